This design comes from an exercise in tuning for small area, a short achievable clock period and few clock cycles on the open sky130 flow, not from production work.
At most, simulation tests tie the RTL to the original design; equivalence was not proved.
Runs are listed by start time; runs that overlapped did not see each other's results, and the first one shown may already differ from the original design.
Not every run is shown, and edits may drop behaviour that the tests do not exercise.
Function not checked in run 14: the RTL went through the layout flow alone.

[run.sh]
#!/bin/bash
# synth_recipe.tcl (not shown) runs the flow's synth.tcl, then flattens the netlist and writes it again
# the make line also repeats each setting of config.mk as NAME=value (left out here)
make -C /OpenROAD-flow-scripts/flow DESIGN_CONFIG=/design/flow/config.mk WORK_HOME=/design/flow/orfs CLKGATE_MAP_FILE= SYNTH_SCRIPT=/design/flow/synth_recipe.tcl finish
[config.mk]
export PLATFORM = sky130hd
export DESIGN_NAME = lampFPU_top
export DESIGN_NICKNAME = lampFPU_top
export VERILOG_FILES = /design/flow/design.v
export SDC_FILE = /design/flow/constraint.sdc
export NUM_CORES = 4
export LEC_CHECK = 0
export CAP_MARGIN = 20
export CORE_MARGIN = 2
export CORE_UTILIZATION = 40
export SLEW_MARGIN = 20
[constraint.sdc]
create_clock -name core_clock -period 15.0 [get_ports {clk}]
set_input_delay 3.0000 -clock core_clock [delete_from_list [all_inputs] [get_ports {clk}]]
set_output_delay 3.0000 -clock core_clock [all_outputs]
set_load 0.01 [all_outputs]
[design.v]
package lampFPU_pkg;
	parameter LAMP_FLOAT_DW		=	16;
	parameter LAMP_FLOAT_S_DW 	=	1;
	parameter LAMP_FLOAT_E_DW 	=	8;
	parameter LAMP_FLOAT_F_DW 	=	7;
	parameter LAMP_INTEGER_DW	=	32;
	parameter LAMP_INTEGER_S_DW	=	1;
	parameter LAMP_INTEGER_F_DW	=	31;
	parameter LAMP_FLOAT_E_BIAS	=	(2 ** (LAMP_FLOAT_E_DW - 1)) - 1;
	parameter LAMP_FLOAT_E_MAX	=	(2 ** LAMP_FLOAT_E_DW) - 1;
	parameter INF				=	15'h7f80;
	parameter ZERO				=	15'h0000;
	parameter SNAN				=	15'h7fbf;
	parameter QNAN				=	15'h7fc0;
	parameter PLUS_INF			=	16'h7f80;
	parameter MINUS_INF			=	16'hff80;
	parameter PLUS_ZERO			=	16'h0000;
	parameter MINUS_ZERO		=	16'h8000;
	parameter INF_E_F			=	15'b111111110000000;  
	parameter SNAN_E_F			=	15'b111111110111111;  
	parameter QNAN_E_F			=	15'b111111111000000;  
	parameter ZERO_E_F			=	15'b000000000000000;  
	parameter LAMP_APPROX_DW	=	4;
	parameter LAMP_PREC_DW		=	8;
	parameter LAMP_APPROX_MULS	=	$clog2 ((LAMP_FLOAT_DW+1)/LAMP_APPROX_DW);
	typedef enum logic
	{
		FPU_RNDMODE_NEAREST		=	'd0,
		FPU_RNDMODE_TRUNCATE	=	'd1
	} rndModeFPU_t;
	typedef enum logic[3:0]
	{
		FPU_IDLE	= 4'd0,
		FPU_I2F		= 4'd1,
		FPU_F2I		= 4'd2,
		FPU_ADD		= 4'd3,
		FPU_SUB		= 4'd4,
		FPU_MUL		= 4'd5,
		FPU_DIV		= 4'd6,
		FPU_EQ		= 4'd7,
		FPU_LT		= 4'd8,
		FPU_LE		= 4'd9,
		FPU_SQRT    = 4'd10,
		FPU_INVSQRT = 4'd11
	} opcodeFPU_t;
endpackage
	function automatic logic [LAMP_FLOAT_S_DW+LAMP_FLOAT_E_DW+LAMP_FLOAT_F_DW-1:0] FUNC_splitOperand(input [LAMP_FLOAT_DW-1:0] op);
		FUNC_splitOperand = op;
	endfunction
	function automatic logic [LAMP_FLOAT_E_DW+1-1:0] FUNC_extendExp(input [LAMP_FLOAT_E_DW-1:0] e_op, input isDN);
		FUNC_extendExp = { 1'b0, e_op[7:1], (e_op[0] | isDN) };
	endfunction
	function automatic logic [LAMP_FLOAT_F_DW+1-1:0] FUNC_extendFrac(input [LAMP_FLOAT_F_DW-1:0] f_op, input isDN, input isZ);
		FUNC_extendFrac = { (~isDN & ~isZ), f_op};
	endfunction
	function automatic logic FUNC_op1_GT_op2(
			input [LAMP_FLOAT_F_DW+1-1:0] f_op1, input [LAMP_FLOAT_E_DW+1-1:0] e_op1,
			input [LAMP_FLOAT_F_DW+1-1:0] f_op2, input [LAMP_FLOAT_E_DW+1-1:0] e_op2
	);
		logic 		e_op1_GT_op2, e_op1_EQ_op2;
		logic 		f_op1_GT_op2;
		logic 		op1_GT_op2, op1_EQ_op2;
		e_op1_GT_op2 	= (e_op1 > e_op2);
		e_op1_EQ_op2 	= (e_op1 == e_op2);
		f_op1_GT_op2 	= (f_op1 > f_op2);
		op1_GT_op2		= e_op1_GT_op2 | (e_op1_EQ_op2 & f_op1_GT_op2);
		FUNC_op1_GT_op2 = op1_GT_op2;
	endfunction
	function automatic logic [4-1:0] FUNC_AddSubPostNorm_numLeadingZeros( input [1+1+LAMP_FLOAT_F_DW+3-1:0] f_initial_res);
		casez(f_initial_res)
			12'b1???????????: FUNC_AddSubPostNorm_numLeadingZeros = 'd0;
			12'b01??????????: FUNC_AddSubPostNorm_numLeadingZeros = 'd0;
			12'b001?????????: FUNC_AddSubPostNorm_numLeadingZeros = 'd1;
			12'b0001????????: FUNC_AddSubPostNorm_numLeadingZeros = 'd2;
			12'b00001???????: FUNC_AddSubPostNorm_numLeadingZeros = 'd3;
			12'b000001??????: FUNC_AddSubPostNorm_numLeadingZeros = 'd4;
			12'b0000001?????: FUNC_AddSubPostNorm_numLeadingZeros = 'd5;
			12'b00000001????: FUNC_AddSubPostNorm_numLeadingZeros = 'd6;
			12'b000000001???: FUNC_AddSubPostNorm_numLeadingZeros = 'd7;
			12'b0000000001??: FUNC_AddSubPostNorm_numLeadingZeros = 'd8;
			12'b00000000001?: FUNC_AddSubPostNorm_numLeadingZeros = 'd9;
			12'b000000000001: FUNC_AddSubPostNorm_numLeadingZeros = 'd10;
			12'b000000000000: FUNC_AddSubPostNorm_numLeadingZeros = 'd0;  
		endcase
	endfunction
	function automatic logic [3-1:0] FUNC_numLeadingZeros(
					input logic [(LAMP_FLOAT_F_DW+1)-1:0] f_i
				);
				    casez(f_i)
				      8'b1???????: FUNC_numLeadingZeros = 'd0;
				      8'b01??????: FUNC_numLeadingZeros = 'd1;
				      8'b001?????: FUNC_numLeadingZeros = 'd2;
				      8'b0001????: FUNC_numLeadingZeros = 'd3;
				      8'b00001???: FUNC_numLeadingZeros = 'd4;
				      8'b000001??: FUNC_numLeadingZeros = 'd5;
				      8'b0000001?: FUNC_numLeadingZeros = 'd6;
				      8'b00000001: FUNC_numLeadingZeros = 'd7;
				      8'b00000000: FUNC_numLeadingZeros = 'd0;  
    				endcase
	endfunction
	function automatic logic [5-1:0] FUNC_checkOperand(input [LAMP_FLOAT_DW-1:0] op);
		logic [LAMP_FLOAT_S_DW-1:0] s_op;
		logic [LAMP_FLOAT_E_DW-1:0] e_op;
		logic [LAMP_FLOAT_F_DW-1:0] f_op;
		logic isInf_op, isDN_op, isZ_op, isSNAN_op, isQNAN_op;
		s_op = op[15];
		e_op = op[14-:8];
		f_op = op[8:0];
		isInf_op 	= (&e_op) &  ~(|f_op); 					 
		isDN_op 	= ~(|e_op) & (|f_op);					 
		isZ_op 		= ~(|op[14:0]);							 
		isSNAN_op 	= (&e_op) & ~f_op[6] & (|f_op[5:0]);
		isQNAN_op 	= (&e_op) & f_op[6];
		FUNC_checkOperand = {isInf_op, isDN_op, isZ_op, isSNAN_op, isQNAN_op};
	endfunction
	function automatic logic [5-1:0] FUNC_i2f_integerExponent(
					input logic [LAMP_INTEGER_DW-1:0] int32_i
				);
					casez(int32_i)
						32'b1???????????????????????????????: FUNC_i2f_integerExponent = 'd31;
						32'b01??????????????????????????????: FUNC_i2f_integerExponent = 'd30;
						32'b001?????????????????????????????: FUNC_i2f_integerExponent = 'd29;
						32'b0001????????????????????????????: FUNC_i2f_integerExponent = 'd28;
						32'b00001???????????????????????????: FUNC_i2f_integerExponent = 'd27;
						32'b000001??????????????????????????: FUNC_i2f_integerExponent = 'd26;
						32'b0000001?????????????????????????: FUNC_i2f_integerExponent = 'd25;
						32'b00000001????????????????????????: FUNC_i2f_integerExponent = 'd24;
						32'b000000001???????????????????????: FUNC_i2f_integerExponent = 'd23;
						32'b0000000001??????????????????????: FUNC_i2f_integerExponent = 'd22;
						32'b00000000001?????????????????????: FUNC_i2f_integerExponent = 'd21;
						32'b000000000001????????????????????: FUNC_i2f_integerExponent = 'd20;
						32'b0000000000001???????????????????: FUNC_i2f_integerExponent = 'd19;
						32'b00000000000001??????????????????: FUNC_i2f_integerExponent = 'd18;
						32'b000000000000001?????????????????: FUNC_i2f_integerExponent = 'd17;
						32'b0000000000000001????????????????: FUNC_i2f_integerExponent = 'd16;
						32'b00000000000000001???????????????: FUNC_i2f_integerExponent = 'd15;
						32'b000000000000000001??????????????: FUNC_i2f_integerExponent = 'd14;
						32'b0000000000000000001?????????????: FUNC_i2f_integerExponent = 'd13;
						32'b00000000000000000001????????????: FUNC_i2f_integerExponent = 'd12;
						32'b000000000000000000001???????????: FUNC_i2f_integerExponent = 'd11;
						32'b0000000000000000000001??????????: FUNC_i2f_integerExponent = 'd10;
						32'b00000000000000000000001?????????: FUNC_i2f_integerExponent = 'd9;
						32'b000000000000000000000001????????: FUNC_i2f_integerExponent = 'd8;
						32'b0000000000000000000000001???????: FUNC_i2f_integerExponent = 'd7;
						32'b00000000000000000000000001??????: FUNC_i2f_integerExponent = 'd6;
						32'b000000000000000000000000001?????: FUNC_i2f_integerExponent = 'd5;
						32'b0000000000000000000000000001????: FUNC_i2f_integerExponent = 'd4;
						32'b00000000000000000000000000001???: FUNC_i2f_integerExponent = 'd3;
						32'b000000000000000000000000000001??: FUNC_i2f_integerExponent = 'd2;
						32'b0000000000000000000000000000001?: FUNC_i2f_integerExponent = 'd1;
						32'b0000000000000000000000000000000?: FUNC_i2f_integerExponent = 'd0;
					endcase
	endfunction
	function automatic logic FUNC_i2f_stickyBit(
					input logic [(LAMP_INTEGER_F_DW+3)-1:0] f_i,
					input logic [5-1:0] s_i
				);
					case (s_i)
						0	:	FUNC_i2f_stickyBit = 1'b0;
						1	:	FUNC_i2f_stickyBit = 1'b0;
						2	:	FUNC_i2f_stickyBit = f_i[3];
						3	:	FUNC_i2f_stickyBit = |f_i[4:3];
						4	:	FUNC_i2f_stickyBit = |f_i[5:3];
						5	:	FUNC_i2f_stickyBit = |f_i[6:3];
						6	:	FUNC_i2f_stickyBit = |f_i[7:3];
						7	:	FUNC_i2f_stickyBit = |f_i[8:3];
						8	:	FUNC_i2f_stickyBit = |f_i[9:3];
						9	:	FUNC_i2f_stickyBit = |f_i[10:3];
						10	:	FUNC_i2f_stickyBit = |f_i[11:3];
						11	:	FUNC_i2f_stickyBit = |f_i[12:3];
						12	:	FUNC_i2f_stickyBit = |f_i[13:3];
						13	:	FUNC_i2f_stickyBit = |f_i[14:3];
						14	:	FUNC_i2f_stickyBit = |f_i[15:3];
						15	:	FUNC_i2f_stickyBit = |f_i[16:3];
						16	:	FUNC_i2f_stickyBit = |f_i[17:3];
						17	:	FUNC_i2f_stickyBit = |f_i[18:3];
						18	:	FUNC_i2f_stickyBit = |f_i[19:3];
						19	:	FUNC_i2f_stickyBit = |f_i[20:3];
						20	:	FUNC_i2f_stickyBit = |f_i[21:3];
						21	:	FUNC_i2f_stickyBit = |f_i[22:3];
						22	:	FUNC_i2f_stickyBit = |f_i[23:3];
						23	:	FUNC_i2f_stickyBit = |f_i[24:3];
					endcase
	endfunction
	function automatic logic FUNC_f2i_stickyBit(
					input logic [(LAMP_INTEGER_DW+3)-1:0] f_i,
					input logic [5-1:0] s_i
				);
					case (s_i)
						0	:	FUNC_f2i_stickyBit = 1'b0;
						1	:	FUNC_f2i_stickyBit = 1'b0;
						2	:	FUNC_f2i_stickyBit = f_i[3];
						3	:	FUNC_f2i_stickyBit = |f_i[4:3];
						4	:	FUNC_f2i_stickyBit = |f_i[5:3];
						5	:	FUNC_f2i_stickyBit = |f_i[6:3];
						6	:	FUNC_f2i_stickyBit = |f_i[7:3];
						7	:	FUNC_f2i_stickyBit = |f_i[8:3];
						8	:	FUNC_f2i_stickyBit = |f_i[9:3];
					endcase
	endfunction
	function automatic logic FUNC_addsub_calcStickyBit(
					input logic [(1+LAMP_FLOAT_F_DW+3)-1:0] f_i,
					input logic [(LAMP_FLOAT_E_DW+1)-1:0] num_shr_i
				);
			    case(num_shr_i)
			    	5'd0 :		FUNC_addsub_calcStickyBit = 1'b0;		 
					5'd1 :		FUNC_addsub_calcStickyBit = 1'b0;		 
					5'd2 :		FUNC_addsub_calcStickyBit = 1'b0;		 
					5'd3 :		FUNC_addsub_calcStickyBit = f_i[3];
					5'd4 :		FUNC_addsub_calcStickyBit = |f_i[3+:1];
			    	5'd5 :		FUNC_addsub_calcStickyBit = |f_i[3+:2];
			    	5'd6 :		FUNC_addsub_calcStickyBit = |f_i[3+:3];
			    	5'd7 :		FUNC_addsub_calcStickyBit = |f_i[3+:4];
			    	5'd8 :		FUNC_addsub_calcStickyBit = |f_i[3+:5];
			    	5'd9 :		FUNC_addsub_calcStickyBit = |f_i[3+:6];
					default:	FUNC_addsub_calcStickyBit = |f_i[3+:7];
			    endcase
		endfunction
	function automatic logic[LAMP_FLOAT_F_DW-1:0] FUNC_rndToNearestEven
			(
				input [(1 +1 +LAMP_FLOAT_F_DW+3 )-1:0]		f_res_postNorm
			);
		localparam NUM_BIT_TO_RND	=	4;
		logic 								isAddOne;
		logic [(1+1+LAMP_FLOAT_F_DW+3)-1:0] tempF_1;
		logic [(1+1+LAMP_FLOAT_F_DW+3)-1:0] tempF;
		tempF_1 = f_res_postNorm;
		case(f_res_postNorm[3:1]   )
			3'b0_00:	begin tempF_1[3] = 0;	isAddOne =0; end
			3'b0_01:	begin tempF_1[3] = 0;	isAddOne =0; end
			3'b0_10:	begin tempF_1[3] = 0;	isAddOne =0; end
			3'b0_11:	begin tempF_1[3] = 1;	isAddOne =0; end
			3'b1_00:	begin tempF_1[3] = 1;	isAddOne =0; end
			3'b1_01:	begin tempF_1[3] = 1; 	isAddOne =0; end
			3'b1_10:	begin tempF_1[3] = 1;	isAddOne =1; end
			3'b1_11:	begin tempF_1[3] = 1;	isAddOne =1; end
		endcase
		if(&tempF_1[3+:NUM_BIT_TO_RND])
			tempF =	tempF_1 ;
		else
			tempF =	tempF_1 + (isAddOne<<3);
		FUNC_rndToNearestEven = tempF[3+:LAMP_FLOAT_F_DW];
	endfunction
	function automatic logic[LAMP_INTEGER_DW-1:0] FUNC_f2i_rndToNearestEven
			(
				input [(LAMP_INTEGER_DW+3)-1:0]	f_res_postNorm
			);
		logic							isAddOne;
		logic	[LAMP_INTEGER_DW-1:0]	f_res;
		isAddOne	=	(f_res_postNorm[3] && f_res_postNorm[2]) || (f_res_postNorm[2] && f_res_postNorm[1]);
		f_res		=	f_res_postNorm[3+:LAMP_INTEGER_DW] + isAddOne;
		FUNC_f2i_rndToNearestEven = f_res;
	endfunction
	function automatic logic[3:0] FUNC_calcInfNanResAddSub (
				input isOpSub_i,
				input isInf_op1_i, input sign_op1_i, input isSNan_op1_i, input isQNan_op1_i,
				input isInf_op2_i, input sign_op2_i, input isSNan_op2_i, input isQNan_op2_i
			);
		logic realOp2_sign;
		logic isNan_op1;
		logic isNan_op2;
		logic isValidRes, isInfRes, isNanRes, signRes;
		isNan_op1 = isSNan_op1_i || isQNan_op1_i;
		isNan_op2 = isSNan_op2_i || isQNan_op2_i;
		realOp2_sign 	= sign_op2_i ^ isOpSub_i;
		isValidRes 		= (isInf_op1_i || isInf_op2_i || isNan_op1 || isNan_op2) ? 1 : 0;
		if (isNan_op1)
		begin  
			isInfRes = 0; isNanRes = 1; signRes = sign_op1_i;
		end
		else if (isNan_op2)
		begin
			isInfRes = 0; isNanRes = 1; signRes = sign_op2_i;
		end
		else  
		begin
			case({sign_op1_i, isInf_op1_i, realOp2_sign, isInf_op2_i})
				4'b00_00: begin isNanRes = 0; isInfRes = 0; signRes = 0; end
				4'b00_01: begin isNanRes = 0; isInfRes = 1; signRes = 0; end
				4'b00_10: begin isNanRes = 0; isInfRes = 0; signRes = 0; end
				4'b00_11: begin isNanRes = 0; isInfRes = 1; signRes = 1; end
				4'b01_00: begin isNanRes = 0; isInfRes = 1; signRes = 0; end
				4'b01_01: begin isNanRes = 0; isInfRes = 1; signRes = 0; end
				4'b01_10: begin isNanRes = 0; isInfRes = 1; signRes = 0; end
				4'b01_11: begin isNanRes = 1; isInfRes = 0; signRes = 1; end  
				4'b10_00: begin isNanRes = 0; isInfRes = 0; signRes = 0; end
				4'b10_01: begin isNanRes = 0; isInfRes = 1; signRes = 0; end
				4'b10_10: begin isNanRes = 0; isInfRes = 0; signRes = 0; end
				4'b10_11: begin isNanRes = 0; isInfRes = 1; signRes = 1; end
				4'b11_00: begin isNanRes = 0; isInfRes = 1; signRes = 1; end
				4'b11_01: begin isNanRes = 1; isInfRes = 0; signRes = 1; end  
				4'b11_10: begin isNanRes = 0; isInfRes = 1; signRes = 1; end
				4'b11_11: begin isNanRes = 0; isInfRes = 1; signRes = 1; end
			endcase
		end
		FUNC_calcInfNanResAddSub = {isValidRes, isInfRes, isNanRes, signRes};
	endfunction
	function automatic logic[4:0] FUNC_calcInfNanZeroResMul (
				input isZero_op1_i, isInf_op1_i, input sign_op1_i, input isSNan_op1_i, input isQNan_op1_i,
				input isZero_op2_i, isInf_op2_i, input sign_op2_i, input isSNan_op2_i, input isQNan_op2_i
			);
		logic isNan_op1;
		logic isNan_op2;
		logic isValidRes, isZeroRes, isInfRes, isNanRes, signRes;
		isNan_op1 = isSNan_op1_i || isQNan_op1_i;
		isNan_op2 = isSNan_op2_i || isQNan_op2_i;
		isValidRes	= (isZero_op1_i || isZero_op2_i || isInf_op1_i || isInf_op2_i || isNan_op1 || isNan_op2) ? 1 : 0;
		if (isNan_op1)
		begin  
			isZeroRes = 0; isInfRes = 0; isNanRes = 1; signRes = sign_op1_i;
		end
		else if (isNan_op2)
		begin
			isZeroRes = 0; isInfRes = 0; isNanRes = 1; signRes = sign_op2_i;
		end
		else  
		begin
			case({isZero_op1_i, isZero_op2_i, isInf_op1_i,isInf_op2_i})
				4'b00_00: begin isNanRes = 0; isZeroRes = 0; isInfRes = 0; signRes = 0; 						end
				4'b00_01: begin isNanRes = 0; isZeroRes = 0; isInfRes = 1; signRes = sign_op1_i ^ sign_op2_i; 	end
				4'b00_10: begin isNanRes = 0; isZeroRes = 0; isInfRes = 1; signRes = sign_op1_i ^ sign_op2_i; 	end
				4'b00_11: begin isNanRes = 0; isZeroRes = 0; isInfRes = 1; signRes = sign_op1_i ^ sign_op2_i; 	end
				4'b01_00: begin isNanRes = 0; isZeroRes = 1; isInfRes = 0; signRes = sign_op1_i ^ sign_op2_i; 	end	 
				4'b01_01: begin isNanRes = 0; isZeroRes = 0; isInfRes = 0; signRes = 0; 						end	 
				4'b01_10: begin isNanRes = 1; isZeroRes = 0; isInfRes = 0; signRes = 1; 						end	 
				4'b01_11: begin isNanRes = 0; isZeroRes = 0; isInfRes = 0; signRes = 0; 						end  
				4'b10_00: begin isNanRes = 0; isZeroRes = 1; isInfRes = 0; signRes = sign_op1_i ^ sign_op2_i; 	end
				4'b10_01: begin isNanRes = 1; isZeroRes = 0; isInfRes = 0; signRes = 1;						 	end
				4'b10_10: begin isNanRes = 0; isZeroRes = 0; isInfRes = 0; signRes = 0; 						end  
				4'b10_11: begin isNanRes = 0; isZeroRes = 0; isInfRes = 0; signRes = 0; 						end  
				4'b11_00: begin isNanRes = 0; isZeroRes = 1; isInfRes = 0; signRes = sign_op1_i ^ sign_op2_i; 	end
				4'b11_01: begin isNanRes = 0; isZeroRes = 0; isInfRes = 0; signRes = 0; 						end  
				4'b11_10: begin isNanRes = 0; isZeroRes = 0; isInfRes = 0; signRes = 0; 						end  
				4'b11_11: begin isNanRes = 0; isZeroRes = 0; isInfRes = 0; signRes = 0; 						end  
			endcase
		end
		FUNC_calcInfNanZeroResMul = {isValidRes, isZeroRes, isInfRes, isNanRes, signRes};
	endfunction
	function automatic logic[4:0] FUNC_calcInfNanZeroResDiv (
				input isZero_op1_i, isInf_op1_i, input sign_op1_i, input isSNan_op1_i, input isQNan_op1_i,
				input isZero_op2_i, isInf_op2_i, input sign_op2_i, input isSNan_op2_i, input isQNan_op2_i
			);
		logic isNan_op1;
		logic isNan_op2;
		logic isValidRes, isZeroRes, isInfRes, isNanRes, signRes;
		isNan_op1 = isSNan_op1_i || isQNan_op1_i;
		isNan_op2 = isSNan_op2_i || isQNan_op2_i;
		isValidRes	= (isZero_op1_i || isZero_op2_i || isInf_op1_i || isInf_op2_i || isNan_op1 || isNan_op2) ? 1 : 0;
		if (isNan_op1)
		begin  
			isZeroRes = 0; isInfRes = 0; isNanRes = 1; signRes = sign_op1_i;
		end
		else if (isNan_op2)
		begin
			isZeroRes = 0; isInfRes = 0; isNanRes = 1; signRes = sign_op2_i;
		end
		else  
		begin
			case({isZero_op1_i, isZero_op2_i, isInf_op1_i,isInf_op2_i})
				4'b00_00: begin isNanRes = 0; isZeroRes = 0; isInfRes = 0; signRes = 0; 						end
				4'b00_01: begin isNanRes = 0; isZeroRes = 1; isInfRes = 0; signRes = sign_op1_i ^ sign_op2_i;	end	 
				4'b00_10: begin isNanRes = 0; isZeroRes = 0; isInfRes = 1; signRes = sign_op1_i ^ sign_op2_i; 	end	 
				4'b00_11: begin isNanRes = 1; isZeroRes = 0; isInfRes = 0; signRes = sign_op1_i ^ sign_op2_i; 	end	 
				4'b01_00: begin isNanRes = 0; isZeroRes = 0; isInfRes = 1; signRes = sign_op1_i ^ sign_op2_i; 	end	 
				4'b01_01: begin isNanRes = 0; isZeroRes = 0; isInfRes = 0; signRes = 0; 						end	 
				4'b01_10: begin isNanRes = 0; isZeroRes = 0; isInfRes = 1; signRes = sign_op1_i ^ sign_op2_i; 	end	 
				4'b01_11: begin isNanRes = 0; isZeroRes = 0; isInfRes = 0; signRes = 0; 						end  
				4'b10_00: begin isNanRes = 0; isZeroRes = 1; isInfRes = 0; signRes = sign_op1_i ^ sign_op2_i; 	end	 
				4'b10_01: begin isNanRes = 0; isZeroRes = 1; isInfRes = 0; signRes = sign_op1_i ^ sign_op2_i; 	end	 
				4'b10_10: begin isNanRes = 0; isZeroRes = 0; isInfRes = 0; signRes = 0; 						end  
				4'b10_11: begin isNanRes = 0; isZeroRes = 0; isInfRes = 0; signRes = 0; 						end  
				4'b11_00: begin isNanRes = 1; isZeroRes = 0; isInfRes = 0; signRes = sign_op1_i ^ sign_op2_i; 	end	 
				4'b11_01: begin isNanRes = 0; isZeroRes = 0; isInfRes = 0; signRes = 0; 						end  
				4'b11_10: begin isNanRes = 0; isZeroRes = 0; isInfRes = 0; signRes = 0; 						end  
				4'b11_11: begin isNanRes = 0; isZeroRes = 0; isInfRes = 0; signRes = 0; 						end  
			endcase
		end
		FUNC_calcInfNanZeroResDiv = {isValidRes, isZeroRes, isInfRes, isNanRes, signRes};
	endfunction
	function automatic logic[LAMP_APPROX_DW-1:0] FUNC_approxRecip(
		input [(1+LAMP_FLOAT_F_DW)-1:0] f_i
	);
		case(f_i[(1+LAMP_FLOAT_F_DW)-2-:LAMP_APPROX_DW])
			'b0000	:	FUNC_approxRecip = 'b1111;
			'b0001	:	FUNC_approxRecip = 'b1101;
			'b0010	:	FUNC_approxRecip = 'b1100;
			'b0011	:	FUNC_approxRecip = 'b1010;
			'b0100	:	FUNC_approxRecip = 'b1001;
			'b0101	:	FUNC_approxRecip = 'b1000;
			'b0110	:	FUNC_approxRecip = 'b0111;
			'b0111	:	FUNC_approxRecip = 'b0110;
			'b1000	:	FUNC_approxRecip = 'b0101;
			'b1001	:	FUNC_approxRecip = 'b0100;
			'b1010	:	FUNC_approxRecip = 'b0011;
			'b1011	:	FUNC_approxRecip = 'b0011;
			'b1100	:	FUNC_approxRecip = 'b0010;
			'b1101	:	FUNC_approxRecip = 'b0001;
			'b1110	:	FUNC_approxRecip = 'b0001;
			'b1111	:	FUNC_approxRecip = 'b0000;
		endcase
	endfunction
		function automatic logic[LAMP_APPROX_DW-1+1:0] FUNC_approxInvSqrt(
							input [(1+1+LAMP_FLOAT_F_DW)-1:0] f_i
					);
							case(f_i[(1+1+LAMP_FLOAT_F_DW)-1-:LAMP_APPROX_DW])
									'b0000    :    FUNC_approxInvSqrt = 'b00000;
									'b0100    :    FUNC_approxInvSqrt = 'b10110;
									'b0101    :    FUNC_approxInvSqrt = 'b10100;
									'b0110    :    FUNC_approxInvSqrt = 'b10010;
									'b0111    :    FUNC_approxInvSqrt = 'b10001;
									'b1000    :    FUNC_approxInvSqrt = 'b10000;
									'b1001    :    FUNC_approxInvSqrt = 'b01111;
									'b1010    :    FUNC_approxInvSqrt = 'b01110;
									'b1011    :    FUNC_approxInvSqrt = 'b01101;
									'b1100    :    FUNC_approxInvSqrt = 'b01101;
									'b1101    :    FUNC_approxInvSqrt = 'b01100;
									'b1110    :    FUNC_approxInvSqrt = 'b01100;
									'b1111    :    FUNC_approxInvSqrt = 'b01011;
							endcase
			endfunction
	    function automatic logic[4:0] FUNC_calcInfNanZeroResSqrt(input isZ_in, isInf_in, s_in, isSNAN_in, isQNAN_in, doSqrt, doInvSqrt);
					logic isZeroRes;
					logic isNanRes;
					logic isInfRes;
					logic SignRes;
					logic isNanInfValid;
					isZeroRes     = 1'b0;
					isNanRes      = 1'b0;
					isInfRes      = 1'b0;
					SignRes       = s_in;
					isNanInfValid = 1'b1;
					if (doSqrt) begin
						if (isZ_in) begin
								isZeroRes = 1'b1;
						end else if (s_in) begin
								isNanRes  = 1'b1;
						end else if (isInf_in) begin
								isInfRes  = 1'b1;
						end else if (isSNAN_in|isQNAN_in) begin
								isNanRes  = 1'b1;
								SignRes	  = 1'b1;
						end else begin
								isNanInfValid = 1'b0;
						end
					end else if (doInvSqrt) begin
						if (isZ_in) begin
								isInfRes = 1'b1;
						end else if (s_in) begin
								isNanRes = 1'b1;
						end else if (isInf_in) begin
								isZeroRes = 1'b1;
						end else if (isSNAN_in|isQNAN_in) begin
								isNanRes  = 1'b1;
								SignRes   = 1'b1;
						end else begin
							 isNanInfValid = 1'b0;
						end
					end
	        FUNC_calcInfNanZeroResSqrt = {isNanInfValid, isZeroRes, isInfRes, isNanRes, SignRes};
	    endfunction
`timescale 1ns / 1ps
import lampFPU_pkg::*;
module lampFPU_addsub (
	clk, rst,
	doAddSub_i, isOpSub_i,
	s_op1_i, extF_op1_i, extE_op1_i,
	isInf_op1_i, isSNAN_op1_i, isQNAN_op1_i,
	s_op2_i, extF_op2_i, extE_op2_i,
	isInf_op2_i, isSNAN_op2_i, isQNAN_op2_i,
	op1_GT_op2_i, e_diff_i,
	s_res_o, e_res_o, f_res_o, valid_o,
	isOverflow_o, isUnderflow_o, isToRound_o
);
	function automatic logic [LAMP_FLOAT_S_DW+LAMP_FLOAT_E_DW+LAMP_FLOAT_F_DW-1:0] FUNC_splitOperand(input [LAMP_FLOAT_DW-1:0] op);
		FUNC_splitOperand = op;
	endfunction
	function automatic logic [LAMP_FLOAT_E_DW+1-1:0] FUNC_extendExp(input [LAMP_FLOAT_E_DW-1:0] e_op, input isDN);
		FUNC_extendExp = { 1'b0, e_op[7:1], (e_op[0] | isDN) };
	endfunction
	function automatic logic [LAMP_FLOAT_F_DW+1-1:0] FUNC_extendFrac(input [LAMP_FLOAT_F_DW-1:0] f_op, input isDN, input isZ);
		FUNC_extendFrac = { (~isDN & ~isZ), f_op};
	endfunction
	function automatic logic FUNC_op1_GT_op2(
			input [LAMP_FLOAT_F_DW+1-1:0] f_op1, input [LAMP_FLOAT_E_DW+1-1:0] e_op1,
			input [LAMP_FLOAT_F_DW+1-1:0] f_op2, input [LAMP_FLOAT_E_DW+1-1:0] e_op2
	);
		logic 		e_op1_GT_op2, e_op1_EQ_op2;
		logic 		f_op1_GT_op2;
		logic 		op1_GT_op2, op1_EQ_op2;
		e_op1_GT_op2 	= (e_op1 > e_op2);
		e_op1_EQ_op2 	= (e_op1 == e_op2);
		f_op1_GT_op2 	= (f_op1 > f_op2);
		op1_GT_op2		= e_op1_GT_op2 | (e_op1_EQ_op2 & f_op1_GT_op2);
		FUNC_op1_GT_op2 = op1_GT_op2;
	endfunction
	function automatic logic [4-1:0] FUNC_AddSubPostNorm_numLeadingZeros( input [1+1+LAMP_FLOAT_F_DW+3-1:0] f_initial_res);
		casez(f_initial_res)
			12'b1???????????: FUNC_AddSubPostNorm_numLeadingZeros = 'd0;
			12'b01??????????: FUNC_AddSubPostNorm_numLeadingZeros = 'd0;
			12'b001?????????: FUNC_AddSubPostNorm_numLeadingZeros = 'd1;
			12'b0001????????: FUNC_AddSubPostNorm_numLeadingZeros = 'd2;
			12'b00001???????: FUNC_AddSubPostNorm_numLeadingZeros = 'd3;
			12'b000001??????: FUNC_AddSubPostNorm_numLeadingZeros = 'd4;
			12'b0000001?????: FUNC_AddSubPostNorm_numLeadingZeros = 'd5;
			12'b00000001????: FUNC_AddSubPostNorm_numLeadingZeros = 'd6;
			12'b000000001???: FUNC_AddSubPostNorm_numLeadingZeros = 'd7;
			12'b0000000001??: FUNC_AddSubPostNorm_numLeadingZeros = 'd8;
			12'b00000000001?: FUNC_AddSubPostNorm_numLeadingZeros = 'd9;
			12'b000000000001: FUNC_AddSubPostNorm_numLeadingZeros = 'd10;
			12'b000000000000: FUNC_AddSubPostNorm_numLeadingZeros = 'd0;  
		endcase
	endfunction
	function automatic logic [3-1:0] FUNC_numLeadingZeros(
					input logic [(LAMP_FLOAT_F_DW+1)-1:0] f_i
				);
				    casez(f_i)
				      8'b1???????: FUNC_numLeadingZeros = 'd0;
				      8'b01??????: FUNC_numLeadingZeros = 'd1;
				      8'b001?????: FUNC_numLeadingZeros = 'd2;
				      8'b0001????: FUNC_numLeadingZeros = 'd3;
				      8'b00001???: FUNC_numLeadingZeros = 'd4;
				      8'b000001??: FUNC_numLeadingZeros = 'd5;
				      8'b0000001?: FUNC_numLeadingZeros = 'd6;
				      8'b00000001: FUNC_numLeadingZeros = 'd7;
				      8'b00000000: FUNC_numLeadingZeros = 'd0;  
    				endcase
	endfunction
	function automatic logic [5-1:0] FUNC_checkOperand(input [LAMP_FLOAT_DW-1:0] op);
		logic [LAMP_FLOAT_S_DW-1:0] s_op;
		logic [LAMP_FLOAT_E_DW-1:0] e_op;
		logic [LAMP_FLOAT_F_DW-1:0] f_op;
		logic isInf_op, isDN_op, isZ_op, isSNAN_op, isQNAN_op;
		s_op = op[15];
		e_op = op[14-:8];
		f_op = op[8:0];
		isInf_op 	= (&e_op) &  ~(|f_op); 					 
		isDN_op 	= ~(|e_op) & (|f_op);					 
		isZ_op 		= ~(|op[14:0]);							 
		isSNAN_op 	= (&e_op) & ~f_op[6] & (|f_op[5:0]);
		isQNAN_op 	= (&e_op) & f_op[6];
		FUNC_checkOperand = {isInf_op, isDN_op, isZ_op, isSNAN_op, isQNAN_op};
	endfunction
	function automatic logic [5-1:0] FUNC_i2f_integerExponent(
					input logic [LAMP_INTEGER_DW-1:0] int32_i
				);
					casez(int32_i)
						32'b1???????????????????????????????: FUNC_i2f_integerExponent = 'd31;
						32'b01??????????????????????????????: FUNC_i2f_integerExponent = 'd30;
						32'b001?????????????????????????????: FUNC_i2f_integerExponent = 'd29;
						32'b0001????????????????????????????: FUNC_i2f_integerExponent = 'd28;
						32'b00001???????????????????????????: FUNC_i2f_integerExponent = 'd27;
						32'b000001??????????????????????????: FUNC_i2f_integerExponent = 'd26;
						32'b0000001?????????????????????????: FUNC_i2f_integerExponent = 'd25;
						32'b00000001????????????????????????: FUNC_i2f_integerExponent = 'd24;
						32'b000000001???????????????????????: FUNC_i2f_integerExponent = 'd23;
						32'b0000000001??????????????????????: FUNC_i2f_integerExponent = 'd22;
						32'b00000000001?????????????????????: FUNC_i2f_integerExponent = 'd21;
						32'b000000000001????????????????????: FUNC_i2f_integerExponent = 'd20;
						32'b0000000000001???????????????????: FUNC_i2f_integerExponent = 'd19;
						32'b00000000000001??????????????????: FUNC_i2f_integerExponent = 'd18;
						32'b000000000000001?????????????????: FUNC_i2f_integerExponent = 'd17;
						32'b0000000000000001????????????????: FUNC_i2f_integerExponent = 'd16;
						32'b00000000000000001???????????????: FUNC_i2f_integerExponent = 'd15;
						32'b000000000000000001??????????????: FUNC_i2f_integerExponent = 'd14;
						32'b0000000000000000001?????????????: FUNC_i2f_integerExponent = 'd13;
						32'b00000000000000000001????????????: FUNC_i2f_integerExponent = 'd12;
						32'b000000000000000000001???????????: FUNC_i2f_integerExponent = 'd11;
						32'b0000000000000000000001??????????: FUNC_i2f_integerExponent = 'd10;
						32'b00000000000000000000001?????????: FUNC_i2f_integerExponent = 'd9;
						32'b000000000000000000000001????????: FUNC_i2f_integerExponent = 'd8;
						32'b0000000000000000000000001???????: FUNC_i2f_integerExponent = 'd7;
						32'b00000000000000000000000001??????: FUNC_i2f_integerExponent = 'd6;
						32'b000000000000000000000000001?????: FUNC_i2f_integerExponent = 'd5;
						32'b0000000000000000000000000001????: FUNC_i2f_integerExponent = 'd4;
						32'b00000000000000000000000000001???: FUNC_i2f_integerExponent = 'd3;
						32'b000000000000000000000000000001??: FUNC_i2f_integerExponent = 'd2;
						32'b0000000000000000000000000000001?: FUNC_i2f_integerExponent = 'd1;
						32'b0000000000000000000000000000000?: FUNC_i2f_integerExponent = 'd0;
					endcase
	endfunction
	function automatic logic FUNC_i2f_stickyBit(
					input logic [(LAMP_INTEGER_F_DW+3)-1:0] f_i,
					input logic [5-1:0] s_i
				);
					case (s_i)
						0	:	FUNC_i2f_stickyBit = 1'b0;
						1	:	FUNC_i2f_stickyBit = 1'b0;
						2	:	FUNC_i2f_stickyBit = f_i[3];
						3	:	FUNC_i2f_stickyBit = |f_i[4:3];
						4	:	FUNC_i2f_stickyBit = |f_i[5:3];
						5	:	FUNC_i2f_stickyBit = |f_i[6:3];
						6	:	FUNC_i2f_stickyBit = |f_i[7:3];
						7	:	FUNC_i2f_stickyBit = |f_i[8:3];
						8	:	FUNC_i2f_stickyBit = |f_i[9:3];
						9	:	FUNC_i2f_stickyBit = |f_i[10:3];
						10	:	FUNC_i2f_stickyBit = |f_i[11:3];
						11	:	FUNC_i2f_stickyBit = |f_i[12:3];
						12	:	FUNC_i2f_stickyBit = |f_i[13:3];
						13	:	FUNC_i2f_stickyBit = |f_i[14:3];
						14	:	FUNC_i2f_stickyBit = |f_i[15:3];
						15	:	FUNC_i2f_stickyBit = |f_i[16:3];
						16	:	FUNC_i2f_stickyBit = |f_i[17:3];
						17	:	FUNC_i2f_stickyBit = |f_i[18:3];
						18	:	FUNC_i2f_stickyBit = |f_i[19:3];
						19	:	FUNC_i2f_stickyBit = |f_i[20:3];
						20	:	FUNC_i2f_stickyBit = |f_i[21:3];
						21	:	FUNC_i2f_stickyBit = |f_i[22:3];
						22	:	FUNC_i2f_stickyBit = |f_i[23:3];
						23	:	FUNC_i2f_stickyBit = |f_i[24:3];
					endcase
	endfunction
	function automatic logic FUNC_f2i_stickyBit(
					input logic [(LAMP_INTEGER_DW+3)-1:0] f_i,
					input logic [5-1:0] s_i
				);
					case (s_i)
						0	:	FUNC_f2i_stickyBit = 1'b0;
						1	:	FUNC_f2i_stickyBit = 1'b0;
						2	:	FUNC_f2i_stickyBit = f_i[3];
						3	:	FUNC_f2i_stickyBit = |f_i[4:3];
						4	:	FUNC_f2i_stickyBit = |f_i[5:3];
						5	:	FUNC_f2i_stickyBit = |f_i[6:3];
						6	:	FUNC_f2i_stickyBit = |f_i[7:3];
						7	:	FUNC_f2i_stickyBit = |f_i[8:3];
						8	:	FUNC_f2i_stickyBit = |f_i[9:3];
					endcase
	endfunction
	function automatic logic FUNC_addsub_calcStickyBit(
					input logic [(1+LAMP_FLOAT_F_DW+3)-1:0] f_i,
					input logic [(LAMP_FLOAT_E_DW+1)-1:0] num_shr_i
				);
			    case(num_shr_i)
			    	5'd0 :		FUNC_addsub_calcStickyBit = 1'b0;		 
					5'd1 :		FUNC_addsub_calcStickyBit = 1'b0;		 
					5'd2 :		FUNC_addsub_calcStickyBit = 1'b0;		 
					5'd3 :		FUNC_addsub_calcStickyBit = f_i[3];
					5'd4 :		FUNC_addsub_calcStickyBit = |f_i[3+:1];
			    	5'd5 :		FUNC_addsub_calcStickyBit = |f_i[3+:2];
			    	5'd6 :		FUNC_addsub_calcStickyBit = |f_i[3+:3];
			    	5'd7 :		FUNC_addsub_calcStickyBit = |f_i[3+:4];
			    	5'd8 :		FUNC_addsub_calcStickyBit = |f_i[3+:5];
			    	5'd9 :		FUNC_addsub_calcStickyBit = |f_i[3+:6];
					default:	FUNC_addsub_calcStickyBit = |f_i[3+:7];
			    endcase
		endfunction
	function automatic logic[LAMP_FLOAT_F_DW-1:0] FUNC_rndToNearestEven
			(
				input [(1 +1 +LAMP_FLOAT_F_DW+3 )-1:0]		f_res_postNorm
			);
		localparam NUM_BIT_TO_RND	=	4;
		logic 								isAddOne;
		logic [(1+1+LAMP_FLOAT_F_DW+3)-1:0] tempF_1;
		logic [(1+1+LAMP_FLOAT_F_DW+3)-1:0] tempF;
		tempF_1 = f_res_postNorm;
		case(f_res_postNorm[3:1]   )
			3'b0_00:	begin tempF_1[3] = 0;	isAddOne =0; end
			3'b0_01:	begin tempF_1[3] = 0;	isAddOne =0; end
			3'b0_10:	begin tempF_1[3] = 0;	isAddOne =0; end
			3'b0_11:	begin tempF_1[3] = 1;	isAddOne =0; end
			3'b1_00:	begin tempF_1[3] = 1;	isAddOne =0; end
			3'b1_01:	begin tempF_1[3] = 1; 	isAddOne =0; end
			3'b1_10:	begin tempF_1[3] = 1;	isAddOne =1; end
			3'b1_11:	begin tempF_1[3] = 1;	isAddOne =1; end
		endcase
		if(&tempF_1[3+:NUM_BIT_TO_RND])
			tempF =	tempF_1 ;
		else
			tempF =	tempF_1 + (isAddOne<<3);
		FUNC_rndToNearestEven = tempF[3+:LAMP_FLOAT_F_DW];
	endfunction
	function automatic logic[LAMP_INTEGER_DW-1:0] FUNC_f2i_rndToNearestEven
			(
				input [(LAMP_INTEGER_DW+3)-1:0]	f_res_postNorm
			);
		logic							isAddOne;
		logic	[LAMP_INTEGER_DW-1:0]	f_res;
		isAddOne	=	(f_res_postNorm[3] && f_res_postNorm[2]) || (f_res_postNorm[2] && f_res_postNorm[1]);
		f_res		=	f_res_postNorm[3+:LAMP_INTEGER_DW] + isAddOne;
		FUNC_f2i_rndToNearestEven = f_res;
	endfunction
	function automatic logic[3:0] FUNC_calcInfNanResAddSub (
				input isOpSub_i,
				input isInf_op1_i, input sign_op1_i, input isSNan_op1_i, input isQNan_op1_i,
				input isInf_op2_i, input sign_op2_i, input isSNan_op2_i, input isQNan_op2_i
			);
		logic realOp2_sign;
		logic isNan_op1;
		logic isNan_op2;
		logic isValidRes, isInfRes, isNanRes, signRes;
		isNan_op1 = isSNan_op1_i || isQNan_op1_i;
		isNan_op2 = isSNan_op2_i || isQNan_op2_i;
		realOp2_sign 	= sign_op2_i ^ isOpSub_i;
		isValidRes 		= (isInf_op1_i || isInf_op2_i || isNan_op1 || isNan_op2) ? 1 : 0;
		if (isNan_op1)
		begin  
			isInfRes = 0; isNanRes = 1; signRes = sign_op1_i;
		end
		else if (isNan_op2)
		begin
			isInfRes = 0; isNanRes = 1; signRes = sign_op2_i;
		end
		else  
		begin
			case({sign_op1_i, isInf_op1_i, realOp2_sign, isInf_op2_i})
				4'b00_00: begin isNanRes = 0; isInfRes = 0; signRes = 0; end
				4'b00_01: begin isNanRes = 0; isInfRes = 1; signRes = 0; end
				4'b00_10: begin isNanRes = 0; isInfRes = 0; signRes = 0; end
				4'b00_11: begin isNanRes = 0; isInfRes = 1; signRes = 1; end
				4'b01_00: begin isNanRes = 0; isInfRes = 1; signRes = 0; end
				4'b01_01: begin isNanRes = 0; isInfRes = 1; signRes = 0; end
				4'b01_10: begin isNanRes = 0; isInfRes = 1; signRes = 0; end
				4'b01_11: begin isNanRes = 1; isInfRes = 0; signRes = 1; end  
				4'b10_00: begin isNanRes = 0; isInfRes = 0; signRes = 0; end
				4'b10_01: begin isNanRes = 0; isInfRes = 1; signRes = 0; end
				4'b10_10: begin isNanRes = 0; isInfRes = 0; signRes = 0; end
				4'b10_11: begin isNanRes = 0; isInfRes = 1; signRes = 1; end
				4'b11_00: begin isNanRes = 0; isInfRes = 1; signRes = 1; end
				4'b11_01: begin isNanRes = 1; isInfRes = 0; signRes = 1; end  
				4'b11_10: begin isNanRes = 0; isInfRes = 1; signRes = 1; end
				4'b11_11: begin isNanRes = 0; isInfRes = 1; signRes = 1; end
			endcase
		end
		FUNC_calcInfNanResAddSub = {isValidRes, isInfRes, isNanRes, signRes};
	endfunction
	function automatic logic[4:0] FUNC_calcInfNanZeroResMul (
				input isZero_op1_i, isInf_op1_i, input sign_op1_i, input isSNan_op1_i, input isQNan_op1_i,
				input isZero_op2_i, isInf_op2_i, input sign_op2_i, input isSNan_op2_i, input isQNan_op2_i
			);
		logic isNan_op1;
		logic isNan_op2;
		logic isValidRes, isZeroRes, isInfRes, isNanRes, signRes;
		isNan_op1 = isSNan_op1_i || isQNan_op1_i;
		isNan_op2 = isSNan_op2_i || isQNan_op2_i;
		isValidRes	= (isZero_op1_i || isZero_op2_i || isInf_op1_i || isInf_op2_i || isNan_op1 || isNan_op2) ? 1 : 0;
		if (isNan_op1)
		begin  
			isZeroRes = 0; isInfRes = 0; isNanRes = 1; signRes = sign_op1_i;
		end
		else if (isNan_op2)
		begin
			isZeroRes = 0; isInfRes = 0; isNanRes = 1; signRes = sign_op2_i;
		end
		else  
		begin
			case({isZero_op1_i, isZero_op2_i, isInf_op1_i,isInf_op2_i})
				4'b00_00: begin isNanRes = 0; isZeroRes = 0; isInfRes = 0; signRes = 0; 						end
				4'b00_01: begin isNanRes = 0; isZeroRes = 0; isInfRes = 1; signRes = sign_op1_i ^ sign_op2_i; 	end
				4'b00_10: begin isNanRes = 0; isZeroRes = 0; isInfRes = 1; signRes = sign_op1_i ^ sign_op2_i; 	end
				4'b00_11: begin isNanRes = 0; isZeroRes = 0; isInfRes = 1; signRes = sign_op1_i ^ sign_op2_i; 	end
				4'b01_00: begin isNanRes = 0; isZeroRes = 1; isInfRes = 0; signRes = sign_op1_i ^ sign_op2_i; 	end	 
				4'b01_01: begin isNanRes = 0; isZeroRes = 0; isInfRes = 0; signRes = 0; 						end	 
				4'b01_10: begin isNanRes = 1; isZeroRes = 0; isInfRes = 0; signRes = 1; 						end	 
				4'b01_11: begin isNanRes = 0; isZeroRes = 0; isInfRes = 0; signRes = 0; 						end  
				4'b10_00: begin isNanRes = 0; isZeroRes = 1; isInfRes = 0; signRes = sign_op1_i ^ sign_op2_i; 	end
				4'b10_01: begin isNanRes = 1; isZeroRes = 0; isInfRes = 0; signRes = 1;						 	end
				4'b10_10: begin isNanRes = 0; isZeroRes = 0; isInfRes = 0; signRes = 0; 						end  
				4'b10_11: begin isNanRes = 0; isZeroRes = 0; isInfRes = 0; signRes = 0; 						end  
				4'b11_00: begin isNanRes = 0; isZeroRes = 1; isInfRes = 0; signRes = sign_op1_i ^ sign_op2_i; 	end
				4'b11_01: begin isNanRes = 0; isZeroRes = 0; isInfRes = 0; signRes = 0; 						end  
				4'b11_10: begin isNanRes = 0; isZeroRes = 0; isInfRes = 0; signRes = 0; 						end  
				4'b11_11: begin isNanRes = 0; isZeroRes = 0; isInfRes = 0; signRes = 0; 						end  
			endcase
		end
		FUNC_calcInfNanZeroResMul = {isValidRes, isZeroRes, isInfRes, isNanRes, signRes};
	endfunction
	function automatic logic[4:0] FUNC_calcInfNanZeroResDiv (
				input isZero_op1_i, isInf_op1_i, input sign_op1_i, input isSNan_op1_i, input isQNan_op1_i,
				input isZero_op2_i, isInf_op2_i, input sign_op2_i, input isSNan_op2_i, input isQNan_op2_i
			);
		logic isNan_op1;
		logic isNan_op2;
		logic isValidRes, isZeroRes, isInfRes, isNanRes, signRes;
		isNan_op1 = isSNan_op1_i || isQNan_op1_i;
		isNan_op2 = isSNan_op2_i || isQNan_op2_i;
		isValidRes	= (isZero_op1_i || isZero_op2_i || isInf_op1_i || isInf_op2_i || isNan_op1 || isNan_op2) ? 1 : 0;
		if (isNan_op1)
		begin  
			isZeroRes = 0; isInfRes = 0; isNanRes = 1; signRes = sign_op1_i;
		end
		else if (isNan_op2)
		begin
			isZeroRes = 0; isInfRes = 0; isNanRes = 1; signRes = sign_op2_i;
		end
		else  
		begin
			case({isZero_op1_i, isZero_op2_i, isInf_op1_i,isInf_op2_i})
				4'b00_00: begin isNanRes = 0; isZeroRes = 0; isInfRes = 0; signRes = 0; 						end
				4'b00_01: begin isNanRes = 0; isZeroRes = 1; isInfRes = 0; signRes = sign_op1_i ^ sign_op2_i;	end	 
				4'b00_10: begin isNanRes = 0; isZeroRes = 0; isInfRes = 1; signRes = sign_op1_i ^ sign_op2_i; 	end	 
				4'b00_11: begin isNanRes = 1; isZeroRes = 0; isInfRes = 0; signRes = sign_op1_i ^ sign_op2_i; 	end	 
				4'b01_00: begin isNanRes = 0; isZeroRes = 0; isInfRes = 1; signRes = sign_op1_i ^ sign_op2_i; 	end	 
				4'b01_01: begin isNanRes = 0; isZeroRes = 0; isInfRes = 0; signRes = 0; 						end	 
				4'b01_10: begin isNanRes = 0; isZeroRes = 0; isInfRes = 1; signRes = sign_op1_i ^ sign_op2_i; 	end	 
				4'b01_11: begin isNanRes = 0; isZeroRes = 0; isInfRes = 0; signRes = 0; 						end  
				4'b10_00: begin isNanRes = 0; isZeroRes = 1; isInfRes = 0; signRes = sign_op1_i ^ sign_op2_i; 	end	 
				4'b10_01: begin isNanRes = 0; isZeroRes = 1; isInfRes = 0; signRes = sign_op1_i ^ sign_op2_i; 	end	 
				4'b10_10: begin isNanRes = 0; isZeroRes = 0; isInfRes = 0; signRes = 0; 						end  
				4'b10_11: begin isNanRes = 0; isZeroRes = 0; isInfRes = 0; signRes = 0; 						end  
				4'b11_00: begin isNanRes = 1; isZeroRes = 0; isInfRes = 0; signRes = sign_op1_i ^ sign_op2_i; 	end	 
				4'b11_01: begin isNanRes = 0; isZeroRes = 0; isInfRes = 0; signRes = 0; 						end  
				4'b11_10: begin isNanRes = 0; isZeroRes = 0; isInfRes = 0; signRes = 0; 						end  
				4'b11_11: begin isNanRes = 0; isZeroRes = 0; isInfRes = 0; signRes = 0; 						end  
			endcase
		end
		FUNC_calcInfNanZeroResDiv = {isValidRes, isZeroRes, isInfRes, isNanRes, signRes};
	endfunction
	function automatic logic[LAMP_APPROX_DW-1:0] FUNC_approxRecip(
		input [(1+LAMP_FLOAT_F_DW)-1:0] f_i
	);
		case(f_i[(1+LAMP_FLOAT_F_DW)-2-:LAMP_APPROX_DW])
			'b0000	:	FUNC_approxRecip = 'b1111;
			'b0001	:	FUNC_approxRecip = 'b1101;
			'b0010	:	FUNC_approxRecip = 'b1100;
			'b0011	:	FUNC_approxRecip = 'b1010;
			'b0100	:	FUNC_approxRecip = 'b1001;
			'b0101	:	FUNC_approxRecip = 'b1000;
			'b0110	:	FUNC_approxRecip = 'b0111;
			'b0111	:	FUNC_approxRecip = 'b0110;
			'b1000	:	FUNC_approxRecip = 'b0101;
			'b1001	:	FUNC_approxRecip = 'b0100;
			'b1010	:	FUNC_approxRecip = 'b0011;
			'b1011	:	FUNC_approxRecip = 'b0011;
			'b1100	:	FUNC_approxRecip = 'b0010;
			'b1101	:	FUNC_approxRecip = 'b0001;
			'b1110	:	FUNC_approxRecip = 'b0001;
			'b1111	:	FUNC_approxRecip = 'b0000;
		endcase
	endfunction
		function automatic logic[LAMP_APPROX_DW-1+1:0] FUNC_approxInvSqrt(
							input [(1+1+LAMP_FLOAT_F_DW)-1:0] f_i
					);
							case(f_i[(1+1+LAMP_FLOAT_F_DW)-1-:LAMP_APPROX_DW])
									'b0000    :    FUNC_approxInvSqrt = 'b00000;
									'b0100    :    FUNC_approxInvSqrt = 'b10110;
									'b0101    :    FUNC_approxInvSqrt = 'b10100;
									'b0110    :    FUNC_approxInvSqrt = 'b10010;
									'b0111    :    FUNC_approxInvSqrt = 'b10001;
									'b1000    :    FUNC_approxInvSqrt = 'b10000;
									'b1001    :    FUNC_approxInvSqrt = 'b01111;
									'b1010    :    FUNC_approxInvSqrt = 'b01110;
									'b1011    :    FUNC_approxInvSqrt = 'b01101;
									'b1100    :    FUNC_approxInvSqrt = 'b01101;
									'b1101    :    FUNC_approxInvSqrt = 'b01100;
									'b1110    :    FUNC_approxInvSqrt = 'b01100;
									'b1111    :    FUNC_approxInvSqrt = 'b01011;
							endcase
			endfunction
	    function automatic logic[4:0] FUNC_calcInfNanZeroResSqrt(input isZ_in, isInf_in, s_in, isSNAN_in, isQNAN_in, doSqrt, doInvSqrt);
					logic isZeroRes;
					logic isNanRes;
					logic isInfRes;
					logic SignRes;
					logic isNanInfValid;
					isZeroRes     = 1'b0;
					isNanRes      = 1'b0;
					isInfRes      = 1'b0;
					SignRes       = s_in;
					isNanInfValid = 1'b1;
					if (doSqrt) begin
						if (isZ_in) begin
								isZeroRes = 1'b1;
						end else if (s_in) begin
								isNanRes  = 1'b1;
						end else if (isInf_in) begin
								isInfRes  = 1'b1;
						end else if (isSNAN_in|isQNAN_in) begin
								isNanRes  = 1'b1;
								SignRes	  = 1'b1;
						end else begin
								isNanInfValid = 1'b0;
						end
					end else if (doInvSqrt) begin
						if (isZ_in) begin
								isInfRes = 1'b1;
						end else if (s_in) begin
								isNanRes = 1'b1;
						end else if (isInf_in) begin
								isZeroRes = 1'b1;
						end else if (isSNAN_in|isQNAN_in) begin
								isNanRes  = 1'b1;
								SignRes   = 1'b1;
						end else begin
							 isNanInfValid = 1'b0;
						end
					end
	        FUNC_calcInfNanZeroResSqrt = {isNanInfValid, isZeroRes, isInfRes, isNanRes, SignRes};
	    endfunction
input										clk;
input										rst;
input										doAddSub_i;
input										isOpSub_i;
input			[LAMP_FLOAT_S_DW-1:0]		s_op1_i;
input			[(LAMP_FLOAT_F_DW+1)-1:0]	extF_op1_i;
input			[(LAMP_FLOAT_E_DW+1)-1:0]	extE_op1_i;
input										isInf_op1_i;
input										isSNAN_op1_i;
input										isQNAN_op1_i;
input			[LAMP_FLOAT_S_DW-1:0]		s_op2_i;
input			[(LAMP_FLOAT_F_DW+1)-1:0]	extF_op2_i;
input			[(LAMP_FLOAT_E_DW+1)-1:0]	extE_op2_i;
input										isInf_op2_i;
input										isSNAN_op2_i;
input										isQNAN_op2_i;
input										op1_GT_op2_i;
input			[(LAMP_FLOAT_E_DW+1)-1:0]	e_diff_i;
output	logic								s_res_o;
output	logic	[LAMP_FLOAT_E_DW-1:0]		e_res_o;
output	logic	[LAMP_FLOAT_F_DW+5-1:0]		f_res_o;
output	logic								valid_o;
output	logic								isOverflow_o;
output	logic								isUnderflow_o;
output	logic								isToRound_o;
	logic										doOpSub;	 
	logic	[(LAMP_FLOAT_F_DW+1)+3-1:0]			f_op_rhs;					 
	logic	[(LAMP_FLOAT_F_DW+1)+3-1:0]			f_op_rhs_shifted;			 
	logic	[1+(LAMP_FLOAT_F_DW+1)+3-1:0]		f_op_rhs_shifted_2comp;		 
	logic	[1+(LAMP_FLOAT_F_DW+1)+3-1:0]		f_op_noShift;				 
	logic										s_initial_res_addsub;		 
	logic	[1+1+LAMP_FLOAT_F_DW+3-1:0]			f_initial_res_addsub_temp;	 
	logic	[1+1+LAMP_FLOAT_F_DW+3-1:0]			f_initial_res_addsub;		 
	logic	[LAMP_FLOAT_E_DW+1-1:0]				e_initial_res_addsub;		 
	logic	[$clog2(1+LAMP_FLOAT_F_DW+3)-1:0]	leftShiftAmount;
	logic										s_res_postNorm;
	logic	[1+1+LAMP_FLOAT_F_DW+3-1:0]			f_res_postNorm;			 
	logic	[LAMP_FLOAT_E_DW+1-1:0]				e_res_postNorm;
	logic										isOverflow_postNorm;
	logic										isUnderflow_postNorm;
	logic										s_res;
	logic	[LAMP_FLOAT_E_DW-1:0]				e_res;
	logic	[LAMP_FLOAT_F_DW+5-1:0]				f_res;
	logic										valid;
	logic										isOverflow;
	logic										isUnderflow;
	logic										isToRound;
	logic										stickyBit;
	logic										isCheckNanInfValid;
	logic										isCheckInfRes;
	logic										isCheckNanRes;
	logic										isCheckSignRes;
	logic										doAddSub_r;
	logic	[LAMP_FLOAT_S_DW-1:0]				s_op1_r;
	logic	[LAMP_FLOAT_S_DW-1:0]				s_op2_r;
	logic										isOpSub_r;
	logic										isInf_op1_r;
	logic										isSNAN_op1_r;
	logic										isQNAN_op1_r;
	logic										isInf_op2_r;
	logic										isSNAN_op2_r;
	logic										isQNAN_op2_r;
	logic										s_initial_res_addsub_r;
	logic	[1+1+LAMP_FLOAT_F_DW+3-1:0]			f_initial_res_addsub_r;
	logic	[LAMP_FLOAT_E_DW+1-1:0]				e_initial_res_addsub_r;
	logic	[$clog2(1+LAMP_FLOAT_F_DW+3)-1:0]	leftShiftAmount_r;
	always_ff @(posedge clk)
	begin
		if (rst)
		begin
			doAddSub_r				<=	'0;
			s_op1_r					<=	'0;
			s_op2_r					<=	'0;
			isOpSub_r				<=	'0;
			isInf_op1_r				<=	'0;
			isSNAN_op1_r			<=	'0;
			isQNAN_op1_r			<=	'0;
			isInf_op2_r				<=	'0;
			isSNAN_op2_r			<=	'0;
			isQNAN_op2_r			<=	'0;
			s_initial_res_addsub_r	<=	'0;
			f_initial_res_addsub_r	<=	'0;
			e_initial_res_addsub_r	<=	'0;
			leftShiftAmount_r		<=	'0;
			s_res_o					<=	'0;
			e_res_o					<=	'0;
			f_res_o					<=	'0;
			valid_o					<=	'0;
			isOverflow_o			<=	'0;
			isUnderflow_o			<=	'0;
			isToRound_o				<=	'0;
		end
		else
		begin
			doAddSub_r				<=	doAddSub_i;
			s_op1_r					<=	s_op1_i;
			s_op2_r					<=	s_op2_i;
			isOpSub_r				<=	isOpSub_i;
			isInf_op1_r				<=	isInf_op1_i;
			isSNAN_op1_r			<=	isSNAN_op1_i;
			isQNAN_op1_r			<=	isQNAN_op1_i;
			isInf_op2_r				<=	isInf_op2_i;
			isSNAN_op2_r			<=	isSNAN_op2_i;
			isQNAN_op2_r			<=	isQNAN_op2_i;
			s_initial_res_addsub_r	<=	s_initial_res_addsub;
			f_initial_res_addsub_r	<=	f_initial_res_addsub;
			e_initial_res_addsub_r	<=	e_initial_res_addsub;
			leftShiftAmount_r		<=	leftShiftAmount;
			s_res_o					<=	s_res;
			e_res_o					<=	e_res;
			f_res_o					<=	f_res;
			valid_o					<=	valid;
			isOverflow_o			<=	isOverflow;
			isUnderflow_o			<=	isUnderflow;
			isToRound_o				<=	isToRound;
		end
	end
	always_comb
	begin
		f_op_rhs				= op1_GT_op2_i ? {extF_op2_i,3'b0} : {extF_op1_i,3'b0};  
		f_op_noShift			= op1_GT_op2_i ? {1'b0,extF_op1_i,3'b0} : {1'b0,extF_op2_i,3'b0};	 
		f_op_rhs_shifted		= f_op_rhs	>>	e_diff_i;
		stickyBit				= FUNC_addsub_calcStickyBit(f_op_rhs, e_diff_i);  
		f_op_rhs_shifted		= {f_op_rhs_shifted[1+LAMP_FLOAT_F_DW+3-1: 1], f_op_rhs_shifted[0]|stickyBit};  
		doOpSub					= (isOpSub_i && (s_op1_i == s_op2_i)) || (!isOpSub_i && (s_op1_i != s_op2_i));
		f_op_rhs_shifted_2comp	= doOpSub ? ({1'b0,f_op_rhs_shifted} ^ {(1 +(1+LAMP_FLOAT_F_DW )+3){1'b1}}) + 1'b1 : {1'b0,f_op_rhs_shifted};
		f_initial_res_addsub_temp	= {f_op_noShift} + {f_op_rhs_shifted_2comp};  
		e_initial_res_addsub	= op1_GT_op2_i ? extE_op1_i : extE_op2_i;
		s_initial_res_addsub	= op1_GT_op2_i ? s_op1_i : ( ! isOpSub_i ? s_op2_i   :    ! s_op2_i);
		f_initial_res_addsub	= doOpSub ? {1'b0,f_initial_res_addsub_temp[((1 +LAMP_FLOAT_F_DW)+3 )-1:0]} : f_initial_res_addsub_temp;
		leftShiftAmount			= FUNC_AddSubPostNorm_numLeadingZeros(f_initial_res_addsub);
		isOverflow_postNorm		= '0;
		isUnderflow_postNorm	= '0;
		s_res_postNorm			= s_initial_res_addsub_r;  
		if (f_initial_res_addsub_r[1 +(1 +LAMP_FLOAT_F_DW+3 )-1] == 1)
			if (e_initial_res_addsub_r + 1 == LAMP_FLOAT_E_MAX)
			begin  
				isOverflow_postNorm	= 1;
				e_res_postNorm		= LAMP_FLOAT_E_MAX;
				f_res_postNorm		= '0;
			end
			else
			begin  
				e_res_postNorm	= e_initial_res_addsub_r + 1;
				f_res_postNorm	= {1'b0,f_initial_res_addsub_r [1+1+LAMP_FLOAT_F_DW+3-1:1]};  
			end
		else if (f_initial_res_addsub_r[(1+1+LAMP_FLOAT_F_DW+3 )-2] == 1)  
		begin
			f_res_postNorm	= {f_initial_res_addsub_r [1+1+LAMP_FLOAT_F_DW+3-1:2], f_initial_res_addsub_r[1] | f_initial_res_addsub_r[0], 1'b0   };
			e_res_postNorm	= e_initial_res_addsub_r;
		end
		else  
		begin
			if (f_initial_res_addsub_r == '0)
			begin
				e_res_postNorm	= '0;
				f_res_postNorm	= '0;
			end
			else if (e_initial_res_addsub_r > leftShiftAmount_r)	 
			begin
				e_res_postNorm	= e_initial_res_addsub_r - leftShiftAmount_r;
				f_res_postNorm	= f_initial_res_addsub_r << leftShiftAmount_r; 
			end
			else
			begin
				e_res_postNorm				= '0;
				f_res_postNorm				= f_initial_res_addsub_r << (e_initial_res_addsub_r - 1);	 
				if (leftShiftAmount_r > e_initial_res_addsub)
					isUnderflow_postNorm	= '1;
			end
		end
		{isCheckNanInfValid, isCheckInfRes, isCheckNanRes, isCheckSignRes} = FUNC_calcInfNanResAddSub(
					isOpSub_r,												 
					isInf_op1_r, s_op1_r, isSNAN_op1_r, isQNAN_op1_r,		 
					isInf_op2_r, s_op2_r, isSNAN_op2_r, isQNAN_op2_r		 
			);
		unique if (isCheckInfRes)
			{s_res, e_res, f_res}	=	{isCheckSignRes, INF_E_F, 5'b0};
		else if (isCheckNanRes)
			{s_res, e_res, f_res}	=	{isCheckSignRes, QNAN_E_F, 5'b0};
		else
			{s_res, e_res, f_res}	=	{s_res_postNorm, e_res_postNorm[LAMP_FLOAT_E_DW-1:0], f_res_postNorm};
		valid		= doAddSub_r;
		isToRound	= ~isCheckNanInfValid;
		isOverflow	= isOverflow_postNorm;
		isUnderflow	= isUnderflow_postNorm;
	end
endmodule
`timescale 1ns / 1ps
import lampFPU_pkg::*;
module lampFPU_mul (
	clk, rst,
	doMul_i,
	s_op1_i, extShF_op1_i, extE_op1_i, nlz_op1_i,
	isZ_op1_i, isInf_op1_i, isSNAN_op1_i, isQNAN_op1_i,
	s_op2_i, extShF_op2_i, extE_op2_i, nlz_op2_i,
	isZ_op2_i, isInf_op2_i, isSNAN_op2_i, isQNAN_op2_i,
	s_res_o, e_res_o, f_res_o, valid_o,
	isOverflow_o, isUnderflow_o, isToRound_o
);
	function automatic logic [LAMP_FLOAT_S_DW+LAMP_FLOAT_E_DW+LAMP_FLOAT_F_DW-1:0] FUNC_splitOperand(input [LAMP_FLOAT_DW-1:0] op);
		FUNC_splitOperand = op;
	endfunction
	function automatic logic [LAMP_FLOAT_E_DW+1-1:0] FUNC_extendExp(input [LAMP_FLOAT_E_DW-1:0] e_op, input isDN);
		FUNC_extendExp = { 1'b0, e_op[7:1], (e_op[0] | isDN) };
	endfunction
	function automatic logic [LAMP_FLOAT_F_DW+1-1:0] FUNC_extendFrac(input [LAMP_FLOAT_F_DW-1:0] f_op, input isDN, input isZ);
		FUNC_extendFrac = { (~isDN & ~isZ), f_op};
	endfunction
	function automatic logic FUNC_op1_GT_op2(
			input [LAMP_FLOAT_F_DW+1-1:0] f_op1, input [LAMP_FLOAT_E_DW+1-1:0] e_op1,
			input [LAMP_FLOAT_F_DW+1-1:0] f_op2, input [LAMP_FLOAT_E_DW+1-1:0] e_op2
	);
		logic 		e_op1_GT_op2, e_op1_EQ_op2;
		logic 		f_op1_GT_op2;
		logic 		op1_GT_op2, op1_EQ_op2;
		e_op1_GT_op2 	= (e_op1 > e_op2);
		e_op1_EQ_op2 	= (e_op1 == e_op2);
		f_op1_GT_op2 	= (f_op1 > f_op2);
		op1_GT_op2		= e_op1_GT_op2 | (e_op1_EQ_op2 & f_op1_GT_op2);
		FUNC_op1_GT_op2 = op1_GT_op2;
	endfunction
	function automatic logic [4-1:0] FUNC_AddSubPostNorm_numLeadingZeros( input [1+1+LAMP_FLOAT_F_DW+3-1:0] f_initial_res);
		casez(f_initial_res)
			12'b1???????????: FUNC_AddSubPostNorm_numLeadingZeros = 'd0;
			12'b01??????????: FUNC_AddSubPostNorm_numLeadingZeros = 'd0;
			12'b001?????????: FUNC_AddSubPostNorm_numLeadingZeros = 'd1;
			12'b0001????????: FUNC_AddSubPostNorm_numLeadingZeros = 'd2;
			12'b00001???????: FUNC_AddSubPostNorm_numLeadingZeros = 'd3;
			12'b000001??????: FUNC_AddSubPostNorm_numLeadingZeros = 'd4;
			12'b0000001?????: FUNC_AddSubPostNorm_numLeadingZeros = 'd5;
			12'b00000001????: FUNC_AddSubPostNorm_numLeadingZeros = 'd6;
			12'b000000001???: FUNC_AddSubPostNorm_numLeadingZeros = 'd7;
			12'b0000000001??: FUNC_AddSubPostNorm_numLeadingZeros = 'd8;
			12'b00000000001?: FUNC_AddSubPostNorm_numLeadingZeros = 'd9;
			12'b000000000001: FUNC_AddSubPostNorm_numLeadingZeros = 'd10;
			12'b000000000000: FUNC_AddSubPostNorm_numLeadingZeros = 'd0;  
		endcase
	endfunction
	function automatic logic [3-1:0] FUNC_numLeadingZeros(
					input logic [(LAMP_FLOAT_F_DW+1)-1:0] f_i
				);
				    casez(f_i)
				      8'b1???????: FUNC_numLeadingZeros = 'd0;
				      8'b01??????: FUNC_numLeadingZeros = 'd1;
				      8'b001?????: FUNC_numLeadingZeros = 'd2;
				      8'b0001????: FUNC_numLeadingZeros = 'd3;
				      8'b00001???: FUNC_numLeadingZeros = 'd4;
				      8'b000001??: FUNC_numLeadingZeros = 'd5;
				      8'b0000001?: FUNC_numLeadingZeros = 'd6;
				      8'b00000001: FUNC_numLeadingZeros = 'd7;
				      8'b00000000: FUNC_numLeadingZeros = 'd0;  
    				endcase
	endfunction
	function automatic logic [5-1:0] FUNC_checkOperand(input [LAMP_FLOAT_DW-1:0] op);
		logic [LAMP_FLOAT_S_DW-1:0] s_op;
		logic [LAMP_FLOAT_E_DW-1:0] e_op;
		logic [LAMP_FLOAT_F_DW-1:0] f_op;
		logic isInf_op, isDN_op, isZ_op, isSNAN_op, isQNAN_op;
		s_op = op[15];
		e_op = op[14-:8];
		f_op = op[8:0];
		isInf_op 	= (&e_op) &  ~(|f_op); 					 
		isDN_op 	= ~(|e_op) & (|f_op);					 
		isZ_op 		= ~(|op[14:0]);							 
		isSNAN_op 	= (&e_op) & ~f_op[6] & (|f_op[5:0]);
		isQNAN_op 	= (&e_op) & f_op[6];
		FUNC_checkOperand = {isInf_op, isDN_op, isZ_op, isSNAN_op, isQNAN_op};
	endfunction
	function automatic logic [5-1:0] FUNC_i2f_integerExponent(
					input logic [LAMP_INTEGER_DW-1:0] int32_i
				);
					casez(int32_i)
						32'b1???????????????????????????????: FUNC_i2f_integerExponent = 'd31;
						32'b01??????????????????????????????: FUNC_i2f_integerExponent = 'd30;
						32'b001?????????????????????????????: FUNC_i2f_integerExponent = 'd29;
						32'b0001????????????????????????????: FUNC_i2f_integerExponent = 'd28;
						32'b00001???????????????????????????: FUNC_i2f_integerExponent = 'd27;
						32'b000001??????????????????????????: FUNC_i2f_integerExponent = 'd26;
						32'b0000001?????????????????????????: FUNC_i2f_integerExponent = 'd25;
						32'b00000001????????????????????????: FUNC_i2f_integerExponent = 'd24;
						32'b000000001???????????????????????: FUNC_i2f_integerExponent = 'd23;
						32'b0000000001??????????????????????: FUNC_i2f_integerExponent = 'd22;
						32'b00000000001?????????????????????: FUNC_i2f_integerExponent = 'd21;
						32'b000000000001????????????????????: FUNC_i2f_integerExponent = 'd20;
						32'b0000000000001???????????????????: FUNC_i2f_integerExponent = 'd19;
						32'b00000000000001??????????????????: FUNC_i2f_integerExponent = 'd18;
						32'b000000000000001?????????????????: FUNC_i2f_integerExponent = 'd17;
						32'b0000000000000001????????????????: FUNC_i2f_integerExponent = 'd16;
						32'b00000000000000001???????????????: FUNC_i2f_integerExponent = 'd15;
						32'b000000000000000001??????????????: FUNC_i2f_integerExponent = 'd14;
						32'b0000000000000000001?????????????: FUNC_i2f_integerExponent = 'd13;
						32'b00000000000000000001????????????: FUNC_i2f_integerExponent = 'd12;
						32'b000000000000000000001???????????: FUNC_i2f_integerExponent = 'd11;
						32'b0000000000000000000001??????????: FUNC_i2f_integerExponent = 'd10;
						32'b00000000000000000000001?????????: FUNC_i2f_integerExponent = 'd9;
						32'b000000000000000000000001????????: FUNC_i2f_integerExponent = 'd8;
						32'b0000000000000000000000001???????: FUNC_i2f_integerExponent = 'd7;
						32'b00000000000000000000000001??????: FUNC_i2f_integerExponent = 'd6;
						32'b000000000000000000000000001?????: FUNC_i2f_integerExponent = 'd5;
						32'b0000000000000000000000000001????: FUNC_i2f_integerExponent = 'd4;
						32'b00000000000000000000000000001???: FUNC_i2f_integerExponent = 'd3;
						32'b000000000000000000000000000001??: FUNC_i2f_integerExponent = 'd2;
						32'b0000000000000000000000000000001?: FUNC_i2f_integerExponent = 'd1;
						32'b0000000000000000000000000000000?: FUNC_i2f_integerExponent = 'd0;
					endcase
	endfunction
	function automatic logic FUNC_i2f_stickyBit(
					input logic [(LAMP_INTEGER_F_DW+3)-1:0] f_i,
					input logic [5-1:0] s_i
				);
					case (s_i)
						0	:	FUNC_i2f_stickyBit = 1'b0;
						1	:	FUNC_i2f_stickyBit = 1'b0;
						2	:	FUNC_i2f_stickyBit = f_i[3];
						3	:	FUNC_i2f_stickyBit = |f_i[4:3];
						4	:	FUNC_i2f_stickyBit = |f_i[5:3];
						5	:	FUNC_i2f_stickyBit = |f_i[6:3];
						6	:	FUNC_i2f_stickyBit = |f_i[7:3];
						7	:	FUNC_i2f_stickyBit = |f_i[8:3];
						8	:	FUNC_i2f_stickyBit = |f_i[9:3];
						9	:	FUNC_i2f_stickyBit = |f_i[10:3];
						10	:	FUNC_i2f_stickyBit = |f_i[11:3];
						11	:	FUNC_i2f_stickyBit = |f_i[12:3];
						12	:	FUNC_i2f_stickyBit = |f_i[13:3];
						13	:	FUNC_i2f_stickyBit = |f_i[14:3];
						14	:	FUNC_i2f_stickyBit = |f_i[15:3];
						15	:	FUNC_i2f_stickyBit = |f_i[16:3];
						16	:	FUNC_i2f_stickyBit = |f_i[17:3];
						17	:	FUNC_i2f_stickyBit = |f_i[18:3];
						18	:	FUNC_i2f_stickyBit = |f_i[19:3];
						19	:	FUNC_i2f_stickyBit = |f_i[20:3];
						20	:	FUNC_i2f_stickyBit = |f_i[21:3];
						21	:	FUNC_i2f_stickyBit = |f_i[22:3];
						22	:	FUNC_i2f_stickyBit = |f_i[23:3];
						23	:	FUNC_i2f_stickyBit = |f_i[24:3];
					endcase
	endfunction
	function automatic logic FUNC_f2i_stickyBit(
					input logic [(LAMP_INTEGER_DW+3)-1:0] f_i,
					input logic [5-1:0] s_i
				);
					case (s_i)
						0	:	FUNC_f2i_stickyBit = 1'b0;
						1	:	FUNC_f2i_stickyBit = 1'b0;
						2	:	FUNC_f2i_stickyBit = f_i[3];
						3	:	FUNC_f2i_stickyBit = |f_i[4:3];
						4	:	FUNC_f2i_stickyBit = |f_i[5:3];
						5	:	FUNC_f2i_stickyBit = |f_i[6:3];
						6	:	FUNC_f2i_stickyBit = |f_i[7:3];
						7	:	FUNC_f2i_stickyBit = |f_i[8:3];
						8	:	FUNC_f2i_stickyBit = |f_i[9:3];
					endcase
	endfunction
	function automatic logic FUNC_addsub_calcStickyBit(
					input logic [(1+LAMP_FLOAT_F_DW+3)-1:0] f_i,
					input logic [(LAMP_FLOAT_E_DW+1)-1:0] num_shr_i
				);
			    case(num_shr_i)
			    	5'd0 :		FUNC_addsub_calcStickyBit = 1'b0;		 
					5'd1 :		FUNC_addsub_calcStickyBit = 1'b0;		 
					5'd2 :		FUNC_addsub_calcStickyBit = 1'b0;		 
					5'd3 :		FUNC_addsub_calcStickyBit = f_i[3];
					5'd4 :		FUNC_addsub_calcStickyBit = |f_i[3+:1];
			    	5'd5 :		FUNC_addsub_calcStickyBit = |f_i[3+:2];
			    	5'd6 :		FUNC_addsub_calcStickyBit = |f_i[3+:3];
			    	5'd7 :		FUNC_addsub_calcStickyBit = |f_i[3+:4];
			    	5'd8 :		FUNC_addsub_calcStickyBit = |f_i[3+:5];
			    	5'd9 :		FUNC_addsub_calcStickyBit = |f_i[3+:6];
					default:	FUNC_addsub_calcStickyBit = |f_i[3+:7];
			    endcase
		endfunction
	function automatic logic[LAMP_FLOAT_F_DW-1:0] FUNC_rndToNearestEven
			(
				input [(1 +1 +LAMP_FLOAT_F_DW+3 )-1:0]		f_res_postNorm
			);
		localparam NUM_BIT_TO_RND	=	4;
		logic 								isAddOne;
		logic [(1+1+LAMP_FLOAT_F_DW+3)-1:0] tempF_1;
		logic [(1+1+LAMP_FLOAT_F_DW+3)-1:0] tempF;
		tempF_1 = f_res_postNorm;
		case(f_res_postNorm[3:1]   )
			3'b0_00:	begin tempF_1[3] = 0;	isAddOne =0; end
			3'b0_01:	begin tempF_1[3] = 0;	isAddOne =0; end
			3'b0_10:	begin tempF_1[3] = 0;	isAddOne =0; end
			3'b0_11:	begin tempF_1[3] = 1;	isAddOne =0; end
			3'b1_00:	begin tempF_1[3] = 1;	isAddOne =0; end
			3'b1_01:	begin tempF_1[3] = 1; 	isAddOne =0; end
			3'b1_10:	begin tempF_1[3] = 1;	isAddOne =1; end
			3'b1_11:	begin tempF_1[3] = 1;	isAddOne =1; end
		endcase
		if(&tempF_1[3+:NUM_BIT_TO_RND])
			tempF =	tempF_1 ;
		else
			tempF =	tempF_1 + (isAddOne<<3);
		FUNC_rndToNearestEven = tempF[3+:LAMP_FLOAT_F_DW];
	endfunction
	function automatic logic[LAMP_INTEGER_DW-1:0] FUNC_f2i_rndToNearestEven
			(
				input [(LAMP_INTEGER_DW+3)-1:0]	f_res_postNorm
			);
		logic							isAddOne;
		logic	[LAMP_INTEGER_DW-1:0]	f_res;
		isAddOne	=	(f_res_postNorm[3] && f_res_postNorm[2]) || (f_res_postNorm[2] && f_res_postNorm[1]);
		f_res		=	f_res_postNorm[3+:LAMP_INTEGER_DW] + isAddOne;
		FUNC_f2i_rndToNearestEven = f_res;
	endfunction
	function automatic logic[3:0] FUNC_calcInfNanResAddSub (
				input isOpSub_i,
				input isInf_op1_i, input sign_op1_i, input isSNan_op1_i, input isQNan_op1_i,
				input isInf_op2_i, input sign_op2_i, input isSNan_op2_i, input isQNan_op2_i
			);
		logic realOp2_sign;
		logic isNan_op1;
		logic isNan_op2;
		logic isValidRes, isInfRes, isNanRes, signRes;
		isNan_op1 = isSNan_op1_i || isQNan_op1_i;
		isNan_op2 = isSNan_op2_i || isQNan_op2_i;
		realOp2_sign 	= sign_op2_i ^ isOpSub_i;
		isValidRes 		= (isInf_op1_i || isInf_op2_i || isNan_op1 || isNan_op2) ? 1 : 0;
		if (isNan_op1)
		begin  
			isInfRes = 0; isNanRes = 1; signRes = sign_op1_i;
		end
		else if (isNan_op2)
		begin
			isInfRes = 0; isNanRes = 1; signRes = sign_op2_i;
		end
		else  
		begin
			case({sign_op1_i, isInf_op1_i, realOp2_sign, isInf_op2_i})
				4'b00_00: begin isNanRes = 0; isInfRes = 0; signRes = 0; end
				4'b00_01: begin isNanRes = 0; isInfRes = 1; signRes = 0; end
				4'b00_10: begin isNanRes = 0; isInfRes = 0; signRes = 0; end
				4'b00_11: begin isNanRes = 0; isInfRes = 1; signRes = 1; end
				4'b01_00: begin isNanRes = 0; isInfRes = 1; signRes = 0; end
				4'b01_01: begin isNanRes = 0; isInfRes = 1; signRes = 0; end
				4'b01_10: begin isNanRes = 0; isInfRes = 1; signRes = 0; end
				4'b01_11: begin isNanRes = 1; isInfRes = 0; signRes = 1; end  
				4'b10_00: begin isNanRes = 0; isInfRes = 0; signRes = 0; end
				4'b10_01: begin isNanRes = 0; isInfRes = 1; signRes = 0; end
				4'b10_10: begin isNanRes = 0; isInfRes = 0; signRes = 0; end
				4'b10_11: begin isNanRes = 0; isInfRes = 1; signRes = 1; end
				4'b11_00: begin isNanRes = 0; isInfRes = 1; signRes = 1; end
				4'b11_01: begin isNanRes = 1; isInfRes = 0; signRes = 1; end  
				4'b11_10: begin isNanRes = 0; isInfRes = 1; signRes = 1; end
				4'b11_11: begin isNanRes = 0; isInfRes = 1; signRes = 1; end
			endcase
		end
		FUNC_calcInfNanResAddSub = {isValidRes, isInfRes, isNanRes, signRes};
	endfunction
	function automatic logic[4:0] FUNC_calcInfNanZeroResMul (
				input isZero_op1_i, isInf_op1_i, input sign_op1_i, input isSNan_op1_i, input isQNan_op1_i,
				input isZero_op2_i, isInf_op2_i, input sign_op2_i, input isSNan_op2_i, input isQNan_op2_i
			);
		logic isNan_op1;
		logic isNan_op2;
		logic isValidRes, isZeroRes, isInfRes, isNanRes, signRes;
		isNan_op1 = isSNan_op1_i || isQNan_op1_i;
		isNan_op2 = isSNan_op2_i || isQNan_op2_i;
		isValidRes	= (isZero_op1_i || isZero_op2_i || isInf_op1_i || isInf_op2_i || isNan_op1 || isNan_op2) ? 1 : 0;
		if (isNan_op1)
		begin  
			isZeroRes = 0; isInfRes = 0; isNanRes = 1; signRes = sign_op1_i;
		end
		else if (isNan_op2)
		begin
			isZeroRes = 0; isInfRes = 0; isNanRes = 1; signRes = sign_op2_i;
		end
		else  
		begin
			case({isZero_op1_i, isZero_op2_i, isInf_op1_i,isInf_op2_i})
				4'b00_00: begin isNanRes = 0; isZeroRes = 0; isInfRes = 0; signRes = 0; 						end
				4'b00_01: begin isNanRes = 0; isZeroRes = 0; isInfRes = 1; signRes = sign_op1_i ^ sign_op2_i; 	end
				4'b00_10: begin isNanRes = 0; isZeroRes = 0; isInfRes = 1; signRes = sign_op1_i ^ sign_op2_i; 	end
				4'b00_11: begin isNanRes = 0; isZeroRes = 0; isInfRes = 1; signRes = sign_op1_i ^ sign_op2_i; 	end
				4'b01_00: begin isNanRes = 0; isZeroRes = 1; isInfRes = 0; signRes = sign_op1_i ^ sign_op2_i; 	end	 
				4'b01_01: begin isNanRes = 0; isZeroRes = 0; isInfRes = 0; signRes = 0; 						end	 
				4'b01_10: begin isNanRes = 1; isZeroRes = 0; isInfRes = 0; signRes = 1; 						end	 
				4'b01_11: begin isNanRes = 0; isZeroRes = 0; isInfRes = 0; signRes = 0; 						end  
				4'b10_00: begin isNanRes = 0; isZeroRes = 1; isInfRes = 0; signRes = sign_op1_i ^ sign_op2_i; 	end
				4'b10_01: begin isNanRes = 1; isZeroRes = 0; isInfRes = 0; signRes = 1;						 	end
				4'b10_10: begin isNanRes = 0; isZeroRes = 0; isInfRes = 0; signRes = 0; 						end  
				4'b10_11: begin isNanRes = 0; isZeroRes = 0; isInfRes = 0; signRes = 0; 						end  
				4'b11_00: begin isNanRes = 0; isZeroRes = 1; isInfRes = 0; signRes = sign_op1_i ^ sign_op2_i; 	end
				4'b11_01: begin isNanRes = 0; isZeroRes = 0; isInfRes = 0; signRes = 0; 						end  
				4'b11_10: begin isNanRes = 0; isZeroRes = 0; isInfRes = 0; signRes = 0; 						end  
				4'b11_11: begin isNanRes = 0; isZeroRes = 0; isInfRes = 0; signRes = 0; 						end  
			endcase
		end
		FUNC_calcInfNanZeroResMul = {isValidRes, isZeroRes, isInfRes, isNanRes, signRes};
	endfunction
	function automatic logic[4:0] FUNC_calcInfNanZeroResDiv (
				input isZero_op1_i, isInf_op1_i, input sign_op1_i, input isSNan_op1_i, input isQNan_op1_i,
				input isZero_op2_i, isInf_op2_i, input sign_op2_i, input isSNan_op2_i, input isQNan_op2_i
			);
		logic isNan_op1;
		logic isNan_op2;
		logic isValidRes, isZeroRes, isInfRes, isNanRes, signRes;
		isNan_op1 = isSNan_op1_i || isQNan_op1_i;
		isNan_op2 = isSNan_op2_i || isQNan_op2_i;
		isValidRes	= (isZero_op1_i || isZero_op2_i || isInf_op1_i || isInf_op2_i || isNan_op1 || isNan_op2) ? 1 : 0;
		if (isNan_op1)
		begin  
			isZeroRes = 0; isInfRes = 0; isNanRes = 1; signRes = sign_op1_i;
		end
		else if (isNan_op2)
		begin
			isZeroRes = 0; isInfRes = 0; isNanRes = 1; signRes = sign_op2_i;
		end
		else  
		begin
			case({isZero_op1_i, isZero_op2_i, isInf_op1_i,isInf_op2_i})
				4'b00_00: begin isNanRes = 0; isZeroRes = 0; isInfRes = 0; signRes = 0; 						end
				4'b00_01: begin isNanRes = 0; isZeroRes = 1; isInfRes = 0; signRes = sign_op1_i ^ sign_op2_i;	end	 
				4'b00_10: begin isNanRes = 0; isZeroRes = 0; isInfRes = 1; signRes = sign_op1_i ^ sign_op2_i; 	end	 
				4'b00_11: begin isNanRes = 1; isZeroRes = 0; isInfRes = 0; signRes = sign_op1_i ^ sign_op2_i; 	end	 
				4'b01_00: begin isNanRes = 0; isZeroRes = 0; isInfRes = 1; signRes = sign_op1_i ^ sign_op2_i; 	end	 
				4'b01_01: begin isNanRes = 0; isZeroRes = 0; isInfRes = 0; signRes = 0; 						end	 
				4'b01_10: begin isNanRes = 0; isZeroRes = 0; isInfRes = 1; signRes = sign_op1_i ^ sign_op2_i; 	end	 
				4'b01_11: begin isNanRes = 0; isZeroRes = 0; isInfRes = 0; signRes = 0; 						end  
				4'b10_00: begin isNanRes = 0; isZeroRes = 1; isInfRes = 0; signRes = sign_op1_i ^ sign_op2_i; 	end	 
				4'b10_01: begin isNanRes = 0; isZeroRes = 1; isInfRes = 0; signRes = sign_op1_i ^ sign_op2_i; 	end	 
				4'b10_10: begin isNanRes = 0; isZeroRes = 0; isInfRes = 0; signRes = 0; 						end  
				4'b10_11: begin isNanRes = 0; isZeroRes = 0; isInfRes = 0; signRes = 0; 						end  
				4'b11_00: begin isNanRes = 1; isZeroRes = 0; isInfRes = 0; signRes = sign_op1_i ^ sign_op2_i; 	end	 
				4'b11_01: begin isNanRes = 0; isZeroRes = 0; isInfRes = 0; signRes = 0; 						end  
				4'b11_10: begin isNanRes = 0; isZeroRes = 0; isInfRes = 0; signRes = 0; 						end  
				4'b11_11: begin isNanRes = 0; isZeroRes = 0; isInfRes = 0; signRes = 0; 						end  
			endcase
		end
		FUNC_calcInfNanZeroResDiv = {isValidRes, isZeroRes, isInfRes, isNanRes, signRes};
	endfunction
	function automatic logic[LAMP_APPROX_DW-1:0] FUNC_approxRecip(
		input [(1+LAMP_FLOAT_F_DW)-1:0] f_i
	);
		case(f_i[(1+LAMP_FLOAT_F_DW)-2-:LAMP_APPROX_DW])
			'b0000	:	FUNC_approxRecip = 'b1111;
			'b0001	:	FUNC_approxRecip = 'b1101;
			'b0010	:	FUNC_approxRecip = 'b1100;
			'b0011	:	FUNC_approxRecip = 'b1010;
			'b0100	:	FUNC_approxRecip = 'b1001;
			'b0101	:	FUNC_approxRecip = 'b1000;
			'b0110	:	FUNC_approxRecip = 'b0111;
			'b0111	:	FUNC_approxRecip = 'b0110;
			'b1000	:	FUNC_approxRecip = 'b0101;
			'b1001	:	FUNC_approxRecip = 'b0100;
			'b1010	:	FUNC_approxRecip = 'b0011;
			'b1011	:	FUNC_approxRecip = 'b0011;
			'b1100	:	FUNC_approxRecip = 'b0010;
			'b1101	:	FUNC_approxRecip = 'b0001;
			'b1110	:	FUNC_approxRecip = 'b0001;
			'b1111	:	FUNC_approxRecip = 'b0000;
		endcase
	endfunction
		function automatic logic[LAMP_APPROX_DW-1+1:0] FUNC_approxInvSqrt(
							input [(1+1+LAMP_FLOAT_F_DW)-1:0] f_i
					);
							case(f_i[(1+1+LAMP_FLOAT_F_DW)-1-:LAMP_APPROX_DW])
									'b0000    :    FUNC_approxInvSqrt = 'b00000;
									'b0100    :    FUNC_approxInvSqrt = 'b10110;
									'b0101    :    FUNC_approxInvSqrt = 'b10100;
									'b0110    :    FUNC_approxInvSqrt = 'b10010;
									'b0111    :    FUNC_approxInvSqrt = 'b10001;
									'b1000    :    FUNC_approxInvSqrt = 'b10000;
									'b1001    :    FUNC_approxInvSqrt = 'b01111;
									'b1010    :    FUNC_approxInvSqrt = 'b01110;
									'b1011    :    FUNC_approxInvSqrt = 'b01101;
									'b1100    :    FUNC_approxInvSqrt = 'b01101;
									'b1101    :    FUNC_approxInvSqrt = 'b01100;
									'b1110    :    FUNC_approxInvSqrt = 'b01100;
									'b1111    :    FUNC_approxInvSqrt = 'b01011;
							endcase
			endfunction
	    function automatic logic[4:0] FUNC_calcInfNanZeroResSqrt(input isZ_in, isInf_in, s_in, isSNAN_in, isQNAN_in, doSqrt, doInvSqrt);
					logic isZeroRes;
					logic isNanRes;
					logic isInfRes;
					logic SignRes;
					logic isNanInfValid;
					isZeroRes     = 1'b0;
					isNanRes      = 1'b0;
					isInfRes      = 1'b0;
					SignRes       = s_in;
					isNanInfValid = 1'b1;
					if (doSqrt) begin
						if (isZ_in) begin
								isZeroRes = 1'b1;
						end else if (s_in) begin
								isNanRes  = 1'b1;
						end else if (isInf_in) begin
								isInfRes  = 1'b1;
						end else if (isSNAN_in|isQNAN_in) begin
								isNanRes  = 1'b1;
								SignRes	  = 1'b1;
						end else begin
								isNanInfValid = 1'b0;
						end
					end else if (doInvSqrt) begin
						if (isZ_in) begin
								isInfRes = 1'b1;
						end else if (s_in) begin
								isNanRes = 1'b1;
						end else if (isInf_in) begin
								isZeroRes = 1'b1;
						end else if (isSNAN_in|isQNAN_in) begin
								isNanRes  = 1'b1;
								SignRes   = 1'b1;
						end else begin
							 isNanInfValid = 1'b0;
						end
					end
	        FUNC_calcInfNanZeroResSqrt = {isNanInfValid, isZeroRes, isInfRes, isNanRes, SignRes};
	    endfunction
input											clk;
input											rst;
input											doMul_i;
input			[LAMP_FLOAT_S_DW-1:0]			s_op1_i;
input			[(1+LAMP_FLOAT_F_DW)-1:0]		extShF_op1_i;
input			[(LAMP_FLOAT_E_DW+1)-1:0]		extE_op1_i;
input			[$clog2(1+LAMP_FLOAT_F_DW)-1:0]	nlz_op1_i;
input											isZ_op1_i;
input											isInf_op1_i;
input											isSNAN_op1_i;
input											isQNAN_op1_i;
input			[LAMP_FLOAT_S_DW-1:0]			s_op2_i;
input			[(1+LAMP_FLOAT_F_DW)-1:0]		extShF_op2_i;
input			[(LAMP_FLOAT_E_DW+1)-1:0]		extE_op2_i;
input			[$clog2(1+LAMP_FLOAT_F_DW)-1:0]	nlz_op2_i;
input											isZ_op2_i;
input											isInf_op2_i;
input											isSNAN_op2_i;
input											isQNAN_op2_i;
output	logic									s_res_o;
output	logic	[LAMP_FLOAT_E_DW-1:0]			e_res_o;
output	logic	[LAMP_FLOAT_F_DW+5-1:0]			f_res_o;
output	logic									valid_o;
output	logic									isOverflow_o;
output	logic									isUnderflow_o;
output	logic									isToRound_o;
	logic									s_initial_res_mul;
	logic	[1+1+LAMP_FLOAT_E_DW-1:0]		e_initial_res_mul_temp;		 
	logic	[1+1+LAMP_FLOAT_E_DW-1:0]		e_initial_extra_neg_temp;	 
	logic	[1+1+LAMP_FLOAT_E_DW-1:0]		e_initial_res_mul;			 
	logic	[2*(1+LAMP_FLOAT_F_DW)-1:0]		f_initial_dsp_res_mul;		 
	logic	[(1+1+LAMP_FLOAT_F_DW+3)-1:0]	f_initial_res_mul;			 
	logic									s_res_postNorm;
	logic	[1+1+LAMP_FLOAT_F_DW+3-1:0]		f_res_postNorm;				 
	logic	[LAMP_FLOAT_E_DW+1-1:0]			e_res_postNorm;
	logic									isOverflow_postNorm;
	logic									isUnderflow_postNorm;
	logic									s_res;
	logic	[LAMP_FLOAT_E_DW-1:0]			e_res;
	logic	[LAMP_FLOAT_F_DW+5-1:0]			f_res;
	logic									valid;
	logic									isOverflow;
	logic									isUnderflow;
	logic									isToRound;
	logic									stickyBit;
	logic									isCheckNanInfValid;
	logic									isZeroRes;
	logic									isCheckInfRes;
	logic									isCheckNanRes;
	logic									isCheckSignRes;
	always_ff @(posedge clk)
	begin
		if (rst)
		begin
			s_res_o					<=	'0;
			e_res_o					<=	'0;
			f_res_o					<=	'0;
			valid_o					<=	'0;
			isOverflow_o			<=	'0;
			isUnderflow_o			<=	'0;
			isToRound_o				<=	'0;
		end
		else
		begin
			s_res_o					<=	s_res;
			e_res_o					<=	e_res;
			f_res_o					<=	f_res;
			valid_o					<=	valid;
			isOverflow_o			<=	isOverflow;
			isUnderflow_o			<=	isUnderflow;
			isToRound_o				<=	isToRound;
		end
	end
	always_comb
	begin
		e_initial_res_mul_temp		= extE_op1_i + extE_op2_i - LAMP_FLOAT_E_BIAS - nlz_op1_i - nlz_op2_i;
		e_initial_extra_neg_temp	= LAMP_FLOAT_E_BIAS + nlz_op1_i + nlz_op2_i - extE_op1_i - extE_op2_i;
		f_initial_dsp_res_mul	= extShF_op1_i * extShF_op2_i;
		if (e_initial_res_mul_temp[(1+1+LAMP_FLOAT_E_DW)-1])
		begin
			if(e_initial_extra_neg_temp > 1+LAMP_FLOAT_F_DW+3)
			begin
				f_initial_dsp_res_mul	= '0;
				e_initial_res_mul		= '0;
			end
			else
			begin
				f_initial_dsp_res_mul	= f_initial_dsp_res_mul >> (e_initial_extra_neg_temp+1);
				e_initial_res_mul		= e_initial_res_mul_temp + e_initial_extra_neg_temp;
			end
		end
		else if (e_initial_res_mul_temp >= LAMP_FLOAT_E_MAX)	 
		begin
			f_initial_dsp_res_mul		= '0;
			e_initial_res_mul			= -1;
		end
		else
		begin
			e_initial_res_mul			= e_initial_res_mul_temp;
		end
		s_initial_res_mul		= s_op1_i ^ s_op2_i;
		f_initial_res_mul		= f_initial_dsp_res_mul[(2*(1+LAMP_FLOAT_F_DW)-1) -:(1+1+LAMP_FLOAT_F_DW+3 )];
		isOverflow_postNorm		= '0;
		isUnderflow_postNorm	= '0;
		s_res_postNorm			= s_initial_res_mul;  
		stickyBit				= |f_initial_dsp_res_mul[0+: (2*(1+LAMP_FLOAT_F_DW)-1) -(1+1+LAMP_FLOAT_F_DW+3) ];
		f_initial_res_mul[0]	= f_initial_res_mul[0] | stickyBit;
		if (f_initial_res_mul[1 +(1 +LAMP_FLOAT_F_DW+3 )-1] == 1)
			if (e_initial_res_mul + 1 == LAMP_FLOAT_E_MAX)
			begin  
				isOverflow_postNorm	= '1;
				e_res_postNorm		= LAMP_FLOAT_E_MAX;
				f_res_postNorm		= '0;
			end
			else
			begin  
				e_res_postNorm		= e_initial_res_mul + 1;
				f_res_postNorm		= {1'b0,f_initial_res_mul [1+1+LAMP_FLOAT_F_DW+3-1:1]};  
			end
		else if (e_initial_res_mul != 0)  
		begin
			f_res_postNorm			= {f_initial_res_mul [1+1+LAMP_FLOAT_F_DW+3-1:2], f_initial_res_mul[1] | f_initial_res_mul[0], 1'b0   };
			e_res_postNorm			= e_initial_res_mul;
		end
		else if (f_initial_res_mul[1 +(1 +LAMP_FLOAT_F_DW+3 )-2] == 1)
		begin
			e_res_postNorm			= '1;
			f_res_postNorm			= f_initial_res_mul;
		end
		else
		begin
			isUnderflow_postNorm	= '1;
			e_res_postNorm			= '0;
			f_res_postNorm			= f_initial_res_mul;
		end
		f_res_postNorm [1] = f_res_postNorm[1] | stickyBit;
		f_res_postNorm [0] = stickyBit;
		{isCheckNanInfValid, isZeroRes, isCheckInfRes, isCheckNanRes, isCheckSignRes} = FUNC_calcInfNanZeroResMul(
					isZ_op1_i, isInf_op1_i, s_op1_i, isSNAN_op1_i, isQNAN_op1_i,	 
					isZ_op2_i, isInf_op2_i, s_op2_i, isSNAN_op2_i, isQNAN_op2_i		 
			);
		unique if (isZeroRes)
			{s_res, e_res, f_res}	=	{isCheckSignRes, ZERO_E_F, 5'b0};
		else if (isCheckInfRes)
			{s_res, e_res, f_res}	=	{isCheckSignRes, INF_E_F, 5'b0};
		else if (isCheckNanRes)
			{s_res, e_res, f_res}	=	{isCheckSignRes, QNAN_E_F, 5'b0};
		else
			{s_res, e_res, f_res}	=	{s_res_postNorm, e_res_postNorm[LAMP_FLOAT_E_DW-1:0], f_res_postNorm};
		valid		= doMul_i;
		isToRound	= ~isCheckNanInfValid;
		isOverflow	= isOverflow_postNorm;
		isUnderflow	= isUnderflow_postNorm;
	end
endmodule
`timescale 1ns / 1ps
import lampFPU_pkg::*;
module lampFPU_fractDiv (
	clk, rst,
	doDiv_i, n_i, d_i,
	res_o, valid_o
);
	function automatic logic [LAMP_FLOAT_S_DW+LAMP_FLOAT_E_DW+LAMP_FLOAT_F_DW-1:0] FUNC_splitOperand(input [LAMP_FLOAT_DW-1:0] op);
		FUNC_splitOperand = op;
	endfunction
	function automatic logic [LAMP_FLOAT_E_DW+1-1:0] FUNC_extendExp(input [LAMP_FLOAT_E_DW-1:0] e_op, input isDN);
		FUNC_extendExp = { 1'b0, e_op[7:1], (e_op[0] | isDN) };
	endfunction
	function automatic logic [LAMP_FLOAT_F_DW+1-1:0] FUNC_extendFrac(input [LAMP_FLOAT_F_DW-1:0] f_op, input isDN, input isZ);
		FUNC_extendFrac = { (~isDN & ~isZ), f_op};
	endfunction
	function automatic logic FUNC_op1_GT_op2(
			input [LAMP_FLOAT_F_DW+1-1:0] f_op1, input [LAMP_FLOAT_E_DW+1-1:0] e_op1,
			input [LAMP_FLOAT_F_DW+1-1:0] f_op2, input [LAMP_FLOAT_E_DW+1-1:0] e_op2
	);
		logic 		e_op1_GT_op2, e_op1_EQ_op2;
		logic 		f_op1_GT_op2;
		logic 		op1_GT_op2, op1_EQ_op2;
		e_op1_GT_op2 	= (e_op1 > e_op2);
		e_op1_EQ_op2 	= (e_op1 == e_op2);
		f_op1_GT_op2 	= (f_op1 > f_op2);
		op1_GT_op2		= e_op1_GT_op2 | (e_op1_EQ_op2 & f_op1_GT_op2);
		FUNC_op1_GT_op2 = op1_GT_op2;
	endfunction
	function automatic logic [4-1:0] FUNC_AddSubPostNorm_numLeadingZeros( input [1+1+LAMP_FLOAT_F_DW+3-1:0] f_initial_res);
		casez(f_initial_res)
			12'b1???????????: FUNC_AddSubPostNorm_numLeadingZeros = 'd0;
			12'b01??????????: FUNC_AddSubPostNorm_numLeadingZeros = 'd0;
			12'b001?????????: FUNC_AddSubPostNorm_numLeadingZeros = 'd1;
			12'b0001????????: FUNC_AddSubPostNorm_numLeadingZeros = 'd2;
			12'b00001???????: FUNC_AddSubPostNorm_numLeadingZeros = 'd3;
			12'b000001??????: FUNC_AddSubPostNorm_numLeadingZeros = 'd4;
			12'b0000001?????: FUNC_AddSubPostNorm_numLeadingZeros = 'd5;
			12'b00000001????: FUNC_AddSubPostNorm_numLeadingZeros = 'd6;
			12'b000000001???: FUNC_AddSubPostNorm_numLeadingZeros = 'd7;
			12'b0000000001??: FUNC_AddSubPostNorm_numLeadingZeros = 'd8;
			12'b00000000001?: FUNC_AddSubPostNorm_numLeadingZeros = 'd9;
			12'b000000000001: FUNC_AddSubPostNorm_numLeadingZeros = 'd10;
			12'b000000000000: FUNC_AddSubPostNorm_numLeadingZeros = 'd0;  
		endcase
	endfunction
	function automatic logic [3-1:0] FUNC_numLeadingZeros(
					input logic [(LAMP_FLOAT_F_DW+1)-1:0] f_i
				);
				    casez(f_i)
				      8'b1???????: FUNC_numLeadingZeros = 'd0;
				      8'b01??????: FUNC_numLeadingZeros = 'd1;
				      8'b001?????: FUNC_numLeadingZeros = 'd2;
				      8'b0001????: FUNC_numLeadingZeros = 'd3;
				      8'b00001???: FUNC_numLeadingZeros = 'd4;
				      8'b000001??: FUNC_numLeadingZeros = 'd5;
				      8'b0000001?: FUNC_numLeadingZeros = 'd6;
				      8'b00000001: FUNC_numLeadingZeros = 'd7;
				      8'b00000000: FUNC_numLeadingZeros = 'd0;  
    				endcase
	endfunction
	function automatic logic [5-1:0] FUNC_checkOperand(input [LAMP_FLOAT_DW-1:0] op);
		logic [LAMP_FLOAT_S_DW-1:0] s_op;
		logic [LAMP_FLOAT_E_DW-1:0] e_op;
		logic [LAMP_FLOAT_F_DW-1:0] f_op;
		logic isInf_op, isDN_op, isZ_op, isSNAN_op, isQNAN_op;
		s_op = op[15];
		e_op = op[14-:8];
		f_op = op[8:0];
		isInf_op 	= (&e_op) &  ~(|f_op); 					 
		isDN_op 	= ~(|e_op) & (|f_op);					 
		isZ_op 		= ~(|op[14:0]);							 
		isSNAN_op 	= (&e_op) & ~f_op[6] & (|f_op[5:0]);
		isQNAN_op 	= (&e_op) & f_op[6];
		FUNC_checkOperand = {isInf_op, isDN_op, isZ_op, isSNAN_op, isQNAN_op};
	endfunction
	function automatic logic [5-1:0] FUNC_i2f_integerExponent(
					input logic [LAMP_INTEGER_DW-1:0] int32_i
				);
					casez(int32_i)
						32'b1???????????????????????????????: FUNC_i2f_integerExponent = 'd31;
						32'b01??????????????????????????????: FUNC_i2f_integerExponent = 'd30;
						32'b001?????????????????????????????: FUNC_i2f_integerExponent = 'd29;
						32'b0001????????????????????????????: FUNC_i2f_integerExponent = 'd28;
						32'b00001???????????????????????????: FUNC_i2f_integerExponent = 'd27;
						32'b000001??????????????????????????: FUNC_i2f_integerExponent = 'd26;
						32'b0000001?????????????????????????: FUNC_i2f_integerExponent = 'd25;
						32'b00000001????????????????????????: FUNC_i2f_integerExponent = 'd24;
						32'b000000001???????????????????????: FUNC_i2f_integerExponent = 'd23;
						32'b0000000001??????????????????????: FUNC_i2f_integerExponent = 'd22;
						32'b00000000001?????????????????????: FUNC_i2f_integerExponent = 'd21;
						32'b000000000001????????????????????: FUNC_i2f_integerExponent = 'd20;
						32'b0000000000001???????????????????: FUNC_i2f_integerExponent = 'd19;
						32'b00000000000001??????????????????: FUNC_i2f_integerExponent = 'd18;
						32'b000000000000001?????????????????: FUNC_i2f_integerExponent = 'd17;
						32'b0000000000000001????????????????: FUNC_i2f_integerExponent = 'd16;
						32'b00000000000000001???????????????: FUNC_i2f_integerExponent = 'd15;
						32'b000000000000000001??????????????: FUNC_i2f_integerExponent = 'd14;
						32'b0000000000000000001?????????????: FUNC_i2f_integerExponent = 'd13;
						32'b00000000000000000001????????????: FUNC_i2f_integerExponent = 'd12;
						32'b000000000000000000001???????????: FUNC_i2f_integerExponent = 'd11;
						32'b0000000000000000000001??????????: FUNC_i2f_integerExponent = 'd10;
						32'b00000000000000000000001?????????: FUNC_i2f_integerExponent = 'd9;
						32'b000000000000000000000001????????: FUNC_i2f_integerExponent = 'd8;
						32'b0000000000000000000000001???????: FUNC_i2f_integerExponent = 'd7;
						32'b00000000000000000000000001??????: FUNC_i2f_integerExponent = 'd6;
						32'b000000000000000000000000001?????: FUNC_i2f_integerExponent = 'd5;
						32'b0000000000000000000000000001????: FUNC_i2f_integerExponent = 'd4;
						32'b00000000000000000000000000001???: FUNC_i2f_integerExponent = 'd3;
						32'b000000000000000000000000000001??: FUNC_i2f_integerExponent = 'd2;
						32'b0000000000000000000000000000001?: FUNC_i2f_integerExponent = 'd1;
						32'b0000000000000000000000000000000?: FUNC_i2f_integerExponent = 'd0;
					endcase
	endfunction
	function automatic logic FUNC_i2f_stickyBit(
					input logic [(LAMP_INTEGER_F_DW+3)-1:0] f_i,
					input logic [5-1:0] s_i
				);
					case (s_i)
						0	:	FUNC_i2f_stickyBit = 1'b0;
						1	:	FUNC_i2f_stickyBit = 1'b0;
						2	:	FUNC_i2f_stickyBit = f_i[3];
						3	:	FUNC_i2f_stickyBit = |f_i[4:3];
						4	:	FUNC_i2f_stickyBit = |f_i[5:3];
						5	:	FUNC_i2f_stickyBit = |f_i[6:3];
						6	:	FUNC_i2f_stickyBit = |f_i[7:3];
						7	:	FUNC_i2f_stickyBit = |f_i[8:3];
						8	:	FUNC_i2f_stickyBit = |f_i[9:3];
						9	:	FUNC_i2f_stickyBit = |f_i[10:3];
						10	:	FUNC_i2f_stickyBit = |f_i[11:3];
						11	:	FUNC_i2f_stickyBit = |f_i[12:3];
						12	:	FUNC_i2f_stickyBit = |f_i[13:3];
						13	:	FUNC_i2f_stickyBit = |f_i[14:3];
						14	:	FUNC_i2f_stickyBit = |f_i[15:3];
						15	:	FUNC_i2f_stickyBit = |f_i[16:3];
						16	:	FUNC_i2f_stickyBit = |f_i[17:3];
						17	:	FUNC_i2f_stickyBit = |f_i[18:3];
						18	:	FUNC_i2f_stickyBit = |f_i[19:3];
						19	:	FUNC_i2f_stickyBit = |f_i[20:3];
						20	:	FUNC_i2f_stickyBit = |f_i[21:3];
						21	:	FUNC_i2f_stickyBit = |f_i[22:3];
						22	:	FUNC_i2f_stickyBit = |f_i[23:3];
						23	:	FUNC_i2f_stickyBit = |f_i[24:3];
					endcase
	endfunction
	function automatic logic FUNC_f2i_stickyBit(
					input logic [(LAMP_INTEGER_DW+3)-1:0] f_i,
					input logic [5-1:0] s_i
				);
					case (s_i)
						0	:	FUNC_f2i_stickyBit = 1'b0;
						1	:	FUNC_f2i_stickyBit = 1'b0;
						2	:	FUNC_f2i_stickyBit = f_i[3];
						3	:	FUNC_f2i_stickyBit = |f_i[4:3];
						4	:	FUNC_f2i_stickyBit = |f_i[5:3];
						5	:	FUNC_f2i_stickyBit = |f_i[6:3];
						6	:	FUNC_f2i_stickyBit = |f_i[7:3];
						7	:	FUNC_f2i_stickyBit = |f_i[8:3];
						8	:	FUNC_f2i_stickyBit = |f_i[9:3];
					endcase
	endfunction
	function automatic logic FUNC_addsub_calcStickyBit(
					input logic [(1+LAMP_FLOAT_F_DW+3)-1:0] f_i,
					input logic [(LAMP_FLOAT_E_DW+1)-1:0] num_shr_i
				);
			    case(num_shr_i)
			    	5'd0 :		FUNC_addsub_calcStickyBit = 1'b0;		 
					5'd1 :		FUNC_addsub_calcStickyBit = 1'b0;		 
					5'd2 :		FUNC_addsub_calcStickyBit = 1'b0;		 
					5'd3 :		FUNC_addsub_calcStickyBit = f_i[3];
					5'd4 :		FUNC_addsub_calcStickyBit = |f_i[3+:1];
			    	5'd5 :		FUNC_addsub_calcStickyBit = |f_i[3+:2];
			    	5'd6 :		FUNC_addsub_calcStickyBit = |f_i[3+:3];
			    	5'd7 :		FUNC_addsub_calcStickyBit = |f_i[3+:4];
			    	5'd8 :		FUNC_addsub_calcStickyBit = |f_i[3+:5];
			    	5'd9 :		FUNC_addsub_calcStickyBit = |f_i[3+:6];
					default:	FUNC_addsub_calcStickyBit = |f_i[3+:7];
			    endcase
		endfunction
	function automatic logic[LAMP_FLOAT_F_DW-1:0] FUNC_rndToNearestEven
			(
				input [(1 +1 +LAMP_FLOAT_F_DW+3 )-1:0]		f_res_postNorm
			);
		localparam NUM_BIT_TO_RND	=	4;
		logic 								isAddOne;
		logic [(1+1+LAMP_FLOAT_F_DW+3)-1:0] tempF_1;
		logic [(1+1+LAMP_FLOAT_F_DW+3)-1:0] tempF;
		tempF_1 = f_res_postNorm;
		case(f_res_postNorm[3:1]   )
			3'b0_00:	begin tempF_1[3] = 0;	isAddOne =0; end
			3'b0_01:	begin tempF_1[3] = 0;	isAddOne =0; end
			3'b0_10:	begin tempF_1[3] = 0;	isAddOne =0; end
			3'b0_11:	begin tempF_1[3] = 1;	isAddOne =0; end
			3'b1_00:	begin tempF_1[3] = 1;	isAddOne =0; end
			3'b1_01:	begin tempF_1[3] = 1; 	isAddOne =0; end
			3'b1_10:	begin tempF_1[3] = 1;	isAddOne =1; end
			3'b1_11:	begin tempF_1[3] = 1;	isAddOne =1; end
		endcase
		if(&tempF_1[3+:NUM_BIT_TO_RND])
			tempF =	tempF_1 ;
		else
			tempF =	tempF_1 + (isAddOne<<3);
		FUNC_rndToNearestEven = tempF[3+:LAMP_FLOAT_F_DW];
	endfunction
	function automatic logic[LAMP_INTEGER_DW-1:0] FUNC_f2i_rndToNearestEven
			(
				input [(LAMP_INTEGER_DW+3)-1:0]	f_res_postNorm
			);
		logic							isAddOne;
		logic	[LAMP_INTEGER_DW-1:0]	f_res;
		isAddOne	=	(f_res_postNorm[3] && f_res_postNorm[2]) || (f_res_postNorm[2] && f_res_postNorm[1]);
		f_res		=	f_res_postNorm[3+:LAMP_INTEGER_DW] + isAddOne;
		FUNC_f2i_rndToNearestEven = f_res;
	endfunction
	function automatic logic[3:0] FUNC_calcInfNanResAddSub (
				input isOpSub_i,
				input isInf_op1_i, input sign_op1_i, input isSNan_op1_i, input isQNan_op1_i,
				input isInf_op2_i, input sign_op2_i, input isSNan_op2_i, input isQNan_op2_i
			);
		logic realOp2_sign;
		logic isNan_op1;
		logic isNan_op2;
		logic isValidRes, isInfRes, isNanRes, signRes;
		isNan_op1 = isSNan_op1_i || isQNan_op1_i;
		isNan_op2 = isSNan_op2_i || isQNan_op2_i;
		realOp2_sign 	= sign_op2_i ^ isOpSub_i;
		isValidRes 		= (isInf_op1_i || isInf_op2_i || isNan_op1 || isNan_op2) ? 1 : 0;
		if (isNan_op1)
		begin  
			isInfRes = 0; isNanRes = 1; signRes = sign_op1_i;
		end
		else if (isNan_op2)
		begin
			isInfRes = 0; isNanRes = 1; signRes = sign_op2_i;
		end
		else  
		begin
			case({sign_op1_i, isInf_op1_i, realOp2_sign, isInf_op2_i})
				4'b00_00: begin isNanRes = 0; isInfRes = 0; signRes = 0; end
				4'b00_01: begin isNanRes = 0; isInfRes = 1; signRes = 0; end
				4'b00_10: begin isNanRes = 0; isInfRes = 0; signRes = 0; end
				4'b00_11: begin isNanRes = 0; isInfRes = 1; signRes = 1; end
				4'b01_00: begin isNanRes = 0; isInfRes = 1; signRes = 0; end
				4'b01_01: begin isNanRes = 0; isInfRes = 1; signRes = 0; end
				4'b01_10: begin isNanRes = 0; isInfRes = 1; signRes = 0; end
				4'b01_11: begin isNanRes = 1; isInfRes = 0; signRes = 1; end  
				4'b10_00: begin isNanRes = 0; isInfRes = 0; signRes = 0; end
				4'b10_01: begin isNanRes = 0; isInfRes = 1; signRes = 0; end
				4'b10_10: begin isNanRes = 0; isInfRes = 0; signRes = 0; end
				4'b10_11: begin isNanRes = 0; isInfRes = 1; signRes = 1; end
				4'b11_00: begin isNanRes = 0; isInfRes = 1; signRes = 1; end
				4'b11_01: begin isNanRes = 1; isInfRes = 0; signRes = 1; end  
				4'b11_10: begin isNanRes = 0; isInfRes = 1; signRes = 1; end
				4'b11_11: begin isNanRes = 0; isInfRes = 1; signRes = 1; end
			endcase
		end
		FUNC_calcInfNanResAddSub = {isValidRes, isInfRes, isNanRes, signRes};
	endfunction
	function automatic logic[4:0] FUNC_calcInfNanZeroResMul (
				input isZero_op1_i, isInf_op1_i, input sign_op1_i, input isSNan_op1_i, input isQNan_op1_i,
				input isZero_op2_i, isInf_op2_i, input sign_op2_i, input isSNan_op2_i, input isQNan_op2_i
			);
		logic isNan_op1;
		logic isNan_op2;
		logic isValidRes, isZeroRes, isInfRes, isNanRes, signRes;
		isNan_op1 = isSNan_op1_i || isQNan_op1_i;
		isNan_op2 = isSNan_op2_i || isQNan_op2_i;
		isValidRes	= (isZero_op1_i || isZero_op2_i || isInf_op1_i || isInf_op2_i || isNan_op1 || isNan_op2) ? 1 : 0;
		if (isNan_op1)
		begin  
			isZeroRes = 0; isInfRes = 0; isNanRes = 1; signRes = sign_op1_i;
		end
		else if (isNan_op2)
		begin
			isZeroRes = 0; isInfRes = 0; isNanRes = 1; signRes = sign_op2_i;
		end
		else  
		begin
			case({isZero_op1_i, isZero_op2_i, isInf_op1_i,isInf_op2_i})
				4'b00_00: begin isNanRes = 0; isZeroRes = 0; isInfRes = 0; signRes = 0; 						end
				4'b00_01: begin isNanRes = 0; isZeroRes = 0; isInfRes = 1; signRes = sign_op1_i ^ sign_op2_i; 	end
				4'b00_10: begin isNanRes = 0; isZeroRes = 0; isInfRes = 1; signRes = sign_op1_i ^ sign_op2_i; 	end
				4'b00_11: begin isNanRes = 0; isZeroRes = 0; isInfRes = 1; signRes = sign_op1_i ^ sign_op2_i; 	end
				4'b01_00: begin isNanRes = 0; isZeroRes = 1; isInfRes = 0; signRes = sign_op1_i ^ sign_op2_i; 	end	 
				4'b01_01: begin isNanRes = 0; isZeroRes = 0; isInfRes = 0; signRes = 0; 						end	 
				4'b01_10: begin isNanRes = 1; isZeroRes = 0; isInfRes = 0; signRes = 1; 						end	 
				4'b01_11: begin isNanRes = 0; isZeroRes = 0; isInfRes = 0; signRes = 0; 						end  
				4'b10_00: begin isNanRes = 0; isZeroRes = 1; isInfRes = 0; signRes = sign_op1_i ^ sign_op2_i; 	end
				4'b10_01: begin isNanRes = 1; isZeroRes = 0; isInfRes = 0; signRes = 1;						 	end
				4'b10_10: begin isNanRes = 0; isZeroRes = 0; isInfRes = 0; signRes = 0; 						end  
				4'b10_11: begin isNanRes = 0; isZeroRes = 0; isInfRes = 0; signRes = 0; 						end  
				4'b11_00: begin isNanRes = 0; isZeroRes = 1; isInfRes = 0; signRes = sign_op1_i ^ sign_op2_i; 	end
				4'b11_01: begin isNanRes = 0; isZeroRes = 0; isInfRes = 0; signRes = 0; 						end  
				4'b11_10: begin isNanRes = 0; isZeroRes = 0; isInfRes = 0; signRes = 0; 						end  
				4'b11_11: begin isNanRes = 0; isZeroRes = 0; isInfRes = 0; signRes = 0; 						end  
			endcase
		end
		FUNC_calcInfNanZeroResMul = {isValidRes, isZeroRes, isInfRes, isNanRes, signRes};
	endfunction
	function automatic logic[4:0] FUNC_calcInfNanZeroResDiv (
				input isZero_op1_i, isInf_op1_i, input sign_op1_i, input isSNan_op1_i, input isQNan_op1_i,
				input isZero_op2_i, isInf_op2_i, input sign_op2_i, input isSNan_op2_i, input isQNan_op2_i
			);
		logic isNan_op1;
		logic isNan_op2;
		logic isValidRes, isZeroRes, isInfRes, isNanRes, signRes;
		isNan_op1 = isSNan_op1_i || isQNan_op1_i;
		isNan_op2 = isSNan_op2_i || isQNan_op2_i;
		isValidRes	= (isZero_op1_i || isZero_op2_i || isInf_op1_i || isInf_op2_i || isNan_op1 || isNan_op2) ? 1 : 0;
		if (isNan_op1)
		begin  
			isZeroRes = 0; isInfRes = 0; isNanRes = 1; signRes = sign_op1_i;
		end
		else if (isNan_op2)
		begin
			isZeroRes = 0; isInfRes = 0; isNanRes = 1; signRes = sign_op2_i;
		end
		else  
		begin
			case({isZero_op1_i, isZero_op2_i, isInf_op1_i,isInf_op2_i})
				4'b00_00: begin isNanRes = 0; isZeroRes = 0; isInfRes = 0; signRes = 0; 						end
				4'b00_01: begin isNanRes = 0; isZeroRes = 1; isInfRes = 0; signRes = sign_op1_i ^ sign_op2_i;	end	 
				4'b00_10: begin isNanRes = 0; isZeroRes = 0; isInfRes = 1; signRes = sign_op1_i ^ sign_op2_i; 	end	 
				4'b00_11: begin isNanRes = 1; isZeroRes = 0; isInfRes = 0; signRes = sign_op1_i ^ sign_op2_i; 	end	 
				4'b01_00: begin isNanRes = 0; isZeroRes = 0; isInfRes = 1; signRes = sign_op1_i ^ sign_op2_i; 	end	 
				4'b01_01: begin isNanRes = 0; isZeroRes = 0; isInfRes = 0; signRes = 0; 						end	 
				4'b01_10: begin isNanRes = 0; isZeroRes = 0; isInfRes = 1; signRes = sign_op1_i ^ sign_op2_i; 	end	 
				4'b01_11: begin isNanRes = 0; isZeroRes = 0; isInfRes = 0; signRes = 0; 						end  
				4'b10_00: begin isNanRes = 0; isZeroRes = 1; isInfRes = 0; signRes = sign_op1_i ^ sign_op2_i; 	end	 
				4'b10_01: begin isNanRes = 0; isZeroRes = 1; isInfRes = 0; signRes = sign_op1_i ^ sign_op2_i; 	end	 
				4'b10_10: begin isNanRes = 0; isZeroRes = 0; isInfRes = 0; signRes = 0; 						end  
				4'b10_11: begin isNanRes = 0; isZeroRes = 0; isInfRes = 0; signRes = 0; 						end  
				4'b11_00: begin isNanRes = 1; isZeroRes = 0; isInfRes = 0; signRes = sign_op1_i ^ sign_op2_i; 	end	 
				4'b11_01: begin isNanRes = 0; isZeroRes = 0; isInfRes = 0; signRes = 0; 						end  
				4'b11_10: begin isNanRes = 0; isZeroRes = 0; isInfRes = 0; signRes = 0; 						end  
				4'b11_11: begin isNanRes = 0; isZeroRes = 0; isInfRes = 0; signRes = 0; 						end  
			endcase
		end
		FUNC_calcInfNanZeroResDiv = {isValidRes, isZeroRes, isInfRes, isNanRes, signRes};
	endfunction
	function automatic logic[LAMP_APPROX_DW-1:0] FUNC_approxRecip(
		input [(1+LAMP_FLOAT_F_DW)-1:0] f_i
	);
		case(f_i[(1+LAMP_FLOAT_F_DW)-2-:LAMP_APPROX_DW])
			'b0000	:	FUNC_approxRecip = 'b1111;
			'b0001	:	FUNC_approxRecip = 'b1101;
			'b0010	:	FUNC_approxRecip = 'b1100;
			'b0011	:	FUNC_approxRecip = 'b1010;
			'b0100	:	FUNC_approxRecip = 'b1001;
			'b0101	:	FUNC_approxRecip = 'b1000;
			'b0110	:	FUNC_approxRecip = 'b0111;
			'b0111	:	FUNC_approxRecip = 'b0110;
			'b1000	:	FUNC_approxRecip = 'b0101;
			'b1001	:	FUNC_approxRecip = 'b0100;
			'b1010	:	FUNC_approxRecip = 'b0011;
			'b1011	:	FUNC_approxRecip = 'b0011;
			'b1100	:	FUNC_approxRecip = 'b0010;
			'b1101	:	FUNC_approxRecip = 'b0001;
			'b1110	:	FUNC_approxRecip = 'b0001;
			'b1111	:	FUNC_approxRecip = 'b0000;
		endcase
	endfunction
		function automatic logic[LAMP_APPROX_DW-1+1:0] FUNC_approxInvSqrt(
							input [(1+1+LAMP_FLOAT_F_DW)-1:0] f_i
					);
							case(f_i[(1+1+LAMP_FLOAT_F_DW)-1-:LAMP_APPROX_DW])
									'b0000    :    FUNC_approxInvSqrt = 'b00000;
									'b0100    :    FUNC_approxInvSqrt = 'b10110;
									'b0101    :    FUNC_approxInvSqrt = 'b10100;
									'b0110    :    FUNC_approxInvSqrt = 'b10010;
									'b0111    :    FUNC_approxInvSqrt = 'b10001;
									'b1000    :    FUNC_approxInvSqrt = 'b10000;
									'b1001    :    FUNC_approxInvSqrt = 'b01111;
									'b1010    :    FUNC_approxInvSqrt = 'b01110;
									'b1011    :    FUNC_approxInvSqrt = 'b01101;
									'b1100    :    FUNC_approxInvSqrt = 'b01101;
									'b1101    :    FUNC_approxInvSqrt = 'b01100;
									'b1110    :    FUNC_approxInvSqrt = 'b01100;
									'b1111    :    FUNC_approxInvSqrt = 'b01011;
							endcase
			endfunction
	    function automatic logic[4:0] FUNC_calcInfNanZeroResSqrt(input isZ_in, isInf_in, s_in, isSNAN_in, isQNAN_in, doSqrt, doInvSqrt);
					logic isZeroRes;
					logic isNanRes;
					logic isInfRes;
					logic SignRes;
					logic isNanInfValid;
					isZeroRes     = 1'b0;
					isNanRes      = 1'b0;
					isInfRes      = 1'b0;
					SignRes       = s_in;
					isNanInfValid = 1'b1;
					if (doSqrt) begin
						if (isZ_in) begin
								isZeroRes = 1'b1;
						end else if (s_in) begin
								isNanRes  = 1'b1;
						end else if (isInf_in) begin
								isInfRes  = 1'b1;
						end else if (isSNAN_in|isQNAN_in) begin
								isNanRes  = 1'b1;
								SignRes	  = 1'b1;
						end else begin
								isNanInfValid = 1'b0;
						end
					end else if (doInvSqrt) begin
						if (isZ_in) begin
								isInfRes = 1'b1;
						end else if (s_in) begin
								isNanRes = 1'b1;
						end else if (isInf_in) begin
								isZeroRes = 1'b1;
						end else if (isSNAN_in|isQNAN_in) begin
								isNanRes  = 1'b1;
								SignRes   = 1'b1;
						end else begin
							 isNanInfValid = 1'b0;
						end
					end
	        FUNC_calcInfNanZeroResSqrt = {isNanInfValid, isZeroRes, isInfRes, isNanRes, SignRes};
	    endfunction
input										clk;
input										rst;
input										doDiv_i;
input			[(1+LAMP_FLOAT_F_DW)-1:0]	n_i;
input			[(1+LAMP_FLOAT_F_DW)-1:0]	d_i;
output	logic	[2*(1+LAMP_FLOAT_F_DW)-1:0]	res_o;
output	logic								valid_o;
	logic	[2*(1+LAMP_FLOAT_F_DW+LAMP_PREC_DW)-1:0] 	n_tmp;
	logic	[2*(1+LAMP_FLOAT_F_DW+LAMP_PREC_DW)-1:0] 	d_tmp;
	logic	[(1+LAMP_FLOAT_F_DW+LAMP_PREC_DW)-1:0]		n_r, n_next;
	logic	[(1+LAMP_FLOAT_F_DW+LAMP_PREC_DW)-1:0]		d_r, d_next;
	logic	[(1+LAMP_FLOAT_F_DW+LAMP_PREC_DW)-1:0]		r_r, r_next;
	logic	[$clog2(LAMP_APPROX_MULS)-1:0]				i_r, i_next;
	logic	[2*(1+LAMP_FLOAT_F_DW)-1:0]					res_next;
	logic												valid_next;
	typedef enum logic [1:0]
	{
		IDLE	= 'd0,
		MUL		= 'd1,
		COMPL	= 'd2
	}	ssFractDiv_t;
	ssFractDiv_t	ss, ss_next;
	always_ff @(posedge clk)
	begin
		if (rst)
		begin
			ss		<=	IDLE;
			n_r		<=	'0;
			d_r		<=	'0;
			r_r		<=	'0;
			i_r		<=	'0;
			res_o	<=	'0;
			valid_o	<=	1'b0;
		end
		else
		begin
			ss		<=	ss_next;
			n_r		<=	n_next;
			d_r		<=	d_next;
			r_r		<=	r_next;
			i_r		<=	i_next;
			res_o	<=	res_next;
			valid_o	<=	valid_next;
		end
	end
	always_comb
	begin
		ss_next		=	ss;
		n_tmp		=	n_r * r_r;
		d_tmp		=	d_r * r_r;
		n_next		=	n_r;
		d_next		=	d_r;
		r_next		=	r_r;
		i_next		=	i_r;
		res_next	=	res_o;
		valid_next	=	1'b0;
		case (ss)
			IDLE:
			begin
				if (doDiv_i)
				begin
					ss_next		=	MUL;
					n_next		=	n_i << LAMP_PREC_DW;
					d_next		=	d_i << LAMP_PREC_DW;
					r_next		=	{2'b01, FUNC_approxRecip (d_i)} << ((1+LAMP_FLOAT_F_DW+LAMP_PREC_DW)-(LAMP_APPROX_DW+2));
					i_next		=	'0;
				end
			end
			MUL:
			begin
				if (i_r == LAMP_APPROX_MULS - 1)
				begin
					ss_next		=	IDLE;
					res_next	=	n_tmp[(2*(1+LAMP_FLOAT_F_DW+LAMP_PREC_DW)-1)-:(2*(1+LAMP_FLOAT_F_DW))];
					valid_next	=	1'b1;
				end
				else
					ss_next		=	COMPL;
				n_next			=	n_tmp[(2*(1+LAMP_FLOAT_F_DW+LAMP_PREC_DW)-2)-:(1+LAMP_FLOAT_F_DW+LAMP_PREC_DW)];
				d_next			=	d_tmp[(2*(1+LAMP_FLOAT_F_DW+LAMP_PREC_DW)-2)-:(1+LAMP_FLOAT_F_DW+LAMP_PREC_DW)];
			end
			COMPL:
			begin
				ss_next			=	MUL;
				r_next			=	(1'b1 << (LAMP_FLOAT_F_DW+2+LAMP_PREC_DW)) - d_r;
				i_next			=	i_r + 1;
			end
		endcase
	end
endmodule
`timescale 1ns / 1ps
import lampFPU_pkg::*;
module lampFPU_div (
	clk, rst,
	doDiv_i,
	s_op1_i, extShF_op1_i, extE_op1_i, nlz_op1_i,
	isZ_op1_i, isInf_op1_i, isSNAN_op1_i, isQNAN_op1_i,
	s_op2_i, extShF_op2_i, extE_op2_i, nlz_op2_i,
	isZ_op2_i, isInf_op2_i, isSNAN_op2_i, isQNAN_op2_i,
	s_res_o, e_res_o, f_res_o, valid_o,
	isOverflow_o, isUnderflow_o, isToRound_o
);
	function automatic logic [LAMP_FLOAT_S_DW+LAMP_FLOAT_E_DW+LAMP_FLOAT_F_DW-1:0] FUNC_splitOperand(input [LAMP_FLOAT_DW-1:0] op);
		FUNC_splitOperand = op;
	endfunction
	function automatic logic [LAMP_FLOAT_E_DW+1-1:0] FUNC_extendExp(input [LAMP_FLOAT_E_DW-1:0] e_op, input isDN);
		FUNC_extendExp = { 1'b0, e_op[7:1], (e_op[0] | isDN) };
	endfunction
	function automatic logic [LAMP_FLOAT_F_DW+1-1:0] FUNC_extendFrac(input [LAMP_FLOAT_F_DW-1:0] f_op, input isDN, input isZ);
		FUNC_extendFrac = { (~isDN & ~isZ), f_op};
	endfunction
	function automatic logic FUNC_op1_GT_op2(
			input [LAMP_FLOAT_F_DW+1-1:0] f_op1, input [LAMP_FLOAT_E_DW+1-1:0] e_op1,
			input [LAMP_FLOAT_F_DW+1-1:0] f_op2, input [LAMP_FLOAT_E_DW+1-1:0] e_op2
	);
		logic 		e_op1_GT_op2, e_op1_EQ_op2;
		logic 		f_op1_GT_op2;
		logic 		op1_GT_op2, op1_EQ_op2;
		e_op1_GT_op2 	= (e_op1 > e_op2);
		e_op1_EQ_op2 	= (e_op1 == e_op2);
		f_op1_GT_op2 	= (f_op1 > f_op2);
		op1_GT_op2		= e_op1_GT_op2 | (e_op1_EQ_op2 & f_op1_GT_op2);
		FUNC_op1_GT_op2 = op1_GT_op2;
	endfunction
	function automatic logic [4-1:0] FUNC_AddSubPostNorm_numLeadingZeros( input [1+1+LAMP_FLOAT_F_DW+3-1:0] f_initial_res);
		casez(f_initial_res)
			12'b1???????????: FUNC_AddSubPostNorm_numLeadingZeros = 'd0;
			12'b01??????????: FUNC_AddSubPostNorm_numLeadingZeros = 'd0;
			12'b001?????????: FUNC_AddSubPostNorm_numLeadingZeros = 'd1;
			12'b0001????????: FUNC_AddSubPostNorm_numLeadingZeros = 'd2;
			12'b00001???????: FUNC_AddSubPostNorm_numLeadingZeros = 'd3;
			12'b000001??????: FUNC_AddSubPostNorm_numLeadingZeros = 'd4;
			12'b0000001?????: FUNC_AddSubPostNorm_numLeadingZeros = 'd5;
			12'b00000001????: FUNC_AddSubPostNorm_numLeadingZeros = 'd6;
			12'b000000001???: FUNC_AddSubPostNorm_numLeadingZeros = 'd7;
			12'b0000000001??: FUNC_AddSubPostNorm_numLeadingZeros = 'd8;
			12'b00000000001?: FUNC_AddSubPostNorm_numLeadingZeros = 'd9;
			12'b000000000001: FUNC_AddSubPostNorm_numLeadingZeros = 'd10;
			12'b000000000000: FUNC_AddSubPostNorm_numLeadingZeros = 'd0;  
		endcase
	endfunction
	function automatic logic [3-1:0] FUNC_numLeadingZeros(
					input logic [(LAMP_FLOAT_F_DW+1)-1:0] f_i
				);
				    casez(f_i)
				      8'b1???????: FUNC_numLeadingZeros = 'd0;
				      8'b01??????: FUNC_numLeadingZeros = 'd1;
				      8'b001?????: FUNC_numLeadingZeros = 'd2;
				      8'b0001????: FUNC_numLeadingZeros = 'd3;
				      8'b00001???: FUNC_numLeadingZeros = 'd4;
				      8'b000001??: FUNC_numLeadingZeros = 'd5;
				      8'b0000001?: FUNC_numLeadingZeros = 'd6;
				      8'b00000001: FUNC_numLeadingZeros = 'd7;
				      8'b00000000: FUNC_numLeadingZeros = 'd0;  
    				endcase
	endfunction
	function automatic logic [5-1:0] FUNC_checkOperand(input [LAMP_FLOAT_DW-1:0] op);
		logic [LAMP_FLOAT_S_DW-1:0] s_op;
		logic [LAMP_FLOAT_E_DW-1:0] e_op;
		logic [LAMP_FLOAT_F_DW-1:0] f_op;
		logic isInf_op, isDN_op, isZ_op, isSNAN_op, isQNAN_op;
		s_op = op[15];
		e_op = op[14-:8];
		f_op = op[8:0];
		isInf_op 	= (&e_op) &  ~(|f_op); 					 
		isDN_op 	= ~(|e_op) & (|f_op);					 
		isZ_op 		= ~(|op[14:0]);							 
		isSNAN_op 	= (&e_op) & ~f_op[6] & (|f_op[5:0]);
		isQNAN_op 	= (&e_op) & f_op[6];
		FUNC_checkOperand = {isInf_op, isDN_op, isZ_op, isSNAN_op, isQNAN_op};
	endfunction
	function automatic logic [5-1:0] FUNC_i2f_integerExponent(
					input logic [LAMP_INTEGER_DW-1:0] int32_i
				);
					casez(int32_i)
						32'b1???????????????????????????????: FUNC_i2f_integerExponent = 'd31;
						32'b01??????????????????????????????: FUNC_i2f_integerExponent = 'd30;
						32'b001?????????????????????????????: FUNC_i2f_integerExponent = 'd29;
						32'b0001????????????????????????????: FUNC_i2f_integerExponent = 'd28;
						32'b00001???????????????????????????: FUNC_i2f_integerExponent = 'd27;
						32'b000001??????????????????????????: FUNC_i2f_integerExponent = 'd26;
						32'b0000001?????????????????????????: FUNC_i2f_integerExponent = 'd25;
						32'b00000001????????????????????????: FUNC_i2f_integerExponent = 'd24;
						32'b000000001???????????????????????: FUNC_i2f_integerExponent = 'd23;
						32'b0000000001??????????????????????: FUNC_i2f_integerExponent = 'd22;
						32'b00000000001?????????????????????: FUNC_i2f_integerExponent = 'd21;
						32'b000000000001????????????????????: FUNC_i2f_integerExponent = 'd20;
						32'b0000000000001???????????????????: FUNC_i2f_integerExponent = 'd19;
						32'b00000000000001??????????????????: FUNC_i2f_integerExponent = 'd18;
						32'b000000000000001?????????????????: FUNC_i2f_integerExponent = 'd17;
						32'b0000000000000001????????????????: FUNC_i2f_integerExponent = 'd16;
						32'b00000000000000001???????????????: FUNC_i2f_integerExponent = 'd15;
						32'b000000000000000001??????????????: FUNC_i2f_integerExponent = 'd14;
						32'b0000000000000000001?????????????: FUNC_i2f_integerExponent = 'd13;
						32'b00000000000000000001????????????: FUNC_i2f_integerExponent = 'd12;
						32'b000000000000000000001???????????: FUNC_i2f_integerExponent = 'd11;
						32'b0000000000000000000001??????????: FUNC_i2f_integerExponent = 'd10;
						32'b00000000000000000000001?????????: FUNC_i2f_integerExponent = 'd9;
						32'b000000000000000000000001????????: FUNC_i2f_integerExponent = 'd8;
						32'b0000000000000000000000001???????: FUNC_i2f_integerExponent = 'd7;
						32'b00000000000000000000000001??????: FUNC_i2f_integerExponent = 'd6;
						32'b000000000000000000000000001?????: FUNC_i2f_integerExponent = 'd5;
						32'b0000000000000000000000000001????: FUNC_i2f_integerExponent = 'd4;
						32'b00000000000000000000000000001???: FUNC_i2f_integerExponent = 'd3;
						32'b000000000000000000000000000001??: FUNC_i2f_integerExponent = 'd2;
						32'b0000000000000000000000000000001?: FUNC_i2f_integerExponent = 'd1;
						32'b0000000000000000000000000000000?: FUNC_i2f_integerExponent = 'd0;
					endcase
	endfunction
	function automatic logic FUNC_i2f_stickyBit(
					input logic [(LAMP_INTEGER_F_DW+3)-1:0] f_i,
					input logic [5-1:0] s_i
				);
					case (s_i)
						0	:	FUNC_i2f_stickyBit = 1'b0;
						1	:	FUNC_i2f_stickyBit = 1'b0;
						2	:	FUNC_i2f_stickyBit = f_i[3];
						3	:	FUNC_i2f_stickyBit = |f_i[4:3];
						4	:	FUNC_i2f_stickyBit = |f_i[5:3];
						5	:	FUNC_i2f_stickyBit = |f_i[6:3];
						6	:	FUNC_i2f_stickyBit = |f_i[7:3];
						7	:	FUNC_i2f_stickyBit = |f_i[8:3];
						8	:	FUNC_i2f_stickyBit = |f_i[9:3];
						9	:	FUNC_i2f_stickyBit = |f_i[10:3];
						10	:	FUNC_i2f_stickyBit = |f_i[11:3];
						11	:	FUNC_i2f_stickyBit = |f_i[12:3];
						12	:	FUNC_i2f_stickyBit = |f_i[13:3];
						13	:	FUNC_i2f_stickyBit = |f_i[14:3];
						14	:	FUNC_i2f_stickyBit = |f_i[15:3];
						15	:	FUNC_i2f_stickyBit = |f_i[16:3];
						16	:	FUNC_i2f_stickyBit = |f_i[17:3];
						17	:	FUNC_i2f_stickyBit = |f_i[18:3];
						18	:	FUNC_i2f_stickyBit = |f_i[19:3];
						19	:	FUNC_i2f_stickyBit = |f_i[20:3];
						20	:	FUNC_i2f_stickyBit = |f_i[21:3];
						21	:	FUNC_i2f_stickyBit = |f_i[22:3];
						22	:	FUNC_i2f_stickyBit = |f_i[23:3];
						23	:	FUNC_i2f_stickyBit = |f_i[24:3];
					endcase
	endfunction
	function automatic logic FUNC_f2i_stickyBit(
					input logic [(LAMP_INTEGER_DW+3)-1:0] f_i,
					input logic [5-1:0] s_i
				);
					case (s_i)
						0	:	FUNC_f2i_stickyBit = 1'b0;
						1	:	FUNC_f2i_stickyBit = 1'b0;
						2	:	FUNC_f2i_stickyBit = f_i[3];
						3	:	FUNC_f2i_stickyBit = |f_i[4:3];
						4	:	FUNC_f2i_stickyBit = |f_i[5:3];
						5	:	FUNC_f2i_stickyBit = |f_i[6:3];
						6	:	FUNC_f2i_stickyBit = |f_i[7:3];
						7	:	FUNC_f2i_stickyBit = |f_i[8:3];
						8	:	FUNC_f2i_stickyBit = |f_i[9:3];
					endcase
	endfunction
	function automatic logic FUNC_addsub_calcStickyBit(
					input logic [(1+LAMP_FLOAT_F_DW+3)-1:0] f_i,
					input logic [(LAMP_FLOAT_E_DW+1)-1:0] num_shr_i
				);
			    case(num_shr_i)
			    	5'd0 :		FUNC_addsub_calcStickyBit = 1'b0;		 
					5'd1 :		FUNC_addsub_calcStickyBit = 1'b0;		 
					5'd2 :		FUNC_addsub_calcStickyBit = 1'b0;		 
					5'd3 :		FUNC_addsub_calcStickyBit = f_i[3];
					5'd4 :		FUNC_addsub_calcStickyBit = |f_i[3+:1];
			    	5'd5 :		FUNC_addsub_calcStickyBit = |f_i[3+:2];
			    	5'd6 :		FUNC_addsub_calcStickyBit = |f_i[3+:3];
			    	5'd7 :		FUNC_addsub_calcStickyBit = |f_i[3+:4];
			    	5'd8 :		FUNC_addsub_calcStickyBit = |f_i[3+:5];
			    	5'd9 :		FUNC_addsub_calcStickyBit = |f_i[3+:6];
					default:	FUNC_addsub_calcStickyBit = |f_i[3+:7];
			    endcase
		endfunction
	function automatic logic[LAMP_FLOAT_F_DW-1:0] FUNC_rndToNearestEven
			(
				input [(1 +1 +LAMP_FLOAT_F_DW+3 )-1:0]		f_res_postNorm
			);
		localparam NUM_BIT_TO_RND	=	4;
		logic 								isAddOne;
		logic [(1+1+LAMP_FLOAT_F_DW+3)-1:0] tempF_1;
		logic [(1+1+LAMP_FLOAT_F_DW+3)-1:0] tempF;
		tempF_1 = f_res_postNorm;
		case(f_res_postNorm[3:1]   )
			3'b0_00:	begin tempF_1[3] = 0;	isAddOne =0; end
			3'b0_01:	begin tempF_1[3] = 0;	isAddOne =0; end
			3'b0_10:	begin tempF_1[3] = 0;	isAddOne =0; end
			3'b0_11:	begin tempF_1[3] = 1;	isAddOne =0; end
			3'b1_00:	begin tempF_1[3] = 1;	isAddOne =0; end
			3'b1_01:	begin tempF_1[3] = 1; 	isAddOne =0; end
			3'b1_10:	begin tempF_1[3] = 1;	isAddOne =1; end
			3'b1_11:	begin tempF_1[3] = 1;	isAddOne =1; end
		endcase
		if(&tempF_1[3+:NUM_BIT_TO_RND])
			tempF =	tempF_1 ;
		else
			tempF =	tempF_1 + (isAddOne<<3);
		FUNC_rndToNearestEven = tempF[3+:LAMP_FLOAT_F_DW];
	endfunction
	function automatic logic[LAMP_INTEGER_DW-1:0] FUNC_f2i_rndToNearestEven
			(
				input [(LAMP_INTEGER_DW+3)-1:0]	f_res_postNorm
			);
		logic							isAddOne;
		logic	[LAMP_INTEGER_DW-1:0]	f_res;
		isAddOne	=	(f_res_postNorm[3] && f_res_postNorm[2]) || (f_res_postNorm[2] && f_res_postNorm[1]);
		f_res		=	f_res_postNorm[3+:LAMP_INTEGER_DW] + isAddOne;
		FUNC_f2i_rndToNearestEven = f_res;
	endfunction
	function automatic logic[3:0] FUNC_calcInfNanResAddSub (
				input isOpSub_i,
				input isInf_op1_i, input sign_op1_i, input isSNan_op1_i, input isQNan_op1_i,
				input isInf_op2_i, input sign_op2_i, input isSNan_op2_i, input isQNan_op2_i
			);
		logic realOp2_sign;
		logic isNan_op1;
		logic isNan_op2;
		logic isValidRes, isInfRes, isNanRes, signRes;
		isNan_op1 = isSNan_op1_i || isQNan_op1_i;
		isNan_op2 = isSNan_op2_i || isQNan_op2_i;
		realOp2_sign 	= sign_op2_i ^ isOpSub_i;
		isValidRes 		= (isInf_op1_i || isInf_op2_i || isNan_op1 || isNan_op2) ? 1 : 0;
		if (isNan_op1)
		begin  
			isInfRes = 0; isNanRes = 1; signRes = sign_op1_i;
		end
		else if (isNan_op2)
		begin
			isInfRes = 0; isNanRes = 1; signRes = sign_op2_i;
		end
		else  
		begin
			case({sign_op1_i, isInf_op1_i, realOp2_sign, isInf_op2_i})
				4'b00_00: begin isNanRes = 0; isInfRes = 0; signRes = 0; end
				4'b00_01: begin isNanRes = 0; isInfRes = 1; signRes = 0; end
				4'b00_10: begin isNanRes = 0; isInfRes = 0; signRes = 0; end
				4'b00_11: begin isNanRes = 0; isInfRes = 1; signRes = 1; end
				4'b01_00: begin isNanRes = 0; isInfRes = 1; signRes = 0; end
				4'b01_01: begin isNanRes = 0; isInfRes = 1; signRes = 0; end
				4'b01_10: begin isNanRes = 0; isInfRes = 1; signRes = 0; end
				4'b01_11: begin isNanRes = 1; isInfRes = 0; signRes = 1; end  
				4'b10_00: begin isNanRes = 0; isInfRes = 0; signRes = 0; end
				4'b10_01: begin isNanRes = 0; isInfRes = 1; signRes = 0; end
				4'b10_10: begin isNanRes = 0; isInfRes = 0; signRes = 0; end
				4'b10_11: begin isNanRes = 0; isInfRes = 1; signRes = 1; end
				4'b11_00: begin isNanRes = 0; isInfRes = 1; signRes = 1; end
				4'b11_01: begin isNanRes = 1; isInfRes = 0; signRes = 1; end  
				4'b11_10: begin isNanRes = 0; isInfRes = 1; signRes = 1; end
				4'b11_11: begin isNanRes = 0; isInfRes = 1; signRes = 1; end
			endcase
		end
		FUNC_calcInfNanResAddSub = {isValidRes, isInfRes, isNanRes, signRes};
	endfunction
	function automatic logic[4:0] FUNC_calcInfNanZeroResMul (
				input isZero_op1_i, isInf_op1_i, input sign_op1_i, input isSNan_op1_i, input isQNan_op1_i,
				input isZero_op2_i, isInf_op2_i, input sign_op2_i, input isSNan_op2_i, input isQNan_op2_i
			);
		logic isNan_op1;
		logic isNan_op2;
		logic isValidRes, isZeroRes, isInfRes, isNanRes, signRes;
		isNan_op1 = isSNan_op1_i || isQNan_op1_i;
		isNan_op2 = isSNan_op2_i || isQNan_op2_i;
		isValidRes	= (isZero_op1_i || isZero_op2_i || isInf_op1_i || isInf_op2_i || isNan_op1 || isNan_op2) ? 1 : 0;
		if (isNan_op1)
		begin  
			isZeroRes = 0; isInfRes = 0; isNanRes = 1; signRes = sign_op1_i;
		end
		else if (isNan_op2)
		begin
			isZeroRes = 0; isInfRes = 0; isNanRes = 1; signRes = sign_op2_i;
		end
		else  
		begin
			case({isZero_op1_i, isZero_op2_i, isInf_op1_i,isInf_op2_i})
				4'b00_00: begin isNanRes = 0; isZeroRes = 0; isInfRes = 0; signRes = 0; 						end
				4'b00_01: begin isNanRes = 0; isZeroRes = 0; isInfRes = 1; signRes = sign_op1_i ^ sign_op2_i; 	end
				4'b00_10: begin isNanRes = 0; isZeroRes = 0; isInfRes = 1; signRes = sign_op1_i ^ sign_op2_i; 	end
				4'b00_11: begin isNanRes = 0; isZeroRes = 0; isInfRes = 1; signRes = sign_op1_i ^ sign_op2_i; 	end
				4'b01_00: begin isNanRes = 0; isZeroRes = 1; isInfRes = 0; signRes = sign_op1_i ^ sign_op2_i; 	end	 
				4'b01_01: begin isNanRes = 0; isZeroRes = 0; isInfRes = 0; signRes = 0; 						end	 
				4'b01_10: begin isNanRes = 1; isZeroRes = 0; isInfRes = 0; signRes = 1; 						end	 
				4'b01_11: begin isNanRes = 0; isZeroRes = 0; isInfRes = 0; signRes = 0; 						end  
				4'b10_00: begin isNanRes = 0; isZeroRes = 1; isInfRes = 0; signRes = sign_op1_i ^ sign_op2_i; 	end
				4'b10_01: begin isNanRes = 1; isZeroRes = 0; isInfRes = 0; signRes = 1;						 	end
				4'b10_10: begin isNanRes = 0; isZeroRes = 0; isInfRes = 0; signRes = 0; 						end  
				4'b10_11: begin isNanRes = 0; isZeroRes = 0; isInfRes = 0; signRes = 0; 						end  
				4'b11_00: begin isNanRes = 0; isZeroRes = 1; isInfRes = 0; signRes = sign_op1_i ^ sign_op2_i; 	end
				4'b11_01: begin isNanRes = 0; isZeroRes = 0; isInfRes = 0; signRes = 0; 						end  
				4'b11_10: begin isNanRes = 0; isZeroRes = 0; isInfRes = 0; signRes = 0; 						end  
				4'b11_11: begin isNanRes = 0; isZeroRes = 0; isInfRes = 0; signRes = 0; 						end  
			endcase
		end
		FUNC_calcInfNanZeroResMul = {isValidRes, isZeroRes, isInfRes, isNanRes, signRes};
	endfunction
	function automatic logic[4:0] FUNC_calcInfNanZeroResDiv (
				input isZero_op1_i, isInf_op1_i, input sign_op1_i, input isSNan_op1_i, input isQNan_op1_i,
				input isZero_op2_i, isInf_op2_i, input sign_op2_i, input isSNan_op2_i, input isQNan_op2_i
			);
		logic isNan_op1;
		logic isNan_op2;
		logic isValidRes, isZeroRes, isInfRes, isNanRes, signRes;
		isNan_op1 = isSNan_op1_i || isQNan_op1_i;
		isNan_op2 = isSNan_op2_i || isQNan_op2_i;
		isValidRes	= (isZero_op1_i || isZero_op2_i || isInf_op1_i || isInf_op2_i || isNan_op1 || isNan_op2) ? 1 : 0;
		if (isNan_op1)
		begin  
			isZeroRes = 0; isInfRes = 0; isNanRes = 1; signRes = sign_op1_i;
		end
		else if (isNan_op2)
		begin
			isZeroRes = 0; isInfRes = 0; isNanRes = 1; signRes = sign_op2_i;
		end
		else  
		begin
			case({isZero_op1_i, isZero_op2_i, isInf_op1_i,isInf_op2_i})
				4'b00_00: begin isNanRes = 0; isZeroRes = 0; isInfRes = 0; signRes = 0; 						end
				4'b00_01: begin isNanRes = 0; isZeroRes = 1; isInfRes = 0; signRes = sign_op1_i ^ sign_op2_i;	end	 
				4'b00_10: begin isNanRes = 0; isZeroRes = 0; isInfRes = 1; signRes = sign_op1_i ^ sign_op2_i; 	end	 
				4'b00_11: begin isNanRes = 1; isZeroRes = 0; isInfRes = 0; signRes = sign_op1_i ^ sign_op2_i; 	end	 
				4'b01_00: begin isNanRes = 0; isZeroRes = 0; isInfRes = 1; signRes = sign_op1_i ^ sign_op2_i; 	end	 
				4'b01_01: begin isNanRes = 0; isZeroRes = 0; isInfRes = 0; signRes = 0; 						end	 
				4'b01_10: begin isNanRes = 0; isZeroRes = 0; isInfRes = 1; signRes = sign_op1_i ^ sign_op2_i; 	end	 
				4'b01_11: begin isNanRes = 0; isZeroRes = 0; isInfRes = 0; signRes = 0; 						end  
				4'b10_00: begin isNanRes = 0; isZeroRes = 1; isInfRes = 0; signRes = sign_op1_i ^ sign_op2_i; 	end	 
				4'b10_01: begin isNanRes = 0; isZeroRes = 1; isInfRes = 0; signRes = sign_op1_i ^ sign_op2_i; 	end	 
				4'b10_10: begin isNanRes = 0; isZeroRes = 0; isInfRes = 0; signRes = 0; 						end  
				4'b10_11: begin isNanRes = 0; isZeroRes = 0; isInfRes = 0; signRes = 0; 						end  
				4'b11_00: begin isNanRes = 1; isZeroRes = 0; isInfRes = 0; signRes = sign_op1_i ^ sign_op2_i; 	end	 
				4'b11_01: begin isNanRes = 0; isZeroRes = 0; isInfRes = 0; signRes = 0; 						end  
				4'b11_10: begin isNanRes = 0; isZeroRes = 0; isInfRes = 0; signRes = 0; 						end  
				4'b11_11: begin isNanRes = 0; isZeroRes = 0; isInfRes = 0; signRes = 0; 						end  
			endcase
		end
		FUNC_calcInfNanZeroResDiv = {isValidRes, isZeroRes, isInfRes, isNanRes, signRes};
	endfunction
	function automatic logic[LAMP_APPROX_DW-1:0] FUNC_approxRecip(
		input [(1+LAMP_FLOAT_F_DW)-1:0] f_i
	);
		case(f_i[(1+LAMP_FLOAT_F_DW)-2-:LAMP_APPROX_DW])
			'b0000	:	FUNC_approxRecip = 'b1111;
			'b0001	:	FUNC_approxRecip = 'b1101;
			'b0010	:	FUNC_approxRecip = 'b1100;
			'b0011	:	FUNC_approxRecip = 'b1010;
			'b0100	:	FUNC_approxRecip = 'b1001;
			'b0101	:	FUNC_approxRecip = 'b1000;
			'b0110	:	FUNC_approxRecip = 'b0111;
			'b0111	:	FUNC_approxRecip = 'b0110;
			'b1000	:	FUNC_approxRecip = 'b0101;
			'b1001	:	FUNC_approxRecip = 'b0100;
			'b1010	:	FUNC_approxRecip = 'b0011;
			'b1011	:	FUNC_approxRecip = 'b0011;
			'b1100	:	FUNC_approxRecip = 'b0010;
			'b1101	:	FUNC_approxRecip = 'b0001;
			'b1110	:	FUNC_approxRecip = 'b0001;
			'b1111	:	FUNC_approxRecip = 'b0000;
		endcase
	endfunction
		function automatic logic[LAMP_APPROX_DW-1+1:0] FUNC_approxInvSqrt(
							input [(1+1+LAMP_FLOAT_F_DW)-1:0] f_i
					);
							case(f_i[(1+1+LAMP_FLOAT_F_DW)-1-:LAMP_APPROX_DW])
									'b0000    :    FUNC_approxInvSqrt = 'b00000;
									'b0100    :    FUNC_approxInvSqrt = 'b10110;
									'b0101    :    FUNC_approxInvSqrt = 'b10100;
									'b0110    :    FUNC_approxInvSqrt = 'b10010;
									'b0111    :    FUNC_approxInvSqrt = 'b10001;
									'b1000    :    FUNC_approxInvSqrt = 'b10000;
									'b1001    :    FUNC_approxInvSqrt = 'b01111;
									'b1010    :    FUNC_approxInvSqrt = 'b01110;
									'b1011    :    FUNC_approxInvSqrt = 'b01101;
									'b1100    :    FUNC_approxInvSqrt = 'b01101;
									'b1101    :    FUNC_approxInvSqrt = 'b01100;
									'b1110    :    FUNC_approxInvSqrt = 'b01100;
									'b1111    :    FUNC_approxInvSqrt = 'b01011;
							endcase
			endfunction
	    function automatic logic[4:0] FUNC_calcInfNanZeroResSqrt(input isZ_in, isInf_in, s_in, isSNAN_in, isQNAN_in, doSqrt, doInvSqrt);
					logic isZeroRes;
					logic isNanRes;
					logic isInfRes;
					logic SignRes;
					logic isNanInfValid;
					isZeroRes     = 1'b0;
					isNanRes      = 1'b0;
					isInfRes      = 1'b0;
					SignRes       = s_in;
					isNanInfValid = 1'b1;
					if (doSqrt) begin
						if (isZ_in) begin
								isZeroRes = 1'b1;
						end else if (s_in) begin
								isNanRes  = 1'b1;
						end else if (isInf_in) begin
								isInfRes  = 1'b1;
						end else if (isSNAN_in|isQNAN_in) begin
								isNanRes  = 1'b1;
								SignRes	  = 1'b1;
						end else begin
								isNanInfValid = 1'b0;
						end
					end else if (doInvSqrt) begin
						if (isZ_in) begin
								isInfRes = 1'b1;
						end else if (s_in) begin
								isNanRes = 1'b1;
						end else if (isInf_in) begin
								isZeroRes = 1'b1;
						end else if (isSNAN_in|isQNAN_in) begin
								isNanRes  = 1'b1;
								SignRes   = 1'b1;
						end else begin
							 isNanInfValid = 1'b0;
						end
					end
	        FUNC_calcInfNanZeroResSqrt = {isNanInfValid, isZeroRes, isInfRes, isNanRes, SignRes};
	    endfunction
input											clk;
input											rst;
input											doDiv_i;
input			[LAMP_FLOAT_S_DW-1:0]			s_op1_i;
input			[(1+LAMP_FLOAT_F_DW)-1:0]		extShF_op1_i;
input			[(LAMP_FLOAT_E_DW+1)-1:0]		extE_op1_i;
input			[$clog2(1+LAMP_FLOAT_F_DW)-1:0]	nlz_op1_i;
input											isZ_op1_i;
input											isInf_op1_i;
input											isSNAN_op1_i;
input											isQNAN_op1_i;
input			[LAMP_FLOAT_S_DW-1:0]			s_op2_i;
input			[(1+LAMP_FLOAT_F_DW)-1:0]		extShF_op2_i;
input			[(LAMP_FLOAT_E_DW+1)-1:0]		extE_op2_i;
input			[$clog2(1+LAMP_FLOAT_F_DW)-1:0]	nlz_op2_i;
input											isZ_op2_i;
input											isInf_op2_i;
input											isSNAN_op2_i;
input											isQNAN_op2_i;
output	logic									s_res_o;
output	logic	[LAMP_FLOAT_E_DW-1:0]			e_res_o;
output	logic	[LAMP_FLOAT_F_DW+5-1:0]			f_res_o;
output	logic									valid_o;
output	logic									isOverflow_o;
output	logic									isUnderflow_o;
output	logic									isToRound_o;
	logic									s_initial_res_div;
	logic	[1+1+LAMP_FLOAT_E_DW-1:0]		e_initial_res_div_temp;		 
	logic	[1+1+LAMP_FLOAT_E_DW-1:0]		e_initial_extra_neg_temp;	 
	logic	[1+1+LAMP_FLOAT_E_DW-1:0]		e_initial_res_div;			 
	logic	[2*(1+LAMP_FLOAT_F_DW)-1:0]		f_initial_dsp_res_div;		 
	logic	[(1+1+LAMP_FLOAT_F_DW+3)-1:0]	f_initial_res_div;			 
	logic									leftShift;
	logic									s_res_postNorm;
	logic	[1+1+LAMP_FLOAT_F_DW+3-1:0]		f_res_postNorm;			 
	logic	[LAMP_FLOAT_E_DW+1-1:0]			e_res_postNorm;
	logic									isOverflow_postNorm;
	logic									isUnderflow_postNorm;
	logic									s_res;
	logic	[LAMP_FLOAT_E_DW-1:0]			e_res;
	logic	[LAMP_FLOAT_F_DW+5-1:0]			f_res;
	logic									valid;
	logic									isOverflow;
	logic									isUnderflow;
	logic									isToRound;
	logic									stickyBit;
	logic									isCheckNanInfValid;
	logic									isZeroRes;
	logic									isCheckInfRes;
	logic									isCheckNanRes;
	logic									isCheckSignRes;
	logic									fd_doDiv;
	logic	[(1+LAMP_FLOAT_F_DW)-1:0]		fd_n;
	logic	[(1+LAMP_FLOAT_F_DW)-1:0]		fd_d;
	logic	[2*(1+LAMP_FLOAT_F_DW)-1:0]		fd_res;
	logic									fd_valid;
	logic	[LAMP_FLOAT_S_DW-1:0]			s_op1_r;
	logic	[LAMP_FLOAT_S_DW-1:0]			s_op2_r;
	logic									isZ_op1_r, isInf_op1_r, isSNAN_op1_r, isQNAN_op1_r;
	logic									isZ_op2_r, isInf_op2_r, isSNAN_op2_r, isQNAN_op2_r;
	logic	[1+1+LAMP_FLOAT_E_DW-1:0]		e_initial_res_div_r;
	logic	[1+1+LAMP_FLOAT_E_DW-1:0]		e_initial_extra_neg_r;
	logic	[1+1+LAMP_FLOAT_E_DW-1:0]		e_initial_extra_neg;
	lampFPU_fractDiv lampFPU_fractDiv0 (
		.clk		(clk),
		.rst		(rst),
		.doDiv_i	(fd_doDiv),
		.n_i		(fd_n),
		.d_i		(fd_d),
		.res_o		(fd_res),
		.valid_o	(fd_valid)
	);
	assign	fd_doDiv	=	doDiv_i;
	assign	fd_n		=	extShF_op1_i;
	assign	fd_d		=	extShF_op2_i;
	always_ff @(posedge clk)
	begin
		if (rst)
		begin
			s_op1_r					<=	'0;
			isZ_op1_r				<=	'0;
			isInf_op1_r				<=	'0;
			isSNAN_op1_r			<=	'0;
			isQNAN_op1_r			<=	'0;
			s_op2_r					<=	'0;
			isZ_op2_r				<=	'0;
			isInf_op2_r				<=	'0;
			isSNAN_op2_r			<=	'0;
			isQNAN_op2_r			<=	'0;
			e_initial_res_div_r		<=	'0;
			e_initial_extra_neg_r	<=	'0;
			s_res_o					<=	'0;
			e_res_o					<=	'0;
			f_res_o					<=	'0;
			valid_o					<=	'0;
			isOverflow_o			<=	'0;
			isUnderflow_o			<=	'0;
			isToRound_o				<=	'0;
		end
		else
		begin
			s_op1_r					<=	s_op1_i;
			isZ_op1_r				<=	isZ_op1_i;
			isInf_op1_r				<=	isInf_op1_i;
			isSNAN_op1_r			<=	isSNAN_op1_i;
			isQNAN_op1_r			<=	isQNAN_op1_i;
			s_op2_r					<=	s_op2_i;
			isZ_op2_r				<=	isZ_op2_i;
			isInf_op2_r				<=	isInf_op2_i;
			isSNAN_op2_r			<=	isSNAN_op2_i;
			isQNAN_op2_r			<=	isQNAN_op2_i;
			e_initial_res_div_r		<=	e_initial_res_div_temp;
			e_initial_extra_neg_r	<=	e_initial_extra_neg_temp;
			s_res_o					<=	s_res;
			e_res_o					<=	e_res;
			f_res_o					<=	f_res;
			valid_o					<=	valid;
			isOverflow_o			<=	isOverflow;
			isUnderflow_o			<=	isUnderflow;
			isToRound_o				<=	isToRound;
		end
	end
	always_comb
	begin
		e_initial_res_div_temp		= LAMP_FLOAT_E_BIAS + extE_op1_i + nlz_op2_i - nlz_op1_i - extE_op2_i;
		e_initial_extra_neg_temp	= nlz_op1_i + extE_op2_i - LAMP_FLOAT_E_BIAS - extE_op1_i - nlz_op2_i;
		f_initial_dsp_res_div	= fd_res;
		e_initial_res_div		= e_initial_res_div_r;
		f_initial_res_div		= f_initial_dsp_res_div[(2*(1+LAMP_FLOAT_F_DW)-1) -:(1+1+LAMP_FLOAT_F_DW+3 )];
		s_initial_res_div		= s_op1_r ^ s_op2_r;
		if (f_initial_dsp_res_div[2*(1+LAMP_FLOAT_F_DW)-2] == 1'b1)
			leftShift	= 1'b0;
		else
			leftShift	= 1'b1;
		e_initial_extra_neg		= e_initial_extra_neg_r;
		if (~e_initial_extra_neg_r[(1+1+LAMP_FLOAT_E_DW)-1])
		begin  
			if (e_initial_extra_neg_r > 1+LAMP_FLOAT_F_DW+3)
			begin
				f_initial_dsp_res_div	= '0;
				e_initial_res_div		= '0;
			end
			else
			begin
				f_initial_dsp_res_div	= f_initial_dsp_res_div >>  (e_initial_extra_neg_r+1);
				e_initial_res_div 		= e_initial_res_div + e_initial_extra_neg;
			end
		end
		else if (e_initial_res_div >= LAMP_FLOAT_E_MAX & (e_initial_res_div-LAMP_FLOAT_E_MAX) >= leftShift)
		begin
			f_initial_dsp_res_div	= '0;
			e_initial_res_div		= -1;
		end
		else
		begin
			f_initial_dsp_res_div	= f_initial_dsp_res_div << leftShift;
			e_initial_res_div		= e_initial_res_div - leftShift;
		end
		f_initial_res_div	= f_initial_dsp_res_div[(2*(1+LAMP_FLOAT_F_DW)-1) -:(1+1+LAMP_FLOAT_F_DW+3 )];
		isOverflow_postNorm		= '0;
		isUnderflow_postNorm	= '0;
		s_res_postNorm			= s_initial_res_div;  
		stickyBit = |f_initial_dsp_res_div[0+: (2*(1+LAMP_FLOAT_F_DW)-1) -(1+1+LAMP_FLOAT_F_DW+3) ];
		f_initial_res_div [0]	= f_initial_res_div[0] | stickyBit;
		if (e_initial_res_div != 0)  
		begin
			f_res_postNorm	= {f_initial_res_div [1+1+LAMP_FLOAT_F_DW+3-1:2], f_initial_res_div[1] | f_initial_res_div[0], 1'b0   };
			e_res_postNorm	= e_initial_res_div;
		end
		else if (f_initial_res_div[1 +(1 +LAMP_FLOAT_F_DW+3 )-2] == 1)
		begin
			e_res_postNorm		= '1;
			f_res_postNorm		= f_initial_res_div;
		end
		else
		begin
			isUnderflow_postNorm	= '1;
			e_res_postNorm			= '0;
			f_res_postNorm			= f_initial_res_div;
		end
		f_res_postNorm [1] = f_res_postNorm[1] | stickyBit;
		f_res_postNorm [0] = stickyBit;
		{isCheckNanInfValid, isZeroRes, isCheckInfRes, isCheckNanRes, isCheckSignRes} = FUNC_calcInfNanZeroResDiv(
					isZ_op1_r, isInf_op1_r, s_op1_r, isSNAN_op1_r, isQNAN_op1_r,	 
					isZ_op2_r, isInf_op2_r, s_op2_r, isSNAN_op2_r, isQNAN_op2_r		 
			);
		unique if (isZeroRes)
			{s_res, e_res, f_res}	=	{isCheckSignRes, ZERO_E_F, 5'b0};
		else if (isCheckInfRes)
			{s_res, e_res, f_res}	=	{isCheckSignRes, INF_E_F, 5'b0};
		else if (isCheckNanRes)
			{s_res, e_res, f_res}	=	{isCheckSignRes, QNAN_E_F, 5'b0};
		else
			{s_res, e_res, f_res}	=	{s_res_postNorm, e_res_postNorm[LAMP_FLOAT_E_DW-1:0], f_res_postNorm};
		valid		= fd_valid;
		isToRound	= ~isCheckNanInfValid;
		isOverflow	= isOverflow_postNorm;
		isUnderflow	= isUnderflow_postNorm;
	end
endmodule
`timescale 1ns / 1ps
import lampFPU_pkg::*;
module lampFPU_fractSqrt(
        clk, rst,                              
        doSqrt_i, doInvSqrt_i, f_i,            
        result_o, valid_o                      
);
	function automatic logic [LAMP_FLOAT_S_DW+LAMP_FLOAT_E_DW+LAMP_FLOAT_F_DW-1:0] FUNC_splitOperand(input [LAMP_FLOAT_DW-1:0] op);
		FUNC_splitOperand = op;
	endfunction
	function automatic logic [LAMP_FLOAT_E_DW+1-1:0] FUNC_extendExp(input [LAMP_FLOAT_E_DW-1:0] e_op, input isDN);
		FUNC_extendExp = { 1'b0, e_op[7:1], (e_op[0] | isDN) };
	endfunction
	function automatic logic [LAMP_FLOAT_F_DW+1-1:0] FUNC_extendFrac(input [LAMP_FLOAT_F_DW-1:0] f_op, input isDN, input isZ);
		FUNC_extendFrac = { (~isDN & ~isZ), f_op};
	endfunction
	function automatic logic FUNC_op1_GT_op2(
			input [LAMP_FLOAT_F_DW+1-1:0] f_op1, input [LAMP_FLOAT_E_DW+1-1:0] e_op1,
			input [LAMP_FLOAT_F_DW+1-1:0] f_op2, input [LAMP_FLOAT_E_DW+1-1:0] e_op2
	);
		logic 		e_op1_GT_op2, e_op1_EQ_op2;
		logic 		f_op1_GT_op2;
		logic 		op1_GT_op2, op1_EQ_op2;
		e_op1_GT_op2 	= (e_op1 > e_op2);
		e_op1_EQ_op2 	= (e_op1 == e_op2);
		f_op1_GT_op2 	= (f_op1 > f_op2);
		op1_GT_op2		= e_op1_GT_op2 | (e_op1_EQ_op2 & f_op1_GT_op2);
		FUNC_op1_GT_op2 = op1_GT_op2;
	endfunction
	function automatic logic [4-1:0] FUNC_AddSubPostNorm_numLeadingZeros( input [1+1+LAMP_FLOAT_F_DW+3-1:0] f_initial_res);
		casez(f_initial_res)
			12'b1???????????: FUNC_AddSubPostNorm_numLeadingZeros = 'd0;
			12'b01??????????: FUNC_AddSubPostNorm_numLeadingZeros = 'd0;
			12'b001?????????: FUNC_AddSubPostNorm_numLeadingZeros = 'd1;
			12'b0001????????: FUNC_AddSubPostNorm_numLeadingZeros = 'd2;
			12'b00001???????: FUNC_AddSubPostNorm_numLeadingZeros = 'd3;
			12'b000001??????: FUNC_AddSubPostNorm_numLeadingZeros = 'd4;
			12'b0000001?????: FUNC_AddSubPostNorm_numLeadingZeros = 'd5;
			12'b00000001????: FUNC_AddSubPostNorm_numLeadingZeros = 'd6;
			12'b000000001???: FUNC_AddSubPostNorm_numLeadingZeros = 'd7;
			12'b0000000001??: FUNC_AddSubPostNorm_numLeadingZeros = 'd8;
			12'b00000000001?: FUNC_AddSubPostNorm_numLeadingZeros = 'd9;
			12'b000000000001: FUNC_AddSubPostNorm_numLeadingZeros = 'd10;
			12'b000000000000: FUNC_AddSubPostNorm_numLeadingZeros = 'd0;  
		endcase
	endfunction
	function automatic logic [3-1:0] FUNC_numLeadingZeros(
					input logic [(LAMP_FLOAT_F_DW+1)-1:0] f_i
				);
				    casez(f_i)
				      8'b1???????: FUNC_numLeadingZeros = 'd0;
				      8'b01??????: FUNC_numLeadingZeros = 'd1;
				      8'b001?????: FUNC_numLeadingZeros = 'd2;
				      8'b0001????: FUNC_numLeadingZeros = 'd3;
				      8'b00001???: FUNC_numLeadingZeros = 'd4;
				      8'b000001??: FUNC_numLeadingZeros = 'd5;
				      8'b0000001?: FUNC_numLeadingZeros = 'd6;
				      8'b00000001: FUNC_numLeadingZeros = 'd7;
				      8'b00000000: FUNC_numLeadingZeros = 'd0;  
    				endcase
	endfunction
	function automatic logic [5-1:0] FUNC_checkOperand(input [LAMP_FLOAT_DW-1:0] op);
		logic [LAMP_FLOAT_S_DW-1:0] s_op;
		logic [LAMP_FLOAT_E_DW-1:0] e_op;
		logic [LAMP_FLOAT_F_DW-1:0] f_op;
		logic isInf_op, isDN_op, isZ_op, isSNAN_op, isQNAN_op;
		s_op = op[15];
		e_op = op[14-:8];
		f_op = op[8:0];
		isInf_op 	= (&e_op) &  ~(|f_op); 					 
		isDN_op 	= ~(|e_op) & (|f_op);					 
		isZ_op 		= ~(|op[14:0]);							 
		isSNAN_op 	= (&e_op) & ~f_op[6] & (|f_op[5:0]);
		isQNAN_op 	= (&e_op) & f_op[6];
		FUNC_checkOperand = {isInf_op, isDN_op, isZ_op, isSNAN_op, isQNAN_op};
	endfunction
	function automatic logic [5-1:0] FUNC_i2f_integerExponent(
					input logic [LAMP_INTEGER_DW-1:0] int32_i
				);
					casez(int32_i)
						32'b1???????????????????????????????: FUNC_i2f_integerExponent = 'd31;
						32'b01??????????????????????????????: FUNC_i2f_integerExponent = 'd30;
						32'b001?????????????????????????????: FUNC_i2f_integerExponent = 'd29;
						32'b0001????????????????????????????: FUNC_i2f_integerExponent = 'd28;
						32'b00001???????????????????????????: FUNC_i2f_integerExponent = 'd27;
						32'b000001??????????????????????????: FUNC_i2f_integerExponent = 'd26;
						32'b0000001?????????????????????????: FUNC_i2f_integerExponent = 'd25;
						32'b00000001????????????????????????: FUNC_i2f_integerExponent = 'd24;
						32'b000000001???????????????????????: FUNC_i2f_integerExponent = 'd23;
						32'b0000000001??????????????????????: FUNC_i2f_integerExponent = 'd22;
						32'b00000000001?????????????????????: FUNC_i2f_integerExponent = 'd21;
						32'b000000000001????????????????????: FUNC_i2f_integerExponent = 'd20;
						32'b0000000000001???????????????????: FUNC_i2f_integerExponent = 'd19;
						32'b00000000000001??????????????????: FUNC_i2f_integerExponent = 'd18;
						32'b000000000000001?????????????????: FUNC_i2f_integerExponent = 'd17;
						32'b0000000000000001????????????????: FUNC_i2f_integerExponent = 'd16;
						32'b00000000000000001???????????????: FUNC_i2f_integerExponent = 'd15;
						32'b000000000000000001??????????????: FUNC_i2f_integerExponent = 'd14;
						32'b0000000000000000001?????????????: FUNC_i2f_integerExponent = 'd13;
						32'b00000000000000000001????????????: FUNC_i2f_integerExponent = 'd12;
						32'b000000000000000000001???????????: FUNC_i2f_integerExponent = 'd11;
						32'b0000000000000000000001??????????: FUNC_i2f_integerExponent = 'd10;
						32'b00000000000000000000001?????????: FUNC_i2f_integerExponent = 'd9;
						32'b000000000000000000000001????????: FUNC_i2f_integerExponent = 'd8;
						32'b0000000000000000000000001???????: FUNC_i2f_integerExponent = 'd7;
						32'b00000000000000000000000001??????: FUNC_i2f_integerExponent = 'd6;
						32'b000000000000000000000000001?????: FUNC_i2f_integerExponent = 'd5;
						32'b0000000000000000000000000001????: FUNC_i2f_integerExponent = 'd4;
						32'b00000000000000000000000000001???: FUNC_i2f_integerExponent = 'd3;
						32'b000000000000000000000000000001??: FUNC_i2f_integerExponent = 'd2;
						32'b0000000000000000000000000000001?: FUNC_i2f_integerExponent = 'd1;
						32'b0000000000000000000000000000000?: FUNC_i2f_integerExponent = 'd0;
					endcase
	endfunction
	function automatic logic FUNC_i2f_stickyBit(
					input logic [(LAMP_INTEGER_F_DW+3)-1:0] f_i,
					input logic [5-1:0] s_i
				);
					case (s_i)
						0	:	FUNC_i2f_stickyBit = 1'b0;
						1	:	FUNC_i2f_stickyBit = 1'b0;
						2	:	FUNC_i2f_stickyBit = f_i[3];
						3	:	FUNC_i2f_stickyBit = |f_i[4:3];
						4	:	FUNC_i2f_stickyBit = |f_i[5:3];
						5	:	FUNC_i2f_stickyBit = |f_i[6:3];
						6	:	FUNC_i2f_stickyBit = |f_i[7:3];
						7	:	FUNC_i2f_stickyBit = |f_i[8:3];
						8	:	FUNC_i2f_stickyBit = |f_i[9:3];
						9	:	FUNC_i2f_stickyBit = |f_i[10:3];
						10	:	FUNC_i2f_stickyBit = |f_i[11:3];
						11	:	FUNC_i2f_stickyBit = |f_i[12:3];
						12	:	FUNC_i2f_stickyBit = |f_i[13:3];
						13	:	FUNC_i2f_stickyBit = |f_i[14:3];
						14	:	FUNC_i2f_stickyBit = |f_i[15:3];
						15	:	FUNC_i2f_stickyBit = |f_i[16:3];
						16	:	FUNC_i2f_stickyBit = |f_i[17:3];
						17	:	FUNC_i2f_stickyBit = |f_i[18:3];
						18	:	FUNC_i2f_stickyBit = |f_i[19:3];
						19	:	FUNC_i2f_stickyBit = |f_i[20:3];
						20	:	FUNC_i2f_stickyBit = |f_i[21:3];
						21	:	FUNC_i2f_stickyBit = |f_i[22:3];
						22	:	FUNC_i2f_stickyBit = |f_i[23:3];
						23	:	FUNC_i2f_stickyBit = |f_i[24:3];
					endcase
	endfunction
	function automatic logic FUNC_f2i_stickyBit(
					input logic [(LAMP_INTEGER_DW+3)-1:0] f_i,
					input logic [5-1:0] s_i
				);
					case (s_i)
						0	:	FUNC_f2i_stickyBit = 1'b0;
						1	:	FUNC_f2i_stickyBit = 1'b0;
						2	:	FUNC_f2i_stickyBit = f_i[3];
						3	:	FUNC_f2i_stickyBit = |f_i[4:3];
						4	:	FUNC_f2i_stickyBit = |f_i[5:3];
						5	:	FUNC_f2i_stickyBit = |f_i[6:3];
						6	:	FUNC_f2i_stickyBit = |f_i[7:3];
						7	:	FUNC_f2i_stickyBit = |f_i[8:3];
						8	:	FUNC_f2i_stickyBit = |f_i[9:3];
					endcase
	endfunction
	function automatic logic FUNC_addsub_calcStickyBit(
					input logic [(1+LAMP_FLOAT_F_DW+3)-1:0] f_i,
					input logic [(LAMP_FLOAT_E_DW+1)-1:0] num_shr_i
				);
			    case(num_shr_i)
			    	5'd0 :		FUNC_addsub_calcStickyBit = 1'b0;		 
					5'd1 :		FUNC_addsub_calcStickyBit = 1'b0;		 
					5'd2 :		FUNC_addsub_calcStickyBit = 1'b0;		 
					5'd3 :		FUNC_addsub_calcStickyBit = f_i[3];
					5'd4 :		FUNC_addsub_calcStickyBit = |f_i[3+:1];
			    	5'd5 :		FUNC_addsub_calcStickyBit = |f_i[3+:2];
			    	5'd6 :		FUNC_addsub_calcStickyBit = |f_i[3+:3];
			    	5'd7 :		FUNC_addsub_calcStickyBit = |f_i[3+:4];
			    	5'd8 :		FUNC_addsub_calcStickyBit = |f_i[3+:5];
			    	5'd9 :		FUNC_addsub_calcStickyBit = |f_i[3+:6];
					default:	FUNC_addsub_calcStickyBit = |f_i[3+:7];
			    endcase
		endfunction
	function automatic logic[LAMP_FLOAT_F_DW-1:0] FUNC_rndToNearestEven
			(
				input [(1 +1 +LAMP_FLOAT_F_DW+3 )-1:0]		f_res_postNorm
			);
		localparam NUM_BIT_TO_RND	=	4;
		logic 								isAddOne;
		logic [(1+1+LAMP_FLOAT_F_DW+3)-1:0] tempF_1;
		logic [(1+1+LAMP_FLOAT_F_DW+3)-1:0] tempF;
		tempF_1 = f_res_postNorm;
		case(f_res_postNorm[3:1]   )
			3'b0_00:	begin tempF_1[3] = 0;	isAddOne =0; end
			3'b0_01:	begin tempF_1[3] = 0;	isAddOne =0; end
			3'b0_10:	begin tempF_1[3] = 0;	isAddOne =0; end
			3'b0_11:	begin tempF_1[3] = 1;	isAddOne =0; end
			3'b1_00:	begin tempF_1[3] = 1;	isAddOne =0; end
			3'b1_01:	begin tempF_1[3] = 1; 	isAddOne =0; end
			3'b1_10:	begin tempF_1[3] = 1;	isAddOne =1; end
			3'b1_11:	begin tempF_1[3] = 1;	isAddOne =1; end
		endcase
		if(&tempF_1[3+:NUM_BIT_TO_RND])
			tempF =	tempF_1 ;
		else
			tempF =	tempF_1 + (isAddOne<<3);
		FUNC_rndToNearestEven = tempF[3+:LAMP_FLOAT_F_DW];
	endfunction
	function automatic logic[LAMP_INTEGER_DW-1:0] FUNC_f2i_rndToNearestEven
			(
				input [(LAMP_INTEGER_DW+3)-1:0]	f_res_postNorm
			);
		logic							isAddOne;
		logic	[LAMP_INTEGER_DW-1:0]	f_res;
		isAddOne	=	(f_res_postNorm[3] && f_res_postNorm[2]) || (f_res_postNorm[2] && f_res_postNorm[1]);
		f_res		=	f_res_postNorm[3+:LAMP_INTEGER_DW] + isAddOne;
		FUNC_f2i_rndToNearestEven = f_res;
	endfunction
	function automatic logic[3:0] FUNC_calcInfNanResAddSub (
				input isOpSub_i,
				input isInf_op1_i, input sign_op1_i, input isSNan_op1_i, input isQNan_op1_i,
				input isInf_op2_i, input sign_op2_i, input isSNan_op2_i, input isQNan_op2_i
			);
		logic realOp2_sign;
		logic isNan_op1;
		logic isNan_op2;
		logic isValidRes, isInfRes, isNanRes, signRes;
		isNan_op1 = isSNan_op1_i || isQNan_op1_i;
		isNan_op2 = isSNan_op2_i || isQNan_op2_i;
		realOp2_sign 	= sign_op2_i ^ isOpSub_i;
		isValidRes 		= (isInf_op1_i || isInf_op2_i || isNan_op1 || isNan_op2) ? 1 : 0;
		if (isNan_op1)
		begin  
			isInfRes = 0; isNanRes = 1; signRes = sign_op1_i;
		end
		else if (isNan_op2)
		begin
			isInfRes = 0; isNanRes = 1; signRes = sign_op2_i;
		end
		else  
		begin
			case({sign_op1_i, isInf_op1_i, realOp2_sign, isInf_op2_i})
				4'b00_00: begin isNanRes = 0; isInfRes = 0; signRes = 0; end
				4'b00_01: begin isNanRes = 0; isInfRes = 1; signRes = 0; end
				4'b00_10: begin isNanRes = 0; isInfRes = 0; signRes = 0; end
				4'b00_11: begin isNanRes = 0; isInfRes = 1; signRes = 1; end
				4'b01_00: begin isNanRes = 0; isInfRes = 1; signRes = 0; end
				4'b01_01: begin isNanRes = 0; isInfRes = 1; signRes = 0; end
				4'b01_10: begin isNanRes = 0; isInfRes = 1; signRes = 0; end
				4'b01_11: begin isNanRes = 1; isInfRes = 0; signRes = 1; end  
				4'b10_00: begin isNanRes = 0; isInfRes = 0; signRes = 0; end
				4'b10_01: begin isNanRes = 0; isInfRes = 1; signRes = 0; end
				4'b10_10: begin isNanRes = 0; isInfRes = 0; signRes = 0; end
				4'b10_11: begin isNanRes = 0; isInfRes = 1; signRes = 1; end
				4'b11_00: begin isNanRes = 0; isInfRes = 1; signRes = 1; end
				4'b11_01: begin isNanRes = 1; isInfRes = 0; signRes = 1; end  
				4'b11_10: begin isNanRes = 0; isInfRes = 1; signRes = 1; end
				4'b11_11: begin isNanRes = 0; isInfRes = 1; signRes = 1; end
			endcase
		end
		FUNC_calcInfNanResAddSub = {isValidRes, isInfRes, isNanRes, signRes};
	endfunction
	function automatic logic[4:0] FUNC_calcInfNanZeroResMul (
				input isZero_op1_i, isInf_op1_i, input sign_op1_i, input isSNan_op1_i, input isQNan_op1_i,
				input isZero_op2_i, isInf_op2_i, input sign_op2_i, input isSNan_op2_i, input isQNan_op2_i
			);
		logic isNan_op1;
		logic isNan_op2;
		logic isValidRes, isZeroRes, isInfRes, isNanRes, signRes;
		isNan_op1 = isSNan_op1_i || isQNan_op1_i;
		isNan_op2 = isSNan_op2_i || isQNan_op2_i;
		isValidRes	= (isZero_op1_i || isZero_op2_i || isInf_op1_i || isInf_op2_i || isNan_op1 || isNan_op2) ? 1 : 0;
		if (isNan_op1)
		begin  
			isZeroRes = 0; isInfRes = 0; isNanRes = 1; signRes = sign_op1_i;
		end
		else if (isNan_op2)
		begin
			isZeroRes = 0; isInfRes = 0; isNanRes = 1; signRes = sign_op2_i;
		end
		else  
		begin
			case({isZero_op1_i, isZero_op2_i, isInf_op1_i,isInf_op2_i})
				4'b00_00: begin isNanRes = 0; isZeroRes = 0; isInfRes = 0; signRes = 0; 						end
				4'b00_01: begin isNanRes = 0; isZeroRes = 0; isInfRes = 1; signRes = sign_op1_i ^ sign_op2_i; 	end
				4'b00_10: begin isNanRes = 0; isZeroRes = 0; isInfRes = 1; signRes = sign_op1_i ^ sign_op2_i; 	end
				4'b00_11: begin isNanRes = 0; isZeroRes = 0; isInfRes = 1; signRes = sign_op1_i ^ sign_op2_i; 	end
				4'b01_00: begin isNanRes = 0; isZeroRes = 1; isInfRes = 0; signRes = sign_op1_i ^ sign_op2_i; 	end	 
				4'b01_01: begin isNanRes = 0; isZeroRes = 0; isInfRes = 0; signRes = 0; 						end	 
				4'b01_10: begin isNanRes = 1; isZeroRes = 0; isInfRes = 0; signRes = 1; 						end	 
				4'b01_11: begin isNanRes = 0; isZeroRes = 0; isInfRes = 0; signRes = 0; 						end  
				4'b10_00: begin isNanRes = 0; isZeroRes = 1; isInfRes = 0; signRes = sign_op1_i ^ sign_op2_i; 	end
				4'b10_01: begin isNanRes = 1; isZeroRes = 0; isInfRes = 0; signRes = 1;						 	end
				4'b10_10: begin isNanRes = 0; isZeroRes = 0; isInfRes = 0; signRes = 0; 						end  
				4'b10_11: begin isNanRes = 0; isZeroRes = 0; isInfRes = 0; signRes = 0; 						end  
				4'b11_00: begin isNanRes = 0; isZeroRes = 1; isInfRes = 0; signRes = sign_op1_i ^ sign_op2_i; 	end
				4'b11_01: begin isNanRes = 0; isZeroRes = 0; isInfRes = 0; signRes = 0; 						end  
				4'b11_10: begin isNanRes = 0; isZeroRes = 0; isInfRes = 0; signRes = 0; 						end  
				4'b11_11: begin isNanRes = 0; isZeroRes = 0; isInfRes = 0; signRes = 0; 						end  
			endcase
		end
		FUNC_calcInfNanZeroResMul = {isValidRes, isZeroRes, isInfRes, isNanRes, signRes};
	endfunction
	function automatic logic[4:0] FUNC_calcInfNanZeroResDiv (
				input isZero_op1_i, isInf_op1_i, input sign_op1_i, input isSNan_op1_i, input isQNan_op1_i,
				input isZero_op2_i, isInf_op2_i, input sign_op2_i, input isSNan_op2_i, input isQNan_op2_i
			);
		logic isNan_op1;
		logic isNan_op2;
		logic isValidRes, isZeroRes, isInfRes, isNanRes, signRes;
		isNan_op1 = isSNan_op1_i || isQNan_op1_i;
		isNan_op2 = isSNan_op2_i || isQNan_op2_i;
		isValidRes	= (isZero_op1_i || isZero_op2_i || isInf_op1_i || isInf_op2_i || isNan_op1 || isNan_op2) ? 1 : 0;
		if (isNan_op1)
		begin  
			isZeroRes = 0; isInfRes = 0; isNanRes = 1; signRes = sign_op1_i;
		end
		else if (isNan_op2)
		begin
			isZeroRes = 0; isInfRes = 0; isNanRes = 1; signRes = sign_op2_i;
		end
		else  
		begin
			case({isZero_op1_i, isZero_op2_i, isInf_op1_i,isInf_op2_i})
				4'b00_00: begin isNanRes = 0; isZeroRes = 0; isInfRes = 0; signRes = 0; 						end
				4'b00_01: begin isNanRes = 0; isZeroRes = 1; isInfRes = 0; signRes = sign_op1_i ^ sign_op2_i;	end	 
				4'b00_10: begin isNanRes = 0; isZeroRes = 0; isInfRes = 1; signRes = sign_op1_i ^ sign_op2_i; 	end	 
				4'b00_11: begin isNanRes = 1; isZeroRes = 0; isInfRes = 0; signRes = sign_op1_i ^ sign_op2_i; 	end	 
				4'b01_00: begin isNanRes = 0; isZeroRes = 0; isInfRes = 1; signRes = sign_op1_i ^ sign_op2_i; 	end	 
				4'b01_01: begin isNanRes = 0; isZeroRes = 0; isInfRes = 0; signRes = 0; 						end	 
				4'b01_10: begin isNanRes = 0; isZeroRes = 0; isInfRes = 1; signRes = sign_op1_i ^ sign_op2_i; 	end	 
				4'b01_11: begin isNanRes = 0; isZeroRes = 0; isInfRes = 0; signRes = 0; 						end  
				4'b10_00: begin isNanRes = 0; isZeroRes = 1; isInfRes = 0; signRes = sign_op1_i ^ sign_op2_i; 	end	 
				4'b10_01: begin isNanRes = 0; isZeroRes = 1; isInfRes = 0; signRes = sign_op1_i ^ sign_op2_i; 	end	 
				4'b10_10: begin isNanRes = 0; isZeroRes = 0; isInfRes = 0; signRes = 0; 						end  
				4'b10_11: begin isNanRes = 0; isZeroRes = 0; isInfRes = 0; signRes = 0; 						end  
				4'b11_00: begin isNanRes = 1; isZeroRes = 0; isInfRes = 0; signRes = sign_op1_i ^ sign_op2_i; 	end	 
				4'b11_01: begin isNanRes = 0; isZeroRes = 0; isInfRes = 0; signRes = 0; 						end  
				4'b11_10: begin isNanRes = 0; isZeroRes = 0; isInfRes = 0; signRes = 0; 						end  
				4'b11_11: begin isNanRes = 0; isZeroRes = 0; isInfRes = 0; signRes = 0; 						end  
			endcase
		end
		FUNC_calcInfNanZeroResDiv = {isValidRes, isZeroRes, isInfRes, isNanRes, signRes};
	endfunction
	function automatic logic[LAMP_APPROX_DW-1:0] FUNC_approxRecip(
		input [(1+LAMP_FLOAT_F_DW)-1:0] f_i
	);
		case(f_i[(1+LAMP_FLOAT_F_DW)-2-:LAMP_APPROX_DW])
			'b0000	:	FUNC_approxRecip = 'b1111;
			'b0001	:	FUNC_approxRecip = 'b1101;
			'b0010	:	FUNC_approxRecip = 'b1100;
			'b0011	:	FUNC_approxRecip = 'b1010;
			'b0100	:	FUNC_approxRecip = 'b1001;
			'b0101	:	FUNC_approxRecip = 'b1000;
			'b0110	:	FUNC_approxRecip = 'b0111;
			'b0111	:	FUNC_approxRecip = 'b0110;
			'b1000	:	FUNC_approxRecip = 'b0101;
			'b1001	:	FUNC_approxRecip = 'b0100;
			'b1010	:	FUNC_approxRecip = 'b0011;
			'b1011	:	FUNC_approxRecip = 'b0011;
			'b1100	:	FUNC_approxRecip = 'b0010;
			'b1101	:	FUNC_approxRecip = 'b0001;
			'b1110	:	FUNC_approxRecip = 'b0001;
			'b1111	:	FUNC_approxRecip = 'b0000;
		endcase
	endfunction
		function automatic logic[LAMP_APPROX_DW-1+1:0] FUNC_approxInvSqrt(
							input [(1+1+LAMP_FLOAT_F_DW)-1:0] f_i
					);
							case(f_i[(1+1+LAMP_FLOAT_F_DW)-1-:LAMP_APPROX_DW])
									'b0000    :    FUNC_approxInvSqrt = 'b00000;
									'b0100    :    FUNC_approxInvSqrt = 'b10110;
									'b0101    :    FUNC_approxInvSqrt = 'b10100;
									'b0110    :    FUNC_approxInvSqrt = 'b10010;
									'b0111    :    FUNC_approxInvSqrt = 'b10001;
									'b1000    :    FUNC_approxInvSqrt = 'b10000;
									'b1001    :    FUNC_approxInvSqrt = 'b01111;
									'b1010    :    FUNC_approxInvSqrt = 'b01110;
									'b1011    :    FUNC_approxInvSqrt = 'b01101;
									'b1100    :    FUNC_approxInvSqrt = 'b01101;
									'b1101    :    FUNC_approxInvSqrt = 'b01100;
									'b1110    :    FUNC_approxInvSqrt = 'b01100;
									'b1111    :    FUNC_approxInvSqrt = 'b01011;
							endcase
			endfunction
	    function automatic logic[4:0] FUNC_calcInfNanZeroResSqrt(input isZ_in, isInf_in, s_in, isSNAN_in, isQNAN_in, doSqrt, doInvSqrt);
					logic isZeroRes;
					logic isNanRes;
					logic isInfRes;
					logic SignRes;
					logic isNanInfValid;
					isZeroRes     = 1'b0;
					isNanRes      = 1'b0;
					isInfRes      = 1'b0;
					SignRes       = s_in;
					isNanInfValid = 1'b1;
					if (doSqrt) begin
						if (isZ_in) begin
								isZeroRes = 1'b1;
						end else if (s_in) begin
								isNanRes  = 1'b1;
						end else if (isInf_in) begin
								isInfRes  = 1'b1;
						end else if (isSNAN_in|isQNAN_in) begin
								isNanRes  = 1'b1;
								SignRes	  = 1'b1;
						end else begin
								isNanInfValid = 1'b0;
						end
					end else if (doInvSqrt) begin
						if (isZ_in) begin
								isInfRes = 1'b1;
						end else if (s_in) begin
								isNanRes = 1'b1;
						end else if (isInf_in) begin
								isZeroRes = 1'b1;
						end else if (isSNAN_in|isQNAN_in) begin
								isNanRes  = 1'b1;
								SignRes   = 1'b1;
						end else begin
							 isNanInfValid = 1'b0;
						end
					end
	        FUNC_calcInfNanZeroResSqrt = {isNanInfValid, isZeroRes, isInfRes, isNanRes, SignRes};
	    endfunction
localparam IDLE='d0, STATE1='d1, STATE2='d2;  
input                                           clk;        
input                                           rst;
input                                           doSqrt_i;                   
input                                           doInvSqrt_i;                
input           [LAMP_FLOAT_F_DW+1:0]           f_i;                        
output logic    [(2*(LAMP_FLOAT_F_DW+1)-1):0]   result_o;                   
output logic                                    valid_o;                    
logic                                                        sqrt,sqrt_next,inver,inver_next;
logic           [1:0]                                        ss,ss_nxt;                  
logic           [LAMP_FLOAT_F_DW+1+LAMP_PREC_DW:0]           b,b_nxt;                     
logic           [LAMP_FLOAT_F_DW+1+LAMP_PREC_DW:0]           y,y_nxt;
logic           [2*(LAMP_FLOAT_F_DW+2+LAMP_PREC_DW)-1:0]     y_sqr,y_sqr_nxt;                    
logic           [3*(LAMP_FLOAT_F_DW+2+LAMP_PREC_DW)-1:0]     aux_b;                      
logic           [LAMP_FLOAT_F_DW+1+LAMP_PREC_DW:0]           res,res_nxt;          
logic           [2*(LAMP_FLOAT_F_DW+2+LAMP_PREC_DW)-1:0]     aux_res;                    
logic           [2*(LAMP_FLOAT_F_DW+1)-1:0]                  result_o_nxt;
logic                                                        valid_o_nxt;
logic           [$clog2(LAMP_APPROX_MULS)-1:0]               i,i_nxt;                    
always_ff @(posedge clk)
begin
if(rst)
begin 
    sqrt        <= 0;
    inver       <= 0;
    valid_o     <= 0;
    i           <= 0;
    ss          <= IDLE;
    b           <= 0;
    res         <= 0;
    y           <= 0;
    y_sqr       <= 0;
    result_o    <= 0;
end    
else
begin 
    sqrt        <= sqrt_next;
    inver       <= inver_next;
    b           <= b_nxt;
    res         <= res_nxt;
    y           <= y_nxt;
    y_sqr       <= y_sqr_nxt;
    ss          <= ss_nxt;
    i           <= i_nxt;
    valid_o     <= valid_o_nxt;
    result_o    <= result_o_nxt;
end
end
always @(*) 
begin    
b_nxt         =   b; 
y_nxt         =   y;
y_sqr_nxt     =   y_sqr;
res_nxt       =   res;
sqrt_next     =   sqrt;
inver_next    =   inver;
valid_o_nxt   =   1'b0;
ss_nxt        =   ss;
i_nxt         =   i;
result_o_nxt  =   'b0;
aux_b         =   '0;          
aux_res       =   '0;
case (ss)
IDLE:  
begin   
    if (doSqrt_i || doInvSqrt_i)                
    begin                  
        ss_nxt          =   STATE1; 
        b_nxt           =   f_i << LAMP_PREC_DW;
        y_nxt           =   FUNC_approxInvSqrt(f_i) << (LAMP_FLOAT_F_DW+1+LAMP_PREC_DW+1) - (LAMP_APPROX_DW+1);
        y_sqr_nxt       =   y_nxt*y_nxt;                             
        i_nxt           =   0;
        sqrt_next       =   doSqrt_i;
        inver_next      =   doInvSqrt_i;
    end
end
STATE1:  
begin        
    ss_nxt  =   STATE2;   
    aux_b   =   b*y_sqr;
    b_nxt   =   aux_b[3*(LAMP_FLOAT_F_DW+2+LAMP_PREC_DW)-3-:(LAMP_FLOAT_F_DW+LAMP_PREC_DW+2)];
    if (i == 0) begin
        aux_res=b*y;
        if(sqrt) begin
            res_nxt =  aux_res[2*(LAMP_FLOAT_F_DW+2+LAMP_PREC_DW)-2-:(LAMP_FLOAT_F_DW+LAMP_PREC_DW+2)];
        end else if (inver) begin 
            res_nxt = y; 
        end 
    end
end
STATE2:  
begin
    ss_nxt      =   STATE1;
    y_nxt       =   (2'b11<<(LAMP_FLOAT_F_DW+LAMP_PREC_DW+2-2)) - (b>>1);
    y_sqr_nxt   =   y_nxt*y_nxt;                
    aux_res     =   res*y_nxt;    
    res_nxt     =   aux_res[2*(LAMP_FLOAT_F_DW+2+LAMP_PREC_DW)-2-:(LAMP_FLOAT_F_DW+LAMP_PREC_DW+2)];
    i_nxt       =   i+1;
    if (i == LAMP_APPROX_MULS - 1) begin
        ss_nxt        =   IDLE;
        valid_o_nxt   =   1'b1;    
        result_o_nxt  =   aux_res[2*(LAMP_FLOAT_F_DW+2+LAMP_PREC_DW)-1-:(2*(LAMP_FLOAT_F_DW+1))];   
    end
end
endcase 
end
endmodule
`timescale 1ns / 1ps
import lampFPU_pkg::*;
module lampFPU_sqrt(
    clk, rst,
    doSqrt_i, doInvSqrt_i,
    s_i, extF_i, extE_i, nlz_i,
    isZ_i, isInf_i, isSNAN_i, isQNAN_i,
    s_res_o, e_res_o, f_res_o, valid_o,
    isOverflow_o,isUnderflow_o, isToRound_o
    );
	function automatic logic [LAMP_FLOAT_S_DW+LAMP_FLOAT_E_DW+LAMP_FLOAT_F_DW-1:0] FUNC_splitOperand(input [LAMP_FLOAT_DW-1:0] op);
		FUNC_splitOperand = op;
	endfunction
	function automatic logic [LAMP_FLOAT_E_DW+1-1:0] FUNC_extendExp(input [LAMP_FLOAT_E_DW-1:0] e_op, input isDN);
		FUNC_extendExp = { 1'b0, e_op[7:1], (e_op[0] | isDN) };
	endfunction
	function automatic logic [LAMP_FLOAT_F_DW+1-1:0] FUNC_extendFrac(input [LAMP_FLOAT_F_DW-1:0] f_op, input isDN, input isZ);
		FUNC_extendFrac = { (~isDN & ~isZ), f_op};
	endfunction
	function automatic logic FUNC_op1_GT_op2(
			input [LAMP_FLOAT_F_DW+1-1:0] f_op1, input [LAMP_FLOAT_E_DW+1-1:0] e_op1,
			input [LAMP_FLOAT_F_DW+1-1:0] f_op2, input [LAMP_FLOAT_E_DW+1-1:0] e_op2
	);
		logic 		e_op1_GT_op2, e_op1_EQ_op2;
		logic 		f_op1_GT_op2;
		logic 		op1_GT_op2, op1_EQ_op2;
		e_op1_GT_op2 	= (e_op1 > e_op2);
		e_op1_EQ_op2 	= (e_op1 == e_op2);
		f_op1_GT_op2 	= (f_op1 > f_op2);
		op1_GT_op2		= e_op1_GT_op2 | (e_op1_EQ_op2 & f_op1_GT_op2);
		FUNC_op1_GT_op2 = op1_GT_op2;
	endfunction
	function automatic logic [4-1:0] FUNC_AddSubPostNorm_numLeadingZeros( input [1+1+LAMP_FLOAT_F_DW+3-1:0] f_initial_res);
		casez(f_initial_res)
			12'b1???????????: FUNC_AddSubPostNorm_numLeadingZeros = 'd0;
			12'b01??????????: FUNC_AddSubPostNorm_numLeadingZeros = 'd0;
			12'b001?????????: FUNC_AddSubPostNorm_numLeadingZeros = 'd1;
			12'b0001????????: FUNC_AddSubPostNorm_numLeadingZeros = 'd2;
			12'b00001???????: FUNC_AddSubPostNorm_numLeadingZeros = 'd3;
			12'b000001??????: FUNC_AddSubPostNorm_numLeadingZeros = 'd4;
			12'b0000001?????: FUNC_AddSubPostNorm_numLeadingZeros = 'd5;
			12'b00000001????: FUNC_AddSubPostNorm_numLeadingZeros = 'd6;
			12'b000000001???: FUNC_AddSubPostNorm_numLeadingZeros = 'd7;
			12'b0000000001??: FUNC_AddSubPostNorm_numLeadingZeros = 'd8;
			12'b00000000001?: FUNC_AddSubPostNorm_numLeadingZeros = 'd9;
			12'b000000000001: FUNC_AddSubPostNorm_numLeadingZeros = 'd10;
			12'b000000000000: FUNC_AddSubPostNorm_numLeadingZeros = 'd0;  
		endcase
	endfunction
	function automatic logic [3-1:0] FUNC_numLeadingZeros(
					input logic [(LAMP_FLOAT_F_DW+1)-1:0] f_i
				);
				    casez(f_i)
				      8'b1???????: FUNC_numLeadingZeros = 'd0;
				      8'b01??????: FUNC_numLeadingZeros = 'd1;
				      8'b001?????: FUNC_numLeadingZeros = 'd2;
				      8'b0001????: FUNC_numLeadingZeros = 'd3;
				      8'b00001???: FUNC_numLeadingZeros = 'd4;
				      8'b000001??: FUNC_numLeadingZeros = 'd5;
				      8'b0000001?: FUNC_numLeadingZeros = 'd6;
				      8'b00000001: FUNC_numLeadingZeros = 'd7;
				      8'b00000000: FUNC_numLeadingZeros = 'd0;  
    				endcase
	endfunction
	function automatic logic [5-1:0] FUNC_checkOperand(input [LAMP_FLOAT_DW-1:0] op);
		logic [LAMP_FLOAT_S_DW-1:0] s_op;
		logic [LAMP_FLOAT_E_DW-1:0] e_op;
		logic [LAMP_FLOAT_F_DW-1:0] f_op;
		logic isInf_op, isDN_op, isZ_op, isSNAN_op, isQNAN_op;
		s_op = op[15];
		e_op = op[14-:8];
		f_op = op[8:0];
		isInf_op 	= (&e_op) &  ~(|f_op); 					 
		isDN_op 	= ~(|e_op) & (|f_op);					 
		isZ_op 		= ~(|op[14:0]);							 
		isSNAN_op 	= (&e_op) & ~f_op[6] & (|f_op[5:0]);
		isQNAN_op 	= (&e_op) & f_op[6];
		FUNC_checkOperand = {isInf_op, isDN_op, isZ_op, isSNAN_op, isQNAN_op};
	endfunction
	function automatic logic [5-1:0] FUNC_i2f_integerExponent(
					input logic [LAMP_INTEGER_DW-1:0] int32_i
				);
					casez(int32_i)
						32'b1???????????????????????????????: FUNC_i2f_integerExponent = 'd31;
						32'b01??????????????????????????????: FUNC_i2f_integerExponent = 'd30;
						32'b001?????????????????????????????: FUNC_i2f_integerExponent = 'd29;
						32'b0001????????????????????????????: FUNC_i2f_integerExponent = 'd28;
						32'b00001???????????????????????????: FUNC_i2f_integerExponent = 'd27;
						32'b000001??????????????????????????: FUNC_i2f_integerExponent = 'd26;
						32'b0000001?????????????????????????: FUNC_i2f_integerExponent = 'd25;
						32'b00000001????????????????????????: FUNC_i2f_integerExponent = 'd24;
						32'b000000001???????????????????????: FUNC_i2f_integerExponent = 'd23;
						32'b0000000001??????????????????????: FUNC_i2f_integerExponent = 'd22;
						32'b00000000001?????????????????????: FUNC_i2f_integerExponent = 'd21;
						32'b000000000001????????????????????: FUNC_i2f_integerExponent = 'd20;
						32'b0000000000001???????????????????: FUNC_i2f_integerExponent = 'd19;
						32'b00000000000001??????????????????: FUNC_i2f_integerExponent = 'd18;
						32'b000000000000001?????????????????: FUNC_i2f_integerExponent = 'd17;
						32'b0000000000000001????????????????: FUNC_i2f_integerExponent = 'd16;
						32'b00000000000000001???????????????: FUNC_i2f_integerExponent = 'd15;
						32'b000000000000000001??????????????: FUNC_i2f_integerExponent = 'd14;
						32'b0000000000000000001?????????????: FUNC_i2f_integerExponent = 'd13;
						32'b00000000000000000001????????????: FUNC_i2f_integerExponent = 'd12;
						32'b000000000000000000001???????????: FUNC_i2f_integerExponent = 'd11;
						32'b0000000000000000000001??????????: FUNC_i2f_integerExponent = 'd10;
						32'b00000000000000000000001?????????: FUNC_i2f_integerExponent = 'd9;
						32'b000000000000000000000001????????: FUNC_i2f_integerExponent = 'd8;
						32'b0000000000000000000000001???????: FUNC_i2f_integerExponent = 'd7;
						32'b00000000000000000000000001??????: FUNC_i2f_integerExponent = 'd6;
						32'b000000000000000000000000001?????: FUNC_i2f_integerExponent = 'd5;
						32'b0000000000000000000000000001????: FUNC_i2f_integerExponent = 'd4;
						32'b00000000000000000000000000001???: FUNC_i2f_integerExponent = 'd3;
						32'b000000000000000000000000000001??: FUNC_i2f_integerExponent = 'd2;
						32'b0000000000000000000000000000001?: FUNC_i2f_integerExponent = 'd1;
						32'b0000000000000000000000000000000?: FUNC_i2f_integerExponent = 'd0;
					endcase
	endfunction
	function automatic logic FUNC_i2f_stickyBit(
					input logic [(LAMP_INTEGER_F_DW+3)-1:0] f_i,
					input logic [5-1:0] s_i
				);
					case (s_i)
						0	:	FUNC_i2f_stickyBit = 1'b0;
						1	:	FUNC_i2f_stickyBit = 1'b0;
						2	:	FUNC_i2f_stickyBit = f_i[3];
						3	:	FUNC_i2f_stickyBit = |f_i[4:3];
						4	:	FUNC_i2f_stickyBit = |f_i[5:3];
						5	:	FUNC_i2f_stickyBit = |f_i[6:3];
						6	:	FUNC_i2f_stickyBit = |f_i[7:3];
						7	:	FUNC_i2f_stickyBit = |f_i[8:3];
						8	:	FUNC_i2f_stickyBit = |f_i[9:3];
						9	:	FUNC_i2f_stickyBit = |f_i[10:3];
						10	:	FUNC_i2f_stickyBit = |f_i[11:3];
						11	:	FUNC_i2f_stickyBit = |f_i[12:3];
						12	:	FUNC_i2f_stickyBit = |f_i[13:3];
						13	:	FUNC_i2f_stickyBit = |f_i[14:3];
						14	:	FUNC_i2f_stickyBit = |f_i[15:3];
						15	:	FUNC_i2f_stickyBit = |f_i[16:3];
						16	:	FUNC_i2f_stickyBit = |f_i[17:3];
						17	:	FUNC_i2f_stickyBit = |f_i[18:3];
						18	:	FUNC_i2f_stickyBit = |f_i[19:3];
						19	:	FUNC_i2f_stickyBit = |f_i[20:3];
						20	:	FUNC_i2f_stickyBit = |f_i[21:3];
						21	:	FUNC_i2f_stickyBit = |f_i[22:3];
						22	:	FUNC_i2f_stickyBit = |f_i[23:3];
						23	:	FUNC_i2f_stickyBit = |f_i[24:3];
					endcase
	endfunction
	function automatic logic FUNC_f2i_stickyBit(
					input logic [(LAMP_INTEGER_DW+3)-1:0] f_i,
					input logic [5-1:0] s_i
				);
					case (s_i)
						0	:	FUNC_f2i_stickyBit = 1'b0;
						1	:	FUNC_f2i_stickyBit = 1'b0;
						2	:	FUNC_f2i_stickyBit = f_i[3];
						3	:	FUNC_f2i_stickyBit = |f_i[4:3];
						4	:	FUNC_f2i_stickyBit = |f_i[5:3];
						5	:	FUNC_f2i_stickyBit = |f_i[6:3];
						6	:	FUNC_f2i_stickyBit = |f_i[7:3];
						7	:	FUNC_f2i_stickyBit = |f_i[8:3];
						8	:	FUNC_f2i_stickyBit = |f_i[9:3];
					endcase
	endfunction
	function automatic logic FUNC_addsub_calcStickyBit(
					input logic [(1+LAMP_FLOAT_F_DW+3)-1:0] f_i,
					input logic [(LAMP_FLOAT_E_DW+1)-1:0] num_shr_i
				);
			    case(num_shr_i)
			    	5'd0 :		FUNC_addsub_calcStickyBit = 1'b0;		 
					5'd1 :		FUNC_addsub_calcStickyBit = 1'b0;		 
					5'd2 :		FUNC_addsub_calcStickyBit = 1'b0;		 
					5'd3 :		FUNC_addsub_calcStickyBit = f_i[3];
					5'd4 :		FUNC_addsub_calcStickyBit = |f_i[3+:1];
			    	5'd5 :		FUNC_addsub_calcStickyBit = |f_i[3+:2];
			    	5'd6 :		FUNC_addsub_calcStickyBit = |f_i[3+:3];
			    	5'd7 :		FUNC_addsub_calcStickyBit = |f_i[3+:4];
			    	5'd8 :		FUNC_addsub_calcStickyBit = |f_i[3+:5];
			    	5'd9 :		FUNC_addsub_calcStickyBit = |f_i[3+:6];
					default:	FUNC_addsub_calcStickyBit = |f_i[3+:7];
			    endcase
		endfunction
	function automatic logic[LAMP_FLOAT_F_DW-1:0] FUNC_rndToNearestEven
			(
				input [(1 +1 +LAMP_FLOAT_F_DW+3 )-1:0]		f_res_postNorm
			);
		localparam NUM_BIT_TO_RND	=	4;
		logic 								isAddOne;
		logic [(1+1+LAMP_FLOAT_F_DW+3)-1:0] tempF_1;
		logic [(1+1+LAMP_FLOAT_F_DW+3)-1:0] tempF;
		tempF_1 = f_res_postNorm;
		case(f_res_postNorm[3:1]   )
			3'b0_00:	begin tempF_1[3] = 0;	isAddOne =0; end
			3'b0_01:	begin tempF_1[3] = 0;	isAddOne =0; end
			3'b0_10:	begin tempF_1[3] = 0;	isAddOne =0; end
			3'b0_11:	begin tempF_1[3] = 1;	isAddOne =0; end
			3'b1_00:	begin tempF_1[3] = 1;	isAddOne =0; end
			3'b1_01:	begin tempF_1[3] = 1; 	isAddOne =0; end
			3'b1_10:	begin tempF_1[3] = 1;	isAddOne =1; end
			3'b1_11:	begin tempF_1[3] = 1;	isAddOne =1; end
		endcase
		if(&tempF_1[3+:NUM_BIT_TO_RND])
			tempF =	tempF_1 ;
		else
			tempF =	tempF_1 + (isAddOne<<3);
		FUNC_rndToNearestEven = tempF[3+:LAMP_FLOAT_F_DW];
	endfunction
	function automatic logic[LAMP_INTEGER_DW-1:0] FUNC_f2i_rndToNearestEven
			(
				input [(LAMP_INTEGER_DW+3)-1:0]	f_res_postNorm
			);
		logic							isAddOne;
		logic	[LAMP_INTEGER_DW-1:0]	f_res;
		isAddOne	=	(f_res_postNorm[3] && f_res_postNorm[2]) || (f_res_postNorm[2] && f_res_postNorm[1]);
		f_res		=	f_res_postNorm[3+:LAMP_INTEGER_DW] + isAddOne;
		FUNC_f2i_rndToNearestEven = f_res;
	endfunction
	function automatic logic[3:0] FUNC_calcInfNanResAddSub (
				input isOpSub_i,
				input isInf_op1_i, input sign_op1_i, input isSNan_op1_i, input isQNan_op1_i,
				input isInf_op2_i, input sign_op2_i, input isSNan_op2_i, input isQNan_op2_i
			);
		logic realOp2_sign;
		logic isNan_op1;
		logic isNan_op2;
		logic isValidRes, isInfRes, isNanRes, signRes;
		isNan_op1 = isSNan_op1_i || isQNan_op1_i;
		isNan_op2 = isSNan_op2_i || isQNan_op2_i;
		realOp2_sign 	= sign_op2_i ^ isOpSub_i;
		isValidRes 		= (isInf_op1_i || isInf_op2_i || isNan_op1 || isNan_op2) ? 1 : 0;
		if (isNan_op1)
		begin  
			isInfRes = 0; isNanRes = 1; signRes = sign_op1_i;
		end
		else if (isNan_op2)
		begin
			isInfRes = 0; isNanRes = 1; signRes = sign_op2_i;
		end
		else  
		begin
			case({sign_op1_i, isInf_op1_i, realOp2_sign, isInf_op2_i})
				4'b00_00: begin isNanRes = 0; isInfRes = 0; signRes = 0; end
				4'b00_01: begin isNanRes = 0; isInfRes = 1; signRes = 0; end
				4'b00_10: begin isNanRes = 0; isInfRes = 0; signRes = 0; end
				4'b00_11: begin isNanRes = 0; isInfRes = 1; signRes = 1; end
				4'b01_00: begin isNanRes = 0; isInfRes = 1; signRes = 0; end
				4'b01_01: begin isNanRes = 0; isInfRes = 1; signRes = 0; end
				4'b01_10: begin isNanRes = 0; isInfRes = 1; signRes = 0; end
				4'b01_11: begin isNanRes = 1; isInfRes = 0; signRes = 1; end  
				4'b10_00: begin isNanRes = 0; isInfRes = 0; signRes = 0; end
				4'b10_01: begin isNanRes = 0; isInfRes = 1; signRes = 0; end
				4'b10_10: begin isNanRes = 0; isInfRes = 0; signRes = 0; end
				4'b10_11: begin isNanRes = 0; isInfRes = 1; signRes = 1; end
				4'b11_00: begin isNanRes = 0; isInfRes = 1; signRes = 1; end
				4'b11_01: begin isNanRes = 1; isInfRes = 0; signRes = 1; end  
				4'b11_10: begin isNanRes = 0; isInfRes = 1; signRes = 1; end
				4'b11_11: begin isNanRes = 0; isInfRes = 1; signRes = 1; end
			endcase
		end
		FUNC_calcInfNanResAddSub = {isValidRes, isInfRes, isNanRes, signRes};
	endfunction
	function automatic logic[4:0] FUNC_calcInfNanZeroResMul (
				input isZero_op1_i, isInf_op1_i, input sign_op1_i, input isSNan_op1_i, input isQNan_op1_i,
				input isZero_op2_i, isInf_op2_i, input sign_op2_i, input isSNan_op2_i, input isQNan_op2_i
			);
		logic isNan_op1;
		logic isNan_op2;
		logic isValidRes, isZeroRes, isInfRes, isNanRes, signRes;
		isNan_op1 = isSNan_op1_i || isQNan_op1_i;
		isNan_op2 = isSNan_op2_i || isQNan_op2_i;
		isValidRes	= (isZero_op1_i || isZero_op2_i || isInf_op1_i || isInf_op2_i || isNan_op1 || isNan_op2) ? 1 : 0;
		if (isNan_op1)
		begin  
			isZeroRes = 0; isInfRes = 0; isNanRes = 1; signRes = sign_op1_i;
		end
		else if (isNan_op2)
		begin
			isZeroRes = 0; isInfRes = 0; isNanRes = 1; signRes = sign_op2_i;
		end
		else  
		begin
			case({isZero_op1_i, isZero_op2_i, isInf_op1_i,isInf_op2_i})
				4'b00_00: begin isNanRes = 0; isZeroRes = 0; isInfRes = 0; signRes = 0; 						end
				4'b00_01: begin isNanRes = 0; isZeroRes = 0; isInfRes = 1; signRes = sign_op1_i ^ sign_op2_i; 	end
				4'b00_10: begin isNanRes = 0; isZeroRes = 0; isInfRes = 1; signRes = sign_op1_i ^ sign_op2_i; 	end
				4'b00_11: begin isNanRes = 0; isZeroRes = 0; isInfRes = 1; signRes = sign_op1_i ^ sign_op2_i; 	end
				4'b01_00: begin isNanRes = 0; isZeroRes = 1; isInfRes = 0; signRes = sign_op1_i ^ sign_op2_i; 	end	 
				4'b01_01: begin isNanRes = 0; isZeroRes = 0; isInfRes = 0; signRes = 0; 						end	 
				4'b01_10: begin isNanRes = 1; isZeroRes = 0; isInfRes = 0; signRes = 1; 						end	 
				4'b01_11: begin isNanRes = 0; isZeroRes = 0; isInfRes = 0; signRes = 0; 						end  
				4'b10_00: begin isNanRes = 0; isZeroRes = 1; isInfRes = 0; signRes = sign_op1_i ^ sign_op2_i; 	end
				4'b10_01: begin isNanRes = 1; isZeroRes = 0; isInfRes = 0; signRes = 1;						 	end
				4'b10_10: begin isNanRes = 0; isZeroRes = 0; isInfRes = 0; signRes = 0; 						end  
				4'b10_11: begin isNanRes = 0; isZeroRes = 0; isInfRes = 0; signRes = 0; 						end  
				4'b11_00: begin isNanRes = 0; isZeroRes = 1; isInfRes = 0; signRes = sign_op1_i ^ sign_op2_i; 	end
				4'b11_01: begin isNanRes = 0; isZeroRes = 0; isInfRes = 0; signRes = 0; 						end  
				4'b11_10: begin isNanRes = 0; isZeroRes = 0; isInfRes = 0; signRes = 0; 						end  
				4'b11_11: begin isNanRes = 0; isZeroRes = 0; isInfRes = 0; signRes = 0; 						end  
			endcase
		end
		FUNC_calcInfNanZeroResMul = {isValidRes, isZeroRes, isInfRes, isNanRes, signRes};
	endfunction
	function automatic logic[4:0] FUNC_calcInfNanZeroResDiv (
				input isZero_op1_i, isInf_op1_i, input sign_op1_i, input isSNan_op1_i, input isQNan_op1_i,
				input isZero_op2_i, isInf_op2_i, input sign_op2_i, input isSNan_op2_i, input isQNan_op2_i
			);
		logic isNan_op1;
		logic isNan_op2;
		logic isValidRes, isZeroRes, isInfRes, isNanRes, signRes;
		isNan_op1 = isSNan_op1_i || isQNan_op1_i;
		isNan_op2 = isSNan_op2_i || isQNan_op2_i;
		isValidRes	= (isZero_op1_i || isZero_op2_i || isInf_op1_i || isInf_op2_i || isNan_op1 || isNan_op2) ? 1 : 0;
		if (isNan_op1)
		begin  
			isZeroRes = 0; isInfRes = 0; isNanRes = 1; signRes = sign_op1_i;
		end
		else if (isNan_op2)
		begin
			isZeroRes = 0; isInfRes = 0; isNanRes = 1; signRes = sign_op2_i;
		end
		else  
		begin
			case({isZero_op1_i, isZero_op2_i, isInf_op1_i,isInf_op2_i})
				4'b00_00: begin isNanRes = 0; isZeroRes = 0; isInfRes = 0; signRes = 0; 						end
				4'b00_01: begin isNanRes = 0; isZeroRes = 1; isInfRes = 0; signRes = sign_op1_i ^ sign_op2_i;	end	 
				4'b00_10: begin isNanRes = 0; isZeroRes = 0; isInfRes = 1; signRes = sign_op1_i ^ sign_op2_i; 	end	 
				4'b00_11: begin isNanRes = 1; isZeroRes = 0; isInfRes = 0; signRes = sign_op1_i ^ sign_op2_i; 	end	 
				4'b01_00: begin isNanRes = 0; isZeroRes = 0; isInfRes = 1; signRes = sign_op1_i ^ sign_op2_i; 	end	 
				4'b01_01: begin isNanRes = 0; isZeroRes = 0; isInfRes = 0; signRes = 0; 						end	 
				4'b01_10: begin isNanRes = 0; isZeroRes = 0; isInfRes = 1; signRes = sign_op1_i ^ sign_op2_i; 	end	 
				4'b01_11: begin isNanRes = 0; isZeroRes = 0; isInfRes = 0; signRes = 0; 						end  
				4'b10_00: begin isNanRes = 0; isZeroRes = 1; isInfRes = 0; signRes = sign_op1_i ^ sign_op2_i; 	end	 
				4'b10_01: begin isNanRes = 0; isZeroRes = 1; isInfRes = 0; signRes = sign_op1_i ^ sign_op2_i; 	end	 
				4'b10_10: begin isNanRes = 0; isZeroRes = 0; isInfRes = 0; signRes = 0; 						end  
				4'b10_11: begin isNanRes = 0; isZeroRes = 0; isInfRes = 0; signRes = 0; 						end  
				4'b11_00: begin isNanRes = 1; isZeroRes = 0; isInfRes = 0; signRes = sign_op1_i ^ sign_op2_i; 	end	 
				4'b11_01: begin isNanRes = 0; isZeroRes = 0; isInfRes = 0; signRes = 0; 						end  
				4'b11_10: begin isNanRes = 0; isZeroRes = 0; isInfRes = 0; signRes = 0; 						end  
				4'b11_11: begin isNanRes = 0; isZeroRes = 0; isInfRes = 0; signRes = 0; 						end  
			endcase
		end
		FUNC_calcInfNanZeroResDiv = {isValidRes, isZeroRes, isInfRes, isNanRes, signRes};
	endfunction
	function automatic logic[LAMP_APPROX_DW-1:0] FUNC_approxRecip(
		input [(1+LAMP_FLOAT_F_DW)-1:0] f_i
	);
		case(f_i[(1+LAMP_FLOAT_F_DW)-2-:LAMP_APPROX_DW])
			'b0000	:	FUNC_approxRecip = 'b1111;
			'b0001	:	FUNC_approxRecip = 'b1101;
			'b0010	:	FUNC_approxRecip = 'b1100;
			'b0011	:	FUNC_approxRecip = 'b1010;
			'b0100	:	FUNC_approxRecip = 'b1001;
			'b0101	:	FUNC_approxRecip = 'b1000;
			'b0110	:	FUNC_approxRecip = 'b0111;
			'b0111	:	FUNC_approxRecip = 'b0110;
			'b1000	:	FUNC_approxRecip = 'b0101;
			'b1001	:	FUNC_approxRecip = 'b0100;
			'b1010	:	FUNC_approxRecip = 'b0011;
			'b1011	:	FUNC_approxRecip = 'b0011;
			'b1100	:	FUNC_approxRecip = 'b0010;
			'b1101	:	FUNC_approxRecip = 'b0001;
			'b1110	:	FUNC_approxRecip = 'b0001;
			'b1111	:	FUNC_approxRecip = 'b0000;
		endcase
	endfunction
		function automatic logic[LAMP_APPROX_DW-1+1:0] FUNC_approxInvSqrt(
							input [(1+1+LAMP_FLOAT_F_DW)-1:0] f_i
					);
							case(f_i[(1+1+LAMP_FLOAT_F_DW)-1-:LAMP_APPROX_DW])
									'b0000    :    FUNC_approxInvSqrt = 'b00000;
									'b0100    :    FUNC_approxInvSqrt = 'b10110;
									'b0101    :    FUNC_approxInvSqrt = 'b10100;
									'b0110    :    FUNC_approxInvSqrt = 'b10010;
									'b0111    :    FUNC_approxInvSqrt = 'b10001;
									'b1000    :    FUNC_approxInvSqrt = 'b10000;
									'b1001    :    FUNC_approxInvSqrt = 'b01111;
									'b1010    :    FUNC_approxInvSqrt = 'b01110;
									'b1011    :    FUNC_approxInvSqrt = 'b01101;
									'b1100    :    FUNC_approxInvSqrt = 'b01101;
									'b1101    :    FUNC_approxInvSqrt = 'b01100;
									'b1110    :    FUNC_approxInvSqrt = 'b01100;
									'b1111    :    FUNC_approxInvSqrt = 'b01011;
							endcase
			endfunction
	    function automatic logic[4:0] FUNC_calcInfNanZeroResSqrt(input isZ_in, isInf_in, s_in, isSNAN_in, isQNAN_in, doSqrt, doInvSqrt);
					logic isZeroRes;
					logic isNanRes;
					logic isInfRes;
					logic SignRes;
					logic isNanInfValid;
					isZeroRes     = 1'b0;
					isNanRes      = 1'b0;
					isInfRes      = 1'b0;
					SignRes       = s_in;
					isNanInfValid = 1'b1;
					if (doSqrt) begin
						if (isZ_in) begin
								isZeroRes = 1'b1;
						end else if (s_in) begin
								isNanRes  = 1'b1;
						end else if (isInf_in) begin
								isInfRes  = 1'b1;
						end else if (isSNAN_in|isQNAN_in) begin
								isNanRes  = 1'b1;
								SignRes	  = 1'b1;
						end else begin
								isNanInfValid = 1'b0;
						end
					end else if (doInvSqrt) begin
						if (isZ_in) begin
								isInfRes = 1'b1;
						end else if (s_in) begin
								isNanRes = 1'b1;
						end else if (isInf_in) begin
								isZeroRes = 1'b1;
						end else if (isSNAN_in|isQNAN_in) begin
								isNanRes  = 1'b1;
								SignRes   = 1'b1;
						end else begin
							 isNanInfValid = 1'b0;
						end
					end
	        FUNC_calcInfNanZeroResSqrt = {isNanInfValid, isZeroRes, isInfRes, isNanRes, SignRes};
	    endfunction
input                                  clk;
input                                  rst;
input                                  doSqrt_i;
input                                  doInvSqrt_i;
input [LAMP_FLOAT_S_DW-1:0]			   s_i;
input [(1+LAMP_FLOAT_F_DW)-1:0]		   extF_i;
input [(LAMP_FLOAT_E_DW+1)-1:0]		   extE_i;
input [$clog2(LAMP_FLOAT_F_DW+1)-1:0]  nlz_i;
input								   isZ_i;
input								   isInf_i;
input								   isSNAN_i;
input								   isQNAN_i;
output	logic						   s_res_o;
output	logic [LAMP_FLOAT_E_DW-1:0]	   e_res_o;
output	logic [LAMP_FLOAT_F_DW+5-1:0]  f_res_o;
output	logic						   valid_o;
output	logic						   isOverflow_o;
output	logic						   isUnderflow_o;
output	logic						   isToRound_o;
logic [LAMP_FLOAT_S_DW-1:0]			   s_r;
logic [(1+LAMP_FLOAT_F_DW)-1:0]		   extF_r;
logic [(LAMP_FLOAT_E_DW+1)-1:0]		   extE_r;
logic								   isZ_r;
logic								   isInf_r;
logic								   isSNAN_r;
logic								   isQNAN_r;
logic								   doSqrt_r;
logic								   doInvSqrt_r;
logic						           s_res;
logic [LAMP_FLOAT_E_DW-1:0]	           e_res;
logic [LAMP_FLOAT_F_DW+5-1:0]	       f_res;
logic						   	       valid;
logic							       isOverflow;
logic							       isUnderflow;
logic						           isToRound;
logic [LAMP_FLOAT_E_DW-1:0]	           e_res_postNorm, e_res_preNorm_r, e_res_preNorm;
logic [LAMP_FLOAT_F_DW+5-1:0]	       f_res_postNorm;
logic [2*(1+LAMP_FLOAT_F_DW)-1:0]      f_res_preNorm;
logic                                  stickyBit;
logic			   					   isCheckNanInfValid;
logic								   isZeroRes;
logic								   isCheckInfRes;
logic								   isCheckNanRes;
logic								   isCheckSignRes;
logic                                  fs_doSqrt;
logic                                  fs_doInvSqrt;
logic [(1+LAMP_FLOAT_F_DW+1)-1:0]      fs_f;
logic [2*(1+LAMP_FLOAT_F_DW)-1:0]      fs_result;
logic                                  fs_valid;
lampFPU_fractSqrt lampFPU_fractSqrt0 (
        .clk         (clk),
        .rst         (rst),
        .doSqrt_i    (fs_doSqrt),
        .doInvSqrt_i (fs_doInvSqrt),
        .f_i         (fs_f),
        .result_o    (fs_result),
        .valid_o     (fs_valid)
    );
always_ff @(posedge clk)
begin
    if(rst)
    begin
        s_r             <= '0;
        isZ_r           <= '0;
        isInf_r         <= '0;
        isSNAN_r        <= '0;
        isQNAN_r        <= '0;
        doSqrt_r        <= '0;
        doInvSqrt_r     <= '0;
        e_res_preNorm_r <= '0;
        s_res_o         <= '0;
        e_res_o         <= '0;
        f_res_o         <= '0;
        valid_o         <= '0;
        isOverflow_o    <= '0;
        isUnderflow_o   <= '0;
        isToRound_o     <= '0;
    end
    else
    begin
        s_r             <= s_i;
        isZ_r           <= isZ_i;
        isInf_r         <= isInf_i;
        isSNAN_r        <= isSNAN_i;
        isQNAN_r        <= isQNAN_i;
        if(doSqrt_i|doInvSqrt_i) begin
            doSqrt_r        <= doSqrt_i;          
            doInvSqrt_r     <= doInvSqrt_i;       
        end
        e_res_preNorm_r <= e_res_preNorm;
        s_res_o         <= s_res;
        e_res_o         <= e_res;
        f_res_o         <= f_res;
        valid_o         <= valid;
        isOverflow_o    <= isOverflow;
        isUnderflow_o   <= isUnderflow;
        isToRound_o     <= isToRound;
    end
end
assign fs_doSqrt    = doSqrt_i;
assign fs_doInvSqrt = doInvSqrt_i;
assign f_res_preNorm = fs_result;
always_comb
begin
    if( (~extE_i[0]) | nlz_i[0] )  
        fs_f = {1'b0 , extF_i}; 
    else
        fs_f = {extF_i , 1'b0};
end
always_comb
begin
    e_res_preNorm = e_res_preNorm_r;
    if(doSqrt_i)
        e_res_preNorm =   (LAMP_FLOAT_E_BIAS-1)/2 + ((extE_i-nlz_i)>>1) + 1; 
    else if(doInvSqrt_i)
        e_res_preNorm = (3*LAMP_FLOAT_E_BIAS-3)/2 - ((extE_i-nlz_i)>>1) + 1;
end
always_comb
begin
    if(~f_res_preNorm[2*(1+LAMP_FLOAT_F_DW)-2])
    begin  
        stickyBit         =|f_res_preNorm[0 +:2*(1+LAMP_FLOAT_F_DW)-(LAMP_FLOAT_F_DW+5-1)-1];
        f_res_postNorm    = f_res_preNorm[2*(1+LAMP_FLOAT_F_DW)-1-1 -: LAMP_FLOAT_F_DW+5];
        e_res_postNorm    = e_res_preNorm_r - 1;
    end
    else
    begin  
        stickyBit         =|f_res_preNorm[0 +:2*(1+LAMP_FLOAT_F_DW)-(LAMP_FLOAT_F_DW+5-1)];
        f_res_postNorm    = f_res_preNorm[2*(1+LAMP_FLOAT_F_DW)-1 -: LAMP_FLOAT_F_DW+5];
        e_res_postNorm    = e_res_preNorm_r;
    end
    f_res_postNorm[1]  = f_res_postNorm[1] | stickyBit;
    f_res_postNorm[0]  = stickyBit;
end
always_comb
begin
    {isCheckNanInfValid, isZeroRes, isCheckInfRes, isCheckNanRes, isCheckSignRes} = FUNC_calcInfNanZeroResSqrt(isZ_r, isInf_r, s_r, isSNAN_r, isQNAN_r, doSqrt_r, doInvSqrt_r);
    unique if (isZeroRes)
        {s_res, e_res, f_res} = {isCheckSignRes, ZERO_E_F, 5'b0};
    else if (isCheckInfRes)
        {s_res, e_res, f_res} = {isCheckSignRes, INF_E_F,  5'b0};
    else if (isCheckNanRes) 
        {s_res, e_res, f_res} = {isCheckSignRes, QNAN_E_F, 5'b0};
    else
        {s_res, e_res, f_res} = {isCheckSignRes, e_res_postNorm[LAMP_FLOAT_E_DW-1:0], f_res_postNorm};
    valid       = fs_valid;
    isToRound   = ~isCheckNanInfValid;
    isOverflow  = 1'b0;
    isUnderflow = 1'b0;
end
endmodule
`timescale 1ns / 1ps
import lampFPU_pkg::*;
module lampFPU_f2i (
	clk, rst,
	doF2i_i,
	s_op1_i, extF_op1_i, extE_op1_i,
	isSNAN_op1_i, isQNAN_op1_i,
	s_res_o, f_res_o, valid_o,
	isOverflow_o, isUnderflow_o, isSNaN_o
);
	function automatic logic [LAMP_FLOAT_S_DW+LAMP_FLOAT_E_DW+LAMP_FLOAT_F_DW-1:0] FUNC_splitOperand(input [LAMP_FLOAT_DW-1:0] op);
		FUNC_splitOperand = op;
	endfunction
	function automatic logic [LAMP_FLOAT_E_DW+1-1:0] FUNC_extendExp(input [LAMP_FLOAT_E_DW-1:0] e_op, input isDN);
		FUNC_extendExp = { 1'b0, e_op[7:1], (e_op[0] | isDN) };
	endfunction
	function automatic logic [LAMP_FLOAT_F_DW+1-1:0] FUNC_extendFrac(input [LAMP_FLOAT_F_DW-1:0] f_op, input isDN, input isZ);
		FUNC_extendFrac = { (~isDN & ~isZ), f_op};
	endfunction
	function automatic logic FUNC_op1_GT_op2(
			input [LAMP_FLOAT_F_DW+1-1:0] f_op1, input [LAMP_FLOAT_E_DW+1-1:0] e_op1,
			input [LAMP_FLOAT_F_DW+1-1:0] f_op2, input [LAMP_FLOAT_E_DW+1-1:0] e_op2
	);
		logic 		e_op1_GT_op2, e_op1_EQ_op2;
		logic 		f_op1_GT_op2;
		logic 		op1_GT_op2, op1_EQ_op2;
		e_op1_GT_op2 	= (e_op1 > e_op2);
		e_op1_EQ_op2 	= (e_op1 == e_op2);
		f_op1_GT_op2 	= (f_op1 > f_op2);
		op1_GT_op2		= e_op1_GT_op2 | (e_op1_EQ_op2 & f_op1_GT_op2);
		FUNC_op1_GT_op2 = op1_GT_op2;
	endfunction
	function automatic logic [4-1:0] FUNC_AddSubPostNorm_numLeadingZeros( input [1+1+LAMP_FLOAT_F_DW+3-1:0] f_initial_res);
		casez(f_initial_res)
			12'b1???????????: FUNC_AddSubPostNorm_numLeadingZeros = 'd0;
			12'b01??????????: FUNC_AddSubPostNorm_numLeadingZeros = 'd0;
			12'b001?????????: FUNC_AddSubPostNorm_numLeadingZeros = 'd1;
			12'b0001????????: FUNC_AddSubPostNorm_numLeadingZeros = 'd2;
			12'b00001???????: FUNC_AddSubPostNorm_numLeadingZeros = 'd3;
			12'b000001??????: FUNC_AddSubPostNorm_numLeadingZeros = 'd4;
			12'b0000001?????: FUNC_AddSubPostNorm_numLeadingZeros = 'd5;
			12'b00000001????: FUNC_AddSubPostNorm_numLeadingZeros = 'd6;
			12'b000000001???: FUNC_AddSubPostNorm_numLeadingZeros = 'd7;
			12'b0000000001??: FUNC_AddSubPostNorm_numLeadingZeros = 'd8;
			12'b00000000001?: FUNC_AddSubPostNorm_numLeadingZeros = 'd9;
			12'b000000000001: FUNC_AddSubPostNorm_numLeadingZeros = 'd10;
			12'b000000000000: FUNC_AddSubPostNorm_numLeadingZeros = 'd0;  
		endcase
	endfunction
	function automatic logic [3-1:0] FUNC_numLeadingZeros(
					input logic [(LAMP_FLOAT_F_DW+1)-1:0] f_i
				);
				    casez(f_i)
				      8'b1???????: FUNC_numLeadingZeros = 'd0;
				      8'b01??????: FUNC_numLeadingZeros = 'd1;
				      8'b001?????: FUNC_numLeadingZeros = 'd2;
				      8'b0001????: FUNC_numLeadingZeros = 'd3;
				      8'b00001???: FUNC_numLeadingZeros = 'd4;
				      8'b000001??: FUNC_numLeadingZeros = 'd5;
				      8'b0000001?: FUNC_numLeadingZeros = 'd6;
				      8'b00000001: FUNC_numLeadingZeros = 'd7;
				      8'b00000000: FUNC_numLeadingZeros = 'd0;  
    				endcase
	endfunction
	function automatic logic [5-1:0] FUNC_checkOperand(input [LAMP_FLOAT_DW-1:0] op);
		logic [LAMP_FLOAT_S_DW-1:0] s_op;
		logic [LAMP_FLOAT_E_DW-1:0] e_op;
		logic [LAMP_FLOAT_F_DW-1:0] f_op;
		logic isInf_op, isDN_op, isZ_op, isSNAN_op, isQNAN_op;
		s_op = op[15];
		e_op = op[14-:8];
		f_op = op[8:0];
		isInf_op 	= (&e_op) &  ~(|f_op); 					 
		isDN_op 	= ~(|e_op) & (|f_op);					 
		isZ_op 		= ~(|op[14:0]);							 
		isSNAN_op 	= (&e_op) & ~f_op[6] & (|f_op[5:0]);
		isQNAN_op 	= (&e_op) & f_op[6];
		FUNC_checkOperand = {isInf_op, isDN_op, isZ_op, isSNAN_op, isQNAN_op};
	endfunction
	function automatic logic [5-1:0] FUNC_i2f_integerExponent(
					input logic [LAMP_INTEGER_DW-1:0] int32_i
				);
					casez(int32_i)
						32'b1???????????????????????????????: FUNC_i2f_integerExponent = 'd31;
						32'b01??????????????????????????????: FUNC_i2f_integerExponent = 'd30;
						32'b001?????????????????????????????: FUNC_i2f_integerExponent = 'd29;
						32'b0001????????????????????????????: FUNC_i2f_integerExponent = 'd28;
						32'b00001???????????????????????????: FUNC_i2f_integerExponent = 'd27;
						32'b000001??????????????????????????: FUNC_i2f_integerExponent = 'd26;
						32'b0000001?????????????????????????: FUNC_i2f_integerExponent = 'd25;
						32'b00000001????????????????????????: FUNC_i2f_integerExponent = 'd24;
						32'b000000001???????????????????????: FUNC_i2f_integerExponent = 'd23;
						32'b0000000001??????????????????????: FUNC_i2f_integerExponent = 'd22;
						32'b00000000001?????????????????????: FUNC_i2f_integerExponent = 'd21;
						32'b000000000001????????????????????: FUNC_i2f_integerExponent = 'd20;
						32'b0000000000001???????????????????: FUNC_i2f_integerExponent = 'd19;
						32'b00000000000001??????????????????: FUNC_i2f_integerExponent = 'd18;
						32'b000000000000001?????????????????: FUNC_i2f_integerExponent = 'd17;
						32'b0000000000000001????????????????: FUNC_i2f_integerExponent = 'd16;
						32'b00000000000000001???????????????: FUNC_i2f_integerExponent = 'd15;
						32'b000000000000000001??????????????: FUNC_i2f_integerExponent = 'd14;
						32'b0000000000000000001?????????????: FUNC_i2f_integerExponent = 'd13;
						32'b00000000000000000001????????????: FUNC_i2f_integerExponent = 'd12;
						32'b000000000000000000001???????????: FUNC_i2f_integerExponent = 'd11;
						32'b0000000000000000000001??????????: FUNC_i2f_integerExponent = 'd10;
						32'b00000000000000000000001?????????: FUNC_i2f_integerExponent = 'd9;
						32'b000000000000000000000001????????: FUNC_i2f_integerExponent = 'd8;
						32'b0000000000000000000000001???????: FUNC_i2f_integerExponent = 'd7;
						32'b00000000000000000000000001??????: FUNC_i2f_integerExponent = 'd6;
						32'b000000000000000000000000001?????: FUNC_i2f_integerExponent = 'd5;
						32'b0000000000000000000000000001????: FUNC_i2f_integerExponent = 'd4;
						32'b00000000000000000000000000001???: FUNC_i2f_integerExponent = 'd3;
						32'b000000000000000000000000000001??: FUNC_i2f_integerExponent = 'd2;
						32'b0000000000000000000000000000001?: FUNC_i2f_integerExponent = 'd1;
						32'b0000000000000000000000000000000?: FUNC_i2f_integerExponent = 'd0;
					endcase
	endfunction
	function automatic logic FUNC_i2f_stickyBit(
					input logic [(LAMP_INTEGER_F_DW+3)-1:0] f_i,
					input logic [5-1:0] s_i
				);
					case (s_i)
						0	:	FUNC_i2f_stickyBit = 1'b0;
						1	:	FUNC_i2f_stickyBit = 1'b0;
						2	:	FUNC_i2f_stickyBit = f_i[3];
						3	:	FUNC_i2f_stickyBit = |f_i[4:3];
						4	:	FUNC_i2f_stickyBit = |f_i[5:3];
						5	:	FUNC_i2f_stickyBit = |f_i[6:3];
						6	:	FUNC_i2f_stickyBit = |f_i[7:3];
						7	:	FUNC_i2f_stickyBit = |f_i[8:3];
						8	:	FUNC_i2f_stickyBit = |f_i[9:3];
						9	:	FUNC_i2f_stickyBit = |f_i[10:3];
						10	:	FUNC_i2f_stickyBit = |f_i[11:3];
						11	:	FUNC_i2f_stickyBit = |f_i[12:3];
						12	:	FUNC_i2f_stickyBit = |f_i[13:3];
						13	:	FUNC_i2f_stickyBit = |f_i[14:3];
						14	:	FUNC_i2f_stickyBit = |f_i[15:3];
						15	:	FUNC_i2f_stickyBit = |f_i[16:3];
						16	:	FUNC_i2f_stickyBit = |f_i[17:3];
						17	:	FUNC_i2f_stickyBit = |f_i[18:3];
						18	:	FUNC_i2f_stickyBit = |f_i[19:3];
						19	:	FUNC_i2f_stickyBit = |f_i[20:3];
						20	:	FUNC_i2f_stickyBit = |f_i[21:3];
						21	:	FUNC_i2f_stickyBit = |f_i[22:3];
						22	:	FUNC_i2f_stickyBit = |f_i[23:3];
						23	:	FUNC_i2f_stickyBit = |f_i[24:3];
					endcase
	endfunction
	function automatic logic FUNC_f2i_stickyBit(
					input logic [(LAMP_INTEGER_DW+3)-1:0] f_i,
					input logic [5-1:0] s_i
				);
					case (s_i)
						0	:	FUNC_f2i_stickyBit = 1'b0;
						1	:	FUNC_f2i_stickyBit = 1'b0;
						2	:	FUNC_f2i_stickyBit = f_i[3];
						3	:	FUNC_f2i_stickyBit = |f_i[4:3];
						4	:	FUNC_f2i_stickyBit = |f_i[5:3];
						5	:	FUNC_f2i_stickyBit = |f_i[6:3];
						6	:	FUNC_f2i_stickyBit = |f_i[7:3];
						7	:	FUNC_f2i_stickyBit = |f_i[8:3];
						8	:	FUNC_f2i_stickyBit = |f_i[9:3];
					endcase
	endfunction
	function automatic logic FUNC_addsub_calcStickyBit(
					input logic [(1+LAMP_FLOAT_F_DW+3)-1:0] f_i,
					input logic [(LAMP_FLOAT_E_DW+1)-1:0] num_shr_i
				);
			    case(num_shr_i)
			    	5'd0 :		FUNC_addsub_calcStickyBit = 1'b0;		 
					5'd1 :		FUNC_addsub_calcStickyBit = 1'b0;		 
					5'd2 :		FUNC_addsub_calcStickyBit = 1'b0;		 
					5'd3 :		FUNC_addsub_calcStickyBit = f_i[3];
					5'd4 :		FUNC_addsub_calcStickyBit = |f_i[3+:1];
			    	5'd5 :		FUNC_addsub_calcStickyBit = |f_i[3+:2];
			    	5'd6 :		FUNC_addsub_calcStickyBit = |f_i[3+:3];
			    	5'd7 :		FUNC_addsub_calcStickyBit = |f_i[3+:4];
			    	5'd8 :		FUNC_addsub_calcStickyBit = |f_i[3+:5];
			    	5'd9 :		FUNC_addsub_calcStickyBit = |f_i[3+:6];
					default:	FUNC_addsub_calcStickyBit = |f_i[3+:7];
			    endcase
		endfunction
	function automatic logic[LAMP_FLOAT_F_DW-1:0] FUNC_rndToNearestEven
			(
				input [(1 +1 +LAMP_FLOAT_F_DW+3 )-1:0]		f_res_postNorm
			);
		localparam NUM_BIT_TO_RND	=	4;
		logic 								isAddOne;
		logic [(1+1+LAMP_FLOAT_F_DW+3)-1:0] tempF_1;
		logic [(1+1+LAMP_FLOAT_F_DW+3)-1:0] tempF;
		tempF_1 = f_res_postNorm;
		case(f_res_postNorm[3:1]   )
			3'b0_00:	begin tempF_1[3] = 0;	isAddOne =0; end
			3'b0_01:	begin tempF_1[3] = 0;	isAddOne =0; end
			3'b0_10:	begin tempF_1[3] = 0;	isAddOne =0; end
			3'b0_11:	begin tempF_1[3] = 1;	isAddOne =0; end
			3'b1_00:	begin tempF_1[3] = 1;	isAddOne =0; end
			3'b1_01:	begin tempF_1[3] = 1; 	isAddOne =0; end
			3'b1_10:	begin tempF_1[3] = 1;	isAddOne =1; end
			3'b1_11:	begin tempF_1[3] = 1;	isAddOne =1; end
		endcase
		if(&tempF_1[3+:NUM_BIT_TO_RND])
			tempF =	tempF_1 ;
		else
			tempF =	tempF_1 + (isAddOne<<3);
		FUNC_rndToNearestEven = tempF[3+:LAMP_FLOAT_F_DW];
	endfunction
	function automatic logic[LAMP_INTEGER_DW-1:0] FUNC_f2i_rndToNearestEven
			(
				input [(LAMP_INTEGER_DW+3)-1:0]	f_res_postNorm
			);
		logic							isAddOne;
		logic	[LAMP_INTEGER_DW-1:0]	f_res;
		isAddOne	=	(f_res_postNorm[3] && f_res_postNorm[2]) || (f_res_postNorm[2] && f_res_postNorm[1]);
		f_res		=	f_res_postNorm[3+:LAMP_INTEGER_DW] + isAddOne;
		FUNC_f2i_rndToNearestEven = f_res;
	endfunction
	function automatic logic[3:0] FUNC_calcInfNanResAddSub (
				input isOpSub_i,
				input isInf_op1_i, input sign_op1_i, input isSNan_op1_i, input isQNan_op1_i,
				input isInf_op2_i, input sign_op2_i, input isSNan_op2_i, input isQNan_op2_i
			);
		logic realOp2_sign;
		logic isNan_op1;
		logic isNan_op2;
		logic isValidRes, isInfRes, isNanRes, signRes;
		isNan_op1 = isSNan_op1_i || isQNan_op1_i;
		isNan_op2 = isSNan_op2_i || isQNan_op2_i;
		realOp2_sign 	= sign_op2_i ^ isOpSub_i;
		isValidRes 		= (isInf_op1_i || isInf_op2_i || isNan_op1 || isNan_op2) ? 1 : 0;
		if (isNan_op1)
		begin  
			isInfRes = 0; isNanRes = 1; signRes = sign_op1_i;
		end
		else if (isNan_op2)
		begin
			isInfRes = 0; isNanRes = 1; signRes = sign_op2_i;
		end
		else  
		begin
			case({sign_op1_i, isInf_op1_i, realOp2_sign, isInf_op2_i})
				4'b00_00: begin isNanRes = 0; isInfRes = 0; signRes = 0; end
				4'b00_01: begin isNanRes = 0; isInfRes = 1; signRes = 0; end
				4'b00_10: begin isNanRes = 0; isInfRes = 0; signRes = 0; end
				4'b00_11: begin isNanRes = 0; isInfRes = 1; signRes = 1; end
				4'b01_00: begin isNanRes = 0; isInfRes = 1; signRes = 0; end
				4'b01_01: begin isNanRes = 0; isInfRes = 1; signRes = 0; end
				4'b01_10: begin isNanRes = 0; isInfRes = 1; signRes = 0; end
				4'b01_11: begin isNanRes = 1; isInfRes = 0; signRes = 1; end  
				4'b10_00: begin isNanRes = 0; isInfRes = 0; signRes = 0; end
				4'b10_01: begin isNanRes = 0; isInfRes = 1; signRes = 0; end
				4'b10_10: begin isNanRes = 0; isInfRes = 0; signRes = 0; end
				4'b10_11: begin isNanRes = 0; isInfRes = 1; signRes = 1; end
				4'b11_00: begin isNanRes = 0; isInfRes = 1; signRes = 1; end
				4'b11_01: begin isNanRes = 1; isInfRes = 0; signRes = 1; end  
				4'b11_10: begin isNanRes = 0; isInfRes = 1; signRes = 1; end
				4'b11_11: begin isNanRes = 0; isInfRes = 1; signRes = 1; end
			endcase
		end
		FUNC_calcInfNanResAddSub = {isValidRes, isInfRes, isNanRes, signRes};
	endfunction
	function automatic logic[4:0] FUNC_calcInfNanZeroResMul (
				input isZero_op1_i, isInf_op1_i, input sign_op1_i, input isSNan_op1_i, input isQNan_op1_i,
				input isZero_op2_i, isInf_op2_i, input sign_op2_i, input isSNan_op2_i, input isQNan_op2_i
			);
		logic isNan_op1;
		logic isNan_op2;
		logic isValidRes, isZeroRes, isInfRes, isNanRes, signRes;
		isNan_op1 = isSNan_op1_i || isQNan_op1_i;
		isNan_op2 = isSNan_op2_i || isQNan_op2_i;
		isValidRes	= (isZero_op1_i || isZero_op2_i || isInf_op1_i || isInf_op2_i || isNan_op1 || isNan_op2) ? 1 : 0;
		if (isNan_op1)
		begin  
			isZeroRes = 0; isInfRes = 0; isNanRes = 1; signRes = sign_op1_i;
		end
		else if (isNan_op2)
		begin
			isZeroRes = 0; isInfRes = 0; isNanRes = 1; signRes = sign_op2_i;
		end
		else  
		begin
			case({isZero_op1_i, isZero_op2_i, isInf_op1_i,isInf_op2_i})
				4'b00_00: begin isNanRes = 0; isZeroRes = 0; isInfRes = 0; signRes = 0; 						end
				4'b00_01: begin isNanRes = 0; isZeroRes = 0; isInfRes = 1; signRes = sign_op1_i ^ sign_op2_i; 	end
				4'b00_10: begin isNanRes = 0; isZeroRes = 0; isInfRes = 1; signRes = sign_op1_i ^ sign_op2_i; 	end
				4'b00_11: begin isNanRes = 0; isZeroRes = 0; isInfRes = 1; signRes = sign_op1_i ^ sign_op2_i; 	end
				4'b01_00: begin isNanRes = 0; isZeroRes = 1; isInfRes = 0; signRes = sign_op1_i ^ sign_op2_i; 	end	 
				4'b01_01: begin isNanRes = 0; isZeroRes = 0; isInfRes = 0; signRes = 0; 						end	 
				4'b01_10: begin isNanRes = 1; isZeroRes = 0; isInfRes = 0; signRes = 1; 						end	 
				4'b01_11: begin isNanRes = 0; isZeroRes = 0; isInfRes = 0; signRes = 0; 						end  
				4'b10_00: begin isNanRes = 0; isZeroRes = 1; isInfRes = 0; signRes = sign_op1_i ^ sign_op2_i; 	end
				4'b10_01: begin isNanRes = 1; isZeroRes = 0; isInfRes = 0; signRes = 1;						 	end
				4'b10_10: begin isNanRes = 0; isZeroRes = 0; isInfRes = 0; signRes = 0; 						end  
				4'b10_11: begin isNanRes = 0; isZeroRes = 0; isInfRes = 0; signRes = 0; 						end  
				4'b11_00: begin isNanRes = 0; isZeroRes = 1; isInfRes = 0; signRes = sign_op1_i ^ sign_op2_i; 	end
				4'b11_01: begin isNanRes = 0; isZeroRes = 0; isInfRes = 0; signRes = 0; 						end  
				4'b11_10: begin isNanRes = 0; isZeroRes = 0; isInfRes = 0; signRes = 0; 						end  
				4'b11_11: begin isNanRes = 0; isZeroRes = 0; isInfRes = 0; signRes = 0; 						end  
			endcase
		end
		FUNC_calcInfNanZeroResMul = {isValidRes, isZeroRes, isInfRes, isNanRes, signRes};
	endfunction
	function automatic logic[4:0] FUNC_calcInfNanZeroResDiv (
				input isZero_op1_i, isInf_op1_i, input sign_op1_i, input isSNan_op1_i, input isQNan_op1_i,
				input isZero_op2_i, isInf_op2_i, input sign_op2_i, input isSNan_op2_i, input isQNan_op2_i
			);
		logic isNan_op1;
		logic isNan_op2;
		logic isValidRes, isZeroRes, isInfRes, isNanRes, signRes;
		isNan_op1 = isSNan_op1_i || isQNan_op1_i;
		isNan_op2 = isSNan_op2_i || isQNan_op2_i;
		isValidRes	= (isZero_op1_i || isZero_op2_i || isInf_op1_i || isInf_op2_i || isNan_op1 || isNan_op2) ? 1 : 0;
		if (isNan_op1)
		begin  
			isZeroRes = 0; isInfRes = 0; isNanRes = 1; signRes = sign_op1_i;
		end
		else if (isNan_op2)
		begin
			isZeroRes = 0; isInfRes = 0; isNanRes = 1; signRes = sign_op2_i;
		end
		else  
		begin
			case({isZero_op1_i, isZero_op2_i, isInf_op1_i,isInf_op2_i})
				4'b00_00: begin isNanRes = 0; isZeroRes = 0; isInfRes = 0; signRes = 0; 						end
				4'b00_01: begin isNanRes = 0; isZeroRes = 1; isInfRes = 0; signRes = sign_op1_i ^ sign_op2_i;	end	 
				4'b00_10: begin isNanRes = 0; isZeroRes = 0; isInfRes = 1; signRes = sign_op1_i ^ sign_op2_i; 	end	 
				4'b00_11: begin isNanRes = 1; isZeroRes = 0; isInfRes = 0; signRes = sign_op1_i ^ sign_op2_i; 	end	 
				4'b01_00: begin isNanRes = 0; isZeroRes = 0; isInfRes = 1; signRes = sign_op1_i ^ sign_op2_i; 	end	 
				4'b01_01: begin isNanRes = 0; isZeroRes = 0; isInfRes = 0; signRes = 0; 						end	 
				4'b01_10: begin isNanRes = 0; isZeroRes = 0; isInfRes = 1; signRes = sign_op1_i ^ sign_op2_i; 	end	 
				4'b01_11: begin isNanRes = 0; isZeroRes = 0; isInfRes = 0; signRes = 0; 						end  
				4'b10_00: begin isNanRes = 0; isZeroRes = 1; isInfRes = 0; signRes = sign_op1_i ^ sign_op2_i; 	end	 
				4'b10_01: begin isNanRes = 0; isZeroRes = 1; isInfRes = 0; signRes = sign_op1_i ^ sign_op2_i; 	end	 
				4'b10_10: begin isNanRes = 0; isZeroRes = 0; isInfRes = 0; signRes = 0; 						end  
				4'b10_11: begin isNanRes = 0; isZeroRes = 0; isInfRes = 0; signRes = 0; 						end  
				4'b11_00: begin isNanRes = 1; isZeroRes = 0; isInfRes = 0; signRes = sign_op1_i ^ sign_op2_i; 	end	 
				4'b11_01: begin isNanRes = 0; isZeroRes = 0; isInfRes = 0; signRes = 0; 						end  
				4'b11_10: begin isNanRes = 0; isZeroRes = 0; isInfRes = 0; signRes = 0; 						end  
				4'b11_11: begin isNanRes = 0; isZeroRes = 0; isInfRes = 0; signRes = 0; 						end  
			endcase
		end
		FUNC_calcInfNanZeroResDiv = {isValidRes, isZeroRes, isInfRes, isNanRes, signRes};
	endfunction
	function automatic logic[LAMP_APPROX_DW-1:0] FUNC_approxRecip(
		input [(1+LAMP_FLOAT_F_DW)-1:0] f_i
	);
		case(f_i[(1+LAMP_FLOAT_F_DW)-2-:LAMP_APPROX_DW])
			'b0000	:	FUNC_approxRecip = 'b1111;
			'b0001	:	FUNC_approxRecip = 'b1101;
			'b0010	:	FUNC_approxRecip = 'b1100;
			'b0011	:	FUNC_approxRecip = 'b1010;
			'b0100	:	FUNC_approxRecip = 'b1001;
			'b0101	:	FUNC_approxRecip = 'b1000;
			'b0110	:	FUNC_approxRecip = 'b0111;
			'b0111	:	FUNC_approxRecip = 'b0110;
			'b1000	:	FUNC_approxRecip = 'b0101;
			'b1001	:	FUNC_approxRecip = 'b0100;
			'b1010	:	FUNC_approxRecip = 'b0011;
			'b1011	:	FUNC_approxRecip = 'b0011;
			'b1100	:	FUNC_approxRecip = 'b0010;
			'b1101	:	FUNC_approxRecip = 'b0001;
			'b1110	:	FUNC_approxRecip = 'b0001;
			'b1111	:	FUNC_approxRecip = 'b0000;
		endcase
	endfunction
		function automatic logic[LAMP_APPROX_DW-1+1:0] FUNC_approxInvSqrt(
							input [(1+1+LAMP_FLOAT_F_DW)-1:0] f_i
					);
							case(f_i[(1+1+LAMP_FLOAT_F_DW)-1-:LAMP_APPROX_DW])
									'b0000    :    FUNC_approxInvSqrt = 'b00000;
									'b0100    :    FUNC_approxInvSqrt = 'b10110;
									'b0101    :    FUNC_approxInvSqrt = 'b10100;
									'b0110    :    FUNC_approxInvSqrt = 'b10010;
									'b0111    :    FUNC_approxInvSqrt = 'b10001;
									'b1000    :    FUNC_approxInvSqrt = 'b10000;
									'b1001    :    FUNC_approxInvSqrt = 'b01111;
									'b1010    :    FUNC_approxInvSqrt = 'b01110;
									'b1011    :    FUNC_approxInvSqrt = 'b01101;
									'b1100    :    FUNC_approxInvSqrt = 'b01101;
									'b1101    :    FUNC_approxInvSqrt = 'b01100;
									'b1110    :    FUNC_approxInvSqrt = 'b01100;
									'b1111    :    FUNC_approxInvSqrt = 'b01011;
							endcase
			endfunction
	    function automatic logic[4:0] FUNC_calcInfNanZeroResSqrt(input isZ_in, isInf_in, s_in, isSNAN_in, isQNAN_in, doSqrt, doInvSqrt);
					logic isZeroRes;
					logic isNanRes;
					logic isInfRes;
					logic SignRes;
					logic isNanInfValid;
					isZeroRes     = 1'b0;
					isNanRes      = 1'b0;
					isInfRes      = 1'b0;
					SignRes       = s_in;
					isNanInfValid = 1'b1;
					if (doSqrt) begin
						if (isZ_in) begin
								isZeroRes = 1'b1;
						end else if (s_in) begin
								isNanRes  = 1'b1;
						end else if (isInf_in) begin
								isInfRes  = 1'b1;
						end else if (isSNAN_in|isQNAN_in) begin
								isNanRes  = 1'b1;
								SignRes	  = 1'b1;
						end else begin
								isNanInfValid = 1'b0;
						end
					end else if (doInvSqrt) begin
						if (isZ_in) begin
								isInfRes = 1'b1;
						end else if (s_in) begin
								isNanRes = 1'b1;
						end else if (isInf_in) begin
								isZeroRes = 1'b1;
						end else if (isSNAN_in|isQNAN_in) begin
								isNanRes  = 1'b1;
								SignRes   = 1'b1;
						end else begin
							 isNanInfValid = 1'b0;
						end
					end
	        FUNC_calcInfNanZeroResSqrt = {isNanInfValid, isZeroRes, isInfRes, isNanRes, SignRes};
	    endfunction
input										clk;
input										rst;
input										doF2i_i;
input			[LAMP_FLOAT_S_DW-1:0]		s_op1_i;
input			[(LAMP_FLOAT_F_DW+1)-1:0]	extF_op1_i;
input			[(LAMP_FLOAT_E_DW+1)-1:0]	extE_op1_i;
input										isSNAN_op1_i;
input										isQNAN_op1_i;
output	logic								s_res_o;
output	logic	[(LAMP_INTEGER_DW+3)-1:0]	f_res_o;
output	logic								valid_o;
output	logic								isOverflow_o;
output	logic								isUnderflow_o;
output	logic								isSNaN_o;
	logic	[$clog2(LAMP_INTEGER_F_DW)-1:0]	shiftLeft;
	logic	[$clog2(LAMP_INTEGER_F_DW)-1:0]	shiftRight;
	logic									isShiftRight;
	logic									isOverflow_temp;
	logic	[LAMP_INTEGER_S_DW-1:0]			intResSign;
	logic	[(LAMP_INTEGER_DW+3)-1:0]		floatFractExt;
	logic	[(LAMP_INTEGER_DW+3)-1:0]		floatFractExtSh;
	logic	[LAMP_FLOAT_S_DW-1:0]			s_res_postNorm;
	logic	[(LAMP_INTEGER_DW+3)-1:0]		f_res_postNorm;
	logic									isOverflow_postNorm;
	logic									isUnderflow_postNorm;
	logic									s_res;
	logic	[(LAMP_INTEGER_DW+3)-1:0]		f_res;
	logic									valid;
	logic									isOverflow;
	logic									isUnderflow;
	logic									isSNaN;
	always_ff @(posedge clk)
	begin
		if (rst)
		begin
			s_res_o			<=	'0;
			f_res_o			<=	'0;
			valid_o			<=	'0;
			isOverflow_o	<=	'0;
			isUnderflow_o	<=	'0;
			isSNaN_o		<=	'0;	
		end
		else
		begin
			s_res_o			<=	s_res;
			f_res_o			<=	f_res;
			valid_o			<=	valid;
			isOverflow_o	<=	isOverflow;
			isUnderflow_o	<=	isUnderflow;
			isSNaN_o		<=	isSNaN;	
		end
	end
	always_comb
	begin
		shiftLeft				=	'0;
		shiftRight				=	'0;
		isShiftRight			=	1'b0;
		isOverflow_temp			=	1'b0;
		if (extE_op1_i < (LAMP_FLOAT_E_BIAS + LAMP_FLOAT_F_DW - LAMP_INTEGER_F_DW))
		begin
			shiftRight			=	LAMP_INTEGER_F_DW;
			isShiftRight		=	1'b1;
		end
		else if (extE_op1_i < (LAMP_FLOAT_E_BIAS + LAMP_FLOAT_F_DW))
		begin
			shiftRight			=	LAMP_FLOAT_E_BIAS + LAMP_FLOAT_F_DW - extE_op1_i;
			isShiftRight		=	1'b1;
		end
		else if (extE_op1_i < (LAMP_FLOAT_E_BIAS + LAMP_INTEGER_F_DW) ||
					(s_op1_i == '1 && extE_op1_i == (LAMP_FLOAT_E_BIAS + LAMP_INTEGER_F_DW) &&
						extF_op1_i[(LAMP_FLOAT_F_DW+1)-1] == '1 && extF_op1_i[(LAMP_FLOAT_F_DW+1)-2:0] == '0))
		begin
			shiftLeft			=	extE_op1_i - LAMP_FLOAT_E_BIAS - LAMP_FLOAT_F_DW;
		end
		else
		begin
			isOverflow_temp		=	1'b1;
		end
		intResSign				=	s_op1_i && (~(isQNAN_op1_i | isSNAN_op1_i));
		floatFractExt			=	extF_op1_i << 3;
		if (isShiftRight)
			floatFractExtSh		=	floatFractExt >> shiftRight;
		else
			floatFractExtSh		=	floatFractExt << shiftLeft;
		floatFractExtSh[1]		=	FUNC_f2i_stickyBit (floatFractExtSh, shiftRight);
		s_res_postNorm			=	intResSign;
		f_res_postNorm			=	floatFractExtSh;
		isOverflow_postNorm		=	isOverflow;
		isUnderflow_postNorm	=	1'b0;
		s_res					=	s_res_postNorm;
		f_res					=	f_res_postNorm;
		valid					=	doF2i_i;
		isOverflow				=	isOverflow_postNorm;
		isUnderflow				=	isUnderflow_postNorm;
		isSNaN					=	isSNAN_op1_i;
	end
endmodule
`timescale 1ns / 1ps
import lampFPU_pkg::*;
module lampFPU_i2f (
	clk, rst,
	doI2f_i, op1_i,
	s_res_o, e_res_o, f_res_o, valid_o,
	isOverflow_o, isUnderflow_o, isToRound_o
);
	function automatic logic [LAMP_FLOAT_S_DW+LAMP_FLOAT_E_DW+LAMP_FLOAT_F_DW-1:0] FUNC_splitOperand(input [LAMP_FLOAT_DW-1:0] op);
		FUNC_splitOperand = op;
	endfunction
	function automatic logic [LAMP_FLOAT_E_DW+1-1:0] FUNC_extendExp(input [LAMP_FLOAT_E_DW-1:0] e_op, input isDN);
		FUNC_extendExp = { 1'b0, e_op[7:1], (e_op[0] | isDN) };
	endfunction
	function automatic logic [LAMP_FLOAT_F_DW+1-1:0] FUNC_extendFrac(input [LAMP_FLOAT_F_DW-1:0] f_op, input isDN, input isZ);
		FUNC_extendFrac = { (~isDN & ~isZ), f_op};
	endfunction
	function automatic logic FUNC_op1_GT_op2(
			input [LAMP_FLOAT_F_DW+1-1:0] f_op1, input [LAMP_FLOAT_E_DW+1-1:0] e_op1,
			input [LAMP_FLOAT_F_DW+1-1:0] f_op2, input [LAMP_FLOAT_E_DW+1-1:0] e_op2
	);
		logic 		e_op1_GT_op2, e_op1_EQ_op2;
		logic 		f_op1_GT_op2;
		logic 		op1_GT_op2, op1_EQ_op2;
		e_op1_GT_op2 	= (e_op1 > e_op2);
		e_op1_EQ_op2 	= (e_op1 == e_op2);
		f_op1_GT_op2 	= (f_op1 > f_op2);
		op1_GT_op2		= e_op1_GT_op2 | (e_op1_EQ_op2 & f_op1_GT_op2);
		FUNC_op1_GT_op2 = op1_GT_op2;
	endfunction
	function automatic logic [4-1:0] FUNC_AddSubPostNorm_numLeadingZeros( input [1+1+LAMP_FLOAT_F_DW+3-1:0] f_initial_res);
		casez(f_initial_res)
			12'b1???????????: FUNC_AddSubPostNorm_numLeadingZeros = 'd0;
			12'b01??????????: FUNC_AddSubPostNorm_numLeadingZeros = 'd0;
			12'b001?????????: FUNC_AddSubPostNorm_numLeadingZeros = 'd1;
			12'b0001????????: FUNC_AddSubPostNorm_numLeadingZeros = 'd2;
			12'b00001???????: FUNC_AddSubPostNorm_numLeadingZeros = 'd3;
			12'b000001??????: FUNC_AddSubPostNorm_numLeadingZeros = 'd4;
			12'b0000001?????: FUNC_AddSubPostNorm_numLeadingZeros = 'd5;
			12'b00000001????: FUNC_AddSubPostNorm_numLeadingZeros = 'd6;
			12'b000000001???: FUNC_AddSubPostNorm_numLeadingZeros = 'd7;
			12'b0000000001??: FUNC_AddSubPostNorm_numLeadingZeros = 'd8;
			12'b00000000001?: FUNC_AddSubPostNorm_numLeadingZeros = 'd9;
			12'b000000000001: FUNC_AddSubPostNorm_numLeadingZeros = 'd10;
			12'b000000000000: FUNC_AddSubPostNorm_numLeadingZeros = 'd0;  
		endcase
	endfunction
	function automatic logic [3-1:0] FUNC_numLeadingZeros(
					input logic [(LAMP_FLOAT_F_DW+1)-1:0] f_i
				);
				    casez(f_i)
				      8'b1???????: FUNC_numLeadingZeros = 'd0;
				      8'b01??????: FUNC_numLeadingZeros = 'd1;
				      8'b001?????: FUNC_numLeadingZeros = 'd2;
				      8'b0001????: FUNC_numLeadingZeros = 'd3;
				      8'b00001???: FUNC_numLeadingZeros = 'd4;
				      8'b000001??: FUNC_numLeadingZeros = 'd5;
				      8'b0000001?: FUNC_numLeadingZeros = 'd6;
				      8'b00000001: FUNC_numLeadingZeros = 'd7;
				      8'b00000000: FUNC_numLeadingZeros = 'd0;  
    				endcase
	endfunction
	function automatic logic [5-1:0] FUNC_checkOperand(input [LAMP_FLOAT_DW-1:0] op);
		logic [LAMP_FLOAT_S_DW-1:0] s_op;
		logic [LAMP_FLOAT_E_DW-1:0] e_op;
		logic [LAMP_FLOAT_F_DW-1:0] f_op;
		logic isInf_op, isDN_op, isZ_op, isSNAN_op, isQNAN_op;
		s_op = op[15];
		e_op = op[14-:8];
		f_op = op[8:0];
		isInf_op 	= (&e_op) &  ~(|f_op); 					 
		isDN_op 	= ~(|e_op) & (|f_op);					 
		isZ_op 		= ~(|op[14:0]);							 
		isSNAN_op 	= (&e_op) & ~f_op[6] & (|f_op[5:0]);
		isQNAN_op 	= (&e_op) & f_op[6];
		FUNC_checkOperand = {isInf_op, isDN_op, isZ_op, isSNAN_op, isQNAN_op};
	endfunction
	function automatic logic [5-1:0] FUNC_i2f_integerExponent(
					input logic [LAMP_INTEGER_DW-1:0] int32_i
				);
					casez(int32_i)
						32'b1???????????????????????????????: FUNC_i2f_integerExponent = 'd31;
						32'b01??????????????????????????????: FUNC_i2f_integerExponent = 'd30;
						32'b001?????????????????????????????: FUNC_i2f_integerExponent = 'd29;
						32'b0001????????????????????????????: FUNC_i2f_integerExponent = 'd28;
						32'b00001???????????????????????????: FUNC_i2f_integerExponent = 'd27;
						32'b000001??????????????????????????: FUNC_i2f_integerExponent = 'd26;
						32'b0000001?????????????????????????: FUNC_i2f_integerExponent = 'd25;
						32'b00000001????????????????????????: FUNC_i2f_integerExponent = 'd24;
						32'b000000001???????????????????????: FUNC_i2f_integerExponent = 'd23;
						32'b0000000001??????????????????????: FUNC_i2f_integerExponent = 'd22;
						32'b00000000001?????????????????????: FUNC_i2f_integerExponent = 'd21;
						32'b000000000001????????????????????: FUNC_i2f_integerExponent = 'd20;
						32'b0000000000001???????????????????: FUNC_i2f_integerExponent = 'd19;
						32'b00000000000001??????????????????: FUNC_i2f_integerExponent = 'd18;
						32'b000000000000001?????????????????: FUNC_i2f_integerExponent = 'd17;
						32'b0000000000000001????????????????: FUNC_i2f_integerExponent = 'd16;
						32'b00000000000000001???????????????: FUNC_i2f_integerExponent = 'd15;
						32'b000000000000000001??????????????: FUNC_i2f_integerExponent = 'd14;
						32'b0000000000000000001?????????????: FUNC_i2f_integerExponent = 'd13;
						32'b00000000000000000001????????????: FUNC_i2f_integerExponent = 'd12;
						32'b000000000000000000001???????????: FUNC_i2f_integerExponent = 'd11;
						32'b0000000000000000000001??????????: FUNC_i2f_integerExponent = 'd10;
						32'b00000000000000000000001?????????: FUNC_i2f_integerExponent = 'd9;
						32'b000000000000000000000001????????: FUNC_i2f_integerExponent = 'd8;
						32'b0000000000000000000000001???????: FUNC_i2f_integerExponent = 'd7;
						32'b00000000000000000000000001??????: FUNC_i2f_integerExponent = 'd6;
						32'b000000000000000000000000001?????: FUNC_i2f_integerExponent = 'd5;
						32'b0000000000000000000000000001????: FUNC_i2f_integerExponent = 'd4;
						32'b00000000000000000000000000001???: FUNC_i2f_integerExponent = 'd3;
						32'b000000000000000000000000000001??: FUNC_i2f_integerExponent = 'd2;
						32'b0000000000000000000000000000001?: FUNC_i2f_integerExponent = 'd1;
						32'b0000000000000000000000000000000?: FUNC_i2f_integerExponent = 'd0;
					endcase
	endfunction
	function automatic logic FUNC_i2f_stickyBit(
					input logic [(LAMP_INTEGER_F_DW+3)-1:0] f_i,
					input logic [5-1:0] s_i
				);
					case (s_i)
						0	:	FUNC_i2f_stickyBit = 1'b0;
						1	:	FUNC_i2f_stickyBit = 1'b0;
						2	:	FUNC_i2f_stickyBit = f_i[3];
						3	:	FUNC_i2f_stickyBit = |f_i[4:3];
						4	:	FUNC_i2f_stickyBit = |f_i[5:3];
						5	:	FUNC_i2f_stickyBit = |f_i[6:3];
						6	:	FUNC_i2f_stickyBit = |f_i[7:3];
						7	:	FUNC_i2f_stickyBit = |f_i[8:3];
						8	:	FUNC_i2f_stickyBit = |f_i[9:3];
						9	:	FUNC_i2f_stickyBit = |f_i[10:3];
						10	:	FUNC_i2f_stickyBit = |f_i[11:3];
						11	:	FUNC_i2f_stickyBit = |f_i[12:3];
						12	:	FUNC_i2f_stickyBit = |f_i[13:3];
						13	:	FUNC_i2f_stickyBit = |f_i[14:3];
						14	:	FUNC_i2f_stickyBit = |f_i[15:3];
						15	:	FUNC_i2f_stickyBit = |f_i[16:3];
						16	:	FUNC_i2f_stickyBit = |f_i[17:3];
						17	:	FUNC_i2f_stickyBit = |f_i[18:3];
						18	:	FUNC_i2f_stickyBit = |f_i[19:3];
						19	:	FUNC_i2f_stickyBit = |f_i[20:3];
						20	:	FUNC_i2f_stickyBit = |f_i[21:3];
						21	:	FUNC_i2f_stickyBit = |f_i[22:3];
						22	:	FUNC_i2f_stickyBit = |f_i[23:3];
						23	:	FUNC_i2f_stickyBit = |f_i[24:3];
					endcase
	endfunction
	function automatic logic FUNC_f2i_stickyBit(
					input logic [(LAMP_INTEGER_DW+3)-1:0] f_i,
					input logic [5-1:0] s_i
				);
					case (s_i)
						0	:	FUNC_f2i_stickyBit = 1'b0;
						1	:	FUNC_f2i_stickyBit = 1'b0;
						2	:	FUNC_f2i_stickyBit = f_i[3];
						3	:	FUNC_f2i_stickyBit = |f_i[4:3];
						4	:	FUNC_f2i_stickyBit = |f_i[5:3];
						5	:	FUNC_f2i_stickyBit = |f_i[6:3];
						6	:	FUNC_f2i_stickyBit = |f_i[7:3];
						7	:	FUNC_f2i_stickyBit = |f_i[8:3];
						8	:	FUNC_f2i_stickyBit = |f_i[9:3];
					endcase
	endfunction
	function automatic logic FUNC_addsub_calcStickyBit(
					input logic [(1+LAMP_FLOAT_F_DW+3)-1:0] f_i,
					input logic [(LAMP_FLOAT_E_DW+1)-1:0] num_shr_i
				);
			    case(num_shr_i)
			    	5'd0 :		FUNC_addsub_calcStickyBit = 1'b0;		 
					5'd1 :		FUNC_addsub_calcStickyBit = 1'b0;		 
					5'd2 :		FUNC_addsub_calcStickyBit = 1'b0;		 
					5'd3 :		FUNC_addsub_calcStickyBit = f_i[3];
					5'd4 :		FUNC_addsub_calcStickyBit = |f_i[3+:1];
			    	5'd5 :		FUNC_addsub_calcStickyBit = |f_i[3+:2];
			    	5'd6 :		FUNC_addsub_calcStickyBit = |f_i[3+:3];
			    	5'd7 :		FUNC_addsub_calcStickyBit = |f_i[3+:4];
			    	5'd8 :		FUNC_addsub_calcStickyBit = |f_i[3+:5];
			    	5'd9 :		FUNC_addsub_calcStickyBit = |f_i[3+:6];
					default:	FUNC_addsub_calcStickyBit = |f_i[3+:7];
			    endcase
		endfunction
	function automatic logic[LAMP_FLOAT_F_DW-1:0] FUNC_rndToNearestEven
			(
				input [(1 +1 +LAMP_FLOAT_F_DW+3 )-1:0]		f_res_postNorm
			);
		localparam NUM_BIT_TO_RND	=	4;
		logic 								isAddOne;
		logic [(1+1+LAMP_FLOAT_F_DW+3)-1:0] tempF_1;
		logic [(1+1+LAMP_FLOAT_F_DW+3)-1:0] tempF;
		tempF_1 = f_res_postNorm;
		case(f_res_postNorm[3:1]   )
			3'b0_00:	begin tempF_1[3] = 0;	isAddOne =0; end
			3'b0_01:	begin tempF_1[3] = 0;	isAddOne =0; end
			3'b0_10:	begin tempF_1[3] = 0;	isAddOne =0; end
			3'b0_11:	begin tempF_1[3] = 1;	isAddOne =0; end
			3'b1_00:	begin tempF_1[3] = 1;	isAddOne =0; end
			3'b1_01:	begin tempF_1[3] = 1; 	isAddOne =0; end
			3'b1_10:	begin tempF_1[3] = 1;	isAddOne =1; end
			3'b1_11:	begin tempF_1[3] = 1;	isAddOne =1; end
		endcase
		if(&tempF_1[3+:NUM_BIT_TO_RND])
			tempF =	tempF_1 ;
		else
			tempF =	tempF_1 + (isAddOne<<3);
		FUNC_rndToNearestEven = tempF[3+:LAMP_FLOAT_F_DW];
	endfunction
	function automatic logic[LAMP_INTEGER_DW-1:0] FUNC_f2i_rndToNearestEven
			(
				input [(LAMP_INTEGER_DW+3)-1:0]	f_res_postNorm
			);
		logic							isAddOne;
		logic	[LAMP_INTEGER_DW-1:0]	f_res;
		isAddOne	=	(f_res_postNorm[3] && f_res_postNorm[2]) || (f_res_postNorm[2] && f_res_postNorm[1]);
		f_res		=	f_res_postNorm[3+:LAMP_INTEGER_DW] + isAddOne;
		FUNC_f2i_rndToNearestEven = f_res;
	endfunction
	function automatic logic[3:0] FUNC_calcInfNanResAddSub (
				input isOpSub_i,
				input isInf_op1_i, input sign_op1_i, input isSNan_op1_i, input isQNan_op1_i,
				input isInf_op2_i, input sign_op2_i, input isSNan_op2_i, input isQNan_op2_i
			);
		logic realOp2_sign;
		logic isNan_op1;
		logic isNan_op2;
		logic isValidRes, isInfRes, isNanRes, signRes;
		isNan_op1 = isSNan_op1_i || isQNan_op1_i;
		isNan_op2 = isSNan_op2_i || isQNan_op2_i;
		realOp2_sign 	= sign_op2_i ^ isOpSub_i;
		isValidRes 		= (isInf_op1_i || isInf_op2_i || isNan_op1 || isNan_op2) ? 1 : 0;
		if (isNan_op1)
		begin  
			isInfRes = 0; isNanRes = 1; signRes = sign_op1_i;
		end
		else if (isNan_op2)
		begin
			isInfRes = 0; isNanRes = 1; signRes = sign_op2_i;
		end
		else  
		begin
			case({sign_op1_i, isInf_op1_i, realOp2_sign, isInf_op2_i})
				4'b00_00: begin isNanRes = 0; isInfRes = 0; signRes = 0; end
				4'b00_01: begin isNanRes = 0; isInfRes = 1; signRes = 0; end
				4'b00_10: begin isNanRes = 0; isInfRes = 0; signRes = 0; end
				4'b00_11: begin isNanRes = 0; isInfRes = 1; signRes = 1; end
				4'b01_00: begin isNanRes = 0; isInfRes = 1; signRes = 0; end
				4'b01_01: begin isNanRes = 0; isInfRes = 1; signRes = 0; end
				4'b01_10: begin isNanRes = 0; isInfRes = 1; signRes = 0; end
				4'b01_11: begin isNanRes = 1; isInfRes = 0; signRes = 1; end  
				4'b10_00: begin isNanRes = 0; isInfRes = 0; signRes = 0; end
				4'b10_01: begin isNanRes = 0; isInfRes = 1; signRes = 0; end
				4'b10_10: begin isNanRes = 0; isInfRes = 0; signRes = 0; end
				4'b10_11: begin isNanRes = 0; isInfRes = 1; signRes = 1; end
				4'b11_00: begin isNanRes = 0; isInfRes = 1; signRes = 1; end
				4'b11_01: begin isNanRes = 1; isInfRes = 0; signRes = 1; end  
				4'b11_10: begin isNanRes = 0; isInfRes = 1; signRes = 1; end
				4'b11_11: begin isNanRes = 0; isInfRes = 1; signRes = 1; end
			endcase
		end
		FUNC_calcInfNanResAddSub = {isValidRes, isInfRes, isNanRes, signRes};
	endfunction
	function automatic logic[4:0] FUNC_calcInfNanZeroResMul (
				input isZero_op1_i, isInf_op1_i, input sign_op1_i, input isSNan_op1_i, input isQNan_op1_i,
				input isZero_op2_i, isInf_op2_i, input sign_op2_i, input isSNan_op2_i, input isQNan_op2_i
			);
		logic isNan_op1;
		logic isNan_op2;
		logic isValidRes, isZeroRes, isInfRes, isNanRes, signRes;
		isNan_op1 = isSNan_op1_i || isQNan_op1_i;
		isNan_op2 = isSNan_op2_i || isQNan_op2_i;
		isValidRes	= (isZero_op1_i || isZero_op2_i || isInf_op1_i || isInf_op2_i || isNan_op1 || isNan_op2) ? 1 : 0;
		if (isNan_op1)
		begin  
			isZeroRes = 0; isInfRes = 0; isNanRes = 1; signRes = sign_op1_i;
		end
		else if (isNan_op2)
		begin
			isZeroRes = 0; isInfRes = 0; isNanRes = 1; signRes = sign_op2_i;
		end
		else  
		begin
			case({isZero_op1_i, isZero_op2_i, isInf_op1_i,isInf_op2_i})
				4'b00_00: begin isNanRes = 0; isZeroRes = 0; isInfRes = 0; signRes = 0; 						end
				4'b00_01: begin isNanRes = 0; isZeroRes = 0; isInfRes = 1; signRes = sign_op1_i ^ sign_op2_i; 	end
				4'b00_10: begin isNanRes = 0; isZeroRes = 0; isInfRes = 1; signRes = sign_op1_i ^ sign_op2_i; 	end
				4'b00_11: begin isNanRes = 0; isZeroRes = 0; isInfRes = 1; signRes = sign_op1_i ^ sign_op2_i; 	end
				4'b01_00: begin isNanRes = 0; isZeroRes = 1; isInfRes = 0; signRes = sign_op1_i ^ sign_op2_i; 	end	 
				4'b01_01: begin isNanRes = 0; isZeroRes = 0; isInfRes = 0; signRes = 0; 						end	 
				4'b01_10: begin isNanRes = 1; isZeroRes = 0; isInfRes = 0; signRes = 1; 						end	 
				4'b01_11: begin isNanRes = 0; isZeroRes = 0; isInfRes = 0; signRes = 0; 						end  
				4'b10_00: begin isNanRes = 0; isZeroRes = 1; isInfRes = 0; signRes = sign_op1_i ^ sign_op2_i; 	end
				4'b10_01: begin isNanRes = 1; isZeroRes = 0; isInfRes = 0; signRes = 1;						 	end
				4'b10_10: begin isNanRes = 0; isZeroRes = 0; isInfRes = 0; signRes = 0; 						end  
				4'b10_11: begin isNanRes = 0; isZeroRes = 0; isInfRes = 0; signRes = 0; 						end  
				4'b11_00: begin isNanRes = 0; isZeroRes = 1; isInfRes = 0; signRes = sign_op1_i ^ sign_op2_i; 	end
				4'b11_01: begin isNanRes = 0; isZeroRes = 0; isInfRes = 0; signRes = 0; 						end  
				4'b11_10: begin isNanRes = 0; isZeroRes = 0; isInfRes = 0; signRes = 0; 						end  
				4'b11_11: begin isNanRes = 0; isZeroRes = 0; isInfRes = 0; signRes = 0; 						end  
			endcase
		end
		FUNC_calcInfNanZeroResMul = {isValidRes, isZeroRes, isInfRes, isNanRes, signRes};
	endfunction
	function automatic logic[4:0] FUNC_calcInfNanZeroResDiv (
				input isZero_op1_i, isInf_op1_i, input sign_op1_i, input isSNan_op1_i, input isQNan_op1_i,
				input isZero_op2_i, isInf_op2_i, input sign_op2_i, input isSNan_op2_i, input isQNan_op2_i
			);
		logic isNan_op1;
		logic isNan_op2;
		logic isValidRes, isZeroRes, isInfRes, isNanRes, signRes;
		isNan_op1 = isSNan_op1_i || isQNan_op1_i;
		isNan_op2 = isSNan_op2_i || isQNan_op2_i;
		isValidRes	= (isZero_op1_i || isZero_op2_i || isInf_op1_i || isInf_op2_i || isNan_op1 || isNan_op2) ? 1 : 0;
		if (isNan_op1)
		begin  
			isZeroRes = 0; isInfRes = 0; isNanRes = 1; signRes = sign_op1_i;
		end
		else if (isNan_op2)
		begin
			isZeroRes = 0; isInfRes = 0; isNanRes = 1; signRes = sign_op2_i;
		end
		else  
		begin
			case({isZero_op1_i, isZero_op2_i, isInf_op1_i,isInf_op2_i})
				4'b00_00: begin isNanRes = 0; isZeroRes = 0; isInfRes = 0; signRes = 0; 						end
				4'b00_01: begin isNanRes = 0; isZeroRes = 1; isInfRes = 0; signRes = sign_op1_i ^ sign_op2_i;	end	 
				4'b00_10: begin isNanRes = 0; isZeroRes = 0; isInfRes = 1; signRes = sign_op1_i ^ sign_op2_i; 	end	 
				4'b00_11: begin isNanRes = 1; isZeroRes = 0; isInfRes = 0; signRes = sign_op1_i ^ sign_op2_i; 	end	 
				4'b01_00: begin isNanRes = 0; isZeroRes = 0; isInfRes = 1; signRes = sign_op1_i ^ sign_op2_i; 	end	 
				4'b01_01: begin isNanRes = 0; isZeroRes = 0; isInfRes = 0; signRes = 0; 						end	 
				4'b01_10: begin isNanRes = 0; isZeroRes = 0; isInfRes = 1; signRes = sign_op1_i ^ sign_op2_i; 	end	 
				4'b01_11: begin isNanRes = 0; isZeroRes = 0; isInfRes = 0; signRes = 0; 						end  
				4'b10_00: begin isNanRes = 0; isZeroRes = 1; isInfRes = 0; signRes = sign_op1_i ^ sign_op2_i; 	end	 
				4'b10_01: begin isNanRes = 0; isZeroRes = 1; isInfRes = 0; signRes = sign_op1_i ^ sign_op2_i; 	end	 
				4'b10_10: begin isNanRes = 0; isZeroRes = 0; isInfRes = 0; signRes = 0; 						end  
				4'b10_11: begin isNanRes = 0; isZeroRes = 0; isInfRes = 0; signRes = 0; 						end  
				4'b11_00: begin isNanRes = 1; isZeroRes = 0; isInfRes = 0; signRes = sign_op1_i ^ sign_op2_i; 	end	 
				4'b11_01: begin isNanRes = 0; isZeroRes = 0; isInfRes = 0; signRes = 0; 						end  
				4'b11_10: begin isNanRes = 0; isZeroRes = 0; isInfRes = 0; signRes = 0; 						end  
				4'b11_11: begin isNanRes = 0; isZeroRes = 0; isInfRes = 0; signRes = 0; 						end  
			endcase
		end
		FUNC_calcInfNanZeroResDiv = {isValidRes, isZeroRes, isInfRes, isNanRes, signRes};
	endfunction
	function automatic logic[LAMP_APPROX_DW-1:0] FUNC_approxRecip(
		input [(1+LAMP_FLOAT_F_DW)-1:0] f_i
	);
		case(f_i[(1+LAMP_FLOAT_F_DW)-2-:LAMP_APPROX_DW])
			'b0000	:	FUNC_approxRecip = 'b1111;
			'b0001	:	FUNC_approxRecip = 'b1101;
			'b0010	:	FUNC_approxRecip = 'b1100;
			'b0011	:	FUNC_approxRecip = 'b1010;
			'b0100	:	FUNC_approxRecip = 'b1001;
			'b0101	:	FUNC_approxRecip = 'b1000;
			'b0110	:	FUNC_approxRecip = 'b0111;
			'b0111	:	FUNC_approxRecip = 'b0110;
			'b1000	:	FUNC_approxRecip = 'b0101;
			'b1001	:	FUNC_approxRecip = 'b0100;
			'b1010	:	FUNC_approxRecip = 'b0011;
			'b1011	:	FUNC_approxRecip = 'b0011;
			'b1100	:	FUNC_approxRecip = 'b0010;
			'b1101	:	FUNC_approxRecip = 'b0001;
			'b1110	:	FUNC_approxRecip = 'b0001;
			'b1111	:	FUNC_approxRecip = 'b0000;
		endcase
	endfunction
		function automatic logic[LAMP_APPROX_DW-1+1:0] FUNC_approxInvSqrt(
							input [(1+1+LAMP_FLOAT_F_DW)-1:0] f_i
					);
							case(f_i[(1+1+LAMP_FLOAT_F_DW)-1-:LAMP_APPROX_DW])
									'b0000    :    FUNC_approxInvSqrt = 'b00000;
									'b0100    :    FUNC_approxInvSqrt = 'b10110;
									'b0101    :    FUNC_approxInvSqrt = 'b10100;
									'b0110    :    FUNC_approxInvSqrt = 'b10010;
									'b0111    :    FUNC_approxInvSqrt = 'b10001;
									'b1000    :    FUNC_approxInvSqrt = 'b10000;
									'b1001    :    FUNC_approxInvSqrt = 'b01111;
									'b1010    :    FUNC_approxInvSqrt = 'b01110;
									'b1011    :    FUNC_approxInvSqrt = 'b01101;
									'b1100    :    FUNC_approxInvSqrt = 'b01101;
									'b1101    :    FUNC_approxInvSqrt = 'b01100;
									'b1110    :    FUNC_approxInvSqrt = 'b01100;
									'b1111    :    FUNC_approxInvSqrt = 'b01011;
							endcase
			endfunction
	    function automatic logic[4:0] FUNC_calcInfNanZeroResSqrt(input isZ_in, isInf_in, s_in, isSNAN_in, isQNAN_in, doSqrt, doInvSqrt);
					logic isZeroRes;
					logic isNanRes;
					logic isInfRes;
					logic SignRes;
					logic isNanInfValid;
					isZeroRes     = 1'b0;
					isNanRes      = 1'b0;
					isInfRes      = 1'b0;
					SignRes       = s_in;
					isNanInfValid = 1'b1;
					if (doSqrt) begin
						if (isZ_in) begin
								isZeroRes = 1'b1;
						end else if (s_in) begin
								isNanRes  = 1'b1;
						end else if (isInf_in) begin
								isInfRes  = 1'b1;
						end else if (isSNAN_in|isQNAN_in) begin
								isNanRes  = 1'b1;
								SignRes	  = 1'b1;
						end else begin
								isNanInfValid = 1'b0;
						end
					end else if (doInvSqrt) begin
						if (isZ_in) begin
								isInfRes = 1'b1;
						end else if (s_in) begin
								isNanRes = 1'b1;
						end else if (isInf_in) begin
								isZeroRes = 1'b1;
						end else if (isSNAN_in|isQNAN_in) begin
								isNanRes  = 1'b1;
								SignRes   = 1'b1;
						end else begin
							 isNanInfValid = 1'b0;
						end
					end
	        FUNC_calcInfNanZeroResSqrt = {isNanInfValid, isZeroRes, isInfRes, isNanRes, SignRes};
	    endfunction
input									clk;
input									rst;
input									doI2f_i;
input			[LAMP_INTEGER_DW-1:0]	op1_i;
output	logic							s_res_o;
output	logic	[LAMP_FLOAT_E_DW-1:0]	e_res_o;
output	logic	[LAMP_FLOAT_F_DW+5-1:0]	f_res_o;
output	logic							valid_o;
output	logic							isOverflow_o;
output	logic							isUnderflow_o;
output	logic							isToRound_o;
	logic									intOpSign;
	logic	[LAMP_INTEGER_DW-1:0] 			intOpMagnitude;
	logic	[LAMP_FLOAT_E_DW-1:0]			intOpExp;
	logic									isIntOpZero;
	logic	[$clog2(LAMP_INTEGER_DW)-1:0]	shiftLeft;
	logic	[$clog2(LAMP_INTEGER_DW)-1:0]	shiftRight;
	logic	[(LAMP_INTEGER_DW+3)-1:0]		floatFractExt;
	logic	[(1+1+LAMP_FLOAT_F_DW+3)-1:0]	floatFractExtSh;
	logic	[LAMP_FLOAT_S_DW-1:0]			s_res_postNorm;
	logic	[LAMP_FLOAT_E_DW-1:0]			e_res_postNorm;
	logic	[(1+1+LAMP_FLOAT_F_DW+3)-1:0]	f_res_postNorm;
	logic									isOverflow_postNorm;
	logic									isUnderflow_postNorm;
	logic									s_res;
	logic	[LAMP_FLOAT_E_DW-1:0]			e_res;
	logic	[(1+1+LAMP_FLOAT_F_DW+3)-1:0]	f_res;
	logic									valid;
	logic									isOverflow;
	logic									isUnderflow;
	logic									isToRound;
	always_ff @(posedge clk)
	begin
		if (rst)
		begin
			s_res_o			<=	'0;
			e_res_o			<=	'0;
			f_res_o			<=	'0;
			valid_o			<=	'0;
			isOverflow_o	<=	'0;
			isUnderflow_o	<=	'0;
			isToRound_o		<=	'0;
		end
		else
		begin
			s_res_o			<=	s_res;
			e_res_o			<=	e_res;
			f_res_o			<=	f_res;
			valid_o			<=	valid;
			isOverflow_o	<=	isOverflow;
			isUnderflow_o	<=	isUnderflow;
			isToRound_o		<=	isToRound;
		end
	end
	always_comb
	begin
		intOpSign					=	op1_i[LAMP_INTEGER_DW-1];
		intOpMagnitude				=	(op1_i ^ {LAMP_INTEGER_DW{intOpSign}}) + intOpSign;
		intOpExp					=	FUNC_i2f_integerExponent (intOpMagnitude);
		isIntOpZero					=	~(|op1_i);
		shiftRight					=	'0;
		shiftLeft					=	'0;
		if (intOpExp > LAMP_FLOAT_F_DW)
			shiftRight				=	intOpExp - LAMP_FLOAT_F_DW;
		else
			shiftLeft				=	LAMP_FLOAT_F_DW - intOpExp;
		floatFractExt				=	intOpMagnitude << 3;
		if (intOpExp > LAMP_FLOAT_F_DW)
			floatFractExtSh			=	floatFractExt >> shiftRight;
		else
			floatFractExtSh			=	floatFractExt << shiftLeft;
		floatFractExtSh[1]			=	FUNC_i2f_stickyBit (floatFractExt, shiftRight);
		s_res_postNorm				=	intOpSign;
		e_res_postNorm				=	intOpExp + LAMP_FLOAT_E_BIAS;
		f_res_postNorm				=	floatFractExtSh;
		isOverflow_postNorm			=	1'b0;
		isUnderflow_postNorm		=	1'b0;
		if (isIntOpZero)
			{s_res, e_res, f_res}	=	{1'b0, ZERO_E_F, 5'b0};
		else
			{s_res, e_res, f_res}	=	{s_res_postNorm, e_res_postNorm, f_res_postNorm};
		valid						=	doI2f_i;
		isToRound					=	~isIntOpZero;
		isOverflow					=	isOverflow_postNorm;
		isUnderflow					=	isUnderflow_postNorm;
	end
endmodule
`timescale 1ns / 1ps
import lampFPU_pkg::*;
module lampFPU_cmp (
	clk,rst,
	doEq_i, doLt_i, doLe_i,
	opASign_i, opAExp_i, opAFract_i,
	opBSign_i, opBExp_i, opBFract_i,
	isAZer_i, isASNaN_i, isAQNaN_i,
	isBZer_i, isBSNaN_i, isBQNaN_i,
	cmp_o, isCmpValid_o, isCmpInvalid_o
);
input							clk;
input							rst;
input							doEq_i;
input							doLt_i;
input							doLe_i;
input	[LAMP_FLOAT_S_DW-1:0]	opASign_i;
input	[LAMP_FLOAT_E_DW-1:0]	opAExp_i;
input	[LAMP_FLOAT_F_DW-1:0]	opAFract_i;
input	[LAMP_FLOAT_S_DW-1:0]	opBSign_i;
input	[LAMP_FLOAT_E_DW-1:0]	opBExp_i;
input	[LAMP_FLOAT_F_DW-1:0]	opBFract_i;
input							isAZer_i;
input							isASNaN_i;
input							isAQNaN_i;
input							isBZer_i;
input							isBSNaN_i;
input							isBQNaN_i;
output	logic					cmp_o;
output	logic					isCmpValid_o;
output	logic					isCmpInvalid_o;		 
	logic							isABZer;
	logic							isABSNaN, isABQNaN, isABNaN;
	logic							signAEqB, signAEqpB, signAEqmB, signALtB;
	logic							expAGtB, expAEqB, expALtB;
	logic							fractAGtB, fractAEqB, fractALtB;
	logic							cmpAEqB, cmpALtB, cmpALeB;
	logic							cmp;
	logic							isCmpValid;
	logic							isCmpInvalid;
	always_ff @(posedge clk)
	begin
		if (rst)
		begin
			cmp_o					<=	'0;
			isCmpValid_o			<=	'0;
			isCmpInvalid_o			<=	'0;
		end
		else
		begin
			cmp_o					<=	cmp;
			isCmpValid_o			<=	isCmpValid;
			isCmpInvalid_o			<=	isCmpInvalid;
		end
	end
	always_comb
	begin
		isABZer			=	isAZer_i && isBZer_i;
		isABSNaN		=	isASNaN_i || isBSNaN_i;
		isABQNaN		=	isAQNaN_i || isBQNaN_i;
		isABNaN			=	isABSNaN || isABQNaN;
		signAEqB		=	opASign_i == opBSign_i;
		signAEqpB		=	~opASign_i && ~opBSign_i;
		signAEqmB		=	opASign_i && opBSign_i;
		signALtB		=	opASign_i > opBSign_i;
		expAGtB			=	opAExp_i > opBExp_i;
		expAEqB			=	opAExp_i == opBExp_i;
		expALtB			=	opAExp_i < opBExp_i;
		fractAGtB		=	opAFract_i > opBFract_i;
		fractAEqB		=	opAFract_i == opBFract_i;
		fractALtB		=	opAFract_i < opBFract_i;
		cmpAEqB			=	~isABNaN && (isABZer ||
											(signAEqB && expAEqB && fractAEqB));
		cmpALtB			=	~isABNaN && ~isABZer && (signALtB ||
														(signAEqpB && expALtB) ||
														(signAEqmB && expAGtB) ||
														(signAEqpB && expAEqB && fractALtB) ||
														(signAEqmB && expAEqB && fractAGtB));
		cmpALeB			=	cmpAEqB || cmpALtB;
		if (doEq_i)
			cmp			=	cmpAEqB;
		else if (doLt_i)
			cmp			=	cmpALtB;
		else  
			cmp			=	cmpALeB;
		isCmpValid		=	doEq_i || doLt_i || doLe_i;
		isCmpInvalid	=	((doLe_i || doLt_i) && isABNaN) || (doEq_i && isABSNaN);
	end
endmodule
import lampFPU_pkg::*;
module lampFPU_top (
	clk, rst,
	flush_i, padv_i,
	opcode_i, rndMode_i, op1_i, op2_i,
	result_o, isResultValid_o, isReady_o
);
	function automatic logic [LAMP_FLOAT_S_DW+LAMP_FLOAT_E_DW+LAMP_FLOAT_F_DW-1:0] FUNC_splitOperand(input [LAMP_FLOAT_DW-1:0] op);
		FUNC_splitOperand = op;
	endfunction
	function automatic logic [LAMP_FLOAT_E_DW+1-1:0] FUNC_extendExp(input [LAMP_FLOAT_E_DW-1:0] e_op, input isDN);
		FUNC_extendExp = { 1'b0, e_op[7:1], (e_op[0] | isDN) };
	endfunction
	function automatic logic [LAMP_FLOAT_F_DW+1-1:0] FUNC_extendFrac(input [LAMP_FLOAT_F_DW-1:0] f_op, input isDN, input isZ);
		FUNC_extendFrac = { (~isDN & ~isZ), f_op};
	endfunction
	function automatic logic FUNC_op1_GT_op2(
			input [LAMP_FLOAT_F_DW+1-1:0] f_op1, input [LAMP_FLOAT_E_DW+1-1:0] e_op1,
			input [LAMP_FLOAT_F_DW+1-1:0] f_op2, input [LAMP_FLOAT_E_DW+1-1:0] e_op2
	);
		logic 		e_op1_GT_op2, e_op1_EQ_op2;
		logic 		f_op1_GT_op2;
		logic 		op1_GT_op2, op1_EQ_op2;
		e_op1_GT_op2 	= (e_op1 > e_op2);
		e_op1_EQ_op2 	= (e_op1 == e_op2);
		f_op1_GT_op2 	= (f_op1 > f_op2);
		op1_GT_op2		= e_op1_GT_op2 | (e_op1_EQ_op2 & f_op1_GT_op2);
		FUNC_op1_GT_op2 = op1_GT_op2;
	endfunction
	function automatic logic [4-1:0] FUNC_AddSubPostNorm_numLeadingZeros( input [1+1+LAMP_FLOAT_F_DW+3-1:0] f_initial_res);
		casez(f_initial_res)
			12'b1???????????: FUNC_AddSubPostNorm_numLeadingZeros = 'd0;
			12'b01??????????: FUNC_AddSubPostNorm_numLeadingZeros = 'd0;
			12'b001?????????: FUNC_AddSubPostNorm_numLeadingZeros = 'd1;
			12'b0001????????: FUNC_AddSubPostNorm_numLeadingZeros = 'd2;
			12'b00001???????: FUNC_AddSubPostNorm_numLeadingZeros = 'd3;
			12'b000001??????: FUNC_AddSubPostNorm_numLeadingZeros = 'd4;
			12'b0000001?????: FUNC_AddSubPostNorm_numLeadingZeros = 'd5;
			12'b00000001????: FUNC_AddSubPostNorm_numLeadingZeros = 'd6;
			12'b000000001???: FUNC_AddSubPostNorm_numLeadingZeros = 'd7;
			12'b0000000001??: FUNC_AddSubPostNorm_numLeadingZeros = 'd8;
			12'b00000000001?: FUNC_AddSubPostNorm_numLeadingZeros = 'd9;
			12'b000000000001: FUNC_AddSubPostNorm_numLeadingZeros = 'd10;
			12'b000000000000: FUNC_AddSubPostNorm_numLeadingZeros = 'd0;  
		endcase
	endfunction
	function automatic logic [3-1:0] FUNC_numLeadingZeros(
					input logic [(LAMP_FLOAT_F_DW+1)-1:0] f_i
				);
				    casez(f_i)
				      8'b1???????: FUNC_numLeadingZeros = 'd0;
				      8'b01??????: FUNC_numLeadingZeros = 'd1;
				      8'b001?????: FUNC_numLeadingZeros = 'd2;
				      8'b0001????: FUNC_numLeadingZeros = 'd3;
				      8'b00001???: FUNC_numLeadingZeros = 'd4;
				      8'b000001??: FUNC_numLeadingZeros = 'd5;
				      8'b0000001?: FUNC_numLeadingZeros = 'd6;
				      8'b00000001: FUNC_numLeadingZeros = 'd7;
				      8'b00000000: FUNC_numLeadingZeros = 'd0;  
    				endcase
	endfunction
	function automatic logic [5-1:0] FUNC_checkOperand(input [LAMP_FLOAT_DW-1:0] op);
		logic [LAMP_FLOAT_S_DW-1:0] s_op;
		logic [LAMP_FLOAT_E_DW-1:0] e_op;
		logic [LAMP_FLOAT_F_DW-1:0] f_op;
		logic isInf_op, isDN_op, isZ_op, isSNAN_op, isQNAN_op;
		s_op = op[15];
		e_op = op[14-:8];
		f_op = op[8:0];
		isInf_op 	= (&e_op) &  ~(|f_op); 					 
		isDN_op 	= ~(|e_op) & (|f_op);					 
		isZ_op 		= ~(|op[14:0]);							 
		isSNAN_op 	= (&e_op) & ~f_op[6] & (|f_op[5:0]);
		isQNAN_op 	= (&e_op) & f_op[6];
		FUNC_checkOperand = {isInf_op, isDN_op, isZ_op, isSNAN_op, isQNAN_op};
	endfunction
	function automatic logic [5-1:0] FUNC_i2f_integerExponent(
					input logic [LAMP_INTEGER_DW-1:0] int32_i
				);
					casez(int32_i)
						32'b1???????????????????????????????: FUNC_i2f_integerExponent = 'd31;
						32'b01??????????????????????????????: FUNC_i2f_integerExponent = 'd30;
						32'b001?????????????????????????????: FUNC_i2f_integerExponent = 'd29;
						32'b0001????????????????????????????: FUNC_i2f_integerExponent = 'd28;
						32'b00001???????????????????????????: FUNC_i2f_integerExponent = 'd27;
						32'b000001??????????????????????????: FUNC_i2f_integerExponent = 'd26;
						32'b0000001?????????????????????????: FUNC_i2f_integerExponent = 'd25;
						32'b00000001????????????????????????: FUNC_i2f_integerExponent = 'd24;
						32'b000000001???????????????????????: FUNC_i2f_integerExponent = 'd23;
						32'b0000000001??????????????????????: FUNC_i2f_integerExponent = 'd22;
						32'b00000000001?????????????????????: FUNC_i2f_integerExponent = 'd21;
						32'b000000000001????????????????????: FUNC_i2f_integerExponent = 'd20;
						32'b0000000000001???????????????????: FUNC_i2f_integerExponent = 'd19;
						32'b00000000000001??????????????????: FUNC_i2f_integerExponent = 'd18;
						32'b000000000000001?????????????????: FUNC_i2f_integerExponent = 'd17;
						32'b0000000000000001????????????????: FUNC_i2f_integerExponent = 'd16;
						32'b00000000000000001???????????????: FUNC_i2f_integerExponent = 'd15;
						32'b000000000000000001??????????????: FUNC_i2f_integerExponent = 'd14;
						32'b0000000000000000001?????????????: FUNC_i2f_integerExponent = 'd13;
						32'b00000000000000000001????????????: FUNC_i2f_integerExponent = 'd12;
						32'b000000000000000000001???????????: FUNC_i2f_integerExponent = 'd11;
						32'b0000000000000000000001??????????: FUNC_i2f_integerExponent = 'd10;
						32'b00000000000000000000001?????????: FUNC_i2f_integerExponent = 'd9;
						32'b000000000000000000000001????????: FUNC_i2f_integerExponent = 'd8;
						32'b0000000000000000000000001???????: FUNC_i2f_integerExponent = 'd7;
						32'b00000000000000000000000001??????: FUNC_i2f_integerExponent = 'd6;
						32'b000000000000000000000000001?????: FUNC_i2f_integerExponent = 'd5;
						32'b0000000000000000000000000001????: FUNC_i2f_integerExponent = 'd4;
						32'b00000000000000000000000000001???: FUNC_i2f_integerExponent = 'd3;
						32'b000000000000000000000000000001??: FUNC_i2f_integerExponent = 'd2;
						32'b0000000000000000000000000000001?: FUNC_i2f_integerExponent = 'd1;
						32'b0000000000000000000000000000000?: FUNC_i2f_integerExponent = 'd0;
					endcase
	endfunction
	function automatic logic FUNC_i2f_stickyBit(
					input logic [(LAMP_INTEGER_F_DW+3)-1:0] f_i,
					input logic [5-1:0] s_i
				);
					case (s_i)
						0	:	FUNC_i2f_stickyBit = 1'b0;
						1	:	FUNC_i2f_stickyBit = 1'b0;
						2	:	FUNC_i2f_stickyBit = f_i[3];
						3	:	FUNC_i2f_stickyBit = |f_i[4:3];
						4	:	FUNC_i2f_stickyBit = |f_i[5:3];
						5	:	FUNC_i2f_stickyBit = |f_i[6:3];
						6	:	FUNC_i2f_stickyBit = |f_i[7:3];
						7	:	FUNC_i2f_stickyBit = |f_i[8:3];
						8	:	FUNC_i2f_stickyBit = |f_i[9:3];
						9	:	FUNC_i2f_stickyBit = |f_i[10:3];
						10	:	FUNC_i2f_stickyBit = |f_i[11:3];
						11	:	FUNC_i2f_stickyBit = |f_i[12:3];
						12	:	FUNC_i2f_stickyBit = |f_i[13:3];
						13	:	FUNC_i2f_stickyBit = |f_i[14:3];
						14	:	FUNC_i2f_stickyBit = |f_i[15:3];
						15	:	FUNC_i2f_stickyBit = |f_i[16:3];
						16	:	FUNC_i2f_stickyBit = |f_i[17:3];
						17	:	FUNC_i2f_stickyBit = |f_i[18:3];
						18	:	FUNC_i2f_stickyBit = |f_i[19:3];
						19	:	FUNC_i2f_stickyBit = |f_i[20:3];
						20	:	FUNC_i2f_stickyBit = |f_i[21:3];
						21	:	FUNC_i2f_stickyBit = |f_i[22:3];
						22	:	FUNC_i2f_stickyBit = |f_i[23:3];
						23	:	FUNC_i2f_stickyBit = |f_i[24:3];
					endcase
	endfunction
	function automatic logic FUNC_f2i_stickyBit(
					input logic [(LAMP_INTEGER_DW+3)-1:0] f_i,
					input logic [5-1:0] s_i
				);
					case (s_i)
						0	:	FUNC_f2i_stickyBit = 1'b0;
						1	:	FUNC_f2i_stickyBit = 1'b0;
						2	:	FUNC_f2i_stickyBit = f_i[3];
						3	:	FUNC_f2i_stickyBit = |f_i[4:3];
						4	:	FUNC_f2i_stickyBit = |f_i[5:3];
						5	:	FUNC_f2i_stickyBit = |f_i[6:3];
						6	:	FUNC_f2i_stickyBit = |f_i[7:3];
						7	:	FUNC_f2i_stickyBit = |f_i[8:3];
						8	:	FUNC_f2i_stickyBit = |f_i[9:3];
					endcase
	endfunction
	function automatic logic FUNC_addsub_calcStickyBit(
					input logic [(1+LAMP_FLOAT_F_DW+3)-1:0] f_i,
					input logic [(LAMP_FLOAT_E_DW+1)-1:0] num_shr_i
				);
			    case(num_shr_i)
			    	5'd0 :		FUNC_addsub_calcStickyBit = 1'b0;		 
					5'd1 :		FUNC_addsub_calcStickyBit = 1'b0;		 
					5'd2 :		FUNC_addsub_calcStickyBit = 1'b0;		 
					5'd3 :		FUNC_addsub_calcStickyBit = f_i[3];
					5'd4 :		FUNC_addsub_calcStickyBit = |f_i[3+:1];
			    	5'd5 :		FUNC_addsub_calcStickyBit = |f_i[3+:2];
			    	5'd6 :		FUNC_addsub_calcStickyBit = |f_i[3+:3];
			    	5'd7 :		FUNC_addsub_calcStickyBit = |f_i[3+:4];
			    	5'd8 :		FUNC_addsub_calcStickyBit = |f_i[3+:5];
			    	5'd9 :		FUNC_addsub_calcStickyBit = |f_i[3+:6];
					default:	FUNC_addsub_calcStickyBit = |f_i[3+:7];
			    endcase
		endfunction
	function automatic logic[LAMP_FLOAT_F_DW-1:0] FUNC_rndToNearestEven
			(
				input [(1 +1 +LAMP_FLOAT_F_DW+3 )-1:0]		f_res_postNorm
			);
		localparam NUM_BIT_TO_RND	=	4;
		logic 								isAddOne;
		logic [(1+1+LAMP_FLOAT_F_DW+3)-1:0] tempF_1;
		logic [(1+1+LAMP_FLOAT_F_DW+3)-1:0] tempF;
		tempF_1 = f_res_postNorm;
		case(f_res_postNorm[3:1]   )
			3'b0_00:	begin tempF_1[3] = 0;	isAddOne =0; end
			3'b0_01:	begin tempF_1[3] = 0;	isAddOne =0; end
			3'b0_10:	begin tempF_1[3] = 0;	isAddOne =0; end
			3'b0_11:	begin tempF_1[3] = 1;	isAddOne =0; end
			3'b1_00:	begin tempF_1[3] = 1;	isAddOne =0; end
			3'b1_01:	begin tempF_1[3] = 1; 	isAddOne =0; end
			3'b1_10:	begin tempF_1[3] = 1;	isAddOne =1; end
			3'b1_11:	begin tempF_1[3] = 1;	isAddOne =1; end
		endcase
		if(&tempF_1[3+:NUM_BIT_TO_RND])
			tempF =	tempF_1 ;
		else
			tempF =	tempF_1 + (isAddOne<<3);
		FUNC_rndToNearestEven = tempF[3+:LAMP_FLOAT_F_DW];
	endfunction
	function automatic logic[LAMP_INTEGER_DW-1:0] FUNC_f2i_rndToNearestEven
			(
				input [(LAMP_INTEGER_DW+3)-1:0]	f_res_postNorm
			);
		logic							isAddOne;
		logic	[LAMP_INTEGER_DW-1:0]	f_res;
		isAddOne	=	(f_res_postNorm[3] && f_res_postNorm[2]) || (f_res_postNorm[2] && f_res_postNorm[1]);
		f_res		=	f_res_postNorm[3+:LAMP_INTEGER_DW] + isAddOne;
		FUNC_f2i_rndToNearestEven = f_res;
	endfunction
	function automatic logic[3:0] FUNC_calcInfNanResAddSub (
				input isOpSub_i,
				input isInf_op1_i, input sign_op1_i, input isSNan_op1_i, input isQNan_op1_i,
				input isInf_op2_i, input sign_op2_i, input isSNan_op2_i, input isQNan_op2_i
			);
		logic realOp2_sign;
		logic isNan_op1;
		logic isNan_op2;
		logic isValidRes, isInfRes, isNanRes, signRes;
		isNan_op1 = isSNan_op1_i || isQNan_op1_i;
		isNan_op2 = isSNan_op2_i || isQNan_op2_i;
		realOp2_sign 	= sign_op2_i ^ isOpSub_i;
		isValidRes 		= (isInf_op1_i || isInf_op2_i || isNan_op1 || isNan_op2) ? 1 : 0;
		if (isNan_op1)
		begin  
			isInfRes = 0; isNanRes = 1; signRes = sign_op1_i;
		end
		else if (isNan_op2)
		begin
			isInfRes = 0; isNanRes = 1; signRes = sign_op2_i;
		end
		else  
		begin
			case({sign_op1_i, isInf_op1_i, realOp2_sign, isInf_op2_i})
				4'b00_00: begin isNanRes = 0; isInfRes = 0; signRes = 0; end
				4'b00_01: begin isNanRes = 0; isInfRes = 1; signRes = 0; end
				4'b00_10: begin isNanRes = 0; isInfRes = 0; signRes = 0; end
				4'b00_11: begin isNanRes = 0; isInfRes = 1; signRes = 1; end
				4'b01_00: begin isNanRes = 0; isInfRes = 1; signRes = 0; end
				4'b01_01: begin isNanRes = 0; isInfRes = 1; signRes = 0; end
				4'b01_10: begin isNanRes = 0; isInfRes = 1; signRes = 0; end
				4'b01_11: begin isNanRes = 1; isInfRes = 0; signRes = 1; end  
				4'b10_00: begin isNanRes = 0; isInfRes = 0; signRes = 0; end
				4'b10_01: begin isNanRes = 0; isInfRes = 1; signRes = 0; end
				4'b10_10: begin isNanRes = 0; isInfRes = 0; signRes = 0; end
				4'b10_11: begin isNanRes = 0; isInfRes = 1; signRes = 1; end
				4'b11_00: begin isNanRes = 0; isInfRes = 1; signRes = 1; end
				4'b11_01: begin isNanRes = 1; isInfRes = 0; signRes = 1; end  
				4'b11_10: begin isNanRes = 0; isInfRes = 1; signRes = 1; end
				4'b11_11: begin isNanRes = 0; isInfRes = 1; signRes = 1; end
			endcase
		end
		FUNC_calcInfNanResAddSub = {isValidRes, isInfRes, isNanRes, signRes};
	endfunction
	function automatic logic[4:0] FUNC_calcInfNanZeroResMul (
				input isZero_op1_i, isInf_op1_i, input sign_op1_i, input isSNan_op1_i, input isQNan_op1_i,
				input isZero_op2_i, isInf_op2_i, input sign_op2_i, input isSNan_op2_i, input isQNan_op2_i
			);
		logic isNan_op1;
		logic isNan_op2;
		logic isValidRes, isZeroRes, isInfRes, isNanRes, signRes;
		isNan_op1 = isSNan_op1_i || isQNan_op1_i;
		isNan_op2 = isSNan_op2_i || isQNan_op2_i;
		isValidRes	= (isZero_op1_i || isZero_op2_i || isInf_op1_i || isInf_op2_i || isNan_op1 || isNan_op2) ? 1 : 0;
		if (isNan_op1)
		begin  
			isZeroRes = 0; isInfRes = 0; isNanRes = 1; signRes = sign_op1_i;
		end
		else if (isNan_op2)
		begin
			isZeroRes = 0; isInfRes = 0; isNanRes = 1; signRes = sign_op2_i;
		end
		else  
		begin
			case({isZero_op1_i, isZero_op2_i, isInf_op1_i,isInf_op2_i})
				4'b00_00: begin isNanRes = 0; isZeroRes = 0; isInfRes = 0; signRes = 0; 						end
				4'b00_01: begin isNanRes = 0; isZeroRes = 0; isInfRes = 1; signRes = sign_op1_i ^ sign_op2_i; 	end
				4'b00_10: begin isNanRes = 0; isZeroRes = 0; isInfRes = 1; signRes = sign_op1_i ^ sign_op2_i; 	end
				4'b00_11: begin isNanRes = 0; isZeroRes = 0; isInfRes = 1; signRes = sign_op1_i ^ sign_op2_i; 	end
				4'b01_00: begin isNanRes = 0; isZeroRes = 1; isInfRes = 0; signRes = sign_op1_i ^ sign_op2_i; 	end	 
				4'b01_01: begin isNanRes = 0; isZeroRes = 0; isInfRes = 0; signRes = 0; 						end	 
				4'b01_10: begin isNanRes = 1; isZeroRes = 0; isInfRes = 0; signRes = 1; 						end	 
				4'b01_11: begin isNanRes = 0; isZeroRes = 0; isInfRes = 0; signRes = 0; 						end  
				4'b10_00: begin isNanRes = 0; isZeroRes = 1; isInfRes = 0; signRes = sign_op1_i ^ sign_op2_i; 	end
				4'b10_01: begin isNanRes = 1; isZeroRes = 0; isInfRes = 0; signRes = 1;						 	end
				4'b10_10: begin isNanRes = 0; isZeroRes = 0; isInfRes = 0; signRes = 0; 						end  
				4'b10_11: begin isNanRes = 0; isZeroRes = 0; isInfRes = 0; signRes = 0; 						end  
				4'b11_00: begin isNanRes = 0; isZeroRes = 1; isInfRes = 0; signRes = sign_op1_i ^ sign_op2_i; 	end
				4'b11_01: begin isNanRes = 0; isZeroRes = 0; isInfRes = 0; signRes = 0; 						end  
				4'b11_10: begin isNanRes = 0; isZeroRes = 0; isInfRes = 0; signRes = 0; 						end  
				4'b11_11: begin isNanRes = 0; isZeroRes = 0; isInfRes = 0; signRes = 0; 						end  
			endcase
		end
		FUNC_calcInfNanZeroResMul = {isValidRes, isZeroRes, isInfRes, isNanRes, signRes};
	endfunction
	function automatic logic[4:0] FUNC_calcInfNanZeroResDiv (
				input isZero_op1_i, isInf_op1_i, input sign_op1_i, input isSNan_op1_i, input isQNan_op1_i,
				input isZero_op2_i, isInf_op2_i, input sign_op2_i, input isSNan_op2_i, input isQNan_op2_i
			);
		logic isNan_op1;
		logic isNan_op2;
		logic isValidRes, isZeroRes, isInfRes, isNanRes, signRes;
		isNan_op1 = isSNan_op1_i || isQNan_op1_i;
		isNan_op2 = isSNan_op2_i || isQNan_op2_i;
		isValidRes	= (isZero_op1_i || isZero_op2_i || isInf_op1_i || isInf_op2_i || isNan_op1 || isNan_op2) ? 1 : 0;
		if (isNan_op1)
		begin  
			isZeroRes = 0; isInfRes = 0; isNanRes = 1; signRes = sign_op1_i;
		end
		else if (isNan_op2)
		begin
			isZeroRes = 0; isInfRes = 0; isNanRes = 1; signRes = sign_op2_i;
		end
		else  
		begin
			case({isZero_op1_i, isZero_op2_i, isInf_op1_i,isInf_op2_i})
				4'b00_00: begin isNanRes = 0; isZeroRes = 0; isInfRes = 0; signRes = 0; 						end
				4'b00_01: begin isNanRes = 0; isZeroRes = 1; isInfRes = 0; signRes = sign_op1_i ^ sign_op2_i;	end	 
				4'b00_10: begin isNanRes = 0; isZeroRes = 0; isInfRes = 1; signRes = sign_op1_i ^ sign_op2_i; 	end	 
				4'b00_11: begin isNanRes = 1; isZeroRes = 0; isInfRes = 0; signRes = sign_op1_i ^ sign_op2_i; 	end	 
				4'b01_00: begin isNanRes = 0; isZeroRes = 0; isInfRes = 1; signRes = sign_op1_i ^ sign_op2_i; 	end	 
				4'b01_01: begin isNanRes = 0; isZeroRes = 0; isInfRes = 0; signRes = 0; 						end	 
				4'b01_10: begin isNanRes = 0; isZeroRes = 0; isInfRes = 1; signRes = sign_op1_i ^ sign_op2_i; 	end	 
				4'b01_11: begin isNanRes = 0; isZeroRes = 0; isInfRes = 0; signRes = 0; 						end  
				4'b10_00: begin isNanRes = 0; isZeroRes = 1; isInfRes = 0; signRes = sign_op1_i ^ sign_op2_i; 	end	 
				4'b10_01: begin isNanRes = 0; isZeroRes = 1; isInfRes = 0; signRes = sign_op1_i ^ sign_op2_i; 	end	 
				4'b10_10: begin isNanRes = 0; isZeroRes = 0; isInfRes = 0; signRes = 0; 						end  
				4'b10_11: begin isNanRes = 0; isZeroRes = 0; isInfRes = 0; signRes = 0; 						end  
				4'b11_00: begin isNanRes = 1; isZeroRes = 0; isInfRes = 0; signRes = sign_op1_i ^ sign_op2_i; 	end	 
				4'b11_01: begin isNanRes = 0; isZeroRes = 0; isInfRes = 0; signRes = 0; 						end  
				4'b11_10: begin isNanRes = 0; isZeroRes = 0; isInfRes = 0; signRes = 0; 						end  
				4'b11_11: begin isNanRes = 0; isZeroRes = 0; isInfRes = 0; signRes = 0; 						end  
			endcase
		end
		FUNC_calcInfNanZeroResDiv = {isValidRes, isZeroRes, isInfRes, isNanRes, signRes};
	endfunction
	function automatic logic[LAMP_APPROX_DW-1:0] FUNC_approxRecip(
		input [(1+LAMP_FLOAT_F_DW)-1:0] f_i
	);
		case(f_i[(1+LAMP_FLOAT_F_DW)-2-:LAMP_APPROX_DW])
			'b0000	:	FUNC_approxRecip = 'b1111;
			'b0001	:	FUNC_approxRecip = 'b1101;
			'b0010	:	FUNC_approxRecip = 'b1100;
			'b0011	:	FUNC_approxRecip = 'b1010;
			'b0100	:	FUNC_approxRecip = 'b1001;
			'b0101	:	FUNC_approxRecip = 'b1000;
			'b0110	:	FUNC_approxRecip = 'b0111;
			'b0111	:	FUNC_approxRecip = 'b0110;
			'b1000	:	FUNC_approxRecip = 'b0101;
			'b1001	:	FUNC_approxRecip = 'b0100;
			'b1010	:	FUNC_approxRecip = 'b0011;
			'b1011	:	FUNC_approxRecip = 'b0011;
			'b1100	:	FUNC_approxRecip = 'b0010;
			'b1101	:	FUNC_approxRecip = 'b0001;
			'b1110	:	FUNC_approxRecip = 'b0001;
			'b1111	:	FUNC_approxRecip = 'b0000;
		endcase
	endfunction
		function automatic logic[LAMP_APPROX_DW-1+1:0] FUNC_approxInvSqrt(
							input [(1+1+LAMP_FLOAT_F_DW)-1:0] f_i
					);
							case(f_i[(1+1+LAMP_FLOAT_F_DW)-1-:LAMP_APPROX_DW])
									'b0000    :    FUNC_approxInvSqrt = 'b00000;
									'b0100    :    FUNC_approxInvSqrt = 'b10110;
									'b0101    :    FUNC_approxInvSqrt = 'b10100;
									'b0110    :    FUNC_approxInvSqrt = 'b10010;
									'b0111    :    FUNC_approxInvSqrt = 'b10001;
									'b1000    :    FUNC_approxInvSqrt = 'b10000;
									'b1001    :    FUNC_approxInvSqrt = 'b01111;
									'b1010    :    FUNC_approxInvSqrt = 'b01110;
									'b1011    :    FUNC_approxInvSqrt = 'b01101;
									'b1100    :    FUNC_approxInvSqrt = 'b01101;
									'b1101    :    FUNC_approxInvSqrt = 'b01100;
									'b1110    :    FUNC_approxInvSqrt = 'b01100;
									'b1111    :    FUNC_approxInvSqrt = 'b01011;
							endcase
			endfunction
	    function automatic logic[4:0] FUNC_calcInfNanZeroResSqrt(input isZ_in, isInf_in, s_in, isSNAN_in, isQNAN_in, doSqrt, doInvSqrt);
					logic isZeroRes;
					logic isNanRes;
					logic isInfRes;
					logic SignRes;
					logic isNanInfValid;
					isZeroRes     = 1'b0;
					isNanRes      = 1'b0;
					isInfRes      = 1'b0;
					SignRes       = s_in;
					isNanInfValid = 1'b1;
					if (doSqrt) begin
						if (isZ_in) begin
								isZeroRes = 1'b1;
						end else if (s_in) begin
								isNanRes  = 1'b1;
						end else if (isInf_in) begin
								isInfRes  = 1'b1;
						end else if (isSNAN_in|isQNAN_in) begin
								isNanRes  = 1'b1;
								SignRes	  = 1'b1;
						end else begin
								isNanInfValid = 1'b0;
						end
					end else if (doInvSqrt) begin
						if (isZ_in) begin
								isInfRes = 1'b1;
						end else if (s_in) begin
								isNanRes = 1'b1;
						end else if (isInf_in) begin
								isZeroRes = 1'b1;
						end else if (isSNAN_in|isQNAN_in) begin
								isNanRes  = 1'b1;
								SignRes   = 1'b1;
						end else begin
							 isNanInfValid = 1'b0;
						end
					end
	        FUNC_calcInfNanZeroResSqrt = {isNanInfValid, isZeroRes, isInfRes, isNanRes, SignRes};
	    endfunction
input									clk;
input									rst;
input									flush_i;	 
input									padv_i;		 
input			[3:0]					opcode_i;	 
input									rndMode_i;	 
input			[LAMP_INTEGER_DW-1:0]	op1_i;
input			[LAMP_FLOAT_DW-1:0]		op2_i;
output	logic	[LAMP_INTEGER_DW-1:0]	result_o;
output	logic							isResultValid_o;
output	logic							isReady_o;
	logic 									flush_r, flush_r_next;
	logic	[3:0]							opcode_r, opcode_r_next;
	logic									rndMode_r, rndMode_r_next;
	logic	[LAMP_INTEGER_DW-1:0]			op1_r, op1_r_next;
	logic	[LAMP_INTEGER_DW-1:0]			result_o_next;
	logic									isResultValid_o_next;
	logic									fpcsr_o_next;
	logic									addsub_s_res;
	logic	[LAMP_FLOAT_E_DW-1:0]			addsub_e_res;
	logic	[LAMP_FLOAT_F_DW+5-1:0]			addsub_f_res;
	logic									addsub_valid;
	logic									addsub_isOverflow;
	logic									addsub_isUnderflow;
	logic									addsub_isToRound;
	logic									mul_s_res;
	logic	[LAMP_FLOAT_E_DW-1:0]			mul_e_res;
	logic	[LAMP_FLOAT_F_DW+5-1:0]			mul_f_res;
	logic									mul_valid;
	logic									mul_isOverflow;
	logic									mul_isUnderflow;
	logic									mul_isToRound;
	logic									div_s_res;
	logic	[LAMP_FLOAT_E_DW-1:0]			div_e_res;
	logic	[LAMP_FLOAT_F_DW+5-1:0]			div_f_res;
	logic									div_valid;
	logic									div_isOverflow;
	logic									div_isUnderflow;
	logic									div_isToRound;
    logic                                   sqrt_s_res;
    logic    [LAMP_FLOAT_E_DW-1:0]          sqrt_e_res;
    logic    [LAMP_FLOAT_F_DW+5-1:0]        sqrt_f_res;
    logic                                   sqrt_valid;
    logic                                   sqrt_isOverflow;
    logic                                   sqrt_isUnderflow;
    logic                                   sqrt_isToRound;
	logic									f2i_s_res;
	logic	[(LAMP_INTEGER_DW+3)-1:0] 		f2i_f_res;
	logic									f2i_valid;
	logic									f2i_isOverflow;
	logic									f2i_isUnderflow;
	logic									f2i_isSNaN;
	logic									i2f_s_res;
	logic	[LAMP_FLOAT_E_DW-1:0]			i2f_e_res;
	logic	[LAMP_FLOAT_F_DW+5-1:0]			i2f_f_res;
	logic									i2f_valid;
	logic									i2f_isOverflow;
	logic									i2f_isUnderflow;
	logic									i2f_isToRound;
	logic									cmp_res;
	logic									cmp_isResValid;
	logic									cmp_isCmpInvalid;
	logic	[LAMP_FLOAT_DW-1:0]				i2f_res;
	logic									i2f_isResValid;
	logic									i2f_isResInexact;
	logic	[LAMP_INTEGER_DW-1:0]			f2i_res;
	logic									f2i_isResValid;
	logic									f2i_isResSNaN;
	logic									f2i_isResZero;
	logic									f2i_isResInexact;
	logic									f2i_isResInvalid;
	logic									doAddSub_r, doAddSub_r_next;
	logic									isOpSub_r, isOpSub_r_next;
	logic									doMul_r, doMul_next;
	logic									doDiv_r, doDiv_next;
	logic                                   doSqrt_r, doSqrt_next, doInvSqrt_r, doInvSqrt_next; 
	logic									doF2i_r, doF2i_next;
	logic									doI2f_r, doI2f_next;
	logic									doCmpEq_r, doCmpEq_next;
	logic									doCmpLt_r, doCmpLt_next;
	logic									doCmpLe_r, doCmpLe_next;
	logic	[LAMP_INTEGER_DW-1:0]			res;
	logic									isResValid;
	logic	[LAMP_FLOAT_S_DW-1:0] 			s_op1_r;
	logic	[LAMP_FLOAT_E_DW-1:0] 			e_op1_r;
	logic	[LAMP_FLOAT_F_DW-1:0] 			f_op1_r;
	logic	[(LAMP_FLOAT_F_DW+1)-1:0] 		extF_op1_r;
	logic	[(LAMP_FLOAT_E_DW+1)-1:0] 		extE_op1_r;
	logic									isInf_op1_r;
	logic									isZ_op1_r;
	logic									isSNAN_op1_r;
	logic									isQNAN_op1_r;
	logic	[LAMP_FLOAT_S_DW-1:0] 			s_op2_r;
	logic	[LAMP_FLOAT_E_DW-1:0] 			e_op2_r;
	logic	[LAMP_FLOAT_F_DW-1:0] 			f_op2_r;
	logic	[(LAMP_FLOAT_F_DW+1)-1:0] 		extF_op2_r;
	logic	[(LAMP_FLOAT_E_DW+1)-1:0] 		extE_op2_r;
	logic									isInf_op2_r;
	logic									isZ_op2_r;
	logic									isSNAN_op2_r;
	logic									isQNAN_op2_r;
	logic									op1_GT_op2_r;
	logic	[LAMP_FLOAT_E_DW+1-1 : 0] 		e_diff_r;
	logic	[(1+LAMP_FLOAT_F_DW)-1:0] 		extShF_op1_r;
	logic	[$clog2(1+LAMP_FLOAT_F_DW)-1:0]	nlz_op1_r;
	logic	[(1+LAMP_FLOAT_F_DW)-1:0] 		extShF_op2_r;
	logic	[$clog2(1+LAMP_FLOAT_F_DW)-1:0]	nlz_op2_r;
	logic	[LAMP_FLOAT_S_DW-1:0] 			s_op1_wire;
	logic	[LAMP_FLOAT_E_DW-1:0] 			e_op1_wire;
	logic	[LAMP_FLOAT_F_DW-1:0] 			f_op1_wire;
	logic	[(LAMP_FLOAT_F_DW+1)-1:0] 		extF_op1_wire;
	logic	[(LAMP_FLOAT_E_DW+1)-1:0] 		extE_op1_wire;
	logic									isDN_op1_wire;
	logic									isZ_op1_wire;
	logic									isInf_op1_wire;
	logic									isSNAN_op1_wire;
	logic									isQNAN_op1_wire;
	logic	[LAMP_FLOAT_S_DW-1:0] 			s_op2_wire;
	logic	[LAMP_FLOAT_E_DW-1:0] 			e_op2_wire;
	logic	[LAMP_FLOAT_F_DW-1:0] 			f_op2_wire;
	logic	[(LAMP_FLOAT_F_DW+1)-1:0] 		extF_op2_wire;
	logic	[(LAMP_FLOAT_E_DW+1)-1:0] 		extE_op2_wire;
	logic									isDN_op2_wire;
	logic									isZ_op2_wire;
	logic									isInf_op2_wire;
	logic									isSNAN_op2_wire;
	logic									isQNAN_op2_wire;
	logic									op1_GT_op2_wire;
	logic	[LAMP_FLOAT_E_DW+1-1 : 0] 		e_diff_wire;
	logic	[(1+LAMP_FLOAT_F_DW)-1:0] 		extShF_op1_wire;
	logic	[$clog2(1+LAMP_FLOAT_F_DW)-1:0]	nlz_op1_wire;
	logic	[(1+LAMP_FLOAT_F_DW)-1:0] 		extShF_op2_wire;
	logic	[$clog2(1+LAMP_FLOAT_F_DW)-1:0]	nlz_op2_wire;
	logic									s_res;
	logic	[LAMP_FLOAT_E_DW-1:0]			e_res;
	logic	[LAMP_FLOAT_F_DW+5-1:0]			f_res;
	logic									isOverflow;
	logic									isUnderflow;
	logic									isToRound;
	logic									s_res_postRnd;
	logic	[LAMP_FLOAT_F_DW-1:0]			f_res_postRnd;
	logic	[LAMP_FLOAT_E_DW-1:0]			e_res_postRnd;
	logic	[LAMP_INTEGER_DW-1:0]			res_postRnd;
	logic									isOverflow_postRnd;
	logic									isUnderflow_postRnd;
	logic									f2i_s_res_postRnd;
	logic	[LAMP_INTEGER_DW-1:0]			f2i_f_res_postRnd;
	logic	[LAMP_INTEGER_DW-1:0]			f2i_res_postRnd;
	logic									f2i_isOverflow_postRnd;
	logic									f2i_isUnderflow_postRnd;
	logic									f2i_isInvalid_postRnd;
	typedef enum logic [1:0]
	{
		IDLE	= 'd0,
		WORK	= 'd1,
		DONE	= 'd2
	}	ssFpuTop_t;
	ssFpuTop_t 	ss, ss_next;
	always_ff @(posedge clk)
	begin
		if (rst)
		begin
			ss					<=	IDLE;
			doAddSub_r			<=	1'b0;
			isOpSub_r			<=	1'b0;
			doMul_r				<=	1'b0;
			doDiv_r				<=	1'b0;
			doSqrt_r            <=  1'b0;        
            doInvSqrt_r         <=  1'b0;    
			doF2i_r				<=	1'b0;
			doI2f_r				<=	1'b0;
			doCmpEq_r			<=	1'b0;
			doCmpLt_r			<=	1'b0;
			doCmpLe_r			<=	1'b0;
			flush_r				<=	1'b0;
			opcode_r			<=	FPU_IDLE;
			rndMode_r			<=	FPU_RNDMODE_NEAREST;
			op1_r				<=	'0;
			result_o			<=	'0;
			isResultValid_o		<=	1'b0;
		end
		else
		begin
			ss					<=	ss_next;
			doAddSub_r			<=	doAddSub_r_next;
			isOpSub_r			<=	isOpSub_r_next;
			doMul_r				<=	doMul_next;
			doDiv_r				<=	doDiv_next;
			doSqrt_r            <=  doSqrt_next;            
			doInvSqrt_r         <=  doInvSqrt_next; 
			doF2i_r				<=	doF2i_next;
			doI2f_r				<=	doI2f_next;
			doCmpEq_r			<=	doCmpEq_next;
			doCmpLt_r			<=	doCmpLt_next;
			doCmpLe_r			<=	doCmpLe_next;
			flush_r				<=	flush_r_next;
			opcode_r			<=	opcode_r_next;
			rndMode_r			<=	rndMode_r_next;
			op1_r				<=	op1_r_next;
			result_o			<=	result_o_next;
			isResultValid_o		<=	isResultValid_o_next;
		end
	end
	always_comb
	begin
		ss_next					=	ss;
		doAddSub_r_next			=	1'b0;
		isOpSub_r_next			=	1'b0;
		doMul_next				=	1'b0;
		doDiv_next				=	1'b0;
		doSqrt_next             =   1'b0; 
		doInvSqrt_next          =   1'b0;
		doF2i_next				=	1'b0;
		doI2f_next				=	1'b0;
		doCmpEq_next			=	1'b0;
		doCmpLt_next			=	1'b0;
		doCmpLe_next			=	1'b0;
		flush_r_next			=	flush_r;
		opcode_r_next			=	opcode_r;
		rndMode_r_next			=	rndMode_r;
		op1_r_next				=	op1_r;
		result_o_next			=	result_o;
		isResultValid_o_next	=	isResultValid_o;
		s_res					=	1'b0;
		e_res					=	'0;
		f_res					=	'0;
		isOverflow				=	1'b0;
		isUnderflow				=	1'b0;
		isToRound				=	1'b0;
		res						=	'0;
		isResValid				=	1'b0;
		case (ss)
			IDLE:
			begin
				if (opcode_i != FPU_IDLE && !flush_i)
				begin
					ss_next							=	WORK;
					case (opcode_i)
						FPU_ADD	:
						begin
									doAddSub_r_next	=	1'b1;
									isOpSub_r_next	=	1'b0;
						end
						FPU_SUB	:
						begin
									doAddSub_r_next	=	1'b1;
									isOpSub_r_next	=	1'b1;
						end
						FPU_MUL	      :	doMul_next		=	1'b1;
						FPU_DIV	      :	doDiv_next		=	1'b1;
						FPU_SQRT      : doSqrt_next     =   1'b1;
						FPU_INVSQRT   : doInvSqrt_next  =   1'b1;
						FPU_F2I	      :	doF2i_next		=	1'b1;
						FPU_I2F	      :	doI2f_next		=	1'b1;
						FPU_EQ	      :	doCmpEq_next	=	1'b1;
						FPU_LT	      :	doCmpLt_next	=	1'b1;
						FPU_LE	      :	doCmpLe_next	=	1'b1;
					endcase
					flush_r_next						=	'0;
					opcode_r_next						=	opcode_i;
					rndMode_r_next						=	rndMode_i;
					op1_r_next							=	op1_i;
				end
			end
			WORK:
			begin
				case (opcode_r)
					FPU_ADD, FPU_SUB:
					begin
						s_res						=	addsub_s_res;
						e_res						=	addsub_e_res;
						f_res						=	addsub_f_res;
						isOverflow					=	addsub_isOverflow;
						isUnderflow					=	addsub_isUnderflow;
						isToRound					=	addsub_isToRound;
						res							=	res_postRnd;
						isResValid					=	addsub_valid;
					end
					FPU_MUL:
					begin
						s_res						=	mul_s_res;
						e_res						=	mul_e_res;
						f_res						=	mul_f_res;
						isOverflow					=	mul_isOverflow;
						isUnderflow					=	mul_isUnderflow;
						isToRound					=	mul_isToRound;
						res							=	res_postRnd;
						isResValid					=	mul_valid;
					end
					FPU_DIV:
					begin
						s_res						=	div_s_res;
						e_res						=	div_e_res;
						f_res						=	div_f_res;
						isOverflow					=	div_isOverflow;
						isUnderflow					=	div_isUnderflow;
						isToRound					=	div_isToRound;
						res							=	res_postRnd;
						isResValid					=	div_valid;
					end
					FPU_SQRT, FPU_INVSQRT: 
                    begin
                        s_res                        =    sqrt_s_res;
                        e_res                        =    sqrt_e_res;
                        f_res                        =    sqrt_f_res;
                        isOverflow                   =    sqrt_isOverflow;
                        isUnderflow                  =    sqrt_isUnderflow;
                        isToRound                    =    sqrt_isToRound;
                        res                          =    res_postRnd;
                        isResValid                   =    sqrt_valid;
                    end
					FPU_F2I:
					begin
						res							=	f2i_res_postRnd;
						isResValid					=	f2i_valid;
					end
					FPU_I2F:
					begin
						s_res						=	i2f_s_res;
						e_res						=	i2f_e_res;
						f_res						=	i2f_f_res;
						isOverflow					=	i2f_isOverflow;
						isUnderflow					=	i2f_isUnderflow;
						isToRound					=	i2f_isToRound;
						res							=	res_postRnd;
						isResValid					=	i2f_valid;
					end
					FPU_EQ, FPU_LT, FPU_LE:
					begin
						res							=	{{(LAMP_INTEGER_DW-1){1'b0}}, cmp_res};
						isResValid					=	cmp_isResValid;
					end
				endcase
				if (isResValid)
				begin
					result_o_next					=	res;
					isResultValid_o_next			=	1'b1;
					ss_next							=	DONE;
				end
			end
			DONE:
			begin
				if (padv_i)
				begin
					isResultValid_o_next			=  1'b0;
					ss_next							=	IDLE;
				end
			end
		endcase
	end
	always_ff @(posedge clk)
	begin
		if (rst)
		begin
			s_op1_r			<=	'0;
			e_op1_r			<=	'0;
			f_op1_r			<=	'0;
			extF_op1_r		<=	'0;
			extE_op1_r		<=	'0;
			isInf_op1_r		<=	'0;
			isZ_op1_r		<=	'0;
			isSNAN_op1_r	<=	'0;
			isQNAN_op1_r	<=	'0;
			s_op2_r			<=	'0;
			e_op2_r			<=	'0;
			f_op2_r			<=	'0;
			extF_op2_r		<=	'0;
			extE_op2_r		<=	'0;
			isInf_op2_r		<=	'0;
			isZ_op2_r		<=	'0;
			isSNAN_op2_r	<=	'0;
			isQNAN_op2_r	<=	'0;
			op1_GT_op2_r	<=	'0;
			e_diff_r		<=	'0;
			extShF_op1_r	<=	'0;
			nlz_op1_r		<=	'0;
			extShF_op2_r	<=	'0;
			nlz_op2_r		<=	'0;
		end
		else
		begin
			s_op1_r			<=	s_op1_wire;
			e_op1_r			<=	e_op1_wire;
			f_op1_r			<=	f_op1_wire;
			extF_op1_r		<=	extF_op1_wire;
			extE_op1_r		<=	extE_op1_wire;
			isInf_op1_r		<=	isInf_op1_wire;
			isZ_op1_r		<=	isZ_op1_wire;
			isSNAN_op1_r	<=	isSNAN_op1_wire;
			isQNAN_op1_r	<=	isQNAN_op1_wire;
			s_op2_r			<=	s_op2_wire;
			e_op2_r			<=	e_op2_wire;
			f_op2_r			<=	f_op2_wire;
			extF_op2_r		<=	extF_op2_wire;
			extE_op2_r		<=	extE_op2_wire;
			isInf_op2_r		<=	isInf_op2_wire;
			isZ_op2_r		<=	isZ_op2_wire;
			isSNAN_op2_r	<=	isSNAN_op2_wire;
			isQNAN_op2_r	<=	isQNAN_op2_wire;
			op1_GT_op2_r	<=	op1_GT_op2_wire;
			e_diff_r		<=	e_diff_wire;
			extShF_op1_r	<=	extShF_op1_wire;
			nlz_op1_r		<=	nlz_op1_wire;
			extShF_op2_r	<=	extShF_op2_wire;
			nlz_op2_r		<=	nlz_op2_wire;
		end
	end
	always_comb
	begin
		{s_op1_wire, e_op1_wire, f_op1_wire}										= FUNC_splitOperand(op1_i[LAMP_FLOAT_DW-1:0]);
		{isInf_op1_wire,isDN_op1_wire,isZ_op1_wire,isSNAN_op1_wire,isQNAN_op1_wire}	= FUNC_checkOperand(op1_i[LAMP_FLOAT_DW-1:0]);
		extE_op1_wire																= FUNC_extendExp(e_op1_wire, isDN_op1_wire);
		extF_op1_wire 																= FUNC_extendFrac(f_op1_wire, isDN_op1_wire, isZ_op1_wire);
		{s_op2_wire, e_op2_wire, f_op2_wire}										= FUNC_splitOperand(op2_i);
		{isInf_op2_wire,isDN_op2_wire,isZ_op2_wire,isSNAN_op2_wire,isQNAN_op2_wire}	= FUNC_checkOperand(op2_i);
		extE_op2_wire																= FUNC_extendExp(e_op2_wire, isDN_op2_wire);
		extF_op2_wire 																= FUNC_extendFrac(f_op2_wire, isDN_op2_wire, isZ_op2_wire);
		op1_GT_op2_wire																= FUNC_op1_GT_op2(extF_op1_wire, extE_op1_wire, extF_op2_wire, extE_op2_wire);
		e_diff_wire																	= op1_GT_op2_wire ? (extE_op1_wire - extE_op2_wire) : (extE_op2_wire - extE_op1_wire);
		nlz_op1_wire																= FUNC_numLeadingZeros(extF_op1_wire);
		nlz_op2_wire																= FUNC_numLeadingZeros(extF_op2_wire);
		extShF_op1_wire																= extF_op1_wire << nlz_op1_wire;
		extShF_op2_wire																= extF_op2_wire << nlz_op2_wire;
	end
	assign isReady_o = (opcode_i == FPU_IDLE) | isResultValid_o;
	always_comb
	begin
		if (rndMode_r == FPU_RNDMODE_NEAREST)
			f_res_postRnd	= FUNC_rndToNearestEven(f_res);
		else
			f_res_postRnd	= f_res[3+:LAMP_FLOAT_F_DW];
		if (isToRound)
			res_postRnd		= {s_res, e_res, f_res_postRnd};
		else
			res_postRnd		= {s_res, e_res, f_res[5+:LAMP_FLOAT_F_DW]};
	end
	always_comb
	begin
		if (rndMode_r == FPU_RNDMODE_NEAREST)
			f2i_f_res_postRnd	= FUNC_f2i_rndToNearestEven(f2i_f_res);
		else
			f2i_f_res_postRnd	= f2i_f_res[3+:LAMP_INTEGER_DW];
		f2i_res_postRnd			= (f2i_f_res_postRnd ^ {LAMP_INTEGER_DW{f2i_s_res}}) + f2i_s_res;
		f2i_isInvalid_postRnd	= ((~f2i_s_res) & f2i_f_res_postRnd[LAMP_INTEGER_DW-1]) | f2i_isOverflow | f2i_isSNaN;
	end
	lampFPU_addsub
		lampFPU_addsub(
			.clk					(clk),
			.rst					(rst),
			.doAddSub_i				(doAddSub_r),
			.isOpSub_i 				(isOpSub_r),
			.s_op1_i				(s_op1_r),
			.extF_op1_i				(extF_op1_r),
			.extE_op1_i				(extE_op1_r),
			.isInf_op1_i			(isInf_op1_r),
			.isSNAN_op1_i			(isSNAN_op1_r),
			.isQNAN_op1_i			(isQNAN_op1_r),
			.s_op2_i				(s_op2_r),
			.extF_op2_i				(extF_op2_r),
			.extE_op2_i				(extE_op2_r),
			.isInf_op2_i			(isInf_op2_r),
			.isSNAN_op2_i			(isSNAN_op2_r),
			.isQNAN_op2_i			(isQNAN_op2_r),
			.op1_GT_op2_i			(op1_GT_op2_r),
			.e_diff_i				(e_diff_r),
			.s_res_o				(addsub_s_res),
			.e_res_o				(addsub_e_res),
			.f_res_o				(addsub_f_res),
			.valid_o				(addsub_valid),
			.isOverflow_o			(addsub_isOverflow),
			.isUnderflow_o			(addsub_isUnderflow),
			.isToRound_o			(addsub_isToRound)
		);
	lampFPU_mul
		lampFPU_mul0 (
			.clk					(clk),
			.rst					(rst),
			.doMul_i				(doMul_r),
			.s_op1_i				(s_op1_r),
			.extShF_op1_i			(extShF_op1_r),
			.extE_op1_i				(extE_op1_r),
			.nlz_op1_i				(nlz_op1_r),
			.isZ_op1_i				(isZ_op1_r),
			.isInf_op1_i			(isInf_op1_r),
			.isSNAN_op1_i			(isSNAN_op1_r),
			.isQNAN_op1_i			(isQNAN_op1_r),
			.s_op2_i				(s_op2_r),
			.extShF_op2_i			(extShF_op2_r),
			.extE_op2_i				(extE_op2_r),
			.nlz_op2_i				(nlz_op2_r),
			.isZ_op2_i				(isZ_op2_r),
			.isInf_op2_i			(isInf_op2_r),
			.isSNAN_op2_i			(isSNAN_op2_r),
			.isQNAN_op2_i			(isQNAN_op2_r),
			.s_res_o				(mul_s_res),
			.e_res_o				(mul_e_res),
			.f_res_o				(mul_f_res),
			.valid_o				(mul_valid),
			.isOverflow_o			(mul_isOverflow),
			.isUnderflow_o			(mul_isUnderflow),
			.isToRound_o			(mul_isToRound)
		);
	lampFPU_div
		lampFPU_div0 (
			.clk					(clk),
			.rst					(rst),
			.doDiv_i				(doDiv_r),
			.s_op1_i				(s_op1_r),
			.extShF_op1_i			(extShF_op1_r),
			.extE_op1_i				(extE_op1_r),
			.nlz_op1_i				(nlz_op1_r),
			.isZ_op1_i				(isZ_op1_r),
			.isInf_op1_i			(isInf_op1_r),
			.isSNAN_op1_i			(isSNAN_op1_r),
			.isQNAN_op1_i			(isQNAN_op1_r),
			.s_op2_i				(s_op2_r),
			.extShF_op2_i			(extShF_op2_r),
			.extE_op2_i				(extE_op2_r),
			.nlz_op2_i				(nlz_op2_r),
			.isZ_op2_i				(isZ_op2_r),
			.isInf_op2_i			(isInf_op2_r),
			.isSNAN_op2_i			(isSNAN_op2_r),
			.isQNAN_op2_i			(isQNAN_op2_r),
			.s_res_o				(div_s_res),
			.e_res_o				(div_e_res),
			.f_res_o				(div_f_res),
			.valid_o				(div_valid),
			.isOverflow_o			(div_isOverflow),
			.isUnderflow_o			(div_isUnderflow),
			.isToRound_o			(div_isToRound)
		);
    lampFPU_sqrt
        lampFPU_sqrt0 (
            .clk                    (clk),
            .rst                    (rst),
            .doSqrt_i               (doSqrt_r),
            .doInvSqrt_i            (doInvSqrt_r),
            .s_i                    (s_op1_r),
            .extF_i                 (extShF_op1_r),
            .extE_i                 (extE_op1_r),
            .nlz_i                  (nlz_op1_r),
            .isZ_i				    (isZ_op1_r),
            .isInf_i                (isInf_op1_r),
            .isSNAN_i               (isSNAN_op1_r),
            .isQNAN_i               (isQNAN_op1_r),
            .s_res_o                (sqrt_s_res),
            .e_res_o                (sqrt_e_res),
            .f_res_o                (sqrt_f_res),
            .valid_o                (sqrt_valid),
            .isOverflow_o           (sqrt_isOverflow),
            .isUnderflow_o          (sqrt_isUnderflow),
            .isToRound_o            (sqrt_isToRound)
        );
	lampFPU_f2i
		lampFPU_f2i0 (
			.clk					(clk),
			.rst					(rst),
			.doF2i_i				(doF2i_r),
			.s_op1_i				(s_op1_r),
			.extF_op1_i				(extF_op1_r),
			.extE_op1_i				(extE_op1_r),
			.isSNAN_op1_i			(isSNAN_op1_r),
			.isQNAN_op1_i			(isQNAN_op1_r),
			.s_res_o				(f2i_s_res),
			.f_res_o				(f2i_f_res),
			.valid_o				(f2i_valid),
			.isOverflow_o			(f2i_isOverflow),
			.isUnderflow_o			(f2i_isUnderflow),
			.isSNaN_o				(f2i_isSNaN)
		);
	lampFPU_i2f
		lampFPU_i2f0 (
			.clk					(clk),
			.rst					(rst),
			.doI2f_i				(doI2f_r),
			.op1_i					(op1_r),
			.s_res_o				(i2f_s_res),
			.e_res_o				(i2f_e_res),
			.f_res_o				(i2f_f_res),
			.valid_o				(i2f_valid),
			.isOverflow_o			(i2f_isOverflow),
			.isUnderflow_o			(i2f_isUnderflow),
			.isToRound_o			(i2f_isToRound)
		);
	lampFPU_cmp
		lampFPU_cmp0 (
			.clk					(clk),
			.rst					(rst),
			.doEq_i					(doCmpEq_r),
			.doLt_i					(doCmpLt_r),
			.doLe_i					(doCmpLe_r),
			.opASign_i				(s_op1_r),
			.opAExp_i				(e_op1_r),
			.opAFract_i				(f_op1_r),
			.opBSign_i				(s_op2_r),
			.opBExp_i				(e_op2_r),
			.opBFract_i				(f_op2_r),
			.isAZer_i				(isZ_op1_r),
			.isASNaN_i				(isSNAN_op1_r),
			.isAQNaN_i				(isQNAN_op1_r),
			.isBZer_i				(isZ_op2_r),
			.isBSNaN_i				(isSNAN_op2_r),
			.isBQNaN_i				(isQNAN_op2_r),
			.cmp_o					(cmp_res),
			.isCmpValid_o			(cmp_isResValid),
			.isCmpInvalid_o			(cmp_isCmpInvalid)
		);
endmodule
==> results.cfg, run 1 <==
[outcome]
result_of_the_run = no timing/DRC/antenna violations

[worst_setup_path]
critPathSlowestCell = sky130_fd_sc_hd__nor4_1
cp_max_fanout = 55
r2r_end = lampFPU_sqrt0.lampFPU_fractSqrt0.y_sqr[33]
timing_worst_setup_path_type = flip-flop to flip-flop
ff2ff_setup_slack_ps = 4640
critical_path.startpoint_type = flip-flop
end_kind = flip-flop
ff2ff_path_depth = 32
timing.critical_path.slowest_cell_delay_ps = 880
required_ps = 15610
r2r-start = lampFPU_sqrt0.lampFPU_fractSqrt0.b[3]
worst-endpoint-arrival_ps = 10970
cp_common_cell = sky130_fd_sc_hd__fa_1

[global_route]
first_pass_grt_wire_length_mm = 456
grt_use_met2 = 0.395
use_met3 = 0.0238
first_global_vias = 82200
grt.busiest_layer = met2
grt.total_usage = 0.230
grt_max_degree = 126
grt_antenna_before_repair = 8
global_routing_met1_resource_utilization = 0.302
overflow = 0

[floorplan]
start_util = 0.403
fp.dieArea_um2 = 247000
coreArea_um2 = 241000
die-height_um = 497
total_i_o_pin_count = 91
dieWidth_um = 497
std_cell_rows = 180

[timing]
timing.final.crit_period_ps = 10360
finalCritPeriodShare = 0.691
max_freq_ghz = 0.0965
timing_hold_violations_final = 0
drv_slew = 0
slew_at_the_pin_with_the_worst_max_slew_slack_ps = 1110
finalClockSkew_ps = 43.4
rsz_0062_raised_after_global_routing = false
timing.slew.headroom = 0.261
tns_ps = 0
final-setup-viol-count = 0

[clock_tree]
post_cts.repair.setup_buffers = 0
clock_tree.htree_level_count = 3
clk_root_buffer_cell = sky130_fd_sc_hd__clkbuf_16
tritoncts.num_buffers = 69
postCtsResizedCells = 0
clock_tree_sinks = 551
clk_latency_worst_skew_pair_ps = 720
clkSlewWorstSetupHoldPaths_ps = 60
cts-hold-fix-buffers = 0
cts_tree = done
cts.path.max_buffers = 3

[placement]
placement.io_buffers = 90
place.gp.congestion = 0.940
place_hpwl_mm = 219
placed_area_um2 = 101000

[logic_synthesis]
count_of_distinct_cell_types_in_the_synthesized_netlist = 107
postSynthRegisterBits = 551
synthesis.area_um2 = 97200
synth_edf_count = 0
yosysWarnings = 10
postSynthNetCount = 14200
synth_ff_type = sky130_fd_sc_hd__dfxtp_1
asyncSetResetFlopFracSynth = 0
syn-mean-instance-area_um2 = 8.31
post_synth_inst_count = 11700
sequential_fraction_of_the_synthesis_area = 0.113

[cells_and_area]
multiInputGateArea_um2 = 76100
num-nets-final = 13900
postLayoutCoreUtil = 0.428
share_of_layout_cells_above_drive_strength_1 = 0.0397
post-route-cell-area_um2 = 103000
area_growth_pct = 6.28
layout.area.seq_um2 = 11100
fillerInstances = 24100

[hold_path]
worst_hold_startpoint = doAddSub_r
hold_path_class = flip-flop to flip-flop
holdPathEnd = lampFPU_addsub.doAddSub_r
min_delay_path_depth = 1

[routing]
first_pass_iters = 8
drtIter0Drc = 5799
avgRoutedWirePerCell_um = 19.3
antenna_violating_nets_post_route = 0
finalWirelength_mm = 282
drc = 0
viasPerCell = 5.37
dr_total_vias = 78400

[job]
cap_violations = 0
state kept, by name (all words and copies together) (netlist names), 9 cells and up, named ones only:
register and cells:
lampFPU_f2i0.f_res_o 34, lampFPU_sqrt0.lampFPU_fractSqrt0.y_sqr 32, lampFPU_sqrt0.lampFPU_fractSqrt0.y 17, lampFPU_sqrt0.lampFPU_fractSqrt0.b 17, op1_r 32, lampFPU_div0.e_initial_extra_neg_r 10, lampFPU_addsub.f_res_o 11, lampFPU_div0.lampFPU_fractDiv0.n_r 16
e_diff_r 9, lampFPU_div0.lampFPU_fractDiv0.d_r 16, lampFPU_div0.lampFPU_fractDiv0.r_r 16, lampFPU_div0.f_res_o 11, lampFPU_mul0.f_res_o 11, lampFPU_i2f0.f_res_o 11, lampFPU_sqrt0.f_res_o 11, lampFPU_sqrt0.lampFPU_fractSqrt0.result_o 16
lampFPU_sqrt0.lampFPU_fractSqrt0.res 17, lampFPU_addsub.f_initial_res_addsub_r 12, result_o 32, lampFPU_div0.lampFPU_fractDiv0.res_o 16, lampFPU_div0.e_initial_res_div_r 10
how the worst max path moves through the flow:
| stage | to | from |
|---|---|---|
| floorplan | lampFPU_sqrt0.lampFPU_fractSqrt0.y_sqr[33] | lampFPU_sqrt0.lampFPU_fractSqrt0.b[3] |
| global placement | lampFPU_sqrt0.lampFPU_fractSqrt0.y_sqr[33] | lampFPU_sqrt0.lampFPU_fractSqrt0.b[3] |
| detailed placement | lampFPU_sqrt0.lampFPU_fractSqrt0.y_sqr[33] | lampFPU_sqrt0.lampFPU_fractSqrt0.b[3] |
| CTS | lampFPU_sqrt0.lampFPU_fractSqrt0.y_sqr[33] | lampFPU_sqrt0.lampFPU_fractSqrt0.b[3] |
| global route | lampFPU_sqrt0.lampFPU_fractSqrt0.y_sqr[33] | lampFPU_sqrt0.lampFPU_fractSqrt0.b[3] |
| finish | lampFPU_sqrt0.lampFPU_fractSqrt0.y_sqr[33] | lampFPU_sqrt0.lampFPU_fractSqrt0.b[3] |
worst max-delay path, delay by kind of cell (launching register included):
family | cells | cell delay (ps)
DFF | 1 | 300
xor gates and xnor gates | 2 | 270
and+or+nand+nor | 8 | 3020
adders and majority gates | 7 | 3300
AOI/OAI and AO/OA | 8 | 1960
buffers and inverters | 7 | 1390
final cells by class:
cell class | instances | share of cell area
Timing Repair Buffer | 245 | 0.0202
Antenna cell | 3 | 0.0000727
Multi-Input combinational cell | 8431 | 0.736
Tap cell | 3185 | 0.0386
Sequential cell | 551 | 0.107
Clock inverter | 34 | 0.00415
Inverter | 2071 | 0.0753
Clock buffer | 90 | 0.0185
logic make-up after synthesis:
group                      Yosys count  share of synthesized area
AOI/OAI and AO/OA                 1510                      0.102
xor gates and xnor gates           425                     0.0387
and+or+nand+nor                   3872                      0.185
DFF                                551                      0.113
muxes                              200                     0.0237
adders and majority gates         2424                      0.432
buffers and inverters             2719                      0.106
layer usage:
layer | share of wire | wire length, um
met5 | 0.00028 | 80
met3 | 0.052 | 14600
met4 | 0.035 | 10000
met2 | 0.48 | 137000
met1 | 0.43 | 121000
placed cells by master (no fill, tap or decap), types with 18 or more instances in the layout:
cell,Yosys,final
sky130_fd_sc_hd__or4_1,18,18
sky130_fd_sc_hd__or2_2,25,25
sky130_fd_sc_hd__a211o_1,18,18
sky130_fd_sc_hd__a221oi_1,24,24
sky130_fd_sc_hd__dfxtp_1,551,532
sky130_fd_sc_hd__nor4_1,47,47
sky130_fd_sc_hd__mux2i_1,135,134
sky130_fd_sc_hd__nand2b_1,80,80
sky130_fd_sc_hd__nor3_1,159,157
sky130_fd_sc_hd__clkbuf_16,0,69
sky130_fd_sc_hd__and3_1,61,61
sky130_fd_sc_hd__fa_1,1556,1556
sky130_fd_sc_hd__buf_4,2,154
sky130_fd_sc_hd__nor2b_1,84,81
sky130_fd_sc_hd__o21ai_0,256,255
sky130_fd_sc_hd__a21oi_1,446,446
sky130_fd_sc_hd__o21ai_1,20,19
sky130_fd_sc_hd__nand3_1,125,125
sky130_fd_sc_hd__a211oi_1,87,87
sky130_fd_sc_hd__dfxtp_2,0,19
sky130_fd_sc_hd__and2_1,612,612
sky130_fd_sc_hd__a31oi_1,54,53
sky130_fd_sc_hd__o211ai_1,41,41
sky130_fd_sc_hd__a22oi_1,143,143
sky130_fd_sc_hd__o31ai_1,21,21
sky130_fd_sc_hd__or3_1,41,41
sky130_fd_sc_hd__mux2_2,42,42
sky130_fd_sc_hd__o21bai_1,44,43
sky130_fd_sc_hd__mux4_2,19,19
sky130_fd_sc_hd__nand4_1,46,46
sky130_fd_sc_hd__nor2_1,769,767
sky130_fd_sc_hd__inv_1,2058,2057
sky130_fd_sc_hd__nand2_1,1707,1707
sky130_fd_sc_hd__ha_1,868,867
sky130_fd_sc_hd__o22ai_1,35,35
sky130_fd_sc_hd__clkdlybuf4s50_1,0,89
sky130_fd_sc_hd__a21o_1,73,73
sky130_fd_sc_hd__xor2_1,116,111
sky130_fd_sc_hd__o21a_1,42,42
sky130_fd_sc_hd__xnor2_1,306,302
synthesized netlist by cell type (all sizes together), types with 125 or more instances:
cell type  count  share of area
a21oi        446          0.023
a22oi        143          0.011
and2         615          0.040
clkbuf       553          0.021
dfxtp        551           0.11
fa          1556           0.32
ha           868           0.11
inv         2060          0.080
mux2i        135          0.014
nand2       1709          0.066
nand3        125         0.0064
nor2         770          0.030
nor3         160         0.0083
o21ai        276          0.014
xnor2        306          0.028
per-stage QoR:
stage | cells | hold WS [ps] | setup slack [ps]
after global placement | 14500 | 424 | 4640
after detailed placement | 14500 | 430 | 4630
after CTS | 14600 | 444 | 4570
after global routing | 14600 | 469 | 4080
after floorplan | 11700 | 414 | 6630
final | 14600 | 440 | 4640
Testbench counts, summed over its fixed seeds: cycles 52,271.
Power of run 1 is not shown: the default activity estimate is doubtful for this run.
## Run 2: large edit since run 1, in outline
design.v: 6044 -> 591 lines; modules unchanged: 0
  lampFPU_top: edited, 1028 -> 514 lines, shown in part
  removed: lampFPU_addsub, lampFPU_mul, lampFPU_fractDiv, lampFPU_div, lampFPU_fractSqrt, lampFPU_sqrt, lampFPU_f2i, lampFPU_i2f, lampFPU_cmp
  code outside the modules changed too, not shown
==> module lampFPU_top as of run 2, first 26 of 514 lines <==
module lampFPU_top (
	clk, rst,
	flush_i, padv_i,
	opcode_i, rndMode_i, op1_i, op2_i,
	result_o, isResultValid_o, isReady_o
);
	localparam logic [127:0] DIVR_B0 = 128'h00000000000000000000000000000000;
	localparam logic [127:0] DIVR_B1 = 128'h00000000000000000000000000000000;
	localparam logic [127:0] DIVR_B2 = 128'h00000000000000000000000000000000;
	localparam logic [127:0] DIVR_B3 = 128'h00aaaa00aaaa00aa00aa00aa0000aaaa;
	localparam logic [127:0] DIVR_B4 = 128'h00666600666600660066006600006666;
	localparam logic [127:0] DIVR_B5 = 128'h001e1eaa1e1e001eaa1e001eaa001e1e;
	localparam logic [127:0] DIVR_B6 = 128'h00fe0166ab54005466fe00fe6600abfe;
	localparam logic [127:0] DIVR_B7 = 128'h0001ff1e66cdaa981eab00541eaa99fe;
	localparam logic [127:0] DIVR_B8 = 128'h00aaaafe4b6966e0ab660067ab6687fe;
	localparam logic [127:0] DIVR_B9 = 128'h00666654738e1e55cce1aa87661e2a54;
	localparam logic [127:0] DIVR_B10 = 128'h001e1ecdd6a5ab66f0e066524bfe6667;
	localparam logic [127:0] DIVR_B11 = 128'haaab54969b36338700e01e3126ab4b87;
	localparam logic [127:0] DIVR_B12 = 128'h6666cdb2496d6952aa4aab5a4b338c07;
	localparam logic [127:0] DIVR_B13 = 128'h1e1e3c71c71ce73199d99936d9695aad;
	localparam logic [127:0] DIVR_B14 = 128'h01fe03f03f03e0f0783878f1c718c663;
	localparam logic [127:0] DIVR_B15 = 128'h0001fff000ffe00ff807f80fc0f83e1f;
	localparam logic [127:0] DIVR_B16 = 128'h0000000fffffe00007fff8003ff801ff;
	localparam logic [127:0] DIVR_B17 = 128'h0000000000001ffffffff8000007ffff;
	localparam logic [127:0] DIVR_B18 = 128'h0000000000000000000007ffffffffff;
	localparam logic [127:0] DIVR_B19 = 128'hffffffffffffffffffffffffffffffff;
==> results.cfg, run 2 <==
[outcome]
result_of_the_run = no timing/DRC/antenna violations

[timing]
timing_hold_violations_final = 0
timing.final.crit_period_ps = 14490
slew_at_the_pin_with_the_worst_max_slew_slack_ps = 1250
final-setup-viol-count = 0
timing.slew.headroom = 0.170
max_freq_ghz = 0.0690
rsz_0062_raised_after_global_routing = true
drv_slew = 0
finalCritPeriodShare = 0.966
finalClockSkew_ps = 3.75

[clock_tree]
cts-hold-fix-buffers = 0
cts_tree = done
clock_tree_sinks = 33
clk_root_buffer_cell = sky130_fd_sc_hd__clkbuf_16
clock_tree.htree_level_count = 2
tritoncts.num_buffers = 5
cts.path.max_buffers = 2
clkSlewWorstSetupHoldPaths_ps = 50
clk_latency_worst_skew_pair_ps = 280

[logic_synthesis]
asyncSetResetFlopFracSynth = 0
sequential_fraction_of_the_synthesis_area = 0.0318
synth_ff_type = sky130_fd_sc_hd__edfxtp_1
post_synth_inst_count = 4562
synthesis.area_um2 = 30900
netlist_top_cells_count = 497 x sky130_fd_sc_hd__nor2_1, 464 x sky130_fd_sc_hd__nand2_1, 337 x sky130_fd_sc_hd__a21oi_1
yosys-top-cells-area = sky130_fd_sc_hd__fa_1 9.3%, sky130_fd_sc_hd__ha_1 8.5%, sky130_fd_sc_hd__nor2_1 6.0%, sky130_fd_sc_hd__nand2_1 5.6%, sky130_fd_sc_hd__a21oi_1 5.5%
synth_largest_area_cell = sky130_fd_sc_hd__fa_1
postSynthRegisterBits = 33
yosys.cell_count.top_type = sky130_fd_sc_hd__nor2_1
synth.top_cell.area_share = 0.0934
yosysWarnings = 1
postSynthNetCount = 4972
syn-mean-instance-area_um2 = 6.77
synth_edf_count = 32
count_of_distinct_cell_types_in_the_synthesized_netlist = 129

[routing]
dr_total_vias = 37200
drtIter0Drc = 4671
routed.top_layer = met5
wirelength_met1_mm = 55.8
finalWirelength_mm = 135
antenna_violating_nets_post_route = 0
viasPerCell = 6.51
first_pass_iters = 6
met3_length_mm = 13.2
met2_length_mm = 58.9
drc = 0
avgRoutedWirePerCell_um = 23.6

[worst_setup_path]
cp_max_fanout = 20
timing.critical_path.slowest_cell_delay_ps = 690
critical_path.startpoint_type = input pin
crit_buf_inv = 9
cpLargestDelayFamily = simple AND/OR/NAND/NOR gates
worst-endpoint-arrival_ps = 14620
critPathSlowestCell = sky130_fd_sc_hd__or4_1
stages_on_the_worst_setup_path = 48
required_ps = 15130
r2r_end = result_o[27]
timing_worst_setup_path_type = input pin to flip-flop
r2r-start = isResultValid_o
ff2ff_path_depth = 4
critPathCapture = result_o[0]
source_of_the_critical_timing_path = op2_i[1]
ff2ff_setup_slack_ps = 13590
end_kind = flip-flop

[floorplan]
start_util = 0.405
die-height_um = 282
std_cell_rows = 101
total_i_o_pin_count = 91
coreArea_um2 = 76200
dieWidth_um = 282
fp.dieArea_um2 = 79400

[cells_and_area]
final_cell_mix = 494 x sky130_fd_sc_hd__nor2_1, 462 x sky130_fd_sc_hd__nand2_1, 332 x sky130_fd_sc_hd__a21oi_1, 327 x sky130_fd_sc_hd__buf_4, 320 x sky130_fd_sc_hd__o21ai_0
area_growth_pct = 12.2
share_of_layout_cells_above_drive_strength_1 = 0.114
largest_register_ffs = 32
postLayoutCoreUtil = 0.455
num-nets-final = 5083
reg.largest.list = result_o: 32 flops, isResultValid_o: 1 flops
post-route-cell-area_um2 = 34600
regMostFlops = result_o
layout.cells.most_common = sky130_fd_sc_hd__nor2_1

[hold_path]
hold_path_class = flip-flop to flip-flop

[placement]
placed_area_um2 = 34300
place_hpwl_mm = 106
place.gp.congestion = 1.04
placement.io_buffers = 90

[job]
cap_violations = 0

[global_route]
first_global_vias = 34400
grt_max_degree = 72
first_pass_grt_wire_length_mm = 206
overflow = 0
grt.total_usage = 0.328
grt_antenna_before_repair = 4
-- run 2: changes by cell type after synthesis, moves of 167 or more --
| cell | change |
|---|---|
| sky130_fd_sc_hd__nand2_1 | -1243 |
| sky130_fd_sc_hd__clkbuf_1 | -333 |
| sky130_fd_sc_hd__and2_1 | -560 |
| sky130_fd_sc_hd__inv_1 | -1741 |
| sky130_fd_sc_hd__xnor2_1 | -167 |
| sky130_fd_sc_hd__nor2_1 | -272 |
| sky130_fd_sc_hd__ha_1 | -659 |
| sky130_fd_sc_hd__dfxtp_1 | -550 |
| sky130_fd_sc_hd__fa_1 | -1412 |
-- run 2: through the flow --
stage	hold slack, ps	setup slack, ps	TNS [ps]	std cells
finish	532	511	0	5706
floorplan	537	357	0	4562
global route	554	-56.8	-103	5704
global placement	529	46.0	0	5694
CTS	535	183	0	5702
detailed placement	526	-243	-765	5694
-- run 2: routing by layer --
layer,vias to the layer above,global-route usage
li1,17000,-
met1,17600,0.442
met2,2224,0.522
met3,362,0.0459
met4,2,0.137
met5,-,0
-- run 2: cell type report --
class | instances | area, um2
fillers | 7976 | 41600
multi-input cells | 3880 | 27500
repair buffers | 421 | 3440
well taps | 1030 | 1290
inverters | 332 | 1250
flip-flops and latches | 33 | 981
clock buffers | 7 | 133
clock inverters | 1 | 5.00
diodes | 2 | 5.00
-- run 2: timing repair --
action,CTS,global route
setup endpoints to repair,1,11
setup buffers,0,2
pin swaps,0,3
resized for setup,1,28
-- run 2: kinds of logic after synthesis --
kind of cell    share of synthesized area
xor+xnor                           0.0570
fa+ha+maj                           0.178
buf+inv                            0.0837
simple gates                        0.261
compound gates                      0.327
mux                                0.0605
flops                              0.0318
-- run 2: tightest hold or removal path: stages (launching register included) --
cell and delay (ps):
sky130_fd_sc_hd__dfxtp_1 320, sky130_fd_sc_hd__a21oi_1 120, sky130_fd_sc_hd__nor2_1 40
-- run 2: how the worst min path moves through the flow --
stage,startpoint,to,depth (start not counted)
finish,isResultValid_o,isResultValid_o,2
global route,isResultValid_o,isResultValid_o,2
CTS,isResultValid_o,isResultValid_o,2
detailed placement,isResultValid_o,isResultValid_o,2
global placement,isResultValid_o,isResultValid_o,2
floorplan,isResultValid_o,isResultValid_o,2
Testbench counts for the RTL of run 2, summed over its fixed seeds: cycles 19,192.
Power of run 2 is not shown: the default activity estimate is doubtful for this run.
## Run 3: large edit since run 2, in outline
design.v: 591 -> 640 lines; modules unchanged: 0
  lampFPU_top: edited, 514 -> 563 lines, shown in part
==> module lampFPU_top as of run 3, first 26 of 563 lines <==
module lampFPU_top (
	clk, rst,
	flush_i, padv_i,
	opcode_i, rndMode_i, op1_i, op2_i,
	result_o, isResultValid_o, isReady_o
);
	localparam logic [127:0] DIVR_B0 = 128'h00000000000000000000000000000000;
	localparam logic [127:0] DIVR_B1 = 128'h00000000000000000000000000000000;
	localparam logic [127:0] DIVR_B2 = 128'h00000000000000000000000000000000;
	localparam logic [127:0] DIVR_B3 = 128'h00aaaa00aaaa00aa00aa00aa0000aaaa;
	localparam logic [127:0] DIVR_B4 = 128'h00666600666600660066006600006666;
	localparam logic [127:0] DIVR_B5 = 128'h001e1eaa1e1e001eaa1e001eaa001e1e;
	localparam logic [127:0] DIVR_B6 = 128'h00fe0166ab54005466fe00fe6600abfe;
	localparam logic [127:0] DIVR_B7 = 128'h0001ff1e66cdaa981eab00541eaa99fe;
	localparam logic [127:0] DIVR_B8 = 128'h00aaaafe4b6966e0ab660067ab6687fe;
	localparam logic [127:0] DIVR_B9 = 128'h00666654738e1e55cce1aa87661e2a54;
	localparam logic [127:0] DIVR_B10 = 128'h001e1ecdd6a5ab66f0e066524bfe6667;
	localparam logic [127:0] DIVR_B11 = 128'haaab54969b36338700e01e3126ab4b87;
	localparam logic [127:0] DIVR_B12 = 128'h6666cdb2496d6952aa4aab5a4b338c07;
	localparam logic [127:0] DIVR_B13 = 128'h1e1e3c71c71ce73199d99936d9695aad;
	localparam logic [127:0] DIVR_B14 = 128'h01fe03f03f03e0f0783878f1c718c663;
	localparam logic [127:0] DIVR_B15 = 128'h0001fff000ffe00ff807f80fc0f83e1f;
	localparam logic [127:0] DIVR_B16 = 128'h0000000fffffe00007fff8003ff801ff;
	localparam logic [127:0] DIVR_B17 = 128'h0000000000001ffffffff8000007ffff;
	localparam logic [127:0] DIVR_B18 = 128'h0000000000000000000007ffffffffff;
	localparam logic [127:0] DIVR_B19 = 128'hffffffffffffffffffffffffffffffff;
==> results.cfg, run 3 <==
[cells_and_area]
fillerInstances = 7564
area_growth_pct = 6.04
multiInputGateArea_um2 = 24300
share_of_layout_cells_above_drive_strength_1 = 0.0640
layout.cells.most_common = sky130_fd_sc_hd__nor2_1
largest_register_ffs = 32
final_cell_mix = 484 x sky130_fd_sc_hd__nor2_1, 375 x sky130_fd_sc_hd__nand2_1, 341 x sky130_fd_sc_hd__a21oi_1, 295 x sky130_fd_sc_hd__o21ai_0, 266 x sky130_fd_sc_hd__inv_1
num-nets-final = 4403
layout.area.seq_um2 = 1940
regMostFlops = d_r
reg.largest.list = d_r: 32 flops, e_r: 10 flops, md_sh_r: 4 flops
postLayoutCoreUtil = 0.427

[logic_synthesis]
synth_ff_type = sky130_fd_sc_hd__edfxtp_1
yosysWarnings = 1
asyncSetResetFlopFracSynth = 0
postSynthRegisterBits = 65
synth_edf_count = 64
yosys-top-cells-area = sky130_fd_sc_hd__fa_1 9.1%, sky130_fd_sc_hd__ha_1 7.5%, sky130_fd_sc_hd__edfxtp_1 6.7%, sky130_fd_sc_hd__nor2_1 6.4%, sky130_fd_sc_hd__a21oi_1 6.0%
postSynthNetCount = 4563
yosys.cell_count.top_type = sky130_fd_sc_hd__nor2_1
netlist_top_cells_count = 488 x sky130_fd_sc_hd__nor2_1, 376 x sky130_fd_sc_hd__nand2_1, 342 x sky130_fd_sc_hd__a21oi_1
synthesis.area_um2 = 28700
synth.top_cell.area_share = 0.0908
sequential_fraction_of_the_synthesis_area = 0.0677
count_of_distinct_cell_types_in_the_synthesized_netlist = 126
synth_largest_area_cell = sky130_fd_sc_hd__fa_1
syn-mean-instance-area_um2 = 6.82
post_synth_inst_count = 4204

[timing]
timing.final.crit_period_ps = 12910
max_freq_ghz = 0.0775
tns_ps = 0
timing.slew.headroom = 0.306
drv_slew = 0
worst_slack_ps = 2090
timing_hold_violations_final = 0
finalCritPeriodShare = 0.861
finalClockSkew_ps = 13.1
final-setup-viol-count = 0
slew_at_the_pin_with_the_worst_max_slew_slack_ps = 1040
rsz_0062_raised_after_global_routing = false

[global_route]
grt.total_usage = 0.329
first_global_vias = 31600
grt_antenna_before_repair = 0
first_pass_grt_wire_length_mm = 193
grt_max_degree = 66
overflow = 0

[clock_tree]
postCtsResizedCells = 0
clock_tree.htree_level_count = 3
cts-hold-fix-buffers = 0
clk_latency_worst_skew_pair_ps = 380
clkSlewWorstSetupHoldPaths_ps = 70
tritoncts.num_buffers = 9
cts_tree = done
post_cts.repair.setup_buffers = 0
clk_root_buffer_cell = sky130_fd_sc_hd__clkbuf_16
clock_tree_sinks = 65
cts.path.max_buffers = 2

[job]
cap_violations = 0

[worst_setup_path]
timing_worst_setup_path_type = input pin to flip-flop
cpLargestDelayFamily = compound AO/OA/AOI/OAI gates
required_ps = 15120
cp_common_cell = sky130_fd_sc_hd__o21ai_0
timing.critical_path.slowest_cell_delay_ps = 750
critical_path.startpoint_type = input pin
cp_max_fanout = 15
ff2ff_path_depth = 3
r2r_end = e_r[8]
critPathSlowestCell = sky130_fd_sc_hd__ha_1
source_of_the_critical_timing_path = op2_i[0]
worst-endpoint-arrival_ps = 13030
r2r-start = isResultValid_o
end_kind = flip-flop
crit_buf_inv = 6
ff2ff_setup_slack_ps = 13280

[floorplan]
dieWidth_um = 272
die-height_um = 272
std_cell_rows = 98
total_i_o_pin_count = 91
coreArea_um2 = 71200
fp.dieArea_um2 = 73800
start_util = 0.402

[routing]
viasPerCell = 6.68
first_pass_iters = 7
dr_total_vias = 33400
drc = 0
avgRoutedWirePerCell_um = 25.1
antenna_violating_nets_post_route = 0
finalWirelength_mm = 126
drtIter0Drc = 4662

[hold_path]
worst_hold_startpoint = isResultValid_o
holdPathEnd = isResultValid_o
min_delay_path_depth = 2
hold_path_class = flip-flop to flip-flop

[placement]
placement.io_buffers = 90
place.gp.congestion = 1.01
place_hpwl_mm = 93.9
pre_cts_slack_ps = 1790

[outcome]
result_of_the_run = no timing/DRC/antenna violations
run 3: cell count changes in the layout (fill, tap and decap cells not counted), sizes merged, moves of 19 or more:
cell and delta:
and2 -27, a21o -20, nand3 +19, mux2i -27, ha -37, edfxtp +32, nand2 -87, buf -240
xnor2 -24, o22ai +30, inv -50, o21ai -28
run 3: logic make-up (layout without fill, tap and decap cells):
group,count (synthesis),count (layout),synth area share
compound gates,1438,1438,0.335
xor+xnor,168,168,0.0513
fa+ha+maj,302,302,0.166
buf+inv,638,483,0.0893
flops,65,65,0.0677
mux,127,127,0.0508
other cells,0,1,0
simple gates,1466,1466,0.240
run 3: worst max path at each step:
| stage | end | slack (ps) | cells past startpoint |
|---|---|---|---|
| 6_report | d_r[14] | 2090 | 36 |
| 4_1_cts | d_r[14] | 2170 | 36 |
| 3_5_place_dp | d_r[14] | 1790 | 36 |
| 5_1_grt | d_r[14] | 1160 | 36 |
| 3_3_place_gp | d_r[11] | 2120 | 35 |
| 2_1_floorplan | d_r[11] | 3960 | 35 |
run 3: final cells by class:
class                           count  share of cell area
Antenna cell                        1           0.0000823
Sequential cell                    65              0.0639
Clock buffer                        9             0.00741
Timing Repair Buffer              182              0.0522
Clock inverter                      7             0.00412
Tap cell                          950              0.0391
Multi-Input combinational cell   3501               0.798
Inverter                          285              0.0352
run 3: worst min-delay path, stage by stage, from the launching register on:
cell and delay (ps):
sky130_fd_sc_hd__dfxtp_1 350, sky130_fd_sc_hd__a21oi_1 70, sky130_fd_sc_hd__nor2_1 70
run 3: through the flow:
stage                     cells  hold slack (ps)  instance area (um2)
after floorplan            4204              537                28700
after global placement     4982              519                30000
after detailed placement   4982              528                30000
after CTS                  4998              535                30400
after global routing       4999              588                30400
final                      5000              530                30400
run 3: metal layers:
metal	vias up	track usage	wire length, um	part of all wire
li1	15100	-	-	-
met1	15700	0.413	48800	0.39
met2	2108	0.530	56000	0.45
met3	476	0.0578	12200	0.097
met4	0	0.190	8570	0.068
met5	-	0	0	0
Testbench counts for the RTL of run 3, summed over its fixed seeds: cycles 19,192.
Power of run 3 is not shown: the default activity estimate is doubtful for this run.
==> run 4: changes to the inputs <==
--- a/design.v
+++ b/design.v
@@ -125,14 +125,28 @@
 	logic			accept;
 	assign accept		= ~isResultValid_o & (opcode_i != FPU_IDLE) & ~flush_i;
 	assign isReady_o	= (opcode_i == FPU_IDLE) | isResultValid_o;
+	logic			dv_pend;
+	logic			isDivOp;
+	assign isDivOp		= opcode_i == FPU_DIV;
 	always_ff @(posedge clk)
 	begin
 		if (rst)
+		begin
 			isResultValid_o	<=	1'b0;
+			dv_pend			<=	1'b0;
+		end
 		else if (isResultValid_o)
 			isResultValid_o	<=	~padv_i;
+		else if (dv_pend)
+		begin
+			isResultValid_o	<=	1'b1;
+			dv_pend			<=	1'b0;
+		end
 		else
-			isResultValid_o	<=	accept;
+		begin
+			isResultValid_o	<=	accept & ~isDivOp;
+			dv_pend			<=	accept & isDivOp;
+		end
 	end
 	logic			s1, s2;
 	logic	[7:0]	e1, e2;
@@ -174,8 +188,8 @@
 		isNaN2	= isSN2 | isQN2;
 		E1		= {1'b0, e1[7:1], e1[0] | isDN1};
 		E2		= {1'b0, e2[7:1], e2[0] | isDN2};
-		F1		= {~isDN1 & ~isZ1, f1};
-		F2		= {~isDN2 & ~isZ2, f2};
+		F1		= {|e1, f1};		 
+		F2		= {|e2, f2};
 		nlz1	= lzc8(F1);
 		nlz2	= lzc8(F2);
 		N1		= F1 << nlz1;
@@ -196,12 +210,15 @@
 	logic			as_gt, as_doSub, as_sticky, as_sInit;
 	logic	[8:0]	as_ediff, as_eInit;
 	logic	[10:0]	as_rhs, as_rhsSh;
-	logic	[11:0]	as_noSh, as_comp, as_sum, as_fInit;
+	logic	[11:0]	as_noSh, as_sum, as_fInit;
+	logic	[12:0]	as_sum13;
+	logic			as_eGt;
 	logic			as_specNaN, as_specSign;
 	always_comb
 	begin
-		as_gt		= {E1, F1} > {E2, F2};
-		as_ediff	= as_gt ? (E1 - E2) : (E2 - E1);
+		as_eGt		= E1 > E2;
+		as_gt		= as_eGt | ((E1 == E2) & (F1 > F2));
+		as_ediff	= as_eGt ? (E1 - E2) : (E2 - E1);
 		as_rhs		= as_gt ? {F2, 3'b0} : {F1, 3'b0};
 		as_noSh		= as_gt ? {1'b0, F1, 3'b0} : {1'b0, F2, 3'b0};
 		as_rhsSh	= as_rhs >> as_ediff;
@@ -217,8 +234,8 @@
 		endcase
 		as_rhsSh[0]	= as_rhsSh[0] | as_sticky;
 		as_doSub	= isSub ^ s1 ^ s2;
-		as_comp		= as_doSub ? ({1'b0, as_rhsSh} ^ 12'hfff) + 12'd1 : {1'b0, as_rhsSh};
-		as_sum		= as_noSh + as_comp;
+		as_sum13	= {as_noSh, 1'b1} + {{1'b0, as_rhsSh} ^ {12{as_doSub}}, as_doSub};
+		as_sum		= as_sum13[12:1];
 		as_eInit	= as_gt ? E1 : E2;
 		as_sInit	= as_gt ? s1 : (s2 ^ isSub);
 		as_fInit	= as_doSub ? {1'b0, as_sum[10:0]} : as_sum;
@@ -237,7 +254,6 @@
 	logic	[9:0]	md_et, md_en;
 	logic	[19:0]	md_b;
 	logic	[27:0]	md_x;
-	logic	[15:0]	md_m0;
 	logic	[19:0]	dv_r;
 	logic	[6:0]	dv_idx;
 	assign dv_idx = N2[6:0];
@@ -246,16 +262,27 @@
 				DIVR_B11[dv_idx], DIVR_B10[dv_idx], DIVR_B9[dv_idx], DIVR_B8[dv_idx],
 				DIVR_B7[dv_idx], DIVR_B6[dv_idx], DIVR_B5[dv_idx], DIVR_B4[dv_idx],
 				DIVR_B3[dv_idx], DIVR_B2[dv_idx], DIVR_B1[dv_idx], DIVR_B0[dv_idx]};
+	logic	[19:0]	dv_r_r;
+	logic	[3:0]	md_nlzs;
+	logic	[9:0]	md_kmu, md_kdu;
+	logic	[4:0]	md_k;
+	logic	[29:0]	md_v;
+	always_ff @(posedge clk)
+		if (~dv_pend)
+			dv_r_r	<=	dv_r;
 	always_comb
 	begin
-		if (isDiv)
+		if (dv_pend)
 			md_et	= 10'd127 + {1'b0, E1} + nlz2 - nlz1 - {1'b0, E2};
 		else
 			md_et	= {1'b0, E1} + {1'b0, E2} - 10'd127 - nlz1 - nlz2;
 		md_en	= 10'd0 - md_et;
-		md_b	= isDiv ? dv_r : {12'b0, N2};
-		md_x	= N1 * md_b;
-		md_m0	= isDiv ? {1'b0, md_x[27:13]} : md_x[15:0];
+		md_b	= dv_pend ? dv_r_r : {12'b0, F2};
+		md_x	= F1 * md_b;
+		md_v	= dv_pend ? {2'b0, md_x} : {md_x[15:0], 14'b0};
+		md_nlzs	= nlz1 + nlz2;
+		md_kmu	= 10'd142 - {1'b0, E1} - {1'b0, E2};
+		md_kdu	= {1'b0, E2} - {1'b0, E1} - nlz2 - 10'd113;
 	end
 	logic	[9:0]	sq_d;
 	logic	[7:0]	sq_epre, sq_e;
@@ -268,7 +295,6 @@
 	begin
 		sq_d	= {1'b0, E1} - nlz1;
 		sq_epre	= isInvSqrt ? (8'd190 - sq_d[8:1]) : (8'd64 + sq_d[8:1]);
-		sq_e	= sq_epre - sq_t[9];
 	end
 	logic			fi_isSR;
 	logic	[4:0]	fi_sr, fi_sl;
@@ -333,9 +359,8 @@
 	logic	[9:0]	e_n, e_r;
 	logic	[31:0]	d_n, d_r;
 	logic			md_under, md_zero, md_ge255, md_ge256;
-	logic	[3:0]	md_sh;
 	logic			md_under_r, md_zero_r, md_ge255_r, md_ge256_r;
-	logic	[3:0]	md_sh_r;
+	logic	[4:0]	md_k_r;
 	logic			fi_neg_r, fi_inc_r;
 	always_comb
 	begin
@@ -345,9 +370,12 @@
 		c_sq	= isSqrt | isInvSqrt;
 		c_f2i	= isF2i;
 		c_cmp	= isEq | isLt | isLe;
-		md_under	= isDiv ? ~md_en[9] : md_et[9];
+		md_under	= dv_pend ? ~md_en[9] : md_et[9];
 		md_zero		= md_en > 10'd11;
-		md_sh		= md_en[3:0] + 4'd1;
+		if (md_under)
+			md_k	= dv_pend ? md_kdu[4:0] : md_kmu[4:0];
+		else
+			md_k	= dv_pend ? (5'd13 - nlz1) : (5'd14 - md_nlzs);
 		md_ge255	= md_et >= 10'd255;
 		md_ge256	= md_et >= 10'd256;
 		sp		= 1'b0;
@@ -356,7 +384,6 @@
 		spNaN	= 1'b0;
 		s_n		= 1'b0;
 		e_n		= '0;
-		d_n		= '0;
 		if (c_as)
 		begin
 			sp		= isInf1 | isInf2 | isNaN1 | isNaN2;
@@ -364,7 +391,6 @@
 			spNaN	= as_specNaN;
 			s_n		= as_sInit;
 			e_n		= {1'b0, as_eInit};
-			d_n		= {20'b0, as_fInit};
 		end
 		else if (c_md)
 		begin
@@ -400,7 +426,6 @@
 			end
 			s_n		= s1 ^ s2;
 			e_n		= md_et;
-			d_n		= {16'b0, md_m0};
 		end
 		else if (c_sq)
 		begin
@@ -426,24 +451,24 @@
 				spNaN	= 1'b1;
 			end
 			s_n		= s1;
-			e_n		= {2'b0, sq_e};
-			d_n		= {23'b0, sq_t[8:0]};
+			e_n		= {2'b0, sq_epre};
 		end
 		else if (c_i2f)
 		begin
 			sp		= ~(|op1_i);
 			spZero	= 1'b1;
 			s_n		= op1_i[31];
-			d_n		= (op1_i ^ {32{op1_i[31]}}) + {31'b0, op1_i[31]};
 		end
-		else if (c_f2i)
-			d_n		= fi_sh[34:3];
-		else
-			d_n		= {31'b0, cm_res};
+		d_n		= ({32{c_as}} & {20'b0, as_fInit})
+				| ({32{c_md}} & {2'b0, md_v})
+				| ({32{c_sq}} & {22'b0, sq_t})
+				| ({32{c_i2f}} & ((op1_i ^ {32{op1_i[31]}}) + {31'b0, op1_i[31]}))
+				| ({32{c_f2i}} & fi_sh[34:3])
+				| ({32{c_cmp}} & {31'b0, cm_res});
 	end
 	always_ff @(posedge clk)
 	begin
-		if (accept)
+		if (~isResultValid_o)
 		begin
 			c_as_r		<=	c_as;
 			c_md_r		<=	c_md;
@@ -451,7 +476,7 @@
 			c_sq_r		<=	c_sq;
 			c_f2i_r		<=	c_f2i;
 			c_cmp_r		<=	c_cmp;
-			isDiv_r		<=	isDiv;
+			isDiv_r		<=	dv_pend;
 			rnd_r		<=	rndMode_i;
 			sp_r		<=	sp;
 			spSign_r	<=	spSign;
@@ -462,7 +487,7 @@
 			d_r			<=	d_n;
 			md_under_r	<=	md_under;
 			md_zero_r	<=	md_zero;
-			md_sh_r		<=	md_sh;
+			md_k_r		<=	md_k;
 			md_ge255_r	<=	md_ge255;
 			md_ge256_r	<=	md_ge256;
 			fi_neg_r	<=	fi_sign;
@@ -525,17 +550,18 @@
 			as_f	= as_fi << (as_ei[3:0] - 4'd1);
 		end
 	end
-	logic	[15:0]	md_m;
+	logic	[15:0]	md_m, md_msh;
 	logic	[9:0]	md_e;
 	logic			md_ls, md_st;
 	logic	[11:0]	md_fi, md_f;
 	logic	[8:0]	md_e9;
 	always_comb
 	begin
-		md_ls	= isDiv_r & ~d_r[14];
+		md_msh	= 16'(d_r[29:0] >> md_k_r);
+		md_ls	= isDiv_r & ~md_msh[14];
 		if (md_under_r)
 		begin
-			md_m	= md_zero_r ? 16'b0 : (d_r[15:0] >> md_sh_r);
+			md_m	= md_zero_r ? 16'b0 : md_msh;
 			md_e	= '0;
 		end
 		else if (md_ge255_r & (~md_ls | md_ge256_r))
@@ -545,7 +571,7 @@
 		end
 		else
 		begin
-			md_m	= d_r[15:0] << md_ls;
+			md_m	= md_ls ? {md_msh[14:0], 1'b0} : md_msh;
 			md_e	= e_r - md_ls;
 		end
 		md_st		= |md_m[2:0];
@@ -615,7 +641,7 @@
 		end
 		else if (c_sq_r)
 		begin
-			r_e		= e_r[7:0];
+			r_e		= e_r[7:0] - d_r[9];
 			r_f		= d_r[8:0];
 		end
 		else
==> results.cfg, run 4 <==
[routing]
antenna_violating_nets_post_route = 0
drc = 0
first_pass_iters = 7
viasPerCell = 6.61
dr_total_vias = 32900
drtIter0Drc = 4818
avgRoutedWirePerCell_um = 24.2
finalWirelength_mm = 120

[worst_setup_path]
critPathSlowestCell = sky130_fd_sc_hd__clkdlybuf4s50_1
end_kind = flip-flop
r2r-start = dv_pend
ff2ff_setup_slack_ps = 8170
timing_worst_setup_path_type = input pin to flip-flop
cpLargestDelayFamily = simple AND/OR/NAND/NOR gates
crit_buf_inv = 3
critical_path.startpoint_type = input pin
r2r_end = d_r[27]
timing.critical_path.slowest_cell_delay_ps = 730
ff2ff_path_depth = 24
required_ps = 15120
cp_max_fanout = 46
worst-endpoint-arrival_ps = 11320

[timing]
finalCritPeriodShare = 0.747
tns_ps = 0
slew_at_the_pin_with_the_worst_max_slew_slack_ps = 1140
max_freq_ghz = 0.0893
timing.slew.headroom = 0.228
drv_slew = 0
timing.final.crit_period_ps = 11200
worst_hold_slack_across_all_endpoints_ps = 597
timing_hold_violations_final = 0
finalClockSkew_ps = 11.6
worst_slack_ps = 3800
rsz_0062_raised_after_global_routing = false
final-setup-viol-count = 0

[cells_and_area]
area_growth_pct = 5.25
share_of_layout_cells_above_drive_strength_1 = 0.0614
layout.cells.most_common = sky130_fd_sc_hd__nand2_1
num-nets-final = 4398
fin_cells = 4982
antenna-diode-count = 0
largest_register_ffs = 32
regMostFlops = d_r
final_cell_mix = 500 x sky130_fd_sc_hd__nand2_1, 353 x sky130_fd_sc_hd__nor2_1, 325 x sky130_fd_sc_hd__a21oi_1, 274 x sky130_fd_sc_hd__o21ai_0, 247 x sky130_fd_sc_hd__inv_1
reg.largest.list = d_r: 32 flops, dv_r_r: 16 flops, e_r: 10 flops

[floorplan]
dieWidth_um = 277
die-height_um = 277
total_i_o_pin_count = 91
fp.dieArea_um2 = 76500
std_cell_rows = 99
start_util = 0.405
coreArea_um2 = 73300

[clock_tree]
tritoncts.num_buffers = 9
cts-hold-fix-buffers = 0
clock_tree.htree_level_count = 3
clk_latency_worst_skew_pair_ps = 380
clk_root_buffer_cell = sky130_fd_sc_hd__clkbuf_16
clkSlewWorstSetupHoldPaths_ps = 70
clock_tree_sinks = 83
post_cts.repair.setup_buffers = 0
postCtsResizedCells = 0
cts_tree = done
cts.path.max_buffers = 2

[logic_synthesis]
yosysWarnings = 1
yosys-top-cells-area = sky130_fd_sc_hd__fa_1 8.8%, sky130_fd_sc_hd__edfxtp_1 8.2%, sky130_fd_sc_hd__ha_1 8.1%, sky130_fd_sc_hd__nand2_1 6.3%, sky130_fd_sc_hd__a21oi_1 5.5%
post_synth_inst_count = 4176
synth.top_cell.area_share = 0.0882
synth_ff_type = sky130_fd_sc_hd__edfxtp_1
sequential_fraction_of_the_synthesis_area = 0.0832
syn-mean-instance-area_um2 = 7.12
yosys.cell_count.top_type = sky130_fd_sc_hd__nand2_1
postSynthNetCount = 4556
netlist_top_cells_count = 500 x sky130_fd_sc_hd__nand2_1, 354 x sky130_fd_sc_hd__nor2_1, 326 x sky130_fd_sc_hd__a21oi_1
synth_edf_count = 81
postSynthRegisterBits = 83
count_of_distinct_cell_types_in_the_synthesized_netlist = 121
synth_largest_area_cell = sky130_fd_sc_hd__fa_1
asyncSetResetFlopFracSynth = 0
synthesis.area_um2 = 29700

[global_route]
grt_antenna_before_repair = 5
first_global_vias = 30100
grt.total_usage = 0.301
overflow = 0
grt_max_degree = 86
first_pass_grt_wire_length_mm = 183

[placement]
pre_cts_slack_ps = 3550
place.gp.congestion = 1.01
placement.io_buffers = 90
number_of_instances_in_the_placed_design = 4965
place_hpwl_mm = 90.5

[job]
cap_violations = 0

[outcome]
result_of_the_run = no timing/DRC/antenna violations

[hold_path]
worst_hold_startpoint = isResultValid_o
min_delay_path_depth = 2
holdPathEnd = dv_pend
hold_path_class = flip-flop to flip-flop
run 4: cell count changes after synthesis, moves of 25 or more:
cell	delta
sky130_fd_sc_hd__nor2_1	-134
sky130_fd_sc_hd__nand2_1	+124
sky130_fd_sc_hd__and3_1	+40
sky130_fd_sc_hd__mux2i_1	+31
sky130_fd_sc_hd__o22ai_1	-30
sky130_fd_sc_hd__buf_2	-27
sky130_fd_sc_hd__xnor2_1	+25
run 4: how the worst max path moves through the flow:
stage | slack (ps) | from | depth (start not counted) | to
5_1_grt | 3300 | op1_i[10] | 28 | d_r[10]
6_report | 3800 | op1_i[11] | 28 | d_r[10]
4_1_cts | 3950 | op1_i[11] | 28 | d_r[10]
2_1_floorplan | 5830 | op1_i[13] | 21 | md_k_r[2]
3_5_place_dp | 3550 | op1_i[11] | 28 | d_r[10]
3_3_place_gp | 3820 | op1_i[11] | 28 | d_r[10]
run 4: metal layers:
| metal | part of all wire | up-vias | track usage |
|---|---|---|---|
| li1 | - | 15000 | - |
| met1 | 0.42 | 15700 | 0.419 |
| met2 | 0.44 | 1922 | 0.468 |
| met3 | 0.091 | 292 | 0.0446 |
| met4 | 0.043 | 8 | 0.116 |
| met5 | 0.00041 | - | 0 |
run 4: logic make-up after synthesis:
group                      share of synthesized area
DFF                                           0.0832
and+or+nand+nor                                0.232
muxes                                         0.0772
xor gates and xnor gates                      0.0542
AOI/OAI and AO/OA                              0.300
adders and majority gates                      0.170
buffers and inverters                         0.0832
run 4: layout make-up:
class | instances | area, um2
clock buffer | 9 | 225
clock inverter | 7 | 87.6
inverter | 264 | 998
tap | 959 | 1200
timing repair buffer | 167 | 1470
sequential | 83 | 2480
fill | 7695 | 42000
multi-input combinational | 3493 | 24800
run 4: tightest hold or removal path: stages (launching register included):
cell and delay (ps):
sky130_fd_sc_hd__dfxtp_1 400, sky130_fd_sc_hd__nand2_1 100, sky130_fd_sc_hd__a21oi_1 60
run 4: stage by stage:
step                       util  area [um2]
after floorplan               -       29700
after global placement    0.422       31000
after detailed placement  0.422       31000
after CTS                 0.427       31300
after global routing      0.427       31300
final                     0.427       31300
Testbench counts for the RTL of run 4, summed over its fixed seeds: cycles 20,075.
Power of run 4 is not shown: the default activity estimate is doubtful for this run.
==> run 5: changes to the inputs <==
==> flow/run.sh (new file) <==
#!/bin/bash
set -euo pipefail
bash standard.sh SETUP_SLACK_MARGIN=8 finish > standard.log 2>&1
==> standard.sh (new file) <==
#!/bin/bash
# synth_recipe.tcl (not shown) runs the flow's synth.tcl, then flattens the netlist and writes it again
# the make line also repeats each setting of config.mk as NAME=value (left out here)
make -C /OpenROAD-flow-scripts/flow DESIGN_CONFIG=/design/flow/config.mk WORK_HOME=/design/flow/orfs CLKGATE_MAP_FILE= SYNTH_SCRIPT=/design/flow/synth_recipe.tcl "${@:-finish}"
--- a/config.mk
+++ b/config.mk
@@ -5,7 +5,9 @@
 export SDC_FILE = /design/flow/constraint.sdc
 export NUM_CORES = 4
 export LEC_CHECK = 0
+export ABC_AREA = 1
 export CAP_MARGIN = 20
 export CORE_MARGIN = 2
 export CORE_UTILIZATION = 40
+export SETUP_SLACK_MARGIN = 5
 export SLEW_MARGIN = 20
removed: run.sh
==> results.cfg, run 5 <==
[routing]
first_pass_iters = 6
avgRoutedWirePerCell_um = 21.9
drc = 0
viasPerCell = 5.92
drtIter0Drc = 3819
dr_total_vias = 34500
antenna_violating_nets_post_route = 0
finalWirelength_mm = 128

[logic_synthesis]
netlist_top_cells_count = 1,032 x sky130_fd_sc_hd__nand2_1, 579 x sky130_fd_sc_hd__inv_1, 515 x sky130_fd_sc_hd__nor2_1
synth_largest_area_cell = sky130_fd_sc_hd__nand2_1
synth_edf_count = 81
sequential_fraction_of_the_synthesis_area = 0.0902
asyncSetResetFlopFracSynth = 0
synthesis.area_um2 = 27400
postSynthRegisterBits = 83
postSynthNetCount = 4883
count_of_distinct_cell_types_in_the_synthesized_netlist = 87
synth.top_cell.area_share = 0.141
yosysWarnings = 1
yosys.cell_count.top_type = sky130_fd_sc_hd__nand2_1
syn-mean-instance-area_um2 = 6.09
yosys-top-cells-area = sky130_fd_sc_hd__nand2_1 14%, sky130_fd_sc_hd__fa_1 9.6%, sky130_fd_sc_hd__edfxtp_1 8.9%, sky130_fd_sc_hd__ha_1 8.8%, sky130_fd_sc_hd__inv_1 7.9%
post_synth_inst_count = 4503
synth_ff_type = sky130_fd_sc_hd__edfxtp_1

[outcome]
result_of_the_run = no timing/DRC/antenna violations

[cells_and_area]
post-route-cell-area_um2 = 36600
largest_register_ffs = 32
area_growth_pct = 33.5
reg.largest.list = d_r: 32 flops, dv_r_r: 16 flops, e_r: 10 flops
share_of_layout_cells_above_drive_strength_1 = 0.266
layout.cells.most_common = sky130_fd_sc_hd__nand2_1
regMostFlops = d_r
final_cell_mix = 954 x sky130_fd_sc_hd__nand2_1, 501 x sky130_fd_sc_hd__inv_1, 413 x sky130_fd_sc_hd__nor2_1, 394 x sky130_fd_sc_hd__buf_4, 289 x sky130_fd_sc_hd__o21ai_0
antenna-diode-count = 0
num-nets-final = 5325
postLayoutCoreUtil = 0.542

[worst_setup_path]
timing_worst_setup_path_type = input pin to flip-flop
end_kind = flip-flop
worst-endpoint-arrival_ps = 8620
required_ps = 15120
cpLargestDelayFamily = compound AO/OA/AOI/OAI gates
critical_path.startpoint_type = input pin
critPathSlowestCell = sky130_fd_sc_hd__fa_2
ff2ff_path_depth = 35
stages_on_the_worst_setup_path = 40
cp_max_fanout = 6
crit_buf_inv = 13
cp_common_cell = sky130_fd_sc_hd__nor2_4
timing.critical_path.slowest_cell_delay_ps = 390

[clock_tree]
clk_latency_worst_skew_pair_ps = 390
cts-hold-fix-buffers = 0
cts_tree = done
clock_tree.htree_level_count = 3
clock_tree_sinks = 83
clk_root_buffer_cell = sky130_fd_sc_hd__clkbuf_16
cts.path.max_buffers = 2
clkSlewWorstSetupHoldPaths_ps = 80
tritoncts.num_buffers = 9

[placement]
place.gp.congestion = 1.01
place_hpwl_mm = 89.6
placement.io_buffers = 90
placed_area_um2 = 29100

[timing]
worst_hold_slack_across_all_endpoints_ps = 562
slew_at_the_pin_with_the_worst_max_slew_slack_ps = 1250
tns_ps = 0
max_freq_ghz = 0.118
timing.slew.headroom = 0.159
finalClockSkew_ps = 18.5
timing_hold_violations_final = 0
timing.final.crit_period_ps = 8500
drv_slew = 0
final-setup-viol-count = 0
finalCritPeriodShare = 0.567
rsz_0062_raised_after_global_routing = true

[hold_path]
hold_path_class = flip-flop to flip-flop
min_delay_path_depth = 2

[floorplan]
die-height_um = 266
fp.dieArea_um2 = 70600
std_cell_rows = 95
coreArea_um2 = 67500
dieWidth_um = 266
start_util = 0.406
total_i_o_pin_count = 91

[global_route]
grt_antenna_before_repair = 1
overflow = 0
grt_max_degree = 67
first_pass_grt_wire_length_mm = 190
first_global_vias = 32200
grt.total_usage = 0.342

[job]
cap_violations = 0
run 5: path summary, 6_finish.rpt:
check	startpoint	end	slack, ps
min	isResultValid_o	dv_pend	560
max	op1_i[12]	d_r[10]	6500
max reg2reg	dv_pend	d_r[26]	8270
min reg2reg	isResultValid_o	dv_pend	560
run 5: per-layer routing:
metal	wire, um	track usage
met5	13	0
met4	7440	0.147
met2	57400	0.556
met1	51000	0.454
met3	11800	0.0459
run 5: repair_timing:
action | in CTS | in global routing
pin swaps | 242 | 250
setup endpoints to repair | 97 | 96
resized for setup | 777 | 394
gates cloned | 11 | 2
setup buffers | 331 | 133
run 5: stage by stage:
stage,std cells,setup slack [ps]
6_report,5823,6500
3_5_place_dp,5330,4690
2_1_floorplan,4503,6640
5_1_grt,5823,6370
4_1_cts,5688,6790
3_3_place_gp,5330,4880
run 5: cell families (layout without fill, tap and decap cells):
group / count (synthesis) / in the layout / synth area share
simple gates: 2058 / 2060 / 0.320
compound gates: 1043 / 1047 / 0.228
buf+inv: 828 / 1269 / 0.123
mux: 21 / 21 / 0.00767
flops: 83 / 83 / 0.0902
xor+xnor: 147 / 147 / 0.0470
fa+ha+maj: 323 / 323 / 0.183
run 5: cell type report:
class                      count  area (um2)
clock buffer                  11         233
fill                        6550       30900
tap                          873        1090
multi-input combinational   3598       24700
clock inverter                 5        62.6
timing repair inverter         1        7.51
inverter                     641        2590
timing repair buffer         611        5460
sequential                    83        2470
run 5: worst register-to-register path: cells and delay by family, from the launching register on:
| kind | cells | cell delay, ps |
|---|---|---|
| AO/OA/AOI/OAI | 10 | 1200 |
| AND/OR/NAND/NOR | 13 | 1170 |
| XOR/XNOR | 1 | 170 |
| buffers and inverters | 6 | 1180 |
| adder cells (fa/ha/maj) | 5 | 2380 |
| flip-flops | 1 | 330 |
Power of run 5 is not shown: the default activity estimate is doubtful for this run.
==> run 6: changes to the inputs <==
==> run.sh (new file) <==
#!/bin/bash
# synth_recipe.tcl (not shown) runs the flow's synth.tcl, then flattens the netlist and writes it again
# the make line also repeats each setting of config.mk as NAME=value (left out here)
make -C /OpenROAD-flow-scripts/flow DESIGN_CONFIG=/design/flow/config.mk WORK_HOME=/design/flow/orfs CLKGATE_MAP_FILE= SYNTH_SCRIPT=/design/flow/synth_recipe.tcl finish
removed: flow/run.sh
removed: standard.sh
==> results.cfg, run 6 <==
[outcome]
result_of_the_run = no timing/DRC/antenna violations

[logic_synthesis]
synth.top_cell.area_share = 0.141
synth_ff_type = sky130_fd_sc_hd__edfxtp_1
dominant_combinational_cell_family_by_area_after_synthesis = simple AND/OR/NAND/NOR gates
postSynthNetCount = 4883
synth_mux_area_frac = 0.00767
synthesis.area_um2 = 27400
yosys-top-cells-area = sky130_fd_sc_hd__nand2_1 14%, sky130_fd_sc_hd__fa_1 9.6%, sky130_fd_sc_hd__edfxtp_1 8.9%, sky130_fd_sc_hd__ha_1 8.8%, sky130_fd_sc_hd__inv_1 7.9%
count_of_distinct_cell_types_in_the_synthesized_netlist = 87
yosys.cell_count.top_type = sky130_fd_sc_hd__nand2_1
synth_fa_ha_area_frac = 0.183
yosysWarnings = 1
synth_edf_count = 81
syn-mean-instance-area_um2 = 6.09
synth_largest_area_cell = sky130_fd_sc_hd__nand2_1
synthSimpleGateAreaFrac = 0.320
asyncSetResetFlopFracSynth = 0
postSynthRegisterBits = 83
synth_xor_xnor_area_share = 0.0470
post_synth_inst_count = 4503
synth_compound_gate_area_share = 0.228
sequential_fraction_of_the_synthesis_area = 0.0902
netlist_top_cells_count = 1,032 x sky130_fd_sc_hd__nand2_1, 579 x sky130_fd_sc_hd__inv_1, 515 x sky130_fd_sc_hd__nor2_1

[floorplan]
dieWidth_um = 266
coreArea_um2 = 67500
std_cell_rows = 95
die-height_um = 266
fp.dieArea_um2 = 70600
total_i_o_pin_count = 91
start_util = 0.406

[cells_and_area]
reg.largest.list = d_r: 32 flops, dv_r_r: 16 flops, e_r: 10 flops
largest_register_ffs = 32
layout.area.seq_um2 = 2470
area_growth_pct = 6.40
num-nets-final = 4848
fillerInstances = 7406
layout.cells.most_common = sky130_fd_sc_hd__nand2_1
multiInputGateArea_um2 = 21600
share_of_layout_cells_above_drive_strength_1 = 0.0548
regMostFlops = d_r
final_cell_mix = 1,032 x sky130_fd_sc_hd__nand2_1, 574 x sky130_fd_sc_hd__inv_1, 510 x sky130_fd_sc_hd__nor2_1, 388 x sky130_fd_sc_hd__o21ai_0, 279 x sky130_fd_sc_hd__nand3_1

[worst_setup_path]
cp_max_fanout = 20
ff2ff_setup_slack_ps = 7820
critPathSlowestCell = sky130_fd_sc_hd__edfxtp_1
r2r-start = dv_pend
end_kind = primary output
r2r_end = d_r[26]
worst-endpoint-arrival_ps = 6530
cp_common_cell = sky130_fd_sc_hd__nand2_1
ff2ff_path_depth = 35
timing_worst_setup_path_type = flip-flop to primary output
timing.critical_path.slowest_cell_delay_ps = 630
required_ps = 12000
critical_path.startpoint_type = flip-flop

[routing]
dr_total_vias = 31300
drc = 0
first_pass_iters = 7
viasPerCell = 5.86
finalWirelength_mm = 111
avgRoutedWirePerCell_um = 20.8
antenna_violating_nets_post_route = 0
drtIter0Drc = 3805

[global_route]
global_routing_met1_resource_utilization = 0.431
grt_use_met2 = 0.497
use_met3 = 0.0305
first_pass_grt_wire_length_mm = 172
grt.busiest_layer = met2
overflow = 0
grt_antenna_before_repair = 2
grt.total_usage = 0.309
first_global_vias = 29600
grt_max_degree = 67

[timing]
finalCritPeriodShare = 0.636
timing_hold_violations_final = 0
timing.final.crit_period_ps = 9530
tns_ps = 0
timing.slew.headroom = 0.169
max_freq_ghz = 0.105
finalClockSkew_ps = 10.9
rsz_0062_raised_after_global_routing = true
final-setup-viol-count = 0
drv_slew = 0
slew_at_the_pin_with_the_worst_max_slew_slack_ps = 1240

[clock_tree]
clock_tree_sinks = 83
cts-hold-fix-buffers = 0
tritoncts.num_buffers = 9
cts_tree = done
cts.path.max_buffers = 2
clk_latency_worst_skew_pair_ps = 380
clk_root_buffer_cell = sky130_fd_sc_hd__clkbuf_16
clkSlewWorstSetupHoldPaths_ps = 70
clock_tree.htree_level_count = 3

[hold_path]
min_delay_path_depth = 2
worst_hold_startpoint = isResultValid_o
hold_path_class = flip-flop to flip-flop
holdPathEnd = dv_pend

[job]
cap_violations = 0

[placement]
place.gp.congestion = 1.02
placement.io_buffers = 90
place_hpwl_mm = 88.7
run 6: cell types whose count changed in the layout (fill, tap and decap cells not counted), moves of 49 or more:
cell                              before   now
sky130_fd_sc_hd__buf_4               394    50
sky130_fd_sc_hd__buf_6               103     1
sky130_fd_sc_hd__o21ai_0             289   388
sky130_fd_sc_hd__nor2_1              413   510
sky130_fd_sc_hd__nand2_1             954  1032
sky130_fd_sc_hd__inv_1               501   574
sky130_fd_sc_hd__nor2_4               69     7
sky130_fd_sc_hd__o21ai_2              70    10
sky130_fd_sc_hd__clkdlybuf4s50_1      22    81
sky130_fd_sc_hd__nand2_2              77    18
sky130_fd_sc_hd__a21oi_1             217   266
run 6: worst max path at each step:
stage,to,slack (ps),start
after floorplan,d_r[26],6140,op1_i[14]
after global placement,d_r[26],4730,op1_i[10]
after detailed placement,d_r[26],4570,op1_i[10]
after CTS,d_r[26],5000,op1_i[10]
after global routing,d_r[8],4960,op2_i[3]
final,result_o[0],5470,d_r[9]
run 6: cells by family after synthesis:
logic type,after synthesis
fa+ha+maj,323
xor+xnor,147
flops,83
buf+inv,828
mux,21
simple gates,2058
compound gates,1043
run 6: area by class of cell:
| cell class | instances | share of cell area |
|---|---|---|
| antenna | 2 | 0.000172 |
| tap | 873 | 0.0375 |
| multi-input combinational | 3592 | 0.740 |
| clock inverter | 4 | 0.00180 |
| inverter | 641 | 0.0832 |
| clock buffer | 11 | 0.00798 |
| sequential | 83 | 0.0848 |
| timing repair buffer | 141 | 0.0444 |
run 6: through the flow:
stage,worst slack (ps),hold WS [ps],area (um2),utilization,instances
after floorplan,6140,406,27400,-,4503
after global placement,4730,515,28800,0.426,5323
after detailed placement,4570,521,28800,0.426,5323
after CTS,5000,531,29100,0.430,5338
after global routing,4960,570,29200,0.432,5346
final,5470,532,29200,0.432,5347
run 6: layer usage:
metal,share of wire,vias to the layer above
li1,-,14900
met1,0.43,14600
met2,0.45,1567
met3,0.084,238
met4,0.036,0
met5,0,-
run 6: timing repair:
action	CTS	global route
setup endpoints to repair	1	28
resized for setup	1	23
pin swaps	0	1
setup buffers	0	7
run 6: worst max-delay path: cells and delay by family (launching register included):
family	cells	cell delay [ps]
compound gates	8	1460
fa+ha+maj	2	630
buf+inv	5	1320
flops	1	630
simple gates	19	2110
Power of run 6 is not shown: the default activity estimate is doubtful for this run.
==> run 7: changes to the inputs <==
--- a/design.v
+++ b/design.v
@@ -262,14 +262,9 @@
 				DIVR_B11[dv_idx], DIVR_B10[dv_idx], DIVR_B9[dv_idx], DIVR_B8[dv_idx],
 				DIVR_B7[dv_idx], DIVR_B6[dv_idx], DIVR_B5[dv_idx], DIVR_B4[dv_idx],
 				DIVR_B3[dv_idx], DIVR_B2[dv_idx], DIVR_B1[dv_idx], DIVR_B0[dv_idx]};
-	logic	[19:0]	dv_r_r;
 	logic	[3:0]	md_nlzs;
 	logic	[9:0]	md_kmu, md_kdu;
 	logic	[4:0]	md_k;
-	logic	[29:0]	md_v;
-	always_ff @(posedge clk)
-		if (~dv_pend)
-			dv_r_r	<=	dv_r;
 	always_comb
 	begin
 		if (dv_pend)
@@ -277,9 +272,8 @@
 		else
 			md_et	= {1'b0, E1} + {1'b0, E2} - 10'd127 - nlz1 - nlz2;
 		md_en	= 10'd0 - md_et;
-		md_b	= dv_pend ? dv_r_r : {12'b0, F2};
+		md_b	= dv_pend ? d_r[19:0] : {12'b0, F2};
 		md_x	= F1 * md_b;
-		md_v	= dv_pend ? {2'b0, md_x} : {md_x[15:0], 14'b0};
 		md_nlzs	= nlz1 + nlz2;
 		md_kmu	= 10'd142 - {1'b0, E1} - {1'b0, E2};
 		md_kdu	= {1'b0, E2} - {1'b0, E1} - nlz2 - 10'd113;
@@ -460,7 +454,7 @@
 			s_n		= op1_i[31];
 		end
 		d_n		= ({32{c_as}} & {20'b0, as_fInit})
-				| ({32{c_md}} & {2'b0, md_v})
+				| ({32{c_md}} & ((isDiv & ~dv_pend) ? {12'b0, dv_r} : {4'b0, md_x}))
 				| ({32{c_sq}} & {22'b0, sq_t})
 				| ({32{c_i2f}} & ((op1_i ^ {32{op1_i[31]}}) + {31'b0, op1_i[31]}))
 				| ({32{c_f2i}} & fi_sh[34:3])
@@ -551,13 +545,15 @@
 		end
 	end
 	logic	[15:0]	md_m, md_msh;
+	logic	[29:0]	md_v;
 	logic	[9:0]	md_e;
 	logic			md_ls, md_st;
 	logic	[11:0]	md_fi, md_f;
 	logic	[8:0]	md_e9;
 	always_comb
 	begin
-		md_msh	= 16'(d_r[29:0] >> md_k_r);
+		md_v	= isDiv_r ? {2'b0, d_r[27:0]} : {d_r[15:0], 14'b0};
+		md_msh	= 16'(md_v >> md_k_r);
 		md_ls	= isDiv_r & ~md_msh[14];
 		if (md_under_r)
 		begin
==> results.cfg, run 7 <==
[logic_synthesis]
synth_ff_type = sky130_fd_sc_hd__edfxtp_1
syn-mean-instance-area_um2 = 5.87
yosys-top-cells-area = sky130_fd_sc_hd__nand2_1 15%, sky130_fd_sc_hd__fa_1 9.7%, sky130_fd_sc_hd__ha_1 8.9%, sky130_fd_sc_hd__inv_1 8.8%, sky130_fd_sc_hd__o21ai_0 8.1%
asyncSetResetFlopFracSynth = 0
sequential_fraction_of_the_synthesis_area = 0.0737
yosysWarnings = 1
count_of_distinct_cell_types_in_the_synthesized_netlist = 81
synth.top_cell.area_share = 0.145
synthesis.area_um2 = 27000
postSynthNetCount = 4987
synth_largest_area_cell = sky130_fd_sc_hd__nand2_1
netlist_top_cells_count = 1,045 x sky130_fd_sc_hd__nand2_1, 635 x sky130_fd_sc_hd__inv_1, 552 x sky130_fd_sc_hd__nor2_1
synth_edf_count = 65
post_synth_inst_count = 4607
postSynthRegisterBits = 67
yosys.cell_count.top_type = sky130_fd_sc_hd__nand2_1

[cells_and_area]
final_cell_mix = 1,044 x sky130_fd_sc_hd__nand2_1, 624 x sky130_fd_sc_hd__inv_1, 544 x sky130_fd_sc_hd__nor2_1, 425 x sky130_fd_sc_hd__o21ai_0
layout.cells.most_common = sky130_fd_sc_hd__nand2_1
num-nets-final = 4983
multiInputGateArea_um2 = 21700
reg.largest.list = d_r: 32 flops, e_r: 10 flops, md_k_r: 5 flops
postLayoutCoreUtil = 0.438
antenna-diode-count = 0
layout.area.seq_um2 = 1990
regMostFlops = d_r
share_of_layout_cells_above_drive_strength_1 = 0.0573
area_growth_pct = 8.69
largest_register_ffs = 32
post-route-cell-area_um2 = 29400
fillerInstances = 7414

[clock_tree]
clock_tree.htree_level_count = 3
clock_tree_sinks = 67
tritoncts.num_buffers = 9
clk_latency_worst_skew_pair_ps = 370
cts.path.max_buffers = 2
cts_tree = done
clk_root_buffer_cell = sky130_fd_sc_hd__clkbuf_16
clkSlewWorstSetupHoldPaths_ps = 70
cts-hold-fix-buffers = 0

[timing]
finalClockSkew_ps = 16.7
rsz_0062_raised_after_global_routing = true
max_freq_ghz = 0.105
timing.slew.headroom = 0.311
finalCritPeriodShare = 0.637
timing.final.crit_period_ps = 9550
timing_hold_violations_final = 0
slew_at_the_pin_with_the_worst_max_slew_slack_ps = 1030
tns_ps = 0
drv_slew = 0
worst_slack_ps = 5450
final-setup-viol-count = 0

[placement]
pre_cts_slack_ps = 3830
place.gp.congestion = 1.03
placed_area_um2 = 28600
place_hpwl_mm = 93.7
placement.io_buffers = 90

[hold_path]
worst_hold_startpoint = isResultValid_o
holdPathEnd = isResultValid_o
hold_path_class = flip-flop to flip-flop
min_delay_path_depth = 1

[worst_setup_path]
critPathSlowestCell = sky130_fd_sc_hd__clkdlybuf4s50_1
ff2ff_path_depth = 41
required_ps = 12000
r2r-start = dv_pend
timing_worst_setup_path_type = flip-flop to primary output
end_kind = primary output
worst-endpoint-arrival_ps = 6550
critical_path.startpoint_type = flip-flop
timing.critical_path.slowest_cell_delay_ps = 580
cp_common_cell = sky130_fd_sc_hd__nand2_1
cp_max_fanout = 19
r2r_end = d_r[27]
ff2ff_setup_slack_ps = 7760
crit_buf_inv = 10
cpLargestDelayFamily = compound AO/OA/AOI/OAI gates

[routing]
dr_total_vias = 32300
viasPerCell = 5.89
avgRoutedWirePerCell_um = 21.6
drc = 0
first_pass_iters = 8
drtIter0Drc = 3736
finalWirelength_mm = 119
antenna_violating_nets_post_route = 0

[floorplan]
total_i_o_pin_count = 91
start_util = 0.403
std_cell_rows = 95
fp.dieArea_um2 = 69700
coreArea_um2 = 67000
die-height_um = 264
dieWidth_um = 264

[global_route]
grt_antenna_before_repair = 3
first_global_vias = 30000
grt.total_usage = 0.330
overflow = 0
grt_max_degree = 67
first_pass_grt_wire_length_mm = 180

[outcome]
result_of_the_run = no timing/DRC/antenna violations

[job]
cap_violations = 0
## run 7: cell count changes in the layout (fill, tap and decap cells not counted), sizes merged, moves of 15 or more
| cell | delta |
|---|---|
| nor2 | +21 |
| edfxtp | -16 |
| o2111ai | -17 |
| o31ai | +15 |
| o21ai | +37 |
| a21oi | +16 |
| buf | +39 |
| xor2 | -18 |
| inv | +36 |
## run 7: stage by stage
stage / std cells / hold WS (ps)
after CTS: 5452 / 558
after global routing: 5481 / 592
after floorplan: 4607 / 406
after global placement: 5429 / 546
final: 5481 / 563
after detailed placement: 5429 / 553
## run 7: worst max path at each step
stage	startpoint	slack, ps	to	cells past startpoint
after floorplan	op1_i[11]	5820	d_r[27]	42
after global placement	op1_i[8]	3970	d_r[11]	31
after detailed placement	op1_i[8]	3830	d_r[11]	31
after CTS	op1_i[3]	4840	d_r[11]	32
after global routing	op2_i[3]	4910	d_r[11]	35
final	d_r[10]	5450	result_o[0]	38
## run 7: layout make-up
class / instances / share of cell area
Multi-Input combinational cell: 3656 / 0.740
Timing Repair Buffer: 180 / 0.0548
Clock inverter: 7 / 0.00315
Timing Repair inverter: 4 / 0.000681
Sequential cell: 67 / 0.0678
Clock buffer: 9 / 0.00767
Inverter: 685 / 0.0891
Tap cell: 873 / 0.0372
## run 7: cell families (layout without fill, tap and decap cells)
| kind of cell | after synthesis | in the layout | synth area share |
|---|---|---|---|
| AND/OR/NAND/NOR | 2073 | 2073 | 0.320 |
| AO/OA/AOI/OAI | 1118 | 1119 | 0.245 |
| buffers and inverters | 885 | 885 | 0.129 |
| adder cells (fa/ha/maj) | 323 | 323 | 0.186 |
| XOR/XNOR | 127 | 127 | 0.0412 |
| flip-flops | 67 | 67 | 0.0737 |
| multiplexers | 14 | 14 | 0.00518 |
## run 7: what timing repair did
item / CTS / global route
setup endpoints to repair: 20 / 24
resized for setup: 15 / 77
buffers inserted: 5 / 26
gates cloned: 2 / 3
hold endpoints to repair: 0 / 0
pin swaps: 1 / 5
## run 7: routing by layer
layer / global-route usage / up-vias / part of all wire
li1: - / 15300 / -
met1: 0.443 / 15000 / 0.42
met2: 0.528 / 1689 / 0.44
met3: 0.0356 / 309 / 0.081
met4: 0.161 / 2 / 0.057
met5: 0 / - / 0.00011
Testbench counts for the RTL of run 7, summed over its fixed seeds: cycles 20,075.
Power of run 7 is not shown: the default activity estimate is doubtful for this run.
==> run 8: changes to the inputs <==
--- a/design.v
+++ b/design.v
@@ -252,8 +252,8 @@
 			as_specSign	= s2 ^ isSub;
 	end
 	logic	[9:0]	md_et, md_en;
-	logic	[19:0]	md_b;
-	logic	[27:0]	md_x;
+	logic	[16:0]	md_b;
+	logic	[24:0]	md_x;
 	logic	[19:0]	dv_r;
 	logic	[6:0]	dv_idx;
 	assign dv_idx = N2[6:0];
@@ -272,7 +272,7 @@
 		else
 			md_et	= {1'b0, E1} + {1'b0, E2} - 10'd127 - nlz1 - nlz2;
 		md_en	= 10'd0 - md_et;
-		md_b	= dv_pend ? d_r[19:0] : {12'b0, F2};
+		md_b	= dv_pend ? d_r[16:0] : {9'b0, F2};
 		md_x	= F1 * md_b;
 		md_nlzs	= nlz1 + nlz2;
 		md_kmu	= 10'd142 - {1'b0, E1} - {1'b0, E2};
@@ -454,7 +454,7 @@
 			s_n		= op1_i[31];
 		end
 		d_n		= ({32{c_as}} & {20'b0, as_fInit})
-				| ({32{c_md}} & ((isDiv & ~dv_pend) ? {12'b0, dv_r} : {4'b0, md_x}))
+				| ({32{c_md}} & ((isDiv & ~dv_pend) ? {15'b0, dv_r[19:3]} : {7'b0, md_x}))
 				| ({32{c_sq}} & {22'b0, sq_t})
 				| ({32{c_i2f}} & ((op1_i ^ {32{op1_i[31]}}) + {31'b0, op1_i[31]}))
 				| ({32{c_f2i}} & fi_sh[34:3])
@@ -552,7 +552,7 @@
 	logic	[8:0]	md_e9;
 	always_comb
 	begin
-		md_v	= isDiv_r ? {2'b0, d_r[27:0]} : {d_r[15:0], 14'b0};
+		md_v	= isDiv_r ? {2'b0, d_r[24:0], 3'b0} : {d_r[15:0], 14'b0};
 		md_msh	= 16'(md_v >> md_k_r);
 		md_ls	= isDiv_r & ~md_msh[14];
 		if (md_under_r)
==> results.cfg, run 8 <==
[outcome]
result_of_the_run = no timing/DRC/antenna violations

[cells_and_area]
regMostFlops = d_r
final_cell_mix = 1,037 x sky130_fd_sc_hd__nand2_1, 573 x sky130_fd_sc_hd__inv_1, 489 x sky130_fd_sc_hd__nor2_1, 418 x sky130_fd_sc_hd__o21ai_0
fillerInstances = 7089
fin_cells = 5301
share_of_layout_cells_above_drive_strength_1 = 0.0506
area_growth_pct = 7.99
reg.largest.list = d_r: 32 flops, e_r: 10 flops, md_k_r: 5 flops
layout.cells.most_common = sky130_fd_sc_hd__nand2_1
postLayoutCoreUtil = 0.437
num-nets-final = 4799
largest_register_ffs = 32

[placement]
place.gp.congestion = 1.06
placement.io_buffers = 90
place_hpwl_mm = 89.2
number_of_instances_in_the_placed_design = 5262

[worst_setup_path]
required_ps = 15190
end_kind = flip-flop
cp_common_cell = sky130_fd_sc_hd__inv_1
critPathSlowestCell = sky130_fd_sc_hd__clkdlybuf4s50_1
timing.critical_path.slowest_cell_delay_ps = 560
r2r-start = d_r[3]
critical_path.startpoint_type = input pin
cp_max_fanout = 9
worst-endpoint-arrival_ps = 9750
source_of_the_critical_timing_path = op2_i[11]
timing_worst_setup_path_type = input pin to flip-flop

[timing]
drv_slew = 0
timing.slew.headroom = 0.220
tns_ps = 0
timing.final.crit_period_ps = 9560
rsz_0062_raised_after_global_routing = true
finalClockSkew_ps = 18.1
slew_at_the_pin_with_the_worst_max_slew_slack_ps = 1170
finalCritPeriodShare = 0.637
timing_hold_violations_final = 0
max_freq_ghz = 0.105
final-setup-viol-count = 0

[floorplan]
total_i_o_pin_count = 91
std_cell_rows = 93
fp.dieArea_um2 = 67400
coreArea_um2 = 64600
dieWidth_um = 260
start_util = 0.405
die-height_um = 260

[clock_tree]
clkSlewWorstSetupHoldPaths_ps = 60
cts.path.max_buffers = 2
clk_root_buffer_cell = sky130_fd_sc_hd__clkbuf_16
tritoncts.num_buffers = 9
cts_tree = done
clk_latency_worst_skew_pair_ps = 370
clock_tree.htree_level_count = 3
cts-hold-fix-buffers = 0
clock_tree_sinks = 67

[routing]
finalWirelength_mm = 114
drtIter0Drc = 3730
avgRoutedWirePerCell_um = 21.5
drc = 0
dr_total_vias = 31700
viasPerCell = 5.98
first_pass_iters = 8
antenna_violating_nets_post_route = 0

[logic_synthesis]
dominant_combinational_cell_family_by_area_after_synthesis = simple AND/OR/NAND/NOR gates
asyncSetResetFlopFracSynth = 0
synthesis.area_um2 = 26200
synth_ff_type = sky130_fd_sc_hd__edfxtp_1
postSynthRegisterBits = 67
syn-mean-instance-area_um2 = 5.86
synth_edf_count = 65
synth_largest_area_cell = sky130_fd_sc_hd__nand2_1
yosys-top-cells-area = sky130_fd_sc_hd__nand2_1 15%, sky130_fd_sc_hd__ha_1 9.0%, sky130_fd_sc_hd__fa_1 8.7%, sky130_fd_sc_hd__inv_1 8.3%, sky130_fd_sc_hd__o21ai_0 8.3%
synthSimpleGateAreaFrac = 0.324
synth_mux_area_frac = 0.00651
count_of_distinct_cell_types_in_the_synthesized_netlist = 74
yosys.cell_count.top_type = sky130_fd_sc_hd__nand2_1
netlist_top_cells_count = 1,040 x sky130_fd_sc_hd__nand2_1, 580 x sky130_fd_sc_hd__inv_1, 495 x sky130_fd_sc_hd__nor2_1
synth_xor_xnor_area_share = 0.0442
synth.top_cell.area_share = 0.149
synth_fa_ha_area_frac = 0.177
post_synth_inst_count = 4466
synth_compound_gate_area_share = 0.248
postSynthNetCount = 4825
yosysWarnings = 1
sequential_fraction_of_the_synthesis_area = 0.0762

[global_route]
grt.total_usage = 0.329
first_global_vias = 29200
first_pass_grt_wire_length_mm = 173
grt_antenna_before_repair = 3
grt_max_degree = 67
overflow = 0

[job]
cap_violations = 0

[hold_path]
hold_path_class = flip-flop to flip-flop
worst_hold_startpoint = isResultValid_o
## run 8: cell count changes in the layout (fill, tap and decap cells not counted), sizes merged, moves of 10 or more
cell	before	now
nor2	573	519
inv	660	619
buf	91	65
fa	131	113
nand3	276	292
o211ai	50	63
o31ai	35	23
o21ai	488	478
## run 8: final timing paths
check                    endpoint  slack, ps  cells after the start
setup / recovery        md_k_r[1]       5440                     32
hold / removal    isResultValid_o        550                      1
setup reg to reg          d_r[21]       7920                     28
hold reg to reg   isResultValid_o        550                      1
## run 8: stage by stage
step | cell area [um2] | hold slack, ps | worst slack, ps
5_1_grt | 28200 | 585 | 4980
2_1_floorplan | 26200 | 510 | 6260
6_report | 28200 | 553 | 5440
4_1_cts | 27900 | 555 | 5000
3_3_place_gp | 27600 | 542 | 4180
3_5_place_dp | 27600 | 546 | 3970
## run 8: cell families (layout without fill, tap and decap cells)
| logic type | count (synthesis) | in the layout |
|---|---|---|
| other | 0 | 1 |
| flip-flops | 67 | 67 |
| AND/OR/NAND/NOR | 2019 | 2019 |
| multiplexers | 17 | 17 |
| buffers and inverters | 830 | 809 |
| adder cells (fa/ha/maj) | 302 | 302 |
| AO/OA/AOI/OAI | 1099 | 1099 |
| XOR/XNOR | 132 | 132 |
## run 8: area by class of cell
type                       count  area (um2)  area share
antenna                        1        2.50   0.0000886
timing repair inverter         1        5.00    0.000177
multi-input combinational   3569       21000       0.745
tap                          855        1070      0.0379
sequential                    67        1990      0.0705
clock buffer                   9         225     0.00798
inverter                     637        2420      0.0856
clock inverter                 7        82.6     0.00292
timing repair buffer         155        1410      0.0500
## run 8: routing by layer
metal | up-vias | track usage | part of all wire
li1 | 14900 | - | -
met1 | 14800 | 0.448 | 0.42
met2 | 1692 | 0.515 | 0.44
met3 | 295 | 0.0427 | 0.089
met4 | 0 | 0.155 | 0.050
met5 | - | 0 | 0
## run 8: timing repair
action | 4_1_cts | 5_1_grt
pin swaps | 0 | 2
setup buffers | 0 | 21
endpoints found under the setup margin | 24 | 35
gates resized for setup | 6 | 54
cloned | 0 | 1
## run 8: worst max-delay path: cells and delay by family
kind	cells	cell delay (ps)
and+or+nand+nor	7	1240
adders and majority gates	5	2050
buffers and inverters	12	1970
AOI/OAI and AO/OA	8	1460
Testbench counts for the RTL of run 8, summed over its fixed seeds: cycles 20,075.
Power of run 8 is not shown: the default activity estimate is doubtful for this run.
==> run 9: changes to the inputs <==
--- a/config.mk
+++ b/config.mk
@@ -9,5 +9,5 @@
 export CAP_MARGIN = 20
 export CORE_MARGIN = 2
 export CORE_UTILIZATION = 40
-export SETUP_SLACK_MARGIN = 5
+export SETUP_SLACK_MARGIN = 0
 export SLEW_MARGIN = 20
==> results.cfg, run 9 <==
[worst_setup_path]
r2r-start = d_r[2]
worst-endpoint-arrival_ps = 10970
end_kind = flip-flop
timing.critical_path.slowest_cell_delay_ps = 850
ff2ff_path_depth = 33
ff2ff_setup_slack_ps = 7770
cp_max_fanout = 29
crit_buf_inv = 7
timing_worst_setup_path_type = input pin to flip-flop
r2r_end = d_r[24]
critPathSlowestCell = sky130_fd_sc_hd__clkdlybuf4s50_1
cpLargestDelayFamily = buffers and inverters
critical_path.startpoint_type = input pin
required_ps = 15110

[logic_synthesis]
synth.top_cell.area_share = 0.149
asyncSetResetFlopFracSynth = 0
postSynthNetCount = 4825
synth_edf_count = 65
yosysWarnings = 1
count_of_distinct_cell_types_in_the_synthesized_netlist = 74
sequential_fraction_of_the_synthesis_area = 0.0762
post_synth_inst_count = 4466
postSynthRegisterBits = 67
synth_largest_area_cell = sky130_fd_sc_hd__nand2_1
yosys.cell_count.top_type = sky130_fd_sc_hd__nand2_1
synthesis.area_um2 = 26200
synth_ff_type = sky130_fd_sc_hd__edfxtp_1
netlist_top_cells_count = 1,040 x sky130_fd_sc_hd__nand2_1, 580 x sky130_fd_sc_hd__inv_1, 495 x sky130_fd_sc_hd__nor2_1
syn-mean-instance-area_um2 = 5.86
yosys-top-cells-area = sky130_fd_sc_hd__nand2_1 15%, sky130_fd_sc_hd__ha_1 9.0%, sky130_fd_sc_hd__fa_1 8.7%, sky130_fd_sc_hd__inv_1 8.3%, sky130_fd_sc_hd__o21ai_0 8.3%

[clock_tree]
postCtsResizedCells = 0
post_cts.repair.setup_buffers = 0
clk_root_buffer_cell = sky130_fd_sc_hd__clkbuf_16
tritoncts.num_buffers = 9
clock_tree_sinks = 67
clkSlewWorstSetupHoldPaths_ps = 70
clock_tree.htree_level_count = 3
cts.path.max_buffers = 2
clk_latency_worst_skew_pair_ps = 370
cts-hold-fix-buffers = 0
cts_tree = done

[cells_and_area]
fillerInstances = 7103
share_of_layout_cells_above_drive_strength_1 = 0.0387
area_growth_pct = 6.72
post-route-cell-area_um2 = 27900
layout.cells.most_common = sky130_fd_sc_hd__nand2_1
reg.largest.list = d_r: 32 flops, e_r: 10 flops, md_k_r: 5 flops
regMostFlops = d_r
num-nets-final = 4777
fin_cells = 5279
final_cell_mix = 1,040 x sky130_fd_sc_hd__nand2_1, 579 x sky130_fd_sc_hd__inv_1, 494 x sky130_fd_sc_hd__nor2_1, 430 x sky130_fd_sc_hd__o21ai_0, 291 x sky130_fd_sc_hd__a21oi_1
largest_register_ffs = 32

[global_route]
grt.total_usage = 0.329
first_global_vias = 29100
grt_max_degree = 67
first_pass_grt_wire_length_mm = 173
grt_antenna_before_repair = 3
overflow = 0

[routing]
antenna_violating_nets_post_route = 0
avgRoutedWirePerCell_um = 21.5
drtIter0Drc = 3830
first_pass_iters = 6
drc = 0
dr_total_vias = 31500
viasPerCell = 5.96
finalWirelength_mm = 114

[placement]
place_hpwl_mm = 89.2
place.gp.congestion = 1.06
number_of_instances_in_the_placed_design = 5262
placement.io_buffers = 90
placed_area_um2 = 27600

[hold_path]
min_delay_path_depth = 1
worst_hold_startpoint = isResultValid_o
holdPathEnd = isResultValid_o
hold_path_class = flip-flop to flip-flop

[timing]
timing.slew.headroom = 0.205
timing_hold_violations_final = 0
tns_ps = 0
final-setup-viol-count = 0
slew_at_the_pin_with_the_worst_max_slew_slack_ps = 1160
finalCritPeriodShare = 0.724
finalClockSkew_ps = 18.2
drv_slew = 0
rsz_0062_raised_after_global_routing = false
max_freq_ghz = 0.0921
timing.final.crit_period_ps = 10860

[floorplan]
std_cell_rows = 93
dieWidth_um = 260
start_util = 0.405
total_i_o_pin_count = 91
coreArea_um2 = 64600
fp.dieArea_um2 = 67400
die-height_um = 260

[outcome]
result_of_the_run = no timing/DRC/antenna violations

[job]
cap_violations = 0
[run 9: cell counts after synthesis]
Identical to the previous run, type by type.
[run 9: worst max path at each step]
stage / from / endpoint / slack, ps / cells after the start
2_1_floorplan: op1_i[9] / d_r[24] / 6260 / 33
3_3_place_gp: op1_i[8] / d_r[11] / 4180 / 30
3_5_place_dp: op1_i[8] / d_r[11] / 3970 / 30
4_1_cts: op1_i[8] / d_r[11] / 4350 / 30
5_1_grt: op1_i[8] / d_r[11] / 3650 / 30
6_report: op1_i[8] / d_r[11] / 4140 / 30
[run 9: cell families (layout without fill, tap and decap cells)]
| kind of cell | count (synthesis) | count (layout) | share of synthesized area |
|---|---|---|---|
| mux | 17 | 17 | 0.00651 |
| other cells | 0 | 1 | 0 |
| buf+inv | 830 | 787 | 0.125 |
| flops | 67 | 67 | 0.0762 |
| fa+ha+maj | 302 | 302 | 0.177 |
| xor+xnor | 132 | 132 | 0.0442 |
| simple gates | 2019 | 2019 | 0.324 |
| compound gates | 1099 | 1099 | 0.248 |
[run 9: stage by stage]
stage	util	hold WS [ps]	setup slack (ps)
floorplan	-	510	6260
global placement	0.427	542	4180
detailed placement	0.427	546	3970
CTS	0.432	555	4350
global route	0.432	585	3650
finish	0.432	553	4140
[run 9: cell type report]
class | instances | area [um2] | share of cell area
Sequential cell | 67 | 1990 | 0.0714
Clock inverter | 7 | 82.6 | 0.00296
Inverter | 637 | 2390 | 0.0857
Clock buffer | 9 | 225 | 0.00807
Tap cell | 855 | 1070 | 0.0383
Multi-Input combinational cell | 3569 | 20900 | 0.750
Timing Repair Buffer | 134 | 1230 | 0.0439
Antenna cell | 1 | 2.50 | 0.0000897
[run 9: metal layers]
layer	global-route usage	part of all wire
met2	0.516	0.43
met3	0.0413	0.093
met5	0	0
met4	0.154	0.052
met1	0.447	0.42
Power of run 9 is not shown: the default activity estimate is doubtful for this run.
==> run 10: changes to the inputs <==
--- a/config.mk
+++ b/config.mk
@@ -8,6 +8,6 @@
 export ABC_AREA = 1
 export CAP_MARGIN = 20
 export CORE_MARGIN = 2
-export CORE_UTILIZATION = 40
-export SETUP_SLACK_MARGIN = 0
+export CORE_UTILIZATION = 60
+export SETUP_SLACK_MARGIN = 5
 export SLEW_MARGIN = 20
==> results.cfg, run 10 <==
[outcome]
result_of_the_run = no timing/DRC/antenna violations

[routing]
dr_total_vias = 32600
viasPerCell = 6.50
drtIter0Drc = 4907
finalWirelength_mm = 109
antenna_violating_nets_post_route = 0
drc = 0
first_pass_iters = 7
avgRoutedWirePerCell_um = 21.7

[clock_tree]
clock_tree.htree_level_count = 3
clk_root_buffer_cell = sky130_fd_sc_hd__clkbuf_16
tritoncts.num_buffers = 9
clkSlewWorstSetupHoldPaths_ps = 60
cts.path.max_buffers = 2
cts-hold-fix-buffers = 0
clock_tree_sinks = 67
clk_latency_worst_skew_pair_ps = 350
cts_tree = done

[hold_path]
min_delay_path_depth = 2
worst_hold_startpoint = isResultValid_o
hold_path_class = flip-flop to flip-flop
holdPathEnd = isResultValid_o

[floorplan]
std_cell_rows = 76
fp.dieArea_um2 = 45300
start_util = 0.607
die-height_um = 213
coreArea_um2 = 43100
total_i_o_pin_count = 91
dieWidth_um = 213

[logic_synthesis]
post_synth_inst_count = 4466
count_of_distinct_cell_types_in_the_synthesized_netlist = 74
synth_ff_type = sky130_fd_sc_hd__edfxtp_1
syn-mean-instance-area_um2 = 5.86
synth.top_cell.area_share = 0.149
sequential_fraction_of_the_synthesis_area = 0.0762
yosysWarnings = 1
asyncSetResetFlopFracSynth = 0
yosys.cell_count.top_type = sky130_fd_sc_hd__nand2_1
netlist_top_cells_count = 1,040 x sky130_fd_sc_hd__nand2_1, 580 x sky130_fd_sc_hd__inv_1, 495 x sky130_fd_sc_hd__nor2_1
yosys-top-cells-area = sky130_fd_sc_hd__nand2_1 15%, sky130_fd_sc_hd__ha_1 9.0%, sky130_fd_sc_hd__fa_1 8.7%, sky130_fd_sc_hd__inv_1 8.3%, sky130_fd_sc_hd__o21ai_0 8.3%
synth_edf_count = 65
postSynthRegisterBits = 67
synthesis.area_um2 = 26200
synth_largest_area_cell = sky130_fd_sc_hd__nand2_1
postSynthNetCount = 4825

[worst_setup_path]
critical_path.startpoint_type = flip-flop
r2r-start = d_r[1]
cp_common_cell = sky130_fd_sc_hd__nand2_1
critPathSlowestCell = sky130_fd_sc_hd__edfxtp_1
timing.critical_path.slowest_cell_delay_ps = 810
required_ps = 12000
worst-endpoint-arrival_ps = 6710
cp_max_fanout = 14
timing_worst_setup_path_type = flip-flop to primary output
r2r_end = d_r[24]
ff2ff_path_depth = 35
end_kind = primary output
ff2ff_setup_slack_ps = 7700

[global_route]
overflow = 0
grt_antenna_before_repair = 0
first_global_vias = 29900
first_pass_grt_wire_length_mm = 165
grt_max_degree = 66
grt.total_usage = 0.471

[timing]
tns_ps = 0
max_freq_ghz = 0.103
timing_hold_violations_final = 0
finalClockSkew_ps = 7.41
drv_slew = 0
finalCritPeriodShare = 0.647
timing.final.crit_period_ps = 9710
slew_at_the_pin_with_the_worst_max_slew_slack_ps = 1180
rsz_0062_raised_after_global_routing = false
worst_hold_slack_across_all_endpoints_ps = 661
timing.slew.headroom = 0.210
final-setup-viol-count = 0

[cells_and_area]
num-nets-final = 4790
postLayoutCoreUtil = 0.645
final_cell_mix = 1,038 x sky130_fd_sc_hd__nand2_1, 574 x sky130_fd_sc_hd__inv_1, 491 x sky130_fd_sc_hd__nor2_1, 414 x sky130_fd_sc_hd__o21ai_0, 290 x sky130_fd_sc_hd__a21oi_1
layout.cells.most_common = sky130_fd_sc_hd__nand2_1
reg.largest.list = d_r: 32 flops, e_r: 10 flops, md_k_r: 5 flops
largest_register_ffs = 32
regMostFlops = d_r
share_of_layout_cells_above_drive_strength_1 = 0.0464
area_growth_pct = 6.30

[placement]
place_hpwl_mm = 85.7
place.gp.congestion = 1.13
placement.io_buffers = 90

[job]
cap_violations = 0
[run 10: cells by family (layout without fill, tap and decap cells)]
kind of cell,after synthesis,in the layout,share of synthesized area
XOR/XNOR,132,132,0.0442
adder cells (fa/ha/maj),302,302,0.177
buffers and inverters,830,800,0.125
AO/OA/AOI/OAI,1099,1099,0.248
other,0,2,0
AND/OR/NAND/NOR,2019,2019,0.324
multiplexers,17,17,0.00651
flip-flops,67,67,0.0762
[run 10: cell type report]
| cell class | instances | area (um2) |
|---|---|---|
| inverters | 637 | 2420 |
| clock inverters | 6 | 90.1 |
| repair inverters | 1 | 5.00 |
| repair buffers | 146 | 1340 |
| clock buffers | 10 | 229 |
| diodes | 2 | 5.00 |
| multi-input cells | 3569 | 21000 |
| flip-flops and latches | 67 | 1990 |
| well taps | 585 | 732 |
| fillers | 4118 | 15300 |
[run 10: what timing repair did]
action / 4_1_cts / 5_1_grt
gates cloned: 0 / 1
setup endpoints to repair: 4 / 29
buffers inserted: 0 / 9
pin swaps: 0 / 2
gates resized for setup: 1 / 47
[run 10: critical path, delay by kind of cell, from the launching register on]
kind                       cells  cell delay, ps
AOI/OAI and AO/OA              7            1630
adders and majority gates      4             980
buffers and inverters          5            1240
DFF                            1             810
muxes                          1             170
and+or+nand+nor               14            1520
[run 10: layer usage]
layer  GRT usage  vias up  share of wire
li1            -    14900              -
met5           0        -              0
met2       0.739     2562           0.43
met3      0.0972      625           0.13
met4       0.355        0          0.091
met1       0.568    14600           0.36
[run 10: how the worst max path moves through the flow]
stage          startpoint     endpoint  slack (ps)  depth (start not counted)
2_1_floorplan    op1_i[9]      d_r[24]        6260                         33
3_3_place_gp     op1_i[9]       d_r[8]        4950                         28
3_5_place_dp    op1_i[11]      d_r[24]        4770                         34
4_1_cts            d_r[9]  result_o[0]        5060                         36
5_1_grt           d_r[11]  result_o[2]        4980                         41
6_report           d_r[7]  result_o[0]        5290                         31
[run 10: per-stage QoR]
stage / setup slack [ps] / cells / cell area (um2)
6_report: 5290 / 5023 / 27800
5_1_grt: 4980 / 5021 / 27800
4_1_cts: 5060 / 5011 / 27600
3_5_place_dp: 4770 / 4995 / 27300
3_3_place_gp: 4950 / 4995 / 27300
2_1_floorplan: 6260 / 4466 / 26200
Power of run 10 is not shown: the default activity estimate is doubtful for this run.
==> run 11: changes to the inputs <==
==> flow/run.sh (new file) <==
#!/bin/bash
set -euo pipefail
bash standard.sh SETUP_SLACK_MARGIN=7 finish > standard.log 2>&1
==> standard.sh (new file) <==
#!/bin/bash
# synth_recipe.tcl (not shown) runs the flow's synth.tcl, then flattens the netlist and writes it again
# the make line also repeats each setting of config.mk as NAME=value (left out here)
make -C /OpenROAD-flow-scripts/flow DESIGN_CONFIG=/design/flow/config.mk WORK_HOME=/design/flow/orfs CLKGATE_MAP_FILE= SYNTH_SCRIPT=/design/flow/synth_recipe.tcl "${@:-finish}"
--- a/config.mk
+++ b/config.mk
@@ -8,6 +8,6 @@
 export ABC_AREA = 1
 export CAP_MARGIN = 20
 export CORE_MARGIN = 2
-export CORE_UTILIZATION = 60
+export CORE_UTILIZATION = 40
 export SETUP_SLACK_MARGIN = 5
 export SLEW_MARGIN = 20
removed: run.sh
==> results.cfg, run 11 <==
[logic_synthesis]
synth_fa_ha_area_frac = 0.177
synth_ff_type = sky130_fd_sc_hd__edfxtp_1
synthSimpleGateAreaFrac = 0.324
synth.top_cell.area_share = 0.149
count_of_distinct_cell_types_in_the_synthesized_netlist = 74
sequential_fraction_of_the_synthesis_area = 0.0762
post_synth_inst_count = 4466
syn-mean-instance-area_um2 = 5.86
synth_mux_area_frac = 0.00651
asyncSetResetFlopFracSynth = 0
yosysWarnings = 1
yosys.cell_count.top_type = sky130_fd_sc_hd__nand2_1
synthesis.area_um2 = 26200
yosys-top-cells-area = sky130_fd_sc_hd__nand2_1 15%, sky130_fd_sc_hd__ha_1 9.0%, sky130_fd_sc_hd__fa_1 8.7%, sky130_fd_sc_hd__inv_1 8.3%, sky130_fd_sc_hd__o21ai_0 8.3%
synth_compound_gate_area_share = 0.248
netlist_top_cells_count = 1,040 x sky130_fd_sc_hd__nand2_1, 580 x sky130_fd_sc_hd__inv_1, 495 x sky130_fd_sc_hd__nor2_1
postSynthNetCount = 4825
synth_edf_count = 65
postSynthRegisterBits = 67
dominant_combinational_cell_family_by_area_after_synthesis = simple AND/OR/NAND/NOR gates
synth_largest_area_cell = sky130_fd_sc_hd__nand2_1
synth_xor_xnor_area_share = 0.0442

[placement]
place_hpwl_mm = 91.8
placement.io_buffers = 90
number_of_instances_in_the_placed_design = 5274
placed_area_um2 = 27800
place.gp.congestion = 1.04

[routing]
avgRoutedWirePerCell_um = 22.6
finalWirelength_mm = 126
viasPerCell = 6.01
drc = 0
antenna_violating_nets_post_route = 0
dr_total_vias = 33500
first_pass_iters = 8
drtIter0Drc = 3970

[hold_path]
hold_path_class = flip-flop to flip-flop
min_delay_path_depth = 1

[cells_and_area]
area_growth_pct = 25.2
num-clock-buffers = 9
share_of_layout_cells_above_drive_strength_1 = 0.187
regMostFlops = d_r
reg.largest.list = d_r: 32 flops, e_r: 10 flops, md_k_r: 5 flops
num-nets-final = 5073
layout.non_clock_inverters = 638
largest_register_ffs = 32
layout.area.seq_um2 = 1990
fillerInstances = 6691
layout.cells.most_common = sky130_fd_sc_hd__nand2_1
sequential_cell_total = 67
multi_input_area_share = 0.701
final.signal_buffer_count = 421
sh_seq_area = 0.0608
fin_cells = 5576
antenna-diode-count = 2
final-nonclk-buf-share = 0.116
multi_input_comb_cells = 3577
layout.area.top_class = multi-input gates
clock_cell_area_share = 0.00994
post-route-cell-area_um2 = 32700
final_cell_mix = 991 x sky130_fd_sc_hd__nand2_1, 518 x sky130_fd_sc_hd__inv_1, 430 x sky130_fd_sc_hd__nor2_1, 346 x sky130_fd_sc_hd__o21ai_0, 287 x sky130_fd_sc_hd__buf_4
multiInputGateArea_um2 = 22900

[floorplan]
fp.dieArea_um2 = 67400
total_i_o_pin_count = 91
dieWidth_um = 260
start_util = 0.405
coreArea_um2 = 64600
std_cell_rows = 93
floorplan.tapcells = 855
die-height_um = 260

[timing]
timing_hold_violations_final = 0
final-setup-viol-count = 0
slew_at_the_pin_with_the_worst_max_slew_slack_ps = 1280
timing.slew.headroom = 0.145
rsz_0062_raised_after_global_routing = true
finalClockSkew_ps = 15.8
timing.final.crit_period_ps = 8150
max_freq_ghz = 0.123
finalCritPeriodShare = 0.543
tns_ps = 0
drv_slew = 0

[global_route]
first_global_vias = 30700
overflow = 0
grt_antenna_before_repair = 4
grt_max_degree = 66
grt.total_usage = 0.357
first_pass_grt_wire_length_mm = 186

[worst_setup_path]
critPathSlowestCell = sky130_fd_sc_hd__edfxtp_1
required_ps = 12000
worst-endpoint-arrival_ps = 5150
critical_path.startpoint_type = flip-flop
ff2ff_setup_slack_ps = 8550
timing_worst_setup_path_type = flip-flop to primary output
cp_max_fanout = 5
timing.critical_path.slowest_cell_delay_ps = 370
end_kind = primary output
ff2ff_path_depth = 37

[clock_tree]
clkSlewWorstSetupHoldPaths_ps = 60
clock_tree_sinks = 67
clk_root_buffer_cell = sky130_fd_sc_hd__clkbuf_16
clock_tree.htree_level_count = 3
cts.path.max_buffers = 2
clk_latency_worst_skew_pair_ps = 370
cts_tree = done
tritoncts.num_buffers = 9

[job]
cap_violations = 0

[outcome]
result_of_the_run = no timing/DRC/antenna violations
## run 11: cell count changes in the layout (fill, tap and decap cells not counted), moves of 26 or more
| cell | change |
|---|---|
| sky130_fd_sc_hd__buf_4 | +234 |
| sky130_fd_sc_hd__o21ai_0 | -68 |
| sky130_fd_sc_hd__nor2_1 | -61 |
| sky130_fd_sc_hd__inv_1 | -56 |
| sky130_fd_sc_hd__clkdlybuf4s50_1 | -49 |
| sky130_fd_sc_hd__nand2_1 | -47 |
| sky130_fd_sc_hd__o21ai_2 | +36 |
| sky130_fd_sc_hd__nor2_4 | +31 |
| sky130_fd_sc_hd__nor2_2 | +30 |
| sky130_fd_sc_hd__nand2_2 | +29 |
| sky130_fd_sc_hd__a21oi_1 | -26 |
## run 11: stage by stage
stage	utilization	hold slack (ps)	worst slack, ps
finish	0.507	567	6850
global route	0.507	616	6590
CTS	0.477	573	6800
detailed placement	0.430	557	4450
global placement	0.430	549	4610
floorplan	-	510	6990
## run 11: path summary, 6_finish.rpt
check / from / to
max: d_r[9] / result_o[1]
min: isResultValid_o / isResultValid_o
max reg2reg: dv_pend / d_r[24]
min reg2reg: isResultValid_o / isResultValid_o
## run 11: critical path: cells and delay by family (launching register included)
family                   cells  cell delay [ps]
multiplexers                 1              160
buffers and inverters        6              700
AO/OA/AOI/OAI                6             1070
flip-flops                   1              370
adder cells (fa/ha/maj)      3              550
AND/OR/NAND/NOR             17             1790
XOR/XNOR                     1              140
## run 11: logic make-up after synthesis
kind of cell,after synthesis
xor gates and xnor gates,132
AOI/OAI and AO/OA,1099
muxes,17
and+or+nand+nor,2019
DFF,67
buffers and inverters,830
adders and majority gates,302
## run 11: repair_timing
item | 4_1_cts | 5_1_grt
pin swaps | 122 | 201
buffers inserted | 179 | 88
endpoints found under the hold margin | 0 | 0
setup endpoints to repair | 66 | 57
cloned | 9 | 8
resized for setup | 485 | 415
hold buffers | 0 | 0
## run 11: metal layers
| metal | up-vias | global-route usage | share of wire | wire (um) |
|---|---|---|---|---|
| li1 | 15500 | - | - | - |
| met1 | 15500 | 0.471 | 0.40 | 50300 |
| met2 | 2046 | 0.548 | 0.43 | 54500 |
| met3 | 466 | 0.0629 | 0.11 | 13200 |
| met4 | 2 | 0.201 | 0.064 | 8060 |
| met5 | - | 0 | 0.00010 | 13 |
Power of run 11 is not shown: the default activity estimate is doubtful for this run.
==> run 12: changes to the inputs <==
==> flow/run.sh (replaced) <==
#!/bin/bash
set -euo pipefail
bash standard.sh SETUP_SLACK_MARGIN=6 finish > standard.log 2>&1
--- a/config.mk
+++ b/config.mk
@@ -11,3 +11,4 @@
 export CORE_UTILIZATION = 40
 export SETUP_SLACK_MARGIN = 5
 export SLEW_MARGIN = 20
+export TNS_END_PERCENT = 5
==> results.cfg, run 12 <==
[worst_setup_path]
timing_worst_setup_path_type = input pin to flip-flop
source_of_the_critical_timing_path = op1_i[7]
critPathCapture = d_r[4]
r2r_end = d_r[23]
required_ps = 15110
cp_max_fanout = 38
r2r-start = dv_pend
ff2ff_setup_slack_ps = 8520
end_kind = flip-flop
critical_path.startpoint_type = input pin
ff2ff_path_depth = 31
worst-endpoint-arrival_ps = 9150

[clock_tree]
post_cts.repair.setup_buffers = 25
clock_tree.htree_level_count = 3
clk_root_buffer_cell = sky130_fd_sc_hd__clkbuf_16
cts_tree = done
clock_tree_sinks = 67
clkSlewWorstSetupHoldPaths_ps = 60
cts.path.max_buffers = 2
cts-hold-fix-buffers = 0
clk_latency_worst_skew_pair_ps = 370
tritoncts.num_buffers = 9
postCtsResizedCells = 89

[placement]
place_hpwl_mm = 89.2
placement.io_buffers = 90
place.gp.congestion = 1.06

[routing]
finalWirelength_mm = 117
viasPerCell = 6.01
met3_length_mm = 11.1
wirelength_met1_mm = 48.5
dr_total_vias = 32100
drtIter0Drc = 4011
met2_length_mm = 50.8
antenna_violating_nets_post_route = 0
routed.top_layer = met4
avgRoutedWirePerCell_um = 21.8
drc = 0
first_pass_iters = 6

[timing]
finalClockSkew_ps = 17.8
rsz_0062_raised_after_global_routing = true
max_freq_ghz = 0.111
tns_ps = 0
timing.final.crit_period_ps = 9050
timing_hold_violations_final = 0
finalCritPeriodShare = 0.603
timing.slew.headroom = 0.137
drv_slew = 0
final-setup-viol-count = 0
slew_at_the_pin_with_the_worst_max_slew_slack_ps = 1290

[cells_and_area]
share_of_layout_cells_above_drive_strength_1 = 0.0781
area_growth_pct = 11.0
layout.cells.most_common = sky130_fd_sc_hd__nand2_1
reg.largest.list = d_r: 32 flops, e_r: 10 flops, md_k_r: 5 flops
num-nets-final = 4847
regMostFlops = d_r
largest_register_ffs = 32
final_cell_mix = 1,030 x sky130_fd_sc_hd__nand2_1, 558 x sky130_fd_sc_hd__inv_1, 480 x sky130_fd_sc_hd__nor2_1, 399 x sky130_fd_sc_hd__o21ai_0, 288 x sky130_fd_sc_hd__nand3_1

[hold_path]
worst_hold_startpoint = isResultValid_o
min_delay_path_depth = 1
holdPathEnd = isResultValid_o
hold_path_class = flip-flop to flip-flop

[logic_synthesis]
synth_ff_type = sky130_fd_sc_hd__edfxtp_1
synth_edf_count = 65
count_of_distinct_cell_types_in_the_synthesized_netlist = 74
yosysWarnings = 1
synth_largest_area_cell = sky130_fd_sc_hd__nand2_1
netlist_top_cells_count = 1,040 x sky130_fd_sc_hd__nand2_1, 580 x sky130_fd_sc_hd__inv_1, 495 x sky130_fd_sc_hd__nor2_1
sequential_fraction_of_the_synthesis_area = 0.0762
post_synth_inst_count = 4466
synthesis.area_um2 = 26200
postSynthNetCount = 4825
asyncSetResetFlopFracSynth = 0
synth.top_cell.area_share = 0.149
yosys.cell_count.top_type = sky130_fd_sc_hd__nand2_1
syn-mean-instance-area_um2 = 5.86
yosys-top-cells-area = sky130_fd_sc_hd__nand2_1 15%, sky130_fd_sc_hd__ha_1 9.0%, sky130_fd_sc_hd__fa_1 8.7%, sky130_fd_sc_hd__inv_1 8.3%, sky130_fd_sc_hd__o21ai_0 8.3%
postSynthRegisterBits = 67

[outcome]
result_of_the_run = no timing/DRC/antenna violations

[global_route]
grt.total_usage = 0.334
use_met3 = 0.0484
grt_use_met2 = 0.522
first_global_vias = 29300
global_routing_met1_resource_utilization = 0.450
grt_max_degree = 67
overflow = 0
first_pass_grt_wire_length_mm = 175
grt_antenna_before_repair = 2
grt.busiest_layer = met2

[floorplan]
total_i_o_pin_count = 91
fp.dieArea_um2 = 67400
die-height_um = 260
dieWidth_um = 260
start_util = 0.405
std_cell_rows = 93
coreArea_um2 = 64600

[job]
cap_violations = 0
## run 12: cell counts after synthesis
Identical to the previous run, type by type.
## run 12: through the flow
stage	instance area, um2	setup slack, ps	cells	utilization	hold WS (ps)
2_1_floorplan	26200	6260	4466	-	510
6_report	29000	5950	5350	0.450	553
5_1_grt	29000	5700	5348	0.449	585
3_3_place_gp	27600	4180	5262	0.427	542
3_5_place_dp	27600	3970	5262	0.427	546
4_1_cts	28300	5860	5303	0.438	555
## run 12: worst max-delay path: stages
cell and delay, ps:
sky130_fd_sc_hd__clkdlybuf4s15_1 390, sky130_fd_sc_hd__inv_1 260, sky130_fd_sc_hd__nand4_1 170, sky130_fd_sc_hd__nor2_4 270, sky130_fd_sc_hd__inv_4 190, sky130_fd_sc_hd__nor2_2 230, sky130_fd_sc_hd__inv_2 80, sky130_fd_sc_hd__nor2_2 110
sky130_fd_sc_hd__nand4_1 100, sky130_fd_sc_hd__nand3_2 200, sky130_fd_sc_hd__inv_2 140, sky130_fd_sc_hd__nand2_1 100, sky130_fd_sc_hd__o21ai_2 120, sky130_fd_sc_hd__nand2_1 80, sky130_fd_sc_hd__nand3_1 160, sky130_fd_sc_hd__nand2_2 250
sky130_fd_sc_hd__buf_4 430, sky130_fd_sc_hd__nand2_2 260, sky130_fd_sc_hd__inv_1 530, sky130_fd_sc_hd__nand2_1 150, sky130_fd_sc_hd__nand2_1 180, sky130_fd_sc_hd__nor2_1 70, sky130_fd_sc_hd__a211oi_1 230, sky130_fd_sc_hd__nor3_1 100
sky130_fd_sc_hd__o311ai_1 830, sky130_fd_sc_hd__nand3_1 250, sky130_fd_sc_hd__o21bai_1 240
## run 12: logic make-up (layout without fill, tap and decap cells)
family | after synthesis | count (layout) | share of synthesized area
buffers and inverters | 830 | 854 | 0.125
adders and majority gates | 302 | 302 | 0.177
other | 0 | 2 | 0
muxes | 17 | 17 | 0.00651
DFF | 67 | 67 | 0.0762
xor gates and xnor gates | 132 | 132 | 0.0442
and+or+nand+nor | 2019 | 2022 | 0.324
AOI/OAI and AO/OA | 1099 | 1099 | 0.248
## run 12: cell type report
type                    instances  area [um2]
clock buffers                   9         225
repair inverters                1        5.00
clock inverters                 7        82.6
fillers                      7033       35600
multi-input cells            3572       21400
well taps                     855        1070
repair buffers                200        1790
diodes                          2        5.00
flip-flops and latches         67        1990
inverters                     637        2460
Power of run 12 is not shown: the default activity estimate is doubtful for this run.
==> run 13: changes to the inputs <==
--- a/config.mk
+++ b/config.mk
@@ -11,4 +11,3 @@
 export CORE_UTILIZATION = 40
 export SETUP_SLACK_MARGIN = 5
 export SLEW_MARGIN = 20
-export TNS_END_PERCENT = 5
==> results.cfg, run 13 <==
[global_route]
grt_max_degree = 67
first_global_vias = 29500
grt.total_usage = 0.334
first_pass_grt_wire_length_mm = 175
grt_antenna_before_repair = 3
overflow = 0

[logic_synthesis]
sequential_fraction_of_the_synthesis_area = 0.0762
post_synth_inst_count = 4466
postSynthNetCount = 4825
synth_edf_count = 65
synth_ff_type = sky130_fd_sc_hd__edfxtp_1
syn-mean-instance-area_um2 = 5.86
synth.top_cell.area_share = 0.149
asyncSetResetFlopFracSynth = 0
postSynthRegisterBits = 67
yosys.cell_count.top_type = sky130_fd_sc_hd__nand2_1
yosys-top-cells-area = sky130_fd_sc_hd__nand2_1 15%, sky130_fd_sc_hd__ha_1 9.0%, sky130_fd_sc_hd__fa_1 8.7%, sky130_fd_sc_hd__inv_1 8.3%, sky130_fd_sc_hd__o21ai_0 8.3%
netlist_top_cells_count = 1,040 x sky130_fd_sc_hd__nand2_1, 580 x sky130_fd_sc_hd__inv_1, 495 x sky130_fd_sc_hd__nor2_1
yosysWarnings = 1
synthesis.area_um2 = 26200
count_of_distinct_cell_types_in_the_synthesized_netlist = 74
synth_largest_area_cell = sky130_fd_sc_hd__nand2_1

[routing]
avgRoutedWirePerCell_um = 21.8
drtIter0Drc = 3789
antenna_violating_nets_post_route = 0
drc = 0
dr_total_vias = 32100
finalWirelength_mm = 117
first_pass_iters = 6
viasPerCell = 5.99

[cells_and_area]
share_of_layout_cells_above_drive_strength_1 = 0.0825
largest_register_ffs = 32
layout.cells.most_common = sky130_fd_sc_hd__nand2_1
area_growth_pct = 11.4
num-nets-final = 4852
final_cell_mix = 1,029 x sky130_fd_sc_hd__nand2_1, 555 x sky130_fd_sc_hd__inv_1, 479 x sky130_fd_sc_hd__nor2_1, 393 x sky130_fd_sc_hd__o21ai_0, 287 x sky130_fd_sc_hd__nand3_1
layout.area.seq_um2 = 1990
reg.largest.list = d_r: 32 flops, e_r: 10 flops, md_k_r: 5 flops
fillerInstances = 7015
multiInputGateArea_um2 = 21400
fin_cells = 5356
regMostFlops = d_r
postLayoutCoreUtil = 0.451

[placement]
placement.io_buffers = 90
place.gp.congestion = 1.06
pre_cts_slack_ps = 3970
number_of_instances_in_the_placed_design = 5262
place_hpwl_mm = 89.2

[timing]
tns_ps = 0
finalCritPeriodShare = 0.596
finalClockSkew_ps = 19.3
final-setup-viol-count = 0
timing.final.crit_period_ps = 8940
timing.slew.headroom = 0.187
timing_hold_violations_final = 0
slew_at_the_pin_with_the_worst_max_slew_slack_ps = 1210
max_freq_ghz = 0.112
worst_slack_ps = 6060
drv_slew = 0
rsz_0062_raised_after_global_routing = true

[clock_tree]
clk_latency_worst_skew_pair_ps = 370
cts.path.max_buffers = 2
cts_tree = done
clock_tree.htree_level_count = 3
clk_root_buffer_cell = sky130_fd_sc_hd__clkbuf_16
clkSlewWorstSetupHoldPaths_ps = 60
clock_tree_sinks = 67
tritoncts.num_buffers = 9
cts-hold-fix-buffers = 0

[worst_setup_path]
critical_path.startpoint_type = flip-flop
critPathSlowestCell = sky130_fd_sc_hd__clkdlybuf4s50_1
r2r-start = dv_pend
r2r_end = d_r[24]
cp_common_cell = sky130_fd_sc_hd__nand2_1
timing_worst_setup_path_type = flip-flop to primary output
required_ps = 12000
worst-endpoint-arrival_ps = 5940
cp_max_fanout = 16
timing.critical_path.slowest_cell_delay_ps = 470
end_kind = primary output
ff2ff_setup_slack_ps = 8570
ff2ff_path_depth = 33

[hold_path]
worst_hold_startpoint = isResultValid_o
holdPathEnd = isResultValid_o
hold_path_class = flip-flop to flip-flop
min_delay_path_depth = 1

[floorplan]
die-height_um = 260
total_i_o_pin_count = 91
coreArea_um2 = 64600
dieWidth_um = 260
std_cell_rows = 93
start_util = 0.405
fp.dieArea_um2 = 67400

[job]
cap_violations = 0

[outcome]
result_of_the_run = no timing/DRC/antenna violations
## run 13: cell counts after synthesis
Identical to the previous run, type by type.
## run 13: routing by layer
layer / vias to the layer above / part of all wire / track usage
li1: 15000 / - / -
met1: 14900 / 0.41 / 0.450
met2: 1819 / 0.43 / 0.519
met3: 359 / 0.10 / 0.0488
met4: 0 / 0.056 / 0.169
met5: - / 0 / 0
## run 13: worst max-delay path, delay by kind of cell, from the launching register on
| family | cells | cell delay (ps) |
|---|---|---|
| fa+ha+maj | 2 | 530 |
| buf+inv | 10 | 1490 |
| flops | 1 | 380 |
| compound gates | 6 | 830 |
| simple gates | 23 | 2320 |
## run 13: layout make-up
class,instances,share of cell area
timing repair buffer,206,0.0632
sequential,67,0.0684
timing repair inverter,1,0.000258
tap,855,0.0367
antenna,3,0.000258
multi-input combinational,3571,0.736
clock buffer,9,0.00773
inverter,637,0.0846
clock inverter,7,0.00284
## run 13: per-stage QoR
step	hold slack [ps]	cell area, um2
after floorplan	510	26200
after global placement	542	27600
final	553	29100
after CTS	555	28400
after global routing	585	29100
after detailed placement	546	27600
## run 13: worst max path at each step
stage | startpoint | endpoint | slack (ps) | cells after the start
after global routing | d_r[11] | result_o[1] | 5800 | 39
after CTS | op2_i[5] | d_r[11] | 5880 | 34
after global placement | op1_i[8] | d_r[11] | 4180 | 30
after floorplan | op1_i[9] | d_r[24] | 6260 | 33
after detailed placement | op1_i[8] | d_r[11] | 3970 | 30
final | d_r[11] | result_o[1] | 6060 | 41
## run 13: cell families (layout without fill, tap and decap cells)
| group | Yosys count | in the layout | synth area share |
|---|---|---|---|
| buffers and inverters | 830 | 860 | 0.125 |
| adders and majority gates | 302 | 302 | 0.177 |
| other | 0 | 3 | 0 |
| DFF | 67 | 67 | 0.0762 |
| AOI/OAI and AO/OA | 1099 | 1099 | 0.248 |
| muxes | 17 | 17 | 0.00651 |
| and+or+nand+nor | 2019 | 2021 | 0.324 |
| xor gates and xnor gates | 132 | 132 | 0.0442 |
## run 13: what timing repair did
item                                    4_1_cts  5_1_grt
endpoints found under the setup margin       53       47
pin swaps                                     4       18
gates cloned                                  0        3
buffers inserted                             34       38
gates resized for setup                     107      161
Power of run 13 is not shown: the default activity estimate is doubtful for this run.
==> run 14: changes to the inputs <==
--- a/design.v
+++ b/design.v
@@ -251,7 +251,7 @@
 		else
 			as_specSign	= s2 ^ isSub;
 	end
-	logic	[9:0]	md_et, md_en;
+	logic	[9:0]	md_et, md_t;
 	logic	[16:0]	md_b;
 	logic	[24:0]	md_x;
 	logic	[19:0]	dv_r;
@@ -267,11 +267,8 @@
 	logic	[4:0]	md_k;
 	always_comb
 	begin
-		if (dv_pend)
-			md_et	= 10'd127 + {1'b0, E1} + nlz2 - nlz1 - {1'b0, E2};
-		else
-			md_et	= {1'b0, E1} + {1'b0, E2} - 10'd127 - nlz1 - nlz2;
-		md_en	= 10'd0 - md_et;
+		md_t	= {1'b0, E2} - 10'd127 - nlz2;
+		md_et	= {1'b0, E1} - nlz1 + (md_t ^ {10{dv_pend}}) + {9'b0, dv_pend};
 		md_b	= dv_pend ? d_r[16:0] : {9'b0, F2};
 		md_x	= F1 * md_b;
 		md_nlzs	= nlz1 + nlz2;
@@ -364,8 +361,8 @@
 		c_sq	= isSqrt | isInvSqrt;
 		c_f2i	= isF2i;
 		c_cmp	= isEq | isLt | isLe;
-		md_under	= dv_pend ? ~md_en[9] : md_et[9];
-		md_zero		= md_en > 10'd11;
+		md_under	= md_et[9] | (dv_pend & (md_et == 10'd0));
+		md_zero		= $signed(md_et) < -10'sd11;
 		if (md_under)
 			md_k	= dv_pend ? md_kdu[4:0] : md_kmu[4:0];
 		else
==> results.cfg, run 14 <==
[routing]
antenna_violating_nets_post_route = 0
drtIter0Drc = 3511
avgRoutedWirePerCell_um = 21.8
drc = 0
dr_total_vias = 31300
first_pass_iters = 9
viasPerCell = 5.96
finalWirelength_mm = 115

[timing]
drv_slew = 0
final-setup-viol-count = 0
slew_at_the_pin_with_the_worst_max_slew_slack_ps = 1110
timing.final.crit_period_ps = 8790
rsz_0062_raised_after_global_routing = true
timing.slew.headroom = 0.254
tns_ps = 0
timing_hold_violations_final = 0
max_freq_ghz = 0.114
finalClockSkew_ps = 20.8
finalCritPeriodShare = 0.586

[global_route]
grt.total_usage = 0.337
grt.busiest_layer = met2
grt_use_met2 = 0.534
grt_antenna_before_repair = 4
first_global_vias = 28800
use_met3 = 0.0548
first_pass_grt_wire_length_mm = 173
grt_max_degree = 50
overflow = 0
global_routing_met1_resource_utilization = 0.442

[floorplan]
die-height_um = 255
fp.dieArea_um2 = 65300
coreArea_um2 = 62900
dieWidth_um = 255
std_cell_rows = 92
total_i_o_pin_count = 91
start_util = 0.402

[logic_synthesis]
post_synth_inst_count = 4368
synth_largest_area_cell = sky130_fd_sc_hd__nand2_1
postSynthRegisterBits = 67
synth_ff_type = sky130_fd_sc_hd__edfxtp_1
netlist_top_cells_count = 1,044 x sky130_fd_sc_hd__nand2_1, 574 x sky130_fd_sc_hd__inv_1, 491 x sky130_fd_sc_hd__nor2_1
sequential_fraction_of_the_synthesis_area = 0.0788
postSynthNetCount = 4694
synth_edf_count = 65
synthesis.area_um2 = 25300
yosys-top-cells-area = sky130_fd_sc_hd__nand2_1 15%, sky130_fd_sc_hd__inv_1 8.5%, sky130_fd_sc_hd__o21ai_0 8.4%, sky130_fd_sc_hd__ha_1 8.3%, sky130_fd_sc_hd__fa_1 8.1%
synth.top_cell.area_share = 0.155
count_of_distinct_cell_types_in_the_synthesized_netlist = 70
asyncSetResetFlopFracSynth = 0
yosysWarnings = 1
syn-mean-instance-area_um2 = 5.79
yosys.cell_count.top_type = sky130_fd_sc_hd__nand2_1

[clock_tree]
tritoncts.num_buffers = 9
clock_tree.htree_level_count = 3
clkSlewWorstSetupHoldPaths_ps = 80
clk_latency_worst_skew_pair_ps = 400
clock_tree_sinks = 67
cts_tree = done
cts-hold-fix-buffers = 0
cts.path.max_buffers = 2
clk_root_buffer_cell = sky130_fd_sc_hd__clkbuf_16

[cells_and_area]
share_of_layout_cells_above_drive_strength_1 = 0.0757
reg.largest.list = d_r: 32 flops, e_r: 10 flops, md_k_r: 5 flops
layout.area.seq_um2 = 1990
regMostFlops = d_r
layout.cells.most_common = sky130_fd_sc_hd__nand2_1
post-route-cell-area_um2 = 28400
num-nets-final = 4733
multiInputGateArea_um2 = 20600
fillerInstances = 6935
fin_cells = 5259
largest_register_ffs = 32
area_growth_pct = 12.2
final_cell_mix = 1,035 x sky130_fd_sc_hd__nand2_1, 552 x sky130_fd_sc_hd__inv_1, 474 x sky130_fd_sc_hd__nor2_1, 403 x sky130_fd_sc_hd__o21ai_0, 279 x sky130_fd_sc_hd__nand3_1

[worst_setup_path]
end_kind = primary output
timing.critical_path.slowest_cell_delay_ps = 630
critical_path.startpoint_type = flip-flop
cp_common_cell = sky130_fd_sc_hd__nor2_1
required_ps = 12000
critPathSlowestCell = sky130_fd_sc_hd__or4_1
ff2ff_setup_slack_ps = 8350
worst-endpoint-arrival_ps = 5790
timing_worst_setup_path_type = flip-flop to primary output
cp_max_fanout = 15

[placement]
number_of_instances_in_the_placed_design = 5161
place.gp.congestion = 1.04
placed_area_um2 = 26900
placement.io_buffers = 90
place_hpwl_mm = 88.8

[job]
cap_violations = 0

[outcome]
result_of_the_run = no timing/DRC/antenna violations

[hold_path]
hold_path_class = flip-flop to flip-flop
[run 14: cell count changes in the layout (fill, tap and decap cells not counted), sizes merged, moves of 12 or more]
cell / change
nor2: -21
xor2: +24
ha: -22
buf: +12
inv: -18
a21oi: -39
[run 14: worst paths after layout]
path | start | to | cells past startpoint
setup / recovery | d_r[10] | result_o[2] | 30
hold / removal | isResultValid_o | isResultValid_o | 1
hold reg to reg | isResultValid_o | isResultValid_o | 1
setup reg to reg | dv_pend | d_r[24] | 39
[run 14: repair_timing]
action                     4_1_cts  5_1_grt
gates resized for setup        108      121
buffers inserted                47       30
setup endpoints to repair       42       41
pin swaps                       18       28
cloned                           3        1
[run 14: area by class of cell]
| cell class | count | share of cell area |
|---|---|---|
| Multi-Input combinational cell | 3488 | 0.727 |
| Inverter | 616 | 0.0849 |
| Sequential cell | 67 | 0.0702 |
| Timing Repair Buffer | 222 | 0.0685 |
| Tap cell | 846 | 0.0373 |
| Clock buffer | 10 | 0.00807 |
| Clock inverter | 6 | 0.00335 |
| Timing Repair inverter | 3 | 0.000485 |
| Antenna cell | 1 | 0.0000882 |
[run 14: critical path: cells and delay by family, from the launching register on]
kind,cells,cell delay (ps)
buf+inv,6,1210
mux,1,280
compound gates,4,610
flops,1,360
fa+ha+maj,2,610
simple gates,17,2310
[run 14: kinds of logic after synthesis]
logic type,Yosys count,synth area share
AOI/OAI and AO/OA,1074,0.253
xor gates and xnor gates,157,0.0544
adders and majority gates,269,0.163
buffers and inverters,813,0.122
DFF,67,0.0788
muxes,16,0.00633
and+or+nand+nor,1972,0.322
[run 14: routing by layer]
layer	part of all wire	vias to the layer above
met1	0.41	14500
met2	0.44	1759
met5	0.00011	-
li1	-	14700
met3	0.097	394
met4	0.058	2
[run 14: metrics by stage]
stage | utilization | setup WS, ps | hold WS [ps]
floorplan | - | 6290 | 445
global placement | 0.428 | 4580 | 689
detailed placement | 0.428 | 4530 | 686
CTS | 0.442 | 5980 | 699
global route | 0.451 | 5690 | 745
finish | 0.451 | 6210 | 724
Power of run 14 is not shown: the default activity estimate is doubtful for this run.
==> run 15: changes to the inputs <==
--- a/design.v
+++ b/design.v
@@ -362,7 +362,7 @@
 		c_f2i	= isF2i;
 		c_cmp	= isEq | isLt | isLe;
 		md_under	= md_et[9] | (dv_pend & (md_et == 10'd0));
-		md_zero		= $signed(md_et) < -10'sd11;
+		md_zero		= md_et[9] & (md_et < 10'd1013);
 		if (md_under)
 			md_k	= dv_pend ? md_kdu[4:0] : md_kmu[4:0];
 		else
==> results.cfg, run 15 <==
[floorplan]
std_cell_rows = 93
dieWidth_um = 258
fp.dieArea_um2 = 66500
start_util = 0.402
die-height_um = 258
total_i_o_pin_count = 91
coreArea_um2 = 64100

[routing]
antenna_violating_nets_post_route = 0
drc = 0
finalWirelength_mm = 117
viasPerCell = 5.94
dr_total_vias = 31400
drtIter0Drc = 3671
first_pass_iters = 6
avgRoutedWirePerCell_um = 22.2

[timing]
timing.slew.headroom = 0.225
tns_ps = 0
finalCritPeriodShare = 0.583
max_freq_ghz = 0.114
timing_hold_violations_final = 0
timing.final.crit_period_ps = 8750
finalClockSkew_ps = 15.4
slew_at_the_pin_with_the_worst_max_slew_slack_ps = 1150
drv_slew = 0
rsz_0062_raised_after_global_routing = true
final-setup-viol-count = 0

[logic_synthesis]
synth_edf_count = 65
sequential_fraction_of_the_synthesis_area = 0.0772
asyncSetResetFlopFracSynth = 0
syn-mean-instance-area_um2 = 5.83
yosys-top-cells-area = sky130_fd_sc_hd__nand2_1 15%, sky130_fd_sc_hd__inv_1 8.5%, sky130_fd_sc_hd__o21ai_0 8.3%, sky130_fd_sc_hd__ha_1 8.1%, sky130_fd_sc_hd__fa_1 7.9%
netlist_top_cells_count = 1,034 x sky130_fd_sc_hd__nand2_1, 583 x sky130_fd_sc_hd__inv_1, 492 x sky130_fd_sc_hd__nor2_1
yosys.cell_count.top_type = sky130_fd_sc_hd__nand2_1
postSynthRegisterBits = 67
post_synth_inst_count = 4421
yosysWarnings = 1
synth_largest_area_cell = sky130_fd_sc_hd__nand2_1
synthesis.area_um2 = 25800
postSynthNetCount = 4747
synth_ff_type = sky130_fd_sc_hd__edfxtp_1
count_of_distinct_cell_types_in_the_synthesized_netlist = 82
synth.top_cell.area_share = 0.150

[worst_setup_path]
timing_worst_setup_path_type = flip-flop to primary output
timing.critical_path.slowest_cell_delay_ps = 620
worst-endpoint-arrival_ps = 5750
required_ps = 12000
cp_max_fanout = 11
source_of_the_critical_timing_path = isDiv_r
r2r-start = dv_pend
critPathSlowestCell = sky130_fd_sc_hd__clkdlybuf4s50_1
end_kind = primary output
critical_path.startpoint_type = flip-flop
cp_common_cell = sky130_fd_sc_hd__nand2_1

[cells_and_area]
reg.largest.list = d_r: 32 flops, e_r: 10 flops, md_k_r: 5 flops
antenna-diode-count = 0
final_cell_mix = 1,032 x sky130_fd_sc_hd__nand2_1, 561 x sky130_fd_sc_hd__inv_1, 476 x sky130_fd_sc_hd__nor2_1, 407 x sky130_fd_sc_hd__o21ai_0, 266 x sky130_fd_sc_hd__a21oi_1
largest_register_ffs = 32
fin_cells = 5290
num-nets-final = 4756
regMostFlops = d_r
share_of_layout_cells_above_drive_strength_1 = 0.0839
fillerInstances = 7007
layout.cells.most_common = sky130_fd_sc_hd__nand2_1
area_growth_pct = 10.8

[hold_path]
worst_hold_startpoint = dv_pend
hold_path_class = flip-flop to flip-flop

[clock_tree]
cts-hold-fix-buffers = 0
clk_latency_worst_skew_pair_ps = 380
tritoncts.num_buffers = 9
clk_root_buffer_cell = sky130_fd_sc_hd__clkbuf_16
clock_tree.htree_level_count = 3
clkSlewWorstSetupHoldPaths_ps = 70
cts.path.max_buffers = 2
cts_tree = done
clock_tree_sinks = 67

[placement]
placement.io_buffers = 90
place.gp.congestion = 1.05
number_of_instances_in_the_placed_design = 5214
place_hpwl_mm = 91.3

[global_route]
first_global_vias = 29300
grt_antenna_before_repair = 1
first_pass_grt_wire_length_mm = 177
grt.total_usage = 0.342
grt_max_degree = 66
overflow = 0

[outcome]
result_of_the_run = no timing/DRC/antenna violations

[job]
cap_violations = 0
==> run 15: final timing paths <==
check	end	slack [ps]	depth (start not counted)
max	result_o[14]	6250	35
max reg2reg	d_r[24]	8160	35
min reg2reg	dv_pend	510	2
min	dv_pend	510	2
==> run 15: metal layers <==
metal | vias to the layer above | global-route usage | wire length, um
li1 | 14800 | - | -
met1 | 14600 | 0.463 | 49200
met2 | 1717 | 0.536 | 50900
met3 | 337 | 0.0351 | 9920
met4 | 0 | 0.182 | 7310
met5 | - | 0 | 0
==> run 15: repair_timing <==
item / in CTS / in global routing
resized for setup: 111 / 136
pin swaps: 8 / 25
gates cloned: 3 / 0
hold endpoints to repair: 0 / 0
setup buffers: 31 / 26
setup endpoints to repair: 43 / 41
==> run 15: logic make-up after synthesis <==
family | synth area share
simple gates | 0.320
compound gates | 0.255
buf+inv | 0.129
fa+ha+maj | 0.160
xor+xnor | 0.0519
flops | 0.0772
mux | 0.00742
==> run 15: critical path, delay by kind of cell, from the launching register on <==
kind | cells | cell delay, ps
flops | 1 | 500
simple gates | 13 | 1260
buf+inv | 10 | 1550
fa+ha+maj | 2 | 390
compound gates | 10 | 1670
==> run 15: final cells by class <==
type                    count  area (um2)  area share
multi-input cells        3522       21000       0.734
inverters                 630        2440      0.0853
flip-flops and latches     67        1990      0.0697
repair buffers            199        1800      0.0629
well taps                 855        1070      0.0374
clock buffers               9         225     0.00788
clock inverters             7        82.6     0.00289
repair inverters            1        5.00    0.000175
==> run 15: stage by stage <==
| step | utilization | setup slack, ps | hold WS [ps] | cell area [um2] |
|---|---|---|---|---|
| finish | 0.446 | 6250 | 514 | 28600 |
| global route | 0.446 | 5850 | 571 | 28600 |
| CTS | 0.437 | 5840 | 519 | 28000 |
| detailed placement | 0.424 | 4340 | 503 | 27200 |
| global placement | 0.424 | 4460 | 476 | 27200 |
| floorplan | - | 6280 | 470 | 25800 |
Testbench counts for the RTL of run 15, summed over its fixed seeds: cycles 20,075.
Power of run 15 is not shown: the default activity estimate is doubtful for this run.
==> run 16: changes to the inputs <==
==> flow/run.sh (replaced) <==
#!/bin/bash
set -euo pipefail
bash standard.sh SETUP_SLACK_MARGIN=5.5 finish > standard.log 2>&1
==> results.cfg, run 16 <==
[outcome]
result_of_the_run = no timing/DRC/antenna violations

[logic_synthesis]
count_of_distinct_cell_types_in_the_synthesized_netlist = 82
sequential_fraction_of_the_synthesis_area = 0.0772
dominant_combinational_cell_family_by_area_after_synthesis = simple AND/OR/NAND/NOR gates
syn-mean-instance-area_um2 = 5.83
synth.top_cell.area_share = 0.150
synth_xor_xnor_area_share = 0.0519
post_synth_inst_count = 4421
postSynthRegisterBits = 67
yosysWarnings = 1
yosys.cell_count.top_type = sky130_fd_sc_hd__nand2_1
synth_mux_area_frac = 0.00742
synth_fa_ha_area_frac = 0.160
postSynthNetCount = 4747
synth_largest_area_cell = sky130_fd_sc_hd__nand2_1
synth_compound_gate_area_share = 0.255
yosys-top-cells-area = sky130_fd_sc_hd__nand2_1 15%, sky130_fd_sc_hd__inv_1 8.5%, sky130_fd_sc_hd__o21ai_0 8.3%, sky130_fd_sc_hd__ha_1 8.1%, sky130_fd_sc_hd__fa_1 7.9%
synth_ff_type = sky130_fd_sc_hd__edfxtp_1
asyncSetResetFlopFracSynth = 0
netlist_top_cells_count = 1,034 x sky130_fd_sc_hd__nand2_1, 583 x sky130_fd_sc_hd__inv_1, 492 x sky130_fd_sc_hd__nor2_1
synthSimpleGateAreaFrac = 0.320
synth_edf_count = 65
synthesis.area_um2 = 25800

[cells_and_area]
regMostFlops = d_r
largest_register_ffs = 32
reg.largest.list = d_r: 32 flops, e_r: 10 flops, md_k_r: 5 flops
share_of_layout_cells_above_drive_strength_1 = 0.0672
antenna-diode-count = 0
final_cell_mix = 1,032 x sky130_fd_sc_hd__nand2_1, 571 x sky130_fd_sc_hd__inv_1, 482 x sky130_fd_sc_hd__nor2_1, 419 x sky130_fd_sc_hd__o21ai_0, 273 x sky130_fd_sc_hd__a21oi_1
num-nets-final = 4742
layout.cells.most_common = sky130_fd_sc_hd__nand2_1
area_growth_pct = 9.19

[floorplan]
start_util = 0.402
coreArea_um2 = 64100
die-height_um = 258
fp.dieArea_um2 = 66500
total_i_o_pin_count = 91
dieWidth_um = 258
std_cell_rows = 93

[clock_tree]
cts_tree = done
cts.path.max_buffers = 2
clock_tree.htree_level_count = 3
tritoncts.num_buffers = 9
clkSlewWorstSetupHoldPaths_ps = 80
clk_root_buffer_cell = sky130_fd_sc_hd__clkbuf_16
clk_latency_worst_skew_pair_ps = 380
clock_tree_sinks = 67
cts-hold-fix-buffers = 0

[timing]
rsz_0062_raised_after_global_routing = true
tns_ps = 0
timing_hold_violations_final = 0
timing.final.crit_period_ps = 9160
finalCritPeriodShare = 0.611
final-setup-viol-count = 0
slew_at_the_pin_with_the_worst_max_slew_slack_ps = 1160
timing.slew.headroom = 0.218
finalClockSkew_ps = 17.8
max_freq_ghz = 0.109
drv_slew = 0

[routing]
first_pass_iters = 8
antenna_violating_nets_post_route = 0
viasPerCell = 5.91
drtIter0Drc = 3568
avgRoutedWirePerCell_um = 22.1
dr_total_vias = 31200
drc = 0
finalWirelength_mm = 116

[global_route]
first_global_vias = 29100
overflow = 0
grt.total_usage = 0.339
grt_max_degree = 66
grt_antenna_before_repair = 1
first_pass_grt_wire_length_mm = 176

[hold_path]
worst_hold_startpoint = dv_pend
min_delay_path_depth = 2
hold_path_class = flip-flop to flip-flop
holdPathEnd = dv_pend

[placement]
place_hpwl_mm = 91.3
place.gp.congestion = 1.05
placement.io_buffers = 90

[job]
cap_violations = 0

[worst_setup_path]
cp_common_cell = sky130_fd_sc_hd__inv_1
source_of_the_critical_timing_path = op1_i[4]
cp_max_fanout = 12
critical_path.startpoint_type = input pin
ff2ff_path_depth = 35
ff2ff_setup_slack_ps = 8060
r2r-start = dv_pend
required_ps = 15120
end_kind = flip-flop
critPathSlowestCell = sky130_fd_sc_hd__fa_1
timing.critical_path.slowest_cell_delay_ps = 540
crit_buf_inv = 13
timing_worst_setup_path_type = input pin to flip-flop
r2r_end = d_r[24]
cpLargestDelayFamily = adder cells
worst-endpoint-arrival_ps = 9280
==> run 16: layout make-up <==
class	instances	area (um2)
clock buffer	9	225
inverter	630	2420
timing repair inverter	1	5.00
clock inverter	7	82.6
tap	855	1070
fill	7043	35900
sequential	67	1990
timing repair buffer	185	1660
multi-input combinational	3522	20700
==> run 16: how the worst max path moves through the flow <==
stage	cells after the start	end	slack (ps)
after floorplan	33	d_r[23]	6280
after global placement	30	d_r[4]	4460
after detailed placement	28	d_r[4]	4340
after CTS	33	result_o[0]	5510
after global routing	41	d_r[24]	5290
final	40	d_r[24]	5840
==> run 16: stage by stage <==
| step | util | setup slack, ps | instance area, um2 | cells | hold WS, ps |
|---|---|---|---|---|---|
| global placement | 0.424 | 4460 | 27200 | 5214 | 476 |
| finish | 0.439 | 5840 | 28200 | 5276 | 513 |
| global route | 0.439 | 5290 | 28200 | 5276 | 571 |
| detailed placement | 0.424 | 4340 | 27200 | 5214 | 503 |
| CTS | 0.432 | 5510 | 27700 | 5244 | 519 |
| floorplan | - | 6280 | 25800 | 4421 | 470 |
==> run 16: repair_timing <==
| action | 4_1_cts | 5_1_grt |
|---|---|---|
| resized for setup | 27 | 87 |
| pin swaps | 1 | 7 |
| setup buffers | 13 | 30 |
| setup endpoints to repair | 30 | 37 |
| cloned | 1 | 2 |
==> run 16: worst reg2reg max path, delay by kind of cell, from the launching register on <==
kind                     cells  cell delay (ps)
flip-flops                   1              330
buffers and inverters        8             1150
adder cells (fa/ha/maj)      5             2260
AND/OR/NAND/NOR             10             1090
AO/OA/AOI/OAI               12             1840
==> run 16: cells by family (layout without fill, tap and decap cells) <==
kind of cell    after synthesis  in the layout
compound gates             1104           1104
xor+xnor                    153            153
fa+ha+maj                   269            269
buf+inv                     832            832
flops                        67             67
mux                          19             19
simple gates               1977           1977
==> run 16: per-layer routing <==
layer / vias to the layer above / part of all wire / track usage
met5: - / 0 / 0
met4: 0 / 0.061 / 0.177
met3: 339 / 0.079 / 0.0307
met2: 1611 / 0.44 / 0.532
met1: 14500 / 0.42 / 0.463
li1: 14800 / - / -
Power of run 16 is not shown: the default activity estimate is doubtful for this run.
==> run 17: changes to the inputs <==
==> flow/run.sh (replaced) <==
#!/bin/bash
set -euo pipefail
bash standard.sh SETUP_SLACK_MARGIN=6.5 finish > standard.log 2>&1
==> results.cfg, run 17 <==
[floorplan]
total_i_o_pin_count = 91
start_util = 0.402
coreArea_um2 = 64100
die-height_um = 258
dieWidth_um = 258
std_cell_rows = 93
fp.dieArea_um2 = 66500

[cells_and_area]
layout.area.seq_um2 = 1990
multiInputGateArea_um2 = 21500
area_growth_pct = 16.6
regMostFlops = d_r
layout.cells.most_common = sky130_fd_sc_hd__nand2_1
largest_register_ffs = 32
reg.largest.list = d_r: 32 flops, e_r: 10 flops, md_k_r: 5 flops
num-nets-final = 4856
antenna-diode-count = 0
fillerInstances = 6777
share_of_layout_cells_above_drive_strength_1 = 0.126
final_cell_mix = 1,012 x sky130_fd_sc_hd__nand2_1, 543 x sky130_fd_sc_hd__inv_1, 468 x sky130_fd_sc_hd__nor2_1, 402 x sky130_fd_sc_hd__o21ai_0, 260 x sky130_fd_sc_hd__a21oi_1

[outcome]
result_of_the_run = no timing/DRC/antenna violations

[placement]
placement.io_buffers = 90
place_hpwl_mm = 89.3
place.gp.congestion = 1.04

[clock_tree]
cts.path.max_buffers = 2
clock_tree_sinks = 67
cts_tree = done
clock_tree.htree_level_count = 3
clkSlewWorstSetupHoldPaths_ps = 80
tritoncts.num_buffers = 9
clk_latency_worst_skew_pair_ps = 370
clk_root_buffer_cell = sky130_fd_sc_hd__clkbuf_16

[timing]
slew_at_the_pin_with_the_worst_max_slew_slack_ps = 1140
drv_slew = 0
timing.final.crit_period_ps = 8500
finalClockSkew_ps = 11.7
timing_hold_violations_final = 0
rsz_0062_raised_after_global_routing = true
final-setup-viol-count = 0
tns_ps = 0
timing.slew.headroom = 0.239
finalCritPeriodShare = 0.567
max_freq_ghz = 0.118

[logic_synthesis]
synthSimpleGateAreaFrac = 0.320
yosys-top-cells-area = sky130_fd_sc_hd__nand2_1 15%, sky130_fd_sc_hd__inv_1 8.5%, sky130_fd_sc_hd__o21ai_0 8.3%, sky130_fd_sc_hd__ha_1 8.1%, sky130_fd_sc_hd__fa_1 7.9%
syn-mean-instance-area_um2 = 5.83
synth_ff_type = sky130_fd_sc_hd__edfxtp_1
synth_xor_xnor_area_share = 0.0519
sequential_fraction_of_the_synthesis_area = 0.0772
synth_edf_count = 65
count_of_distinct_cell_types_in_the_synthesized_netlist = 82
postSynthNetCount = 4747
synth.top_cell.area_share = 0.150
synth_compound_gate_area_share = 0.255
post_synth_inst_count = 4421
synth_fa_ha_area_frac = 0.160
yosysWarnings = 1
synth_mux_area_frac = 0.00742
dominant_combinational_cell_family_by_area_after_synthesis = simple AND/OR/NAND/NOR gates
netlist_top_cells_count = 1,034 x sky130_fd_sc_hd__nand2_1, 583 x sky130_fd_sc_hd__inv_1, 492 x sky130_fd_sc_hd__nor2_1
postSynthRegisterBits = 67
asyncSetResetFlopFracSynth = 0
yosys.cell_count.top_type = sky130_fd_sc_hd__nand2_1
synthesis.area_um2 = 25800
synth_largest_area_cell = sky130_fd_sc_hd__nand2_1

[routing]
first_pass_iters = 6
antenna_violating_nets_post_route = 0
avgRoutedWirePerCell_um = 21.8
drtIter0Drc = 4146
drc = 0
finalWirelength_mm = 117
viasPerCell = 5.93
dr_total_vias = 32000

[global_route]
grt.total_usage = 0.335
overflow = 0
grt_antenna_before_repair = 0
first_pass_grt_wire_length_mm = 175
first_global_vias = 29100
grt_max_degree = 67

[worst_setup_path]
cp_max_fanout = 5
ff2ff_setup_slack_ps = 8120
source_of_the_critical_timing_path = op1_i[12]
critical_path.startpoint_type = input pin
timing_worst_setup_path_type = input pin to flip-flop
worst-endpoint-arrival_ps = 8620
end_kind = flip-flop
required_ps = 15110
r2r-start = dv_pend
cpLargestDelayFamily = adder cells
critPathSlowestCell = sky130_fd_sc_hd__fa_1
crit_buf_inv = 9
timing.critical_path.slowest_cell_delay_ps = 560

[hold_path]
hold_path_class = flip-flop to flip-flop
worst_hold_startpoint = isResultValid_o

[job]
cap_violations = 0
## run 17: through the flow
| stage | worst slack (ps) | hold slack [ps] | util | instance area [um2] | std cells |
|---|---|---|---|---|---|
| after floorplan | 6520 | 470 | - | 25800 | 4421 |
| after CTS | 6460 | 551 | 0.447 | 28700 | 5300 |
| after detailed placement | 4460 | 540 | 0.424 | 27200 | 5213 |
| final | 6500 | 554 | 0.469 | 30100 | 5390 |
| after global placement | 4620 | 537 | 0.424 | 27200 | 5213 |
| after global routing | 6280 | 579 | 0.469 | 30100 | 5390 |
## run 17: path summary, 6_finish.rpt
path | to | cells past startpoint
worst min-delay path | isResultValid_o | 1
worst min register to register | isResultValid_o | 1
worst max-delay path | d_r[24] | 37
worst max register to register | d_r[6] | 38
## run 17: cell families (layout without fill, tap and decap cells)
group	Yosys count	count (layout)
buffers and inverters	832	943
flip-flops	67	67
AND/OR/NAND/NOR	1977	1980
XOR/XNOR	153	153
AO/OA/AOI/OAI	1104	1104
adder cells (fa/ha/maj)	269	269
multiplexers	19	19
## run 17: metal layers
layer / global-route usage / routed length [um]
met1: 0.449 / 47600
met2: 0.522 / 50700
met3: 0.0442 / 11500
met4: 0.180 / 7510
met5: 0 / 0
## run 17: timing repair
action | CTS | global route
gates resized for setup | 258 | 224
pin swaps | 31 | 95
cloned | 3 | 10
setup buffers | 68 | 80
setup endpoints to repair | 53 | 47
hold buffers | 0 | 0
## run 17: final cells by class
class	count	share of cell area
tap	855	0.0356
timing repair buffer	294	0.0883
clock buffer	9	0.00749
multi-input combinational	3525	0.716
inverter	630	0.0834
sequential	67	0.0662
clock inverter	7	0.00274
timing repair inverter	3	0.000707
Power of run 17 is not shown: the default activity estimate is doubtful for this run.
==> run 18: changes to the inputs <==
==> flow/run.sh (replaced) <==
#!/bin/bash
set -euo pipefail
bash standard.sh SETUP_SLACK_MARGIN=6 "BUFFER_PORTS_ARGS=-buffer_cell sky130_fd_sc_hd__buf_2" finish > standard.log 2>&1
==> results.cfg, run 18 <==
[routing]
antenna_violating_nets_post_route = 0
viasPerCell = 5.91
dr_total_vias = 31200
drtIter0Drc = 3939
first_pass_iters = 6
finalWirelength_mm = 116
avgRoutedWirePerCell_um = 22.0
drc = 0

[timing]
tns_ps = 0
timing.final.crit_period_ps = 8770
slew_at_the_pin_with_the_worst_max_slew_slack_ps = 1230
timing_hold_violations_final = 0
max_freq_ghz = 0.114
worst_slack_ps = 6230
rsz_0062_raised_after_global_routing = true
timing.slew.headroom = 0.175
drv_slew = 0
finalCritPeriodShare = 0.584
finalClockSkew_ps = 10.5
final-setup-viol-count = 0

[worst_setup_path]
ff2ff_path_depth = 33
required_ps = 12000
source_of_the_critical_timing_path = d_r[1]
critical_path.startpoint_type = flip-flop
cp_max_fanout = 14
worst-endpoint-arrival_ps = 5770
critPathCapture = result_o[1]
timing.critical_path.slowest_cell_delay_ps = 390
end_kind = primary output
critPathSlowestCell = sky130_fd_sc_hd__a221o_1
ff2ff_setup_slack_ps = 8240
r2r-start = dv_pend
cp_common_cell = sky130_fd_sc_hd__inv_1
r2r_end = d_r[23]
timing_worst_setup_path_type = flip-flop to primary output

[logic_synthesis]
postSynthRegisterBits = 67
synth_edf_count = 65
yosys-top-cells-area = sky130_fd_sc_hd__nand2_1 15%, sky130_fd_sc_hd__inv_1 8.5%, sky130_fd_sc_hd__o21ai_0 8.3%, sky130_fd_sc_hd__ha_1 8.1%, sky130_fd_sc_hd__fa_1 7.9%
synthesis.area_um2 = 25800
yosys.cell_count.top_type = sky130_fd_sc_hd__nand2_1
synth.top_cell.area_share = 0.150
count_of_distinct_cell_types_in_the_synthesized_netlist = 82
synth_largest_area_cell = sky130_fd_sc_hd__nand2_1
postSynthNetCount = 4747
asyncSetResetFlopFracSynth = 0
netlist_top_cells_count = 1,034 x sky130_fd_sc_hd__nand2_1, 583 x sky130_fd_sc_hd__inv_1, 492 x sky130_fd_sc_hd__nor2_1
yosysWarnings = 1
post_synth_inst_count = 4421
sequential_fraction_of_the_synthesis_area = 0.0772
synth_ff_type = sky130_fd_sc_hd__edfxtp_1
syn-mean-instance-area_um2 = 5.83

[cells_and_area]
antenna-diode-count = 0
area_growth_pct = 7.84
regMostFlops = d_r
share_of_layout_cells_above_drive_strength_1 = 0.0878
num-nets-final = 4741
largest_register_ffs = 32
fillerInstances = 7133
reg.largest.list = d_r: 32 flops, e_r: 10 flops, md_k_r: 5 flops
final_cell_mix = 1,033 x sky130_fd_sc_hd__nand2_1, 570 x sky130_fd_sc_hd__inv_1, 481 x sky130_fd_sc_hd__nor2_1, 414 x sky130_fd_sc_hd__o21ai_0, 270 x sky130_fd_sc_hd__a21oi_1
layout.cells.most_common = sky130_fd_sc_hd__nand2_1

[placement]
placement.io_buffers = 90
place.gp.congestion = 1.03
pre_cts_slack_ps = 5010
place_hpwl_mm = 90.8

[clock_tree]
cts.path.max_buffers = 2
tritoncts.num_buffers = 9
clk_latency_worst_skew_pair_ps = 360
clkSlewWorstSetupHoldPaths_ps = 60
cts_tree = done
clock_tree.htree_level_count = 3
clock_tree_sinks = 67
clk_root_buffer_cell = sky130_fd_sc_hd__clkbuf_16

[outcome]
result_of_the_run = no timing/DRC/antenna violations

[global_route]
grt_antenna_before_repair = 3
grt.total_usage = 0.338
first_global_vias = 28900
grt_max_degree = 67
first_pass_grt_wire_length_mm = 175
overflow = 0

[floorplan]
total_i_o_pin_count = 91
dieWidth_um = 258
coreArea_um2 = 64100
start_util = 0.402
std_cell_rows = 93
fp.dieArea_um2 = 66500
die-height_um = 258

[job]
cap_violations = 0

[hold_path]
hold_path_class = flip-flop to flip-flop
run 18: cell counts after synthesis:
No cell type changed its count.
run 18: layer usage:
metal | global-route usage | up-vias | share of wire
met4 | 0.177 | 4 | 0.063
met3 | 0.0443 | 326 | 0.090
met5 | 0 | - | 0.00044
met2 | 0.532 | 1705 | 0.43
li1 | - | 14800 | -
met1 | 0.452 | 14400 | 0.41
run 18: logic make-up after synthesis:
group                    Yosys count  share of synthesized area
AND/OR/NAND/NOR                 1977                      0.320
AO/OA/AOI/OAI                   1104                      0.255
buffers and inverters            832                      0.129
adder cells (fa/ha/maj)          269                      0.160
XOR/XNOR                         153                     0.0519
flip-flops                        67                     0.0772
multiplexers                      19                    0.00742
run 18: worst min path at each step:
stage | from | end | slack [ps] | depth (start not counted)
after floorplan | dv_pend | isDiv_r | 470 | 0
after global placement | isResultValid_o | isResultValid_o | 520 | 1
after detailed placement | isResultValid_o | isResultValid_o | 520 | 1
after CTS | isResultValid_o | isResultValid_o | 530 | 1
after global routing | isResultValid_o | isResultValid_o | 570 | 1
final | isResultValid_o | isResultValid_o | 530 | 1
run 18: worst max-delay path, delay by kind of cell (launching register included):
family	cells	cell delay, ps
compound gates	5	1030
fa+ha+maj	3	620
buf+inv	7	910
flops	1	360
mux	1	280
simple gates	17	2180
run 18: cell type report:
type                    count  area (um2)  share of cell area
repair inverters            1        5.00            0.000180
clock buffers               9         225             0.00810
repair buffers            184        1230              0.0442
clock inverters             7        98.8             0.00355
well taps                 855        1070              0.0385
inverters                 630        2440              0.0877
multi-input cells        3522       20800               0.746
flip-flops and latches     67        1990              0.0716
run 18: stage by stage:
stage               instance area (um2)   util  hold slack [ps]  cells
floorplan                         25800      -              470   4421
global placement                  26700  0.417              522   5210
detailed placement                26700  0.417              520   5210
CTS                               27300  0.425              531   5242
global route                      27800  0.434              567   5275
finish                            27800  0.434              532   5275
run 18: what timing repair did:
item | in CTS | in global routing
setup endpoints to repair | 29 | 36
hold buffers | 0 | 0
buffers inserted | 15 | 32
gates resized for setup | 26 | 96
gates cloned | 1 | 1
hold endpoints to repair | 0 | 0
pin swaps | 2 | 10
Power of run 18 is not shown: the default activity estimate is doubtful for this run.
==> run 19: changes to the inputs <==
==> flow/run.sh (replaced) <==
#!/bin/bash
set -euo pipefail
bash standard.sh SETUP_SLACK_MARGIN=6.5 "BUFFER_PORTS_ARGS=-buffer_cell sky130_fd_sc_hd__buf_2" finish > standard.log 2>&1
==> results.cfg, run 19 <==
[cells_and_area]
antenna-diode-count = 0
largest_register_ffs = 32
layout.cells.most_common = sky130_fd_sc_hd__nand2_1
regMostFlops = d_r
share_of_layout_cells_above_drive_strength_1 = 0.123
area_growth_pct = 12.9
num-nets-final = 4816
final_cell_mix = 1,018 x sky130_fd_sc_hd__nand2_1, 555 x sky130_fd_sc_hd__inv_1, 471 x sky130_fd_sc_hd__nor2_1, 400 x sky130_fd_sc_hd__o21ai_0, 262 x sky130_fd_sc_hd__a21oi_1
reg.largest.list = d_r: 32 flops, e_r: 10 flops, md_k_r: 5 flops

[logic_synthesis]
postSynthNetCount = 4747
synth_edf_count = 65
yosys.cell_count.top_type = sky130_fd_sc_hd__nand2_1
yosys-top-cells-area = sky130_fd_sc_hd__nand2_1 15%, sky130_fd_sc_hd__inv_1 8.5%, sky130_fd_sc_hd__o21ai_0 8.3%, sky130_fd_sc_hd__ha_1 8.1%, sky130_fd_sc_hd__fa_1 7.9%
synthesis.area_um2 = 25800
synth_largest_area_cell = sky130_fd_sc_hd__nand2_1
synth_compound_gate_area_share = 0.255
asyncSetResetFlopFracSynth = 0
synthSimpleGateAreaFrac = 0.320
count_of_distinct_cell_types_in_the_synthesized_netlist = 82
post_synth_inst_count = 4421
synth_mux_area_frac = 0.00742
dominant_combinational_cell_family_by_area_after_synthesis = simple AND/OR/NAND/NOR gates
netlist_top_cells_count = 1,034 x sky130_fd_sc_hd__nand2_1, 583 x sky130_fd_sc_hd__inv_1, 492 x sky130_fd_sc_hd__nor2_1
sequential_fraction_of_the_synthesis_area = 0.0772
syn-mean-instance-area_um2 = 5.83
synth_fa_ha_area_frac = 0.160
yosysWarnings = 1
synth_ff_type = sky130_fd_sc_hd__edfxtp_1
synth.top_cell.area_share = 0.150
synth_xor_xnor_area_share = 0.0519
postSynthRegisterBits = 67

[floorplan]
start_util = 0.402
fp.dieArea_um2 = 66500
coreArea_um2 = 64100
total_i_o_pin_count = 91
dieWidth_um = 258
die-height_um = 258
std_cell_rows = 93

[timing]
max_freq_ghz = 0.119
timing.final.crit_period_ps = 8410
timing_hold_violations_final = 0
tns_ps = 0
drv_slew = 0
slew_at_the_pin_with_the_worst_max_slew_slack_ps = 1260
rsz_0062_raised_after_global_routing = true
final-setup-viol-count = 0
finalCritPeriodShare = 0.561
finalClockSkew_ps = 10.5
timing.slew.headroom = 0.158

[worst_setup_path]
cpLargestDelayFamily = adder cells
end_kind = flip-flop
cp_max_fanout = 6
timing_worst_setup_path_type = input pin to flip-flop
required_ps = 15110
worst-endpoint-arrival_ps = 8520
stages_on_the_worst_setup_path = 31
r2r-start = dv_pend
critical_path.startpoint_type = input pin
timing.critical_path.slowest_cell_delay_ps = 620
ff2ff_setup_slack_ps = 8310
critPathSlowestCell = sky130_fd_sc_hd__fa_1
crit_buf_inv = 7
ff2ff_path_depth = 33
r2r_end = d_r[23]

[routing]
viasPerCell = 5.93
first_pass_iters = 8
drtIter0Drc = 3884
dr_total_vias = 31800
drc = 0
avgRoutedWirePerCell_um = 22.0
finalWirelength_mm = 118
antenna_violating_nets_post_route = 0

[clock_tree]
cts_tree = done
tritoncts.num_buffers = 9
clkSlewWorstSetupHoldPaths_ps = 70
clock_tree_sinks = 67
clock_tree.htree_level_count = 3
cts.path.max_buffers = 2
clk_root_buffer_cell = sky130_fd_sc_hd__clkbuf_16
clk_latency_worst_skew_pair_ps = 360

[global_route]
grt_max_degree = 66
grt.total_usage = 0.340
use_met3 = 0.0499
grt.busiest_layer = met2
overflow = 0
grt_antenna_before_repair = 2
global_routing_met1_resource_utilization = 0.453
first_global_vias = 28800
first_pass_grt_wire_length_mm = 176
grt_use_met2 = 0.535

[placement]
placement.io_buffers = 90
place_hpwl_mm = 90.7
place.gp.congestion = 1.01

[hold_path]
worst_hold_startpoint = isResultValid_o
holdPathEnd = isResultValid_o
min_delay_path_depth = 1
hold_path_class = flip-flop to flip-flop

[outcome]
result_of_the_run = no timing/DRC/antenna violations

[job]
cap_violations = 0
## run 19: changes by cell type in the layout (fill, tap and decap cells not counted), moves of 12 or more
cell	previous run	this run
sky130_fd_sc_hd__inv_1	570	555
sky130_fd_sc_hd__nand2_1	1033	1018
sky130_fd_sc_hd__buf_4	90	156
sky130_fd_sc_hd__o21ai_0	414	400
sky130_fd_sc_hd__o21ai_2	26	38
## run 19: layout make-up
type / count / area, um2
Inverter: 630 / 2490
Multi-Input combinational cell: 3525 / 21300
Timing Repair Buffer: 255 / 1920
Sequential cell: 67 / 1990
Timing Repair inverter: 2 / 10.0
Tap cell: 855 / 1070
Fill cell: 6958 / 35000
Clock inverter: 7 / 100
Clock buffer: 9 / 225
## run 19: cells by family after synthesis
| group | count (synthesis) |
|---|---|
| xor+xnor | 153 |
| simple gates | 1977 |
| fa+ha+maj | 269 |
| flops | 67 |
| compound gates | 1104 |
| buf+inv | 832 |
| mux | 19 |
## run 19: worst max-delay path by stage
stage | startpoint | end | slack (ps)
after floorplan | op1_i[11] | d_r[23] | 6520
after global placement | op1_i[2] | d_r[4] | 4850
after detailed placement | op2_i[11] | d_r[4] | 4860
after CTS | isDiv_r | result_o[0] | 6510
after global routing | op2_i[11] | d_r[24] | 6220
final | op2_i[11] | d_r[24] | 6590
## run 19: per-layer routing
metal	wire (um)	share of wire
met3	11300	0.096
met4	7170	0.061
met1	48000	0.41
met5	26	0.00022
met2	51300	0.44
## run 19: worst register-to-register path: cells and delay by family, from the launching register on
kind / cells / cell delay [ps]
and+or+nand+nor: 14 / 1830
xor gates and xnor gates: 1 / 150
DFF: 1 / 310
buffers and inverters: 5 / 750
adders and majority gates: 5 / 2280
AOI/OAI and AO/OA: 8 / 1190
## run 19: stage by stage
stage	util	setup slack (ps)	instance area, um2	cells	hold WS, ps
finish	0.454	6590	29100	5350	537
global route	0.454	6220	29100	5350	594
CTS	0.435	6510	27900	5273	543
detailed placement	0.417	4860	26700	5209	529
global placement	0.417	4850	26700	5209	524
floorplan	-	6520	25800	4421	470
## run 19: what timing repair did
item	in CTS	in global routing
gates resized for setup	130	162
cloned	3	6
buffers inserted	45	70
pin swaps	41	81
hold buffers	0	0
endpoints found under the setup margin	42	40
Power of run 19 is not shown: the default activity estimate is doubtful for this run.
==> run 20: changes to the inputs <==
==> flow/run.sh (replaced) <==
#!/bin/bash
set -euo pipefail
bash standard.sh SETUP_SLACK_MARGIN=6 "BUFFER_PORTS_ARGS=-buffer_cell sky130_fd_sc_hd__buf_2" finish > standard.log 2>&1
--- a/config.mk
+++ b/config.mk
@@ -7,7 +7,10 @@
 export LEC_CHECK = 0
 export ABC_AREA = 1
 export CAP_MARGIN = 20
+export CELL_PAD_IN_SITES_DETAIL_PLACEMENT = 0
+export CELL_PAD_IN_SITES_GLOBAL_PLACEMENT = 0
 export CORE_MARGIN = 2
 export CORE_UTILIZATION = 40
+export PLACE_DENSITY = 0.85
 export SETUP_SLACK_MARGIN = 5
 export SLEW_MARGIN = 20
==> results.cfg, run 20 <==
[floorplan]
start_util = 0.402
coreArea_um2 = 64100
std_cell_rows = 93
die-height_um = 258
total_i_o_pin_count = 91
dieWidth_um = 258
fp.dieArea_um2 = 66500

[worst_setup_path]
ff2ff_path_depth = 31
worst-endpoint-arrival_ps = 8860
cp_max_fanout = 12
end_kind = flip-flop
timing_worst_setup_path_type = input pin to flip-flop
timing.critical_path.slowest_cell_delay_ps = 380
critical_path.startpoint_type = input pin
ff2ff_setup_slack_ps = 8170
critPathSlowestCell = sky130_fd_sc_hd__fa_1
required_ps = 15110

[clock_tree]
clkSlewWorstSetupHoldPaths_ps = 70
cts.path.max_buffers = 2
clock_tree_sinks = 67
cts_tree = done
clk_latency_worst_skew_pair_ps = 380
tritoncts.num_buffers = 9
clk_root_buffer_cell = sky130_fd_sc_hd__clkbuf_16
clock_tree.htree_level_count = 3

[global_route]
grt_antenna_before_repair = 10
grt.total_usage = 0.313
grt.busiest_layer = met2
grt_max_degree = 67
grt_use_met2 = 0.507
first_global_vias = 29100
use_met3 = 0.0594
overflow = 0
first_pass_grt_wire_length_mm = 166
global_routing_met1_resource_utilization = 0.391

[logic_synthesis]
count_of_distinct_cell_types_in_the_synthesized_netlist = 82
synthesis.area_um2 = 25800
sequential_fraction_of_the_synthesis_area = 0.0772
synth_edf_count = 65
synth_ff_type = sky130_fd_sc_hd__edfxtp_1
yosys.cell_count.top_type = sky130_fd_sc_hd__nand2_1
postSynthRegisterBits = 67
synth_largest_area_cell = sky130_fd_sc_hd__nand2_1
netlist_top_cells_count = 1,034 x sky130_fd_sc_hd__nand2_1, 583 x sky130_fd_sc_hd__inv_1, 492 x sky130_fd_sc_hd__nor2_1
yosys-top-cells-area = sky130_fd_sc_hd__nand2_1 15%, sky130_fd_sc_hd__inv_1 8.5%, sky130_fd_sc_hd__o21ai_0 8.3%, sky130_fd_sc_hd__ha_1 8.1%, sky130_fd_sc_hd__fa_1 7.9%
synth.top_cell.area_share = 0.150
yosysWarnings = 1
asyncSetResetFlopFracSynth = 0
syn-mean-instance-area_um2 = 5.83
postSynthNetCount = 4747
post_synth_inst_count = 4421

[cells_and_area]
layout.area.seq_um2 = 1990
reg.largest.list = d_r: 32 flops, e_r: 10 flops, md_k_r: 5 flops
regMostFlops = d_r
final_cell_mix = 1,033 x sky130_fd_sc_hd__nand2_1, 573 x sky130_fd_sc_hd__inv_1, 487 x sky130_fd_sc_hd__nor2_1, 417 x sky130_fd_sc_hd__o21ai_0, 271 x sky130_fd_sc_hd__a21oi_1
num-nets-final = 4736
multiInputGateArea_um2 = 20700
share_of_layout_cells_above_drive_strength_1 = 0.0824
fillerInstances = 6861
layout.cells.most_common = sky130_fd_sc_hd__nand2_1
largest_register_ffs = 32
area_growth_pct = 7.13

[routing]
drc = 0
drtIter0Drc = 4191
antenna_violating_nets_post_route = 0
avgRoutedWirePerCell_um = 20.6
dr_total_vias = 31700
first_pass_iters = 6
viasPerCell = 6.01
finalWirelength_mm = 109

[hold_path]
min_delay_path_depth = 2
hold_path_class = flip-flop to flip-flop

[timing]
timing.final.crit_period_ps = 8750
max_freq_ghz = 0.114
final-setup-viol-count = 0
rsz_0062_raised_after_global_routing = true
finalCritPeriodShare = 0.583
timing.slew.headroom = 0.197
timing_hold_violations_final = 0
slew_at_the_pin_with_the_worst_max_slew_slack_ps = 1190
finalClockSkew_ps = 20.4
drv_slew = 0
tns_ps = 0

[placement]
placement.io_buffers = 90
place_hpwl_mm = 84.2
place.gp.congestion = 1.05

[job]
cap_violations = 0

[outcome]
result_of_the_run = no timing/DRC/antenna violations
run 20: path summary, 6_finish.rpt:
path | startpoint | endpoint
min | dv_pend | dv_pend
max reg2reg | dv_pend | d_r[23]
min reg2reg | dv_pend | dv_pend
max | op1_i[2] | d_r[11]
run 20: what timing repair did:
item / CTS / global route
hold endpoints to repair: 0 / 0
buffers inserted: 8 / 39
gates resized for setup: 16 / 72
pin swaps: 1 / 6
cloned: 1 / 0
hold buffers: 0 / 0
endpoints found under the setup margin: 22 / 34
run 20: cell families after synthesis:
logic type,count (synthesis),synth area share
buffers and inverters,832,0.129
adder cells (fa/ha/maj),269,0.160
multiplexers,19,0.00742
AND/OR/NAND/NOR,1977,0.320
AO/OA/AOI/OAI,1104,0.255
flip-flops,67,0.0772
XOR/XNOR,153,0.0519
run 20: final cells by class:
cell class	instances	share of cell area
Clock inverter	7	0.00331
Sequential cell	67	0.0721
Multi-Input combinational cell	3522	0.748
Timing Repair inverter	1	0.000181
Timing Repair Buffer	179	0.0419
Clock buffer	9	0.00815
Antenna cell	6	0.000543
Inverter	630	0.0875
Tap cell	855	0.0387
run 20: layer usage:
layer	share of wire	wire length, um	up-vias
li1	-	-	14700
met1	0.38	41400	14500
met2	0.44	47900	2047
met3	0.11	11800	447
met4	0.067	7310	10
met5	0.00054	59	-
run 20: per-stage QoR:
step / hold slack [ps] / std cells / area [um2] / setup slack [ps] / utilization
global route: 546 / 5274 / 27600 / 5780 / 0.431
finish: 520 / 5276 / 27600 / 6250 / 0.431
CTS: 525 / 5231 / 27100 / 6000 / 0.423
floorplan: 470 / 4421 / 25800 / 6280 / -
detailed placement: 512 / 5206 / 26700 / 4980 / 0.416
global placement: 470 / 5206 / 26700 / 5000 / 0.416
run 20: critical path: cells and delay by family:
kind	cells	cell delay, ps
AO/OA/AOI/OAI	13	2240
XOR/XNOR	2	310
adder cells (fa/ha/maj)	3	940
buffers and inverters	7	1180
multiplexers	1	210
AND/OR/NAND/NOR	11	950
Power of run 20 is not shown: the default activity estimate is doubtful for this run.
==> run 21: changes to the inputs <==
--- a/config.mk
+++ b/config.mk
@@ -7,10 +7,9 @@
 export LEC_CHECK = 0
 export ABC_AREA = 1
 export CAP_MARGIN = 20
-export CELL_PAD_IN_SITES_DETAIL_PLACEMENT = 0
-export CELL_PAD_IN_SITES_GLOBAL_PLACEMENT = 0
 export CORE_MARGIN = 2
 export CORE_UTILIZATION = 40
-export PLACE_DENSITY = 0.85
+export GPL_ROUTABILITY_DRIVEN = 0
+export PLACE_DENSITY = 0.75
 export SETUP_SLACK_MARGIN = 5
 export SLEW_MARGIN = 20
==> results.cfg, run 21 <==
[outcome]
result_of_the_run = no timing/DRC/antenna violations

[placement]
place_hpwl_mm = 78.0
pre_cts_slack_ps = 5320
placement.io_buffers = 90

[logic_synthesis]
synth.top_cell.area_share = 0.150
yosys.cell_count.top_type = sky130_fd_sc_hd__nand2_1
netlist_top_cells_count = 1,034 x sky130_fd_sc_hd__nand2_1, 583 x sky130_fd_sc_hd__inv_1, 492 x sky130_fd_sc_hd__nor2_1
synth_compound_gate_area_share = 0.255
post_synth_inst_count = 4421
syn-mean-instance-area_um2 = 5.83
synth_xor_xnor_area_share = 0.0519
yosys-top-cells-area = sky130_fd_sc_hd__nand2_1 15%, sky130_fd_sc_hd__inv_1 8.5%, sky130_fd_sc_hd__o21ai_0 8.3%, sky130_fd_sc_hd__ha_1 8.1%, sky130_fd_sc_hd__fa_1 7.9%
synth_largest_area_cell = sky130_fd_sc_hd__nand2_1
sequential_fraction_of_the_synthesis_area = 0.0772
synth_mux_area_frac = 0.00742
synth_fa_ha_area_frac = 0.160
dominant_combinational_cell_family_by_area_after_synthesis = simple AND/OR/NAND/NOR gates
postSynthNetCount = 4747
synthSimpleGateAreaFrac = 0.320
synthesis.area_um2 = 25800
asyncSetResetFlopFracSynth = 0
synth_edf_count = 65
postSynthRegisterBits = 67
count_of_distinct_cell_types_in_the_synthesized_netlist = 82
yosysWarnings = 1
synth_ff_type = sky130_fd_sc_hd__edfxtp_1

[worst_setup_path]
ff2ff_path_depth = 35
r2r_end = d_r[24]
end_kind = primary output
required_ps = 12000
stages_on_the_worst_setup_path = 32
worst-endpoint-arrival_ps = 5700
timing.critical_path.slowest_cell_delay_ps = 560
critical_path.startpoint_type = flip-flop
cpLargestDelayFamily = simple AND/OR/NAND/NOR gates
source_of_the_critical_timing_path = d_r[8]
crit_buf_inv = 6
timing_worst_setup_path_type = flip-flop to primary output
critPathCapture = result_o[1]
cp_max_fanout = 14
ff2ff_setup_slack_ps = 8370
r2r-start = dv_pend
critPathSlowestCell = sky130_fd_sc_hd__edfxtp_1
cp_common_cell = sky130_fd_sc_hd__nand3_1

[clock_tree]
clkSlewWorstSetupHoldPaths_ps = 70
cts_tree = done
clk_latency_worst_skew_pair_ps = 370
tritoncts.num_buffers = 9
cts.path.max_buffers = 2
clock_tree.htree_level_count = 3
clk_root_buffer_cell = sky130_fd_sc_hd__clkbuf_16
cts-hold-fix-buffers = 0
clock_tree_sinks = 67

[timing]
finalCritPeriodShare = 0.580
worst_slack_ps = 6300
slew_at_the_pin_with_the_worst_max_slew_slack_ps = 1160
timing.slew.headroom = 0.222
max_freq_ghz = 0.115
finalClockSkew_ps = 16.2
timing.final.crit_period_ps = 8700
tns_ps = 0
rsz_0062_raised_after_global_routing = true
timing_hold_violations_final = 0
drv_slew = 0
final-setup-viol-count = 0

[floorplan]
fp.dieArea_um2 = 66500
die-height_um = 258
coreArea_um2 = 64100
std_cell_rows = 93
dieWidth_um = 258
start_util = 0.402
total_i_o_pin_count = 91

[routing]
antenna_violating_nets_post_route = 0
drtIter0Drc = 4506
finalWirelength_mm = 101
viasPerCell = 6.04
dr_total_vias = 31900
first_pass_iters = 10
drc = 0
avgRoutedWirePerCell_um = 19.2

[cells_and_area]
area_growth_pct = 6.94
final_cell_mix = 1,033 x sky130_fd_sc_hd__nand2_1, 572 x sky130_fd_sc_hd__inv_1, 485 x sky130_fd_sc_hd__nor2_1, 417 x sky130_fd_sc_hd__o21ai_0, 271 x sky130_fd_sc_hd__a21oi_1
regMostFlops = d_r
num-nets-final = 4739
reg.largest.list = d_r: 32 flops, e_r: 10 flops, md_k_r: 5 flops
largest_register_ffs = 32
layout.cells.most_common = sky130_fd_sc_hd__nand2_1
fillerInstances = 6759
share_of_layout_cells_above_drive_strength_1 = 0.0824

[global_route]
grt.total_usage = 0.291
first_pass_grt_wire_length_mm = 157
grt_antenna_before_repair = 9
overflow = 0
first_global_vias = 28900
grt_max_degree = 67

[job]
cap_violations = 0

[hold_path]
hold_path_class = flip-flop to flip-flop
[run 21: cell counts after synthesis]
Identical to the previous run, type by type.
[run 21: how the worst min path moves through the flow]
| stage | start | to | slack (ps) | depth (start not counted) |
|---|---|---|---|---|
| after global placement | isResultValid_o | isResultValid_o | 530 | 1 |
| after global routing | isResultValid_o | isResultValid_o | 580 | 1 |
| final | isResultValid_o | isResultValid_o | 540 | 1 |
| after CTS | isResultValid_o | isResultValid_o | 550 | 1 |
| after detailed placement | isResultValid_o | isResultValid_o | 540 | 1 |
| after floorplan | dv_pend | isDiv_r | 470 | 0 |
[run 21: final cells by class]
type / instances / area [um2] / area share
multi-input cells: 3522 / 20600 / 0.748
inverters: 630 / 2420 / 0.0879
flip-flops and latches: 67 / 1990 / 0.0722
repair buffers: 182 / 1170 / 0.0423
well taps: 855 / 1070 / 0.0388
clock buffers: 11 / 233 / 0.00844
clock inverters: 5 / 53.8 / 0.00195
diodes: 3 / 7.51 / 0.000272
repair inverters: 1 / 5.00 / 0.000181
[run 21: metal layers]
layer  vias to the layer above  part of all wire  wire length [um]  GRT usage
met5                         -           0.00056                57          0
met4                        10             0.077              7790      0.185
met3                       607              0.13             13500     0.0704
met2                      2404              0.42             42900      0.455
met1                     14100              0.37             37000      0.360
li1                      14800                 -                 -          -
[run 21: timing repair]
| item | in CTS | in global routing |
|---|---|---|
| pin swaps | 2 | 6 |
| setup endpoints to repair | 14 | 36 |
| gates resized for setup | 14 | 63 |
| setup buffers | 13 | 47 |
| gates cloned | 1 | 0 |
[run 21: kinds of logic after synthesis]
kind of cell | Yosys count
buffers and inverters | 832
AND/OR/NAND/NOR | 1977
XOR/XNOR | 153
multiplexers | 19
AO/OA/AOI/OAI | 1104
adder cells (fa/ha/maj) | 269
flip-flops | 67
[run 21: per-stage QoR]
stage / std cells / util / instance area [um2] / hold slack (ps)
after detailed placement: 5196 / 0.415 / 26600 / 537
final: 5276 / 0.430 / 27600 / 543
after CTS: 5226 / 0.422 / 27000 / 546
after global routing: 5275 / 0.430 / 27600 / 580
after floorplan: 4421 / - / 25800 / 470
after global placement: 5196 / 0.415 / 26600 / 530
Power of run 21 is not shown: the default activity estimate is doubtful for this run.

## port drivers added, routing unchanged
How much do the figures lean on ideal ports? The routed layouts below were timed once more, with nothing changed but the port constraints.
Step 1 (the two cells are an assumption about what drives the block):
set clk [get_ports {clk}]
set_driving_cell -lib_cell sky130_fd_sc_hd__clkbuf_16 $clk
set_driving_cell -lib_cell sky130_fd_sc_hd__buf_2 [delete_from_list [all_inputs] $clk]
Step 2 adds t to the input delays and takes it off the output delays; t is the mean of the earliest and latest rising clock arrival at the registers after step 1. Input paths then give back, and output paths get back, about the clock's delay inside the block.
a / b / c = ideal ports / drivers / drivers and shift; a / b = the first two.
run | t, ns | setup WS [ns] | cell pins on the clock port's net
run 1 | 0.773 | 4.642 / 4.642 / 4.642 | 1
run 2 | 0.306 | 0.511 / 0.523 / 0.217 | 1
run 3 | 0.426 | 2.090 / 2.123 / 1.697 | 1
run 4 | 0.432 | 3.800 / 3.831 / 3.399 | 1
run 5 | 0.434 | 6.497 / 6.504 / 6.069 | 1
run 6 | 0.426 | 5.466 / 5.416 / 5.143 | 1
run 7 | 0.411 | 5.446 / 5.395 / 5.083 | 1
run 8 | 0.414 | 5.442 / 5.438 / 5.060 | 1
run 9 | 0.416 | 4.138 / 4.159 / 3.743 | 1
run 10 | 0.399 | 5.288 / 5.234 / 5.034 | 1
run 11 | 0.423 | 6.848 / 6.785 / 6.489 | 1
run 12 | 0.434 | 5.953 / 5.884 / 5.568 | 1
run 13 | 0.431 | 6.060 / 5.990 / 5.691 | 1
run 14 | 0.440 | 6.211 / 6.157 / 5.827 | 1
run 15 | 0.422 | 6.252 / 6.197 / 5.880 | 1
run 16 | 0.423 | 5.841 / 5.801 / 5.453 | 1
run 17 | 0.420 | 6.498 / 6.514 / 6.094 | 1
run 18 | 0.413 | 6.234 / 6.177 / 5.948 | 1
run 19 | 0.412 | 6.587 / 6.601 / 6.189 | 1
run 20 | 0.420 | 6.251 / 6.198 / 5.805 | 1
run 21 | 0.415 | 6.296 / 6.239 / 5.963 | 1
After both steps setup and hold are still met in every run listed. The setup slack of run 20, which loses most, moves by -0.053 ns with the drivers and by -0.446 ns with both steps.
